What follows belongs to an exercise in optimizing a design on an open flow for small area; a production flow would make more cautious choices.
Where RTL was checked, it was by simulation tests only, not by an equivalence proof against the original.
Order is by start time. A run may have started before the one above it ended, and the first run may already hold edits.
The series may have gaps, and a smaller design here may also do less where the tests do not look.
Function not checked in run 12: the RTL went through the layout flow alone.

--- design/flow/design.v ---
`timescale 1ns/10ps
module CannyEdge(dAddrRegRow, dAddrRegCol, bWE, bCE, InData, OutData,
	OPMode, bOPEnable, dReadReg, dWriteReg,	clk, rst_b);
input 	[2:0]			dAddrRegRow, dAddrRegCol;
input				bWE, bCE;
input 	[8-1:0] 	InData;
output 	[8-1:0] 	OutData;
reg     [8-1:0] 	OutData;
input 	[2:0]			OPMode;
input 				bOPEnable;
input 	[3:0]			dReadReg, dWriteReg;
input				clk, rst_b;
reg 	[8-1:0]	regX[0:24];	 
reg 	[8-1:0]	regY[0:24];	 
reg 	[8-1:0]	regZ[0:24];	 
reg 	[8-1:0]	Out_gf, Out_gradient, Out_direction, Out_bThres;
integer index;
parameter 			dThresHigh = 15;
parameter			dThresLow = 10;
reg 		[31:0]		tpSum;
reg		[1:0]		IntSignal, IntSignal_nxt;
reg signed 	[31:0] 		Gx, Gy, fGx, fGy;
reg signed	[1:0]		dx, dy;
always @(*)
begin
	IntSignal_nxt = IntSignal;
	if(bCE==1'b0)
		IntSignal_nxt = IntSignal;
	else if(bOPEnable==1'b0)
	begin
		if(OPMode == 0 || OPMode == 2 || OPMode == 3)
		begin
			if(IntSignal == 2'b00)
				IntSignal_nxt = 2'b01;
		end
		else if(OPMode == 1)
		begin
			if(IntSignal == 2'b00)
				IntSignal_nxt = 2'b01;
			else if(IntSignal == 2'b01)
				IntSignal_nxt = 2'b10;
			else if(IntSignal == 2'b10)
				IntSignal_nxt = 2'b11;
		end
	end
	else
		IntSignal_nxt = 2'b00;
end
always @(posedge clk or negedge rst_b)
begin
	if(!rst_b)
		IntSignal <= 2'b00;
	else
		IntSignal <= IntSignal_nxt;
end
always @(posedge clk)
begin
	if(!rst_b) begin
	end
	else if(bCE==1'b0 && bWE==1'b0) 
	begin
		if(dWriteReg == 0)
			regX[dAddrRegRow*5+dAddrRegCol] <= InData;
		else if(dWriteReg == 1)
			regY[dAddrRegRow*5+dAddrRegCol] <= InData;
		else if(dWriteReg == 2)
			regZ[dAddrRegRow*5+dAddrRegCol] <= InData;
		else
			regZ[dAddrRegRow*5+dAddrRegCol] <= 8'h00;
	end
	else if(bCE==1'b0 && bWE==1'b1)
	begin
		if(dReadReg == 0)
			OutData <= Out_gf;
		else if(dReadReg == 1)
			OutData <= Out_gradient;
		else if(dReadReg == 2)
			OutData <= Out_direction;
		else if(dReadReg == 3)
			OutData <= regX[dAddrRegRow*5+dAddrRegCol];
		else if(dReadReg == 4)
			OutData <= Out_bThres;
		else
			OutData <= 8'h00;
	end
	else
	begin
		if(bOPEnable==1'b0)
		begin
			if(OPMode == 0)
			begin
				if(IntSignal == 2'b00)	
				begin
					tpSum <= 8'd1*regX[0]+8'd3*regX[1]+8'd4*regX[2]+8'd3*regX[3]+
						 8'd1*regX[4]+8'd3*regX[5]+8'd7*regX[6]+8'd10*regX[7]+
						 8'd7*regX[8]+8'd3*regX[9]+8'd4*regX[10]+8'd10*regX[11]+
						 8'd16*regX[12]+8'd10*regX[13]+8'd4*regX[14]+8'd3*regX[15]+
						 8'd7*regX[16]+8'd10*regX[17]+8'd7*regX[18]+8'd3*regX[19]+
						 8'd1*regX[20]+8'd3*regX[21]+8'd4*regX[22]+8'd3*regX[23]+
						 8'd1*regX[24];
				 end
				 else if(IntSignal == 2'b01)
				 begin
		        		Out_gf <= (tpSum>>7);
		        		tpSum <= tpSum;
				 end
				 else 
				 begin
					Out_gf <= Out_gf;
					tpSum <= 0;
				 end
			end
		else if(OPMode == 1)
		begin
			if(IntSignal == 2'b00)	
			begin
				Gx <= regX[0]*-1 + regX[1]*0 + regX[2]*1 +
				      regX[5]*-2 + regX[6]*0 + regX[7]*2 +
				      regX[10]*-1 + regX[11]*0 + regX[12]*1;
				Gy <= regX[0]*1 + regX[1]*2 + regX[2]*1 +
				      regX[5]*0 + regX[6]*0 + regX[7]*0 +
				      regX[10]*-1 + regX[11]*-2 + regX[12]*-1;
				Out_gradient <= 8'h00; Out_direction <= 8'h00;
				fGx <= 8'h00; fGy <= 8'h00;
			end
			else if(IntSignal == 2'b01) 
			begin
				if(Gx < 0 & Gy < 0)
					Out_gradient <= (-Gx-Gy)>>3;
				else if(Gx >= 0 & Gy < 0)
					Out_gradient <= (Gx-Gy)>>3;
				else if(Gx >= 0 & Gy >= 0)
					Out_gradient <= (Gy+Gx)>>3;
				else if(Gx < 0 & Gy >= 0)
					Out_gradient <= (Gy-Gx)>>3;
				Gx <= Gx;
				Gy <= Gy;
				Out_direction <= 8'h00;
				fGx <= 8'h00; fGy <= 8'h00;
			end
			else if(IntSignal == 2'b10) 
			begin
					if(Gy < 0)
					begin
						fGx <= -1*Gx;
						fGy <= -1*Gy;
					end
					else
					begin
						fGx <= Gx;
						fGy <= Gy;
					end
			end
			else if(IntSignal == 2'b11) 
			begin
				if(fGx >= 0)
				begin
					if(fGy <= (fGx>>>1))
						Out_direction <= 8'd0;
					else if((fGy > (fGx>>>1))&&(fGy <= (5*fGx)>>>1))
						Out_direction <= 8'd45;
					else if(fGy > (5*fGx)>>>1)
						Out_direction <= 8'd90;
				end
				else 
				begin
					if((fGy) <= ((-fGx)>>>1))
						Out_direction <= 8'd0;
					else if(((fGy > (-fGx)>>>1))&&(fGy <= ((-5*fGx)>>>1)))
						Out_direction <= 8'd135;
					else if(fGy > ((-5*fGx)>>>1))
						Out_direction <= 8'd90;
				end
			end
			else
			begin
				Out_gradient <= 8'h00;
				Out_direction <= 8'h00;
				fGx <= 8'h00; fGy <= 8'h00;
				Gx <= 8'h00; Gy <= 8'h00;
			end
		end
		else if(OPMode == 2)
		begin
			if(IntSignal == 2'b00) 
			begin
				if(regY[6] == 8'd0) begin dx <= 1; dy <= 0; end
				else if(regY[6] == 8'd45) begin dx <= 1; dy <= -1; end
				else if(regY[6] == 8'd90) begin dx <= 0; dy <= 1;  end
				else if(regY[6] == 8'd135) begin dx <= -1; dy <= -1; end
				else begin dx <= 1'b0; dy <= 1'b0; end 
			end
			else if(IntSignal == 2'b01) 
			begin
				if((regX[6] >= regX[6+dx+(5*dy)])&&(regX[6] >= regX[6-dx-(5*dy)]))
				begin
					regX[6+dx+(5*dy)] <= 0;
					regX[6-dx-(5*dy)] <= 0;	 
				end
				else
				begin
					regX[6] <= 0;
				end
			end
		end
		else if(OPMode == 3)
		begin
			if(IntSignal == 2'b00) 
			begin
				if(regY[6] == 8'd0) begin dx <= 0; dy <= 1; end
				else if(regY[6] == 8'd45) begin dx <= -1; dy <= -1; end
				else if(regY[6] == 8'd90) begin dx <= 1; dy <= 0;  end
				else if(regY[6] == 8'd135) begin dx <= 1; dy <= -1; end
				else begin dx <= 1'b0; dy <= 1'b0; end
			end	
			else if(IntSignal == 2'b01) begin
				if(regX[6] >= dThresHigh)		 
					Out_bThres <= 1;
				else if(regX[6] <= dThresLow)		 
					Out_bThres <= 0;
				else					 
				begin
					if(regX[6-5*dy-dx] >= dThresHigh || regX[6+5*dy+dx] >= dThresHigh)
						Out_bThres <= 1;
					else if(regZ[6-5*dy-dx] == 1 || regZ[6+5*dy+dx] == 1)
						Out_bThres <= 1;
					else
						Out_bThres <= 0;
				end
			end
		end
	end	
	end  
end
endmodule
--- design/flow/run.sh ---
#!/bin/bash
# synth_recipe.tcl (not shown) runs the flow's synth.tcl, then flattens the netlist and writes it again
# the make line also repeats each setting of config.mk as NAME=value (left out here)
make -C /OpenROAD-flow-scripts/flow DESIGN_CONFIG=/design/flow/config.mk WORK_HOME=/design/flow/orfs CLKGATE_MAP_FILE= SYNTH_SCRIPT=/design/flow/synth_recipe.tcl finish
--- design/flow/config.mk ---
export PLATFORM = sky130hd
export DESIGN_NAME = CannyEdge
export DESIGN_NICKNAME = CannyEdge
export VERILOG_FILES = /design/flow/design.v
export SDC_FILE = /design/flow/constraint.sdc
export NUM_CORES = 4
export LEC_CHECK = 0
export CAP_MARGIN = 20
export CORE_MARGIN = 2
export CORE_UTILIZATION = 40
export SLEW_MARGIN = 20
--- design/flow/constraint.sdc ---
create_clock -name core_clock -period 12.0 [get_ports {clk}]
set_input_delay 2.4000 -clock core_clock [delete_from_list [all_inputs] [get_ports {clk}]]
set_output_delay 2.4000 -clock core_clock [all_outputs]
set_load 0.01 [all_outputs]
==> notes.md, run 1 <==
* Status: finished clean
* Clock slew at reported path FFs at 60 ps
* Max Cap Viol at 0
* Post-route DRC at 0
* Tmin final at 10650 ps
* Hold buffers post-CTS at 0
* Peak Freq at about 94 MHz
* Initial antenna violation count at 6
* Post-synthesis sequential area ratio at 25.0%
* Final HPWL DP at 164000 um
* WP data arrival at roughly 11000 ps
* Die Width at 411 um
* Worst slew margin at 16.6%
* Commonest non-fill, non-tap cell in the layout: inv_1
* Layout cells sized above 1 at 7.38%
* Most used flip-flop cell after synthesis: edfxtp_1
* Worst Hold Launch: tpSum[8]$_SDFFCE_PN0P_
* Final #Nets at 7752
* Kind of cell adding the most delay to the critical path: adder cells
* Largest net degree at the start of global routing at 117
* Post-synth EDFFs at 379
* Slew Limit Fails at 0
* Ports at 38
* Post-Syn Area at 0.0663 mm^2
* Warnings from Yosys at 1
* Cts repair resizes at 0
* CTS Sinks at 637
* Synthesized flop and latch total at 637
* Critical path buffer and inverter count at 10
* Pre-antenna DRT Iters at 6
* Setup TNS at 0 ps
* TritonCTS Buffers at 72
* Final period utilization at 88.8%
* Worst Path Required at around 13000 ps
* Drt wl/cell at 23.9 um
* Final Hold Viols at 0
* Mapped Cells at around 6300
* Area Overhead vs Synth at 8.68%
* Global-route usage over all layers at roughly a quarter
* Worst setup path class: reg -> reg
* Clk Latency, worst-skew pair at 720 ps
* Die height at between 400 and 500 um
* CTS root buf: clkbuf_16
* Synth Net Count at 7736
* Crit-path max FO at 6
* Initial Utilization at 40.2%
* Nature of the critical path endpoint: flip-flop
* Synth top area share at between 20 and 25%
* Area contributors post-synth: fa_1 23%, edfxtp_1 17%, ha_1 12%, dfxtp_1 7.7%, inv_1 6.9%
* RSZ-0062 raised after global routing: false
* Tightest Pin Transition at roughly 1300 ps
* First-pass GRT wire length at about 310000 um
* Worst Clk Skew at 55.8 ps
* Crit Reg-Reg Startpoint: regX[10][3]$_SDFFE_PP0P_
* Vias at 47200
* Post-detailed-route count of antenna-violating nets at 0
* Buffers on Ports at 37
* Slowest CP cell: fa_1
* Vias per inst at about 5.5
* TritonCTS clock tree: done
* Post-Route WL at 204000 um
* Most frequent CP cell: inv_1
* Core area at 0.165 mm^2
* H-tree depth at 3
* Die ar. at 0.169 mm^2
* Postcts setup bufs at 0
* Critical Path Start: regX[10][3]$_SDFFE_PP0P_
* Commonest non-fill, non-tap cells in the layout: 1217 x inv_1, 749 x fa_1, 656 x ha_1
* Netlist cell types at 88
* Final Setup Violations at 0
* Overflow after GRT at 0
* Post-synth ARST share at less than 1%
* Site row count at 149
* GP Congestion at 0.998
* Max incr delay on CP at 660 ps
* First DRT Iteration DRCs at 4440
* Clock tree buffer depth at 3
* Cell taking the most area after synthesis: fa_1
* Worst min path class: reg -> reg
* Avg Synthesized Cell Area at 10.5 um^2
* CP Launch Type: flip-flop
* Vias in the first global route at 47800
-- metrics by stage --
step / util [%] / std cells / instance area [um^2] / setup slack [ps] / hold slack [ps]
6_report: 43.7 / 8557 / 72100 / 1350 / 415
3_5_place_dp: 42.2 / 8422 / 69600 / 1440 / 406
5_1_grt: 43.7 / 8556 / 72100 / 629 / 420
3_3_place_gp: 42.2 / 8422 / 69500 / 1540 / 403
4_1_cts: 43.7 / 8554 / 72100 / 1410 / 416
2_1_floorplan: - / 6293 / 66300 / 2540 / 400
-- state kept, by name, summed over array words and instances (netlist names) --
signal / flops
fGy: 32
Out_gradient: 8
Out_gf: 8
fGx: 32
dx: 2
tpSum: 8
dy: 2
Gx: 32
regX: 256
Out_bThres: 1
IntSignal: 2
Out_direction: 6
regZ: 200
regY: 8
Gy: 32
OutData: 8
-- path summary, 6_finish.rpt --
| check | endpoint | slack (ps) | cells after the start |
|---|---|---|---|
| setup reg to reg | Gy[31]$_SDFFCE_PN0P_ | 1350 | 39 |
| min in group asynchronous | IntSignal[1]$_DFFE_PN0P_ | 1880 | 1 |
| hold / removal | Out_gf[1]$_DFFE_PP_ | 420 | 0 |
| setup / recovery | Gy[31]$_SDFFCE_PN0P_ | 1350 | 39 |
| hold reg to reg | Out_gf[1]$_DFFE_PP_ | 420 | 0 |
| max in group asynchronous | IntSignal[0]$_DFFE_PN0P_ | 9960 | 1 |
-- per-layer routing --
metal	routed length [um]	GRT usage, %
met1	91600	35.3
met2	87900	36.2
met3	18700	5.59
met4	6110	7.24
met5	55	0
-- cell families (layout without fill, tap and decap cells) --
family	Yosys count	count (layout)	synth area share (%)
compound gates	759	759	7.40
xor+xnor	290	290	3.83
fa+ha+maj	1413	1413	35.2
buf+inv	1389	1463	7.91
flops	637	637	25.0
mux	517	517	11.6
other cells	0	1	0
simple gates	1288	1288	9.16
-- final cells by class --
class,instances,area [um^2]
clock inverters,46,601
inverters,1221,4590
clock buffers,86,1900
well taps,2189,2740
fillers,15600,92700
flip-flops and latches,637,16600
repair buffers,110,931
diodes,1,2.50
multi-input cells,4267,44800
-- Yosys cell counts, drive strengths merged (9+ instances only) --
library cell and count:
mux4 199, or4 11, o21bai 34, a211oi 23
and3 27, or3 29, o21ai 166, nor4b 23
buf 48, nand3 85, nand2 174, or2 12
ha 661, dfxtp 256, mux2 9, o211ai 9
o31ai 23, edfxtp 379, a31oi 19, o21a 30
xnor2 173, o41ai 11, mux2i 309, a21o 134
nand2b 42, nor2b 53, nor4 40, xor2 117
fa 752, nor2 617, nor3 69, clkbuf 120
inv 1220, nand4 45, a21oi 203, o22ai 17
and2 31, nor3b 9
Power of run 1 is not shown: the default activity estimate is doubtful for this run.
==> run 2, diff against run 1 <==
==> design/flow/design.v (replaced) <==
`timescale 1ns/10ps
module CannyEdge(dAddrRegRow, dAddrRegCol, bWE, bCE, InData, OutData,
	OPMode, bOPEnable, dReadReg, dWriteReg,	clk, rst_b);
input 	[2:0]	dAddrRegRow, dAddrRegCol;
input		bWE, bCE;
input 	[7:0] 	InData;
output 	[7:0] 	OutData;
reg     [7:0] 	OutData;
input 	[2:0]	OPMode;
input 		bOPEnable;
input 	[3:0]	dReadReg, dWriteReg;
input		clk, rst_b;
wire cmd_wr = rst_b & ~bCE & ~bWE;
wire cmd_rd = rst_b & ~bCE &  bWE;
wire cmd_op = rst_b &  bCE & ~bOPEnable;
wire cmd_cl = bCE & bOPEnable;
wire op0 = cmd_op & (OPMode == 3'd0);
wire op1 = cmd_op & (OPMode == 3'd1);
wire op2 = cmd_op & (OPMode == 3'd2);
wire op3 = cmd_op & (OPMode == 3'd3);
reg [2:0] cnt;
always @(posedge clk or negedge rst_b)
	if (!rst_b)
		cnt <= 3'd0;
	else if (cmd_cl)
		cnt <= 3'd0;
	else if (cmd_op & ~cnt[2])
		cnt <= cnt + 3'd1;
wire [2:0] r = dAddrRegRow, c = dAddrRegCol;
wire [4:0] rs = { r[2], r[1] & r[0], r[1] & ~r[0], ~r[1] & r[0], ~(r[2] | r[1] | r[0]) };
wire [4:0] cs = { c[2], c[1] & c[0], c[1] & ~c[0], ~c[1] & c[0], ~(c[2] | c[1] | c[0]) };
wire [24:0] es;	 
genvar gi;
generate for (gi = 0; gi < 25; gi = gi + 1) begin : ge
	assign es[gi] = rs[gi/5] & cs[gi%5];
end endgenerate
wire wsx = (dWriteReg == 4'd0);
wire wsy = (dWriteReg == 4'd1);
wire wsz = ~wsx & ~wsy;
reg [7:0] X [0:24];
wire [7:0] Dz = InData & {8{~bCE}};	 
wire [24:0] clr;
generate for (gi = 0; gi < 25; gi = gi + 1) begin : gxr
	always @(posedge clk)
		if ((cmd_wr & wsx & es[gi]) | clr[gi])
			X[gi] <= Dz;
end endgenerate
reg [2:0] ycls;
always @(posedge clk)
	if (cmd_wr & wsy & es[6])
		ycls <= (InData == 8'd0)   ? 3'd0 :
		        (InData == 8'd45)  ? 3'd1 :
		        (InData == 8'd90)  ? 3'd2 :
		        (InData == 8'd135) ? 3'd3 : 3'd4;
wire y0 = (ycls == 3'd0), y45 = (ycls == 3'd1), y90 = (ycls == 3'd2),
     y135 = (ycls == 3'd3), yoth = ycls[2];
reg [12:0] zf;	 
generate for (gi = 0; gi < 13; gi = gi + 1) begin : gz
	if ((gi % 5) < 3) begin : u
		always @(posedge clk)
			if (cmd_wr & wsz & es[gi])
				zf[gi] <= (dWriteReg == 4'd2) & (InData == 8'd1);
	end else begin : n
		always @(*) zf[gi] = 1'b0;
	end
end endgenerate
wire [3:0] slot_rd = {es[24]|es[9]|es[23]|es[22]|es[18]|es[17],
                      es[20]|es[5]|es[21]|es[14]|es[16]|es[13],
                      es[4]|es[3]|es[19]|es[10]|es[8]|es[11],
                      es[0]|es[1]|es[15]|es[2]|es[6]|es[7]|es[12]};
wire [3:0] slot_op = {cnt == 3'd3, cnt == 3'd2, cnt == 3'd1, cnt == 3'd0};
wire [3:0] ss = bCE ? slot_op : slot_rd;
function [7:0] m4; input [3:0] s; input [7:0] a, b, c, d;
	m4 = ({8{s[0]}} & a) | ({8{s[1]}} & b) | ({8{s[2]}} & c) | ({8{s[3]}} & d);
endfunction
wire [7:0] LA = m4(ss, X[0], X[4], X[20], X[24]);
wire [7:0] LB = m4(ss, X[1], X[3], X[5], X[9]);
wire [7:0] LC = m4(ss, X[15], X[19], X[21], X[23]);
wire [7:0] LD = m4(ss, X[2], X[10], X[14], X[22]);
wire [7:0] LE = m4(ss, X[6], X[8], X[16], X[18]);
wire [7:0] LF = m4(ss, X[7], X[11], X[13], X[17]);
wire [7:0] LG = {8{ss[0]}} & X[12];
reg [14:0] gacc;	 
wire [8:0] t3 = LB + LC;
wire [14:0] gnext = (gacc & {15{cnt != 3'd0}}) + LA + t3 + {t3,1'b0} + {LD,2'b0} +
                    {LE,2'b0} + {LE,1'b0} + LE + {LF,3'b0} + {LF,1'b0} + {LG,4'b0};
always @(posedge clk) if (op0 & ~cnt[2]) gacc <= gnext;
wire [9:0] sa = X[2] + {X[7],1'b0} + X[12];
wire [9:0] sb = X[0] + {X[5],1'b0} + X[10];
wire [9:0] sc = X[0] + {X[1],1'b0} + X[2];
wire [9:0] sd = X[10] + {X[11],1'b0} + X[12];
wire [10:0] gx = {1'b0,sa} - {1'b0,sb};
wire [10:0] gy = {1'b0,sc} - {1'b0,sd};
wire [9:0] ax = gx[10] ? -gx[9:0] : gx[9:0];
wire [9:0] ay = gy[10] ? -gy[9:0] : gy[9:0];
wire [10:0] gsum2 = ax + ay;
wire [12:0] ax5 = {ax,2'b00} + ax;
wire le1 = {ay,1'b0} <= {1'b0,ax};
wire le5 = {ay,1'b0} <= ax5;
reg [7:0] r_grad;
reg [1:0] r_dir;	 
always @(posedge clk) if (op1) begin
	r_grad <= gsum2[10:3];
	r_dir  <= le1 ? 2'd0 : le5 ? ((gx[10] == gy[10]) ? 2'd1 : 2'd3) : 2'd2;
end
wire [7:0] xa = ({8{y0}} & X[7]) | ({8{y45}} & X[2]) | ({8{y90}} & X[11]) | ({8{y135}} & X[0]);
wire [7:0] xb = ({8{y0}} & X[5]) | ({8{y45}} & X[10]) | ({8{y90}} & X[1]) | ({8{y135}} & X[12]);
wire keep = ~yoth & (X[6] >= xa) & (X[6] >= xb);
assign clr[0]  = op2 & keep & y135;
assign clr[12] = op2 & keep & y135;
assign clr[2]  = op2 & keep & y45;
assign clr[10] = op2 & keep & y45;
assign clr[1]  = op2 & keep & y90;
assign clr[11] = op2 & keep & y90;
assign clr[5]  = op2 & keep & y0;
assign clr[7]  = op2 & keep & y0;
assign clr[6]  = op2 & ~keep;
assign clr[3] = 1'b0; assign clr[4] = 1'b0; assign clr[8] = 1'b0; assign clr[9] = 1'b0;
generate for (gi = 13; gi < 25; gi = gi + 1) begin : gc
	assign clr[gi] = 1'b0;
end endgenerate
function hi; input [7:0] v; hi = (v >= 8'd15); endfunction
wire nb_hi = (y0 & (hi(X[1]) | hi(X[11]))) | (y45 & (hi(X[0]) | hi(X[12]))) |
             (y90 & (hi(X[5]) | hi(X[7]))) | (y135 & (hi(X[2]) | hi(X[10])));
wire nb_z  = (y0 & (zf[1] | zf[11])) | (y45 & (zf[0] | zf[12])) |
             (y90 & (zf[5] | zf[7])) | (y135 & (zf[2] | zf[10])) | (yoth & zf[6]);
wire th = hi(X[6]) | (~(X[6] <= 8'd10) & (nb_hi | nb_z));
reg r_th;
always @(posedge clk) if (op3) r_th <= th;
wire [6:0] lsel = {es[12],
                   es[7]|es[11]|es[13]|es[17],
                   es[6]|es[8]|es[16]|es[18],
                   es[2]|es[10]|es[14]|es[22],
                   es[15]|es[19]|es[21]|es[23],
                   es[1]|es[3]|es[5]|es[9],
                   es[0]|es[4]|es[20]|es[24]};
wire [7:0] xr = ({8{lsel[0]}} & LA) | ({8{lsel[1]}} & LB) | ({8{lsel[2]}} & LC) |
                ({8{lsel[3]}} & LD) | ({8{lsel[4]}} & LE) | ({8{lsel[5]}} & LF) |
                ({8{lsel[6]}} & LG);
wire [7:0] dirv = {r_dir == 2'd3, r_dir == 2'd2, r_dir == 2'd1, r_dir == 2'd2,
                   r_dir[0] ^ r_dir[1], r_dir[0], r_dir[1], r_dir[0]};
always @(posedge clk)
	if (cmd_rd)
		case (dReadReg)
		4'd0: OutData <= gacc[14:7];
		4'd1: OutData <= r_grad;
		4'd2: OutData <= dirv;
		4'd3: OutData <= xr;
		4'd4: OutData <= {7'd0, r_th};
		default: OutData <= 8'd0;
		endcase
endmodule
==> notes.md, run 2 <==
* Status: finished clean
* Vias in the first global route at 12300
* Diode count at 0
* Netlist cell types at 71
* Final period utilization at a little under nine tenths
* Vias at roughly 12000
* Top flop regs: X (200), gacc (15), zf (9)
* Worst setup path class: in -> reg
* First-pass GRT wire length at 77900 um
* Crit-path max FO at 22
* Final #Nets at 1787
* Max Cap Viol at 0
* Area contributors post-synth: edfxtp_1 43%, fa_1 16%, ha_1 9.0%, inv_1 3.9%, a222oi_1 3.2%
* GP Congestion at 0.978
* Warnings from Yosys at 2
* Final Hold Viols at 0
* Ports at 38
* Worst Path Required at 12310 ps
* First DRT Iteration DRCs at ~1400
* Final worst slack at 1730 ps
* Commonest non-fill, non-tap cell in the layout: edfxtp_1
* Slew Limit Fails at 0
* Largest Register: X
* Post-detailed-route count of antenna-violating nets at 0
* Final HPWL DP at 40800 um
* Drt wl/cell at around 25 um
* Tightest Pin Transition at 1180 ps
* Post-route cell area at 0.0192 mm^2
* CTS root buf: clkbuf_16
* Post-route DRC at 0
* Post-Syn Area at approximately 0.017 mm^2
* Die ar. at 0.0446 mm^2
* Postcts setup bufs at 0
* RSZ-0062 raised after global routing: false
* Area Overhead vs Synth at 11.7%
* Most common library cells after synthesis: 246 x edfxtp_1, 180 x inv_1, 134 x fa_1
* Synthesized flop and latch total at between 200 and 250
* H-tree depth at 1
* Cell taking the most area after synthesis: edfxtp_1
* Commonest non-fill, non-tap cells in the layout: 246 x edfxtp_1, 180 x inv_1, 134 x fa_1
* Most used flip-flop cell after synthesis: edfxtp_1
* Initial antenna violation count at 0
* CP Launch Type: input pin
* Post-synth ARST share at 1.20%
* Peak Freq at 97.4 MHz
* Max incr delay on CP at 850 ps
* Overflow after GRT at 0
* Most frequent CP cell: fa_1
* Largest net degree at the start of global routing at 42
* TritonCTS Buffers at 28
* WP data arrival at 10580 ps
* Cts repair resizes at 0
* Site row count at 75
* Nature of the critical path endpoint: flip-flop
* Clock tree buffer depth at 3
* Placed Area at between 0.015 and 0.02 mm^2
* Worst slack, placed at 1180 ps
* Die height at between 200 and 250 um
* Final Setup Violations at 0
* Synth top area share at 43.0%
* Layout cells sized above 1 at just over 6%
* Synth Net Count at ~1700
* Initial Utilization at 40.7%
* Buffers on Ports at 37
* Setup TNS at 0 ps
* Worst Clk Skew at 21.2 ps
* Hold buffers post-CTS at 0
* TritonCTS clock tree: done
* Pre-antenna DRT Iters at 8
* Core area at 0.0421 mm^2
* Worst slew margin at between 20% and 30%
* Avg Synthesized Cell Area at around 12 um^2
* Die Width at 211 um
* Top-count cell post-synth: edfxtp_1
* Post-synthesis sequential area ratio at 43.5%
* Vias per inst at 5.92
* Global-route usage over all layers at 23.7%
* Mapped Cells at 1460
* Slowest CP cell: clkdlybuf4s50_1
* Post-synth EDFFs at 246
* Clk Latency, worst-skew pair at approximately 570 ps
* Max reg flops at 200
* Post-Route WL at ~52000 um
* CTS Sinks at 249
* Clock slew at reported path FFs at 60 ps
* Worst min path class: reg -> reg
* Tmin final at 10270 ps
-- run 2: cell count changes after synthesis, sizes merged, moves of 199 or more --
cell,change
inv,-1036
fa,-618
ha,-537
nor2,-536
mux2i,-301
dfxtp,-256
mux4,-199
-- run 2: path summary, 6_finish.rpt --
path | startpoint | endpoint | slack, ps | cells past startpoint
setup / recovery | dAddrRegCol[0] | gacc[14]$_DFFE_PP_ | 1730 | 32
setup reg to reg | cnt[2]$_DFFE_PN0P_ | gacc[14]$_DFFE_PP_ | 4070 | 31
max in group asynchronous | rst_b | cnt[1]$_DFFE_PN0P_ | 9740 | 1
min in group asynchronous | rst_b | cnt[2]$_DFFE_PN0P_ | 2070 | 1
hold reg to reg | cnt[1]$_DFFE_PN0P_ | cnt[1]$_DFFE_PN0P_ | 580 | 1
hold / removal | cnt[1]$_DFFE_PN0P_ | cnt[1]$_DFFE_PN0P_ | 580 | 1
-- run 2: worst max-delay path: cells and delay by family --
family / cells / cell delay, ps
AO/OA/AOI/OAI: 13 / 2870
XOR/XNOR: 2 / 380
adder cells (fa/ha/maj): 7 / 3240
buffers and inverters: 7 / 1280
AND/OR/NAND/NOR: 3 / 370
-- run 2: final cells by class --
type	count	area, um^2
timing repair buffer	55	505
tap	539	674
clock inverter	14	133
sequential	249	7460
clock buffer	37	776
fill	3880	23000
inverter	184	691
multi-input combinational	981	8940
-- run 2: metal layers --
layer / track usage (%) / wire [um] / up-vias / share of wire, %
met2: 37.4 / 23500 / 619 / 45
met1: 33.2 / 22000 / 6047 / 42
met5: 0 / 0 / - / 0
met3: 4.09 / 4790 / 116 / 9.2
met4: 8.38 / 1900 / 0 / 3.6
li1: - / - / 5414 / -
-- run 2: through the flow --
step	utilization, %	hold WS [ps]	cells
floorplan	-	516	1460
global placement	43.3	544	2007
detailed placement	43.3	566	2008
CTS	45.5	578	2059
global route	45.5	624	2059
finish	45.5	582	2059
-- run 2: cell families after synthesis --
group | Yosys count | synth area share (%)
and+or+nand+nor | 337 | 9.34
DFF | 249 | 43.5
AOI/OAI and AO/OA | 316 | 13.7
adders and majority gates | 258 | 24.7
muxes | 11 | 0.663
xor gates and xnor gates | 59 | 3.05
buffers and inverters | 230 | 5.07
Power of run 2 is not shown: the default activity estimate is doubtful for this run.
==> run 3, diff against run 2 <==
==> design/flow/design.v (replaced) <==
`timescale 1ns/10ps
module CannyEdge(dAddrRegRow, dAddrRegCol, bWE, bCE, InData, OutData,
	OPMode, bOPEnable, dReadReg, dWriteReg,	clk, rst_b);
input 	[2:0]	dAddrRegRow, dAddrRegCol;
input		bWE, bCE;
input 	[7:0] 	InData;
output 	[7:0] 	OutData;
reg     [7:0] 	OutData;
input 	[2:0]	OPMode;
input 		bOPEnable;
input 	[3:0]	dReadReg, dWriteReg;
input		clk, rst_b;
wire cmd_wr = rst_b & ~bCE & ~bWE;
wire cmd_rd = rst_b & ~bCE &  bWE;
wire cmd_op = rst_b &  bCE & ~bOPEnable;
wire cmd_cl = bCE & bOPEnable;
wire op0 = cmd_op & (OPMode == 3'd0);
wire op1 = cmd_op & (OPMode == 3'd1);
wire op2 = cmd_op & (OPMode == 3'd2);
wire op3 = cmd_op & (OPMode == 3'd3);
reg [2:0] cnt;
always @(posedge clk or negedge rst_b)
	if (!rst_b)
		cnt <= 3'd0;
	else if (cmd_cl)
		cnt <= 3'd0;
	else if (cmd_op & ~cnt[2])
		cnt <= cnt + 3'd1;
wire [2:0] r = dAddrRegRow, c = dAddrRegCol;
wire [4:0] rs = { r[2], r[1] & r[0], r[1] & ~r[0], ~r[1] & r[0], ~(r[2] | r[1] | r[0]) };
wire [4:0] cs = { c[2], c[1] & c[0], c[1] & ~c[0], ~c[1] & c[0], ~(c[2] | c[1] | c[0]) };
wire [24:0] es;	 
genvar gi;
generate for (gi = 0; gi < 25; gi = gi + 1) begin : ge
	assign es[gi] = rs[gi/5] & cs[gi%5];
end endgenerate
wire wsx = (dWriteReg == 4'd0);
wire wsy = (dWriteReg == 4'd1);
wire wsz = ~wsx & ~wsy;
reg [7:0] X [0:24];
wire [7:0] Dz = InData & {8{~bCE}};	 
wire [24:0] clr;
generate for (gi = 0; gi < 25; gi = gi + 1) begin : gxr
	always @(posedge clk)
		if ((cmd_wr & wsx & es[gi]) | clr[gi])
			X[gi] <= Dz;
end endgenerate
reg [2:0] ycls;
always @(posedge clk)
	if (cmd_wr & wsy & es[6])
		ycls <= (InData == 8'd0)   ? 3'd0 :
		        (InData == 8'd45)  ? 3'd1 :
		        (InData == 8'd90)  ? 3'd2 :
		        (InData == 8'd135) ? 3'd3 : 3'd4;
wire y0 = (ycls == 3'd0), y45 = (ycls == 3'd1), y90 = (ycls == 3'd2),
     y135 = (ycls == 3'd3), yoth = ycls[2];
reg [12:0] zf;	 
generate for (gi = 0; gi < 13; gi = gi + 1) begin : gz
	if ((gi % 5) < 3) begin : u
		always @(posedge clk)
			if (cmd_wr & wsz & es[gi])
				zf[gi] <= (dWriteReg == 4'd2) & (InData == 8'd1);
	end else begin : n
		always @(*) zf[gi] = 1'b0;
	end
end endgenerate
wire [3:0] slot_rd = {es[24]|es[9]|es[23]|es[22]|es[18]|es[17],
                      es[20]|es[3]|es[21]|es[14]|es[16]|es[13],
                      es[4]|es[5]|es[19]|es[10]|es[8]|es[11],
                      es[0]|es[1]|es[15]|es[2]|es[6]|es[7]|es[12]};
wire [6:0] lane_rd = {es[12],
                   es[7]|es[11]|es[13]|es[17],
                   es[6]|es[8]|es[16]|es[18],
                   es[2]|es[10]|es[14]|es[22],
                   es[15]|es[19]|es[21]|es[23],
                   es[1]|es[3]|es[5]|es[9],
                   es[0]|es[4]|es[20]|es[24]};
wire [3:0] slot_op = {cnt == 3'd3, cnt == 3'd2, cnt == 3'd1, cnt == 3'd0};
wire [1:0] pq = {ycls[1] ^ OPMode[0], ycls[0]};
wire ph = cnt[0];
reg [3:0] slot_pr;
reg [6:0] lane_pr;	 
always @(*)
	case ({pq, ph})
	3'b000: begin slot_pr = 4'b0001; lane_pr = 7'b0100000; end	 
	3'b001: begin slot_pr = 4'b0010; lane_pr = 7'b0000010; end	 
	3'b010: begin slot_pr = 4'b0001; lane_pr = 7'b0001000; end	 
	3'b011: begin slot_pr = 4'b0010; lane_pr = 7'b0001000; end	 
	3'b100: begin slot_pr = 4'b0010; lane_pr = 7'b0100000; end	 
	3'b101: begin slot_pr = 4'b0001; lane_pr = 7'b0000010; end	 
	3'b110: begin slot_pr = 4'b0001; lane_pr = 7'b0000001; end	 
	default: begin slot_pr = 4'b0001; lane_pr = 7'b1000000; end	 
	endcase
wire [3:0] ss = ~bCE ? slot_rd : OPMode[1] ? slot_pr : slot_op;
wire [6:0] lsel = ~bCE ? lane_rd : (lane_pr & {7{~ycls[2]}});
function [7:0] m4; input [3:0] s; input [7:0] a, b, c, d;
	m4 = ({8{s[0]}} & a) | ({8{s[1]}} & b) | ({8{s[2]}} & c) | ({8{s[3]}} & d);
endfunction
wire [7:0] LA = m4(ss, X[0], X[4], X[20], X[24]);
wire [7:0] LB = m4(ss, X[1], X[5], X[3], X[9]);
wire [7:0] LC = m4(ss, X[15], X[19], X[21], X[23]);
wire [7:0] LD = m4(ss, X[2], X[10], X[14], X[22]);
wire [7:0] LE = m4(ss, X[6], X[8], X[16], X[18]);
wire [7:0] LF = m4(ss, X[7], X[11], X[13], X[17]);
wire [7:0] LG = {8{ss[0]}} & X[12];
wire [7:0] xr = ({8{lsel[0]}} & LA) | ({8{lsel[1]}} & LB) | ({8{lsel[2]}} & LC) |
                ({8{lsel[3]}} & LD) | ({8{lsel[4]}} & LE) | ({8{lsel[5]}} & LF) |
                ({8{lsel[6]}} & LG);
reg [14:0] gacc;
reg gcf;
wire gfirst = (cnt == 3'd0);
wire [14:0] gacc_in = gacc & {15{~gfirst}};
wire gcf_in = gcf & ~gfirst;
wire ga_1 = gacc_in[0] ^ LA[0] ^ LB[0];
wire ga_2 = (gacc_in[0] & LA[0]) | (gacc_in[0] & LB[0]) | (LA[0] & LB[0]);
wire ga_3 = LC[0] ^ LE[0] ^ ga_1;
wire ga_4 = (LC[0] & LE[0]) | (LC[0] & ga_1) | (LE[0] & ga_1);
wire ga_5 = gacc_in[1] ^ LA[1] ^ LB[1];
wire ga_6 = (gacc_in[1] & LA[1]) | (gacc_in[1] & LB[1]) | (LA[1] & LB[1]);
wire ga_7 = LB[0] ^ LC[1] ^ LC[0];
wire ga_8 = (LB[0] & LC[1]) | (LB[0] & LC[0]) | (LC[1] & LC[0]);
wire ga_9 = LE[1] ^ LE[0] ^ LF[0];
wire ga_10 = (LE[1] & LE[0]) | (LE[1] & LF[0]) | (LE[0] & LF[0]);
wire ga_11 = ga_2 ^ ga_5 ^ ga_7;
wire ga_12 = (ga_2 & ga_5) | (ga_2 & ga_7) | (ga_5 & ga_7);
wire ga_13 = ga_9 ^ ga_4 ^ ga_11;
wire ga_14 = (ga_9 & ga_4) | (ga_9 & ga_11) | (ga_4 & ga_11);
wire ga_15 = gacc_in[2] ^ LA[2] ^ LB[2];
wire ga_16 = (gacc_in[2] & LA[2]) | (gacc_in[2] & LB[2]) | (LA[2] & LB[2]);
wire ga_17 = LB[1] ^ LC[2] ^ LC[1];
wire ga_18 = (LB[1] & LC[2]) | (LB[1] & LC[1]) | (LC[2] & LC[1]);
wire ga_19 = LD[0] ^ LE[2] ^ LE[1];
wire ga_20 = (LD[0] & LE[2]) | (LD[0] & LE[1]) | (LE[2] & LE[1]);
wire ga_21 = LE[0] ^ LF[1] ^ ga_6;
wire ga_22 = (LE[0] & LF[1]) | (LE[0] & ga_6) | (LF[1] & ga_6);
wire ga_23 = ga_8 ^ ga_10 ^ ga_15;
wire ga_24 = (ga_8 & ga_10) | (ga_8 & ga_15) | (ga_10 & ga_15);
wire ga_25 = ga_17 ^ ga_19 ^ ga_12;
wire ga_26 = (ga_17 & ga_19) | (ga_17 & ga_12) | (ga_19 & ga_12);
wire ga_27 = ga_21 ^ ga_23 ^ ga_14;
wire ga_28 = (ga_21 & ga_23) | (ga_21 & ga_14) | (ga_23 & ga_14);
wire ga_29 = gacc_in[3] ^ LA[3] ^ LB[3];
wire ga_30 = (gacc_in[3] & LA[3]) | (gacc_in[3] & LB[3]) | (LA[3] & LB[3]);
wire ga_31 = LB[2] ^ LC[3] ^ LC[2];
wire ga_32 = (LB[2] & LC[3]) | (LB[2] & LC[2]) | (LC[3] & LC[2]);
wire ga_33 = LD[1] ^ LE[3] ^ LE[2];
wire ga_34 = (LD[1] & LE[3]) | (LD[1] & LE[2]) | (LE[3] & LE[2]);
wire ga_35 = LE[1] ^ LF[2] ^ LF[0];
wire ga_36 = (LE[1] & LF[2]) | (LE[1] & LF[0]) | (LF[2] & LF[0]);
wire ga_37 = ga_16 ^ ga_18 ^ ga_20;
wire ga_38 = (ga_16 & ga_18) | (ga_16 & ga_20) | (ga_18 & ga_20);
wire ga_39 = ga_29 ^ ga_31 ^ ga_33;
wire ga_40 = (ga_29 & ga_31) | (ga_29 & ga_33) | (ga_31 & ga_33);
wire ga_41 = ga_35 ^ ga_22 ^ ga_24;
wire ga_42 = (ga_35 & ga_22) | (ga_35 & ga_24) | (ga_22 & ga_24);
wire ga_43 = ga_37 ^ ga_39 ^ ga_26;
wire ga_44 = (ga_37 & ga_39) | (ga_37 & ga_26) | (ga_39 & ga_26);
wire ga_45 = ga_41 ^ ga_28 ^ ga_43;
wire ga_46 = (ga_41 & ga_28) | (ga_41 & ga_43) | (ga_28 & ga_43);
wire ga_47 = gacc_in[4] ^ LA[4] ^ LB[4];
wire ga_48 = (gacc_in[4] & LA[4]) | (gacc_in[4] & LB[4]) | (LA[4] & LB[4]);
wire ga_49 = LB[3] ^ LC[4] ^ LC[3];
wire ga_50 = (LB[3] & LC[4]) | (LB[3] & LC[3]) | (LC[4] & LC[3]);
wire ga_51 = LD[2] ^ LE[4] ^ LE[3];
wire ga_52 = (LD[2] & LE[4]) | (LD[2] & LE[3]) | (LE[4] & LE[3]);
wire ga_53 = LE[2] ^ LF[3] ^ LF[1];
wire ga_54 = (LE[2] & LF[3]) | (LE[2] & LF[1]) | (LF[3] & LF[1]);
wire ga_55 = LG[0] ^ ga_30 ^ ga_32;
wire ga_56 = (LG[0] & ga_30) | (LG[0] & ga_32) | (ga_30 & ga_32);
wire ga_57 = ga_34 ^ ga_36 ^ ga_47;
wire ga_58 = (ga_34 & ga_36) | (ga_34 & ga_47) | (ga_36 & ga_47);
wire ga_59 = ga_49 ^ ga_51 ^ ga_53;
wire ga_60 = (ga_49 & ga_51) | (ga_49 & ga_53) | (ga_51 & ga_53);
wire ga_61 = ga_38 ^ ga_40 ^ ga_55;
wire ga_62 = (ga_38 & ga_40) | (ga_38 & ga_55) | (ga_40 & ga_55);
wire ga_63 = ga_57 ^ ga_59 ^ ga_42;
wire ga_64 = (ga_57 & ga_59) | (ga_57 & ga_42) | (ga_59 & ga_42);
wire ga_65 = ga_61 ^ ga_44 ^ ga_63;
wire ga_66 = (ga_61 & ga_44) | (ga_61 & ga_63) | (ga_44 & ga_63);
wire ga_67 = gacc_in[5] ^ LA[5] ^ LB[5];
wire ga_68 = (gacc_in[5] & LA[5]) | (gacc_in[5] & LB[5]) | (LA[5] & LB[5]);
wire ga_69 = LB[4] ^ LC[5] ^ LC[4];
wire ga_70 = (LB[4] & LC[5]) | (LB[4] & LC[4]) | (LC[5] & LC[4]);
wire ga_71 = LD[3] ^ LE[5] ^ LE[4];
wire ga_72 = (LD[3] & LE[5]) | (LD[3] & LE[4]) | (LE[5] & LE[4]);
wire ga_73 = LE[3] ^ LF[4] ^ LF[2];
wire ga_74 = (LE[3] & LF[4]) | (LE[3] & LF[2]) | (LF[4] & LF[2]);
wire ga_75 = LG[1] ^ ga_48 ^ ga_50;
wire ga_76 = (LG[1] & ga_48) | (LG[1] & ga_50) | (ga_48 & ga_50);
wire ga_77 = ga_52 ^ ga_54 ^ ga_67;
wire ga_78 = (ga_52 & ga_54) | (ga_52 & ga_67) | (ga_54 & ga_67);
wire ga_79 = ga_69 ^ ga_71 ^ ga_73;
wire ga_80 = (ga_69 & ga_71) | (ga_69 & ga_73) | (ga_71 & ga_73);
wire ga_81 = ga_56 ^ ga_58 ^ ga_60;
wire ga_82 = (ga_56 & ga_58) | (ga_56 & ga_60) | (ga_58 & ga_60);
wire ga_83 = ga_75 ^ ga_77 ^ ga_79;
wire ga_84 = (ga_75 & ga_77) | (ga_75 & ga_79) | (ga_77 & ga_79);
wire ga_85 = ga_62 ^ ga_81 ^ ga_83;
wire ga_86 = (ga_62 & ga_81) | (ga_62 & ga_83) | (ga_81 & ga_83);
wire ga_87 = ga_64 ^ ga_85 ^ ga_66;
wire ga_88 = (ga_64 & ga_85) | (ga_64 & ga_66) | (ga_85 & ga_66);
wire ga_89 = gacc_in[6] ^ LA[6] ^ LB[6];
wire ga_90 = (gacc_in[6] & LA[6]) | (gacc_in[6] & LB[6]) | (LA[6] & LB[6]);
wire ga_91 = LB[5] ^ LC[6] ^ LC[5];
wire ga_92 = (LB[5] & LC[6]) | (LB[5] & LC[5]) | (LC[6] & LC[5]);
wire ga_93 = LD[4] ^ LE[6] ^ LE[5];
wire ga_94 = (LD[4] & LE[6]) | (LD[4] & LE[5]) | (LE[6] & LE[5]);
wire ga_95 = LE[4] ^ LF[5] ^ LF[3];
wire ga_96 = (LE[4] & LF[5]) | (LE[4] & LF[3]) | (LF[5] & LF[3]);
wire ga_97 = LG[2] ^ ga_68 ^ ga_70;
wire ga_98 = (LG[2] & ga_68) | (LG[2] & ga_70) | (ga_68 & ga_70);
wire ga_99 = ga_72 ^ ga_74 ^ ga_89;
wire ga_100 = (ga_72 & ga_74) | (ga_72 & ga_89) | (ga_74 & ga_89);
wire ga_101 = ga_91 ^ ga_93 ^ ga_95;
wire ga_102 = (ga_91 & ga_93) | (ga_91 & ga_95) | (ga_93 & ga_95);
wire ga_103 = ga_76 ^ ga_78 ^ ga_80;
wire ga_104 = (ga_76 & ga_78) | (ga_76 & ga_80) | (ga_78 & ga_80);
wire ga_105 = ga_97 ^ ga_99 ^ ga_101;
wire ga_106 = (ga_97 & ga_99) | (ga_97 & ga_101) | (ga_99 & ga_101);
wire ga_107 = ga_82 ^ ga_84 ^ ga_103;
wire ga_108 = (ga_82 & ga_84) | (ga_82 & ga_103) | (ga_84 & ga_103);
wire ga_109 = ga_105 ^ ga_86 ^ ga_107;
wire ga_110 = (ga_105 & ga_86) | (ga_105 & ga_107) | (ga_86 & ga_107);
wire ga_111 = gacc_in[7] ^ LA[7] ^ LB[7];
wire ga_112 = (gacc_in[7] & LA[7]) | (gacc_in[7] & LB[7]) | (LA[7] & LB[7]);
wire ga_113 = LB[6] ^ LC[7] ^ LC[6];
wire ga_114 = (LB[6] & LC[7]) | (LB[6] & LC[6]) | (LC[7] & LC[6]);
wire ga_115 = LD[5] ^ LE[7] ^ LE[6];
wire ga_116 = (LD[5] & LE[7]) | (LD[5] & LE[6]) | (LE[7] & LE[6]);
wire ga_117 = LE[5] ^ LF[6] ^ LF[4];
wire ga_118 = (LE[5] & LF[6]) | (LE[5] & LF[4]) | (LF[6] & LF[4]);
wire ga_119 = LG[3] ^ ga_90 ^ ga_92;
wire ga_120 = (LG[3] & ga_90) | (LG[3] & ga_92) | (ga_90 & ga_92);
wire ga_121 = ga_94 ^ ga_96 ^ ga_111;
wire ga_122 = (ga_94 & ga_96) | (ga_94 & ga_111) | (ga_96 & ga_111);
wire ga_123 = ga_113 ^ ga_115 ^ ga_117;
wire ga_124 = (ga_113 & ga_115) | (ga_113 & ga_117) | (ga_115 & ga_117);
wire ga_125 = ga_98 ^ ga_100 ^ ga_102;
wire ga_126 = (ga_98 & ga_100) | (ga_98 & ga_102) | (ga_100 & ga_102);
wire ga_127 = ga_119 ^ ga_121 ^ ga_123;
wire ga_128 = (ga_119 & ga_121) | (ga_119 & ga_123) | (ga_121 & ga_123);
wire ga_129 = ga_104 ^ ga_106 ^ ga_125;
wire ga_130 = (ga_104 & ga_106) | (ga_104 & ga_125) | (ga_106 & ga_125);
wire ga_131 = ga_127 ^ ga_108 ^ ga_129;
wire ga_132 = (ga_127 & ga_108) | (ga_127 & ga_129) | (ga_108 & ga_129);
wire ga_133 = gacc_in[8] ^ LB[7] ^ LC[7];
wire ga_134 = (gacc_in[8] & LB[7]) | (gacc_in[8] & LC[7]) | (LB[7] & LC[7]);
wire ga_135 = LD[6] ^ LE[7] ^ LE[6];
wire ga_136 = (LD[6] & LE[7]) | (LD[6] & LE[6]) | (LE[7] & LE[6]);
wire ga_137 = LF[7] ^ LF[5] ^ LG[4];
wire ga_138 = (LF[7] & LF[5]) | (LF[7] & LG[4]) | (LF[5] & LG[4]);
wire ga_139 = gcf_in ^ ga_112 ^ ga_114;
wire ga_140 = (gcf_in & ga_112) | (gcf_in & ga_114) | (ga_112 & ga_114);
wire ga_141 = ga_116 ^ ga_118 ^ ga_133;
wire ga_142 = (ga_116 & ga_118) | (ga_116 & ga_133) | (ga_118 & ga_133);
wire ga_143 = ga_135 ^ ga_137 ^ ga_120;
wire ga_144 = (ga_135 & ga_137) | (ga_135 & ga_120) | (ga_137 & ga_120);
wire ga_145 = ga_122 ^ ga_124 ^ ga_139;
wire ga_146 = (ga_122 & ga_124) | (ga_122 & ga_139) | (ga_124 & ga_139);
wire ga_147 = ga_141 ^ ga_126 ^ ga_143;
wire ga_148 = (ga_141 & ga_126) | (ga_141 & ga_143) | (ga_126 & ga_143);
wire ga_149 = ga_128 ^ ga_145 ^ ga_130;
wire ga_150 = (ga_128 & ga_145) | (ga_128 & ga_130) | (ga_145 & ga_130);
wire ga_151 = ga_147 ^ ga_132 ^ ga_149;
wire ga_152 = (ga_147 & ga_132) | (ga_147 & ga_149) | (ga_132 & ga_149);
wire ga_153 = gacc_in[9] ^ LD[7] ^ LE[7];
wire ga_154 = (gacc_in[9] & LD[7]) | (gacc_in[9] & LE[7]) | (LD[7] & LE[7]);
wire ga_155 = LF[6] ^ LG[5] ^ ga_134;
wire ga_156 = (LF[6] & LG[5]) | (LF[6] & ga_134) | (LG[5] & ga_134);
wire ga_157 = ga_136 ^ ga_138 ^ ga_153;
wire ga_158 = (ga_136 & ga_138) | (ga_136 & ga_153) | (ga_138 & ga_153);
wire ga_159 = ga_140 ^ ga_142 ^ ga_155;
wire ga_160 = (ga_140 & ga_142) | (ga_140 & ga_155) | (ga_142 & ga_155);
wire ga_161 = ga_157 ^ ga_144 ^ ga_146;
wire ga_162 = (ga_157 & ga_144) | (ga_157 & ga_146) | (ga_144 & ga_146);
wire ga_163 = ga_159 ^ ga_148 ^ ga_161;
wire ga_164 = (ga_159 & ga_148) | (ga_159 & ga_161) | (ga_148 & ga_161);
wire ga_165 = ga_150 ^ ga_163 ^ ga_152;
wire ga_166 = (ga_150 & ga_163) | (ga_150 & ga_152) | (ga_163 & ga_152);
wire ga_167 = gacc_in[10] ^ LF[7] ^ LG[6];
wire ga_168 = (gacc_in[10] & LF[7]) | (gacc_in[10] & LG[6]) | (LF[7] & LG[6]);
wire ga_169 = ga_154 ^ ga_167 ^ ga_156;
wire ga_170 = (ga_154 & ga_167) | (ga_154 & ga_156) | (ga_167 & ga_156);
wire ga_171 = ga_158 ^ ga_160 ^ ga_169;
wire ga_172 = (ga_158 & ga_160) | (ga_158 & ga_169) | (ga_160 & ga_169);
wire ga_173 = ga_162 ^ ga_171 ^ ga_164;
wire ga_174 = (ga_162 & ga_171) | (ga_162 & ga_164) | (ga_171 & ga_164);
wire ga_175 = gacc_in[11] ^ LG[7] ^ ga_168;
wire ga_176 = (gacc_in[11] & LG[7]) | (gacc_in[11] & ga_168) | (LG[7] & ga_168);
wire ga_177 = ga_175 ^ ga_170 ^ ga_172;
wire ga_178 = (ga_175 & ga_170) | (ga_175 & ga_172) | (ga_170 & ga_172);
wire ga_179 = gacc_in[12] ^ ga_176 ^ ga_178;
wire ga_180 = (gacc_in[12] & ga_176) | (gacc_in[12] & ga_178) | (ga_176 & ga_178);
wire ga_181 = ga_25 ^ ga_27;
wire ga_182 = ga_25 & ga_27;
wire ga_183 = ga_45 ^ ga_182;
wire ga_184 = ga_45 & ga_182;
wire ga_185 = ga_46 ^ ga_65 ^ ga_184;
wire ga_186 = (ga_46 & ga_65) | (ga_46 & ga_184) | (ga_65 & ga_184);
wire ga_187 = ga_87 ^ ga_186;
wire ga_188 = ga_87 & ga_186;
wire ga_189 = ga_109 ^ ga_88 ^ ga_188;
wire ga_190 = (ga_109 & ga_88) | (ga_109 & ga_188) | (ga_88 & ga_188);
wire ga_191 = ga_110 ^ ga_131 ^ ga_190;
wire ga_192 = (ga_110 & ga_131) | (ga_110 & ga_190) | (ga_131 & ga_190);
wire ga_193 = ga_173 ^ ga_166;
wire ga_194 = ga_173 & ga_166;
wire ga_195 = ga_177 ^ ga_174 ^ ga_194;
wire ga_196 = (ga_177 & ga_174) | (ga_177 & ga_194) | (ga_174 & ga_194);
wire ga_197 = ga_179 ^ ga_196;
wire ga_198 = ga_179 & ga_196;
wire ga_199 = gacc_in[13] ^ ga_180 ^ ga_198;
wire ga_200 = (gacc_in[13] & ga_180) | (gacc_in[13] & ga_198) | (ga_180 & ga_198);
wire ga_201 = gacc_in[14] ^ ga_200;
wire ga_202 = gacc_in[14] & ga_200;
wire [14:0] gnext = {ga_201, ga_199, ga_197, ga_195, ga_193, ga_165, ga_151, ga_191, ga_189, ga_187, ga_185, ga_183, ga_181, ga_13, ga_3};
wire gcf_next = ga_192;
always @(posedge clk) if (op0 & ~cnt[2]) begin
	gacc <= gnext;
	gcf <= gcf_next;
end
wire [7:0] gf = {gacc[14:8] + {6'd0, gcf}, gacc[7]};
wire [7:0] X0 = X[0], X1 = X[1], X2 = X[2], X5 = X[5], X7 = X[7], X10 = X[10], X11 = X[11], X12 = X[12];
wire sb_1 = X2[0] ^ ~X10[0] ^ 1'b1;
wire sb_2 = (X2[0] & ~X10[0]) | (X2[0] & 1'b1) | (~X10[0] & 1'b1);
wire sb_3 = X2[1] ^ ~X10[1] ^ sb_2;
wire sb_4 = (X2[1] & ~X10[1]) | (X2[1] & sb_2) | (~X10[1] & sb_2);
wire sb_5 = X2[2] ^ ~X10[2] ^ sb_4;
wire sb_6 = (X2[2] & ~X10[2]) | (X2[2] & sb_4) | (~X10[2] & sb_4);
wire sb_7 = X2[3] ^ ~X10[3] ^ sb_6;
wire sb_8 = (X2[3] & ~X10[3]) | (X2[3] & sb_6) | (~X10[3] & sb_6);
wire sb_9 = X2[4] ^ ~X10[4] ^ sb_8;
wire sb_10 = (X2[4] & ~X10[4]) | (X2[4] & sb_8) | (~X10[4] & sb_8);
wire sb_11 = X2[5] ^ ~X10[5] ^ sb_10;
wire sb_12 = (X2[5] & ~X10[5]) | (X2[5] & sb_10) | (~X10[5] & sb_10);
wire sb_13 = X2[6] ^ ~X10[6] ^ sb_12;
wire sb_14 = (X2[6] & ~X10[6]) | (X2[6] & sb_12) | (~X10[6] & sb_12);
wire sb_15 = X2[7] ^ ~X10[7] ^ sb_14;
wire sb_16 = (X2[7] & ~X10[7]) | (X2[7] & sb_14) | (~X10[7] & sb_14);
wire sb_17 = 1'b1 ^ sb_16;
wire [8:0] sS = {sb_17, sb_15, sb_13, sb_11, sb_9, sb_7, sb_5, sb_3, sb_1};
wire sb_19 = X12[0] ^ ~X0[0] ^ 1'b1;
wire sb_20 = (X12[0] & ~X0[0]) | (X12[0] & 1'b1) | (~X0[0] & 1'b1);
wire sb_21 = X12[1] ^ ~X0[1] ^ sb_20;
wire sb_22 = (X12[1] & ~X0[1]) | (X12[1] & sb_20) | (~X0[1] & sb_20);
wire sb_23 = X12[2] ^ ~X0[2] ^ sb_22;
wire sb_24 = (X12[2] & ~X0[2]) | (X12[2] & sb_22) | (~X0[2] & sb_22);
wire sb_25 = X12[3] ^ ~X0[3] ^ sb_24;
wire sb_26 = (X12[3] & ~X0[3]) | (X12[3] & sb_24) | (~X0[3] & sb_24);
wire sb_27 = X12[4] ^ ~X0[4] ^ sb_26;
wire sb_28 = (X12[4] & ~X0[4]) | (X12[4] & sb_26) | (~X0[4] & sb_26);
wire sb_29 = X12[5] ^ ~X0[5] ^ sb_28;
wire sb_30 = (X12[5] & ~X0[5]) | (X12[5] & sb_28) | (~X0[5] & sb_28);
wire sb_31 = X12[6] ^ ~X0[6] ^ sb_30;
wire sb_32 = (X12[6] & ~X0[6]) | (X12[6] & sb_30) | (~X0[6] & sb_30);
wire sb_33 = X12[7] ^ ~X0[7] ^ sb_32;
wire sb_34 = (X12[7] & ~X0[7]) | (X12[7] & sb_32) | (~X0[7] & sb_32);
wire sb_35 = 1'b1 ^ sb_34;
wire [8:0] sT = {sb_35, sb_33, sb_31, sb_29, sb_27, sb_25, sb_23, sb_21, sb_19};
wire sb_37 = X7[0] ^ ~X5[0] ^ 1'b1;
wire sb_38 = (X7[0] & ~X5[0]) | (X7[0] & 1'b1) | (~X5[0] & 1'b1);
wire sb_39 = X7[1] ^ ~X5[1] ^ sb_38;
wire sb_40 = (X7[1] & ~X5[1]) | (X7[1] & sb_38) | (~X5[1] & sb_38);
wire sb_41 = X7[2] ^ ~X5[2] ^ sb_40;
wire sb_42 = (X7[2] & ~X5[2]) | (X7[2] & sb_40) | (~X5[2] & sb_40);
wire sb_43 = X7[3] ^ ~X5[3] ^ sb_42;
wire sb_44 = (X7[3] & ~X5[3]) | (X7[3] & sb_42) | (~X5[3] & sb_42);
wire sb_45 = X7[4] ^ ~X5[4] ^ sb_44;
wire sb_46 = (X7[4] & ~X5[4]) | (X7[4] & sb_44) | (~X5[4] & sb_44);
wire sb_47 = X7[5] ^ ~X5[5] ^ sb_46;
wire sb_48 = (X7[5] & ~X5[5]) | (X7[5] & sb_46) | (~X5[5] & sb_46);
wire sb_49 = X7[6] ^ ~X5[6] ^ sb_48;
wire sb_50 = (X7[6] & ~X5[6]) | (X7[6] & sb_48) | (~X5[6] & sb_48);
wire sb_51 = X7[7] ^ ~X5[7] ^ sb_50;
wire sb_52 = (X7[7] & ~X5[7]) | (X7[7] & sb_50) | (~X5[7] & sb_50);
wire sb_53 = 1'b1 ^ sb_52;
wire [8:0] sU = {sb_53, sb_51, sb_49, sb_47, sb_45, sb_43, sb_41, sb_39, sb_37};
wire sb_55 = X1[0] ^ ~X11[0] ^ 1'b1;
wire sb_56 = (X1[0] & ~X11[0]) | (X1[0] & 1'b1) | (~X11[0] & 1'b1);
wire sb_57 = X1[1] ^ ~X11[1] ^ sb_56;
wire sb_58 = (X1[1] & ~X11[1]) | (X1[1] & sb_56) | (~X11[1] & sb_56);
wire sb_59 = X1[2] ^ ~X11[2] ^ sb_58;
wire sb_60 = (X1[2] & ~X11[2]) | (X1[2] & sb_58) | (~X11[2] & sb_58);
wire sb_61 = X1[3] ^ ~X11[3] ^ sb_60;
wire sb_62 = (X1[3] & ~X11[3]) | (X1[3] & sb_60) | (~X11[3] & sb_60);
wire sb_63 = X1[4] ^ ~X11[4] ^ sb_62;
wire sb_64 = (X1[4] & ~X11[4]) | (X1[4] & sb_62) | (~X11[4] & sb_62);
wire sb_65 = X1[5] ^ ~X11[5] ^ sb_64;
wire sb_66 = (X1[5] & ~X11[5]) | (X1[5] & sb_64) | (~X11[5] & sb_64);
wire sb_67 = X1[6] ^ ~X11[6] ^ sb_66;
wire sb_68 = (X1[6] & ~X11[6]) | (X1[6] & sb_66) | (~X11[6] & sb_66);
wire sb_69 = X1[7] ^ ~X11[7] ^ sb_68;
wire sb_70 = (X1[7] & ~X11[7]) | (X1[7] & sb_68) | (~X11[7] & sb_68);
wire sb_71 = 1'b1 ^ sb_70;
wire [8:0] sV = {sb_71, sb_69, sb_67, sb_65, sb_63, sb_61, sb_59, sb_57, sb_55};
wire sb_73 = sS[0] ^ sT[0];
wire sb_74 = sS[0] & sT[0];
wire sb_75 = sU[0] ^ sb_74 ^ sS[1];
wire sb_76 = (sU[0] & sb_74) | (sU[0] & sS[1]) | (sb_74 & sS[1]);
wire sb_77 = sT[1] ^ sb_75;
wire sb_78 = sT[1] & sb_75;
wire sb_79 = sU[1] ^ sS[2] ^ sT[2];
wire sb_80 = (sU[1] & sS[2]) | (sU[1] & sT[2]) | (sS[2] & sT[2]);
wire sb_81 = sb_76 ^ sb_78 ^ sb_79;
wire sb_82 = (sb_76 & sb_78) | (sb_76 & sb_79) | (sb_78 & sb_79);
wire sb_83 = sU[2] ^ sS[3] ^ sT[3];
wire sb_84 = (sU[2] & sS[3]) | (sU[2] & sT[3]) | (sS[3] & sT[3]);
wire sb_85 = sb_80 ^ sb_82 ^ sb_83;
wire sb_86 = (sb_80 & sb_82) | (sb_80 & sb_83) | (sb_82 & sb_83);
wire sb_87 = sU[3] ^ sS[4] ^ sT[4];
wire sb_88 = (sU[3] & sS[4]) | (sU[3] & sT[4]) | (sS[4] & sT[4]);
wire sb_89 = sb_84 ^ sb_86 ^ sb_87;
wire sb_90 = (sb_84 & sb_86) | (sb_84 & sb_87) | (sb_86 & sb_87);
wire sb_91 = sU[4] ^ sS[5] ^ sT[5];
wire sb_92 = (sU[4] & sS[5]) | (sU[4] & sT[5]) | (sS[5] & sT[5]);
wire sb_93 = sb_88 ^ sb_90 ^ sb_91;
wire sb_94 = (sb_88 & sb_90) | (sb_88 & sb_91) | (sb_90 & sb_91);
wire sb_95 = sU[5] ^ sS[6] ^ sT[6];
wire sb_96 = (sU[5] & sS[6]) | (sU[5] & sT[6]) | (sS[6] & sT[6]);
wire sb_97 = sb_92 ^ sb_94 ^ sb_95;
wire sb_98 = (sb_92 & sb_94) | (sb_92 & sb_95) | (sb_94 & sb_95);
wire sb_99 = sU[6] ^ sS[7] ^ sT[7];
wire sb_100 = (sU[6] & sS[7]) | (sU[6] & sT[7]) | (sS[7] & sT[7]);
wire sb_101 = sb_96 ^ sb_98 ^ sb_99;
wire sb_102 = (sb_96 & sb_98) | (sb_96 & sb_99) | (sb_98 & sb_99);
wire sb_103 = sU[7] ^ ~sS[8] ^ ~sT[8];
wire sb_104 = (sU[7] & ~sS[8]) | (sU[7] & ~sT[8]) | (~sS[8] & ~sT[8]);
wire sb_105 = sb_100 ^ sb_103 ^ sb_102;
wire sb_106 = (sb_100 & sb_103) | (sb_100 & sb_102) | (sb_103 & sb_102);
wire sb_107 = ~sU[8] ^ sb_104 ^ sb_106;
wire sb_108 = (~sU[8] & sb_104) | (~sU[8] & sb_106) | (sb_104 & sb_106);
wire sb_109 = 1'b1 ^ sb_108;
wire [10:0] gx = {sb_109, sb_107, sb_105, sb_101, sb_97, sb_93, sb_89, sb_85, sb_81, sb_77, sb_73};
wire sb_111 = 1'b1 ^ sS[0] ^ ~sT[0];
wire sb_112 = (1'b1 & sS[0]) | (1'b1 & ~sT[0]) | (sS[0] & ~sT[0]);
wire sb_113 = sV[0] ^ sS[1] ^ ~sT[1];
wire sb_114 = (sV[0] & sS[1]) | (sV[0] & ~sT[1]) | (sS[1] & ~sT[1]);
wire sb_115 = sb_112 ^ sb_113;
wire sb_116 = sb_112 & sb_113;
wire sb_117 = sV[1] ^ sS[2] ^ ~sT[2];
wire sb_118 = (sV[1] & sS[2]) | (sV[1] & ~sT[2]) | (sS[2] & ~sT[2]);
wire sb_119 = sb_114 ^ sb_116 ^ sb_117;
wire sb_120 = (sb_114 & sb_116) | (sb_114 & sb_117) | (sb_116 & sb_117);
wire sb_121 = sV[2] ^ sS[3] ^ ~sT[3];
wire sb_122 = (sV[2] & sS[3]) | (sV[2] & ~sT[3]) | (sS[3] & ~sT[3]);
wire sb_123 = sb_118 ^ sb_120 ^ sb_121;
wire sb_124 = (sb_118 & sb_120) | (sb_118 & sb_121) | (sb_120 & sb_121);
wire sb_125 = sV[3] ^ sS[4] ^ ~sT[4];
wire sb_126 = (sV[3] & sS[4]) | (sV[3] & ~sT[4]) | (sS[4] & ~sT[4]);
wire sb_127 = sb_122 ^ sb_124 ^ sb_125;
wire sb_128 = (sb_122 & sb_124) | (sb_122 & sb_125) | (sb_124 & sb_125);
wire sb_129 = sV[4] ^ sS[5] ^ ~sT[5];
wire sb_130 = (sV[4] & sS[5]) | (sV[4] & ~sT[5]) | (sS[5] & ~sT[5]);
wire sb_131 = sb_126 ^ sb_128 ^ sb_129;
wire sb_132 = (sb_126 & sb_128) | (sb_126 & sb_129) | (sb_128 & sb_129);
wire sb_133 = sV[5] ^ sS[6] ^ ~sT[6];
wire sb_134 = (sV[5] & sS[6]) | (sV[5] & ~sT[6]) | (sS[6] & ~sT[6]);
wire sb_135 = sb_130 ^ sb_132 ^ sb_133;
wire sb_136 = (sb_130 & sb_132) | (sb_130 & sb_133) | (sb_132 & sb_133);
wire sb_137 = sV[6] ^ sS[7] ^ ~sT[7];
wire sb_138 = (sV[6] & sS[7]) | (sV[6] & ~sT[7]) | (sS[7] & ~sT[7]);
wire sb_139 = sb_134 ^ sb_136 ^ sb_137;
wire sb_140 = (sb_134 & sb_136) | (sb_134 & sb_137) | (sb_136 & sb_137);
wire sb_141 = sV[7] ^ ~sS[8] ^ sT[8];
wire sb_142 = (sV[7] & ~sS[8]) | (sV[7] & sT[8]) | (~sS[8] & sT[8]);
wire sb_143 = sb_138 ^ sb_141 ^ sb_140;
wire sb_144 = (sb_138 & sb_141) | (sb_138 & sb_140) | (sb_141 & sb_140);
wire sb_145 = ~sV[8] ^ sb_142 ^ sb_144;
wire sb_146 = (~sV[8] & sb_142) | (~sV[8] & sb_144) | (sb_142 & sb_144);
wire sb_147 = 1'b1 ^ sb_146;
wire [10:0] gy = {sb_147, sb_145, sb_143, sb_139, sb_135, sb_131, sb_127, sb_123, sb_119, sb_115, sb_111};
reg sx, sy;
always @(posedge clk) begin sx <= gx[10]; sy <= gy[10]; end
wire [9:0] axp = gx[9:0] ^ {10{sx}};
wire [9:0] ayp = gy[9:0] ^ {10{sy}};
wire sb_149 = axp[0] ^ ayp[0] ^ sx;
wire sb_150 = (axp[0] & ayp[0]) | (axp[0] & sx) | (ayp[0] & sx);
wire sb_151 = sy ^ sb_149;
wire sb_152 = sy & sb_149;
wire sb_153 = axp[1] ^ ayp[1] ^ sb_150;
wire sb_154 = (axp[1] & ayp[1]) | (axp[1] & sb_150) | (ayp[1] & sb_150);
wire sb_155 = sb_152 ^ sb_153;
wire sb_156 = sb_152 & sb_153;
wire sb_157 = axp[2] ^ ayp[2] ^ sb_154;
wire sb_158 = (axp[2] & ayp[2]) | (axp[2] & sb_154) | (ayp[2] & sb_154);
wire sb_159 = sb_156 ^ sb_157;
wire sb_160 = sb_156 & sb_157;
wire sb_161 = axp[3] ^ ayp[3] ^ sb_158;
wire sb_162 = (axp[3] & ayp[3]) | (axp[3] & sb_158) | (ayp[3] & sb_158);
wire sb_163 = sb_160 ^ sb_161;
wire sb_164 = sb_160 & sb_161;
wire sb_165 = axp[4] ^ ayp[4] ^ sb_162;
wire sb_166 = (axp[4] & ayp[4]) | (axp[4] & sb_162) | (ayp[4] & sb_162);
wire sb_167 = sb_164 ^ sb_165;
wire sb_168 = sb_164 & sb_165;
wire sb_169 = axp[5] ^ ayp[5] ^ sb_166;
wire sb_170 = (axp[5] & ayp[5]) | (axp[5] & sb_166) | (ayp[5] & sb_166);
wire sb_171 = sb_168 ^ sb_169;
wire sb_172 = sb_168 & sb_169;
wire sb_173 = axp[6] ^ ayp[6] ^ sb_170;
wire sb_174 = (axp[6] & ayp[6]) | (axp[6] & sb_170) | (ayp[6] & sb_170);
wire sb_175 = sb_172 ^ sb_173;
wire sb_176 = sb_172 & sb_173;
wire sb_177 = axp[7] ^ ayp[7] ^ sb_174;
wire sb_178 = (axp[7] & ayp[7]) | (axp[7] & sb_174) | (ayp[7] & sb_174);
wire sb_179 = sb_176 ^ sb_177;
wire sb_180 = sb_176 & sb_177;
wire sb_181 = axp[8] ^ ayp[8] ^ sb_178;
wire sb_182 = (axp[8] & ayp[8]) | (axp[8] & sb_178) | (ayp[8] & sb_178);
wire sb_183 = sb_180 ^ sb_181;
wire sb_184 = sb_180 & sb_181;
wire sb_185 = axp[9] ^ ayp[9] ^ sb_182;
wire sb_186 = (axp[9] & ayp[9]) | (axp[9] & sb_182) | (ayp[9] & sb_182);
wire sb_187 = sb_184 ^ sb_185;
wire sb_188 = sb_184 & sb_185;
wire sb_189 = sb_186 ^ sb_188;
wire [10:0] gsum2 = {sb_189, sb_187, sb_183, sb_179, sb_175, sb_171, sb_167, sb_163, sb_159, sb_155, sb_151};
wire sb_191 = axp[0] ^ sx;
wire sb_192 = axp[0] & sx;
wire sb_193 = axp[1] ^ ~ayp[0] ^ ~sy;
wire sb_194 = (axp[1] & ~ayp[0]) | (axp[1] & ~sy) | (~ayp[0] & ~sy);
wire sb_195 = sb_192 ^ sb_193;
wire sb_196 = sb_192 & sb_193;
wire sb_197 = axp[2] ^ ~ayp[1] ^ sb_194;
wire sb_198 = (axp[2] & ~ayp[1]) | (axp[2] & sb_194) | (~ayp[1] & sb_194);
wire sb_199 = sb_196 ^ sb_197;
wire sb_200 = sb_196 & sb_197;
wire sb_201 = axp[3] ^ ~ayp[2] ^ sb_198;
wire sb_202 = (axp[3] & ~ayp[2]) | (axp[3] & sb_198) | (~ayp[2] & sb_198);
wire sb_203 = sb_200 ^ sb_201;
wire sb_204 = sb_200 & sb_201;
wire sb_205 = axp[4] ^ ~ayp[3] ^ sb_202;
wire sb_206 = (axp[4] & ~ayp[3]) | (axp[4] & sb_202) | (~ayp[3] & sb_202);
wire sb_207 = sb_204 ^ sb_205;
wire sb_208 = sb_204 & sb_205;
wire sb_209 = axp[5] ^ ~ayp[4] ^ sb_206;
wire sb_210 = (axp[5] & ~ayp[4]) | (axp[5] & sb_206) | (~ayp[4] & sb_206);
wire sb_211 = sb_208 ^ sb_209;
wire sb_212 = sb_208 & sb_209;
wire sb_213 = axp[6] ^ ~ayp[5] ^ sb_210;
wire sb_214 = (axp[6] & ~ayp[5]) | (axp[6] & sb_210) | (~ayp[5] & sb_210);
wire sb_215 = sb_212 ^ sb_213;
wire sb_216 = sb_212 & sb_213;
wire sb_217 = axp[7] ^ ~ayp[6] ^ sb_214;
wire sb_218 = (axp[7] & ~ayp[6]) | (axp[7] & sb_214) | (~ayp[6] & sb_214);
wire sb_219 = sb_216 ^ sb_217;
wire sb_220 = sb_216 & sb_217;
wire sb_221 = axp[8] ^ ~ayp[7] ^ sb_218;
wire sb_222 = (axp[8] & ~ayp[7]) | (axp[8] & sb_218) | (~ayp[7] & sb_218);
wire sb_223 = sb_220 ^ sb_221;
wire sb_224 = sb_220 & sb_221;
wire sb_225 = axp[9] ^ ~ayp[8] ^ sb_222;
wire sb_226 = (axp[9] & ~ayp[8]) | (axp[9] & sb_222) | (~ayp[8] & sb_222);
wire sb_227 = sb_224 ^ sb_225;
wire sb_228 = sb_224 & sb_225;
wire sb_229 = ~ayp[9] ^ sb_226 ^ sb_228;
wire sb_230 = (~ayp[9] & sb_226) | (~ayp[9] & sb_228) | (sb_226 & sb_228);
wire sb_231 = 1'b1 ^ sb_230;
wire [11:0] dd = {sb_231, sb_229, sb_227, sb_223, sb_219, sb_215, sb_211, sb_207, sb_203, sb_199, sb_195, sb_191};
wire sb_233 = axp[0] ^ sx ^ dd[2];
wire sb_234 = (axp[0] & sx) | (axp[0] & dd[2]) | (sx & dd[2]);
wire sb_235 = axp[1] ^ dd[3] ^ sb_234;
wire sb_236 = (axp[1] & dd[3]) | (axp[1] & sb_234) | (dd[3] & sb_234);
wire sb_237 = axp[2] ^ dd[4] ^ sb_236;
wire sb_238 = (axp[2] & dd[4]) | (axp[2] & sb_236) | (dd[4] & sb_236);
wire sb_239 = axp[3] ^ dd[5] ^ sb_238;
wire sb_240 = (axp[3] & dd[5]) | (axp[3] & sb_238) | (dd[5] & sb_238);
wire sb_241 = axp[4] ^ dd[6] ^ sb_240;
wire sb_242 = (axp[4] & dd[6]) | (axp[4] & sb_240) | (dd[6] & sb_240);
wire sb_243 = axp[5] ^ dd[7] ^ sb_242;
wire sb_244 = (axp[5] & dd[7]) | (axp[5] & sb_242) | (dd[7] & sb_242);
wire sb_245 = axp[6] ^ dd[8] ^ sb_244;
wire sb_246 = (axp[6] & dd[8]) | (axp[6] & sb_244) | (dd[8] & sb_244);
wire sb_247 = axp[7] ^ dd[9] ^ sb_246;
wire sb_248 = (axp[7] & dd[9]) | (axp[7] & sb_246) | (dd[9] & sb_246);
wire sb_249 = axp[8] ^ sb_248 ^ dd[10];
wire sb_250 = (axp[8] & sb_248) | (axp[8] & dd[10]) | (sb_248 & dd[10]);
wire sb_251 = axp[9] ^ 1'b1 ^ ~dd[11];
wire sb_252 = (axp[9] & 1'b1) | (axp[9] & ~dd[11]) | (1'b1 & ~dd[11]);
wire sb_253 = sb_250 ^ sb_251;
wire sb_254 = sb_250 & sb_251;
wire sb_255 = 1'b1 ^ sb_252 ^ sb_254;
wire sb_256 = (1'b1 & sb_252) | (1'b1 & sb_254) | (sb_252 & sb_254);
wire sb_257 = 1'b1 ^ sb_256;
wire [13:0] ee = {sb_257, sb_255, sb_253, sb_249, sb_247, sb_245, sb_243, sb_241, sb_239, sb_237, sb_235, sb_233, dd[1], dd[0]};
wire le1 = ~dd[11];	 
wire le5 = ~ee[13];	 
reg [7:0] r_grad;
reg [1:0] r_dir;	 
always @(posedge clk) if (op1) begin
	r_grad <= gsum2[10:3];
	r_dir  <= le1 ? 2'd0 : le5 ? ((sx == sy) ? 2'd1 : 2'd3) : 2'd2;
end
function hi; input [7:0] v; hi = (v >= 8'd15); endfunction
wire ge6 = (X[6] >= xr);	 
wire hin = hi(xr);		 
reg nf;			 
always @(posedge clk) nf <= OPMode[0] ? hin : ge6;
wire at1 = (cnt == 3'd1);
wire keep = ~ycls[2] & nf & ge6;
wire nms = op2 & at1;
assign clr[7]  = nms & keep & (ycls[1:0] == 2'd0);
assign clr[5]  = nms & keep & (ycls[1:0] == 2'd0);
assign clr[2]  = nms & keep & (ycls[1:0] == 2'd1);
assign clr[10] = nms & keep & (ycls[1:0] == 2'd1);
assign clr[11] = nms & keep & (ycls[1:0] == 2'd2);
assign clr[1]  = nms & keep & (ycls[1:0] == 2'd2);
assign clr[0]  = nms & keep & (ycls[1:0] == 2'd3);
assign clr[12] = nms & keep & (ycls[1:0] == 2'd3);
assign clr[6]  = nms & ~keep;
assign clr[3] = 1'b0; assign clr[4] = 1'b0; assign clr[8] = 1'b0; assign clr[9] = 1'b0;
generate for (gi = 13; gi < 25; gi = gi + 1) begin : gc
	assign clr[gi] = 1'b0;
end endgenerate
wire nb_z  = (y0 & (zf[1] | zf[11])) | (y45 & (zf[0] | zf[12])) |
             (y90 & (zf[5] | zf[7])) | (y135 & (zf[2] | zf[10])) | (yoth & zf[6]);
wire th = hi(X[6]) | (~(X[6] <= 8'd10) & (nf | hin | nb_z));
reg r_th;
always @(posedge clk) if (op3 & at1) r_th <= th;
wire [7:0] dirv = {r_dir == 2'd3, r_dir == 2'd2, r_dir == 2'd1, r_dir == 2'd2,
                   r_dir[0] ^ r_dir[1], r_dir[0], r_dir[1], r_dir[0]};
always @(posedge clk)
	if (cmd_rd)
		case (dReadReg)
		4'd0: OutData <= gf;
		4'd1: OutData <= r_grad;
		4'd2: OutData <= dirv;
		4'd3: OutData <= xr;
		4'd4: OutData <= {7'd0, r_th};
		default: OutData <= 8'd0;
		endcase
endmodule
==> notes.md, run 3 <==
* Warnings from Yosys at 2
* Max Cap Viol at 0
* Max incr delay on CP at 1120 ps
* Site row count at between 70 and 80
* Buffers on Ports at 37
* Avg Synthesized Cell Area at 12.5 um^2
* Pre-antenna DRT Iters at 6
* Final Hold Viols at 0
* Most frequent CP cell: fa_1
* Post-synth ARST share at 1.19%
* WP data arrival at 10120 ps
* CTS Sinks at 253
* Top flop regs: X (200), gacc (15), zf (9)
* Vias at 10600
* Status: finished clean
* Critical Path Start: bCE
* TritonCTS clock tree: done
* Die height at 206 um
* Post-synth EDFFs at 247
* Final HPWL DP at 34900 um
* H-tree depth at 1
* Worst Hold Launch: cnt[2]$_DFFE_PN0P_
* Worst slew margin at 23.9%
* Worst setup path class: in -> reg
* Largest Register: X
* Largest net degree at the start of global routing at 42
* Worst Clk Skew at around 48 ps
* Ports at 38
* Core area at 0.0406 mm^2
* Final #Nets at 1596
* First DRT Iteration DRCs at 1079
* Worst Path Required at roughly 12000 ps
* Most common library cells after synthesis: 247 x edfxtp_1, 244 x inv_1, 168 x fa_1
* CP Launch Type: input pin
* Clock slew at reported path FFs at 60 ps
* Crit-path max FO at 26
* Post-detailed-route count of antenna-violating nets at 0
* Final worst slack at roughly 2200 ps
* Post-Syn Area at 0.0164 mm^2
* Area Overhead vs Synth at 11.4%
* Setup TNS at 0 ps
* Synth Net Count at 1556
* Top-count cell post-synth: edfxtp_1
* Post-Route WL at 45600 um
* Slowest CP cell: clkdlybuf4s50_1
* Worst min path class: reg -> reg
* Final Setup Violations at 0
* Slew Limit Fails at 0
* Drt wl/cell at 24.0 um
* Synthesized flop and latch total at 253
* Post-synthesis sequential area ratio at roughly 46%
* CP Cell Sequence: clkdlybuf4s50_1 > inv_2 > a221o_2 > a22oi_2 > buf_4 > a22o_1 > a221o_1 > inv_1 > fa_1 > fa_1 > fa_1 > fa_1 > inv_1 > fa_1 > inv_1 > fa_1 > fa_1 > inv_1 > ha_1 > fa_1 > ha_1 > inv_1 > fa_1 > xor2_1
* Peak Freq at 102 MHz
* Initial Utilization at between 40% and 50%
* Cell taking the most area after synthesis: edfxtp_1
* Commonest non-fill, non-tap cell in the layout: edfxtp_1
* Worst slack, placed at roughly 1700 ps
* Crit Reg-Reg Startpoint: X[12][0]$_DFFE_PP_
* Critical path buffer and inverter count at 8
* Post-route DRC at 0
* Tmin final at a little under 10000 ps
* Die ar. at 0.0426 mm^2
* Vias in the first global route at approximately 11000
* Final period utilization at about four fifths
* TritonCTS Buffers at 27
* Tightest Pin Transition at roughly 1100 ps
* Postcts setup bufs at 0
* Overflow after GRT at 0
* Layout cells sized above 1 at under 10%
* Clk Latency, worst-skew pair at slightly below 600 ps
* Vias per inst at 5.55
* Commonest non-fill, non-tap cells in the layout: 247 x edfxtp_1, 244 x inv_1, 168 x fa_1
* Diode count at 0
* Fillers at 3612
* Hold buffers post-CTS at 0
* Kind of cell adding the most delay to the critical path: adder cells
* GP Congestion at between 0.9 and 1
* Mapped Cells at 1309
* Initial antenna violation count at 0
* Synth top area share at 45.2%
* RSZ-0062 raised after global routing: false
* Global-route usage over all layers at 22.1%
* First-pass GRT wire length at 68500 um
* Cts repair resizes at 0
* Nature of the critical path endpoint: flip-flop
* Area contributors post-synth: edfxtp_1 45%, fa_1 21%, inv_1 5.6%, ha_1 3.7%, a22o_1 2.2%
* Max reg flops at 200
* Die Width at 206 um
* Clock tree buffer depth at 3
* CTS root buf: clkbuf_16
* Netlist cell types at 85
* Most used flip-flop cell after synthesis: edfxtp_1
[run 3: changes by cell type after synthesis, moves of 22 or more]
| cell | previous run | this run |
|---|---|---|
| xnor2_1 | 41 | 15 |
| fa_1 | 134 | 168 |
| a222oi_1 | 55 | 13 |
| o21ai_1 | 22 | 0 |
| nand2_1 | 120 | 69 |
| ha_1 | 124 | 49 |
| inv_1 | 180 | 244 |
| a22o_1 | 7 | 41 |
[run 3: kinds of logic (layout without fill, tap and decap cells)]
kind of cell	count (synthesis)	in the layout	share of synthesized area [%]
buf+inv	301	362	7.54
flops	253	253	46.1
simple gates	245	245	7.47
compound gates	242	242	11.8
fa+ha+maj	224	224	24.7
xor+xnor	37	37	1.98
mux	7	7	0.458
[run 3: final timing paths]
| check | endpoint | slack (ps) | cells after the start |
|---|---|---|---|
| max in group asynchronous | cnt[2]$_DFFE_PN0P_ | 9730 | 1 |
| min in group asynchronous | cnt[0]$_DFFE_PN0P_ | 2060 | 1 |
| worst max-delay path | gacc[14]$_DFFE_PP_ | 2170 | 24 |
| worst max register to register | r_dir[1]$_SDFFCE_PP0P_ | 3300 | 26 |
| worst min-delay path | cnt[2]$_DFFE_PN0P_ | 600 | 2 |
| worst min register to register | cnt[2]$_DFFE_PN0P_ | 600 | 2 |
[run 3: tightest hold or removal path, cell delays in order (launching register included)]
cell     delay, ps
dfrtp_1        390
nor2_1          60
a21oi_1        110
[run 3: final cells by class]
class | count | area (um^2) | share of cell area (%)
timing repair buffer | 67 | 593 | 3.25
tap | 532 | 666 | 3.65
clock buffer | 31 | 691 | 3.78
multi-input combinational | 755 | 7660 | 42.0
sequential | 253 | 7550 | 41.4
clock inverter | 19 | 175 | 0.959
inverter | 245 | 920 | 5.04
[run 3: metal layers]
layer  routed length (um)  GRT usage, %
met1                18800          30.0
met2                21700          36.5
met3                 3570          3.15
met4                 1670          7.14
met5                    0             0
[run 3: through the flow]
step           std cells  hold WS [ps]  area [um^2]  utilization, %
2_1_floorplan       1309           529        16400               -
3_5_place_dp        1850           585        17400            42.7
5_1_grt             1902           681        18300            44.9
3_3_place_gp        1850           549        17400            42.7
6_report            1902           603        18300            44.9
4_1_cts             1900           599        18200            44.9
Power of run 3 is not shown: the default activity estimate is doubtful for this run.
==> run 4, diff against run 3 <==
--- a/design/flow/config.mk
+++ b/design/flow/config.mk
@@ -5,7 +5,9 @@
 export SDC_FILE = /design/flow/constraint.sdc
 export NUM_CORES = 4
 export LEC_CHECK = 0
-export CAP_MARGIN = 20
+export CAP_MARGIN = 0
 export CORE_MARGIN = 2
 export CORE_UTILIZATION = 40
-export SLEW_MARGIN = 20
+export CTS_BUF_LIST = sky130_fd_sc_hd__clkbuf_8
+export CTS_CLUSTER_SIZE = 30
+export SLEW_MARGIN = 0
==> notes.md, run 4 <==
* Die ar. at roughly 0.043 mm^2
* Most used flip-flop cell after synthesis: edfxtp_1
* Initial Utilization at 40.3%
* Final HPWL DP at about 35000 um
* Post-synthesis sequential area ratio at 46.1%
* Vias in the first global route at 10900
* Final Setup Violations at 0
* TritonCTS Buffers at between 40 and 50
* Final #Nets at about 1600
* Netlist cell types at 85
* Commonest non-fill, non-tap cells in the layout: 257 x inv_1, 247 x edfxtp_1, 168 x fa_1
* Top-count cell post-synth: edfxtp_1
* Tightest Pin Transition at 1230 ps
* Fillers at 3633
* Post-synth ARST share at 1.19%
* Core area at 0.0406 mm^2
* CTS root buf: clkbuf_8
* Ports at 38
* Pre-antenna DRT Iters at 8
* Area contributors post-synth: edfxtp_1 45%, fa_1 21%, inv_1 5.6%, ha_1 3.7%, a22o_1 2.2%
* Setup TNS at 0 ps
* Post-detailed-route count of antenna-violating nets at 0
* Slew Limit Fails at 0
* RSZ-0062 raised after global routing: false
* Max Cap Viol at 0
* Synthesized flop and latch total at 253
* Clock tree buffer depth at 3
* Largest net degree at the start of global routing at between 40 and 50
* Post-Syn Area at 0.0164 mm^2
* CTS Sinks at 253
* Vias per inst at 5.51
* Postcts setup bufs at 0
* Post-Route WL at roughly 46000 um
* Worst Path Required at roughly 12000 ps
* Largest Register: X
* First DRT Iteration DRCs at 1172
* Worst min path class: reg -> reg
* Status: finished clean
* Global-route usage over all layers at 22.3%
* TritonCTS clock tree: done
* Die Width at 206 um
* Synth Net Count at 1556
* Hold buffers post-CTS at 0
* Cts repair resizes at 0
* Synth top area share at 45.2%
* Worst Clk Skew at 49.8 ps
* Max reg flops at 200
* Post-synth EDFFs at 247
* Worst slew margin at approximately 18%
* Layout cells sized above 1 at 8.61%
* Clk Latency, worst-skew pair at 610 ps
* Vias at 10600
* Commonest non-fill, non-tap cell in the layout: inv_1
* Post-route DRC at 0
* Die height at 206 um
* Area Overhead vs Synth at 11.2%
* Peak Freq at 102 MHz
* Initial antenna violation count at 1
* GP Congestion at between 0.9 and 1
* Most common library cells after synthesis: 247 x edfxtp_1, 244 x inv_1, 168 x fa_1
* Warnings from Yosys at 2
* CP Launch Type: input pin
* Buffers on Ports at 37
* Nature of the critical path endpoint: flip-flop
* Worst setup path class: in -> reg
* Post-route insts no fill at 1928
* Overflow after GRT at 0
* Clock slew at reported path FFs at 60 ps
* Crit-path max FO at 41
* WP data arrival at just over 10000 ps
* Avg Synthesized Cell Area at 12.5 um^2
* Site row count at 74
* First-pass GRT wire length at 68900 um
* Mapped Cells at 1309
* Top flop regs: X (200), gacc (15), zf (9)
* Final Hold Viols at 0
* Final period utilization at 81.4%
* Post-Place Cells at 1850
* Cell taking the most area after synthesis: edfxtp_1
* Tmin final at 9770 ps
* Drt wl/cell at 23.8 um
* H-tree depth at 2
-- run 4: per-layer routing --
layer  up-vias  global-route usage, %  share of wire, %
met4         0                   9.16               4.1
met1      5333                   29.7                41
li1       4673                      -                 -
met3       104                   3.96               8.2
met2       505                   36.0                47
met5         -                      0                 0
-- run 4: through the flow --
stage / instance area (um^2) / worst slack [ps] / util, % / hold slack [ps]
global placement: 17400 / 1700 / 42.7 / 549
floorplan: 16400 / 3450 / - / 529
global route: 18200 / 1830 / 44.9 / 681
finish: 18200 / 2230 / 44.9 / 614
detailed placement: 17400 / 1670 / 42.7 / 585
CTS: 18200 / 2270 / 44.8 / 599
-- run 4: logic make-up (layout without fill, tap and decap cells) --
kind of cell               count (synthesis)  count (layout)  share of synthesized area, %
buffers and inverters                    301             386                          7.54
DFF                                      253             253                          46.1
and+or+nand+nor                          245             245                          7.47
AOI/OAI and AO/OA                        242             242                          11.8
adders and majority gates                224             224                          24.7
xor gates and xnor gates                  37              37                          1.98
muxes                                      7               7                         0.458
other                                      0               2                             0
-- run 4: path summary, 6_finish.rpt --
| check | slack (ps) | cells past startpoint | from | to |
|---|---|---|---|---|
| worst max-delay path | 2230 | 24 | dAddrRegRow[0] | gacc[14]$_DFFE_PP_ |
| worst max register to register | 3320 | 26 | X[12][0]$_DFFE_PP_ | r_dir[1]$_SDFFCE_PP0P_ |
| worst min register to register | 610 | 2 | cnt[2]$_DFFE_PN0P_ | cnt[2]$_DFFE_PN0P_ |
| max in group asynchronous | 9730 | 1 | rst_b | cnt[2]$_DFFE_PN0P_ |
| worst min-delay path | 610 | 2 | cnt[2]$_DFFE_PN0P_ | cnt[2]$_DFFE_PN0P_ |
| min in group asynchronous | 2040 | 1 | rst_b | cnt[1]$_DFFE_PN0P_ |
-- run 4: cell type report --
cell class	count	area, um^2	share of cell area (%)
multi-input cells	755	7650	41.9
clock inverters	33	272	1.49
inverters	245	920	5.04
repair buffers	65	581	3.18
clock buffers	43	592	3.25
well taps	532	666	3.65
flip-flops and latches	253	7550	41.4
diodes	2	5.00	0.0274
-- run 4: critical path, cell delays in order --
cell	delay [ps]
clkdlybuf4s50_1	870
nand2b_1	440
a311oi_1	160
o31a_1	310
or2_1	400
buf_4	370
a222oi_1	600
a21boi_0	380
fa_1	500
fa_1	430
fa_1	520
fa_1	490
inv_1	90
fa_1	170
inv_1	50
fa_1	400
fa_1	360
inv_1	60
ha_1	150
fa_1	160
ha_1	130
inv_1	50
fa_1	370
xor2_1	170
Power of run 4 is not shown: the default activity estimate is doubtful for this run.
==> run 5, diff against run 4 <==
==> design/flow/config.mk (replaced) <==
export PLATFORM = sky130hd
export DESIGN_NAME = CannyEdge
export DESIGN_NICKNAME = CannyEdge
export VERILOG_FILES = /design/flow/design.v
export SDC_FILE = /design/flow/constraint.sdc
export NUM_CORES = 4
export LEC_CHECK = 0
export CAP_MARGIN = 20
export CORE_MARGIN = 2
export CORE_UTILIZATION = 70
export CTS_BUF_LIST = sky130_fd_sc_hd__clkbuf_8
export CTS_CLUSTER_DIAMETER = 60
export CTS_CLUSTER_SIZE = 12
export PLACE_DENSITY = 0.8
export SLEW_MARGIN = 20
==> notes.md, run 5 <==
* Status: finished clean
* Post-route cell area at 0.0176 mm^2
* Max reg flops at 200
* Max Cap Viol at 0
* Ports at 38
* Area contributors post-synth: edfxtp_1 45%, fa_1 21%, inv_1 5.6%, ha_1 3.7%, a22o_1 2.2%
* Clock slew at reported path FFs at 80 ps
* WP data arrival at 9910 ps
* Crit Reg-Reg Startpoint: X[12][0]$_DFFE_PP_
* Initial antenna violation count at 0
* Drt wl/cell at 25.1 um
* Diode count at 0
* Buffers on Ports at 37
* Top-count cell post-synth: edfxtp_1
* FF-to-FF path depth at 26
* Post-detailed-route count of antenna-violating nets at 0
* Worst setup path class: in -> reg
* Die Width at between 150 and 200 um
* Postcts setup bufs at 0
* Largest family of logic cells by synthesized area: adder cells
* Site row count at 56
* Warnings from Yosys at 2
* Global-route usage over all layers at 35.3%
* Avg Synthesized Cell Area at 12.5 um^2
* Layout cells sized above 1 at 6.73%
* Final Setup Violations at 0
* Synth Area in Compound Gates at a little under an eighth
* Synth top area share at a little under half
* Final period utilization at 79.8%
* Initial Utilization at between 70% and 80%
* Die ar. at 0.0247 mm^2
* Vias per inst at around 6.4
* Core area at 0.0233 mm^2
* H-tree depth at 1
* Mapped Cells at 1309
* Netlist cell types at 85
* Adder-cell share of the synthesized area at 24.7%
* Mux contribution to synthesized area at 0.458%
* Overflow after GRT at 0
* Pre-antenna DRT Iters at 9
* Critical Path Start: dAddrRegRow[0]
* Final #Nets at around 1600
* Placed Area at 0.0171 mm^2
* Worst Path Required at 12340 ps
* Xor/xnor share of the synthesized area at under 10%
* CTS root buf: clkbuf_8
* Cell taking the most area after synthesis: edfxtp_1
* Largest Register: X
* Most used flip-flop cell after synthesis: edfxtp_1
* Synthesized flop and latch total at ~250
* Die height at approximately 160 um
* Clock tree buffer depth at 3
* Vias at 10700
* Tmin final at ~9600 ps
* Crit path to: gacc[14]$_DFFE_PP_
* First DRT Iteration DRCs at about 1400
* Crit-path max FO at 35
* Tightest Pin Transition at 1230 ps
* Cts repair resizes at 0
* Synth Net Count at between 1500 and 2000
* Nature of the critical path endpoint: flip-flop
* Worst slew margin at 17.7%
* Final Hold Viols at 0
* Vias in the first global route at 10800
* GP Congestion at 0.997
* Area Overhead vs Synth at 7.10%
* Post-synthesis sequential area ratio at 46.1%
* Post-Syn Area at 0.0164 mm^2
* Setup TNS at 0 ps
* Synth Area in Simple Gates at 7.47%
* CTS Sinks at 253
* Slew Limit Fails at 0
* Commonest non-fill, non-tap cell in the layout: inv_1
* Most common library cells after synthesis: 247 x edfxtp_1, 244 x inv_1, 168 x fa_1
* Worst Clk Skew at 52.8 ps
* Flop-to-flop setup slack at roughly 3300 ps
* First-pass GRT wire length at 63000 um
* CP Launch Type: input pin
* Post-synth ARST share at 1.19%
* Top flop regs: X (200), gacc (15), zf (9)
* TritonCTS Buffers at 28
* FF-to-FF End: r_dir[1]$_SDFFCE_PP0P_
* Clk Latency, worst-skew pair at 630 ps
* TritonCTS clock tree: done
* Post-synth EDFFs at 247
* Post-route DRC at 0
* Worst Hold Launch: cnt[2]$_DFFE_PN0P_
* Peak Freq at roughly 100 MHz
* Hold buffers post-CTS at 0
* Post-Route WL at 42000 um
* Final HPWL DP at 32100 um
* Largest net degree at the start of global routing at 42
* Worst min path class: reg -> reg
* Commonest non-fill, non-tap cells in the layout: 249 x inv_1, 247 x edfxtp_1, 168 x fa_1
* RSZ-0062 raised after global routing: false
[run 5: stage by stage]
stage | worst slack (ps) | hold WS, ps | std cells | util, %
floorplan | 3450 | 529 | 1309 | -
global placement | 2170 | 551 | 1631 | 73.3
detailed placement | 1970 | 573 | 1631 | 73.3
CTS | 2570 | 591 | 1672 | 75.5
global route | 2240 | 668 | 1672 | 75.5
finish | 2430 | 595 | 1672 | 75.5
[run 5: how the worst min path moves through the flow]
| stage | depth (start not counted) | slack [ps] | end |
|---|---|---|---|
| floorplan | 2 | 530 | cnt[2]$_DFFE_PN0P_ |
| global placement | 2 | 550 | cnt[2]$_DFFE_PN0P_ |
| detailed placement | 2 | 570 | cnt[2]$_DFFE_PN0P_ |
| CTS | 2 | 590 | cnt[2]$_DFFE_PN0P_ |
| global route | 2 | 670 | cnt[2]$_DFFE_PN0P_ |
| finish | 2 | 590 | cnt[2]$_DFFE_PN0P_ |
[run 5: per-layer routing]
metal  global-route usage (%)  vias to the layer above  share of wire, %
met4                     15.2                        0               5.1
li1                         -                     4607                 -
met2                     53.9                      676                45
met1                     48.5                     5296                38
met3                     9.69                      152                12
met5                        0                        -                 0
[run 5: kinds of logic after synthesis]
group                    count (synthesis)
adder cells (fa/ha/maj)                224
multiplexers                             7
XOR/XNOR                                37
flip-flops                             253
AND/OR/NAND/NOR                        245
buffers and inverters                  301
AO/OA/AOI/OAI                          242
[run 5: worst max-delay path: stages]
cell,delay (ps)
clkdlybuf4s50_1,870
or3_1,440
a21oi_1,120
o31a_1,340
or2_1,420
buf_4,360
a222oi_1,480
a21boi_0,330
fa_1,500
fa_1,440
fa_1,530
fa_1,480
inv_1,90
fa_1,170
inv_1,50
fa_1,400
fa_1,380
inv_1,70
ha_1,150
fa_1,170
ha_1,140
inv_1,50
fa_1,370
xor2_1,170
[run 5: layout make-up]
type | count | area (um^2)
fillers | 1455 | 5700
clock inverters | 13 | 120
multi-input cells | 755 | 7650
well taps | 319 | 399
clock buffers | 28 | 385
repair buffers | 59 | 536
inverters | 245 | 920
flip-flops and latches | 253 | 7550
Power of run 5 is not shown: the default activity estimate is doubtful for this run.
==> run 6, diff against run 5 <==
--- a/design/flow/config.mk
+++ b/design/flow/config.mk
@@ -8,8 +8,8 @@
 export CAP_MARGIN = 20
 export CORE_MARGIN = 2
 export CORE_UTILIZATION = 70
-export CTS_BUF_LIST = sky130_fd_sc_hd__clkbuf_8
-export CTS_CLUSTER_DIAMETER = 60
-export CTS_CLUSTER_SIZE = 12
+export CTS_BUF_LIST = sky130_fd_sc_hd__clkbuf_16
+export CTS_CLUSTER_DIAMETER = 100
+export CTS_CLUSTER_SIZE = 20
 export PLACE_DENSITY = 0.8
 export SLEW_MARGIN = 20
==> notes.md, run 6 <==
* Status: finished clean
* CTS Sinks at ~250
* Warnings from Yosys at 2
* Drt wl/cell at between 20 and 30 um
* Final period utilization at between 80% and 90%
* Flop-to-flop setup slack at 3280 ps
* Vias in the first global route at roughly 11000
* Top flop regs: X (200), gacc (15), zf (9)
* Buffers on Ports at 37
* Post-Syn Area at 0.0164 mm^2
* Worst Clk Skew at roughly 18 ps
* Synthesized flop and latch total at 253
* First-pass GRT wire length at 63000 um
* Site row count at 56
* Area contributors post-synth: edfxtp_1 45%, fa_1 21%, inv_1 5.6%, ha_1 3.7%, a22o_1 2.2%
* Hold buffers post-CTS at 0
* Pre-antenna DRT Iters at 8
* Die height at 157 um
* Commonest non-fill, non-tap cells in the layout: 248 x inv_1, 247 x edfxtp_1, 168 x fa_1
* WHS at 596 ps
* Postcts setup bufs at 0
* Most common library cells after synthesis: 247 x edfxtp_1, 244 x inv_1, 168 x fa_1
* Avg Synthesized Cell Area at 12.5 um^2
* Post-Route WL at roughly 42000 um
* TritonCTS Buffers at 16
* GP Congestion at approximately 1
* H-tree depth at 1
* Clk Latency, worst-skew pair at 510 ps
* Final HPWL DP at roughly 32000 um
* Ports at 38
* Diode count at 0
* Area of the multi-input gates at 0.00765 mm^2
* Final Hold Viols at 0
* Synth Net Count at ~1600
* Peak Freq at between 100 and 150 MHz
* Crit-path max FO at 35
* Clock tree buffer depth at 3
* Final Setup Violations at 0
* Area Overhead vs Synth at 6.71%
* Post-detailed-route count of antenna-violating nets at 0
* Vias per inst at 6.47
* Worst min path class: reg -> reg
* Core area at 0.0233 mm^2
* Max Cap Viol at 0
* Worst slew margin at 20.9%
* Most used flip-flop cell after synthesis: edfxtp_1
* Die ar. at 0.0247 mm^2
* Post-synthesis sequential area ratio at about 46%
* Global-route usage over all layers at 35.1%
* Setup TNS at 0 ps
* Worst Path Required at 12270 ps
* Cts repair resizes at 0
* Post-route DRC at 0
* Commonest non-fill, non-tap cell in the layout: inv_1
* CP Launch Type: input pin
* First DRT Iteration DRCs at 1407
* Tmin final at 9680 ps
* Overflow after GRT at 0
* Top-count cell post-synth: edfxtp_1
* Clock slew at reported path FFs at 90 ps
* Fillers at around 1500
* TritonCTS clock tree: done
* Cell taking the most area after synthesis: edfxtp_1
* Die Width at 157 um
* WP data arrival at 9950 ps
* Mapped Cells at around 1300
* Synth top area share at 45.2%
* Post-synth ARST share at 1.19%
* Netlist cell types at 85
* Final #Nets at 1577
* Seq. cell area at roughly 0.0076 mm^2
* Largest net degree at the start of global routing at 42
* Nature of the critical path endpoint: flip-flop
* Largest Register: X
* Initial antenna violation count at 0
* Vias at 10700
* Layout cells sized above 1 at 5.47%
* Initial Utilization at 70.5%
* Slew Limit Fails at 0
* Max reg flops at 200
* Final core occ at 75.2%
* Worst setup path class: in -> reg
* RSZ-0062 raised after global routing: false
* Post-synth EDFFs at 247
* CTS root buf: clkbuf_16
* Tightest Pin Transition at 1190 ps
run 6: worst max-delay path, cell delays in order:
cell and delay, ps:
clkdlybuf4s50_1 870, nand2b_1 430, a311oi_1 160, o31a_1 300, or2_1 410, buf_4 350
a222oi_1 500, a21boi_0 340, fa_1 500, fa_1 440, fa_1 530, fa_1 480
inv_1 90, fa_1 170, inv_1 50, fa_1 400, fa_1 380, inv_1 70
ha_1 150, fa_1 180, ha_1 140, inv_1 50, fa_1 370, xor2_1 160
run 6: through the flow:
| step | std cells | area, um^2 | worst slack (ps) |
|---|---|---|---|
| final | 1653 | 17500 | 2320 |
| after floorplan | 1309 | 16400 | 3450 |
| after global placement | 1631 | 17000 | 2170 |
| after CTS | 1653 | 17500 | 2490 |
| after global routing | 1653 | 17500 | 2180 |
| after detailed placement | 1631 | 17100 | 1970 |
run 6: logic make-up after synthesis:
| family | Yosys count | synth area share (%) |
|---|---|---|
| xor+xnor | 37 | 1.98 |
| fa+ha+maj | 224 | 24.7 |
| buf+inv | 301 | 7.54 |
| compound gates | 242 | 11.8 |
| flops | 253 | 46.1 |
| simple gates | 245 | 7.47 |
| mux | 7 | 0.458 |
run 6: layer usage:
metal | routed length (um) | vias to the layer above | global-route usage (%)
met2 | 18900 | 692 | 54.6
met5 | 0 | - | 0
met4 | 2160 | 0 | 14.2
li1 | - | 4584 | -
met1 | 15700 | 5289 | 48.3
met3 | 5090 | 134 | 8.95
run 6: path summary, 6_finish.rpt:
| kind | from | end | cells after the start |
|---|---|---|---|
| max reg2reg | X[12][0]$_DFFE_PP_ | r_dir[1]$_SDFFCE_PP0P_ | 26 |
| min in group asynchronous | rst_b | cnt[1]$_DFFE_PN0P_ | 1 |
| max in group asynchronous | rst_b | cnt[2]$_DFFE_PN0P_ | 1 |
| min reg2reg | cnt[2]$_DFFE_PN0P_ | cnt[2]$_DFFE_PN0P_ | 2 |
| max | dAddrRegRow[0] | gacc[14]$_DFFE_PP_ | 24 |
| min | cnt[2]$_DFFE_PN0P_ | cnt[2]$_DFFE_PN0P_ | 2 |
run 6: cell type report:
cell class	count	area share, %
clock buffers	16	2.29
well taps	319	2.28
repair buffers	59	3.06
multi-input cells	755	43.7
inverters	245	5.26
flip-flops and latches	253	43.2
clock inverters	6	0.229
Power of run 6 is not shown: the default activity estimate is doubtful for this run.
==> run 7, diff against run 6 <==
==> design/flow/flow/run.sh (new file) <==
#!/bin/bash
# Layout flow: the standard synthesis; then invopt.py, a netlist pass that
# removes inverters around full adders (same function, same registers); then
# the standard layout, with the port buffers made of the smallest buffer.
# Each tool's output goes to a log file of its own in this folder.
set -euo pipefail
R="$PWD/orfs/results/sky130hd/CannyEdge/base"
bash standard.sh synth > synth.log 2>&1
cp "$R/1_2_yosys.v" std_1_2_yosys.v
python3 flow/invopt.py std_1_2_yosys.v "$R/1_2_yosys.v" > invopt.log 2>&1
rm -f "$R/1_synth.odb" "$R/1_synth.sdc"
export BUFFER_PORTS_ARGS="-buffer_cell sky130_fd_sc_hd__buf_1"
bash standard.sh > layout.log 2>&1
==> design/flow/flow/invopt.py (new file) <==
#!/usr/bin/env python3
"""Removes inverters around full adders in a mapped sky130hd netlist.

A full adder is self-dual: FA(~a,~b,~c) = (~sum, ~cout). For each fa cell,
this script flips it (feeds it the complement of each input and complements
both outputs) when that lowers the number of inverters: an input driven by an
inverter is fed from the inverter's input instead, and an output that drives
inverters feeds their loads directly. Inverters left without loads are
deleted. The function of the netlist is unchanged; registers are untouched.

usage: invopt.py in.v out.v
"""
import re, sys
from collections import defaultdict

src = open(sys.argv[1]).read()
m_mod = re.search(r'^module .*?;\n', src, re.S | re.M)
body_start = m_mod.end()
end = src.rindex('endmodule')
body = src[body_start:end]
cell_re = re.compile(r'^\s*(sky130_fd_sc_hd__\w+)\s+(\\\S+\s|\S+)\s*\((.*?)\);\n', re.S | re.M)
pin_re = re.compile(r'\.(\w+)\(\s*(.*?)\s*\)(?:,|\s*$)', re.S)

decl_lines = []
cells = {}
order = []
pos = 0
first_cell = None
for m in cell_re.finditer(body):
    if first_cell is None:
        first_cell = m.start()
    typ, name, pins = m.group(1), m.group(2).strip(), m.group(3)
    pd = {}
    for pm in pin_re.finditer(pins):
        pd[pm.group(1)] = pm.group(2).strip()
    cells[name] = {'type': typ, 'pins': pd}
    order.append(name)
decls = body[:first_cell]
rest = cell_re.sub('', body[first_cell:])
if rest.strip():
    sys.exit("unexpected netlist content: " + rest.strip()[:200])

OUTPINS = {'X', 'Y', 'Q', 'Q_N', 'SUM', 'COUT', 'HI', 'LO'}
ports = set()
for m in re.finditer(r'^\s*(input|output)\s+(\[\d+:\d+\]\s+)?(\S+);', decls, re.M):
    ports.add(m.group(3))

def is_port(net):
    base = net.split('[')[0]
    return base in ports or net in ports

drv = {}
loads = defaultdict(set)
def rebuild():
    drv.clear(); loads.clear()
    for n, c in cells.items():
        for p, net in c['pins'].items():
            if p in OUTPINS:
                drv[net] = (n, p)
            else:
                loads[net].add((n, p))
rebuild()

def is_inv(n):
    return n in cells and cells[n]['type'].startswith('sky130_fd_sc_hd__inv_')

def inv_of(net):
    """an existing inverter whose input is net, or None"""
    for (c, p) in loads.get(net, ()):
        if is_inv(c):
            return c
    return None

cnt = [0]
newwires = []
def newnet():
    cnt[0] += 1
    n = f"_invopt_n{cnt[0]}_"
    newwires.append(n)
    return n

def newinv(a, y):
    cnt[0] += 1
    name = f"_invopt_i{cnt[0]}_"
    cells[name] = {'type': 'sky130_fd_sc_hd__inv_1', 'pins': {'A': a, 'Y': y}}
    order.append(name)
    drv[y] = (name, 'Y'); loads[a].add((name, 'A'))
    return name

def connect(c, p, net):
    old = cells[c]['pins'][p]
    loads[old].discard((c, p))
    cells[c]['pins'][p] = net
    loads[net].add((c, p))

def delete_if_dead(c):
    if c in cells and is_inv(c):
        y = cells[c]['pins']['Y']
        if not loads.get(y) and not is_port(y):
            a = cells[c]['pins']['A']
            loads[a].discard((c, 'A'))
            del drv[y]
            del cells[c]
            return True
    return False

def gain(f):
    c = cells[f]
    g = 0
    for p in ('A', 'B', 'CIN'):
        n = c['pins'][p]
        d = drv.get(n)
        if d and is_inv(d[0]):
            if len(loads[n]) == 1 and not is_port(n):
                g += 1
        elif n.startswith("1'") or n.startswith("1'b"):
            pass
        else:
            if inv_of(n) is None:
                g -= 1
    for p in ('SUM', 'COUT'):
        n = c['pins'][p]
        if is_port(n):
            return -99
        ls = loads.get(n, set())
        invs = [x for x in ls if is_inv(x[0])]
        others = [x for x in ls if not is_inv(x[0])]
        g += len(invs)
        if others:
            g -= 1
    return g

def flip(f):
    c = cells[f]
    for p in ('A', 'B', 'CIN'):
        n = c['pins'][p]
        d = drv.get(n)
        if n in ("1'h0", "1'b0"):
            connect(f, p, "1'h1")
        elif n in ("1'h1", "1'b1"):
            connect(f, p, "1'h0")
        elif d and is_inv(d[0]):
            src_net = cells[d[0]]['pins']['A']
            connect(f, p, src_net)
            delete_if_dead(d[0])
        else:
            i = inv_of(n)
            if i is None:
                y = newnet()
                newinv(n, y)
                connect(f, p, y)
            else:
                connect(f, p, cells[i]['pins']['Y'])
    for p in ('SUM', 'COUT'):
        n = c['pins'][p]
        pn = newnet()
        del drv[n]
        c['pins'][p] = pn
        drv[pn] = (f, p)
        ls = list(loads.get(n, set()))
        for (lc, lp) in ls:
            if is_inv(lc):
                y = cells[lc]['pins']['Y']
                for (c2, p2) in list(loads.get(y, set())):
                    connect(c2, p2, pn)
                if is_port(y):
                    # keep the inverter as a buffer-less path is not possible
                    continue
                loads[n].discard((lc, 'A'))
                del drv[y]
                del cells[lc]
        if loads.get(n):
            newinv(pn, n)

def ninv():
    return sum(1 for c in cells if is_inv(c))

before = ninv()
fas = [n for n in order if cells[n]['type'].startswith('sky130_fd_sc_hd__fa_')]
def descend():
    changed = True
    p = 0
    while changed and p < 50:
        changed = False
        p += 1
        for f in fas:
            if gain(f) > 0:
                flip(f)
                changed = True
    return p
passes = descend()
# plateau moves: flip adders whose flip keeps the count, then descend again;
# deterministic order, stop when a round brings no gain
for rnd in range(20):
    start = ninv()
    for f in fas:
        if gain(f) == 0:
            flip(f)
            descend()
    if ninv() >= start:
        break
after = ninv()
print(f"inverters: {before} -> {after} (greedy, then plateau moves)", file=sys.stderr)

def fmt(net):
    return net + ' ' if net.startswith('\\') else net

out = [src[:body_start], decls]
for w in newwires:
    out.append(f"  wire {w};\n")
for n in order:
    if n not in cells:
        continue
    c = cells[n]
    pins = ",\n".join(f"    .{p}({fmt(v)})" for p, v in c['pins'].items())
    out.append(f"  {c['type']} {fmt(n)} (\n{pins}\n  );\n")
out.append(src[end:])
open(sys.argv[2], 'w').write("".join(out))
==> design/flow/standard.sh (new file) <==
#!/bin/bash
# synth_recipe.tcl (not shown) runs the flow's synth.tcl, then flattens the netlist and writes it again
# the make line also repeats each setting of config.mk as NAME=value (left out here)
make -C /OpenROAD-flow-scripts/flow DESIGN_CONFIG=/design/flow/config.mk WORK_HOME=/design/flow/orfs CLKGATE_MAP_FILE= SYNTH_SCRIPT=/design/flow/synth_recipe.tcl "${@:-finish}"
removed: design/flow/run.sh
==> notes.md, run 7 <==
* Status: finished clean
* Worst min path class: reg -> reg
* Clock slew at reported path FFs at 90 ps
* Vias in the first global route at 10300
* Die height at 156 um
* Worst Path Required at 12280 ps
* H-tree depth at 1
* Hold buffers post-CTS at 0
* Seq. cell area at 0.00755 mm^2
* Diode count at 0
* Worst slew margin at 15.0%
* RSZ-0062 raised after global routing: false
* Ports at 38
* Initial antenna violation count at 0
* Peak Freq at 108 MHz
* Mapped Cells at 1229
* Final HPWL DP at between 30000 and 40000 um
* Vias per inst at ~6.8
* Drt wl/cell at 26.2 um
* Layout cells sized above 1 at about 5.9%
* Commonest non-fill, non-tap cells in the layout: 247 x edfxtp_1, 168 x inv_1, 168 x fa_1
* Area of the multi-input gates at 0.00766 mm^2
* Crit-path max FO at 47
* Post-Syn Area at 0.0161 mm^2
* Max reg flops at 200
* CP Launch Type: input pin
* First-pass GRT wire length at ~61000 um
* Tmin final at 9240 ps
* Max Cap Viol at 0
* Initial Utilization at 71.3%
* Slew Limit Fails at 0
* Die Width at around 160 um
* Tightest Pin Transition at roughly 1300 ps
* Buffers on Ports at 37
* Vias at 10400
* Synth Net Count at between 1000 and 1500
* Setup TNS at 0 ps
* TritonCTS clock tree: done
* Post-detailed-route count of antenna-violating nets at 0
* Nature of the critical path endpoint: flip-flop
* Cts repair resizes at 0
* Final Hold Viols at 0
* TritonCTS Buffers at 16
* Post-route DRC at 0
* Fillers at 1395
* Site row count at 55
* Postcts setup bufs at 0
* WP data arrival at approximately 9500 ps
* Die ar. at ~0.024 mm^2
* Largest net degree at the start of global routing at 57
* Final #Nets at 1494
* Worst setup path class: in -> reg
* CTS root buf: clkbuf_16
* Clock tree buffer depth at 3
* First DRT Iteration DRCs at 1442
* Final Setup Violations at 0
* Pre-antenna DRT Iters at 12
* Clk Latency, worst-skew pair at about 520 ps
* Global-route usage over all layers at about a third
* GP Congestion at 1.01
* Top flop regs: X (200), gacc (15), zf (9)
* Overflow after GRT at 0
* Worst Clk Skew at about 19 ps
* Largest Register: X
* Avg Synthesized Cell Area at 13.1 um^2
* Commonest non-fill, non-tap cell in the layout: edfxtp_1
* Final period utilization at 77.0%
* CTS Sinks at about 250
* Area Overhead vs Synth at 5.05%
* Core area at 0.0226 mm^2
* Warnings from Yosys at 2
* Post-Route WL at between 40000 and 50000 um
[run 7: final cells by class]
type                    count  share of cell area (%)
clock buffers              16                    2.37
clock inverters             6                   0.237
inverters                 165                    3.66
multi-input cells         755                    45.3
flip-flops and latches    253                    44.7
well taps                 285                    2.11
repair buffers             56                    1.64
[run 7: per-layer routing]
layer	vias to the layer above	track usage (%)	part of all wire, %
li1	4422	-	-
met1	5112	49.1	38
met2	750	54.1	45
met3	131	8.06	12
met4	0	11.8	4.3
met5	-	0	0
[run 7: critical path, stage by stage]
cell and delay, ps:
buf_1 540, nand2b_1 420, a311oi_1 150, o31a_1 320
or2_1 240, buf_4 310, a222oi_1 430, a21boi_0 270
inv_1 130, fa_1 470, fa_1 520, inv_1 60
fa_1 450, fa_1 450, fa_1 470, fa_1 400
fa_1 360, inv_1 60, ha_1 150, fa_1 170
ha_1 140, inv_1 50, fa_1 370, xor2_1 170
[run 7: metrics by stage]
stage / hold slack (ps) / std cells / cell area [um^2] / setup WS [ps] / utilization (%)
after floorplan: 529 / 1229 / 16100 / 3340 / -
after global placement: 553 / 1512 / 16400 / 2460 / 72.8
after detailed placement: 576 / 1512 / 16400 / 2320 / 72.9
after CTS: 596 / 1534 / 16900 / 2840 / 74.8
after global routing: 631 / 1536 / 16900 / 2380 / 74.9
final: 594 / 1536 / 16900 / 2760 / 74.9
[run 7: path summary, 6_finish.rpt]
path	from	end	slack [ps]	cells past startpoint
worst min register to register	cnt[2]$_DFFE_PN0P_	cnt[2]$_DFFE_PN0P_	590	2
max in group asynchronous	rst_b	cnt[2]$_DFFE_PN0P_	10080	1
worst max register to register	X[0][0]$_DFFE_PP_	r_dir[1]$_SDFFCE_PP0P_	3130	22
worst max-delay path	dAddrRegRow[0]	gacc[14]$_DFFE_PP_	2760	24
worst min-delay path	cnt[2]$_DFFE_PN0P_	cnt[2]$_DFFE_PN0P_	590	2
min in group asynchronous	rst_b	cnt[0]$_DFFE_PN0P_	1710	1
Power of run 7 is not shown: the default activity estimate is doubtful for this run.
==> run 8, diff against run 7 <==
==> design/flow/flow/run.sh (replaced) <==
#!/bin/bash
# Layout flow.
#  1. the standard synthesis (standard.sh synth).
#  2. The same synthesis script once more, with yosys synth's -noabc, so that
#     the full adders written in the RTL reach extract_fa unchanged (fewer
#     inverters). regmap.py checks that it has exactly the standard
#     synthesis's registers (paired by Q net, same cell types) and gives them
#     the standard instance names; if not, the standard netlist is used.
#  3. invopt.py removes inverters around full adders (same function, same
#     registers).
#  4. the standard layout from that netlist, with the port buffers made of
#     the smallest buffer, clock tree synthesis without dummy loads, and
#     power recovery (downsizing of gates off the critical paths) after global
#     routing.
# Each tool's output goes to a log file of its own in this folder.
set -euo pipefail
R="$PWD/orfs/results/sky130hd/CannyEdge/base"
bash standard.sh synth > synth.log 2>&1
cp "$R/1_2_yosys.v" std_1_2_yosys.v
sed 's/yosys synth -nofsm -noshare /yosys synth -nofsm -noshare -noabc /' synth_recipe.tcl > synth_noabc.tcl
sed -e "s|SYNTH_SCRIPT=[^ ]*|SYNTH_SCRIPT=$PWD/synth_noabc.tcl|" \
    -e "s|WORK_HOME=[^ ]*|WORK_HOME=$PWD/orfs_alt|" standard.sh > standard_alt.sh
SRC=std_1_2_yosys.v
if bash standard_alt.sh synth > synth_alt.log 2>&1 &&
   python3 flow/regmap.py std_1_2_yosys.v orfs_alt/results/sky130hd/CannyEdge/base/1_2_yosys.v alt_1_2_yosys.v > regmap.log 2>&1; then
  SRC=alt_1_2_yosys.v
fi
echo "netlist: $SRC" >> regmap.log
python3 flow/invopt.py "$SRC" "$R/1_2_yosys.v" > invopt.log 2>&1
rm -f "$R/1_synth.odb" "$R/1_synth.sdc"
export BUFFER_PORTS_ARGS="-buffer_cell sky130_fd_sc_hd__buf_1"
export CTS_ARGS="-sink_clustering_enable -repair_clock_nets -sink_clustering_size 20 -sink_clustering_max_diameter 100 -buf_list sky130_fd_sc_hd__clkbuf_16 -dont_use_dummy_load"
export RECOVER_POWER=100
bash standard.sh > layout.log 2>&1
==> design/flow/flow/regmap.py (new file) <==
#!/usr/bin/env python3
"""Gives the registers of an alternative synthesis netlist the instance names
of the standard synthesis.

usage: regmap.py std.v alt.v out.v

Registers are paired by the net on their Q pin. The script fails (exit 1),
writing nothing, unless both netlists have the same number of registers, each
Q net appears once in each, and paired registers have the same cell type.
"""
import re, sys

SEQ = re.compile(r'sky130_fd_sc_hd__(?:s?e?df\w*|dl\w*)_\d+$')
cell_re = re.compile(r'^(\s*)(sky130_fd_sc_hd__\w+)\s+(\\\S+\s|\S+)(\s*\()(.*?\);\n)', re.S | re.M)

def regs(txt):
    out = {}
    for m in cell_re.finditer(txt):
        typ, name = m.group(2), m.group(3).strip()
        if SEQ.match(typ):
            q = re.search(r'\.Q\(\s*(.*?)\s*\)', m.group(5))
            if not q:
                sys.exit(f"register {name} without Q pin")
            q = q.group(1)
            if q in out:
                sys.exit(f"Q net {q} driven twice")
            out[q] = (typ, name)
    return out

std = open(sys.argv[1]).read()
alt = open(sys.argv[2]).read()
rs, ra = regs(std), regs(alt)
if set(rs) != set(ra):
    sys.exit(f"register sets differ: {sorted(set(rs) ^ set(ra))[:10]}")
for q in rs:
    if rs[q][0] != ra[q][0]:
        sys.exit(f"register on {q}: {rs[q][0]} vs {ra[q][0]}")
newname = {ra[q][1]: rs[q][1] for q in rs}
stdnames = set(newname.values())
taken = set(m.group(3).strip() for m in cell_re.finditer(alt))
def fmt(n):
    return n + ' ' if n.startswith('\\') else n
k = [0]
def sub(m):
    name = m.group(3).strip()
    if name in newname:
        name = newname[name]
    elif name in stdnames:
        k[0] += 1
        name = f"_regmap_c{k[0]}_"
        assert name not in taken
    return f"{m.group(1)}{m.group(2)} {fmt(name)}{m.group(4)}{m.group(5)}"
out = cell_re.sub(sub, alt)
chk = regs(out)
assert all(chk[q] == rs[q] for q in rs)
open(sys.argv[3], 'w').write(out)
print(f"{len(rs)} registers renamed to the standard synthesis names, {k[0]} other cells renamed")
==> notes.md, run 8 <==
* Status: failed layout checks
* Layout check failures: max-capacitance violations, max-slew violations
* Nature of the critical path endpoint: flip-flop
* Vias in the first global route at ~10000
* Warnings from Yosys at 2
* M1 GR Usage at around half
* Final worst slack at 1740 ps
* FF-to-FF End: r_dir[0]$_SDFFCE_PP0P_
* Clk Latency, worst-skew pair at 500 ps
* Max Cap Viol at 2
* First-pass GRT wire length at a little over 60000 um
* Crit Reg-Reg Startpoint: X[12][0]$_DFFE_PP_
* CP Launch Type: input pin
* First DRT Iteration DRCs at 1554
* Final period utilization at 85.5%
* Post-detailed-route count of antenna-violating nets at 0
* Diode count at 0
* Synth Net Count at around 1400
* Tmin final at between 10000 and 15000 ps
* Pre-antenna DRT Iters at 6
* Top flop regs: X (200), gacc (15), zf (9)
* FF-to-FF path depth at 27
* Die height at 154 um
* Largest net degree at the start of global routing at 49
* Clock slew at reported path FFs at 90 ps
* TritonCTS clock tree: done
* Hold buffers post-CTS at 0
* Largest Register: X
* Worst min path class: reg -> reg
* Placed Area at 0.0161 mm^2
* Buffers on Ports at 37
* Worst Hold Launch: X[6][3]$_DFFE_PP_
* Peak Freq at just under 100 MHz
* Core area at 0.0219 mm^2
* Layout cells sized above 1 at 3.03%
* Post-Syn Area at between 0.015 and 0.02 mm^2
* Post-route DRC at 0
* Post-route cell area at 0.0164 mm^2
* Clock tree buffer depth at 3
* Tightest Pin Transition at 1860 ps
* Final #Nets at 1449
* Cts repair resizes at 0
* Vias at 10100
* Busiest grt layer: met2
* Worst setup path class: in -> reg
* Min-Delay Path Depth at 1
* Drt wl/cell at 28.0 um
* WP data arrival at between 10000 and 15000 ps
* Max reg flops at 200
* Initial antenna violation count at 0
* Worst slew margin at -24.5%
* Final HPWL DP at 31500 um
* Avg Synthesized Cell Area at 13.4 um^2
* Commonest non-fill, non-tap cell in the layout: edfxtp_1
* Area Overhead vs Synth at 4.99%
* GR met3 Demand/Resource at 7.50%
* Worst Path Required at between 10000 and 15000 ps
* Global-route usage over all layers at 35.5%
* Ports at 38
* Commonest non-fill, non-tap cells in the layout: 247 x edfxtp_1, 175 x fa_1, 104 x inv_1
* Mapped Cells at 1164
* CTS root buf: clkbuf_16
* Initial Utilization at 71.5%
* Setup TNS at 0 ps
* Site row count at 54
* Postcts setup bufs at 0
* Die ar. at 0.0236 mm^2
* Flop-to-flop setup slack at 3220 ps
* Final Setup Violations at 0
* Final Hold Viols at 0
* Hold endpoint: r_th$_DFFE_PP_
* GP Congestion at 1.01
* Overflow after GRT at 0
* Worst slack, placed at about 2100 ps
* TritonCTS Buffers at 16
* Met2 Use GR at 54.8%
* Worst Clk Skew at ~25 ps
* Slew Limit Fails at 52
* Crit-path max FO at 31
* Post-Route WL at between 40000 and 50000 um
* CTS Sinks at 253
* Die Width at 154 um
* H-tree depth at 1
* Vias per inst at 6.85
* RSZ-0062 raised after global routing: false
[run 8: area by class of cell]
type                       count  area, um^2
tap                          280         350
timing repair buffer          56         240
inverter                     106         398
clock buffer                  16         400
sequential                   253        7550
multi-input combinational    758        7490
fill                        1385        5460
[run 8: worst max-delay path by stage]
stage | from | to | slack [ps] | cells past startpoint
after global routing | bCE | gacc[14]$_DFFE_PP_ | 1280 | 20
final | bCE | gacc[14]$_DFFE_PP_ | 1740 | 20
after floorplan | dAddrRegCol[1] | gacc[14]$_DFFE_PP_ | 3040 | 21
after detailed placement | dAddrRegCol[0] | gacc[14]$_DFFE_PP_ | 2050 | 18
after CTS | dAddrRegCol[0] | gacc[14]$_DFFE_PP_ | 2530 | 18
after global placement | dAddrRegRow[1] | gacc[14]$_DFFE_PP_ | 2140 | 18
[run 8: metal layers]
layer  wire length [um]  share of wire (%)  vias to the layer above
li1                   -                  -                     4238
met1              15600                 38                     5019
met2              18700                 46                      697
met3               4890                 12                      108
met4               1930                4.7                        0
met5                  0                  0                        -
[run 8: stage by stage]
step	std cells	hold slack, ps	util [%]
floorplan	1164	572	-
CTS	1469	683	75.3
detailed placement	1453	664	73.5
global route	1469	696	75.0
global placement	1453	653	73.5
finish	1469	689	75.0
[run 8: critical path, stage by stage]
cell      delay, ps
buf_1            60
clkbuf_1       1040
inv_1           530
a21oi_1         370
a31oi_4         210
clkbuf_1        390
a222oi_1        590
nand2_1         340
fa_1            580
fa_1            460
fa_1            400
fa_1            470
fa_1            470
fa_1            460
fa_1            410
ha_1            220
fa_1            370
ha_1            200
fa_1            370
xnor2_1         130
Power of run 8 is not shown: the default activity estimate is doubtful for this run.
==> run 9, diff against run 8 <==
--- a/design/flow/flow/run.sh
+++ b/design/flow/flow/run.sh
@@ -9,9 +9,7 @@
 #  3. invopt.py removes inverters around full adders (same function, same
 #     registers).
 #  4. the standard layout from that netlist, with the port buffers made of
-#     the smallest buffer, clock tree synthesis without dummy loads, and
-#     power recovery (downsizing of gates off the critical paths) after global
-#     routing.
+#     the smallest buffer and clock tree synthesis without dummy loads.
 # Each tool's output goes to a log file of its own in this folder.
 set -euo pipefail
 R="$PWD/orfs/results/sky130hd/CannyEdge/base"
@@ -30,5 +28,4 @@
 rm -f "$R/1_synth.odb" "$R/1_synth.sdc"
 export BUFFER_PORTS_ARGS="-buffer_cell sky130_fd_sc_hd__buf_1"
 export CTS_ARGS="-sink_clustering_enable -repair_clock_nets -sink_clustering_size 20 -sink_clustering_max_diameter 100 -buf_list sky130_fd_sc_hd__clkbuf_16 -dont_use_dummy_load"
-export RECOVER_POWER=100
 bash standard.sh > layout.log 2>&1
--- a/design/flow/config.mk
+++ b/design/flow/config.mk
@@ -7,9 +7,9 @@
 export LEC_CHECK = 0
 export CAP_MARGIN = 20
 export CORE_MARGIN = 2
-export CORE_UTILIZATION = 70
+export CORE_UTILIZATION = 80
 export CTS_BUF_LIST = sky130_fd_sc_hd__clkbuf_16
 export CTS_CLUSTER_DIAMETER = 100
 export CTS_CLUSTER_SIZE = 20
-export PLACE_DENSITY = 0.8
+export PLACE_DENSITY = 0.9
 export SLEW_MARGIN = 20
==> notes.md, run 9 <==
* Avg Synthesized Cell Area at ~13 um^2
* Post-detailed-route count of antenna-violating nets at 0
* Vias in the first global route at 10400
* Final Hold Viols at 0
* Drt wl/cell at 29.3 um
* Final period utilization at 81.0%
* Fillers at 978
* Die Width at about 140 um
* Cts repair resizes at 0
* Final Setup Violations at 0
* Final HPWL DP at 31600 um
* Post-Syn Area at 0.0156 mm^2
* Nature of the critical path endpoint: flip-flop
* Initial Utilization at 80.9%
* Postcts setup bufs at 0
* Top flop regs: X (200), gacc (15), zf (9)
* CTS root buf: clkbuf_16
* Overflow after GRT at 0
* CP Launch Type: input pin
* Hold buffers post-CTS at 0
* Core area at 0.0193 mm^2
* Worst Path Required at 12230 ps
* First DRT Iteration DRCs at 1953
* Tmin final at 9720 ps
* Worst Hold Launch: X[6][3]$_DFFE_PP_
* Mapped Cells at 1164
* Final #Nets at around 1400
* Min-Delay Path Depth at 1
* Worst setup path class: in -> reg
* H-tree depth at 1
* Warnings from Yosys at 2
* TritonCTS clock tree: done
* Slew Limit Fails at 0
* Vias at 10500
* RSZ-0062 raised after global routing: false
* Final core occ at 85.2%
* Initial antenna violation count at 1
* Worst slew margin at 21.5%
* FF-to-FF path depth at 26
* Clock slew at reported path FFs at approximately 80 ps
* FF-to-FF End: r_dir[1]$_SDFFCE_PP0P_
* Clk Latency, worst-skew pair at roughly 520 ps
* Largest Register: X
* Setup TNS at 0 ps
* Global-route usage over all layers at 43.4%
* WP data arrival at 9950 ps
* Flop-to-flop setup slack at 3260 ps
* CTS Sinks at 253
* Crit-path max FO at 48
* Ports at 38
* Layout cells sized above 1 at around 4.3%
* TritonCTS Buffers at 16
* Worst Clk Skew at 47.0 ps
* Post-Route WL at 42600 um
* Commonest non-fill, non-tap cell in the layout: edfxtp_1
* Vias per inst at 7.22
* Die height at 144 um
* Buffers on Ports at 37
* Max reg flops at 200
* Post-route DRC at 0
* Pre-antenna DRT Iters at 9
* Site row count at 51
* First-pass GRT wire length at 63300 um
* GP Congestion at between 1 and 1.5
* Crit Reg-Reg Startpoint: X[0][0]$_DFFE_PP_
* Max Cap Viol at 0
* Status: finished clean
* Peak Freq at 103 MHz
* Diode count at 0
* Hold endpoint: r_th$_DFFE_PP_
* Worst min path class: reg -> reg
* Largest net degree at the start of global routing at 49
* Area Overhead vs Synth at 5.26%
* Commonest non-fill, non-tap cells in the layout: 247 x edfxtp_1, 175 x fa_1, 104 x inv_1
* Synth Net Count at approximately 1400
* Tightest Pin Transition at ~1200 ps
* Clock tree buffer depth at 3
* Die ar. at 0.0207 mm^2
[run 9: worst max-delay path by stage]
stage | from | slack (ps) | endpoint | cells after the start
after global routing | dAddrRegRow[1] | 1990 | gacc[14]$_DFFE_PP_ | 18
after global placement | dAddrRegRow[1] | 2230 | gacc[14]$_DFFE_PP_ | 18
after floorplan | dAddrRegCol[1] | 3040 | gacc[14]$_DFFE_PP_ | 21
after CTS | dAddrRegRow[1] | 2480 | gacc[14]$_DFFE_PP_ | 18
final | dAddrRegRow[1] | 2280 | gacc[14]$_DFFE_PP_ | 18
after detailed placement | dAddrRegRow[1] | 2030 | gacc[14]$_DFFE_PP_ | 18
[run 9: cell type report]
type                            instances  area [um^2]  area share (%)
Clock buffer                           16          400            2.43
Sequential cell                       253         7550            45.9
Multi-Input combinational cell        758         7510            45.6
Timing Repair Buffer                   56          282            1.71
Inverter                              106          398            2.42
Tap cell                              265          332            2.01
[run 9: worst max-delay path, cell delays in order]
cell and delay, ps:
buf_1 520, nand2b_1 450, o221ai_2 160, o32a_2 820, a222oi_1 610, o21ai_0 330
fa_1 580, fa_1 510, fa_1 420, fa_1 440, fa_1 470, fa_1 450
fa_1 410, ha_1 240, fa_1 380, ha_1 220, fa_1 390, xnor2_1 130
[run 9: per-layer routing]
layer	track usage, %	wire length [um]
met1	56.7	13900
met2	69.6	20000
met3	11.2	5880
met4	20.3	2840
met5	0	17
[run 9: per-stage QoR]
stage,hold WS (ps),worst slack (ps),instance area (um^2),std cells
3_5_place_dp,655,2030,16100,1437
2_1_floorplan,572,3040,15600,1164
3_3_place_gp,651,2230,16100,1437
5_1_grt,683,1990,16500,1454
4_1_cts,674,2480,16500,1453
6_report,675,2280,16500,1454
Power of run 9 is not shown: the default activity estimate is doubtful for this run.
==> run 10, diff against run 9 <==
--- a/design/flow/flow/run.sh
+++ b/design/flow/flow/run.sh
@@ -9,7 +9,7 @@
 #  3. invopt.py removes inverters around full adders (same function, same
 #     registers).
 #  4. the standard layout from that netlist, with the port buffers made of
-#     the smallest buffer and clock tree synthesis without dummy loads.
+#     the smallest buffer.
 # Each tool's output goes to a log file of its own in this folder.
 set -euo pipefail
 R="$PWD/orfs/results/sky130hd/CannyEdge/base"
@@ -27,5 +27,4 @@
 python3 flow/invopt.py "$SRC" "$R/1_2_yosys.v" > invopt.log 2>&1
 rm -f "$R/1_synth.odb" "$R/1_synth.sdc"
 export BUFFER_PORTS_ARGS="-buffer_cell sky130_fd_sc_hd__buf_1"
-export CTS_ARGS="-sink_clustering_enable -repair_clock_nets -sink_clustering_size 20 -sink_clustering_max_diameter 100 -buf_list sky130_fd_sc_hd__clkbuf_16 -dont_use_dummy_load"
 bash standard.sh > layout.log 2>&1
--- a/design/flow/config.mk
+++ b/design/flow/config.mk
@@ -7,9 +7,9 @@
 export LEC_CHECK = 0
 export CAP_MARGIN = 20
 export CORE_MARGIN = 2
-export CORE_UTILIZATION = 80
+export CORE_UTILIZATION = 70
 export CTS_BUF_LIST = sky130_fd_sc_hd__clkbuf_16
 export CTS_CLUSTER_DIAMETER = 100
 export CTS_CLUSTER_SIZE = 20
-export PLACE_DENSITY = 0.9
+export PLACE_DENSITY = 0.8
 export SLEW_MARGIN = 20
==> notes.md, run 10 <==
* Global-route usage over all layers at 35.5%
* Initial Utilization at 71.5%
* FF-to-FF End: r_dir[0]$_SDFFCE_PP0P_
* Kind of cell adding the most delay to the critical path: adder cells
* FF-to-FF path depth at 26
* Setup TNS at 0 ps
* Overflow after GRT at 0
* First-pass GRT wire length at 61300 um
* Buffers on Ports at 37
* Avg Synthesized Cell Area at approximately 13 um^2
* Clock tree buffer depth at 3
* RSZ-0062 raised after global routing: false
* Synth Net Count at 1422
* Slew Limit Fails at 0
* Ports at 38
* Hold endpoint: r_th$_DFFE_PP_
* Status: finished clean
* Post-Place Cells at 1453
* Vias at 10100
* Postcts setup bufs at 0
* Worst min path class: reg -> reg
* Nature of the critical path endpoint: flip-flop
* Largest net degree at the start of global routing at 49
* Slowest CP cell: fa_1
* Site row count at 54
* Tmin final at 9550 ps
* Worst Path Required at between 10000 and 15000 ps
* CTS root buf: clkbuf_16
* Flop-to-flop setup slack at 3320 ps
* CP Cell Sequence: buf_1 > nor2_1 > a222oi_1 > a31oi_4 > buf_4 > a222oi_1 > nand2_1 > fa_1 > fa_1 > fa_1 > fa_1 > fa_1 > fa_1 > fa_1 > ha_1 > fa_1 > ha_1 > fa_1 > xnor2_1
* Crit Reg-Reg Startpoint: X[0][0]$_DFFE_PP_
* Clk Latency, worst-skew pair at 510 ps
* Diode count at 0
* Post-Route WL at 41100 um
* Core area at 0.0219 mm^2
* Area Overhead vs Synth at 5.68%
* Commonest non-fill, non-tap cell in the layout: edfxtp_1
* Top flop regs: X (200), gacc (15), zf (9)
* WP data arrival at 9820 ps
* Vias in the first global route at 10000
* Final Setup Violations at 0
* Post-route DRC at 0
* Mapped Cells at around 1200
* Max incr delay on CP at slightly below 600 ps
* Worst Clk Skew at about 25 ps
* Worst setup path class: in -> reg
* Initial antenna violation count at 0
* Max Cap Viol at 0
* Clock slew at reported path FFs at 90 ps
* Die Width at 154 um
* Post-route insts no fill at between 1000 and 1500
* Cts repair resizes at 0
* Layout cells sized above 1 at 4.52%
* Vias per inst at approximately 7
* CP Launch Type: input pin
* H-tree depth at 1
* Most frequent CP cell: fa_1
* Peak Freq at 105 MHz
* TritonCTS Buffers at 16
* Fillers at 1365
* Worst Hold Launch: X[6][3]$_DFFE_PP_
* Post-detailed-route count of antenna-violating nets at 0
* Final HPWL DP at 31500 um
* Warnings from Yosys at 2
* Max reg flops at 200
* Final Hold Viols at 0
* GP Congestion at 1.01
* Die ar. at 0.0236 mm^2
* Final #Nets at 1449
* Drt wl/cell at roughly 28 um
* First DRT Iteration DRCs at 1490
* WHS at 684 ps
* Largest Register: X
* Worst slew margin at 25.7%
* Hold buffers post-CTS at 0
* CTS Sinks at between 200 and 300
* Commonest non-fill, non-tap cells in the layout: 247 x edfxtp_1, 175 x fa_1, 107 x inv_1
* Post-Syn Area at 0.0156 mm^2
* Min-Delay Path Depth at 1
* Crit-path max FO at 24
* Tightest Pin Transition at 1110 ps
* Final period utilization at between 70% and 80%
* Pre-antenna DRT Iters at 7
* Critical path buffer and inverter count at 2
* TritonCTS clock tree: done
* Die height at approximately 150 um
[run 10: worst reg2reg max path: cells and delay by family (launching register included)]
family	cells	cell delay, ps
buffers and inverters	3	230
AOI/OAI and AO/OA	4	540
and+or+nand+nor	3	400
DFF	1	510
adders and majority gates	15	6480
xor gates and xnor gates	1	350
[run 10: area by class of cell]
class / instances / area, um^2 / area share (%)
clock inverter: 6 / 38.8 / 0.235
timing repair buffer: 56 / 282 / 1.70
sequential: 253 / 7550 / 45.7
clock buffer: 16 / 400 / 2.42
inverter: 106 / 398 / 2.41
tap: 280 / 350 / 2.12
multi-input combinational: 758 / 7510 / 45.4
[run 10: how the worst max path moves through the flow]
stage,slack [ps],end,start,cells past startpoint
after CTS,2560,gacc[14]$_DFFE_PP_,dAddrRegCol[1],19
after global placement,2140,gacc[14]$_DFFE_PP_,dAddrRegRow[1],18
final,2450,gacc[14]$_DFFE_PP_,dAddrRegCol[1],19
after detailed placement,2050,gacc[14]$_DFFE_PP_,dAddrRegCol[0],18
after floorplan,3040,gacc[14]$_DFFE_PP_,dAddrRegCol[1],21
after global routing,2110,gacc[14]$_DFFE_PP_,dAddrRegCol[0],18
[run 10: through the flow]
step	setup WS [ps]	cell area [um^2]	util (%)
global placement	2140	16100	73.5
global route	2110	16500	75.5
floorplan	3040	15600	-
finish	2450	16500	75.5
CTS	2560	16500	75.5
detailed placement	2050	16100	73.5
[run 10: routing by layer]
| layer | wire length, um | global-route usage [%] |
|---|---|---|
| met1 | 15400 | 51.2 |
| met2 | 18700 | 54.4 |
| met3 | 5040 | 7.55 |
| met4 | 1950 | 13.7 |
| met5 | 0 | 0 |
Power of run 10 is not shown: the default activity estimate is doubtful for this run.
==> run 11, diff against run 10 <==
--- a/design/flow/design.v
+++ b/design/flow/design.v
@@ -102,14 +102,14 @@
 wire [7:0] LD = m4(ss, X[2], X[10], X[14], X[22]);
 wire [7:0] LE = m4(ss, X[6], X[8], X[16], X[18]);
 wire [7:0] LF = m4(ss, X[7], X[11], X[13], X[17]);
-wire [7:0] LG = {8{ss[0]}} & X[12];
+wire [7:0] LG = X[12];	 
 wire [7:0] xr = ({8{lsel[0]}} & LA) | ({8{lsel[1]}} & LB) | ({8{lsel[2]}} & LC) |
                 ({8{lsel[3]}} & LD) | ({8{lsel[4]}} & LE) | ({8{lsel[5]}} & LF) |
                 ({8{lsel[6]}} & LG);
 reg [14:0] gacc;
 reg gcf;
 wire gfirst = (cnt == 3'd0);
-wire [14:0] gacc_in = gacc & {15{~gfirst}};
+wire [14:0] gacc_in = gfirst ? {3'd0, X[12], 4'd0} : gacc;
 wire gcf_in = gcf & ~gfirst;
 wire ga_1 = gacc_in[0] ^ LA[0] ^ LB[0];
 wire ga_2 = (gacc_in[0] & LA[0]) | (gacc_in[0] & LB[0]) | (LA[0] & LB[0]);
@@ -165,18 +165,18 @@
 wire ga_52 = (LD[2] & LE[4]) | (LD[2] & LE[3]) | (LE[4] & LE[3]);
 wire ga_53 = LE[2] ^ LF[3] ^ LF[1];
 wire ga_54 = (LE[2] & LF[3]) | (LE[2] & LF[1]) | (LF[3] & LF[1]);
-wire ga_55 = LG[0] ^ ga_30 ^ ga_32;
-wire ga_56 = (LG[0] & ga_30) | (LG[0] & ga_32) | (ga_30 & ga_32);
-wire ga_57 = ga_34 ^ ga_36 ^ ga_47;
-wire ga_58 = (ga_34 & ga_36) | (ga_34 & ga_47) | (ga_36 & ga_47);
-wire ga_59 = ga_49 ^ ga_51 ^ ga_53;
-wire ga_60 = (ga_49 & ga_51) | (ga_49 & ga_53) | (ga_51 & ga_53);
-wire ga_61 = ga_38 ^ ga_40 ^ ga_55;
-wire ga_62 = (ga_38 & ga_40) | (ga_38 & ga_55) | (ga_40 & ga_55);
-wire ga_63 = ga_57 ^ ga_59 ^ ga_42;
-wire ga_64 = (ga_57 & ga_59) | (ga_57 & ga_42) | (ga_59 & ga_42);
-wire ga_65 = ga_61 ^ ga_44 ^ ga_63;
-wire ga_66 = (ga_61 & ga_44) | (ga_61 & ga_63) | (ga_44 & ga_63);
+wire ga_55 = ga_30 ^ ga_32 ^ ga_34;
+wire ga_56 = (ga_30 & ga_32) | (ga_30 & ga_34) | (ga_32 & ga_34);
+wire ga_57 = ga_36 ^ ga_47 ^ ga_49;
+wire ga_58 = (ga_36 & ga_47) | (ga_36 & ga_49) | (ga_47 & ga_49);
+wire ga_59 = ga_51 ^ ga_53 ^ ga_38;
+wire ga_60 = (ga_51 & ga_53) | (ga_51 & ga_38) | (ga_53 & ga_38);
+wire ga_61 = ga_40 ^ ga_55 ^ ga_57;
+wire ga_62 = (ga_40 & ga_55) | (ga_40 & ga_57) | (ga_55 & ga_57);
+wire ga_63 = ga_42 ^ ga_59 ^ ga_61;
+wire ga_64 = (ga_42 & ga_59) | (ga_42 & ga_61) | (ga_59 & ga_61);
+wire ga_65 = ga_44 ^ ga_63 ^ ga_46;
+wire ga_66 = (ga_44 & ga_63) | (ga_44 & ga_46) | (ga_63 & ga_46);
 wire ga_67 = gacc_in[5] ^ LA[5] ^ LB[5];
 wire ga_68 = (gacc_in[5] & LA[5]) | (gacc_in[5] & LB[5]) | (LA[5] & LB[5]);
 wire ga_69 = LB[4] ^ LC[5] ^ LC[4];
@@ -185,136 +185,120 @@
 wire ga_72 = (LD[3] & LE[5]) | (LD[3] & LE[4]) | (LE[5] & LE[4]);
 wire ga_73 = LE[3] ^ LF[4] ^ LF[2];
 wire ga_74 = (LE[3] & LF[4]) | (LE[3] & LF[2]) | (LF[4] & LF[2]);
-wire ga_75 = LG[1] ^ ga_48 ^ ga_50;
-wire ga_76 = (LG[1] & ga_48) | (LG[1] & ga_50) | (ga_48 & ga_50);
-wire ga_77 = ga_52 ^ ga_54 ^ ga_67;
-wire ga_78 = (ga_52 & ga_54) | (ga_52 & ga_67) | (ga_54 & ga_67);
-wire ga_79 = ga_69 ^ ga_71 ^ ga_73;
-wire ga_80 = (ga_69 & ga_71) | (ga_69 & ga_73) | (ga_71 & ga_73);
-wire ga_81 = ga_56 ^ ga_58 ^ ga_60;
-wire ga_82 = (ga_56 & ga_58) | (ga_56 & ga_60) | (ga_58 & ga_60);
-wire ga_83 = ga_75 ^ ga_77 ^ ga_79;
-wire ga_84 = (ga_75 & ga_77) | (ga_75 & ga_79) | (ga_77 & ga_79);
-wire ga_85 = ga_62 ^ ga_81 ^ ga_83;
-wire ga_86 = (ga_62 & ga_81) | (ga_62 & ga_83) | (ga_81 & ga_83);
-wire ga_87 = ga_64 ^ ga_85 ^ ga_66;
-wire ga_88 = (ga_64 & ga_85) | (ga_64 & ga_66) | (ga_85 & ga_66);
-wire ga_89 = gacc_in[6] ^ LA[6] ^ LB[6];
-wire ga_90 = (gacc_in[6] & LA[6]) | (gacc_in[6] & LB[6]) | (LA[6] & LB[6]);
-wire ga_91 = LB[5] ^ LC[6] ^ LC[5];
-wire ga_92 = (LB[5] & LC[6]) | (LB[5] & LC[5]) | (LC[6] & LC[5]);
-wire ga_93 = LD[4] ^ LE[6] ^ LE[5];
-wire ga_94 = (LD[4] & LE[6]) | (LD[4] & LE[5]) | (LE[6] & LE[5]);
-wire ga_95 = LE[4] ^ LF[5] ^ LF[3];
-wire ga_96 = (LE[4] & LF[5]) | (LE[4] & LF[3]) | (LF[5] & LF[3]);
-wire ga_97 = LG[2] ^ ga_68 ^ ga_70;
-wire ga_98 = (LG[2] & ga_68) | (LG[2] & ga_70) | (ga_68 & ga_70);
-wire ga_99 = ga_72 ^ ga_74 ^ ga_89;
-wire ga_100 = (ga_72 & ga_74) | (ga_72 & ga_89) | (ga_74 & ga_89);
-wire ga_101 = ga_91 ^ ga_93 ^ ga_95;
-wire ga_102 = (ga_91 & ga_93) | (ga_91 & ga_95) | (ga_93 & ga_95);
-wire ga_103 = ga_76 ^ ga_78 ^ ga_80;
-wire ga_104 = (ga_76 & ga_78) | (ga_76 & ga_80) | (ga_78 & ga_80);
-wire ga_105 = ga_97 ^ ga_99 ^ ga_101;
-wire ga_106 = (ga_97 & ga_99) | (ga_97 & ga_101) | (ga_99 & ga_101);
-wire ga_107 = ga_82 ^ ga_84 ^ ga_103;
-wire ga_108 = (ga_82 & ga_84) | (ga_82 & ga_103) | (ga_84 & ga_103);
-wire ga_109 = ga_105 ^ ga_86 ^ ga_107;
-wire ga_110 = (ga_105 & ga_86) | (ga_105 & ga_107) | (ga_86 & ga_107);
-wire ga_111 = gacc_in[7] ^ LA[7] ^ LB[7];
-wire ga_112 = (gacc_in[7] & LA[7]) | (gacc_in[7] & LB[7]) | (LA[7] & LB[7]);
-wire ga_113 = LB[6] ^ LC[7] ^ LC[6];
-wire ga_114 = (LB[6] & LC[7]) | (LB[6] & LC[6]) | (LC[7] & LC[6]);
-wire ga_115 = LD[5] ^ LE[7] ^ LE[6];
-wire ga_116 = (LD[5] & LE[7]) | (LD[5] & LE[6]) | (LE[7] & LE[6]);
-wire ga_117 = LE[5] ^ LF[6] ^ LF[4];
-wire ga_118 = (LE[5] & LF[6]) | (LE[5] & LF[4]) | (LF[6] & LF[4]);
-wire ga_119 = LG[3] ^ ga_90 ^ ga_92;
-wire ga_120 = (LG[3] & ga_90) | (LG[3] & ga_92) | (ga_90 & ga_92);
-wire ga_121 = ga_94 ^ ga_96 ^ ga_111;
-wire ga_122 = (ga_94 & ga_96) | (ga_94 & ga_111) | (ga_96 & ga_111);
-wire ga_123 = ga_113 ^ ga_115 ^ ga_117;
-wire ga_124 = (ga_113 & ga_115) | (ga_113 & ga_117) | (ga_115 & ga_117);
-wire ga_125 = ga_98 ^ ga_100 ^ ga_102;
-wire ga_126 = (ga_98 & ga_100) | (ga_98 & ga_102) | (ga_100 & ga_102);
-wire ga_127 = ga_119 ^ ga_121 ^ ga_123;
-wire ga_128 = (ga_119 & ga_121) | (ga_119 & ga_123) | (ga_121 & ga_123);
-wire ga_129 = ga_104 ^ ga_106 ^ ga_125;
-wire ga_130 = (ga_104 & ga_106) | (ga_104 & ga_125) | (ga_106 & ga_125);
-wire ga_131 = ga_127 ^ ga_108 ^ ga_129;
-wire ga_132 = (ga_127 & ga_108) | (ga_127 & ga_129) | (ga_108 & ga_129);
-wire ga_133 = gacc_in[8] ^ LB[7] ^ LC[7];
-wire ga_134 = (gacc_in[8] & LB[7]) | (gacc_in[8] & LC[7]) | (LB[7] & LC[7]);
-wire ga_135 = LD[6] ^ LE[7] ^ LE[6];
-wire ga_136 = (LD[6] & LE[7]) | (LD[6] & LE[6]) | (LE[7] & LE[6]);
-wire ga_137 = LF[7] ^ LF[5] ^ LG[4];
-wire ga_138 = (LF[7] & LF[5]) | (LF[7] & LG[4]) | (LF[5] & LG[4]);
-wire ga_139 = gcf_in ^ ga_112 ^ ga_114;
-wire ga_140 = (gcf_in & ga_112) | (gcf_in & ga_114) | (ga_112 & ga_114);
-wire ga_141 = ga_116 ^ ga_118 ^ ga_133;
-wire ga_142 = (ga_116 & ga_118) | (ga_116 & ga_133) | (ga_118 & ga_133);
-wire ga_143 = ga_135 ^ ga_137 ^ ga_120;
-wire ga_144 = (ga_135 & ga_137) | (ga_135 & ga_120) | (ga_137 & ga_120);
-wire ga_145 = ga_122 ^ ga_124 ^ ga_139;
-wire ga_146 = (ga_122 & ga_124) | (ga_122 & ga_139) | (ga_124 & ga_139);
-wire ga_147 = ga_141 ^ ga_126 ^ ga_143;
-wire ga_148 = (ga_141 & ga_126) | (ga_141 & ga_143) | (ga_126 & ga_143);
-wire ga_149 = ga_128 ^ ga_145 ^ ga_130;
-wire ga_150 = (ga_128 & ga_145) | (ga_128 & ga_130) | (ga_145 & ga_130);
-wire ga_151 = ga_147 ^ ga_132 ^ ga_149;
-wire ga_152 = (ga_147 & ga_132) | (ga_147 & ga_149) | (ga_132 & ga_149);
-wire ga_153 = gacc_in[9] ^ LD[7] ^ LE[7];
-wire ga_154 = (gacc_in[9] & LD[7]) | (gacc_in[9] & LE[7]) | (LD[7] & LE[7]);
-wire ga_155 = LF[6] ^ LG[5] ^ ga_134;
-wire ga_156 = (LF[6] & LG[5]) | (LF[6] & ga_134) | (LG[5] & ga_134);
-wire ga_157 = ga_136 ^ ga_138 ^ ga_153;
-wire ga_158 = (ga_136 & ga_138) | (ga_136 & ga_153) | (ga_138 & ga_153);
-wire ga_159 = ga_140 ^ ga_142 ^ ga_155;
-wire ga_160 = (ga_140 & ga_142) | (ga_140 & ga_155) | (ga_142 & ga_155);
-wire ga_161 = ga_157 ^ ga_144 ^ ga_146;
-wire ga_162 = (ga_157 & ga_144) | (ga_157 & ga_146) | (ga_144 & ga_146);
-wire ga_163 = ga_159 ^ ga_148 ^ ga_161;
-wire ga_164 = (ga_159 & ga_148) | (ga_159 & ga_161) | (ga_148 & ga_161);
-wire ga_165 = ga_150 ^ ga_163 ^ ga_152;
-wire ga_166 = (ga_150 & ga_163) | (ga_150 & ga_152) | (ga_163 & ga_152);
-wire ga_167 = gacc_in[10] ^ LF[7] ^ LG[6];
-wire ga_168 = (gacc_in[10] & LF[7]) | (gacc_in[10] & LG[6]) | (LF[7] & LG[6]);
-wire ga_169 = ga_154 ^ ga_167 ^ ga_156;
-wire ga_170 = (ga_154 & ga_167) | (ga_154 & ga_156) | (ga_167 & ga_156);
-wire ga_171 = ga_158 ^ ga_160 ^ ga_169;
-wire ga_172 = (ga_158 & ga_160) | (ga_158 & ga_169) | (ga_160 & ga_169);
-wire ga_173 = ga_162 ^ ga_171 ^ ga_164;
-wire ga_174 = (ga_162 & ga_171) | (ga_162 & ga_164) | (ga_171 & ga_164);
-wire ga_175 = gacc_in[11] ^ LG[7] ^ ga_168;
-wire ga_176 = (gacc_in[11] & LG[7]) | (gacc_in[11] & ga_168) | (LG[7] & ga_168);
-wire ga_177 = ga_175 ^ ga_170 ^ ga_172;
-wire ga_178 = (ga_175 & ga_170) | (ga_175 & ga_172) | (ga_170 & ga_172);
-wire ga_179 = gacc_in[12] ^ ga_176 ^ ga_178;
-wire ga_180 = (gacc_in[12] & ga_176) | (gacc_in[12] & ga_178) | (ga_176 & ga_178);
-wire ga_181 = ga_25 ^ ga_27;
-wire ga_182 = ga_25 & ga_27;
-wire ga_183 = ga_45 ^ ga_182;
-wire ga_184 = ga_45 & ga_182;
-wire ga_185 = ga_46 ^ ga_65 ^ ga_184;
-wire ga_186 = (ga_46 & ga_65) | (ga_46 & ga_184) | (ga_65 & ga_184);
-wire ga_187 = ga_87 ^ ga_186;
-wire ga_188 = ga_87 & ga_186;
-wire ga_189 = ga_109 ^ ga_88 ^ ga_188;
-wire ga_190 = (ga_109 & ga_88) | (ga_109 & ga_188) | (ga_88 & ga_188);
-wire ga_191 = ga_110 ^ ga_131 ^ ga_190;
-wire ga_192 = (ga_110 & ga_131) | (ga_110 & ga_190) | (ga_131 & ga_190);
-wire ga_193 = ga_173 ^ ga_166;
-wire ga_194 = ga_173 & ga_166;
-wire ga_195 = ga_177 ^ ga_174 ^ ga_194;
-wire ga_196 = (ga_177 & ga_174) | (ga_177 & ga_194) | (ga_174 & ga_194);
-wire ga_197 = ga_179 ^ ga_196;
-wire ga_198 = ga_179 & ga_196;
-wire ga_199 = gacc_in[13] ^ ga_180 ^ ga_198;
-wire ga_200 = (gacc_in[13] & ga_180) | (gacc_in[13] & ga_198) | (ga_180 & ga_198);
-wire ga_201 = gacc_in[14] ^ ga_200;
-wire ga_202 = gacc_in[14] & ga_200;
-wire [14:0] gnext = {ga_201, ga_199, ga_197, ga_195, ga_193, ga_165, ga_151, ga_191, ga_189, ga_187, ga_185, ga_183, ga_181, ga_13, ga_3};
-wire gcf_next = ga_192;
+wire ga_75 = ga_48 ^ ga_50 ^ ga_52;
+wire ga_76 = (ga_48 & ga_50) | (ga_48 & ga_52) | (ga_50 & ga_52);
+wire ga_77 = ga_54 ^ ga_67 ^ ga_69;
+wire ga_78 = (ga_54 & ga_67) | (ga_54 & ga_69) | (ga_67 & ga_69);
+wire ga_79 = ga_71 ^ ga_73 ^ ga_56;
+wire ga_80 = (ga_71 & ga_73) | (ga_71 & ga_56) | (ga_73 & ga_56);
+wire ga_81 = ga_58 ^ ga_75 ^ ga_77;
+wire ga_82 = (ga_58 & ga_75) | (ga_58 & ga_77) | (ga_75 & ga_77);
+wire ga_83 = ga_60 ^ ga_79 ^ ga_62;
+wire ga_84 = (ga_60 & ga_79) | (ga_60 & ga_62) | (ga_79 & ga_62);
+wire ga_85 = ga_81 ^ ga_64 ^ ga_83;
+wire ga_86 = (ga_81 & ga_64) | (ga_81 & ga_83) | (ga_64 & ga_83);
+wire ga_87 = gacc_in[6] ^ LA[6] ^ LB[6];
+wire ga_88 = (gacc_in[6] & LA[6]) | (gacc_in[6] & LB[6]) | (LA[6] & LB[6]);
+wire ga_89 = LB[5] ^ LC[6] ^ LC[5];
+wire ga_90 = (LB[5] & LC[6]) | (LB[5] & LC[5]) | (LC[6] & LC[5]);
+wire ga_91 = LD[4] ^ LE[6] ^ LE[5];
+wire ga_92 = (LD[4] & LE[6]) | (LD[4] & LE[5]) | (LE[6] & LE[5]);
+wire ga_93 = LE[4] ^ LF[5] ^ LF[3];
+wire ga_94 = (LE[4] & LF[5]) | (LE[4] & LF[3]) | (LF[5] & LF[3]);
+wire ga_95 = ga_68 ^ ga_70 ^ ga_72;
+wire ga_96 = (ga_68 & ga_70) | (ga_68 & ga_72) | (ga_70 & ga_72);
+wire ga_97 = ga_74 ^ ga_87 ^ ga_89;
+wire ga_98 = (ga_74 & ga_87) | (ga_74 & ga_89) | (ga_87 & ga_89);
+wire ga_99 = ga_91 ^ ga_93 ^ ga_76;
+wire ga_100 = (ga_91 & ga_93) | (ga_91 & ga_76) | (ga_93 & ga_76);
+wire ga_101 = ga_78 ^ ga_95 ^ ga_97;
+wire ga_102 = (ga_78 & ga_95) | (ga_78 & ga_97) | (ga_95 & ga_97);
+wire ga_103 = ga_80 ^ ga_99 ^ ga_82;
+wire ga_104 = (ga_80 & ga_99) | (ga_80 & ga_82) | (ga_99 & ga_82);
+wire ga_105 = ga_101 ^ ga_84 ^ ga_103;
+wire ga_106 = (ga_101 & ga_84) | (ga_101 & ga_103) | (ga_84 & ga_103);
+wire ga_107 = gacc_in[7] ^ LA[7] ^ LB[7];
+wire ga_108 = (gacc_in[7] & LA[7]) | (gacc_in[7] & LB[7]) | (LA[7] & LB[7]);
+wire ga_109 = LB[6] ^ LC[7] ^ LC[6];
+wire ga_110 = (LB[6] & LC[7]) | (LB[6] & LC[6]) | (LC[7] & LC[6]);
+wire ga_111 = LD[5] ^ LE[7] ^ LE[6];
+wire ga_112 = (LD[5] & LE[7]) | (LD[5] & LE[6]) | (LE[7] & LE[6]);
+wire ga_113 = LE[5] ^ LF[6] ^ LF[4];
+wire ga_114 = (LE[5] & LF[6]) | (LE[5] & LF[4]) | (LF[6] & LF[4]);
+wire ga_115 = ga_88 ^ ga_90 ^ ga_92;
+wire ga_116 = (ga_88 & ga_90) | (ga_88 & ga_92) | (ga_90 & ga_92);
+wire ga_117 = ga_94 ^ ga_107 ^ ga_109;
+wire ga_118 = (ga_94 & ga_107) | (ga_94 & ga_109) | (ga_107 & ga_109);
+wire ga_119 = ga_111 ^ ga_113 ^ ga_96;
+wire ga_120 = (ga_111 & ga_113) | (ga_111 & ga_96) | (ga_113 & ga_96);
+wire ga_121 = ga_98 ^ ga_115 ^ ga_117;
+wire ga_122 = (ga_98 & ga_115) | (ga_98 & ga_117) | (ga_115 & ga_117);
+wire ga_123 = ga_100 ^ ga_119 ^ ga_102;
+wire ga_124 = (ga_100 & ga_119) | (ga_100 & ga_102) | (ga_119 & ga_102);
+wire ga_125 = ga_121 ^ ga_104 ^ ga_123;
+wire ga_126 = (ga_121 & ga_104) | (ga_121 & ga_123) | (ga_104 & ga_123);
+wire ga_127 = gacc_in[8] ^ LB[7] ^ LC[7];
+wire ga_128 = (gacc_in[8] & LB[7]) | (gacc_in[8] & LC[7]) | (LB[7] & LC[7]);
+wire ga_129 = LD[6] ^ LE[7] ^ LE[6];
+wire ga_130 = (LD[6] & LE[7]) | (LD[6] & LE[6]) | (LE[7] & LE[6]);
+wire ga_131 = LF[7] ^ LF[5] ^ gcf_in;
+wire ga_132 = (LF[7] & LF[5]) | (LF[7] & gcf_in) | (LF[5] & gcf_in);
+wire ga_133 = ga_108 ^ ga_110 ^ ga_112;
+wire ga_134 = (ga_108 & ga_110) | (ga_108 & ga_112) | (ga_110 & ga_112);
+wire ga_135 = ga_114 ^ ga_127 ^ ga_129;
+wire ga_136 = (ga_114 & ga_127) | (ga_114 & ga_129) | (ga_127 & ga_129);
+wire ga_137 = ga_131 ^ ga_116 ^ ga_118;
+wire ga_138 = (ga_131 & ga_116) | (ga_131 & ga_118) | (ga_116 & ga_118);
+wire ga_139 = ga_133 ^ ga_135 ^ ga_120;
+wire ga_140 = (ga_133 & ga_135) | (ga_133 & ga_120) | (ga_135 & ga_120);
+wire ga_141 = ga_122 ^ ga_137 ^ ga_139;
+wire ga_142 = (ga_122 & ga_137) | (ga_122 & ga_139) | (ga_137 & ga_139);
+wire ga_143 = ga_124 ^ ga_141 ^ ga_126;
+wire ga_144 = (ga_124 & ga_141) | (ga_124 & ga_126) | (ga_141 & ga_126);
+wire ga_145 = gacc_in[9] ^ LD[7] ^ LE[7];
+wire ga_146 = (gacc_in[9] & LD[7]) | (gacc_in[9] & LE[7]) | (LD[7] & LE[7]);
+wire ga_147 = LF[6] ^ ga_128 ^ ga_130;
+wire ga_148 = (LF[6] & ga_128) | (LF[6] & ga_130) | (ga_128 & ga_130);
+wire ga_149 = ga_132 ^ ga_145 ^ ga_134;
+wire ga_150 = (ga_132 & ga_145) | (ga_132 & ga_134) | (ga_145 & ga_134);
+wire ga_151 = ga_136 ^ ga_147 ^ ga_138;
+wire ga_152 = (ga_136 & ga_147) | (ga_136 & ga_138) | (ga_147 & ga_138);
+wire ga_153 = ga_149 ^ ga_140 ^ ga_151;
+wire ga_154 = (ga_149 & ga_140) | (ga_149 & ga_151) | (ga_140 & ga_151);
+wire ga_155 = ga_142 ^ ga_153 ^ ga_144;
+wire ga_156 = (ga_142 & ga_153) | (ga_142 & ga_144) | (ga_153 & ga_144);
+wire ga_157 = gacc_in[10] ^ LF[7] ^ ga_146;
+wire ga_158 = (gacc_in[10] & LF[7]) | (gacc_in[10] & ga_146) | (LF[7] & ga_146);
+wire ga_159 = ga_148 ^ ga_157 ^ ga_150;
+wire ga_160 = (ga_148 & ga_157) | (ga_148 & ga_150) | (ga_157 & ga_150);
+wire ga_161 = ga_152 ^ ga_159 ^ ga_154;
+wire ga_162 = (ga_152 & ga_159) | (ga_152 & ga_154) | (ga_159 & ga_154);
+wire ga_163 = gacc_in[11] ^ ga_158 ^ ga_160;
+wire ga_164 = (gacc_in[11] & ga_158) | (gacc_in[11] & ga_160) | (ga_158 & ga_160);
+wire ga_165 = ga_25 ^ ga_27;
+wire ga_166 = ga_25 & ga_27;
+wire ga_167 = ga_45 ^ ga_166;
+wire ga_168 = ga_45 & ga_166;
+wire ga_169 = ga_65 ^ ga_168;
+wire ga_170 = ga_65 & ga_168;
+wire ga_171 = ga_85 ^ ga_66 ^ ga_170;
+wire ga_172 = (ga_85 & ga_66) | (ga_85 & ga_170) | (ga_66 & ga_170);
+wire ga_173 = ga_86 ^ ga_105 ^ ga_172;
+wire ga_174 = (ga_86 & ga_105) | (ga_86 & ga_172) | (ga_105 & ga_172);
+wire ga_175 = ga_106 ^ ga_125 ^ ga_174;
+wire ga_176 = (ga_106 & ga_125) | (ga_106 & ga_174) | (ga_125 & ga_174);
+wire ga_177 = ga_161 ^ ga_156;
+wire ga_178 = ga_161 & ga_156;
+wire ga_179 = ga_163 ^ ga_162 ^ ga_178;
+wire ga_180 = (ga_163 & ga_162) | (ga_163 & ga_178) | (ga_162 & ga_178);
+wire ga_181 = gacc_in[12] ^ ga_164 ^ ga_180;
+wire ga_182 = (gacc_in[12] & ga_164) | (gacc_in[12] & ga_180) | (ga_164 & ga_180);
+wire ga_183 = gacc_in[13] ^ ga_182;
+wire ga_184 = gacc_in[13] & ga_182;
+wire ga_185 = gacc_in[14] ^ ga_184;
+wire ga_186 = gacc_in[14] & ga_184;
+wire [14:0] gnext = {ga_185, ga_183, ga_181, ga_179, ga_177, ga_155, ga_143, ga_175, ga_173, ga_171, ga_169, ga_167, ga_165, ga_13, ga_3};
+wire gcf_next = ga_176;
 always @(posedge clk) if (op0 & ~cnt[2]) begin
 	gacc <= gnext;
 	gcf <= gcf_next;
==> design/flow/flow/run.sh (replaced) <==
#!/bin/bash
# Layout flow.
#  1. the standard synthesis (standard.sh synth).
#  2. The same synthesis script once more, with yosys synth's -noabc, so that
#     the full adders written in the RTL reach extract_fa unchanged (fewer
#     inverters), and with an area-oriented script (abc_map_area.script) for
#     the final ABC mapping. regmap.py checks that it has exactly the standard
#     synthesis's registers (paired by Q net, same cell types) and gives them
#     the standard instance names; if not, the standard netlist is used.
#  3. invopt.py removes inverters around full adders (same function, same
#     registers).
#  4. the standard layout from that netlist, with the port buffers made of
#     the smallest buffer and clock tree synthesis without dummy loads.
# Each tool's output goes to a log file of its own in this folder.
set -euo pipefail
R="$PWD/orfs/results/sky130hd/CannyEdge/base"
bash standard.sh synth > synth.log 2>&1
cp "$R/1_2_yosys.v" std_1_2_yosys.v
{
  sed -n '1p' synth_recipe.tcl | sed 's/yosys synth -nofsm -noshare /yosys synth -nofsm -noshare -noabc /'
  echo 'proc abc {args} {'
  echo '  set i [lsearch $args -script]'
  echo "  if { \$i >= 0 } { lset args [expr {\$i + 1}] $PWD/flow/abc_map_area.script }"
  echo '  yosys abc {*}$args'
  echo '}'
  sed -n '2,$p' synth_recipe.tcl
} > synth_noabc.tcl
sed -e "s|SYNTH_SCRIPT=[^ ]*|SYNTH_SCRIPT=$PWD/synth_noabc.tcl|" \
    -e "s|WORK_HOME=[^ ]*|WORK_HOME=$PWD/orfs_alt|" standard.sh > standard_alt.sh
SRC=std_1_2_yosys.v
if bash standard_alt.sh synth > synth_alt.log 2>&1 &&
   python3 flow/regmap.py std_1_2_yosys.v orfs_alt/results/sky130hd/CannyEdge/base/1_2_yosys.v alt_1_2_yosys.v > regmap.log 2>&1; then
  SRC=alt_1_2_yosys.v
fi
echo "netlist: $SRC" >> regmap.log
python3 flow/invopt.py "$SRC" "$R/1_2_yosys.v" > invopt.log 2>&1
rm -f "$R/1_synth.odb" "$R/1_synth.sdc"
export BUFFER_PORTS_ARGS="-buffer_cell sky130_fd_sc_hd__buf_1"
export CTS_ARGS="-sink_clustering_enable -repair_clock_nets -sink_clustering_size 20 -sink_clustering_max_diameter 100 -buf_list sky130_fd_sc_hd__clkbuf_16 -dont_use_dummy_load"
bash standard.sh > layout.log 2>&1
==> design/flow/flow/abc_map_area.script (new file) <==
strash
dch
map -a
topo
stime -c
dnsize -c
--- a/design/flow/flow/invopt.py
+++ b/design/flow/flow/invopt.py
@@ -62,7 +62,7 @@
 rebuild()
 
 def is_inv(n):
-    return n in cells and cells[n]['type'].startswith('sky130_fd_sc_hd__inv_')
+    return n in cells and (cells[n]['type'].startswith('sky130_fd_sc_hd__inv_') or cells[n]['type'].startswith('sky130_fd_sc_hd__clkinv_'))
 
 def inv_of(net):
     """an existing inverter whose input is net, or None"""
==> notes.md, run 11 <==
* Final period utilization at 79.7%
* Diode count at 0
* Pre-antenna DRT Iters at 6
* Clock slew at reported path FFs at 80 ps
* TritonCTS clock tree: done
* Worst setup path class: in -> reg
* Post-route DRC at 0
* Top flop regs: X (200), gacc (15), zf (9)
* Clk Latency, worst-skew pair at 510 ps
* Die Width at 150 um
* Largest Register: X
* Synth Net Count at between 1000 and 1500
* RSZ-0062 raised after global routing: false
* Die height at 150 um
* Buffers on Ports at 37
* Worst Clk Skew at 52.2 ps
* Peak Freq at 105 MHz
* Nature of the critical path endpoint: flip-flop
* WP data arrival at roughly 10000 ps
* Worst slew margin at 21.9%
* Area Overhead vs Synth at 7.53%
* CTS Sinks at between 200 and 300
* Warnings from Yosys at 2
* Status: finished clean
* Initial antenna violation count at 1
* Core area at 0.0209 mm^2
* Commonest non-fill, non-tap cell in the layout: edfxtp_1
* Cts repair resizes at 0
* Post-detailed-route count of antenna-violating nets at 0
* Setup TNS at 0 ps
* Mapped Cells at around 1100
* Worst Path Required at 12230 ps
* Hold buffers post-CTS at 0
* Commonest non-fill, non-tap cells in the layout: 247 x edfxtp_1, 167 x fa_1, 130 x clkinv_1
* Final Hold Viols at 0
* Initial Utilization at 71.1%
* Post-Route WL at 41300 um
* GP Congestion at approximately 0.97
* Layout cells sized above 1 at 4.27%
* Max reg flops at 200
* Max Cap Viol at 0
* Final core occ at 76.4%
* Vias at 9933
* Post-Syn Area at roughly 0.015 mm^2
* TritonCTS Buffers at 16
* Crit-path max FO at 47
* Tmin final at approximately 9600 ps
* Fillers at 1279
* Global-route usage over all layers at about two fifths
* Clock tree buffer depth at 3
* Postcts setup bufs at 0
* Post-route cell area at 0.0160 mm^2
* H-tree depth at 1
* Slew Limit Fails at 0
* CTS root buf: clkbuf_16
* Avg Synthesized Cell Area at between 10 and 15 um^2
* Flop-to-flop setup slack at 3350 ps
* First DRT Iteration DRCs at 1395
* Worst min path class: reg -> reg
* Final #Nets at 1445
* Final Setup Violations at 0
* Ports at 38
* Die ar. at between 0.02 and 0.025 mm^2
* Vias in the first global route at 10100
* CP Launch Type: input pin
* First-pass GRT wire length at 61600 um
* Placed Area at about 0.016 mm^2
* Final HPWL DP at 31100 um
* Site row count at 53
* Tightest Pin Transition at roughly 1100 ps
* Largest net degree at the start of global routing at 48
* Drt wl/cell at 28.1 um
* Vias per inst at roughly 6.8
* Overflow after GRT at 0
==> run 11: metal layers <==
layer  track usage (%)  share of wire [%]
met1              56.8                 38
met5                 0                  0
met3              9.82                 14
met4              13.6                4.1
met2              58.2                 45
==> run 11: layout make-up <==
cell class | count | area [um^2] | share of cell area, %
Timing Repair Buffer | 58 | 297 | 1.86
Inverter | 157 | 589 | 3.69
Clock buffer | 16 | 400 | 2.51
Tap cell | 275 | 344 | 2.16
Sequential cell | 253 | 7550 | 47.3
Multi-Input combinational cell | 710 | 6780 | 42.5
==> run 11: stage by stage <==
stage	worst slack, ps	hold slack [ps]	instances
3_3_place_gp	2000	545	1452
4_1_cts	2530	583	1468
2_1_floorplan	1600	521	1120
3_5_place_dp	2060	565	1452
6_report	2440	595	1469
5_1_grt	2120	610	1469
==> run 11: path summary, 6_finish.rpt <==
kind                                    start                     end  depth (start not counted)
max                            dAddrRegRow[1]      gacc[14]$_DFFE_PP_                         25
min                        cnt[2]$_DFFE_PN0P_      cnt[2]$_DFFE_PN0P_                          2
max reg2reg                X[12][0]$_DFFE_PP_  r_dir[1]$_SDFFCE_PP0P_                         26
min reg2reg                cnt[2]$_DFFE_PN0P_      cnt[2]$_DFFE_PN0P_                          2
max in group asynchronous               rst_b      cnt[2]$_DFFE_PN0P_                          1
min in group asynchronous               rst_b      cnt[1]$_DFFE_PN0P_                          1
==> run 11: critical path, cell delays in order <==
cell	delay, ps
buf_1	170
clkinv_1	110
nor2_1	340
clkinv_1	320
nor2_1	160
clkinv_1	170
nand4_1	130
a21oi_1	70
nand3_1	100
nand2_1	110
inv_2	730
a22oi_1	200
nand2_1	270
fa_1	480
fa_1	440
fa_1	460
fa_1	430
fa_1	460
fa_1	450
fa_1	410
ha_1	220
fa_1	380
fa_1	400
ha_1	210
xnor2_1	120
Power of run 11 is not shown: the default activity estimate is doubtful for this run.
==> run 12, diff against run 11 <==
--- a/design/flow/design.v
+++ b/design/flow/design.v
@@ -111,194 +111,183 @@
 wire gfirst = (cnt == 3'd0);
 wire [14:0] gacc_in = gfirst ? {3'd0, X[12], 4'd0} : gacc;
 wire gcf_in = gcf & ~gfirst;
-wire ga_1 = gacc_in[0] ^ LA[0] ^ LB[0];
-wire ga_2 = (gacc_in[0] & LA[0]) | (gacc_in[0] & LB[0]) | (LA[0] & LB[0]);
-wire ga_3 = LC[0] ^ LE[0] ^ ga_1;
-wire ga_4 = (LC[0] & LE[0]) | (LC[0] & ga_1) | (LE[0] & ga_1);
-wire ga_5 = gacc_in[1] ^ LA[1] ^ LB[1];
-wire ga_6 = (gacc_in[1] & LA[1]) | (gacc_in[1] & LB[1]) | (LA[1] & LB[1]);
-wire ga_7 = LB[0] ^ LC[1] ^ LC[0];
-wire ga_8 = (LB[0] & LC[1]) | (LB[0] & LC[0]) | (LC[1] & LC[0]);
-wire ga_9 = LE[1] ^ LE[0] ^ LF[0];
-wire ga_10 = (LE[1] & LE[0]) | (LE[1] & LF[0]) | (LE[0] & LF[0]);
-wire ga_11 = ga_2 ^ ga_5 ^ ga_7;
-wire ga_12 = (ga_2 & ga_5) | (ga_2 & ga_7) | (ga_5 & ga_7);
-wire ga_13 = ga_9 ^ ga_4 ^ ga_11;
-wire ga_14 = (ga_9 & ga_4) | (ga_9 & ga_11) | (ga_4 & ga_11);
-wire ga_15 = gacc_in[2] ^ LA[2] ^ LB[2];
-wire ga_16 = (gacc_in[2] & LA[2]) | (gacc_in[2] & LB[2]) | (LA[2] & LB[2]);
-wire ga_17 = LB[1] ^ LC[2] ^ LC[1];
-wire ga_18 = (LB[1] & LC[2]) | (LB[1] & LC[1]) | (LC[2] & LC[1]);
-wire ga_19 = LD[0] ^ LE[2] ^ LE[1];
-wire ga_20 = (LD[0] & LE[2]) | (LD[0] & LE[1]) | (LE[2] & LE[1]);
-wire ga_21 = LE[0] ^ LF[1] ^ ga_6;
-wire ga_22 = (LE[0] & LF[1]) | (LE[0] & ga_6) | (LF[1] & ga_6);
-wire ga_23 = ga_8 ^ ga_10 ^ ga_15;
-wire ga_24 = (ga_8 & ga_10) | (ga_8 & ga_15) | (ga_10 & ga_15);
-wire ga_25 = ga_17 ^ ga_19 ^ ga_12;
-wire ga_26 = (ga_17 & ga_19) | (ga_17 & ga_12) | (ga_19 & ga_12);
-wire ga_27 = ga_21 ^ ga_23 ^ ga_14;
-wire ga_28 = (ga_21 & ga_23) | (ga_21 & ga_14) | (ga_23 & ga_14);
-wire ga_29 = gacc_in[3] ^ LA[3] ^ LB[3];
-wire ga_30 = (gacc_in[3] & LA[3]) | (gacc_in[3] & LB[3]) | (LA[3] & LB[3]);
-wire ga_31 = LB[2] ^ LC[3] ^ LC[2];
-wire ga_32 = (LB[2] & LC[3]) | (LB[2] & LC[2]) | (LC[3] & LC[2]);
-wire ga_33 = LD[1] ^ LE[3] ^ LE[2];
-wire ga_34 = (LD[1] & LE[3]) | (LD[1] & LE[2]) | (LE[3] & LE[2]);
-wire ga_35 = LE[1] ^ LF[2] ^ LF[0];
-wire ga_36 = (LE[1] & LF[2]) | (LE[1] & LF[0]) | (LF[2] & LF[0]);
-wire ga_37 = ga_16 ^ ga_18 ^ ga_20;
-wire ga_38 = (ga_16 & ga_18) | (ga_16 & ga_20) | (ga_18 & ga_20);
-wire ga_39 = ga_29 ^ ga_31 ^ ga_33;
-wire ga_40 = (ga_29 & ga_31) | (ga_29 & ga_33) | (ga_31 & ga_33);
-wire ga_41 = ga_35 ^ ga_22 ^ ga_24;
-wire ga_42 = (ga_35 & ga_22) | (ga_35 & ga_24) | (ga_22 & ga_24);
-wire ga_43 = ga_37 ^ ga_39 ^ ga_26;
-wire ga_44 = (ga_37 & ga_39) | (ga_37 & ga_26) | (ga_39 & ga_26);
-wire ga_45 = ga_41 ^ ga_28 ^ ga_43;
-wire ga_46 = (ga_41 & ga_28) | (ga_41 & ga_43) | (ga_28 & ga_43);
-wire ga_47 = gacc_in[4] ^ LA[4] ^ LB[4];
-wire ga_48 = (gacc_in[4] & LA[4]) | (gacc_in[4] & LB[4]) | (LA[4] & LB[4]);
-wire ga_49 = LB[3] ^ LC[4] ^ LC[3];
-wire ga_50 = (LB[3] & LC[4]) | (LB[3] & LC[3]) | (LC[4] & LC[3]);
-wire ga_51 = LD[2] ^ LE[4] ^ LE[3];
-wire ga_52 = (LD[2] & LE[4]) | (LD[2] & LE[3]) | (LE[4] & LE[3]);
-wire ga_53 = LE[2] ^ LF[3] ^ LF[1];
-wire ga_54 = (LE[2] & LF[3]) | (LE[2] & LF[1]) | (LF[3] & LF[1]);
-wire ga_55 = ga_30 ^ ga_32 ^ ga_34;
-wire ga_56 = (ga_30 & ga_32) | (ga_30 & ga_34) | (ga_32 & ga_34);
-wire ga_57 = ga_36 ^ ga_47 ^ ga_49;
-wire ga_58 = (ga_36 & ga_47) | (ga_36 & ga_49) | (ga_47 & ga_49);
-wire ga_59 = ga_51 ^ ga_53 ^ ga_38;
-wire ga_60 = (ga_51 & ga_53) | (ga_51 & ga_38) | (ga_53 & ga_38);
-wire ga_61 = ga_40 ^ ga_55 ^ ga_57;
-wire ga_62 = (ga_40 & ga_55) | (ga_40 & ga_57) | (ga_55 & ga_57);
-wire ga_63 = ga_42 ^ ga_59 ^ ga_61;
-wire ga_64 = (ga_42 & ga_59) | (ga_42 & ga_61) | (ga_59 & ga_61);
-wire ga_65 = ga_44 ^ ga_63 ^ ga_46;
-wire ga_66 = (ga_44 & ga_63) | (ga_44 & ga_46) | (ga_63 & ga_46);
-wire ga_67 = gacc_in[5] ^ LA[5] ^ LB[5];
-wire ga_68 = (gacc_in[5] & LA[5]) | (gacc_in[5] & LB[5]) | (LA[5] & LB[5]);
-wire ga_69 = LB[4] ^ LC[5] ^ LC[4];
-wire ga_70 = (LB[4] & LC[5]) | (LB[4] & LC[4]) | (LC[5] & LC[4]);
-wire ga_71 = LD[3] ^ LE[5] ^ LE[4];
-wire ga_72 = (LD[3] & LE[5]) | (LD[3] & LE[4]) | (LE[5] & LE[4]);
-wire ga_73 = LE[3] ^ LF[4] ^ LF[2];
-wire ga_74 = (LE[3] & LF[4]) | (LE[3] & LF[2]) | (LF[4] & LF[2]);
-wire ga_75 = ga_48 ^ ga_50 ^ ga_52;
-wire ga_76 = (ga_48 & ga_50) | (ga_48 & ga_52) | (ga_50 & ga_52);
-wire ga_77 = ga_54 ^ ga_67 ^ ga_69;
-wire ga_78 = (ga_54 & ga_67) | (ga_54 & ga_69) | (ga_67 & ga_69);
-wire ga_79 = ga_71 ^ ga_73 ^ ga_56;
-wire ga_80 = (ga_71 & ga_73) | (ga_71 & ga_56) | (ga_73 & ga_56);
-wire ga_81 = ga_58 ^ ga_75 ^ ga_77;
-wire ga_82 = (ga_58 & ga_75) | (ga_58 & ga_77) | (ga_75 & ga_77);
-wire ga_83 = ga_60 ^ ga_79 ^ ga_62;
-wire ga_84 = (ga_60 & ga_79) | (ga_60 & ga_62) | (ga_79 & ga_62);
-wire ga_85 = ga_81 ^ ga_64 ^ ga_83;
-wire ga_86 = (ga_81 & ga_64) | (ga_81 & ga_83) | (ga_64 & ga_83);
-wire ga_87 = gacc_in[6] ^ LA[6] ^ LB[6];
-wire ga_88 = (gacc_in[6] & LA[6]) | (gacc_in[6] & LB[6]) | (LA[6] & LB[6]);
-wire ga_89 = LB[5] ^ LC[6] ^ LC[5];
-wire ga_90 = (LB[5] & LC[6]) | (LB[5] & LC[5]) | (LC[6] & LC[5]);
-wire ga_91 = LD[4] ^ LE[6] ^ LE[5];
-wire ga_92 = (LD[4] & LE[6]) | (LD[4] & LE[5]) | (LE[6] & LE[5]);
-wire ga_93 = LE[4] ^ LF[5] ^ LF[3];
-wire ga_94 = (LE[4] & LF[5]) | (LE[4] & LF[3]) | (LF[5] & LF[3]);
-wire ga_95 = ga_68 ^ ga_70 ^ ga_72;
-wire ga_96 = (ga_68 & ga_70) | (ga_68 & ga_72) | (ga_70 & ga_72);
-wire ga_97 = ga_74 ^ ga_87 ^ ga_89;
-wire ga_98 = (ga_74 & ga_87) | (ga_74 & ga_89) | (ga_87 & ga_89);
-wire ga_99 = ga_91 ^ ga_93 ^ ga_76;
-wire ga_100 = (ga_91 & ga_93) | (ga_91 & ga_76) | (ga_93 & ga_76);
-wire ga_101 = ga_78 ^ ga_95 ^ ga_97;
-wire ga_102 = (ga_78 & ga_95) | (ga_78 & ga_97) | (ga_95 & ga_97);
-wire ga_103 = ga_80 ^ ga_99 ^ ga_82;
-wire ga_104 = (ga_80 & ga_99) | (ga_80 & ga_82) | (ga_99 & ga_82);
-wire ga_105 = ga_101 ^ ga_84 ^ ga_103;
-wire ga_106 = (ga_101 & ga_84) | (ga_101 & ga_103) | (ga_84 & ga_103);
-wire ga_107 = gacc_in[7] ^ LA[7] ^ LB[7];
-wire ga_108 = (gacc_in[7] & LA[7]) | (gacc_in[7] & LB[7]) | (LA[7] & LB[7]);
-wire ga_109 = LB[6] ^ LC[7] ^ LC[6];
-wire ga_110 = (LB[6] & LC[7]) | (LB[6] & LC[6]) | (LC[7] & LC[6]);
-wire ga_111 = LD[5] ^ LE[7] ^ LE[6];
-wire ga_112 = (LD[5] & LE[7]) | (LD[5] & LE[6]) | (LE[7] & LE[6]);
-wire ga_113 = LE[5] ^ LF[6] ^ LF[4];
-wire ga_114 = (LE[5] & LF[6]) | (LE[5] & LF[4]) | (LF[6] & LF[4]);
-wire ga_115 = ga_88 ^ ga_90 ^ ga_92;
-wire ga_116 = (ga_88 & ga_90) | (ga_88 & ga_92) | (ga_90 & ga_92);
-wire ga_117 = ga_94 ^ ga_107 ^ ga_109;
-wire ga_118 = (ga_94 & ga_107) | (ga_94 & ga_109) | (ga_107 & ga_109);
-wire ga_119 = ga_111 ^ ga_113 ^ ga_96;
-wire ga_120 = (ga_111 & ga_113) | (ga_111 & ga_96) | (ga_113 & ga_96);
-wire ga_121 = ga_98 ^ ga_115 ^ ga_117;
-wire ga_122 = (ga_98 & ga_115) | (ga_98 & ga_117) | (ga_115 & ga_117);
-wire ga_123 = ga_100 ^ ga_119 ^ ga_102;
-wire ga_124 = (ga_100 & ga_119) | (ga_100 & ga_102) | (ga_119 & ga_102);
-wire ga_125 = ga_121 ^ ga_104 ^ ga_123;
-wire ga_126 = (ga_121 & ga_104) | (ga_121 & ga_123) | (ga_104 & ga_123);
-wire ga_127 = gacc_in[8] ^ LB[7] ^ LC[7];
-wire ga_128 = (gacc_in[8] & LB[7]) | (gacc_in[8] & LC[7]) | (LB[7] & LC[7]);
-wire ga_129 = LD[6] ^ LE[7] ^ LE[6];
-wire ga_130 = (LD[6] & LE[7]) | (LD[6] & LE[6]) | (LE[7] & LE[6]);
-wire ga_131 = LF[7] ^ LF[5] ^ gcf_in;
-wire ga_132 = (LF[7] & LF[5]) | (LF[7] & gcf_in) | (LF[5] & gcf_in);
-wire ga_133 = ga_108 ^ ga_110 ^ ga_112;
-wire ga_134 = (ga_108 & ga_110) | (ga_108 & ga_112) | (ga_110 & ga_112);
-wire ga_135 = ga_114 ^ ga_127 ^ ga_129;
-wire ga_136 = (ga_114 & ga_127) | (ga_114 & ga_129) | (ga_127 & ga_129);
-wire ga_137 = ga_131 ^ ga_116 ^ ga_118;
-wire ga_138 = (ga_131 & ga_116) | (ga_131 & ga_118) | (ga_116 & ga_118);
-wire ga_139 = ga_133 ^ ga_135 ^ ga_120;
-wire ga_140 = (ga_133 & ga_135) | (ga_133 & ga_120) | (ga_135 & ga_120);
-wire ga_141 = ga_122 ^ ga_137 ^ ga_139;
-wire ga_142 = (ga_122 & ga_137) | (ga_122 & ga_139) | (ga_137 & ga_139);
-wire ga_143 = ga_124 ^ ga_141 ^ ga_126;
-wire ga_144 = (ga_124 & ga_141) | (ga_124 & ga_126) | (ga_141 & ga_126);
-wire ga_145 = gacc_in[9] ^ LD[7] ^ LE[7];
-wire ga_146 = (gacc_in[9] & LD[7]) | (gacc_in[9] & LE[7]) | (LD[7] & LE[7]);
-wire ga_147 = LF[6] ^ ga_128 ^ ga_130;
-wire ga_148 = (LF[6] & ga_128) | (LF[6] & ga_130) | (ga_128 & ga_130);
-wire ga_149 = ga_132 ^ ga_145 ^ ga_134;
-wire ga_150 = (ga_132 & ga_145) | (ga_132 & ga_134) | (ga_145 & ga_134);
-wire ga_151 = ga_136 ^ ga_147 ^ ga_138;
-wire ga_152 = (ga_136 & ga_147) | (ga_136 & ga_138) | (ga_147 & ga_138);
-wire ga_153 = ga_149 ^ ga_140 ^ ga_151;
-wire ga_154 = (ga_149 & ga_140) | (ga_149 & ga_151) | (ga_140 & ga_151);
-wire ga_155 = ga_142 ^ ga_153 ^ ga_144;
-wire ga_156 = (ga_142 & ga_153) | (ga_142 & ga_144) | (ga_153 & ga_144);
-wire ga_157 = gacc_in[10] ^ LF[7] ^ ga_146;
-wire ga_158 = (gacc_in[10] & LF[7]) | (gacc_in[10] & ga_146) | (LF[7] & ga_146);
-wire ga_159 = ga_148 ^ ga_157 ^ ga_150;
-wire ga_160 = (ga_148 & ga_157) | (ga_148 & ga_150) | (ga_157 & ga_150);
-wire ga_161 = ga_152 ^ ga_159 ^ ga_154;
-wire ga_162 = (ga_152 & ga_159) | (ga_152 & ga_154) | (ga_159 & ga_154);
-wire ga_163 = gacc_in[11] ^ ga_158 ^ ga_160;
-wire ga_164 = (gacc_in[11] & ga_158) | (gacc_in[11] & ga_160) | (ga_158 & ga_160);
-wire ga_165 = ga_25 ^ ga_27;
-wire ga_166 = ga_25 & ga_27;
-wire ga_167 = ga_45 ^ ga_166;
-wire ga_168 = ga_45 & ga_166;
-wire ga_169 = ga_65 ^ ga_168;
-wire ga_170 = ga_65 & ga_168;
-wire ga_171 = ga_85 ^ ga_66 ^ ga_170;
-wire ga_172 = (ga_85 & ga_66) | (ga_85 & ga_170) | (ga_66 & ga_170);
-wire ga_173 = ga_86 ^ ga_105 ^ ga_172;
-wire ga_174 = (ga_86 & ga_105) | (ga_86 & ga_172) | (ga_105 & ga_172);
-wire ga_175 = ga_106 ^ ga_125 ^ ga_174;
-wire ga_176 = (ga_106 & ga_125) | (ga_106 & ga_174) | (ga_125 & ga_174);
-wire ga_177 = ga_161 ^ ga_156;
-wire ga_178 = ga_161 & ga_156;
-wire ga_179 = ga_163 ^ ga_162 ^ ga_178;
-wire ga_180 = (ga_163 & ga_162) | (ga_163 & ga_178) | (ga_162 & ga_178);
-wire ga_181 = gacc_in[12] ^ ga_164 ^ ga_180;
-wire ga_182 = (gacc_in[12] & ga_164) | (gacc_in[12] & ga_180) | (ga_164 & ga_180);
-wire ga_183 = gacc_in[13] ^ ga_182;
-wire ga_184 = gacc_in[13] & ga_182;
-wire ga_185 = gacc_in[14] ^ ga_184;
-wire ga_186 = gacc_in[14] & ga_184;
-wire [14:0] gnext = {ga_185, ga_183, ga_181, ga_179, ga_177, ga_155, ga_143, ga_175, ga_173, ga_171, ga_169, ga_167, ga_165, ga_13, ga_3};
-wire gcf_next = ga_176;
+wire ga_1 = LB[0] ^ LC[0];
+wire ga_2 = LB[0] & LC[0];
+wire ga_3 = LB[1] ^ LC[1] ^ ga_2;
+wire ga_4 = (LB[1] & LC[1]) | (LB[1] & ga_2) | (LC[1] & ga_2);
+wire ga_5 = LB[2] ^ LC[2] ^ ga_4;
+wire ga_6 = (LB[2] & LC[2]) | (LB[2] & ga_4) | (LC[2] & ga_4);
+wire ga_7 = LB[3] ^ LC[3] ^ ga_6;
+wire ga_8 = (LB[3] & LC[3]) | (LB[3] & ga_6) | (LC[3] & ga_6);
+wire ga_9 = LB[4] ^ LC[4] ^ ga_8;
+wire ga_10 = (LB[4] & LC[4]) | (LB[4] & ga_8) | (LC[4] & ga_8);
+wire ga_11 = LB[5] ^ LC[5] ^ ga_10;
+wire ga_12 = (LB[5] & LC[5]) | (LB[5] & ga_10) | (LC[5] & ga_10);
+wire ga_13 = LB[6] ^ LC[6] ^ ga_12;
+wire ga_14 = (LB[6] & LC[6]) | (LB[6] & ga_12) | (LC[6] & ga_12);
+wire ga_15 = LB[7] ^ LC[7] ^ ga_14;
+wire ga_16 = (LB[7] & LC[7]) | (LB[7] & ga_14) | (LC[7] & ga_14);
+wire [8:0] t3 = {ga_16, ga_15, ga_13, ga_11, ga_9, ga_7, ga_5, ga_3, ga_1};
+wire ga_17 = gacc_in[0] ^ LA[0] ^ LE[0];
+wire ga_18 = (gacc_in[0] & LA[0]) | (gacc_in[0] & LE[0]) | (LA[0] & LE[0]);
+wire ga_19 = gacc_in[1] ^ LA[1] ^ LE[1];
+wire ga_20 = (gacc_in[1] & LA[1]) | (gacc_in[1] & LE[1]) | (LA[1] & LE[1]);
+wire ga_21 = LE[0] ^ LF[0] ^ t3[0];
+wire ga_22 = (LE[0] & LF[0]) | (LE[0] & t3[0]) | (LF[0] & t3[0]);
+wire ga_23 = ga_18 ^ ga_19 ^ t3[1];
+wire ga_24 = (ga_18 & ga_19) | (ga_18 & t3[1]) | (ga_19 & t3[1]);
+wire ga_25 = gacc_in[2] ^ LA[2] ^ LD[0];
+wire ga_26 = (gacc_in[2] & LA[2]) | (gacc_in[2] & LD[0]) | (LA[2] & LD[0]);
+wire ga_27 = LE[2] ^ LE[1] ^ LE[0];
+wire ga_28 = (LE[2] & LE[1]) | (LE[2] & LE[0]) | (LE[1] & LE[0]);
+wire ga_29 = LF[1] ^ ga_20 ^ ga_25;
+wire ga_30 = (LF[1] & ga_20) | (LF[1] & ga_25) | (ga_20 & ga_25);
+wire ga_31 = ga_27 ^ ga_22 ^ t3[1];
+wire ga_32 = (ga_27 & ga_22) | (ga_27 & t3[1]) | (ga_22 & t3[1]);
+wire ga_33 = ga_29 ^ t3[2] ^ ga_24;
+wire ga_34 = (ga_29 & t3[2]) | (ga_29 & ga_24) | (t3[2] & ga_24);
+wire ga_35 = gacc_in[3] ^ LA[3] ^ LD[1];
+wire ga_36 = (gacc_in[3] & LA[3]) | (gacc_in[3] & LD[1]) | (LA[3] & LD[1]);
+wire ga_37 = LE[3] ^ LE[2] ^ LE[1];
+wire ga_38 = (LE[3] & LE[2]) | (LE[3] & LE[1]) | (LE[2] & LE[1]);
+wire ga_39 = LF[2] ^ LF[0] ^ ga_26;
+wire ga_40 = (LF[2] & LF[0]) | (LF[2] & ga_26) | (LF[0] & ga_26);
+wire ga_41 = ga_28 ^ ga_35 ^ ga_37;
+wire ga_42 = (ga_28 & ga_35) | (ga_28 & ga_37) | (ga_35 & ga_37);
+wire ga_43 = ga_30 ^ ga_39 ^ ga_41;
+wire ga_44 = (ga_30 & ga_39) | (ga_30 & ga_41) | (ga_39 & ga_41);
+wire ga_45 = t3[2] ^ ga_32 ^ ga_43;
+wire ga_46 = (t3[2] & ga_32) | (t3[2] & ga_43) | (ga_32 & ga_43);
+wire ga_47 = t3[3] ^ ga_34 ^ ga_45;
+wire ga_48 = (t3[3] & ga_34) | (t3[3] & ga_45) | (ga_34 & ga_45);
+wire ga_49 = gacc_in[4] ^ LA[4] ^ LD[2];
+wire ga_50 = (gacc_in[4] & LA[4]) | (gacc_in[4] & LD[2]) | (LA[4] & LD[2]);
+wire ga_51 = LE[4] ^ LE[3] ^ LE[2];
+wire ga_52 = (LE[4] & LE[3]) | (LE[4] & LE[2]) | (LE[3] & LE[2]);
+wire ga_53 = LF[3] ^ LF[1] ^ ga_36;
+wire ga_54 = (LF[3] & LF[1]) | (LF[3] & ga_36) | (LF[1] & ga_36);
+wire ga_55 = ga_38 ^ ga_49 ^ ga_51;
+wire ga_56 = (ga_38 & ga_49) | (ga_38 & ga_51) | (ga_49 & ga_51);
+wire ga_57 = ga_40 ^ ga_42 ^ ga_53;
+wire ga_58 = (ga_40 & ga_42) | (ga_40 & ga_53) | (ga_42 & ga_53);
+wire ga_59 = ga_55 ^ ga_44 ^ ga_57;
+wire ga_60 = (ga_55 & ga_44) | (ga_55 & ga_57) | (ga_44 & ga_57);
+wire ga_61 = t3[3] ^ ga_46 ^ ga_59;
+wire ga_62 = (t3[3] & ga_46) | (t3[3] & ga_59) | (ga_46 & ga_59);
+wire ga_63 = t3[4] ^ ga_48 ^ ga_61;
+wire ga_64 = (t3[4] & ga_48) | (t3[4] & ga_61) | (ga_48 & ga_61);
+wire ga_65 = gacc_in[5] ^ LA[5] ^ LD[3];
+wire ga_66 = (gacc_in[5] & LA[5]) | (gacc_in[5] & LD[3]) | (LA[5] & LD[3]);
+wire ga_67 = LE[5] ^ LE[4] ^ LE[3];
+wire ga_68 = (LE[5] & LE[4]) | (LE[5] & LE[3]) | (LE[4] & LE[3]);
+wire ga_69 = LF[4] ^ LF[2] ^ ga_50;
+wire ga_70 = (LF[4] & LF[2]) | (LF[4] & ga_50) | (LF[2] & ga_50);
+wire ga_71 = ga_52 ^ ga_65 ^ ga_67;
+wire ga_72 = (ga_52 & ga_65) | (ga_52 & ga_67) | (ga_65 & ga_67);
+wire ga_73 = ga_54 ^ ga_56 ^ ga_69;
+wire ga_74 = (ga_54 & ga_56) | (ga_54 & ga_69) | (ga_56 & ga_69);
+wire ga_75 = ga_71 ^ ga_58 ^ ga_73;
+wire ga_76 = (ga_71 & ga_58) | (ga_71 & ga_73) | (ga_58 & ga_73);
+wire ga_77 = ga_60 ^ ga_75 ^ t3[4];
+wire ga_78 = (ga_60 & ga_75) | (ga_60 & t3[4]) | (ga_75 & t3[4]);
+wire ga_79 = ga_62 ^ t3[5] ^ ga_77;
+wire ga_80 = (ga_62 & t3[5]) | (ga_62 & ga_77) | (t3[5] & ga_77);
+wire ga_81 = gacc_in[6] ^ LA[6] ^ LD[4];
+wire ga_82 = (gacc_in[6] & LA[6]) | (gacc_in[6] & LD[4]) | (LA[6] & LD[4]);
+wire ga_83 = LE[6] ^ LE[5] ^ LE[4];
+wire ga_84 = (LE[6] & LE[5]) | (LE[6] & LE[4]) | (LE[5] & LE[4]);
+wire ga_85 = LF[5] ^ LF[3] ^ ga_66;
+wire ga_86 = (LF[5] & LF[3]) | (LF[5] & ga_66) | (LF[3] & ga_66);
+wire ga_87 = ga_68 ^ ga_81 ^ ga_83;
+wire ga_88 = (ga_68 & ga_81) | (ga_68 & ga_83) | (ga_81 & ga_83);
+wire ga_89 = ga_70 ^ ga_72 ^ ga_85;
+wire ga_90 = (ga_70 & ga_72) | (ga_70 & ga_85) | (ga_72 & ga_85);
+wire ga_91 = ga_87 ^ ga_74 ^ ga_89;
+wire ga_92 = (ga_87 & ga_74) | (ga_87 & ga_89) | (ga_74 & ga_89);
+wire ga_93 = ga_76 ^ ga_91 ^ t3[5];
+wire ga_94 = (ga_76 & ga_91) | (ga_76 & t3[5]) | (ga_91 & t3[5]);
+wire ga_95 = ga_78 ^ t3[6] ^ ga_80;
+wire ga_96 = (ga_78 & t3[6]) | (ga_78 & ga_80) | (t3[6] & ga_80);
+wire ga_97 = gacc_in[7] ^ LA[7] ^ LD[5];
+wire ga_98 = (gacc_in[7] & LA[7]) | (gacc_in[7] & LD[5]) | (LA[7] & LD[5]);
+wire ga_99 = LE[7] ^ LE[6] ^ LE[5];
+wire ga_100 = (LE[7] & LE[6]) | (LE[7] & LE[5]) | (LE[6] & LE[5]);
+wire ga_101 = LF[6] ^ LF[4] ^ ga_82;
+wire ga_102 = (LF[6] & LF[4]) | (LF[6] & ga_82) | (LF[4] & ga_82);
+wire ga_103 = ga_84 ^ ga_97 ^ ga_99;
+wire ga_104 = (ga_84 & ga_97) | (ga_84 & ga_99) | (ga_97 & ga_99);
+wire ga_105 = ga_86 ^ ga_88 ^ ga_101;
+wire ga_106 = (ga_86 & ga_88) | (ga_86 & ga_101) | (ga_88 & ga_101);
+wire ga_107 = ga_103 ^ ga_90 ^ ga_105;
+wire ga_108 = (ga_103 & ga_90) | (ga_103 & ga_105) | (ga_90 & ga_105);
+wire ga_109 = ga_92 ^ ga_107 ^ t3[6];
+wire ga_110 = (ga_92 & ga_107) | (ga_92 & t3[6]) | (ga_107 & t3[6]);
+wire ga_111 = ga_94 ^ t3[7] ^ ga_96;
+wire ga_112 = (ga_94 & t3[7]) | (ga_94 & ga_96) | (t3[7] & ga_96);
+wire ga_113 = gacc_in[8] ^ LD[6] ^ LE[7];
+wire ga_114 = (gacc_in[8] & LD[6]) | (gacc_in[8] & LE[7]) | (LD[6] & LE[7]);
+wire ga_115 = LE[6] ^ LF[7] ^ LF[5];
+wire ga_116 = (LE[6] & LF[7]) | (LE[6] & LF[5]) | (LF[7] & LF[5]);
+wire ga_117 = gcf_in ^ ga_98 ^ ga_100;
+wire ga_118 = (gcf_in & ga_98) | (gcf_in & ga_100) | (ga_98 & ga_100);
+wire ga_119 = ga_113 ^ ga_115 ^ ga_102;
+wire ga_120 = (ga_113 & ga_115) | (ga_113 & ga_102) | (ga_115 & ga_102);
+wire ga_121 = ga_104 ^ ga_117 ^ ga_106;
+wire ga_122 = (ga_104 & ga_117) | (ga_104 & ga_106) | (ga_117 & ga_106);
+wire ga_123 = ga_119 ^ ga_108 ^ ga_121;
+wire ga_124 = (ga_119 & ga_108) | (ga_119 & ga_121) | (ga_108 & ga_121);
+wire ga_125 = ga_123 ^ t3[8] ^ t3[7];
+wire ga_126 = (ga_123 & t3[8]) | (ga_123 & t3[7]) | (t3[8] & t3[7]);
+wire ga_127 = ga_110 ^ ga_112 ^ ga_125;
+wire ga_128 = (ga_110 & ga_112) | (ga_110 & ga_125) | (ga_112 & ga_125);
+wire ga_129 = gacc_in[9] ^ LD[7] ^ LE[7];
+wire ga_130 = (gacc_in[9] & LD[7]) | (gacc_in[9] & LE[7]) | (LD[7] & LE[7]);
+wire ga_131 = LF[6] ^ ga_114 ^ ga_116;
+wire ga_132 = (LF[6] & ga_114) | (LF[6] & ga_116) | (ga_114 & ga_116);
+wire ga_133 = ga_129 ^ ga_118 ^ ga_131;
+wire ga_134 = (ga_129 & ga_118) | (ga_129 & ga_131) | (ga_118 & ga_131);
+wire ga_135 = ga_120 ^ ga_133 ^ ga_122;
+wire ga_136 = (ga_120 & ga_133) | (ga_120 & ga_122) | (ga_133 & ga_122);
+wire ga_137 = ga_124 ^ ga_135 ^ t3[8];
+wire ga_138 = (ga_124 & ga_135) | (ga_124 & t3[8]) | (ga_135 & t3[8]);
+wire ga_139 = ga_126 ^ ga_137 ^ ga_128;
+wire ga_140 = (ga_126 & ga_137) | (ga_126 & ga_128) | (ga_137 & ga_128);
+wire ga_141 = gacc_in[10] ^ LF[7] ^ ga_130;
+wire ga_142 = (gacc_in[10] & LF[7]) | (gacc_in[10] & ga_130) | (LF[7] & ga_130);
+wire ga_143 = ga_132 ^ ga_141 ^ ga_134;
+wire ga_144 = (ga_132 & ga_141) | (ga_132 & ga_134) | (ga_141 & ga_134);
+wire ga_145 = ga_143 ^ ga_136 ^ ga_138;
+wire ga_146 = (ga_143 & ga_136) | (ga_143 & ga_138) | (ga_136 & ga_138);
+wire ga_147 = gacc_in[11] ^ ga_142 ^ ga_144;
+wire ga_148 = (gacc_in[11] & ga_142) | (gacc_in[11] & ga_144) | (ga_142 & ga_144);
+wire ga_149 = t3[0] ^ ga_17;
+wire ga_150 = t3[0] & ga_17;
+wire ga_151 = ga_21 ^ ga_23 ^ ga_150;
+wire ga_152 = (ga_21 & ga_23) | (ga_21 & ga_150) | (ga_23 & ga_150);
+wire ga_153 = ga_31 ^ ga_33 ^ ga_152;
+wire ga_154 = (ga_31 & ga_33) | (ga_31 & ga_152) | (ga_33 & ga_152);
+wire ga_155 = ga_47 ^ ga_154;
+wire ga_156 = ga_47 & ga_154;
+wire ga_157 = ga_63 ^ ga_156;
+wire ga_158 = ga_63 & ga_156;
+wire ga_159 = ga_64 ^ ga_79 ^ ga_158;
+wire ga_160 = (ga_64 & ga_79) | (ga_64 & ga_158) | (ga_79 & ga_158);
+wire ga_161 = ga_93 ^ ga_95 ^ ga_160;
+wire ga_162 = (ga_93 & ga_95) | (ga_93 & ga_160) | (ga_95 & ga_160);
+wire ga_163 = ga_109 ^ ga_111 ^ ga_162;
+wire ga_164 = (ga_109 & ga_111) | (ga_109 & ga_162) | (ga_111 & ga_162);
+wire ga_165 = ga_145 ^ ga_140;
+wire ga_166 = ga_145 & ga_140;
+wire ga_167 = ga_147 ^ ga_146 ^ ga_166;
+wire ga_168 = (ga_147 & ga_146) | (ga_147 & ga_166) | (ga_146 & ga_166);
+wire ga_169 = gacc_in[12] ^ ga_148 ^ ga_168;
+wire ga_170 = (gacc_in[12] & ga_148) | (gacc_in[12] & ga_168) | (ga_148 & ga_168);
+wire ga_171 = gacc_in[13] ^ ga_170;
+wire ga_172 = gacc_in[13] & ga_170;
+wire ga_173 = gacc_in[14] ^ ga_172;
+wire ga_174 = gacc_in[14] & ga_172;
+wire [14:0] gnext = {ga_173, ga_171, ga_169, ga_167, ga_165, ga_139, ga_127, ga_163, ga_161, ga_159, ga_157, ga_155, ga_153, ga_151, ga_149};
+wire gcf_next = ga_164;
 always @(posedge clk) if (op0 & ~cnt[2]) begin
 	gacc <= gnext;
 	gcf <= gcf_next;
==> notes.md, run 12 <==
* Final worst slack at approximately 1500 ps
* Highest Signal Layer: met4
* Status: finished clean
* First DRT Iteration DRCs at 1151
* Peak Freq at 95.4 MHz
* Die Width at between 100 and 150 um
* Postcts setup bufs at 0
* Pre-antenna DRT Iters at 7
* Warnings from Yosys at 2
* Final #Nets at 1486
* Worst setup path class: in -> reg
* Crit path to: gacc[14]$_DFFE_PP_
* DR WL met2 at 18700 um
* Mapped Cells at 1158
* Critical path buffer and inverter count at 2
* Post-Place Cells at 1500
* RSZ-0062 raised after global routing: false
* Area of the multi-input gates at 0.00668 mm^2
* First-pass GRT wire length at 58300 um
* Post-route DRC at 0
* Layout cells sized above 1 at 4.67%
* Worst min path class: reg -> reg
* Final period utilization at 87.3%
* Tightest Pin Transition at roughly 1100 ps
* Diode count at 0
* Vias in the first global route at 9985
* Crit-path max FO at 30
* Buffers on Ports at 37
* Cts repair resizes at 0
* Post-route insts no fill at ~1500
* Vias at 9668
* Largest Register: X
* Clock slew at reported path FFs at 80 ps
* Flop-to-flop setup slack at around 2500 ps
* FF-to-FF End: gacc[14]$_DFFE_PP_
* Worst Path Required at between 10000 and 15000 ps
* Worst slack, placed at about 1100 ps
* TritonCTS Buffers at 16
* CTS Sinks at around 250
* Worst slew margin at 25.1%
* Slowest CP cell: a2111oi_0
* Top flop regs: X (200), gacc (15), zf (9)
* Area Overhead vs Synth at 7.82%
* Nature of the critical path endpoint: flip-flop
* Die ar. at 0.0224 mm^2
* Final Setup Violations at 0
* Tmin final at 10480 ps
* Clk Latency, worst-skew pair at 510 ps
* TritonCTS clock tree: done
* Drt wl/cell at 25.4 um
* GP Congestion at 1.01
* CP Launch Type: input pin
* Largest net degree at the start of global routing at 36
* CTS root buf: clkbuf_16
* Avg Synthesized Cell Area at around 13 um^2
* Core area at around 0.021 mm^2
* Worst Clk Skew at approximately 38 ps
* Post-Syn Area at 0.0149 mm^2
* Clock tree buffer depth at 3
* Synth Net Count at about 1400
* Max incr delay on CP at between 800 and 900 ps
* Max reg flops at 200
* Critical Path Start: dAddrRegCol[2]
* FF-to-FF path depth at 25
* Slew Limit Fails at 0
* Crit Reg-Reg Startpoint: cnt[0]$_DFFE_PN0P_
* Seq. cell area at 0.00755 mm^2
* Final HPWL DP at 29800 um
* CP Cell Sequence: buf_1 > nor3_1 > clkinv_1 > nor2_1 > a2111oi_0 > o221ai_4 > nand2_1 > o211ai_1 > fa_1 > fa_1 > fa_1 > fa_1 > fa_1 > fa_1 > fa_1 > fa_1 > fa_1 > fa_1 > ha_1 > fa_1 > fa_1 > ha_1 > xnor2_1
* Hold buffers post-CTS at 0
* Global-route usage over all layers at 36.1%
* Met3 Wirelength at around 4200 um
* Setup TNS at 0 ps
* H-tree depth at 1
* Kind of cell adding the most delay to the critical path: adder cells
* Vias per inst at 6.38
* Final Hold Viols at 0
* Site row count at 53
* Commonest non-fill, non-tap cells in the layout: 247 x edfxtp_1, 160 x fa_1, 155 x clkinv_1
* Commonest non-fill, non-tap cell in the layout: edfxtp_1
* Post-Route WL at 38500 um
* Final core occ at approximately three quarters
* Most frequent CP cell: fa_1
* WP data arrival at 10710 ps
* Max Cap Viol at 0
* Initial Utilization at a little under three quarters
* Ports at 38
* Levels on crit path at 23
* M1 WL at about 14000 um
* Fillers at approximately 1300
* Die height at 150 um
* Overflow after GRT at 0
* Initial antenna violation count at 0
* Post-detailed-route count of antenna-violating nets at 0
[run 12: layout make-up]
class / count / share of cell area (%)
inverter: 180 / 4.22
clock buffer: 16 / 2.50
timing repair buffer: 67 / 2.27
sequential: 253 / 47.2
tap: 275 / 2.15
multi-input combinational: 725 / 41.7
[run 12: layer usage]
metal	vias up	global-route usage, %
met1	4783	49.1
met3	95	7.47
li1	4222	-
met4	0	12.5
met2	568	59.2
met5	-	0
[run 12: worst reg2reg max path: stages, from the launching register on]
cell      delay, ps
dfrtp_1         510
clkinv_1        240
ha_1            240
nand2_1         520
clkinv_1        580
o21a_1          340
o21ai_2          80
clkinv_1        280
buf_4           300
nand2_1          80
nand3_1         270
fa_1            530
fa_1            460
fa_1            560
fa_1            440
fa_1            460
fa_1            400
fa_1            400
fa_1            400
fa_1            430
fa_1            420
ha_1            230
fa_1            380
fa_1            390
ha_1            210
xnor2_1         120
[run 12: worst min path at each step]
stage                             start              endpoint  slack [ps]  depth (start not counted)
global route         cnt[2]$_DFFE_PN0P_    cnt[2]$_DFFE_PN0P_         620                          2
CTS                  cnt[2]$_DFFE_PN0P_    cnt[2]$_DFFE_PN0P_         600                          2
finish               cnt[2]$_DFFE_PN0P_    cnt[2]$_DFFE_PN0P_         600                          2
floorplan           r_grad[2]$_DFFE_PP_  OutData[2]$_DFFE_PP_         520                          2
global placement      gacc[7]$_DFFE_PP_  OutData[0]$_DFFE_PP_         560                          2
detailed placement   cnt[2]$_DFFE_PN0P_    cnt[2]$_DFFE_PN0P_         590                          2
[run 12: through the flow]
stage | hold slack, ps | cell area (um^2)
after floorplan | 517 | 14900
after global placement | 564 | 15600
after detailed placement | 586 | 15600
after CTS | 597 | 16000
after global routing | 621 | 16000
final | 597 | 16000
Power of run 12 is not shown: the default activity estimate is doubtful for this run.
==> run 13, diff against run 12 <==
==> design/flow/design.v: back to that of run 11 <==
--- a/design/flow/flow/run.sh
+++ b/design/flow/flow/run.sh
@@ -36,5 +36,5 @@
 python3 flow/invopt.py "$SRC" "$R/1_2_yosys.v" > invopt.log 2>&1
 rm -f "$R/1_synth.odb" "$R/1_synth.sdc"
 export BUFFER_PORTS_ARGS="-buffer_cell sky130_fd_sc_hd__buf_1"
-export CTS_ARGS="-sink_clustering_enable -repair_clock_nets -sink_clustering_size 20 -sink_clustering_max_diameter 100 -buf_list sky130_fd_sc_hd__clkbuf_16 -dont_use_dummy_load"
+export CTS_ARGS="-sink_clustering_enable -repair_clock_nets -sink_clustering_size 14 -sink_clustering_max_diameter 80 -buf_list sky130_fd_sc_hd__clkbuf_8 -dont_use_dummy_load"
 bash standard.sh > layout.log 2>&1
==> notes.md, run 13 <==
* Initial antenna violation count at 1
* Buffers on Ports at 37
* Post-Syn Area at between 0.01 and 0.015 mm^2
* Worst setup path class: in -> reg
* TritonCTS Buffers at 22
* Die Width at 150 um
* Tmin final at approximately 9500 ps
* Global-route usage over all layers at around 38%
* RSZ-0062 raised after global routing: false
* Worst slack, placed at 2060 ps
* Status: finished clean
* Vias in the first global route at 9992
* Die height at 150 um
* Flop-to-flop setup slack at 3300 ps
* FF-to-FF path depth at 26
* Drt wl/cell at 27.7 um
* Layout cells sized above 1 at roughly 4.8%
* Ports at 38
* Final Hold Viols at 0
* Area of the multi-input gates at 0.00679 mm^2
* Commonest non-fill, non-tap cell in the layout: edfxtp_1
* Diode count at 0
* First DRT Iteration DRCs at 1279
* Crit Reg-Reg Startpoint: X[12][0]$_DFFE_PP_
* Worst Path Required at approximately 12000 ps
* Site row count at 53
* CP Launch Type: input pin
* Clock tree buffer depth at 3
* Worst min path class: reg -> reg
* TritonCTS clock tree: done
* FF-to-FF End: r_dir[1]$_SDFFCE_PP0P_
* Post-route DRC at 0
* Pre-antenna DRT Iters at 6
* First-pass GRT wire length at 61200 um
* Vias at 9883
* Avg Synthesized Cell Area at 13.3 um^2
* Max incr delay on CP at 720 ps
* Hold endpoint: OutData[0]$_DFFE_PP_
* Slowest CP cell: inv_2
* Cts repair resizes at 0
* Fillers at 1306
* Initial Utilization at 71.1%
* Slew Limit Fails at 0
* H-tree depth at 1
* Final period utilization at 79.4%
* Worst Clk Skew at 52.5 ps
* Core area at 0.0209 mm^2
* Max Cap Viol at 0
* Setup TNS at 0 ps
* Final Setup Violations at 0
* Critical Path Start: dAddrRegRow[1]
* Nature of the critical path endpoint: flip-flop
* Synth Net Count at between 1000 and 1500
* Die ar. at approximately 0.022 mm^2
* Clk Latency, worst-skew pair at 560 ps
* Min-Delay Path Depth at 2
* Crit-path max FO at 47
* CTS Sinks at 253
* Final HPWL DP at 31100 um
* Seq. cell area at 0.00755 mm^2
* WP data arrival at approximately 9800 ps
* Tightest Pin Transition at 1120 ps
* Hold buffers post-CTS at 0
* Area Overhead vs Synth at 6.84%
* Overflow after GRT at 0
* Max reg flops at 200
* Largest Register: X
* Vias per inst at 6.70
* Final #Nets at 1450
* Worst Hold Launch: r_grad[0]$_DFFE_PP_
* Top flop regs: X (200), gacc (15), zf (9)
* Critical path buffer and inverter count at 5
* Post-detailed-route count of antenna-violating nets at 0
* Clock slew at reported path FFs at 90 ps
* Post-Route WL at 40900 um
* Warnings from Yosys at 2
* Worst slew margin at 24.8%
* Largest net degree at the start of global routing at 48
* Postcts setup bufs at 0
* Commonest non-fill, non-tap cells in the layout: 247 x edfxtp_1, 167 x fa_1, 130 x clkinv_1
* GP Congestion at 0.971
* Mapped Cells at 1120
* Peak Freq at 105 MHz
* CTS root buf: clkbuf_8
* Most frequent CP cell: fa_1
* Kind of cell adding the most delay to the critical path: adder cells
* Final worst slack at 2470 ps
## run 13: worst max-delay path by stage
stage	depth (start not counted)	slack, ps	end
after floorplan	21	1600	gacc[14]$_DFFE_PP_
after global placement	24	2000	gacc[14]$_DFFE_PP_
after detailed placement	24	2060	gacc[14]$_DFFE_PP_
after CTS	24	2590	gacc[14]$_DFFE_PP_
after global routing	24	2150	gacc[14]$_DFFE_PP_
final	25	2470	gacc[14]$_DFFE_PP_
## run 13: layout make-up
type,instances,area share (%)
sequential,253,47.6
timing repair buffer,57,1.82
tap,275,2.17
clock buffer,22,1.91
multi-input combinational,710,42.8
inverter,157,3.72
## run 13: worst register-to-register path: stages (launching register included)
cell,delay [ps]
edfxtp_1,410
clkinv_1,150
ha_1,240
fa_1,380
fa_1,590
clkinv_1,120
fa_1,490
fa_1,420
fa_1,430
fa_1,430
fa_1,450
fa_1,540
xor2_1,470
clkinv_1,240
fa_1,480
fa_1,400
fa_1,390
fa_1,440
clkinv_1,60
ha_1,150
clkinv_1,90
fa_1,400
ha_1,290
a21oi_1,110
o21ai_0,120
nand2_1,90
a21oi_1,60
## run 13: stage by stage
| stage | util, % | cell area (um^2) | hold WS (ps) | instances |
|---|---|---|---|---|
| 6_report | 75.9 | 15900 | 583 | 1474 |
| 5_1_grt | 75.9 | 15900 | 609 | 1474 |
| 2_1_floorplan | - | 14800 | 521 | 1120 |
| 3_5_place_dp | 74.4 | 15500 | 565 | 1452 |
| 4_1_cts | 75.9 | 15900 | 584 | 1474 |
| 3_3_place_gp | 74.4 | 15500 | 545 | 1452 |
## run 13: per-layer routing
layer | global-route usage (%) | vias up | share of wire, % | wire length, um
met5 | 0 | - | 0.042 | 17
met2 | 56.9 | 786 | 45 | 18400
met4 | 13.4 | 2 | 3.8 | 1560
li1 | - | 4130 | - | -
met3 | 8.81 | 107 | 13 | 5400
met1 | 57.6 | 4858 | 38 | 15500
Power of run 13 is not shown: the default activity estimate is doubtful for this run.
==> run 14, diff against run 13 <==
==> design/flow/flow/abc_map_area.script (replaced) <==
strash
dc2
dch
map -a
topo
stime -c
dnsize -c
--- a/design/flow/config.mk
+++ b/design/flow/config.mk
@@ -8,8 +8,5 @@
 export CAP_MARGIN = 20
 export CORE_MARGIN = 2
 export CORE_UTILIZATION = 70
-export CTS_BUF_LIST = sky130_fd_sc_hd__clkbuf_16
-export CTS_CLUSTER_DIAMETER = 100
-export CTS_CLUSTER_SIZE = 20
 export PLACE_DENSITY = 0.8
 export SLEW_MARGIN = 20
==> notes.md, run 14 <==
* Initial antenna violation count at 0
* Setup TNS at 0 ps
* Commonest non-fill, non-tap cell in the layout: edfxtp_1
* Post-route cell area at 0.0159 mm^2
* RSZ-0062 raised after global routing: false
* Die height at ~150 um
* Core area at approximately 0.021 mm^2
* CTS Sinks at 253
* GP Congestion at 0.956
* Final period utilization at 80.2%
* Avg Synthesized Cell Area at ~13 um^2
* Diode count at 0
* Commonest non-fill, non-tap cells in the layout: 247 x edfxtp_1, 167 x fa_1, 152 x clkinv_1
* Worst slack, placed at 2000 ps
* Vias per inst at 6.42
* Clock slew at reported path FFs at 90 ps
* Synth Net Count at 1390
* Final worst slack at 2370 ps
* First-pass GRT wire length at 58800 um
* Layout cells sized above 1 at about 4.6%
* Hold buffers post-CTS at 0
* Worst Path Required at around 12000 ps
* H-tree depth at 1
* Mapped Cells at 1141
* Crit-path max FO at 21
* Clock tree buffer depth at 3
* Die ar. at 0.0225 mm^2
* Vias in the first global route at 9864
* CP Cell Sequence: buf_1 > nor3_1 > clkinv_1 > nor2_1 > clkinv_1 > nand4_1 > nor3_1 > nand3_1 > o21ai_2 > clkinv_1 > a22oi_1 > nand2_1 > fa_1 > fa_1 > fa_1 > fa_1 > fa_1 > fa_1 > fa_1 > ha_1 > fa_1 > fa_1 > ha_1 > xnor2_1
* Buffers on Ports at 37
* Area Overhead vs Synth at 6.81%
* Tightest Pin Transition at 1050 ps
* Warnings from Yosys at 2
* Nature of the critical path endpoint: flip-flop
* Initial Utilization at 71.3%
* Status: finished clean
* Top flop regs: X (200), gacc (15), zf (9)
* Postcts setup bufs at 0
* CTS root buf: clkbuf_8
* Worst Clk Skew at 52.6 ps
* Final HPWL DP at ~30000 um
* FF-to-FF path depth at 21
* Die Width at 150 um
* Largest Register: X
* Max reg flops at 200
* Ports at 38
* Kind of cell adding the most delay to the critical path: adder cells
* Peak Freq at 104 MHz
* WP data arrival at between 9000 and 10000 ps
* Post-route DRC at 0
* Placed Area at 0.0156 mm^2
* Post-Syn Area at 0.0149 mm^2
* Final Setup Violations at 0
* Max incr delay on CP at 800 ps
* Final Hold Viols at 0
* Critical path buffer and inverter count at 4
* Tmin final at about 9600 ps
* Pre-antenna DRT Iters at 6
* Slew Limit Fails at 0
* CP Launch Type: input pin
* Largest net degree at the start of global routing at 49
* Slowest CP cell: clkinv_1
* Clk Latency, worst-skew pair at 570 ps
* Overflow after GRT at 0
* Vias at ~9600
* Site row count at 53
* Max Cap Viol at 0
* Min-Delay Path Depth at 2
* First DRT Iteration DRCs at around 1100
* Final #Nets at between 1000 and 1500
* TritonCTS Buffers at 22
* Worst setup path class: in -> reg
* Post-detailed-route count of antenna-violating nets at 0
* Most frequent CP cell: fa_1
* Post-Route WL at 38700 um
* Drt wl/cell at 25.8 um
* TritonCTS clock tree: done
* Global-route usage over all layers at 36.4%
* Cts repair resizes at 0
* Worst min path class: reg -> reg
* Levels on crit path at 24
* Worst slew margin at 29.9%
## run 14: tightest hold or removal path: stages (launching register included)
cell	delay, ps
edfxtp_1	340
a22oi_1	80
o211ai_1	90
## run 14: final timing paths
check	start	endpoint	slack [ps]
min	r_grad[5]$_DFFE_PP_	OutData[5]$_DFFE_PP_	590
max	dAddrRegRow[2]	gacc[14]$_DFFE_PP_	2370
max in group asynchronous	rst_b	cnt[0]$_DFFE_PN0P_	10170
min in group asynchronous	rst_b	cnt[2]$_DFFE_PN0P_	1640
max reg2reg	cnt[0]$_DFFE_PN0P_	gacc[14]$_DFFE_PP_	2590
min reg2reg	r_grad[5]$_DFFE_PP_	OutData[5]$_DFFE_PP_	590
## run 14: area by class of cell
cell class	instances	area (um^2)
clock buffers	22	303
inverters	177	664
repair buffers	64	342
well taps	275	344
fillers	1299	5010
flip-flops and latches	253	7550
multi-input cells	711	6740
## run 14: stage by stage
stage               hold slack, ps  instances  utilization, %
floorplan                      507       1141               -
global route                   619       1502            76.1
global placement               566       1480            74.6
detailed placement             573       1480            74.6
CTS                            599       1502            76.1
finish                         593       1502            76.1
## run 14: metal layers
metal  global-route usage (%)  vias up  share of wire (%)
li1                         -     4181                  -
met1                     52.7     4798                 39
met2                     58.5      599                 48
met3                     7.71       67                 11
met4                     7.69        0                2.2
met5                        0        -                  0
Power of run 14 is not shown: the default activity estimate is doubtful for this run.
==> run 15, diff against run 14 <==
--- a/design/flow/design.v
+++ b/design/flow/design.v
@@ -305,6 +305,9 @@
 end
 wire [7:0] gf = {gacc[14:8] + {6'd0, gcf}, gacc[7]};
 wire [7:0] X0 = X[0], X1 = X[1], X2 = X[2], X5 = X[5], X7 = X[7], X10 = X[10], X11 = X[11], X12 = X[12];
+wire gsel = ~cnt[1] & ~cnt[2];	 
+wire ngsel = ~gsel;
+wire [7:0] wa = gsel ? X7 : X1, wb = gsel ? X5 : X11;
 wire sb_1 = X2[0] ^ ~X10[0] ^ 1'b1;
 wire sb_2 = (X2[0] & ~X10[0]) | (X2[0] & 1'b1) | (~X10[0] & 1'b1);
 wire sb_3 = X2[1] ^ ~X10[1] ^ sb_2;
@@ -341,240 +344,193 @@
 wire sb_34 = (X12[7] & ~X0[7]) | (X12[7] & sb_32) | (~X0[7] & sb_32);
 wire sb_35 = 1'b1 ^ sb_34;
 wire [8:0] sT = {sb_35, sb_33, sb_31, sb_29, sb_27, sb_25, sb_23, sb_21, sb_19};
-wire sb_37 = X7[0] ^ ~X5[0] ^ 1'b1;
-wire sb_38 = (X7[0] & ~X5[0]) | (X7[0] & 1'b1) | (~X5[0] & 1'b1);
-wire sb_39 = X7[1] ^ ~X5[1] ^ sb_38;
-wire sb_40 = (X7[1] & ~X5[1]) | (X7[1] & sb_38) | (~X5[1] & sb_38);
-wire sb_41 = X7[2] ^ ~X5[2] ^ sb_40;
-wire sb_42 = (X7[2] & ~X5[2]) | (X7[2] & sb_40) | (~X5[2] & sb_40);
-wire sb_43 = X7[3] ^ ~X5[3] ^ sb_42;
-wire sb_44 = (X7[3] & ~X5[3]) | (X7[3] & sb_42) | (~X5[3] & sb_42);
-wire sb_45 = X7[4] ^ ~X5[4] ^ sb_44;
-wire sb_46 = (X7[4] & ~X5[4]) | (X7[4] & sb_44) | (~X5[4] & sb_44);
-wire sb_47 = X7[5] ^ ~X5[5] ^ sb_46;
-wire sb_48 = (X7[5] & ~X5[5]) | (X7[5] & sb_46) | (~X5[5] & sb_46);
-wire sb_49 = X7[6] ^ ~X5[6] ^ sb_48;
-wire sb_50 = (X7[6] & ~X5[6]) | (X7[6] & sb_48) | (~X5[6] & sb_48);
-wire sb_51 = X7[7] ^ ~X5[7] ^ sb_50;
-wire sb_52 = (X7[7] & ~X5[7]) | (X7[7] & sb_50) | (~X5[7] & sb_50);
+wire sb_37 = wa[0] ^ ~wb[0] ^ 1'b1;
+wire sb_38 = (wa[0] & ~wb[0]) | (wa[0] & 1'b1) | (~wb[0] & 1'b1);
+wire sb_39 = wa[1] ^ ~wb[1] ^ sb_38;
+wire sb_40 = (wa[1] & ~wb[1]) | (wa[1] & sb_38) | (~wb[1] & sb_38);
+wire sb_41 = wa[2] ^ ~wb[2] ^ sb_40;
+wire sb_42 = (wa[2] & ~wb[2]) | (wa[2] & sb_40) | (~wb[2] & sb_40);
+wire sb_43 = wa[3] ^ ~wb[3] ^ sb_42;
+wire sb_44 = (wa[3] & ~wb[3]) | (wa[3] & sb_42) | (~wb[3] & sb_42);
+wire sb_45 = wa[4] ^ ~wb[4] ^ sb_44;
+wire sb_46 = (wa[4] & ~wb[4]) | (wa[4] & sb_44) | (~wb[4] & sb_44);
+wire sb_47 = wa[5] ^ ~wb[5] ^ sb_46;
+wire sb_48 = (wa[5] & ~wb[5]) | (wa[5] & sb_46) | (~wb[5] & sb_46);
+wire sb_49 = wa[6] ^ ~wb[6] ^ sb_48;
+wire sb_50 = (wa[6] & ~wb[6]) | (wa[6] & sb_48) | (~wb[6] & sb_48);
+wire sb_51 = wa[7] ^ ~wb[7] ^ sb_50;
+wire sb_52 = (wa[7] & ~wb[7]) | (wa[7] & sb_50) | (~wb[7] & sb_50);
 wire sb_53 = 1'b1 ^ sb_52;
-wire [8:0] sU = {sb_53, sb_51, sb_49, sb_47, sb_45, sb_43, sb_41, sb_39, sb_37};
-wire sb_55 = X1[0] ^ ~X11[0] ^ 1'b1;
-wire sb_56 = (X1[0] & ~X11[0]) | (X1[0] & 1'b1) | (~X11[0] & 1'b1);
-wire sb_57 = X1[1] ^ ~X11[1] ^ sb_56;
-wire sb_58 = (X1[1] & ~X11[1]) | (X1[1] & sb_56) | (~X11[1] & sb_56);
-wire sb_59 = X1[2] ^ ~X11[2] ^ sb_58;
-wire sb_60 = (X1[2] & ~X11[2]) | (X1[2] & sb_58) | (~X11[2] & sb_58);
-wire sb_61 = X1[3] ^ ~X11[3] ^ sb_60;
-wire sb_62 = (X1[3] & ~X11[3]) | (X1[3] & sb_60) | (~X11[3] & sb_60);
-wire sb_63 = X1[4] ^ ~X11[4] ^ sb_62;
-wire sb_64 = (X1[4] & ~X11[4]) | (X1[4] & sb_62) | (~X11[4] & sb_62);
-wire sb_65 = X1[5] ^ ~X11[5] ^ sb_64;
-wire sb_66 = (X1[5] & ~X11[5]) | (X1[5] & sb_64) | (~X11[5] & sb_64);
-wire sb_67 = X1[6] ^ ~X11[6] ^ sb_66;
-wire sb_68 = (X1[6] & ~X11[6]) | (X1[6] & sb_66) | (~X11[6] & sb_66);
-wire sb_69 = X1[7] ^ ~X11[7] ^ sb_68;
-wire sb_70 = (X1[7] & ~X11[7]) | (X1[7] & sb_68) | (~X11[7] & sb_68);
-wire sb_71 = 1'b1 ^ sb_70;
-wire [8:0] sV = {sb_71, sb_69, sb_67, sb_65, sb_63, sb_61, sb_59, sb_57, sb_55};
-wire sb_73 = sS[0] ^ sT[0];
-wire sb_74 = sS[0] & sT[0];
-wire sb_75 = sU[0] ^ sb_74 ^ sS[1];
-wire sb_76 = (sU[0] & sb_74) | (sU[0] & sS[1]) | (sb_74 & sS[1]);
-wire sb_77 = sT[1] ^ sb_75;
-wire sb_78 = sT[1] & sb_75;
-wire sb_79 = sU[1] ^ sS[2] ^ sT[2];
-wire sb_80 = (sU[1] & sS[2]) | (sU[1] & sT[2]) | (sS[2] & sT[2]);
-wire sb_81 = sb_76 ^ sb_78 ^ sb_79;
-wire sb_82 = (sb_76 & sb_78) | (sb_76 & sb_79) | (sb_78 & sb_79);
-wire sb_83 = sU[2] ^ sS[3] ^ sT[3];
-wire sb_84 = (sU[2] & sS[3]) | (sU[2] & sT[3]) | (sS[3] & sT[3]);
-wire sb_85 = sb_80 ^ sb_82 ^ sb_83;
-wire sb_86 = (sb_80 & sb_82) | (sb_80 & sb_83) | (sb_82 & sb_83);
-wire sb_87 = sU[3] ^ sS[4] ^ sT[4];
-wire sb_88 = (sU[3] & sS[4]) | (sU[3] & sT[4]) | (sS[4] & sT[4]);
-wire sb_89 = sb_84 ^ sb_86 ^ sb_87;
-wire sb_90 = (sb_84 & sb_86) | (sb_84 & sb_87) | (sb_86 & sb_87);
-wire sb_91 = sU[4] ^ sS[5] ^ sT[5];
-wire sb_92 = (sU[4] & sS[5]) | (sU[4] & sT[5]) | (sS[5] & sT[5]);
-wire sb_93 = sb_88 ^ sb_90 ^ sb_91;
-wire sb_94 = (sb_88 & sb_90) | (sb_88 & sb_91) | (sb_90 & sb_91);
-wire sb_95 = sU[5] ^ sS[6] ^ sT[6];
-wire sb_96 = (sU[5] & sS[6]) | (sU[5] & sT[6]) | (sS[6] & sT[6]);
-wire sb_97 = sb_92 ^ sb_94 ^ sb_95;
-wire sb_98 = (sb_92 & sb_94) | (sb_92 & sb_95) | (sb_94 & sb_95);
-wire sb_99 = sU[6] ^ sS[7] ^ sT[7];
-wire sb_100 = (sU[6] & sS[7]) | (sU[6] & sT[7]) | (sS[7] & sT[7]);
-wire sb_101 = sb_96 ^ sb_98 ^ sb_99;
-wire sb_102 = (sb_96 & sb_98) | (sb_96 & sb_99) | (sb_98 & sb_99);
-wire sb_103 = sU[7] ^ ~sS[8] ^ ~sT[8];
-wire sb_104 = (sU[7] & ~sS[8]) | (sU[7] & ~sT[8]) | (~sS[8] & ~sT[8]);
-wire sb_105 = sb_100 ^ sb_103 ^ sb_102;
-wire sb_106 = (sb_100 & sb_103) | (sb_100 & sb_102) | (sb_103 & sb_102);
-wire sb_107 = ~sU[8] ^ sb_104 ^ sb_106;
-wire sb_108 = (~sU[8] & sb_104) | (~sU[8] & sb_106) | (sb_104 & sb_106);
-wire sb_109 = 1'b1 ^ sb_108;
-wire [10:0] gx = {sb_109, sb_107, sb_105, sb_101, sb_97, sb_93, sb_89, sb_85, sb_81, sb_77, sb_73};
-wire sb_111 = 1'b1 ^ sS[0] ^ ~sT[0];
-wire sb_112 = (1'b1 & sS[0]) | (1'b1 & ~sT[0]) | (sS[0] & ~sT[0]);
-wire sb_113 = sV[0] ^ sS[1] ^ ~sT[1];
-wire sb_114 = (sV[0] & sS[1]) | (sV[0] & ~sT[1]) | (sS[1] & ~sT[1]);
+wire [8:0] sW = {sb_53, sb_51, sb_49, sb_47, sb_45, sb_43, sb_41, sb_39, sb_37};
+wire [8:0] sTn = sT ^ {9{ngsel}};	 
+wire sb_55 = sTn[0] ^ ngsel ^ sS[0];
+wire sb_56 = (sTn[0] & ngsel) | (sTn[0] & sS[0]) | (ngsel & sS[0]);
+wire sb_57 = sTn[1] ^ sW[0] ^ sS[1];
+wire sb_58 = (sTn[1] & sW[0]) | (sTn[1] & sS[1]) | (sW[0] & sS[1]);
+wire sb_59 = sb_56 ^ sb_57;
+wire sb_60 = sb_56 & sb_57;
+wire sb_61 = sTn[2] ^ sW[1] ^ sS[2];
+wire sb_62 = (sTn[2] & sW[1]) | (sTn[2] & sS[2]) | (sW[1] & sS[2]);
+wire sb_63 = sb_58 ^ sb_60 ^ sb_61;
+wire sb_64 = (sb_58 & sb_60) | (sb_58 & sb_61) | (sb_60 & sb_61);
+wire sb_65 = sTn[3] ^ sW[2] ^ sS[3];
+wire sb_66 = (sTn[3] & sW[2]) | (sTn[3] & sS[3]) | (sW[2] & sS[3]);
+wire sb_67 = sb_62 ^ sb_64 ^ sb_65;
+wire sb_68 = (sb_62 & sb_64) | (sb_62 & sb_65) | (sb_64 & sb_65);
+wire sb_69 = sTn[4] ^ sW[3] ^ sS[4];
+wire sb_70 = (sTn[4] & sW[3]) | (sTn[4] & sS[4]) | (sW[3] & sS[4]);
+wire sb_71 = sb_66 ^ sb_68 ^ sb_69;
+wire sb_72 = (sb_66 & sb_68) | (sb_66 & sb_69) | (sb_68 & sb_69);
+wire sb_73 = sTn[5] ^ sW[4] ^ sS[5];
+wire sb_74 = (sTn[5] & sW[4]) | (sTn[5] & sS[5]) | (sW[4] & sS[5]);
+wire sb_75 = sb_70 ^ sb_72 ^ sb_73;
+wire sb_76 = (sb_70 & sb_72) | (sb_70 & sb_73) | (sb_72 & sb_73);
+wire sb_77 = sTn[6] ^ sW[5] ^ sS[6];
+wire sb_78 = (sTn[6] & sW[5]) | (sTn[6] & sS[6]) | (sW[5] & sS[6]);
+wire sb_79 = sb_74 ^ sb_76 ^ sb_77;
+wire sb_80 = (sb_74 & sb_76) | (sb_74 & sb_77) | (sb_76 & sb_77);
+wire sb_81 = sTn[7] ^ sW[6] ^ sS[7];
+wire sb_82 = (sTn[7] & sW[6]) | (sTn[7] & sS[7]) | (sW[6] & sS[7]);
+wire sb_83 = sb_78 ^ sb_80 ^ sb_81;
+wire sb_84 = (sb_78 & sb_80) | (sb_78 & sb_81) | (sb_80 & sb_81);
+wire sb_85 = ~sTn[8] ^ sW[7] ^ ~sS[8];
+wire sb_86 = (~sTn[8] & sW[7]) | (~sTn[8] & ~sS[8]) | (sW[7] & ~sS[8]);
+wire sb_87 = sb_82 ^ sb_85 ^ sb_84;
+wire sb_88 = (sb_82 & sb_85) | (sb_82 & sb_84) | (sb_85 & sb_84);
+wire sb_89 = ~sW[8] ^ sb_86 ^ sb_88;
+wire sb_90 = (~sW[8] & sb_86) | (~sW[8] & sb_88) | (sb_86 & sb_88);
+wire sb_91 = 1'b1 ^ sb_90;
+wire [10:0] g = {sb_91, sb_89, sb_87, sb_83, sb_79, sb_75, sb_71, sb_67, sb_63, sb_59, sb_55};
+reg sg;
+always @(posedge clk) sg <= g[10];
+wire [9:0] ap = g[9:0] ^ {10{sg}};	 
+reg [7:0] r_grad;
+reg [1:0] r_dir;	 
+reg sxr;
+wire [9:0] axp = {r_dir, r_grad};
+wire [9:0] ayp = ap;
+wire sx = sxr, sy = sg;
+wire sb_93 = axp[0] ^ ayp[0] ^ sx;
+wire sb_94 = (axp[0] & ayp[0]) | (axp[0] & sx) | (ayp[0] & sx);
+wire sb_95 = sy ^ sb_93;
+wire sb_96 = sy & sb_93;
+wire sb_97 = axp[1] ^ ayp[1] ^ sb_94;
+wire sb_98 = (axp[1] & ayp[1]) | (axp[1] & sb_94) | (ayp[1] & sb_94);
+wire sb_99 = sb_96 ^ sb_97;
+wire sb_100 = sb_96 & sb_97;
+wire sb_101 = axp[2] ^ ayp[2] ^ sb_98;
+wire sb_102 = (axp[2] & ayp[2]) | (axp[2] & sb_98) | (ayp[2] & sb_98);
+wire sb_103 = sb_100 ^ sb_101;
+wire sb_104 = sb_100 & sb_101;
+wire sb_105 = axp[3] ^ ayp[3] ^ sb_102;
+wire sb_106 = (axp[3] & ayp[3]) | (axp[3] & sb_102) | (ayp[3] & sb_102);
+wire sb_107 = sb_104 ^ sb_105;
+wire sb_108 = sb_104 & sb_105;
+wire sb_109 = axp[4] ^ ayp[4] ^ sb_106;
+wire sb_110 = (axp[4] & ayp[4]) | (axp[4] & sb_106) | (ayp[4] & sb_106);
+wire sb_111 = sb_108 ^ sb_109;
+wire sb_112 = sb_108 & sb_109;
+wire sb_113 = axp[5] ^ ayp[5] ^ sb_110;
+wire sb_114 = (axp[5] & ayp[5]) | (axp[5] & sb_110) | (ayp[5] & sb_110);
 wire sb_115 = sb_112 ^ sb_113;
 wire sb_116 = sb_112 & sb_113;
-wire sb_117 = sV[1] ^ sS[2] ^ ~sT[2];
-wire sb_118 = (sV[1] & sS[2]) | (sV[1] & ~sT[2]) | (sS[2] & ~sT[2]);
-wire sb_119 = sb_114 ^ sb_116 ^ sb_117;
-wire sb_120 = (sb_114 & sb_116) | (sb_114 & sb_117) | (sb_116 & sb_117);
-wire sb_121 = sV[2] ^ sS[3] ^ ~sT[3];
-wire sb_122 = (sV[2] & sS[3]) | (sV[2] & ~sT[3]) | (sS[3] & ~sT[3]);
-wire sb_123 = sb_118 ^ sb_120 ^ sb_121;
-wire sb_124 = (sb_118 & sb_120) | (sb_118 & sb_121) | (sb_120 & sb_121);
-wire sb_125 = sV[3] ^ sS[4] ^ ~sT[4];
-wire sb_126 = (sV[3] & sS[4]) | (sV[3] & ~sT[4]) | (sS[4] & ~sT[4]);
-wire sb_127 = sb_122 ^ sb_124 ^ sb_125;
-wire sb_128 = (sb_122 & sb_124) | (sb_122 & sb_125) | (sb_124 & sb_125);
-wire sb_129 = sV[4] ^ sS[5] ^ ~sT[5];
-wire sb_130 = (sV[4] & sS[5]) | (sV[4] & ~sT[5]) | (sS[5] & ~sT[5]);
-wire sb_131 = sb_126 ^ sb_128 ^ sb_129;
-wire sb_132 = (sb_126 & sb_128) | (sb_126 & sb_129) | (sb_128 & sb_129);
-wire sb_133 = sV[5] ^ sS[6] ^ ~sT[6];
-wire sb_134 = (sV[5] & sS[6]) | (sV[5] & ~sT[6]) | (sS[6] & ~sT[6]);
-wire sb_135 = sb_130 ^ sb_132 ^ sb_133;
-wire sb_136 = (sb_130 & sb_132) | (sb_130 & sb_133) | (sb_132 & sb_133);
-wire sb_137 = sV[6] ^ sS[7] ^ ~sT[7];
-wire sb_138 = (sV[6] & sS[7]) | (sV[6] & ~sT[7]) | (sS[7] & ~sT[7]);
-wire sb_139 = sb_134 ^ sb_136 ^ sb_137;
-wire sb_140 = (sb_134 & sb_136) | (sb_134 & sb_137) | (sb_136 & sb_137);
-wire sb_141 = sV[7] ^ ~sS[8] ^ sT[8];
-wire sb_142 = (sV[7] & ~sS[8]) | (sV[7] & sT[8]) | (~sS[8] & sT[8]);
-wire sb_143 = sb_138 ^ sb_141 ^ sb_140;
-wire sb_144 = (sb_138 & sb_141) | (sb_138 & sb_140) | (sb_141 & sb_140);
-wire sb_145 = ~sV[8] ^ sb_142 ^ sb_144;
-wire sb_146 = (~sV[8] & sb_142) | (~sV[8] & sb_144) | (sb_142 & sb_144);
-wire sb_147 = 1'b1 ^ sb_146;
-wire [10:0] gy = {sb_147, sb_145, sb_143, sb_139, sb_135, sb_131, sb_127, sb_123, sb_119, sb_115, sb_111};
-reg sx, sy;
-always @(posedge clk) begin sx <= gx[10]; sy <= gy[10]; end
-wire [9:0] axp = gx[9:0] ^ {10{sx}};
-wire [9:0] ayp = gy[9:0] ^ {10{sy}};
-wire sb_149 = axp[0] ^ ayp[0] ^ sx;
-wire sb_150 = (axp[0] & ayp[0]) | (axp[0] & sx) | (ayp[0] & sx);
-wire sb_151 = sy ^ sb_149;
-wire sb_152 = sy & sb_149;
-wire sb_153 = axp[1] ^ ayp[1] ^ sb_150;
-wire sb_154 = (axp[1] & ayp[1]) | (axp[1] & sb_150) | (ayp[1] & sb_150);
+wire sb_117 = axp[6] ^ ayp[6] ^ sb_114;
+wire sb_118 = (axp[6] & ayp[6]) | (axp[6] & sb_114) | (ayp[6] & sb_114);
+wire sb_119 = sb_116 ^ sb_117;
+wire sb_120 = sb_116 & sb_117;
+wire sb_121 = axp[7] ^ ayp[7] ^ sb_118;
+wire sb_122 = (axp[7] & ayp[7]) | (axp[7] & sb_118) | (ayp[7] & sb_118);
+wire sb_123 = sb_120 ^ sb_121;
+wire sb_124 = sb_120 & sb_121;
+wire sb_125 = axp[8] ^ ayp[8] ^ sb_122;
+wire sb_126 = (axp[8] & ayp[8]) | (axp[8] & sb_122) | (ayp[8] & sb_122);
+wire sb_127 = sb_124 ^ sb_125;
+wire sb_128 = sb_124 & sb_125;
+wire sb_129 = axp[9] ^ ayp[9] ^ sb_126;
+wire sb_130 = (axp[9] & ayp[9]) | (axp[9] & sb_126) | (ayp[9] & sb_126);
+wire sb_131 = sb_128 ^ sb_129;
+wire sb_132 = sb_128 & sb_129;
+wire sb_133 = sb_130 ^ sb_132;
+wire [10:0] gsum2 = {sb_133, sb_131, sb_127, sb_123, sb_119, sb_115, sb_111, sb_107, sb_103, sb_99, sb_95};
+wire sb_135 = axp[0] ^ sx;
+wire sb_136 = axp[0] & sx;
+wire sb_137 = axp[1] ^ ~ayp[0] ^ ~sy;
+wire sb_138 = (axp[1] & ~ayp[0]) | (axp[1] & ~sy) | (~ayp[0] & ~sy);
+wire sb_139 = sb_136 ^ sb_137;
+wire sb_140 = sb_136 & sb_137;
+wire sb_141 = axp[2] ^ ~ayp[1] ^ sb_138;
+wire sb_142 = (axp[2] & ~ayp[1]) | (axp[2] & sb_138) | (~ayp[1] & sb_138);
+wire sb_143 = sb_140 ^ sb_141;
+wire sb_144 = sb_140 & sb_141;
+wire sb_145 = axp[3] ^ ~ayp[2] ^ sb_142;
+wire sb_146 = (axp[3] & ~ayp[2]) | (axp[3] & sb_142) | (~ayp[2] & sb_142);
+wire sb_147 = sb_144 ^ sb_145;
+wire sb_148 = sb_144 & sb_145;
+wire sb_149 = axp[4] ^ ~ayp[3] ^ sb_146;
+wire sb_150 = (axp[4] & ~ayp[3]) | (axp[4] & sb_146) | (~ayp[3] & sb_146);
+wire sb_151 = sb_148 ^ sb_149;
+wire sb_152 = sb_148 & sb_149;
+wire sb_153 = axp[5] ^ ~ayp[4] ^ sb_150;
+wire sb_154 = (axp[5] & ~ayp[4]) | (axp[5] & sb_150) | (~ayp[4] & sb_150);
 wire sb_155 = sb_152 ^ sb_153;
 wire sb_156 = sb_152 & sb_153;
-wire sb_157 = axp[2] ^ ayp[2] ^ sb_154;
-wire sb_158 = (axp[2] & ayp[2]) | (axp[2] & sb_154) | (ayp[2] & sb_154);
+wire sb_157 = axp[6] ^ ~ayp[5] ^ sb_154;
+wire sb_158 = (axp[6] & ~ayp[5]) | (axp[6] & sb_154) | (~ayp[5] & sb_154);
 wire sb_159 = sb_156 ^ sb_157;
 wire sb_160 = sb_156 & sb_157;
-wire sb_161 = axp[3] ^ ayp[3] ^ sb_158;
-wire sb_162 = (axp[3] & ayp[3]) | (axp[3] & sb_158) | (ayp[3] & sb_158);
+wire sb_161 = axp[7] ^ ~ayp[6] ^ sb_158;
+wire sb_162 = (axp[7] & ~ayp[6]) | (axp[7] & sb_158) | (~ayp[6] & sb_158);
 wire sb_163 = sb_160 ^ sb_161;
 wire sb_164 = sb_160 & sb_161;
-wire sb_165 = axp[4] ^ ayp[4] ^ sb_162;
-wire sb_166 = (axp[4] & ayp[4]) | (axp[4] & sb_162) | (ayp[4] & sb_162);
+wire sb_165 = axp[8] ^ ~ayp[7] ^ sb_162;
+wire sb_166 = (axp[8] & ~ayp[7]) | (axp[8] & sb_162) | (~ayp[7] & sb_162);
 wire sb_167 = sb_164 ^ sb_165;
 wire sb_168 = sb_164 & sb_165;
-wire sb_169 = axp[5] ^ ayp[5] ^ sb_166;
-wire sb_170 = (axp[5] & ayp[5]) | (axp[5] & sb_166) | (ayp[5] & sb_166);
+wire sb_169 = axp[9] ^ ~ayp[8] ^ sb_166;
+wire sb_170 = (axp[9] & ~ayp[8]) | (axp[9] & sb_166) | (~ayp[8] & sb_166);
 wire sb_171 = sb_168 ^ sb_169;
 wire sb_172 = sb_168 & sb_169;
-wire sb_173 = axp[6] ^ ayp[6] ^ sb_170;
-wire sb_174 = (axp[6] & ayp[6]) | (axp[6] & sb_170) | (ayp[6] & sb_170);
-wire sb_175 = sb_172 ^ sb_173;
-wire sb_176 = sb_172 & sb_173;
-wire sb_177 = axp[7] ^ ayp[7] ^ sb_174;
-wire sb_178 = (axp[7] & ayp[7]) | (axp[7] & sb_174) | (ayp[7] & sb_174);
-wire sb_179 = sb_176 ^ sb_177;
-wire sb_180 = sb_176 & sb_177;
-wire sb_181 = axp[8] ^ ayp[8] ^ sb_178;
-wire sb_182 = (axp[8] & ayp[8]) | (axp[8] & sb_178) | (ayp[8] & sb_178);
-wire sb_183 = sb_180 ^ sb_181;
-wire sb_184 = sb_180 & sb_181;
-wire sb_185 = axp[9] ^ ayp[9] ^ sb_182;
-wire sb_186 = (axp[9] & ayp[9]) | (axp[9] & sb_182) | (ayp[9] & sb_182);
-wire sb_187 = sb_184 ^ sb_185;
-wire sb_188 = sb_184 & sb_185;
-wire sb_189 = sb_186 ^ sb_188;
-wire [10:0] gsum2 = {sb_189, sb_187, sb_183, sb_179, sb_175, sb_171, sb_167, sb_163, sb_159, sb_155, sb_151};
-wire sb_191 = axp[0] ^ sx;
-wire sb_192 = axp[0] & sx;
-wire sb_193 = axp[1] ^ ~ayp[0] ^ ~sy;
-wire sb_194 = (axp[1] & ~ayp[0]) | (axp[1] & ~sy) | (~ayp[0] & ~sy);
-wire sb_195 = sb_192 ^ sb_193;
-wire sb_196 = sb_192 & sb_193;
-wire sb_197 = axp[2] ^ ~ayp[1] ^ sb_194;
-wire sb_198 = (axp[2] & ~ayp[1]) | (axp[2] & sb_194) | (~ayp[1] & sb_194);
-wire sb_199 = sb_196 ^ sb_197;
-wire sb_200 = sb_196 & sb_197;
-wire sb_201 = axp[3] ^ ~ayp[2] ^ sb_198;
-wire sb_202 = (axp[3] & ~ayp[2]) | (axp[3] & sb_198) | (~ayp[2] & sb_198);
-wire sb_203 = sb_200 ^ sb_201;
-wire sb_204 = sb_200 & sb_201;
-wire sb_205 = axp[4] ^ ~ayp[3] ^ sb_202;
-wire sb_206 = (axp[4] & ~ayp[3]) | (axp[4] & sb_202) | (~ayp[3] & sb_202);
-wire sb_207 = sb_204 ^ sb_205;
-wire sb_208 = sb_204 & sb_205;
-wire sb_209 = axp[5] ^ ~ayp[4] ^ sb_206;
-wire sb_210 = (axp[5] & ~ayp[4]) | (axp[5] & sb_206) | (~ayp[4] & sb_206);
-wire sb_211 = sb_208 ^ sb_209;
-wire sb_212 = sb_208 & sb_209;
-wire sb_213 = axp[6] ^ ~ayp[5] ^ sb_210;
-wire sb_214 = (axp[6] & ~ayp[5]) | (axp[6] & sb_210) | (~ayp[5] & sb_210);
-wire sb_215 = sb_212 ^ sb_213;
-wire sb_216 = sb_212 & sb_213;
-wire sb_217 = axp[7] ^ ~ayp[6] ^ sb_214;
-wire sb_218 = (axp[7] & ~ayp[6]) | (axp[7] & sb_214) | (~ayp[6] & sb_214);
-wire sb_219 = sb_216 ^ sb_217;
-wire sb_220 = sb_216 & sb_217;
-wire sb_221 = axp[8] ^ ~ayp[7] ^ sb_218;
-wire sb_222 = (axp[8] & ~ayp[7]) | (axp[8] & sb_218) | (~ayp[7] & sb_218);
-wire sb_223 = sb_220 ^ sb_221;
-wire sb_224 = sb_220 & sb_221;
-wire sb_225 = axp[9] ^ ~ayp[8] ^ sb_222;
-wire sb_226 = (axp[9] & ~ayp[8]) | (axp[9] & sb_222) | (~ayp[8] & sb_222);
-wire sb_227 = sb_224 ^ sb_225;
-wire sb_228 = sb_224 & sb_225;
-wire sb_229 = ~ayp[9] ^ sb_226 ^ sb_228;
-wire sb_230 = (~ayp[9] & sb_226) | (~ayp[9] & sb_228) | (sb_226 & sb_228);
-wire sb_231 = 1'b1 ^ sb_230;
-wire [11:0] dd = {sb_231, sb_229, sb_227, sb_223, sb_219, sb_215, sb_211, sb_207, sb_203, sb_199, sb_195, sb_191};
-wire sb_233 = axp[0] ^ sx ^ dd[2];
-wire sb_234 = (axp[0] & sx) | (axp[0] & dd[2]) | (sx & dd[2]);
-wire sb_235 = axp[1] ^ dd[3] ^ sb_234;
-wire sb_236 = (axp[1] & dd[3]) | (axp[1] & sb_234) | (dd[3] & sb_234);
-wire sb_237 = axp[2] ^ dd[4] ^ sb_236;
-wire sb_238 = (axp[2] & dd[4]) | (axp[2] & sb_236) | (dd[4] & sb_236);
-wire sb_239 = axp[3] ^ dd[5] ^ sb_238;
-wire sb_240 = (axp[3] & dd[5]) | (axp[3] & sb_238) | (dd[5] & sb_238);
-wire sb_241 = axp[4] ^ dd[6] ^ sb_240;
-wire sb_242 = (axp[4] & dd[6]) | (axp[4] & sb_240) | (dd[6] & sb_240);
-wire sb_243 = axp[5] ^ dd[7] ^ sb_242;
-wire sb_244 = (axp[5] & dd[7]) | (axp[5] & sb_242) | (dd[7] & sb_242);
-wire sb_245 = axp[6] ^ dd[8] ^ sb_244;
-wire sb_246 = (axp[6] & dd[8]) | (axp[6] & sb_244) | (dd[8] & sb_244);
-wire sb_247 = axp[7] ^ dd[9] ^ sb_246;
-wire sb_248 = (axp[7] & dd[9]) | (axp[7] & sb_246) | (dd[9] & sb_246);
-wire sb_249 = axp[8] ^ sb_248 ^ dd[10];
-wire sb_250 = (axp[8] & sb_248) | (axp[8] & dd[10]) | (sb_248 & dd[10]);
-wire sb_251 = axp[9] ^ 1'b1 ^ ~dd[11];
-wire sb_252 = (axp[9] & 1'b1) | (axp[9] & ~dd[11]) | (1'b1 & ~dd[11]);
-wire sb_253 = sb_250 ^ sb_251;
-wire sb_254 = sb_250 & sb_251;
-wire sb_255 = 1'b1 ^ sb_252 ^ sb_254;
-wire sb_256 = (1'b1 & sb_252) | (1'b1 & sb_254) | (sb_252 & sb_254);
-wire sb_257 = 1'b1 ^ sb_256;
-wire [13:0] ee = {sb_257, sb_255, sb_253, sb_249, sb_247, sb_245, sb_243, sb_241, sb_239, sb_237, sb_235, sb_233, dd[1], dd[0]};
+wire sb_173 = ~ayp[9] ^ sb_170 ^ sb_172;
+wire sb_174 = (~ayp[9] & sb_170) | (~ayp[9] & sb_172) | (sb_170 & sb_172);
+wire sb_175 = 1'b1 ^ sb_174;
+wire [11:0] dd = {sb_175, sb_173, sb_171, sb_167, sb_163, sb_159, sb_155, sb_151, sb_147, sb_143, sb_139, sb_135};
+wire sb_177 = axp[0] ^ sx ^ dd[2];
+wire sb_178 = (axp[0] & sx) | (axp[0] & dd[2]) | (sx & dd[2]);
+wire sb_179 = axp[1] ^ dd[3] ^ sb_178;
+wire sb_180 = (axp[1] & dd[3]) | (axp[1] & sb_178) | (dd[3] & sb_178);
+wire sb_181 = axp[2] ^ dd[4] ^ sb_180;
+wire sb_182 = (axp[2] & dd[4]) | (axp[2] & sb_180) | (dd[4] & sb_180);
+wire sb_183 = axp[3] ^ dd[5] ^ sb_182;
+wire sb_184 = (axp[3] & dd[5]) | (axp[3] & sb_182) | (dd[5] & sb_182);
+wire sb_185 = axp[4] ^ dd[6] ^ sb_184;
+wire sb_186 = (axp[4] & dd[6]) | (axp[4] & sb_184) | (dd[6] & sb_184);
+wire sb_187 = axp[5] ^ dd[7] ^ sb_186;
+wire sb_188 = (axp[5] & dd[7]) | (axp[5] & sb_186) | (dd[7] & sb_186);
+wire sb_189 = axp[6] ^ dd[8] ^ sb_188;
+wire sb_190 = (axp[6] & dd[8]) | (axp[6] & sb_188) | (dd[8] & sb_188);
+wire sb_191 = axp[7] ^ dd[9] ^ sb_190;
+wire sb_192 = (axp[7] & dd[9]) | (axp[7] & sb_190) | (dd[9] & sb_190);
+wire sb_193 = axp[8] ^ sb_192 ^ dd[10];
+wire sb_194 = (axp[8] & sb_192) | (axp[8] & dd[10]) | (sb_192 & dd[10]);
+wire sb_195 = axp[9] ^ 1'b1 ^ ~dd[11];
+wire sb_196 = (axp[9] & 1'b1) | (axp[9] & ~dd[11]) | (1'b1 & ~dd[11]);
+wire sb_197 = sb_194 ^ sb_195;
+wire sb_198 = sb_194 & sb_195;
+wire sb_199 = 1'b1 ^ sb_196 ^ sb_198;
+wire sb_200 = (1'b1 & sb_196) | (1'b1 & sb_198) | (sb_196 & sb_198);
+wire sb_201 = 1'b1 ^ sb_200;
+wire [13:0] ee = {sb_201, sb_199, sb_197, sb_193, sb_191, sb_189, sb_187, sb_185, sb_183, sb_181, sb_179, sb_177, dd[1], dd[0]};
 wire le1 = ~dd[11];	 
 wire le5 = ~ee[13];	 
-reg [7:0] r_grad;
-reg [1:0] r_dir;	 
-always @(posedge clk) if (op1) begin
-	r_grad <= gsum2[10:3];
-	r_dir  <= le1 ? 2'd0 : le5 ? ((sx == sy) ? 2'd1 : 2'd3) : 2'd2;
-end
+wire [1:0] dirn = le1 ? 2'd0 : le5 ? ((sx == sy) ? 2'd1 : 2'd3) : 2'd2;
+always @(posedge clk)
+	if (op1 & (cnt == 3'd1)) begin
+		{r_dir, r_grad} <= ap;
+		sxr <= sg;
+	end else if (op1 & (cnt == 3'd3)) begin
+		r_grad <= gsum2[10:3];
+		r_dir  <= dirn;
+	end
 function hi; input [7:0] v; hi = (v >= 8'd15); endfunction
 wire ge6 = (X[6] >= xr);	 
 wire hin = hi(xr);		 
==> notes.md, run 15 <==
* Status: finished clean
* Final HPWL DP at 29500 um
* Largest net degree at the start of global routing at a little over 40
* Commonest non-fill, non-tap cells in the layout: 248 x edfxtp_1, 165 x nand2_1, 145 x fa_1
* Die ar. at 0.0219 mm^2
* TritonCTS Buffers at 22
* Final Setup Violations at 0
* Vias per inst at about 6.6
* Avg Synthesized Cell Area at roughly 13 um^2
* Site row count at 52
* Cts repair resizes at 0
* Post-Syn Area at roughly 0.015 mm^2
* Tmin final at 9750 ps
* WP data arrival at 10030 ps
* First DRT Iteration DRCs at about 1500
* RSZ-0062 raised after global routing: false
* Buffers on Ports at 37
* Die height at between 100 and 150 um
* Postcts setup bufs at 0
* Area Overhead vs Synth at 7.28%
* Post-Route WL at a little under 40000 um
* Core area at 0.0203 mm^2
* Synth Net Count at 1341
* Critical path buffer and inverter count at 3
* Most frequent CP cell: fa_1
* Worst Path Required at 12270 ps
* Mapped Cells at 1120
* CTS Sinks at between 200 and 300
* Hold buffers post-CTS at 0
* First-pass GRT wire length at 58400 um
* Final Hold Viols at 0
* Tightest Pin Transition at roughly 1100 ps
* Diode count at 0
* Ports at 38
* H-tree depth at 1
* Initial Utilization at 71.6%
* Crit-path max FO at 40
* Commonest non-fill, non-tap cell in the layout: edfxtp_1
* Post-route DRC at 0
* Nature of the critical path endpoint: flip-flop
* CP Cell Sequence: buf_1 > clkinv_1 > nor2_1 > a21oi_1 > o41ai_1 > o31ai_4 > buf_4 > a22oi_1 > nand2_1 > fa_1 > fa_1 > fa_1 > fa_1 > fa_1 > fa_1 > fa_1 > ha_1 > fa_1 > fa_1 > ha_1 > xnor2_1
* Worst Clk Skew at 49.1 ps
* Drt wl/cell at 26.2 um
* Clk Latency, worst-skew pair at 550 ps
* Peak Freq at 103 MHz
* Top flop regs: X (200), gacc (15), zf (9)
* Clock slew at reported path FFs at roughly 90 ps
* Worst min path class: reg -> reg
* Max incr delay on CP at about 630 ps
* Vias in the first global route at between 9000 and 10000
* Post-detailed-route count of antenna-violating nets at 0
* Final period utilization at 81.3%
* GP Congestion at between 1 and 1.5
* Overflow after GRT at 0
* Worst slew margin at roughly a quarter
* Vias at 9800
* Slowest CP cell: buf_1
* Worst setup path class: in -> reg
* CP Launch Type: input pin
* Kind of cell adding the most delay to the critical path: adder cells
* Warnings from Yosys at 2
* Largest Register: X
* Initial antenna violation count at 1
* CTS root buf: clkbuf_8
* TritonCTS clock tree: done
* Global-route usage over all layers at 36.9%
* Final #Nets at 1433
* Setup TNS at 0 ps
* Max Cap Viol at 0
* Slew Limit Fails at 0
* Max reg flops at 200
* Pre-antenna DRT Iters at 5
* Layout cells sized above 1 at 5.29%
* Die Width at roughly 150 um
* Clock tree buffer depth at 3
run 15: metal layers:
layer | global-route usage (%) | routed length, um | up-vias
li1 | - | - | 4203
met1 | 52.9 | 14500 | 4828
met2 | 55.9 | 17600 | 654
met3 | 8.68 | 4840 | 113
met4 | 15.0 | 1920 | 2
met5 | 0 | 17 | -
run 15: cell type report:
cell class	count	area (um^2)
timing repair buffer	68	372
clock buffer	22	303
sequential	253	7560
inverter	130	488
fill	1323	4700
tap	270	338
multi-input combinational	737	6540
run 15: tightest hold or removal path, stage by stage, from the launching register on:
cell	delay, ps
dfrtp_1	450
clkinv_1	100
a21oi_1	70
run 15: through the flow:
step | hold slack, ps | utilization (%) | std cells | area (um^2) | worst slack (ps)
after floorplan | 529 | - | 1120 | 14500 | 1530
after global placement | 623 | 75.3 | 1458 | 15300 | 2160
after detailed placement | 634 | 75.3 | 1458 | 15300 | 1920
after CTS | 663 | 76.8 | 1480 | 15600 | 2440
after global routing | 683 | 76.9 | 1480 | 15600 | 1890
final | 656 | 76.9 | 1480 | 15600 | 2250
run 15: final timing paths:
path / startpoint / to / depth (start not counted) / slack (ps)
setup / recovery: bCE / gacc[14]$_DFFE_PP_ / 21 / 2250
hold / removal: cnt[1]$_DFFE_PN0P_ / cnt[1]$_DFFE_PN0P_ / 2 / 660
setup reg to reg: cnt[2]$_DFFE_PN0P_ / r_dir[1]$_DFFE_PP_ / 28 / 3270
hold reg to reg: cnt[1]$_DFFE_PN0P_ / cnt[1]$_DFFE_PN0P_ / 2 / 660
max in group asynchronous: rst_b / cnt[1]$_DFFE_PN0P_ / 1 / 10070
min in group asynchronous: rst_b / cnt[0]$_DFFE_PN0P_ / 1 / 1710
Power of run 15 is not shown: the default activity estimate is doubtful for this run.
==> run 16, diff against run 15 <==
--- a/design/flow/design.v
+++ b/design/flow/design.v
@@ -111,194 +111,183 @@
 wire gfirst = (cnt == 3'd0);
 wire [14:0] gacc_in = gfirst ? {3'd0, X[12], 4'd0} : gacc;
 wire gcf_in = gcf & ~gfirst;
-wire ga_1 = gacc_in[0] ^ LA[0] ^ LB[0];
-wire ga_2 = (gacc_in[0] & LA[0]) | (gacc_in[0] & LB[0]) | (LA[0] & LB[0]);
-wire ga_3 = LC[0] ^ LE[0] ^ ga_1;
-wire ga_4 = (LC[0] & LE[0]) | (LC[0] & ga_1) | (LE[0] & ga_1);
-wire ga_5 = gacc_in[1] ^ LA[1] ^ LB[1];
-wire ga_6 = (gacc_in[1] & LA[1]) | (gacc_in[1] & LB[1]) | (LA[1] & LB[1]);
-wire ga_7 = LB[0] ^ LC[1] ^ LC[0];
-wire ga_8 = (LB[0] & LC[1]) | (LB[0] & LC[0]) | (LC[1] & LC[0]);
-wire ga_9 = LE[1] ^ LE[0] ^ LF[0];
-wire ga_10 = (LE[1] & LE[0]) | (LE[1] & LF[0]) | (LE[0] & LF[0]);
-wire ga_11 = ga_2 ^ ga_5 ^ ga_7;
-wire ga_12 = (ga_2 & ga_5) | (ga_2 & ga_7) | (ga_5 & ga_7);
-wire ga_13 = ga_9 ^ ga_4 ^ ga_11;
-wire ga_14 = (ga_9 & ga_4) | (ga_9 & ga_11) | (ga_4 & ga_11);
-wire ga_15 = gacc_in[2] ^ LA[2] ^ LB[2];
-wire ga_16 = (gacc_in[2] & LA[2]) | (gacc_in[2] & LB[2]) | (LA[2] & LB[2]);
-wire ga_17 = LB[1] ^ LC[2] ^ LC[1];
-wire ga_18 = (LB[1] & LC[2]) | (LB[1] & LC[1]) | (LC[2] & LC[1]);
-wire ga_19 = LD[0] ^ LE[2] ^ LE[1];
-wire ga_20 = (LD[0] & LE[2]) | (LD[0] & LE[1]) | (LE[2] & LE[1]);
-wire ga_21 = LE[0] ^ LF[1] ^ ga_6;
-wire ga_22 = (LE[0] & LF[1]) | (LE[0] & ga_6) | (LF[1] & ga_6);
-wire ga_23 = ga_8 ^ ga_10 ^ ga_15;
-wire ga_24 = (ga_8 & ga_10) | (ga_8 & ga_15) | (ga_10 & ga_15);
-wire ga_25 = ga_17 ^ ga_19 ^ ga_12;
-wire ga_26 = (ga_17 & ga_19) | (ga_17 & ga_12) | (ga_19 & ga_12);
-wire ga_27 = ga_21 ^ ga_23 ^ ga_14;
-wire ga_28 = (ga_21 & ga_23) | (ga_21 & ga_14) | (ga_23 & ga_14);
-wire ga_29 = gacc_in[3] ^ LA[3] ^ LB[3];
-wire ga_30 = (gacc_in[3] & LA[3]) | (gacc_in[3] & LB[3]) | (LA[3] & LB[3]);
-wire ga_31 = LB[2] ^ LC[3] ^ LC[2];
-wire ga_32 = (LB[2] & LC[3]) | (LB[2] & LC[2]) | (LC[3] & LC[2]);
-wire ga_33 = LD[1] ^ LE[3] ^ LE[2];
-wire ga_34 = (LD[1] & LE[3]) | (LD[1] & LE[2]) | (LE[3] & LE[2]);
-wire ga_35 = LE[1] ^ LF[2] ^ LF[0];
-wire ga_36 = (LE[1] & LF[2]) | (LE[1] & LF[0]) | (LF[2] & LF[0]);
-wire ga_37 = ga_16 ^ ga_18 ^ ga_20;
-wire ga_38 = (ga_16 & ga_18) | (ga_16 & ga_20) | (ga_18 & ga_20);
-wire ga_39 = ga_29 ^ ga_31 ^ ga_33;
-wire ga_40 = (ga_29 & ga_31) | (ga_29 & ga_33) | (ga_31 & ga_33);
-wire ga_41 = ga_35 ^ ga_22 ^ ga_24;
-wire ga_42 = (ga_35 & ga_22) | (ga_35 & ga_24) | (ga_22 & ga_24);
-wire ga_43 = ga_37 ^ ga_39 ^ ga_26;
-wire ga_44 = (ga_37 & ga_39) | (ga_37 & ga_26) | (ga_39 & ga_26);
-wire ga_45 = ga_41 ^ ga_28 ^ ga_43;
-wire ga_46 = (ga_41 & ga_28) | (ga_41 & ga_43) | (ga_28 & ga_43);
-wire ga_47 = gacc_in[4] ^ LA[4] ^ LB[4];
-wire ga_48 = (gacc_in[4] & LA[4]) | (gacc_in[4] & LB[4]) | (LA[4] & LB[4]);
-wire ga_49 = LB[3] ^ LC[4] ^ LC[3];
-wire ga_50 = (LB[3] & LC[4]) | (LB[3] & LC[3]) | (LC[4] & LC[3]);
-wire ga_51 = LD[2] ^ LE[4] ^ LE[3];
-wire ga_52 = (LD[2] & LE[4]) | (LD[2] & LE[3]) | (LE[4] & LE[3]);
-wire ga_53 = LE[2] ^ LF[3] ^ LF[1];
-wire ga_54 = (LE[2] & LF[3]) | (LE[2] & LF[1]) | (LF[3] & LF[1]);
-wire ga_55 = ga_30 ^ ga_32 ^ ga_34;
-wire ga_56 = (ga_30 & ga_32) | (ga_30 & ga_34) | (ga_32 & ga_34);
-wire ga_57 = ga_36 ^ ga_47 ^ ga_49;
-wire ga_58 = (ga_36 & ga_47) | (ga_36 & ga_49) | (ga_47 & ga_49);
-wire ga_59 = ga_51 ^ ga_53 ^ ga_38;
-wire ga_60 = (ga_51 & ga_53) | (ga_51 & ga_38) | (ga_53 & ga_38);
-wire ga_61 = ga_40 ^ ga_55 ^ ga_57;
-wire ga_62 = (ga_40 & ga_55) | (ga_40 & ga_57) | (ga_55 & ga_57);
-wire ga_63 = ga_42 ^ ga_59 ^ ga_61;
-wire ga_64 = (ga_42 & ga_59) | (ga_42 & ga_61) | (ga_59 & ga_61);
-wire ga_65 = ga_44 ^ ga_63 ^ ga_46;
-wire ga_66 = (ga_44 & ga_63) | (ga_44 & ga_46) | (ga_63 & ga_46);
-wire ga_67 = gacc_in[5] ^ LA[5] ^ LB[5];
-wire ga_68 = (gacc_in[5] & LA[5]) | (gacc_in[5] & LB[5]) | (LA[5] & LB[5]);
-wire ga_69 = LB[4] ^ LC[5] ^ LC[4];
-wire ga_70 = (LB[4] & LC[5]) | (LB[4] & LC[4]) | (LC[5] & LC[4]);
-wire ga_71 = LD[3] ^ LE[5] ^ LE[4];
-wire ga_72 = (LD[3] & LE[5]) | (LD[3] & LE[4]) | (LE[5] & LE[4]);
-wire ga_73 = LE[3] ^ LF[4] ^ LF[2];
-wire ga_74 = (LE[3] & LF[4]) | (LE[3] & LF[2]) | (LF[4] & LF[2]);
-wire ga_75 = ga_48 ^ ga_50 ^ ga_52;
-wire ga_76 = (ga_48 & ga_50) | (ga_48 & ga_52) | (ga_50 & ga_52);
-wire ga_77 = ga_54 ^ ga_67 ^ ga_69;
-wire ga_78 = (ga_54 & ga_67) | (ga_54 & ga_69) | (ga_67 & ga_69);
-wire ga_79 = ga_71 ^ ga_73 ^ ga_56;
-wire ga_80 = (ga_71 & ga_73) | (ga_71 & ga_56) | (ga_73 & ga_56);
-wire ga_81 = ga_58 ^ ga_75 ^ ga_77;
-wire ga_82 = (ga_58 & ga_75) | (ga_58 & ga_77) | (ga_75 & ga_77);
-wire ga_83 = ga_60 ^ ga_79 ^ ga_62;
-wire ga_84 = (ga_60 & ga_79) | (ga_60 & ga_62) | (ga_79 & ga_62);
-wire ga_85 = ga_81 ^ ga_64 ^ ga_83;
-wire ga_86 = (ga_81 & ga_64) | (ga_81 & ga_83) | (ga_64 & ga_83);
-wire ga_87 = gacc_in[6] ^ LA[6] ^ LB[6];
-wire ga_88 = (gacc_in[6] & LA[6]) | (gacc_in[6] & LB[6]) | (LA[6] & LB[6]);
-wire ga_89 = LB[5] ^ LC[6] ^ LC[5];
-wire ga_90 = (LB[5] & LC[6]) | (LB[5] & LC[5]) | (LC[6] & LC[5]);
-wire ga_91 = LD[4] ^ LE[6] ^ LE[5];
-wire ga_92 = (LD[4] & LE[6]) | (LD[4] & LE[5]) | (LE[6] & LE[5]);
-wire ga_93 = LE[4] ^ LF[5] ^ LF[3];
-wire ga_94 = (LE[4] & LF[5]) | (LE[4] & LF[3]) | (LF[5] & LF[3]);
-wire ga_95 = ga_68 ^ ga_70 ^ ga_72;
-wire ga_96 = (ga_68 & ga_70) | (ga_68 & ga_72) | (ga_70 & ga_72);
-wire ga_97 = ga_74 ^ ga_87 ^ ga_89;
-wire ga_98 = (ga_74 & ga_87) | (ga_74 & ga_89) | (ga_87 & ga_89);
-wire ga_99 = ga_91 ^ ga_93 ^ ga_76;
-wire ga_100 = (ga_91 & ga_93) | (ga_91 & ga_76) | (ga_93 & ga_76);
-wire ga_101 = ga_78 ^ ga_95 ^ ga_97;
-wire ga_102 = (ga_78 & ga_95) | (ga_78 & ga_97) | (ga_95 & ga_97);
-wire ga_103 = ga_80 ^ ga_99 ^ ga_82;
-wire ga_104 = (ga_80 & ga_99) | (ga_80 & ga_82) | (ga_99 & ga_82);
-wire ga_105 = ga_101 ^ ga_84 ^ ga_103;
-wire ga_106 = (ga_101 & ga_84) | (ga_101 & ga_103) | (ga_84 & ga_103);
-wire ga_107 = gacc_in[7] ^ LA[7] ^ LB[7];
-wire ga_108 = (gacc_in[7] & LA[7]) | (gacc_in[7] & LB[7]) | (LA[7] & LB[7]);
-wire ga_109 = LB[6] ^ LC[7] ^ LC[6];
-wire ga_110 = (LB[6] & LC[7]) | (LB[6] & LC[6]) | (LC[7] & LC[6]);
-wire ga_111 = LD[5] ^ LE[7] ^ LE[6];
-wire ga_112 = (LD[5] & LE[7]) | (LD[5] & LE[6]) | (LE[7] & LE[6]);
-wire ga_113 = LE[5] ^ LF[6] ^ LF[4];
-wire ga_114 = (LE[5] & LF[6]) | (LE[5] & LF[4]) | (LF[6] & LF[4]);
-wire ga_115 = ga_88 ^ ga_90 ^ ga_92;
-wire ga_116 = (ga_88 & ga_90) | (ga_88 & ga_92) | (ga_90 & ga_92);
-wire ga_117 = ga_94 ^ ga_107 ^ ga_109;
-wire ga_118 = (ga_94 & ga_107) | (ga_94 & ga_109) | (ga_107 & ga_109);
-wire ga_119 = ga_111 ^ ga_113 ^ ga_96;
-wire ga_120 = (ga_111 & ga_113) | (ga_111 & ga_96) | (ga_113 & ga_96);
-wire ga_121 = ga_98 ^ ga_115 ^ ga_117;
-wire ga_122 = (ga_98 & ga_115) | (ga_98 & ga_117) | (ga_115 & ga_117);
-wire ga_123 = ga_100 ^ ga_119 ^ ga_102;
-wire ga_124 = (ga_100 & ga_119) | (ga_100 & ga_102) | (ga_119 & ga_102);
-wire ga_125 = ga_121 ^ ga_104 ^ ga_123;
-wire ga_126 = (ga_121 & ga_104) | (ga_121 & ga_123) | (ga_104 & ga_123);
-wire ga_127 = gacc_in[8] ^ LB[7] ^ LC[7];
-wire ga_128 = (gacc_in[8] & LB[7]) | (gacc_in[8] & LC[7]) | (LB[7] & LC[7]);
-wire ga_129 = LD[6] ^ LE[7] ^ LE[6];
-wire ga_130 = (LD[6] & LE[7]) | (LD[6] & LE[6]) | (LE[7] & LE[6]);
-wire ga_131 = LF[7] ^ LF[5] ^ gcf_in;
-wire ga_132 = (LF[7] & LF[5]) | (LF[7] & gcf_in) | (LF[5] & gcf_in);
-wire ga_133 = ga_108 ^ ga_110 ^ ga_112;
-wire ga_134 = (ga_108 & ga_110) | (ga_108 & ga_112) | (ga_110 & ga_112);
-wire ga_135 = ga_114 ^ ga_127 ^ ga_129;
-wire ga_136 = (ga_114 & ga_127) | (ga_114 & ga_129) | (ga_127 & ga_129);
-wire ga_137 = ga_131 ^ ga_116 ^ ga_118;
-wire ga_138 = (ga_131 & ga_116) | (ga_131 & ga_118) | (ga_116 & ga_118);
-wire ga_139 = ga_133 ^ ga_135 ^ ga_120;
-wire ga_140 = (ga_133 & ga_135) | (ga_133 & ga_120) | (ga_135 & ga_120);
-wire ga_141 = ga_122 ^ ga_137 ^ ga_139;
-wire ga_142 = (ga_122 & ga_137) | (ga_122 & ga_139) | (ga_137 & ga_139);
-wire ga_143 = ga_124 ^ ga_141 ^ ga_126;
-wire ga_144 = (ga_124 & ga_141) | (ga_124 & ga_126) | (ga_141 & ga_126);
-wire ga_145 = gacc_in[9] ^ LD[7] ^ LE[7];
-wire ga_146 = (gacc_in[9] & LD[7]) | (gacc_in[9] & LE[7]) | (LD[7] & LE[7]);
-wire ga_147 = LF[6] ^ ga_128 ^ ga_130;
-wire ga_148 = (LF[6] & ga_128) | (LF[6] & ga_130) | (ga_128 & ga_130);
-wire ga_149 = ga_132 ^ ga_145 ^ ga_134;
-wire ga_150 = (ga_132 & ga_145) | (ga_132 & ga_134) | (ga_145 & ga_134);
-wire ga_151 = ga_136 ^ ga_147 ^ ga_138;
-wire ga_152 = (ga_136 & ga_147) | (ga_136 & ga_138) | (ga_147 & ga_138);
-wire ga_153 = ga_149 ^ ga_140 ^ ga_151;
-wire ga_154 = (ga_149 & ga_140) | (ga_149 & ga_151) | (ga_140 & ga_151);
-wire ga_155 = ga_142 ^ ga_153 ^ ga_144;
-wire ga_156 = (ga_142 & ga_153) | (ga_142 & ga_144) | (ga_153 & ga_144);
-wire ga_157 = gacc_in[10] ^ LF[7] ^ ga_146;
-wire ga_158 = (gacc_in[10] & LF[7]) | (gacc_in[10] & ga_146) | (LF[7] & ga_146);
-wire ga_159 = ga_148 ^ ga_157 ^ ga_150;
-wire ga_160 = (ga_148 & ga_157) | (ga_148 & ga_150) | (ga_157 & ga_150);
-wire ga_161 = ga_152 ^ ga_159 ^ ga_154;
-wire ga_162 = (ga_152 & ga_159) | (ga_152 & ga_154) | (ga_159 & ga_154);
-wire ga_163 = gacc_in[11] ^ ga_158 ^ ga_160;
-wire ga_164 = (gacc_in[11] & ga_158) | (gacc_in[11] & ga_160) | (ga_158 & ga_160);
-wire ga_165 = ga_25 ^ ga_27;
-wire ga_166 = ga_25 & ga_27;
-wire ga_167 = ga_45 ^ ga_166;
-wire ga_168 = ga_45 & ga_166;
-wire ga_169 = ga_65 ^ ga_168;
-wire ga_170 = ga_65 & ga_168;
-wire ga_171 = ga_85 ^ ga_66 ^ ga_170;
-wire ga_172 = (ga_85 & ga_66) | (ga_85 & ga_170) | (ga_66 & ga_170);
-wire ga_173 = ga_86 ^ ga_105 ^ ga_172;
-wire ga_174 = (ga_86 & ga_105) | (ga_86 & ga_172) | (ga_105 & ga_172);
-wire ga_175 = ga_106 ^ ga_125 ^ ga_174;
-wire ga_176 = (ga_106 & ga_125) | (ga_106 & ga_174) | (ga_125 & ga_174);
-wire ga_177 = ga_161 ^ ga_156;
-wire ga_178 = ga_161 & ga_156;
-wire ga_179 = ga_163 ^ ga_162 ^ ga_178;
-wire ga_180 = (ga_163 & ga_162) | (ga_163 & ga_178) | (ga_162 & ga_178);
-wire ga_181 = gacc_in[12] ^ ga_164 ^ ga_180;
-wire ga_182 = (gacc_in[12] & ga_164) | (gacc_in[12] & ga_180) | (ga_164 & ga_180);
-wire ga_183 = gacc_in[13] ^ ga_182;
-wire ga_184 = gacc_in[13] & ga_182;
-wire ga_185 = gacc_in[14] ^ ga_184;
-wire ga_186 = gacc_in[14] & ga_184;
-wire [14:0] gnext = {ga_185, ga_183, ga_181, ga_179, ga_177, ga_155, ga_143, ga_175, ga_173, ga_171, ga_169, ga_167, ga_165, ga_13, ga_3};
-wire gcf_next = ga_176;
+wire ga_1 = LB[0] ^ LC[0];
+wire ga_2 = LB[0] & LC[0];
+wire ga_3 = LB[1] ^ LC[1] ^ ga_2;
+wire ga_4 = (LB[1] & LC[1]) | (LB[1] & ga_2) | (LC[1] & ga_2);
+wire ga_5 = LB[2] ^ LC[2] ^ ga_4;
+wire ga_6 = (LB[2] & LC[2]) | (LB[2] & ga_4) | (LC[2] & ga_4);
+wire ga_7 = LB[3] ^ LC[3] ^ ga_6;
+wire ga_8 = (LB[3] & LC[3]) | (LB[3] & ga_6) | (LC[3] & ga_6);
+wire ga_9 = LB[4] ^ LC[4] ^ ga_8;
+wire ga_10 = (LB[4] & LC[4]) | (LB[4] & ga_8) | (LC[4] & ga_8);
+wire ga_11 = LB[5] ^ LC[5] ^ ga_10;
+wire ga_12 = (LB[5] & LC[5]) | (LB[5] & ga_10) | (LC[5] & ga_10);
+wire ga_13 = LB[6] ^ LC[6] ^ ga_12;
+wire ga_14 = (LB[6] & LC[6]) | (LB[6] & ga_12) | (LC[6] & ga_12);
+wire ga_15 = LB[7] ^ LC[7] ^ ga_14;
+wire ga_16 = (LB[7] & LC[7]) | (LB[7] & ga_14) | (LC[7] & ga_14);
+wire [8:0] t3 = {ga_16, ga_15, ga_13, ga_11, ga_9, ga_7, ga_5, ga_3, ga_1};
+wire ga_17 = gacc_in[0] ^ LA[0] ^ LE[0];
+wire ga_18 = (gacc_in[0] & LA[0]) | (gacc_in[0] & LE[0]) | (LA[0] & LE[0]);
+wire ga_19 = gacc_in[1] ^ LA[1] ^ LE[1];
+wire ga_20 = (gacc_in[1] & LA[1]) | (gacc_in[1] & LE[1]) | (LA[1] & LE[1]);
+wire ga_21 = LE[0] ^ LF[0] ^ t3[0];
+wire ga_22 = (LE[0] & LF[0]) | (LE[0] & t3[0]) | (LF[0] & t3[0]);
+wire ga_23 = ga_18 ^ ga_19 ^ t3[1];
+wire ga_24 = (ga_18 & ga_19) | (ga_18 & t3[1]) | (ga_19 & t3[1]);
+wire ga_25 = gacc_in[2] ^ LA[2] ^ LD[0];
+wire ga_26 = (gacc_in[2] & LA[2]) | (gacc_in[2] & LD[0]) | (LA[2] & LD[0]);
+wire ga_27 = LE[2] ^ LE[1] ^ LE[0];
+wire ga_28 = (LE[2] & LE[1]) | (LE[2] & LE[0]) | (LE[1] & LE[0]);
+wire ga_29 = LF[1] ^ ga_20 ^ ga_25;
+wire ga_30 = (LF[1] & ga_20) | (LF[1] & ga_25) | (ga_20 & ga_25);
+wire ga_31 = ga_27 ^ ga_22 ^ t3[1];
+wire ga_32 = (ga_27 & ga_22) | (ga_27 & t3[1]) | (ga_22 & t3[1]);
+wire ga_33 = ga_29 ^ t3[2] ^ ga_24;
+wire ga_34 = (ga_29 & t3[2]) | (ga_29 & ga_24) | (t3[2] & ga_24);
+wire ga_35 = gacc_in[3] ^ LA[3] ^ LD[1];
+wire ga_36 = (gacc_in[3] & LA[3]) | (gacc_in[3] & LD[1]) | (LA[3] & LD[1]);
+wire ga_37 = LE[3] ^ LE[2] ^ LE[1];
+wire ga_38 = (LE[3] & LE[2]) | (LE[3] & LE[1]) | (LE[2] & LE[1]);
+wire ga_39 = LF[2] ^ LF[0] ^ ga_26;
+wire ga_40 = (LF[2] & LF[0]) | (LF[2] & ga_26) | (LF[0] & ga_26);
+wire ga_41 = ga_28 ^ ga_35 ^ ga_37;
+wire ga_42 = (ga_28 & ga_35) | (ga_28 & ga_37) | (ga_35 & ga_37);
+wire ga_43 = ga_30 ^ ga_39 ^ ga_41;
+wire ga_44 = (ga_30 & ga_39) | (ga_30 & ga_41) | (ga_39 & ga_41);
+wire ga_45 = t3[2] ^ ga_32 ^ ga_43;
+wire ga_46 = (t3[2] & ga_32) | (t3[2] & ga_43) | (ga_32 & ga_43);
+wire ga_47 = t3[3] ^ ga_34 ^ ga_45;
+wire ga_48 = (t3[3] & ga_34) | (t3[3] & ga_45) | (ga_34 & ga_45);
+wire ga_49 = gacc_in[4] ^ LA[4] ^ LD[2];
+wire ga_50 = (gacc_in[4] & LA[4]) | (gacc_in[4] & LD[2]) | (LA[4] & LD[2]);
+wire ga_51 = LE[4] ^ LE[3] ^ LE[2];
+wire ga_52 = (LE[4] & LE[3]) | (LE[4] & LE[2]) | (LE[3] & LE[2]);
+wire ga_53 = LF[3] ^ LF[1] ^ ga_36;
+wire ga_54 = (LF[3] & LF[1]) | (LF[3] & ga_36) | (LF[1] & ga_36);
+wire ga_55 = ga_38 ^ ga_49 ^ ga_51;
+wire ga_56 = (ga_38 & ga_49) | (ga_38 & ga_51) | (ga_49 & ga_51);
+wire ga_57 = ga_40 ^ ga_42 ^ ga_53;
+wire ga_58 = (ga_40 & ga_42) | (ga_40 & ga_53) | (ga_42 & ga_53);
+wire ga_59 = ga_55 ^ ga_44 ^ ga_57;
+wire ga_60 = (ga_55 & ga_44) | (ga_55 & ga_57) | (ga_44 & ga_57);
+wire ga_61 = t3[3] ^ ga_46 ^ ga_59;
+wire ga_62 = (t3[3] & ga_46) | (t3[3] & ga_59) | (ga_46 & ga_59);
+wire ga_63 = t3[4] ^ ga_48 ^ ga_61;
+wire ga_64 = (t3[4] & ga_48) | (t3[4] & ga_61) | (ga_48 & ga_61);
+wire ga_65 = gacc_in[5] ^ LA[5] ^ LD[3];
+wire ga_66 = (gacc_in[5] & LA[5]) | (gacc_in[5] & LD[3]) | (LA[5] & LD[3]);
+wire ga_67 = LE[5] ^ LE[4] ^ LE[3];
+wire ga_68 = (LE[5] & LE[4]) | (LE[5] & LE[3]) | (LE[4] & LE[3]);
+wire ga_69 = LF[4] ^ LF[2] ^ ga_50;
+wire ga_70 = (LF[4] & LF[2]) | (LF[4] & ga_50) | (LF[2] & ga_50);
+wire ga_71 = ga_52 ^ ga_65 ^ ga_67;
+wire ga_72 = (ga_52 & ga_65) | (ga_52 & ga_67) | (ga_65 & ga_67);
+wire ga_73 = ga_54 ^ ga_56 ^ ga_69;
+wire ga_74 = (ga_54 & ga_56) | (ga_54 & ga_69) | (ga_56 & ga_69);
+wire ga_75 = ga_71 ^ ga_58 ^ ga_73;
+wire ga_76 = (ga_71 & ga_58) | (ga_71 & ga_73) | (ga_58 & ga_73);
+wire ga_77 = ga_60 ^ ga_75 ^ t3[4];
+wire ga_78 = (ga_60 & ga_75) | (ga_60 & t3[4]) | (ga_75 & t3[4]);
+wire ga_79 = ga_62 ^ t3[5] ^ ga_77;
+wire ga_80 = (ga_62 & t3[5]) | (ga_62 & ga_77) | (t3[5] & ga_77);
+wire ga_81 = gacc_in[6] ^ LA[6] ^ LD[4];
+wire ga_82 = (gacc_in[6] & LA[6]) | (gacc_in[6] & LD[4]) | (LA[6] & LD[4]);
+wire ga_83 = LE[6] ^ LE[5] ^ LE[4];
+wire ga_84 = (LE[6] & LE[5]) | (LE[6] & LE[4]) | (LE[5] & LE[4]);
+wire ga_85 = LF[5] ^ LF[3] ^ ga_66;
+wire ga_86 = (LF[5] & LF[3]) | (LF[5] & ga_66) | (LF[3] & ga_66);
+wire ga_87 = ga_68 ^ ga_81 ^ ga_83;
+wire ga_88 = (ga_68 & ga_81) | (ga_68 & ga_83) | (ga_81 & ga_83);
+wire ga_89 = ga_70 ^ ga_72 ^ ga_85;
+wire ga_90 = (ga_70 & ga_72) | (ga_70 & ga_85) | (ga_72 & ga_85);
+wire ga_91 = ga_87 ^ ga_74 ^ ga_89;
+wire ga_92 = (ga_87 & ga_74) | (ga_87 & ga_89) | (ga_74 & ga_89);
+wire ga_93 = ga_76 ^ ga_91 ^ t3[5];
+wire ga_94 = (ga_76 & ga_91) | (ga_76 & t3[5]) | (ga_91 & t3[5]);
+wire ga_95 = ga_78 ^ t3[6] ^ ga_80;
+wire ga_96 = (ga_78 & t3[6]) | (ga_78 & ga_80) | (t3[6] & ga_80);
+wire ga_97 = gacc_in[7] ^ LA[7] ^ LD[5];
+wire ga_98 = (gacc_in[7] & LA[7]) | (gacc_in[7] & LD[5]) | (LA[7] & LD[5]);
+wire ga_99 = LE[7] ^ LE[6] ^ LE[5];
+wire ga_100 = (LE[7] & LE[6]) | (LE[7] & LE[5]) | (LE[6] & LE[5]);
+wire ga_101 = LF[6] ^ LF[4] ^ ga_82;
+wire ga_102 = (LF[6] & LF[4]) | (LF[6] & ga_82) | (LF[4] & ga_82);
+wire ga_103 = ga_84 ^ ga_97 ^ ga_99;
+wire ga_104 = (ga_84 & ga_97) | (ga_84 & ga_99) | (ga_97 & ga_99);
+wire ga_105 = ga_86 ^ ga_88 ^ ga_101;
+wire ga_106 = (ga_86 & ga_88) | (ga_86 & ga_101) | (ga_88 & ga_101);
+wire ga_107 = ga_103 ^ ga_90 ^ ga_105;
+wire ga_108 = (ga_103 & ga_90) | (ga_103 & ga_105) | (ga_90 & ga_105);
+wire ga_109 = ga_92 ^ ga_107 ^ t3[6];
+wire ga_110 = (ga_92 & ga_107) | (ga_92 & t3[6]) | (ga_107 & t3[6]);
+wire ga_111 = ga_94 ^ t3[7] ^ ga_96;
+wire ga_112 = (ga_94 & t3[7]) | (ga_94 & ga_96) | (t3[7] & ga_96);
+wire ga_113 = gacc_in[8] ^ LD[6] ^ LE[7];
+wire ga_114 = (gacc_in[8] & LD[6]) | (gacc_in[8] & LE[7]) | (LD[6] & LE[7]);
+wire ga_115 = LE[6] ^ LF[7] ^ LF[5];
+wire ga_116 = (LE[6] & LF[7]) | (LE[6] & LF[5]) | (LF[7] & LF[5]);
+wire ga_117 = gcf_in ^ ga_98 ^ ga_100;
+wire ga_118 = (gcf_in & ga_98) | (gcf_in & ga_100) | (ga_98 & ga_100);
+wire ga_119 = ga_113 ^ ga_115 ^ ga_102;
+wire ga_120 = (ga_113 & ga_115) | (ga_113 & ga_102) | (ga_115 & ga_102);
+wire ga_121 = ga_104 ^ ga_117 ^ ga_106;
+wire ga_122 = (ga_104 & ga_117) | (ga_104 & ga_106) | (ga_117 & ga_106);
+wire ga_123 = ga_119 ^ ga_108 ^ ga_121;
+wire ga_124 = (ga_119 & ga_108) | (ga_119 & ga_121) | (ga_108 & ga_121);
+wire ga_125 = ga_123 ^ t3[8] ^ t3[7];
+wire ga_126 = (ga_123 & t3[8]) | (ga_123 & t3[7]) | (t3[8] & t3[7]);
+wire ga_127 = ga_110 ^ ga_112 ^ ga_125;
+wire ga_128 = (ga_110 & ga_112) | (ga_110 & ga_125) | (ga_112 & ga_125);
+wire ga_129 = gacc_in[9] ^ LD[7] ^ LE[7];
+wire ga_130 = (gacc_in[9] & LD[7]) | (gacc_in[9] & LE[7]) | (LD[7] & LE[7]);
+wire ga_131 = LF[6] ^ ga_114 ^ ga_116;
+wire ga_132 = (LF[6] & ga_114) | (LF[6] & ga_116) | (ga_114 & ga_116);
+wire ga_133 = ga_129 ^ ga_118 ^ ga_131;
+wire ga_134 = (ga_129 & ga_118) | (ga_129 & ga_131) | (ga_118 & ga_131);
+wire ga_135 = ga_120 ^ ga_133 ^ ga_122;
+wire ga_136 = (ga_120 & ga_133) | (ga_120 & ga_122) | (ga_133 & ga_122);
+wire ga_137 = ga_124 ^ ga_135 ^ t3[8];
+wire ga_138 = (ga_124 & ga_135) | (ga_124 & t3[8]) | (ga_135 & t3[8]);
+wire ga_139 = ga_126 ^ ga_137 ^ ga_128;
+wire ga_140 = (ga_126 & ga_137) | (ga_126 & ga_128) | (ga_137 & ga_128);
+wire ga_141 = gacc_in[10] ^ LF[7] ^ ga_130;
+wire ga_142 = (gacc_in[10] & LF[7]) | (gacc_in[10] & ga_130) | (LF[7] & ga_130);
+wire ga_143 = ga_132 ^ ga_141 ^ ga_134;
+wire ga_144 = (ga_132 & ga_141) | (ga_132 & ga_134) | (ga_141 & ga_134);
+wire ga_145 = ga_143 ^ ga_136 ^ ga_138;
+wire ga_146 = (ga_143 & ga_136) | (ga_143 & ga_138) | (ga_136 & ga_138);
+wire ga_147 = gacc_in[11] ^ ga_142 ^ ga_144;
+wire ga_148 = (gacc_in[11] & ga_142) | (gacc_in[11] & ga_144) | (ga_142 & ga_144);
+wire ga_149 = t3[0] ^ ga_17;
+wire ga_150 = t3[0] & ga_17;
+wire ga_151 = ga_21 ^ ga_23 ^ ga_150;
+wire ga_152 = (ga_21 & ga_23) | (ga_21 & ga_150) | (ga_23 & ga_150);
+wire ga_153 = ga_31 ^ ga_33 ^ ga_152;
+wire ga_154 = (ga_31 & ga_33) | (ga_31 & ga_152) | (ga_33 & ga_152);
+wire ga_155 = ga_47 ^ ga_154;
+wire ga_156 = ga_47 & ga_154;
+wire ga_157 = ga_63 ^ ga_156;
+wire ga_158 = ga_63 & ga_156;
+wire ga_159 = ga_64 ^ ga_79 ^ ga_158;
+wire ga_160 = (ga_64 & ga_79) | (ga_64 & ga_158) | (ga_79 & ga_158);
+wire ga_161 = ga_93 ^ ga_95 ^ ga_160;
+wire ga_162 = (ga_93 & ga_95) | (ga_93 & ga_160) | (ga_95 & ga_160);
+wire ga_163 = ga_109 ^ ga_111 ^ ga_162;
+wire ga_164 = (ga_109 & ga_111) | (ga_109 & ga_162) | (ga_111 & ga_162);
+wire ga_165 = ga_145 ^ ga_140;
+wire ga_166 = ga_145 & ga_140;
+wire ga_167 = ga_147 ^ ga_146 ^ ga_166;
+wire ga_168 = (ga_147 & ga_146) | (ga_147 & ga_166) | (ga_146 & ga_166);
+wire ga_169 = gacc_in[12] ^ ga_148 ^ ga_168;
+wire ga_170 = (gacc_in[12] & ga_148) | (gacc_in[12] & ga_168) | (ga_148 & ga_168);
+wire ga_171 = gacc_in[13] ^ ga_170;
+wire ga_172 = gacc_in[13] & ga_170;
+wire ga_173 = gacc_in[14] ^ ga_172;
+wire ga_174 = gacc_in[14] & ga_172;
+wire [14:0] gnext = {ga_173, ga_171, ga_169, ga_167, ga_165, ga_139, ga_127, ga_163, ga_161, ga_159, ga_157, ga_155, ga_153, ga_151, ga_149};
+wire gcf_next = ga_164;
 always @(posedge clk) if (op0 & ~cnt[2]) begin
 	gacc <= gnext;
 	gcf <= gcf_next;
--- a/design/flow/config.mk
+++ b/design/flow/config.mk
@@ -8,5 +8,6 @@
 export CAP_MARGIN = 20
 export CORE_MARGIN = 2
 export CORE_UTILIZATION = 70
+export GPL_TIMING_DRIVEN = 0
 export PLACE_DENSITY = 0.8
 export SLEW_MARGIN = 20
==> notes.md, run 16 <==
* Status: finished clean
* Post-route cell area at about 0.016 mm^2
* TritonCTS Buffers at 22
* Fillers at 1307
* Max Cap Viol at 0
* Worst slew margin at 18.8%
* Busiest grt layer: met2
* Slew Limit Fails at 0
* Most frequent CP cell: fa_1
* Final Hold Viols at 0
* Die ar. at 0.0218 mm^2
* Overflow after GRT at 0
* Initial Utilization at 71.4%
* Core area at 0.0202 mm^2
* Final #Nets at 1427
* Post-Place Cells at ~1500
* Peak Freq at 86.3 MHz
* Area Overhead vs Synth at 8.03%
* Layout cells sized above 1 at approximately 5.5%
* Commonest non-fill, non-tap cells in the layout: 248 x edfxtp_1, 143 x nand2_1, 138 x fa_1
* Synth Net Count at 1349
* First-pass GRT wire length at 54900 um
* Warnings from Yosys at 2
* Drt wl/cell at 24.4 um
* CP Launch Type: input pin
* Final HPWL DP at 27800 um
* Post-route insts no fill at 1480
* Worst min path class: reg -> reg
* Post-Syn Area at 0.0144 mm^2
* Site row count at 52
* Vias in the first global route at 9581
* Initial antenna violation count at 0
* Tightest Pin Transition at 1210 ps
* Placed Area at between 0.015 and 0.02 mm^2
* Buffers on Ports at 37
* First DRT Iteration DRCs at about 1100
* Die Width at 148 um
* Post-route DRC at 0
* H-tree depth at 1
* Die height at 148 um
* Nature of the critical path endpoint: flip-flop
* Vias per inst at 6.44
* Commonest non-fill, non-tap cell in the layout: edfxtp_1
* Kind of cell adding the most delay to the critical path: adder cells
* Mapped Cells at between 1000 and 1500
* CP Cell Sequence: buf_2 > clkinv_1 > nor2_1 > nand2_1 > nand3_1 > clkinvlp_4 > buf_8 > a22oi_1 > nand2_1 > fa_1 > fa_1 > fa_1 > fa_1 > fa_1 > fa_1 > fa_1 > fa_1 > fa_1 > fa_1 > ha_1 > fa_1 > fa_1 > ha_1 > xnor2_1
* Hold buffers post-CTS at 0
* Worst slack, placed at -216 ps
* Diode count at 0
* Final period utilization at ~97%
* Flop-to-flop setup slack at around 1900 ps
* Crit-path max FO at 20
* Postcts setup bufs at 0
* Clk Latency, worst-skew pair at between 500 and 600 ps
* Worst setup path class: in -> reg
* Largest net degree at the start of global routing at 41
* Met2 Use GR at approximately 54%
* Ports at 38
* Clock slew at reported path FFs at ~110 ps
* TritonCTS clock tree: done
* Final Setup Violations at 0
* Top flop regs: X (200), gacc (15), zf (9)
* CTS Sinks at 253
* GR met3 Demand/Resource at between 8 and 9%
* Worst Path Required at between 10000 and 15000 ps
* Avg Synthesized Cell Area at 12.7 um^2
* Slowest CP cell: nand3_1
* Largest Register: X
* Tmin final at 11590 ps
* Max incr delay on CP at approximately 800 ps
* M1 GR Usage at 48.0%
* Worst Clk Skew at 79.4 ps
* Post-Route WL at approximately 36000 um
* WP data arrival at 11890 ps
* Cts repair resizes at 0
* Clock tree buffer depth at 3
* Post-detailed-route count of antenna-violating nets at 0
* Critical path buffer and inverter count at 4
* Final worst slack at 409 ps
* Max reg flops at 200
* Pre-antenna DRT Iters at 6
* Vias at 9536
* Global-route usage over all layers at between 30% and 40%
* CTS root buf: clkbuf_8
* GP Congestion at 0.952
* RSZ-0062 raised after global routing: false
==> run 16: layout make-up <==
class                      count  area, um^2  share of cell area (%)
inverter                     144         546                    3.50
sequential                   253        7560                    48.5
clock buffer                  22         303                    1.94
timing repair buffer          54         393                    2.52
tap                          270         338                    2.17
multi-input combinational    737        6460                    41.4
==> run 16: path summary, 6_finish.rpt <==
kind,end,startpoint,cells past startpoint
setup reg to reg,gacc[14]$_DFFE_PP_,cnt[0]$_DFFE_PN0P_,24
max in group asynchronous,cnt[1]$_DFFE_PN0P_,rst_b,1
min in group asynchronous,cnt[2]$_DFFE_PN0P_,rst_b,1
setup / recovery,gacc[14]$_DFFE_PP_,bCE,24
hold / removal,cnt[2]$_DFFE_PN0P_,cnt[2]$_DFFE_PN0P_,2
hold reg to reg,cnt[2]$_DFFE_PN0P_,cnt[2]$_DFFE_PN0P_,2
==> run 16: routing by layer <==
layer	wire [um]	part of all wire, %	vias to the layer above
li1	-	-	4221
met1	13900	39	4686
met2	17000	47	537
met3	3820	11	92
met4	1350	3.8	0
met5	0	0	-
==> run 16: tightest hold or removal path: cells and delay by family, from the launching register on <==
kind | cells | cell delay, ps
flops | 1 | 430
compound gates | 2 | 180
==> run 16: per-stage QoR <==
step                util, %  TNS (ps)  hold WS, ps
finish                 77.1         0          654
global route           77.1         0          702
CTS                    77.0         0          655
detailed placement     75.5      -398          602
global placement       73.7   -111350          557
floorplan                 -         0          512
Power of run 16 is not shown: the default activity estimate is doubtful for this run.
==> run 17, diff against run 16 <==
--- a/design/flow/config.mk
+++ b/design/flow/config.mk
@@ -8,6 +8,5 @@
 export CAP_MARGIN = 20
 export CORE_MARGIN = 2
 export CORE_UTILIZATION = 70
-export GPL_TIMING_DRIVEN = 0
 export PLACE_DENSITY = 0.8
 export SLEW_MARGIN = 20
==> notes.md, run 17 <==
* Status: finished clean
* Tightest Pin Transition at 1200 ps
* Vias in the first global route at roughly 10000
* Synth Net Count at 1349
* Worst Path Required at about 12000 ps
* Postcts setup bufs at 0
* Layout cells sized above 1 at 5.63%
* Placed Area at 0.0152 mm^2
* Largest net degree at the start of global routing at 41
* Die ar. at 0.0218 mm^2
* Slew Limit Fails at 0
* Post-Syn Area at 0.0144 mm^2
* Final #Nets at 1442
* CTS root buf: clkbuf_8
* Mapped Cells at 1134
* Pre-antenna DRT Iters at 6
* Diode count at 0
* CP Cell Sequence: buf_1 > buf_4 > clkinv_1 > nor2_1 > clkinv_1 > o22ai_2 > buf_4 > clkinv_1 > o211ai_1 > fa_1 > fa_1 > fa_1 > fa_1 > fa_1 > fa_1 > fa_1 > fa_1 > fa_1 > ha_1 > fa_1 > fa_1 > ha_1 > xnor2_1
* Vias at 9698
* Setup TNS at 0 ps
* RSZ-0062 raised after global routing: false
* Drt wl/cell at about 26 um
* Ports at 38
* CP Launch Type: input pin
* Die height at 148 um
* Crit-path max FO at 20
* Max reg flops at 200
* Commonest non-fill, non-tap cells in the layout: 248 x edfxtp_1, 143 x nand2_1, 139 x clkinv_1
* CTS Sinks at 253
* Max Cap Viol at 0
* Worst setup path class: in -> reg
* H-tree depth at 1
* Commonest non-fill, non-tap cell in the layout: edfxtp_1
* Post-detailed-route count of antenna-violating nets at 0
* Warnings from Yosys at 2
* Worst slew margin at between 10% and 20%
* Initial Utilization at a little under three quarters
* Avg Synthesized Cell Area at 12.7 um^2
* Nature of the critical path endpoint: flip-flop
* Slowest CP cell: o22ai_2
* Core area at a little over 0.02 mm^2
* Final period utilization at 89.2%
* Final Hold Viols at 0
* Clk Latency, worst-skew pair at 560 ps
* Site row count at 52
* Buffers on Ports at 37
* Final Setup Violations at 0
* Global-route usage over all layers at 36.3%
* Peak Freq at 93.5 MHz
* Post-route DRC at 0
* Clock slew at reported path FFs at 90 ps
* WP data arrival at 10980 ps
* Initial antenna violation count at 0
* Tmin final at 10700 ps
* Top flop regs: X (200), gacc (15), zf (9)
* Final core occ at 76.8%
* TritonCTS clock tree: done
* Worst min path class: reg -> reg
* First DRT Iteration DRCs at 1211
* Hold buffers post-CTS at 0
* Final HPWL DP at 29600 um
* Most frequent CP cell: fa_1
* TritonCTS Buffers at 22
* Max incr delay on CP at 690 ps
* Vias per inst at 6.49
* Post-route cell area at 0.0155 mm^2
* Post-Route WL at 38400 um
* Cts repair resizes at 0
* Worst Clk Skew at 56.2 ps
* Overflow after GRT at 0
* GP Congestion at 1.06
* Clock tree buffer depth at 3
* First-pass GRT wire length at 57500 um
* Largest Register: X
* Die Width at about 150 um
* Area Overhead vs Synth at 7.59%
-- run 17: worst paths after layout --
check                              startpoint                   end  slack, ps  cells past startpoint
setup / recovery                          bCE    gacc[14]$_DFFE_PP_       1300                     23
hold / removal                 r_th$_DFFE_PP_  OutData[0]$_DFFE_PP_        650                      2
setup reg to reg           cnt[0]$_DFFE_PN0P_    gacc[14]$_DFFE_PP_       3020                     24
hold reg to reg                r_th$_DFFE_PP_  OutData[0]$_DFFE_PP_        650                      2
max in group asynchronous               rst_b    cnt[0]$_DFFE_PN0P_      10100                      1
min in group asynchronous               rst_b    cnt[2]$_DFFE_PN0P_       1700                      1
-- run 17: area by class of cell --
| class | instances | area, um^2 |
|---|---|---|
| Sequential cell | 253 | 7560 |
| Multi-Input combinational cell | 737 | 6400 |
| Fill cell | 1250 | 4700 |
| Inverter | 144 | 541 |
| Timing Repair Buffer | 69 | 392 |
| Tap cell | 270 | 338 |
| Clock buffer | 22 | 303 |
-- run 17: stage by stage --
step                      setup WS (ps)  hold slack (ps)  cells
final                              1300              645   1495
after global routing                994              670   1495
after CTS                          1400              643   1495
after detailed placement            872              613   1473
after global placement              921              602   1473
after floorplan                     120              512   1134
-- run 17: layer usage --
layer | track usage (%) | vias to the layer above | wire [um]
li1 | - | 4251 | -
met1 | 49.0 | 4758 | 14300
met2 | 58.4 | 589 | 18200
met3 | 9.44 | 100 | 4280
met4 | 13.1 | 0 | 1620
met5 | 0 | - | 0
-- run 17: worst max-delay path: cells and delay by family --
family                   cells  cell delay (ps)
adder cells (fa/ha/maj)     13             5240
XOR/XNOR                     1              140
AO/OA/AOI/OAI                2             1380
buffers and inverters        6             1530
AND/OR/NAND/NOR              1              290
Power of run 17 is not shown: the default activity estimate is doubtful for this run.
==> run 18, diff against run 17 <==
--- a/design/flow/flow/run.sh
+++ b/design/flow/flow/run.sh
@@ -36,5 +36,5 @@
 python3 flow/invopt.py "$SRC" "$R/1_2_yosys.v" > invopt.log 2>&1
 rm -f "$R/1_synth.odb" "$R/1_synth.sdc"
 export BUFFER_PORTS_ARGS="-buffer_cell sky130_fd_sc_hd__buf_1"
-export CTS_ARGS="-sink_clustering_enable -repair_clock_nets -sink_clustering_size 14 -sink_clustering_max_diameter 80 -buf_list sky130_fd_sc_hd__clkbuf_8 -dont_use_dummy_load"
+export CTS_ARGS="-sink_clustering_enable -repair_clock_nets -sink_clustering_size 8 -sink_clustering_max_diameter 50 -buf_list sky130_fd_sc_hd__clkbuf_4 -dont_use_dummy_load"
 bash standard.sh > layout.log 2>&1
==> notes.md, run 18 <==
* Post-route DRC at 0
* Final HPWL DP at ~30000 um
* Slew Limit Fails at 0
* Worst Clk Skew at just over 60 ps
* TritonCTS clock tree: done
* First-pass GRT wire length at 58100 um
* Cts repair resizes at 0
* Die Width at ~150 um
* Max Cap Viol at 0
* Worst slack, placed at 872 ps
* Setup TNS at 0 ps
* Worst setup path class: in -> reg
* Largest net degree at the start of global routing at 41
* Clk Latency, worst-skew pair at between 600 and 700 ps
* Final worst slack at 1310 ps
* Buffers on Ports at 37
* Vias in the first global route at ~10000
* Worst min path class: reg -> reg
* Commonest non-fill, non-tap cells in the layout: 248 x edfxtp_1, 143 x nand2_1, 139 x clkinv_1
* Hold buffers post-CTS at 0
* Area of the multi-input gates at 0.00640 mm^2
* Max reg flops at 200
* Nature of the critical path endpoint: flip-flop
* Layout cells sized above 1 at 6.77%
* H-tree depth at 2
* Site row count at 52
* TritonCTS Buffers at 38
* Worst slew margin at 8.59%
* WP data arrival at around 11000 ps
* Worst Path Required at about 12000 ps
* Final period utilization at roughly nine tenths
* Crit-path max FO at 20
* Avg Synthesized Cell Area at 12.7 um^2
* Synth Net Count at between 1000 and 1500
* Global-route usage over all layers at around 37%
* Ports at 38
* Placed Area at 0.0152 mm^2
* CP Launch Type: input pin
* Vias per inst at 6.58
* Tmin final at roughly 11000 ps
* Clock slew at reported path FFs at 80 ps
* Die height at 148 um
* Mapped Cells at 1134
* Post-Syn Area at 0.0144 mm^2
* Post-Place Cells at 1473
* Vias at 9943
* Final Setup Violations at 0
* First DRT Iteration DRCs at 1275
* Peak Freq at 93.5 MHz
* Pre-antenna DRT Iters at 6
* Largest Register: X
* Initial antenna violation count at 1
* Post-route cell area at 0.0155 mm^2
* Warnings from Yosys at 2
* Seq. cell area at 0.00756 mm^2
* Postcts setup bufs at 0
* Tightest Pin Transition at 1360 ps
* Commonest non-fill, non-tap cell in the layout: edfxtp_1
* Final Hold Viols at 0
* Post-route insts no fill at 1512
* Post-Route WL at 38700 um
* CTS Sinks at 253
* Core area at 0.0202 mm^2
* Fillers at roughly 1300
* Final #Nets at 1458
* CTS root buf: clkbuf_4
* Drt wl/cell at about 26 um
* Overflow after GRT at 0
* GP Congestion at between 1 and 1.5
* Initial Utilization at a little under three quarters
* Top flop regs: X (200), gacc (15), zf (9)
* Post-detailed-route count of antenna-violating nets at 0
* RSZ-0062 raised after global routing: false
* Clock tree buffer depth at 3
* Die ar. at about 0.022 mm^2
* Status: finished clean
* Area Overhead vs Synth at 7.44%
## run 18: metal layers
metal	vias to the layer above	global-route usage, %	wire length (um)
met4	0	14.7	1650
met2	691	58.8	18400
met5	-	0	0
li1	4304	-	-
met3	116	5.86	4280
met1	4832	51.7	14400
## run 18: area by class of cell
class	count	area share [%]
multi-input combinational	737	41.2
inverter	144	3.48
tap	270	2.18
timing repair buffer	69	2.52
sequential	253	48.7
antenna	1	0.0161
clock buffer	38	1.84
## run 18: path summary, 6_finish.rpt
path,cells after the start,to,startpoint,slack (ps)
min,2,OutData[0]$_DFFE_PP_,r_th$_DFFE_PP_,650
max in group asynchronous,1,cnt[1]$_DFFE_PN0P_,rst_b,10210
min in group asynchronous,1,cnt[2]$_DFFE_PN0P_,rst_b,1580
max,23,gacc[14]$_DFFE_PP_,bCE,1310
max reg2reg,24,gacc[14]$_DFFE_PP_,cnt[0]$_DFFE_PN0P_,3050
min reg2reg,2,OutData[0]$_DFFE_PP_,r_th$_DFFE_PP_,650
## run 18: per-stage QoR
step           hold slack (ps)  utilization (%)
3_3_place_gp               602             75.2
5_1_grt                    667             76.7
3_5_place_dp               613             75.2
6_report                   652             76.7
2_1_floorplan              512                -
4_1_cts                    643             76.6
## run 18: worst max-delay path, stage by stage
cell,delay [ps]
buf_1,70
buf_4,260
clkinv_1,380
nor2_1,290
clkinv_1,190
o22ai_2,730
buf_4,410
clkinv_1,240
o211ai_1,720
fa_1,570
fa_1,410
fa_1,560
fa_1,430
fa_1,400
fa_1,390
fa_1,410
fa_1,450
fa_1,420
ha_1,220
fa_1,380
fa_1,390
ha_1,210
xnor2_1,140
Power of run 18 is not shown: the default activity estimate is doubtful for this run.
==> run 19, diff against run 18 <==
--- a/design/flow/design.v
+++ b/design/flow/design.v
@@ -111,183 +111,171 @@
 wire gfirst = (cnt == 3'd0);
 wire [14:0] gacc_in = gfirst ? {3'd0, X[12], 4'd0} : gacc;
 wire gcf_in = gcf & ~gfirst;
-wire ga_1 = LB[0] ^ LC[0];
-wire ga_2 = LB[0] & LC[0];
-wire ga_3 = LB[1] ^ LC[1] ^ ga_2;
-wire ga_4 = (LB[1] & LC[1]) | (LB[1] & ga_2) | (LC[1] & ga_2);
-wire ga_5 = LB[2] ^ LC[2] ^ ga_4;
-wire ga_6 = (LB[2] & LC[2]) | (LB[2] & ga_4) | (LC[2] & ga_4);
-wire ga_7 = LB[3] ^ LC[3] ^ ga_6;
-wire ga_8 = (LB[3] & LC[3]) | (LB[3] & ga_6) | (LC[3] & ga_6);
-wire ga_9 = LB[4] ^ LC[4] ^ ga_8;
-wire ga_10 = (LB[4] & LC[4]) | (LB[4] & ga_8) | (LC[4] & ga_8);
-wire ga_11 = LB[5] ^ LC[5] ^ ga_10;
-wire ga_12 = (LB[5] & LC[5]) | (LB[5] & ga_10) | (LC[5] & ga_10);
-wire ga_13 = LB[6] ^ LC[6] ^ ga_12;
-wire ga_14 = (LB[6] & LC[6]) | (LB[6] & ga_12) | (LC[6] & ga_12);
-wire ga_15 = LB[7] ^ LC[7] ^ ga_14;
-wire ga_16 = (LB[7] & LC[7]) | (LB[7] & ga_14) | (LC[7] & ga_14);
-wire [8:0] t3 = {ga_16, ga_15, ga_13, ga_11, ga_9, ga_7, ga_5, ga_3, ga_1};
-wire ga_17 = gacc_in[0] ^ LA[0] ^ LE[0];
-wire ga_18 = (gacc_in[0] & LA[0]) | (gacc_in[0] & LE[0]) | (LA[0] & LE[0]);
-wire ga_19 = gacc_in[1] ^ LA[1] ^ LE[1];
-wire ga_20 = (gacc_in[1] & LA[1]) | (gacc_in[1] & LE[1]) | (LA[1] & LE[1]);
-wire ga_21 = LE[0] ^ LF[0] ^ t3[0];
-wire ga_22 = (LE[0] & LF[0]) | (LE[0] & t3[0]) | (LF[0] & t3[0]);
-wire ga_23 = ga_18 ^ ga_19 ^ t3[1];
-wire ga_24 = (ga_18 & ga_19) | (ga_18 & t3[1]) | (ga_19 & t3[1]);
-wire ga_25 = gacc_in[2] ^ LA[2] ^ LD[0];
-wire ga_26 = (gacc_in[2] & LA[2]) | (gacc_in[2] & LD[0]) | (LA[2] & LD[0]);
-wire ga_27 = LE[2] ^ LE[1] ^ LE[0];
-wire ga_28 = (LE[2] & LE[1]) | (LE[2] & LE[0]) | (LE[1] & LE[0]);
-wire ga_29 = LF[1] ^ ga_20 ^ ga_25;
-wire ga_30 = (LF[1] & ga_20) | (LF[1] & ga_25) | (ga_20 & ga_25);
-wire ga_31 = ga_27 ^ ga_22 ^ t3[1];
-wire ga_32 = (ga_27 & ga_22) | (ga_27 & t3[1]) | (ga_22 & t3[1]);
-wire ga_33 = ga_29 ^ t3[2] ^ ga_24;
-wire ga_34 = (ga_29 & t3[2]) | (ga_29 & ga_24) | (t3[2] & ga_24);
-wire ga_35 = gacc_in[3] ^ LA[3] ^ LD[1];
-wire ga_36 = (gacc_in[3] & LA[3]) | (gacc_in[3] & LD[1]) | (LA[3] & LD[1]);
-wire ga_37 = LE[3] ^ LE[2] ^ LE[1];
-wire ga_38 = (LE[3] & LE[2]) | (LE[3] & LE[1]) | (LE[2] & LE[1]);
-wire ga_39 = LF[2] ^ LF[0] ^ ga_26;
-wire ga_40 = (LF[2] & LF[0]) | (LF[2] & ga_26) | (LF[0] & ga_26);
-wire ga_41 = ga_28 ^ ga_35 ^ ga_37;
-wire ga_42 = (ga_28 & ga_35) | (ga_28 & ga_37) | (ga_35 & ga_37);
-wire ga_43 = ga_30 ^ ga_39 ^ ga_41;
-wire ga_44 = (ga_30 & ga_39) | (ga_30 & ga_41) | (ga_39 & ga_41);
-wire ga_45 = t3[2] ^ ga_32 ^ ga_43;
-wire ga_46 = (t3[2] & ga_32) | (t3[2] & ga_43) | (ga_32 & ga_43);
-wire ga_47 = t3[3] ^ ga_34 ^ ga_45;
-wire ga_48 = (t3[3] & ga_34) | (t3[3] & ga_45) | (ga_34 & ga_45);
-wire ga_49 = gacc_in[4] ^ LA[4] ^ LD[2];
-wire ga_50 = (gacc_in[4] & LA[4]) | (gacc_in[4] & LD[2]) | (LA[4] & LD[2]);
-wire ga_51 = LE[4] ^ LE[3] ^ LE[2];
-wire ga_52 = (LE[4] & LE[3]) | (LE[4] & LE[2]) | (LE[3] & LE[2]);
-wire ga_53 = LF[3] ^ LF[1] ^ ga_36;
-wire ga_54 = (LF[3] & LF[1]) | (LF[3] & ga_36) | (LF[1] & ga_36);
-wire ga_55 = ga_38 ^ ga_49 ^ ga_51;
-wire ga_56 = (ga_38 & ga_49) | (ga_38 & ga_51) | (ga_49 & ga_51);
-wire ga_57 = ga_40 ^ ga_42 ^ ga_53;
-wire ga_58 = (ga_40 & ga_42) | (ga_40 & ga_53) | (ga_42 & ga_53);
-wire ga_59 = ga_55 ^ ga_44 ^ ga_57;
-wire ga_60 = (ga_55 & ga_44) | (ga_55 & ga_57) | (ga_44 & ga_57);
-wire ga_61 = t3[3] ^ ga_46 ^ ga_59;
-wire ga_62 = (t3[3] & ga_46) | (t3[3] & ga_59) | (ga_46 & ga_59);
-wire ga_63 = t3[4] ^ ga_48 ^ ga_61;
-wire ga_64 = (t3[4] & ga_48) | (t3[4] & ga_61) | (ga_48 & ga_61);
-wire ga_65 = gacc_in[5] ^ LA[5] ^ LD[3];
-wire ga_66 = (gacc_in[5] & LA[5]) | (gacc_in[5] & LD[3]) | (LA[5] & LD[3]);
-wire ga_67 = LE[5] ^ LE[4] ^ LE[3];
-wire ga_68 = (LE[5] & LE[4]) | (LE[5] & LE[3]) | (LE[4] & LE[3]);
-wire ga_69 = LF[4] ^ LF[2] ^ ga_50;
-wire ga_70 = (LF[4] & LF[2]) | (LF[4] & ga_50) | (LF[2] & ga_50);
-wire ga_71 = ga_52 ^ ga_65 ^ ga_67;
-wire ga_72 = (ga_52 & ga_65) | (ga_52 & ga_67) | (ga_65 & ga_67);
-wire ga_73 = ga_54 ^ ga_56 ^ ga_69;
-wire ga_74 = (ga_54 & ga_56) | (ga_54 & ga_69) | (ga_56 & ga_69);
-wire ga_75 = ga_71 ^ ga_58 ^ ga_73;
-wire ga_76 = (ga_71 & ga_58) | (ga_71 & ga_73) | (ga_58 & ga_73);
-wire ga_77 = ga_60 ^ ga_75 ^ t3[4];
-wire ga_78 = (ga_60 & ga_75) | (ga_60 & t3[4]) | (ga_75 & t3[4]);
-wire ga_79 = ga_62 ^ t3[5] ^ ga_77;
-wire ga_80 = (ga_62 & t3[5]) | (ga_62 & ga_77) | (t3[5] & ga_77);
+wire ga_1 = LB[0] ^ LC[0] ^ LE[0];
+wire ga_2 = (LB[0] & LC[0]) | (LB[0] & LE[0]) | (LC[0] & LE[0]);
+wire ga_3 = LB[1] ^ LC[1] ^ LE[1];
+wire ga_4 = (LB[1] & LC[1]) | (LB[1] & LE[1]) | (LC[1] & LE[1]);
+wire ga_5 = ga_2 ^ ga_3;
+wire ga_6 = ga_2 & ga_3;
+wire ga_7 = LB[2] ^ LC[2] ^ LE[2];
+wire ga_8 = (LB[2] & LC[2]) | (LB[2] & LE[2]) | (LC[2] & LE[2]);
+wire ga_9 = ga_4 ^ ga_7 ^ ga_6;
+wire ga_10 = (ga_4 & ga_7) | (ga_4 & ga_6) | (ga_7 & ga_6);
+wire ga_11 = LB[3] ^ LC[3] ^ LE[3];
+wire ga_12 = (LB[3] & LC[3]) | (LB[3] & LE[3]) | (LC[3] & LE[3]);
+wire ga_13 = ga_8 ^ ga_11 ^ ga_10;
+wire ga_14 = (ga_8 & ga_11) | (ga_8 & ga_10) | (ga_11 & ga_10);
+wire ga_15 = LB[4] ^ LC[4] ^ LE[4];
+wire ga_16 = (LB[4] & LC[4]) | (LB[4] & LE[4]) | (LC[4] & LE[4]);
+wire ga_17 = ga_12 ^ ga_15 ^ ga_14;
+wire ga_18 = (ga_12 & ga_15) | (ga_12 & ga_14) | (ga_15 & ga_14);
+wire ga_19 = LB[5] ^ LC[5] ^ LE[5];
+wire ga_20 = (LB[5] & LC[5]) | (LB[5] & LE[5]) | (LC[5] & LE[5]);
+wire ga_21 = ga_16 ^ ga_19 ^ ga_18;
+wire ga_22 = (ga_16 & ga_19) | (ga_16 & ga_18) | (ga_19 & ga_18);
+wire ga_23 = LB[6] ^ LC[6] ^ LE[6];
+wire ga_24 = (LB[6] & LC[6]) | (LB[6] & LE[6]) | (LC[6] & LE[6]);
+wire ga_25 = ga_20 ^ ga_23 ^ ga_22;
+wire ga_26 = (ga_20 & ga_23) | (ga_20 & ga_22) | (ga_23 & ga_22);
+wire ga_27 = LB[7] ^ LC[7] ^ LE[7];
+wire ga_28 = (LB[7] & LC[7]) | (LB[7] & LE[7]) | (LC[7] & LE[7]);
+wire ga_29 = ga_24 ^ ga_27 ^ ga_26;
+wire ga_30 = (ga_24 & ga_27) | (ga_24 & ga_26) | (ga_27 & ga_26);
+wire ga_31 = ga_28 ^ ga_30;
+wire ga_32 = ga_28 & ga_30;
+wire [9:0] t7 = {ga_32, ga_31, ga_29, ga_25, ga_21, ga_17, ga_13, ga_9, ga_5, ga_1};
+wire ga_33 = gacc_in[0] ^ LA[0] ^ t7[0];
+wire ga_34 = (gacc_in[0] & LA[0]) | (gacc_in[0] & t7[0]) | (LA[0] & t7[0]);
+wire ga_35 = gacc_in[1] ^ LA[1] ^ LF[0];
+wire ga_36 = (gacc_in[1] & LA[1]) | (gacc_in[1] & LF[0]) | (LA[1] & LF[0]);
+wire ga_37 = t7[0] ^ ga_35 ^ t7[1];
+wire ga_38 = (t7[0] & ga_35) | (t7[0] & t7[1]) | (ga_35 & t7[1]);
+wire ga_39 = gacc_in[2] ^ LA[2] ^ LD[0];
+wire ga_40 = (gacc_in[2] & LA[2]) | (gacc_in[2] & LD[0]) | (LA[2] & LD[0]);
+wire ga_41 = LE[0] ^ LF[1] ^ ga_36;
+wire ga_42 = (LE[0] & LF[1]) | (LE[0] & ga_36) | (LF[1] & ga_36);
+wire ga_43 = ga_39 ^ t7[1] ^ ga_41;
+wire ga_44 = (ga_39 & t7[1]) | (ga_39 & ga_41) | (t7[1] & ga_41);
+wire ga_45 = ga_38 ^ t7[2] ^ ga_43;
+wire ga_46 = (ga_38 & t7[2]) | (ga_38 & ga_43) | (t7[2] & ga_43);
+wire ga_47 = gacc_in[3] ^ LA[3] ^ LD[1];
+wire ga_48 = (gacc_in[3] & LA[3]) | (gacc_in[3] & LD[1]) | (LA[3] & LD[1]);
+wire ga_49 = LE[1] ^ LF[2] ^ LF[0];
+wire ga_50 = (LE[1] & LF[2]) | (LE[1] & LF[0]) | (LF[2] & LF[0]);
+wire ga_51 = ga_40 ^ ga_47 ^ ga_49;
+wire ga_52 = (ga_40 & ga_47) | (ga_40 & ga_49) | (ga_47 & ga_49);
+wire ga_53 = ga_42 ^ ga_51 ^ t7[2];
+wire ga_54 = (ga_42 & ga_51) | (ga_42 & t7[2]) | (ga_51 & t7[2]);
+wire ga_55 = ga_44 ^ t7[3] ^ ga_53;
+wire ga_56 = (ga_44 & t7[3]) | (ga_44 & ga_53) | (t7[3] & ga_53);
+wire ga_57 = gacc_in[4] ^ LA[4] ^ LD[2];
+wire ga_58 = (gacc_in[4] & LA[4]) | (gacc_in[4] & LD[2]) | (LA[4] & LD[2]);
+wire ga_59 = LE[2] ^ LF[3] ^ LF[1];
+wire ga_60 = (LE[2] & LF[3]) | (LE[2] & LF[1]) | (LF[3] & LF[1]);
+wire ga_61 = ga_48 ^ ga_50 ^ ga_57;
+wire ga_62 = (ga_48 & ga_50) | (ga_48 & ga_57) | (ga_50 & ga_57);
+wire ga_63 = ga_59 ^ ga_52 ^ ga_61;
+wire ga_64 = (ga_59 & ga_52) | (ga_59 & ga_61) | (ga_52 & ga_61);
+wire ga_65 = ga_63 ^ t7[3] ^ ga_54;
+wire ga_66 = (ga_63 & t7[3]) | (ga_63 & ga_54) | (t7[3] & ga_54);
+wire ga_67 = t7[4] ^ ga_56 ^ ga_65;
+wire ga_68 = (t7[4] & ga_56) | (t7[4] & ga_65) | (ga_56 & ga_65);
+wire ga_69 = gacc_in[5] ^ LA[5] ^ LD[3];
+wire ga_70 = (gacc_in[5] & LA[5]) | (gacc_in[5] & LD[3]) | (LA[5] & LD[3]);
+wire ga_71 = LE[3] ^ LF[4] ^ LF[2];
+wire ga_72 = (LE[3] & LF[4]) | (LE[3] & LF[2]) | (LF[4] & LF[2]);
+wire ga_73 = ga_58 ^ ga_60 ^ ga_69;
+wire ga_74 = (ga_58 & ga_60) | (ga_58 & ga_69) | (ga_60 & ga_69);
+wire ga_75 = ga_71 ^ ga_62 ^ ga_73;
+wire ga_76 = (ga_71 & ga_62) | (ga_71 & ga_73) | (ga_62 & ga_73);
+wire ga_77 = ga_64 ^ ga_75 ^ t7[4];
+wire ga_78 = (ga_64 & ga_75) | (ga_64 & t7[4]) | (ga_75 & t7[4]);
+wire ga_79 = ga_66 ^ t7[5] ^ ga_68;
+wire ga_80 = (ga_66 & t7[5]) | (ga_66 & ga_68) | (t7[5] & ga_68);
 wire ga_81 = gacc_in[6] ^ LA[6] ^ LD[4];
 wire ga_82 = (gacc_in[6] & LA[6]) | (gacc_in[6] & LD[4]) | (LA[6] & LD[4]);
-wire ga_83 = LE[6] ^ LE[5] ^ LE[4];
-wire ga_84 = (LE[6] & LE[5]) | (LE[6] & LE[4]) | (LE[5] & LE[4]);
-wire ga_85 = LF[5] ^ LF[3] ^ ga_66;
-wire ga_86 = (LF[5] & LF[3]) | (LF[5] & ga_66) | (LF[3] & ga_66);
-wire ga_87 = ga_68 ^ ga_81 ^ ga_83;
-wire ga_88 = (ga_68 & ga_81) | (ga_68 & ga_83) | (ga_81 & ga_83);
-wire ga_89 = ga_70 ^ ga_72 ^ ga_85;
-wire ga_90 = (ga_70 & ga_72) | (ga_70 & ga_85) | (ga_72 & ga_85);
-wire ga_91 = ga_87 ^ ga_74 ^ ga_89;
-wire ga_92 = (ga_87 & ga_74) | (ga_87 & ga_89) | (ga_74 & ga_89);
-wire ga_93 = ga_76 ^ ga_91 ^ t3[5];
-wire ga_94 = (ga_76 & ga_91) | (ga_76 & t3[5]) | (ga_91 & t3[5]);
-wire ga_95 = ga_78 ^ t3[6] ^ ga_80;
-wire ga_96 = (ga_78 & t3[6]) | (ga_78 & ga_80) | (t3[6] & ga_80);
-wire ga_97 = gacc_in[7] ^ LA[7] ^ LD[5];
-wire ga_98 = (gacc_in[7] & LA[7]) | (gacc_in[7] & LD[5]) | (LA[7] & LD[5]);
-wire ga_99 = LE[7] ^ LE[6] ^ LE[5];
-wire ga_100 = (LE[7] & LE[6]) | (LE[7] & LE[5]) | (LE[6] & LE[5]);
-wire ga_101 = LF[6] ^ LF[4] ^ ga_82;
-wire ga_102 = (LF[6] & LF[4]) | (LF[6] & ga_82) | (LF[4] & ga_82);
-wire ga_103 = ga_84 ^ ga_97 ^ ga_99;
-wire ga_104 = (ga_84 & ga_97) | (ga_84 & ga_99) | (ga_97 & ga_99);
-wire ga_105 = ga_86 ^ ga_88 ^ ga_101;
-wire ga_106 = (ga_86 & ga_88) | (ga_86 & ga_101) | (ga_88 & ga_101);
-wire ga_107 = ga_103 ^ ga_90 ^ ga_105;
-wire ga_108 = (ga_103 & ga_90) | (ga_103 & ga_105) | (ga_90 & ga_105);
-wire ga_109 = ga_92 ^ ga_107 ^ t3[6];
-wire ga_110 = (ga_92 & ga_107) | (ga_92 & t3[6]) | (ga_107 & t3[6]);
-wire ga_111 = ga_94 ^ t3[7] ^ ga_96;
-wire ga_112 = (ga_94 & t3[7]) | (ga_94 & ga_96) | (t3[7] & ga_96);
-wire ga_113 = gacc_in[8] ^ LD[6] ^ LE[7];
-wire ga_114 = (gacc_in[8] & LD[6]) | (gacc_in[8] & LE[7]) | (LD[6] & LE[7]);
-wire ga_115 = LE[6] ^ LF[7] ^ LF[5];
-wire ga_116 = (LE[6] & LF[7]) | (LE[6] & LF[5]) | (LF[7] & LF[5]);
-wire ga_117 = gcf_in ^ ga_98 ^ ga_100;
-wire ga_118 = (gcf_in & ga_98) | (gcf_in & ga_100) | (ga_98 & ga_100);
-wire ga_119 = ga_113 ^ ga_115 ^ ga_102;
-wire ga_120 = (ga_113 & ga_115) | (ga_113 & ga_102) | (ga_115 & ga_102);
-wire ga_121 = ga_104 ^ ga_117 ^ ga_106;
-wire ga_122 = (ga_104 & ga_117) | (ga_104 & ga_106) | (ga_117 & ga_106);
-wire ga_123 = ga_119 ^ ga_108 ^ ga_121;
-wire ga_124 = (ga_119 & ga_108) | (ga_119 & ga_121) | (ga_108 & ga_121);
-wire ga_125 = ga_123 ^ t3[8] ^ t3[7];
-wire ga_126 = (ga_123 & t3[8]) | (ga_123 & t3[7]) | (t3[8] & t3[7]);
-wire ga_127 = ga_110 ^ ga_112 ^ ga_125;
-wire ga_128 = (ga_110 & ga_112) | (ga_110 & ga_125) | (ga_112 & ga_125);
-wire ga_129 = gacc_in[9] ^ LD[7] ^ LE[7];
-wire ga_130 = (gacc_in[9] & LD[7]) | (gacc_in[9] & LE[7]) | (LD[7] & LE[7]);
-wire ga_131 = LF[6] ^ ga_114 ^ ga_116;
-wire ga_132 = (LF[6] & ga_114) | (LF[6] & ga_116) | (ga_114 & ga_116);
-wire ga_133 = ga_129 ^ ga_118 ^ ga_131;
-wire ga_134 = (ga_129 & ga_118) | (ga_129 & ga_131) | (ga_118 & ga_131);
-wire ga_135 = ga_120 ^ ga_133 ^ ga_122;
-wire ga_136 = (ga_120 & ga_133) | (ga_120 & ga_122) | (ga_133 & ga_122);
-wire ga_137 = ga_124 ^ ga_135 ^ t3[8];
-wire ga_138 = (ga_124 & ga_135) | (ga_124 & t3[8]) | (ga_135 & t3[8]);
-wire ga_139 = ga_126 ^ ga_137 ^ ga_128;
-wire ga_140 = (ga_126 & ga_137) | (ga_126 & ga_128) | (ga_137 & ga_128);
-wire ga_141 = gacc_in[10] ^ LF[7] ^ ga_130;
-wire ga_142 = (gacc_in[10] & LF[7]) | (gacc_in[10] & ga_130) | (LF[7] & ga_130);
-wire ga_143 = ga_132 ^ ga_141 ^ ga_134;
-wire ga_144 = (ga_132 & ga_141) | (ga_132 & ga_134) | (ga_141 & ga_134);
-wire ga_145 = ga_143 ^ ga_136 ^ ga_138;
-wire ga_146 = (ga_143 & ga_136) | (ga_143 & ga_138) | (ga_136 & ga_138);
-wire ga_147 = gacc_in[11] ^ ga_142 ^ ga_144;
-wire ga_148 = (gacc_in[11] & ga_142) | (gacc_in[11] & ga_144) | (ga_142 & ga_144);
-wire ga_149 = t3[0] ^ ga_17;
-wire ga_150 = t3[0] & ga_17;
-wire ga_151 = ga_21 ^ ga_23 ^ ga_150;
-wire ga_152 = (ga_21 & ga_23) | (ga_21 & ga_150) | (ga_23 & ga_150);
-wire ga_153 = ga_31 ^ ga_33 ^ ga_152;
-wire ga_154 = (ga_31 & ga_33) | (ga_31 & ga_152) | (ga_33 & ga_152);
-wire ga_155 = ga_47 ^ ga_154;
-wire ga_156 = ga_47 & ga_154;
-wire ga_157 = ga_63 ^ ga_156;
-wire ga_158 = ga_63 & ga_156;
-wire ga_159 = ga_64 ^ ga_79 ^ ga_158;
-wire ga_160 = (ga_64 & ga_79) | (ga_64 & ga_158) | (ga_79 & ga_158);
-wire ga_161 = ga_93 ^ ga_95 ^ ga_160;
-wire ga_162 = (ga_93 & ga_95) | (ga_93 & ga_160) | (ga_95 & ga_160);
-wire ga_163 = ga_109 ^ ga_111 ^ ga_162;
-wire ga_164 = (ga_109 & ga_111) | (ga_109 & ga_162) | (ga_111 & ga_162);
-wire ga_165 = ga_145 ^ ga_140;
-wire ga_166 = ga_145 & ga_140;
-wire ga_167 = ga_147 ^ ga_146 ^ ga_166;
-wire ga_168 = (ga_147 & ga_146) | (ga_147 & ga_166) | (ga_146 & ga_166);
-wire ga_169 = gacc_in[12] ^ ga_148 ^ ga_168;
-wire ga_170 = (gacc_in[12] & ga_148) | (gacc_in[12] & ga_168) | (ga_148 & ga_168);
-wire ga_171 = gacc_in[13] ^ ga_170;
-wire ga_172 = gacc_in[13] & ga_170;
-wire ga_173 = gacc_in[14] ^ ga_172;
-wire ga_174 = gacc_in[14] & ga_172;
-wire [14:0] gnext = {ga_173, ga_171, ga_169, ga_167, ga_165, ga_139, ga_127, ga_163, ga_161, ga_159, ga_157, ga_155, ga_153, ga_151, ga_149};
-wire gcf_next = ga_164;
+wire ga_83 = LE[4] ^ LF[5] ^ LF[3];
+wire ga_84 = (LE[4] & LF[5]) | (LE[4] & LF[3]) | (LF[5] & LF[3]);
+wire ga_85 = ga_70 ^ ga_72 ^ ga_81;
+wire ga_86 = (ga_70 & ga_72) | (ga_70 & ga_81) | (ga_72 & ga_81);
+wire ga_87 = ga_83 ^ ga_74 ^ ga_85;
+wire ga_88 = (ga_83 & ga_74) | (ga_83 & ga_85) | (ga_74 & ga_85);
+wire ga_89 = ga_76 ^ ga_87 ^ t7[5];
+wire ga_90 = (ga_76 & ga_87) | (ga_76 & t7[5]) | (ga_87 & t7[5]);
+wire ga_91 = ga_78 ^ t7[6] ^ ga_80;
+wire ga_92 = (ga_78 & t7[6]) | (ga_78 & ga_80) | (t7[6] & ga_80);
+wire ga_93 = gacc_in[7] ^ LA[7] ^ LD[5];
+wire ga_94 = (gacc_in[7] & LA[7]) | (gacc_in[7] & LD[5]) | (LA[7] & LD[5]);
+wire ga_95 = LE[5] ^ LF[6] ^ LF[4];
+wire ga_96 = (LE[5] & LF[6]) | (LE[5] & LF[4]) | (LF[6] & LF[4]);
+wire ga_97 = ga_82 ^ ga_84 ^ ga_93;
+wire ga_98 = (ga_82 & ga_84) | (ga_82 & ga_93) | (ga_84 & ga_93);
+wire ga_99 = ga_95 ^ ga_86 ^ ga_97;
+wire ga_100 = (ga_95 & ga_86) | (ga_95 & ga_97) | (ga_86 & ga_97);
+wire ga_101 = ga_88 ^ ga_99 ^ t7[6];
+wire ga_102 = (ga_88 & ga_99) | (ga_88 & t7[6]) | (ga_99 & t7[6]);
+wire ga_103 = ga_90 ^ t7[7] ^ ga_92;
+wire ga_104 = (ga_90 & t7[7]) | (ga_90 & ga_92) | (t7[7] & ga_92);
+wire ga_105 = gacc_in[8] ^ LD[6] ^ LE[6];
+wire ga_106 = (gacc_in[8] & LD[6]) | (gacc_in[8] & LE[6]) | (LD[6] & LE[6]);
+wire ga_107 = LF[7] ^ LF[5] ^ gcf_in;
+wire ga_108 = (LF[7] & LF[5]) | (LF[7] & gcf_in) | (LF[5] & gcf_in);
+wire ga_109 = ga_94 ^ ga_96 ^ ga_105;
+wire ga_110 = (ga_94 & ga_96) | (ga_94 & ga_105) | (ga_96 & ga_105);
+wire ga_111 = ga_107 ^ ga_98 ^ ga_109;
+wire ga_112 = (ga_107 & ga_98) | (ga_107 & ga_109) | (ga_98 & ga_109);
+wire ga_113 = ga_100 ^ ga_111 ^ t7[7];
+wire ga_114 = (ga_100 & ga_111) | (ga_100 & t7[7]) | (ga_111 & t7[7]);
+wire ga_115 = ga_102 ^ t7[8] ^ ga_104;
+wire ga_116 = (ga_102 & t7[8]) | (ga_102 & ga_104) | (t7[8] & ga_104);
+wire ga_117 = gacc_in[9] ^ LD[7] ^ LE[7];
+wire ga_118 = (gacc_in[9] & LD[7]) | (gacc_in[9] & LE[7]) | (LD[7] & LE[7]);
+wire ga_119 = LF[6] ^ ga_106 ^ ga_108;
+wire ga_120 = (LF[6] & ga_106) | (LF[6] & ga_108) | (ga_106 & ga_108);
+wire ga_121 = ga_117 ^ ga_110 ^ ga_119;
+wire ga_122 = (ga_117 & ga_110) | (ga_117 & ga_119) | (ga_110 & ga_119);
+wire ga_123 = ga_112 ^ ga_121 ^ t7[9];
+wire ga_124 = (ga_112 & ga_121) | (ga_112 & t7[9]) | (ga_121 & t7[9]);
+wire ga_125 = t7[8] ^ ga_114 ^ ga_123;
+wire ga_126 = (t7[8] & ga_114) | (t7[8] & ga_123) | (ga_114 & ga_123);
+wire ga_127 = gacc_in[10] ^ LF[7] ^ ga_118;
+wire ga_128 = (gacc_in[10] & LF[7]) | (gacc_in[10] & ga_118) | (LF[7] & ga_118);
+wire ga_129 = ga_120 ^ ga_127 ^ ga_122;
+wire ga_130 = (ga_120 & ga_127) | (ga_120 & ga_122) | (ga_127 & ga_122);
+wire ga_131 = ga_129 ^ t7[9] ^ ga_124;
+wire ga_132 = (ga_129 & t7[9]) | (ga_129 & ga_124) | (t7[9] & ga_124);
+wire ga_133 = gacc_in[11] ^ ga_128 ^ ga_130;
+wire ga_134 = (gacc_in[11] & ga_128) | (gacc_in[11] & ga_130) | (ga_128 & ga_130);
+wire ga_135 = ga_34 ^ ga_37;
+wire ga_136 = ga_34 & ga_37;
+wire ga_137 = ga_45 ^ ga_136;
+wire ga_138 = ga_45 & ga_136;
+wire ga_139 = ga_46 ^ ga_55 ^ ga_138;
+wire ga_140 = (ga_46 & ga_55) | (ga_46 & ga_138) | (ga_55 & ga_138);
+wire ga_141 = ga_67 ^ ga_140;
+wire ga_142 = ga_67 & ga_140;
+wire ga_143 = ga_77 ^ ga_79 ^ ga_142;
+wire ga_144 = (ga_77 & ga_79) | (ga_77 & ga_142) | (ga_79 & ga_142);
+wire ga_145 = ga_89 ^ ga_91 ^ ga_144;
+wire ga_146 = (ga_89 & ga_91) | (ga_89 & ga_144) | (ga_91 & ga_144);
+wire ga_147 = ga_101 ^ ga_103 ^ ga_146;
+wire ga_148 = (ga_101 & ga_103) | (ga_101 & ga_146) | (ga_103 & ga_146);
+wire ga_149 = ga_113 ^ ga_115;
+wire ga_150 = ga_113 & ga_115;
+wire ga_151 = ga_116 ^ ga_125 ^ ga_150;
+wire ga_152 = (ga_116 & ga_125) | (ga_116 & ga_150) | (ga_125 & ga_150);
+wire ga_153 = ga_126 ^ ga_131 ^ ga_152;
+wire ga_154 = (ga_126 & ga_131) | (ga_126 & ga_152) | (ga_131 & ga_152);
+wire ga_155 = ga_133 ^ ga_132 ^ ga_154;
+wire ga_156 = (ga_133 & ga_132) | (ga_133 & ga_154) | (ga_132 & ga_154);
+wire ga_157 = gacc_in[12] ^ ga_134 ^ ga_156;
+wire ga_158 = (gacc_in[12] & ga_134) | (gacc_in[12] & ga_156) | (ga_134 & ga_156);
+wire ga_159 = gacc_in[13] ^ ga_158;
+wire ga_160 = gacc_in[13] & ga_158;
+wire ga_161 = gacc_in[14] ^ ga_160;
+wire ga_162 = gacc_in[14] & ga_160;
+wire [14:0] gnext = {ga_161, ga_159, ga_157, ga_155, ga_153, ga_151, ga_149, ga_147, ga_145, ga_143, ga_141, ga_139, ga_137, ga_135, ga_33};
+wire gcf_next = ga_148;
 always @(posedge clk) if (op0 & ~cnt[2]) begin
 	gacc <= gnext;
 	gcf <= gcf_next;
--- a/design/flow/flow/run.sh
+++ b/design/flow/flow/run.sh
@@ -36,5 +36,5 @@
 python3 flow/invopt.py "$SRC" "$R/1_2_yosys.v" > invopt.log 2>&1
 rm -f "$R/1_synth.odb" "$R/1_synth.sdc"
 export BUFFER_PORTS_ARGS="-buffer_cell sky130_fd_sc_hd__buf_1"
-export CTS_ARGS="-sink_clustering_enable -repair_clock_nets -sink_clustering_size 8 -sink_clustering_max_diameter 50 -buf_list sky130_fd_sc_hd__clkbuf_4 -dont_use_dummy_load"
+export CTS_ARGS="-sink_clustering_enable -repair_clock_nets -sink_clustering_size 14 -sink_clustering_max_diameter 80 -buf_list sky130_fd_sc_hd__clkbuf_8 -dont_use_dummy_load"
 bash standard.sh > layout.log 2>&1
==> notes.md, run 19 <==
* Status: finished clean
* Area Overhead vs Synth at 7.43%
* Tmin final at 10800 ps
* Avg Synthesized Cell Area at 13.0 um^2
* CTS Sinks at around 250
* Top flop regs: X (200), gacc (15), zf (9)
* Nature of the critical path endpoint: flip-flop
* Final core occ at around 76%
* Crit-path max FO at 14
* Final period utilization at 90.0%
* Initial antenna violation count at 1
* Flop-to-flop setup slack at 2110 ps
* Worst Clk Skew at 53.1 ps
* CP Launch Type: input pin
* Post-Syn Area at between 0.01 and 0.015 mm^2
* WP data arrival at 11090 ps
* Drt wl/cell at 25.6 um
* Ports at 38
* TritonCTS clock tree: done
* Vias in the first global route at between 9000 and 10000
* Post-detailed-route count of antenna-violating nets at 0
* Setup TNS at 0 ps
* Final worst slack at approximately 1200 ps
* Largest net degree at the start of global routing at 39
* Die Width at 147 um
* Die ar. at 0.0215 mm^2
* Buffers on Ports at 37
* Max incr delay on CP at 610 ps
* Clock tree buffer depth at 3
* Global-route usage over all layers at 35.8%
* FF-to-FF path depth at 25
* Vias per inst at 6.51
* CTS root buf: clkbuf_8
* Commonest non-fill, non-tap cell in the layout: edfxtp_1
* First DRT Iteration DRCs at 1099
* Overflow after GRT at 0
* Layout cells sized above 1 at 5.12%
* Most frequent CP cell: fa_1
* Worst Hold Launch: X[6][5]$_DFFE_PP_
* H-tree depth at 1
* RSZ-0062 raised after global routing: false
* Site row count at 52
* Mapped Cells at 1101
* Crit Reg-Reg Startpoint: cnt[0]$_DFFE_PN0P_
* Tightest Pin Transition at 1170 ps
* Worst slew margin at a little over a fifth
* Postcts setup bufs at 0
* Critical Path Start: dAddrRegRow[2]
* Die height at 147 um
* FF-to-FF End: gacc[14]$_DFFE_PP_
* Clock slew at reported path FFs at 90 ps
* Final #Nets at between 1000 and 1500
* Worst min path class: reg -> reg
* TritonCTS Buffers at 22
* Post-Route WL at 37300 um
* GP Congestion at 0.962
* Vias at 9505
* Pre-antenna DRT Iters at 6
* Slew Limit Fails at 0
* Max reg flops at 200
* Warnings from Yosys at 2
* Crit path to: gacc[14]$_DFFE_PP_
* Hold buffers post-CTS at 0
* Commonest non-fill, non-tap cells in the layout: 248 x edfxtp_1, 131 x nand2_1, 131 x fa_1
* Max Cap Viol at 0
* Final Hold Viols at 0
* Cts repair resizes at 0
* Diode count at 0
* Synth Net Count at 1310
* Worst slack, placed at about 740 ps
* Initial Utilization at a little under three quarters
* Clk Latency, worst-skew pair at 570 ps
* Final HPWL DP at about 28000 um
* Slowest CP cell: nor3_1
* Largest Register: X
* First-pass GRT wire length at approximately 56000 um
* Worst setup path class: in -> reg
* Peak Freq at just over 90 MHz
* Worst Path Required at approximately 12000 ps
* Final Setup Violations at 0
* Post-route DRC at 0
* Core area at ~0.020 mm^2
==> run 19: layout make-up <==
class / count / area (um^2)
Clock buffer: 22 / 303
Timing Repair Buffer: 68 / 384
Inverter: 132 / 495
Fill cell: 1286 / 4780
Sequential cell: 253 / 7560
Tap cell: 270 / 338
Multi-Input combinational cell: 716 / 6240
==> run 19: how the worst min path moves through the flow <==
stage	to	slack, ps	depth (start not counted)
final	r_th$_DFFE_PP_	630	2
after global routing	r_th$_DFFE_PP_	650	2
after CTS	r_th$_DFFE_PP_	630	2
after detailed placement	cnt[2]$_DFFE_PN0P_	610	2
after global placement	cnt[2]$_DFFE_PN0P_	590	2
after floorplan	OutData[0]$_DFFE_PP_	530	2
==> run 19: routing by layer <==
layer | part of all wire [%] | track usage, %
met5 | 0.035 | 0
met4 | 4.9 | 15.9
met3 | 8.9 | 5.22
met2 | 49 | 58.4
met1 | 37 | 49.0
==> run 19: critical path: cells and delay by family <==
family                   cells  cell delay [ps]
AND/OR/NAND/NOR              3             1250
XOR/XNOR                     1              130
AO/OA/AOI/OAI                4              750
adder cells (fa/ha/maj)     15             6070
buffers and inverters        2              470
==> run 19: through the flow <==
step,hold slack [ps],area [um^2],instances
after floorplan,528,14300,1101
after global placement,594,15000,1439
after detailed placement,605,15000,1439
after CTS,630,15300,1461
after global routing,652,15300,1461
final,633,15300,1461
Power of run 19 is not shown: the default activity estimate is doubtful for this run.
==> run 20, diff against run 19 <==
--- a/design/flow/config.mk
+++ b/design/flow/config.mk
@@ -5,8 +5,8 @@
 export SDC_FILE = /design/flow/constraint.sdc
 export NUM_CORES = 4
 export LEC_CHECK = 0
-export CAP_MARGIN = 20
+export CAP_MARGIN = 5
 export CORE_MARGIN = 2
 export CORE_UTILIZATION = 70
 export PLACE_DENSITY = 0.8
-export SLEW_MARGIN = 20
+export SLEW_MARGIN = 5
==> notes.md, run 20 <==
* Nature of the critical path endpoint: flip-flop
* CP Launch Type: input pin
* Pre-antenna DRT Iters at 5
* Max reg flops at 200
* Most frequent CP cell: fa_1
* Highest Signal Layer: met5
* RSZ-0062 raised after global routing: false
* Peak Freq at 92.5 MHz
* Worst slew margin at 22.0%
* TritonCTS clock tree: done
* WP data arrival at 11090 ps
* Final #Nets at 1402
* Layout cells sized above 1 at 4.95%
* Post-route DRC at 0
* Vias per inst at 6.45
* Clock slew at reported path FFs at 90 ps
* CTS root buf: clkbuf_8
* Final HPWL DP at 28500 um
* Slowest CP cell: fa_1
* Worst setup path class: in -> reg
* Post-Syn Area at 0.0143 mm^2
* Clk Latency, worst-skew pair at approximately 570 ps
* Overflow after GRT at 0
* Crit Reg-Reg Startpoint: cnt[0]$_DFFE_PN0P_
* Final Setup Violations at 0
* Ports at 38
* Area Overhead vs Synth at 7.35%
* Postcts setup bufs at 0
* Mapped Cells at about 1100
* Worst Hold Launch: cnt[2]$_DFFE_PN0P_
* Synth Net Count at 1310
* Global-route usage over all layers at 35.8%
* Avg Synthesized Cell Area at approximately 13 um^2
* Commonest non-fill, non-tap cells in the layout: 248 x edfxtp_1, 131 x nand2_1, 131 x fa_1
* Top flop regs: X (200), gacc (15), zf (9)
* Vias at roughly 9400
* Crit-path max FO at 28
* Max incr delay on CP at 570 ps
* Final period utilization at 90.0%
* Tightest Pin Transition at approximately 1200 ps
* Tmin final at 10810 ps
* Final Hold Viols at 0
* TritonCTS Buffers at 22
* Core area at between 0.02 and 0.025 mm^2
* Initial antenna violation count at 1
* CTS Sinks at between 200 and 300
* Hold buffers post-CTS at 0
* Post-detailed-route count of antenna-violating nets at 0
* Worst min path class: reg -> reg
* Warnings from Yosys at 2
* Site row count at 52
* Worst Clk Skew at 55.0 ps
* Post-Route WL at ~37000 um
* Critical Path Start: dAddrRegCol[2]
* Die ar. at 0.0215 mm^2
* Commonest non-fill, non-tap cell in the layout: edfxtp_1
* GP Congestion at 0.962
* Vias in the first global route at 9842
* H-tree depth at 1
* First DRT Iteration DRCs at 1034
* Clock tree buffer depth at 3
* Status: finished clean
* Drt wl/cell at approximately 25 um
* Setup TNS at 0 ps
* Initial Utilization at 70.9%
* Met3 Wirelength at 3390 um
* Largest net degree at the start of global routing at 39
* Largest Register: X
* DR WL met2 at 18100 um
* Diode count at 0
* Max Cap Viol at 0
* Worst Path Required at 12290 ps
* Buffers on Ports at 37
* M1 WL at approximately 14000 um
* Die Width at 147 um
* Cts repair resizes at 0
* Slew Limit Fails at 0
* Die height at approximately 150 um
* First-pass GRT wire length at 56300 um
run 20: cell count changes in the layout (fill, tap and decap cells not counted):
cell,delta
nor3_2,-1
nor3_1,+1
nor4_1,+1
nor4_2,-1
run 20: worst max-delay path: cells and delay by family:
kind | cells | cell delay [ps]
xor gates and xnor gates | 1 | 130
AOI/OAI and AO/OA | 3 | 970
buffers and inverters | 4 | 1060
and+or+nand+nor | 3 | 350
adders and majority gates | 15 | 6160
run 20: final cells by class:
class                           count  area (um^2)
Fill cell                        1285         4800
Inverter                          132          495
Sequential cell                   253         7560
Clock buffer                       22          303
Timing Repair Buffer               68          384
Multi-Input combinational cell    716         6230
Tap cell                          270          338
run 20: metal layers:
metal / GRT usage, % / vias to the layer above
li1: - / 4144
met1: 49.0 / 4621
met2: 58.4 / 549
met3: 5.22 / 110
met4: 15.9 / 2
met5: 0 / -
run 20: metrics by stage:
| stage | instance area, um^2 | setup slack (ps) | hold slack (ps) | utilization (%) | std cells |
|---|---|---|---|---|---|
| 2_1_floorplan | 14300 | 667 | 528 | - | 1101 |
| 4_1_cts | 15300 | 1280 | 630 | 76.1 | 1461 |
| 3_3_place_gp | 15000 | 801 | 594 | 74.6 | 1439 |
| 6_report | 15300 | 1190 | 635 | 76.1 | 1461 |
| 5_1_grt | 15300 | 779 | 652 | 76.1 | 1461 |
| 3_5_place_dp | 15000 | 741 | 605 | 74.6 | 1439 |
run 20: path summary, 6_finish.rpt:
path | end | slack (ps) | depth (start not counted)
setup reg to reg | gacc[14]$_DFFE_PP_ | 2140 | 25
min in group asynchronous | cnt[2]$_DFFE_PN0P_ | 1690 | 1
hold reg to reg | cnt[2]$_DFFE_PN0P_ | 630 | 2
max in group asynchronous | cnt[0]$_DFFE_PN0P_ | 10110 | 1
setup / recovery | gacc[14]$_DFFE_PP_ | 1190 | 26
hold / removal | cnt[2]$_DFFE_PN0P_ | 630 | 2
Power of run 20 is not shown: the default activity estimate is doubtful for this run.

re-timing with driven ports:
How much do the figures lean on ideal ports? The routed layouts below were timed once more, with nothing changed but the port constraints.
Step 1, drivers: a clkbuf_16 drives clk and a buf_2 each remaining input, both assumed.
Step 2 adds t to the input delays and takes it off the output delays; t is the mean of the earliest and latest rising clock arrival at the registers after step 1. Input paths then give back, and output paths get back, about the clock's delay inside the block.
a / b / c = no drivers / after step 1 / after step 2; a / b = the first two.
run	shift t [ns]	setup slack, ns	hold slack, ns	worst slew at a driven data input, ns
run 1	0.768	1.349 / 1.349 / 1.349	0.415 / 0.415 / 0.415	0.09
run 2	0.613	1.730 / 1.762 / 1.149	0.582 / 0.582 / 0.582	0.03
run 3	0.616	2.172 / 2.204 / 1.588	0.603 / 0.603 / 0.603	0.03
run 4	0.634	2.229 / 2.258 / 1.624	0.614 / 0.614 / 0.614	0.03
run 5	0.649	2.425 / 2.448 / 1.800	0.595 / 0.595 / 0.595	0.04
run 6	0.554	2.317 / 2.344 / 1.790	0.596 / 0.596 / 0.596	0.04
run 7	0.561	2.761 / 2.785 / 2.224	0.594 / 0.594 / 0.594	0.03
run 8	0.540	1.736 / 1.762 / 1.222	0.689 / 0.689 / 0.689	0.03
run 9	0.538	2.283 / 2.303 / 1.765	0.675 / 0.675 / 0.675	0.04
run 10	0.548	2.448 / 2.472 / 1.924	0.684 / 0.684 / 0.684	0.03
run 11	0.532	2.436 / 2.429 / 1.897	0.595 / 0.595 / 0.595	0.05
run 12	0.536	1.522 / 1.547 / 1.011	0.597 / 0.597 / 0.597	0.03
run 13	0.573	2.471 / 2.469 / 1.896	0.583 / 0.583 / 0.583	0.05
run 14	0.589	2.371 / 2.397 / 1.808	0.593 / 0.593 / 0.593	0.04
run 15	0.572	2.248 / 2.258 / 1.687	0.656 / 0.656 / 0.656	0.04
run 16	0.585	0.409 / 0.421 / -0.164	0.654 / 0.654 / 0.654	0.04
run 17	0.575	1.300 / 1.317 / 0.742	0.645 / 0.645 / 0.645	0.04
run 18	0.677	1.310 / 1.329 / 0.652	0.652 / 0.652 / 0.652	0.04
run 19	0.586	1.197 / 1.218 / 0.632	0.633 / 0.633 / 0.633	0.05
run 20	0.588	1.194 / 1.211 / 0.624	0.635 / 0.635 / 0.635	0.05
Met with ideal ports but missed after step 2: setup timing in run 16. For run 18, which loses most, drivers alone change the setup slack by +0.019 ns; drivers and shift together by -0.658 ns.
